Source: an optimization exercise on an open RTL-to-GDS flow (aim: small area, a short achievable clock period and few clock cycles). Production flows keep margins and buffers that such runs may drop.
Where RTL was checked, it was by simulation tests only, not by an equivalence proof against the original.
Runs are listed by start time; runs that overlapped did not see each other's results, and the first one shown may already differ from the original design.
Some runs may be left out. An edit can pass the tests and still lose a function that they never use.
For runs 10 to 12, only the layout was checked, not whether the RTL still works.
Power figures rest on the tool's default switching activity, not on a simulated workload.

[flow/config.mk]
export PLATFORM = sky130hd
export DESIGN_NAME = tinymoa_dcim
export DESIGN_NICKNAME = tinymoa_dcim
export VERILOG_FILES = /design/flow/design.v
export SDC_FILE = /design/flow/constraint.sdc
export NUM_CORES = 4
export LEC_CHECK = 0
export CAP_MARGIN = 20
export CORE_MARGIN = 2
export CORE_UTILIZATION = 40
export SLEW_MARGIN = 20
[flow/design.v]
`default_nettype none
`timescale 1ns / 1ps
module tinymoa_compressor (
    input  [15:0] in,
    output [4:0]  out
);
    assign out = (5'd0 + in[0]) + in[1]  + in[2]  + in[3]
                       + in[4]  + in[5]  + in[6]  + in[7]
                       + in[8]  + in[9]  + in[10] + in[11]
                       + in[12] + in[13] + in[14] + in[15];
endmodule
`default_nettype none
`timescale 1ns / 1ps
module tinymoa_dcim #(
    parameter ARRAY_DIM = 32,  
    parameter ACC_WIDTH = 11   
)(
    input clk,
    input nrst,
    output reg        mmio_ready,
    input             mmio_write,
    input      [31:0] mmio_wdata,
    input             mmio_read,
    output reg [31:0] mmio_rdata,
    input      [5:0]  mmio_addr,
    input      [31:0] mem_rdata,
    output reg [31:0] mem_wdata,
    output reg        mem_write,
    output reg        mem_read,
    output reg [9:0]  mem_addr
);
    reg        cfg_start;
    reg        cfg_reload_weights;
    reg [2:0]  cfg_precision;     
    reg [9:0]  cfg_weight_base;   
    reg [9:0]  cfg_act_base;      
    reg [9:0]  cfg_result_base;   
    reg [5:0]  cfg_array_size;    
    reg [1:0]  status_reg;        
    reg [ARRAY_DIM-1:0] weight_reg [0:ARRAY_DIM-1];
    reg [ACC_WIDTH-1:0] shift_acc  [0:ARRAY_DIM-1];
    reg [ARRAY_DIM-1:0] act_slice;
    reg [15:0] bias_reg;
    wire [4:0] comp_lo_out [0:ARRAY_DIM-1];  
    wire [4:0] comp_hi_out [0:ARRAY_DIM-1];  
    wire [5:0] popcount [0:ARRAY_DIM-1];
    genvar col;
    generate
        for (col = 0; col < ARRAY_DIM; col = col + 1) begin : gen_col
            wire [ARRAY_DIM-1:0] xnor_bits = ~(weight_reg[col] ^ act_slice);
            tinymoa_compressor comp_lo (
                .in  (xnor_bits[15:0]),
                .out (comp_lo_out[col])
            );
            tinymoa_compressor comp_hi (
                .in  (xnor_bits[31:16]),
                .out (comp_hi_out[col])
            );
            assign popcount[col] = {1'b0, comp_lo_out[col]} + {1'b0, comp_hi_out[col]};
        end
    endgenerate
    localparam IDLE         = 3'd0;
    localparam LOAD_WEIGHTS = 3'd1;
    localparam FETCH_ACT    = 3'd2;
    localparam COMPUTE      = 3'd3;
    localparam STORE_RESULT = 3'd4;
    localparam DONE         = 3'd5;
    reg [2:0] state;
    reg [5:0] row_idx;     
    reg [2:0] bit_plane;   
    reg [1:0] fetch_wait;  
    always @(posedge clk or negedge nrst) begin
        if (!nrst) begin
            cfg_start          <= 1'b0;
            cfg_reload_weights <= 1'b1;
            cfg_precision      <= 3'd1;
            cfg_weight_base    <= 10'h180;
            cfg_act_base       <= 10'h1A0;
            cfg_result_base    <= 10'h1B0;
            cfg_array_size     <= ARRAY_DIM[5:0];
            mmio_ready         <= 1'b0;
            mmio_rdata         <= 32'd0;
        end else begin
            mmio_ready <= 1'b0;
            if (mmio_write) begin
                mmio_ready <= 1'b1;
                case (mmio_addr[5:2])
                    4'd0: {cfg_reload_weights, cfg_precision, cfg_start} <= mmio_wdata[4:0];
                    4'd2: cfg_weight_base <= mmio_wdata[9:0];
                    4'd3: cfg_act_base    <= mmio_wdata[9:0];
                    4'd4: cfg_result_base <= mmio_wdata[9:0];
                    4'd5: cfg_array_size  <= mmio_wdata[5:0];
                    default: ;
                endcase
            end
            if (mmio_read) begin
                mmio_ready <= 1'b1;
                case (mmio_addr[5:2])
                    4'd0: mmio_rdata <= {27'd0, cfg_reload_weights, cfg_precision, cfg_start};
                    4'd1: mmio_rdata <= status_reg;
                    4'd2: mmio_rdata <= {22'd0, cfg_weight_base};
                    4'd3: mmio_rdata <= {22'd0, cfg_act_base};
                    4'd4: mmio_rdata <= {22'd0, cfg_result_base};
                    4'd5: mmio_rdata <= {26'd0, cfg_array_size};
                    default: mmio_rdata <= 32'd0;
                endcase
            end
            if (state != IDLE) cfg_start <= 1'b0;
        end
    end
    wire signed [16:0] store_signed =
        {2'b0, shift_acc[row_idx], 1'b0} - {1'b0, bias_reg};
    wire [31:0] store_word =
        {{15{store_signed[16]}}, store_signed};
    integer i;
    always @(posedge clk or negedge nrst) begin
        if (!nrst) begin
            state      <= IDLE;
            status_reg <= 2'b0;
            row_idx    <= 6'b0;
            bit_plane  <= 3'b0;
            bias_reg   <= 16'b0;
            fetch_wait <= 2'b0;
            mem_write   <= 1'b0;
            mem_read   <= 1'b0;
            mem_addr  <= 10'b0;
            mem_wdata <= 32'b0;
            act_slice  <= {ARRAY_DIM{1'b0}};
            for (i = 0; i < ARRAY_DIM; i = i + 1) begin
                weight_reg[i] <= {ARRAY_DIM{1'b0}};
                shift_acc[i]  <= {ACC_WIDTH{1'b0}};
            end
        end else begin
            mem_write <= 1'b0;
            mem_read <= 1'b0;
            case (state)
                IDLE: begin
                    if (cfg_start) begin
                        status_reg <= 2'b01;  
                        for (i = 0; i < ARRAY_DIM; i = i + 1)
                            shift_acc[i] <= {ACC_WIDTH{1'b0}};
                        bias_reg <= cfg_array_size * ((16'd1 << cfg_precision) - 16'd1);
                        bit_plane <= cfg_precision - 3'd1;
                        row_idx   <= 6'd0;
                        state <= cfg_reload_weights ? LOAD_WEIGHTS : FETCH_ACT;
                    end
                end
                LOAD_WEIGHTS: begin
                    if (row_idx > 6'd1) begin
                        for (i = 0; i < ARRAY_DIM; i = i + 1)
                            weight_reg[i][row_idx - 6'd2] <= mem_rdata[i];
                    end
                    if (row_idx < cfg_array_size) begin
                        mem_read  <= 1'b1;
                        mem_addr <= cfg_weight_base + {4'd0, row_idx};
                        row_idx   <= row_idx + 6'd1;
                    end else if (row_idx == cfg_array_size) begin
                        row_idx <= row_idx + 6'd1;
                    end else begin
                        row_idx <= 6'd0;
                        state   <= FETCH_ACT;
                    end
                end
                FETCH_ACT: begin
                    case (fetch_wait)
                        2'd0: begin
                            mem_read   <= 1'b1;
                            mem_addr  <= cfg_act_base + {7'd0, bit_plane};
                            fetch_wait <= 2'd1;
                        end
                        2'd1: begin
                            fetch_wait <= 2'd2;
                        end
                        2'd2: begin
                            fetch_wait <= 2'd0;
                            act_slice  <= mem_rdata[ARRAY_DIM-1:0];
                            state      <= COMPUTE;
                        end
                        default: fetch_wait <= 2'd0;
                    endcase
                end
                COMPUTE: begin
                    for (i = 0; i < ARRAY_DIM; i = i + 1)
                        shift_acc[i] <= (shift_acc[i] << 1) + {{(ACC_WIDTH-6){1'b0}}, popcount[i]};
                    if (bit_plane > 3'd0) begin
                        bit_plane <= bit_plane - 3'd1;
                        state     <= FETCH_ACT;
                    end else begin
                        row_idx <= 6'd0;
                        state   <= STORE_RESULT;
                    end
                end
                STORE_RESULT: begin
                    if (row_idx < cfg_array_size) begin
                        mem_wdata <= store_word;
                        mem_addr  <= cfg_result_base + {4'd0, row_idx};
                        mem_write   <= 1'b1;
                        row_idx    <= row_idx + 6'd1;
                    end else begin
                        state <= DONE;
                    end
                end
                DONE: begin
                    status_reg <= 2'b10;  
                    state      <= IDLE;
                end
                default: state <= IDLE;
            endcase
        end
    end
endmodule
[flow/constraint.sdc]
create_clock -name core_clock -period 7.5 [get_ports {clk}]
set_input_delay 1.5000 -clock core_clock [delete_from_list [all_inputs] [get_ports {clk}]]
set_output_delay 1.5000 -clock core_clock [all_outputs]
set_load 0.01 [all_outputs]
[flow/run.sh]
#!/bin/bash
# synth_recipe.tcl (not shown) runs the flow's synth.tcl, then flattens the netlist and writes it again
# the make line also repeats each setting of config.mk as NAME=value (left out here)
make -C /OpenROAD-flow-scripts/flow DESIGN_CONFIG=/design/flow/config.mk WORK_HOME=/design/flow/orfs CLKGATE_MAP_FILE= SYNTH_SCRIPT=/design/flow/synth_recipe.tcl finish
==> notes.md, run 1 <==
* Worst Setup Start Kind: flop
* Rel. slew slack at 22.8%
* Initial Utilization at 40.2%
* Row cnt at 190
* Worst skew pair latency at 0.89 ns
* Initial antenna violation count at 10
* Post-DP HPWL at 263 mm
* Final hold violations at 0
* # setup viols final at 0
* Most frequent cells in the layout: 1,474 x dfrtp_1, 1,315 x inv_1, 868 x xnor2_1
* Arr. time, crit path at 7.95 ns
* Placed cell area at 113,000 sq um
* DRC at 0
* Pin count of the biggest net entering global routing at 201
* Crit-path max FO at 13
* Number of nets in the layout at 11,300
* Die area at 273,000 sq um
* Final hold slack at 0.477 ns
* Drt first pass iters at 7
* Outcome: no timing/DRC/antenna violations
* Final min period at 7.18 ns
* Worst slew pin tran at 1.16 ns
* Total Routing Usage GR at 27.4%
* Core area at 268,000 sq um
* Post-route ant nets at 0
* Synth Cell Area at 108,000 sq um
* Post-synth EDFFs at 0
* Ys flop type: dfrtp_1
* Area grow syn2layout at 10.8%
* Hold-fix buffer count after cts at 0
* Worst EP required at 8.28 ns
* # port buffers at 104
* Gr ovfl total at 0
* Top Ports at 151
* CTS root buffer: clkbuf_16
* DIE HEIGHT at 523 microns
* Num CTS Buffers at 189
* Via density at 5.78
* Largest register FFs at 1,024
* Register bit total from synthesis at 1,521
* WL/cell at 28.0 microns
* Async set-reset flop share out of synthesis at 100%
* Clock Tree Buf Depth at 4
* Layout cells sized above 1 at 9.59%
* Layout Skew at 0.0662 ns
* Post-route clock period utilization at 95.7%
* CTS tree: done
* Mean Syn Cell Area at 10.9 sq um
* Top post-synthesis cells by area: dfrtp_1 35%, fa_1 16%, xnor2_1 7.1%, ha_1 6.6%, a32o_1 6.0%
* CTS-repair resized insts at 0
* Crit Path Category: flop to flop
* Largest area contributor in the netlist: dfrtp_1
* WL final at 377 mm
* H-tree depth at 4
* Sequential-to-total area share from yosys stat at 35.4%
* Post-synth top area share at 35.1%
* HP Class: flop to flop
* DR iter-0 viols at 8,001
* Max-Cap Viols at 0
* Commonest non-fill, non-tap cell in the layout: dfrtp_1
* Max Fclk at 0.139 GHz
* RSZ-0062 raised after global routing: no
* First-pass GRT wire length at 549 mm
* Synth Instances at 9,875
* # clock sinks at 1,521
* Via Count at 77,700
* Routability cong. at 0.997
* Number of global-route vias before repair at 79,300
* Final Slew Violations at 0
* CP Capture Type: flop
* Final Cell Area at 119,000 sq um
* Die W at 523 microns
* Yosys Warn Count at 5
* Setup TNS at 0 ns
* Clock-pin slew on the worst setup and hold paths at 0.06 ns
* Post-CTS Setup Inserts at 0
* Post-synth cell types at 87
[per-stage QoR]
step                      setup slack (ns)  std cells  utilization, %
after CTS                            0.367      13500            44.5
after global routing                0.0987      13500            44.5
after global placement               0.412      13100            42.2
after detailed placement             0.364      13100            42.2
after floorplan                      0.868       9907               -
final                                0.324      13500            44.5
[synthesized netlist by cell type (68+ instances only)]
library cell     n
a32oi_1         68
a21o_1         147
buf_2          128
and3_1          94
o21ai_0        452
a22o_1         144
buf_1          110
xnor2_1        868
dfrtp_1       1509
nor2_1         138
o22ai_1         87
mux2_1         110
a32o_1         643
inv_1         1315
nor2b_1         79
xor2_1         547
clkbuf_1       427
mux2_2         247
a21oi_1        190
fa_1           848
nand2_1        518
ha_1           570
[critical path, cell delays in order, from the launching register on]
cell	delay (ns)
dfrtp_2	0.43
buf_4	0.36
buf_4	0.23
xnor2_1	0.13
ha_1	0.25
inv_1	0.07
fa_1	0.42
fa_1	0.54
fa_1	0.44
inv_1	0.16
fa_1	0.45
fa_1	0.44
fa_1	0.60
inv_1	0.08
fa_1	0.43
inv_1	0.06
ha_1	0.16
inv_1	0.06
fa_1	0.46
nor2b_1	0.11
o21ai_0	0.20
a21boi_0	0.46
o2111ai_1	0.20
xor2_1	0.18
o21ai_0	0.15
[layer usage]
metal	vias up	global-route usage (%)	part of all wire, %
met2	3235	41.2	44
met1	40600	37.9	43
met3	763	6.02	8.6
met4	8	11.7	4.9
met5	-	0	0.015
li1	33100	-	-
[logic make-up (layout without fill, tap and decap cells)]
family | after synthesis | after routing | synth area share (%)
xor gates and xnor gates | 1416 | 1416 | 11.5
other | 2 | 36 | 0.00697
and+or+nand+nor | 1038 | 1038 | 4.52
buffers and inverters | 2036 | 2034 | 7.44
DFF | 1521 | 1521 | 35.4
adders and majority gates | 1418 | 1418 | 22.4
AOI/OAI and AO/OA | 2032 | 2032 | 14.4
muxes | 412 | 412 | 4.30
[path summary, 6_finish.rpt]
path                              start            endpoint  slack (ns)  depth (start not counted)
max                        act_slice[1]    shift_acc[18][9]        0.32                         24
min                        mem_wdata[9]        mem_wdata[9]        0.48                          2
max reg2reg                act_slice[1]    shift_acc[18][9]        0.32                         24
min reg2reg                mem_wdata[9]        mem_wdata[9]        0.48                          2
max in group asynchronous          nrst  weight_reg[25][28]        5.10                          3
min in group asynchronous          nrst  cfg_result_base[6]        0.54                          1
[final cells by class]
cell class / count / area (sq um)
Fill cell: 24900 / 149000
Multi-Input combinational cell: 6350 / 61900
Sequential cell: 1521 / 38200
Clock buffer: 266 / 5450
Inverter: 1316 / 4940
Tap cell: 3552 / 4440
Timing Repair Buffer: 384 / 3630
Clock inverter: 68 / 766
Antenna cell: 2 / 5.00
Testbench counts, summed over its fixed seeds: cycles 20,856.
Power of run 1 is not shown: default switching activity piles up to over one toggle a cycle in this logic, so the estimate is an artifact.
==> run 2: changes to the inputs <==
==> flow/design.v (replaced) <==
`default_nettype none
module dcim_colsum (
    input  wire [127:0] x,
    output wire [9:0]   s,
    output wire [9:0]   c
);
    wire s1 = x[0] ^ x[1] ^ x[2];
    wire k2 = (x[0] & x[1]) | (x[0] & x[2]) | (x[1] & x[2]);
    wire s3 = x[3] ^ x[4] ^ x[5];
    wire k4 = (x[3] & x[4]) | (x[3] & x[5]) | (x[4] & x[5]);
    wire s5 = x[32] ^ x[33] ^ x[34];
    wire k6 = (x[32] & x[33]) | (x[32] & x[34]) | (x[33] & x[34]);
    wire s7 = x[35] ^ x[36] ^ x[37];
    wire k8 = (x[35] & x[36]) | (x[35] & x[37]) | (x[36] & x[37]);
    wire s9 = x[38] ^ x[39] ^ x[40];
    wire k10 = (x[38] & x[39]) | (x[38] & x[40]) | (x[39] & x[40]);
    wire s11 = x[64] ^ x[65] ^ x[66];
    wire k12 = (x[64] & x[65]) | (x[64] & x[66]) | (x[65] & x[66]);
    wire s13 = x[67] ^ x[68] ^ x[69];
    wire k14 = (x[67] & x[68]) | (x[67] & x[69]) | (x[68] & x[69]);
    wire s15 = x[70] ^ x[71] ^ x[72];
    wire k16 = (x[70] & x[71]) | (x[70] & x[72]) | (x[71] & x[72]);
    wire s17 = x[73] ^ x[74];
    wire k18 = x[73] & x[74];
    wire s19 = x[96] ^ x[97] ^ x[98];
    wire k20 = (x[96] & x[97]) | (x[96] & x[98]) | (x[97] & x[98]);
    wire s21 = x[99] ^ x[100] ^ x[101];
    wire k22 = (x[99] & x[100]) | (x[99] & x[101]) | (x[100] & x[101]);
    wire s23 = x[102] ^ x[103] ^ x[104];
    wire k24 = (x[102] & x[103]) | (x[102] & x[104]) | (x[103] & x[104]);
    wire s25 = x[105] ^ x[106] ^ x[107];
    wire k26 = (x[105] & x[106]) | (x[105] & x[107]) | (x[106] & x[107]);
    wire s27 = x[6] ^ x[7] ^ x[8];
    wire k28 = (x[6] & x[7]) | (x[6] & x[8]) | (x[7] & x[8]);
    wire s29 = x[9] ^ x[10] ^ x[11];
    wire k30 = (x[9] & x[10]) | (x[9] & x[11]) | (x[10] & x[11]);
    wire s31 = x[12] ^ x[13] ^ x[14];
    wire k32 = (x[12] & x[13]) | (x[12] & x[14]) | (x[13] & x[14]);
    wire s33 = x[15] ^ x[16] ^ x[17];
    wire k34 = (x[15] & x[16]) | (x[15] & x[17]) | (x[16] & x[17]);
    wire s35 = x[18] ^ x[19];
    wire k36 = x[18] & x[19];
    wire s37 = x[41] ^ x[42] ^ x[43];
    wire k38 = (x[41] & x[42]) | (x[41] & x[43]) | (x[42] & x[43]);
    wire s39 = x[44] ^ x[45] ^ x[46];
    wire k40 = (x[44] & x[45]) | (x[44] & x[46]) | (x[45] & x[46]);
    wire s41 = x[47] ^ x[48] ^ x[49];
    wire k42 = (x[47] & x[48]) | (x[47] & x[49]) | (x[48] & x[49]);
    wire s43 = x[50] ^ x[51] ^ x[52];
    wire k44 = (x[50] & x[51]) | (x[50] & x[52]) | (x[51] & x[52]);
    wire s45 = x[53] ^ x[54] ^ x[55];
    wire k46 = (x[53] & x[54]) | (x[53] & x[55]) | (x[54] & x[55]);
    wire s47 = x[56] ^ x[57] ^ x[58];
    wire k48 = (x[56] & x[57]) | (x[56] & x[58]) | (x[57] & x[58]);
    wire s49 = x[59] ^ x[60] ^ x[61];
    wire k50 = (x[59] & x[60]) | (x[59] & x[61]) | (x[60] & x[61]);
    wire s51 = x[75] ^ x[76] ^ x[77];
    wire k52 = (x[75] & x[76]) | (x[75] & x[77]) | (x[76] & x[77]);
    wire s53 = x[78] ^ x[79] ^ x[80];
    wire k54 = (x[78] & x[79]) | (x[78] & x[80]) | (x[79] & x[80]);
    wire s55 = x[81] ^ x[82] ^ x[83];
    wire k56 = (x[81] & x[82]) | (x[81] & x[83]) | (x[82] & x[83]);
    wire s57 = x[84] ^ x[85] ^ x[86];
    wire k58 = (x[84] & x[85]) | (x[84] & x[86]) | (x[85] & x[86]);
    wire s59 = x[87] ^ x[88] ^ x[89];
    wire k60 = (x[87] & x[88]) | (x[87] & x[89]) | (x[88] & x[89]);
    wire s61 = x[90] ^ x[91] ^ x[92];
    wire k62 = (x[90] & x[91]) | (x[90] & x[92]) | (x[91] & x[92]);
    wire s63 = x[93] ^ x[94] ^ x[95];
    wire k64 = (x[93] & x[94]) | (x[93] & x[95]) | (x[94] & x[95]);
    wire s65 = s11 ^ s13 ^ s15;
    wire k66 = (s11 & s13) | (s11 & s15) | (s13 & s15);
    wire s67 = x[108] ^ x[109] ^ x[110];
    wire k68 = (x[108] & x[109]) | (x[108] & x[110]) | (x[109] & x[110]);
    wire s69 = x[111] ^ x[112] ^ x[113];
    wire k70 = (x[111] & x[112]) | (x[111] & x[113]) | (x[112] & x[113]);
    wire s71 = x[114] ^ x[115] ^ x[116];
    wire k72 = (x[114] & x[115]) | (x[114] & x[116]) | (x[115] & x[116]);
    wire s73 = x[117] ^ x[118] ^ x[119];
    wire k74 = (x[117] & x[118]) | (x[117] & x[119]) | (x[118] & x[119]);
    wire s75 = x[120] ^ x[121] ^ x[122];
    wire k76 = (x[120] & x[121]) | (x[120] & x[122]) | (x[121] & x[122]);
    wire s77 = x[123] ^ x[124] ^ x[125];
    wire k78 = (x[123] & x[124]) | (x[123] & x[125]) | (x[124] & x[125]);
    wire s79 = x[126] ^ x[127] ^ s19;
    wire k80 = (x[126] & x[127]) | (x[126] & s19) | (x[127] & s19);
    wire s81 = s21 ^ s23 ^ s25;
    wire k82 = (s21 & s23) | (s21 & s25) | (s23 & s25);
    wire s83 = k12 ^ k14;
    wire k84 = k12 & k14;
    wire s85 = x[20] ^ x[21] ^ x[22];
    wire k86 = (x[20] & x[21]) | (x[20] & x[22]) | (x[21] & x[22]);
    wire s87 = x[23] ^ x[24] ^ x[25];
    wire k88 = (x[23] & x[24]) | (x[23] & x[25]) | (x[24] & x[25]);
    wire s89 = x[26] ^ x[27] ^ x[28];
    wire k90 = (x[26] & x[27]) | (x[26] & x[28]) | (x[27] & x[28]);
    wire s91 = x[62] ^ x[63] ^ s5;
    wire k92 = (x[62] & x[63]) | (x[62] & s5) | (x[63] & s5);
    wire s93 = s7 ^ s9 ^ k2;
    wire k94 = (s7 & s9) | (s7 & k2) | (s9 & k2);
    wire s95 = k4 ^ s37 ^ s39;
    wire k96 = (k4 & s37) | (k4 & s39) | (s37 & s39);
    wire s97 = s41 ^ s43 ^ s45;
    wire k98 = (s41 & s43) | (s41 & s45) | (s43 & s45);
    wire s99 = s47 ^ s49;
    wire k100 = s47 & s49;
    wire s101 = s17 ^ k6 ^ k8;
    wire k102 = (s17 & k6) | (s17 & k8) | (k6 & k8);
    wire s103 = k10 ^ s51 ^ s53;
    wire k104 = (k10 & s51) | (k10 & s53) | (s51 & s53);
    wire s105 = s55 ^ s57 ^ s59;
    wire k106 = (s55 & s57) | (s55 & s59) | (s57 & s59);
    wire s107 = s61 ^ s63 ^ s65;
    wire k108 = (s61 & s63) | (s61 & s65) | (s63 & s65);
    wire s109 = k38 ^ k40 ^ k42;
    wire k110 = (k38 & k40) | (k38 & k42) | (k40 & k42);
    wire s111 = k44 ^ k46;
    wire k112 = k44 & k46;
    wire s113 = k16 ^ k18 ^ s67;
    wire k114 = (k16 & k18) | (k16 & s67) | (k18 & s67);
    wire s115 = s69 ^ s71 ^ s73;
    wire k116 = (s69 & s71) | (s69 & s73) | (s71 & s73);
    wire s117 = s75 ^ s77 ^ s79;
    wire k118 = (s75 & s77) | (s75 & s79) | (s77 & s79);
    wire s119 = s81 ^ s83 ^ k52;
    wire k120 = (s81 & s83) | (s81 & k52) | (s83 & k52);
    wire s121 = k54 ^ k56 ^ k58;
    wire k122 = (k54 & k56) | (k54 & k58) | (k56 & k58);
    wire s123 = k60 ^ k62 ^ k64;
    wire k124 = (k60 & k62) | (k60 & k64) | (k62 & k64);
    wire s125 = k20 ^ k22 ^ k24;
    wire k126 = (k20 & k22) | (k20 & k24) | (k22 & k24);
    wire s127 = k26 ^ k68 ^ k70;
    wire k128 = (k26 & k68) | (k26 & k70) | (k68 & k70);
    wire s129 = k72 ^ k74 ^ k76;
    wire k130 = (k72 & k74) | (k72 & k76) | (k74 & k76);
    wire s131 = x[29] ^ x[30] ^ x[31];
    wire k132 = (x[29] & x[30]) | (x[29] & x[31]) | (x[30] & x[31]);
    wire s133 = s1 ^ s3 ^ s27;
    wire k134 = (s1 & s3) | (s1 & s27) | (s3 & s27);
    wire s135 = k28 ^ k30 ^ k32;
    wire k136 = (k28 & k30) | (k28 & k32) | (k30 & k32);
    wire s137 = k34 ^ k36 ^ s91;
    wire k138 = (k34 & k36) | (k34 & s91) | (k36 & s91);
    wire s139 = s93 ^ s95 ^ s97;
    wire k140 = (s93 & s95) | (s93 & s97) | (s95 & s97);
    wire s141 = k48 ^ k50 ^ s101;
    wire k142 = (k48 & k50) | (k48 & s101) | (k50 & s101);
    wire s143 = s103 ^ s105 ^ s107;
    wire k144 = (s103 & s105) | (s103 & s107) | (s105 & s107);
    wire s145 = s109 ^ s111 ^ k92;
    wire k146 = (s109 & s111) | (s109 & k92) | (s111 & k92);
    wire s147 = k94 ^ k96;
    wire k148 = k94 & k96;
    wire s149 = k66 ^ s113 ^ s115;
    wire k150 = (k66 & s113) | (k66 & s115) | (s113 & s115);
    wire s151 = s117 ^ s119 ^ s121;
    wire k152 = (s117 & s119) | (s117 & s121) | (s119 & s121);
    wire s153 = s123 ^ k102 ^ k104;
    wire k154 = (s123 & k102) | (s123 & k104) | (k102 & k104);
    wire s155 = k106 ^ k108 ^ k110;
    wire k156 = (k106 & k108) | (k106 & k110) | (k108 & k110);
    wire s157 = k78 ^ k80 ^ k82;
    wire k158 = (k78 & k80) | (k78 & k82) | (k80 & k82);
    wire s159 = k84 ^ s125 ^ s127;
    wire k160 = (k84 & s125) | (k84 & s127) | (s125 & s127);
    wire s161 = s129 ^ k114 ^ k116;
    wire k162 = (s129 & k114) | (s129 & k116) | (k114 & k116);
    wire s163 = k118 ^ k120 ^ k122;
    wire k164 = (k118 & k120) | (k118 & k122) | (k120 & k122);
    wire s165 = s29 ^ s31 ^ s33;
    wire k166 = (s29 & s31) | (s29 & s33) | (s31 & s33);
    wire s167 = s35 ^ s85;
    wire k168 = s35 & s85;
    wire s169 = s99 ^ k86 ^ k88;
    wire k170 = (s99 & k86) | (s99 & k88) | (k86 & k88);
    wire s171 = k90 ^ s135 ^ s137;
    wire k172 = (k90 & s135) | (k90 & s137) | (s135 & s137);
    wire s173 = s139 ^ k132;
    wire k174 = s139 & k132;
    wire s175 = k98 ^ k100 ^ s141;
    wire k176 = (k98 & k100) | (k98 & s141) | (k100 & s141);
    wire s177 = s143 ^ s145 ^ s147;
    wire k178 = (s143 & s145) | (s143 & s147) | (s145 & s147);
    wire s179 = k136 ^ k138 ^ k140;
    wire k180 = (k136 & k138) | (k136 & k140) | (k138 & k140);
    wire s181 = k112 ^ s149 ^ s151;
    wire k182 = (k112 & s149) | (k112 & s151) | (s149 & s151);
    wire s183 = s153 ^ s155 ^ k142;
    wire k184 = (s153 & s155) | (s153 & k142) | (s155 & k142);
    wire s185 = k144 ^ k146 ^ k148;
    wire k186 = (k144 & k146) | (k144 & k148) | (k146 & k148);
    wire s187 = k124 ^ s157 ^ s159;
    wire k188 = (k124 & s157) | (k124 & s159) | (s157 & s159);
    wire s189 = s161 ^ s163 ^ k150;
    wire k190 = (s161 & s163) | (s161 & k150) | (s163 & k150);
    wire s191 = k152 ^ k154 ^ k156;
    wire k192 = (k152 & k154) | (k152 & k156) | (k154 & k156);
    wire s193 = k126 ^ k128 ^ k130;
    wire k194 = (k126 & k128) | (k126 & k130) | (k128 & k130);
    wire s195 = k158 ^ k160 ^ k162;
    wire k196 = (k158 & k160) | (k158 & k162) | (k160 & k162);
    wire s197 = s87 ^ s89 ^ s131;
    wire k198 = (s87 & s89) | (s87 & s131) | (s89 & s131);
    wire s199 = k134 ^ s169 ^ s171;
    wire k200 = (k134 & s169) | (k134 & s171) | (s169 & s171);
    wire s201 = s173 ^ k166;
    wire k202 = s173 & k166;
    wire s203 = s175 ^ s177 ^ s179;
    wire k204 = (s175 & s177) | (s175 & s179) | (s177 & s179);
    wire s205 = k170 ^ k172 ^ k174;
    wire k206 = (k170 & k172) | (k170 & k174) | (k172 & k174);
    wire s207 = s181 ^ s183 ^ s185;
    wire k208 = (s181 & s183) | (s181 & s185) | (s183 & s185);
    wire s209 = k176 ^ k178 ^ k180;
    wire k210 = (k176 & k178) | (k176 & k180) | (k178 & k180);
    wire s211 = s187 ^ s189 ^ s191;
    wire k212 = (s187 & s189) | (s187 & s191) | (s189 & s191);
    wire s213 = k182 ^ k184 ^ k186;
    wire k214 = (k182 & k184) | (k182 & k186) | (k184 & k186);
    wire s215 = k164 ^ s193 ^ s195;
    wire k216 = (k164 & s193) | (k164 & s195) | (s193 & s195);
    wire s217 = k188 ^ k190 ^ k192;
    wire k218 = (k188 & k190) | (k188 & k192) | (k190 & k192);
    wire s219 = s133 ^ s165;
    wire k220 = s133 & s165;
    wire s221 = k168 ^ s199 ^ s201;
    wire k222 = (k168 & s199) | (k168 & s201) | (s199 & s201);
    wire s223 = s203 ^ s205 ^ k200;
    wire k224 = (s203 & s205) | (s203 & k200) | (s205 & k200);
    wire s225 = s207 ^ s209 ^ k204;
    wire k226 = (s207 & s209) | (s207 & k204) | (s209 & k204);
    wire s227 = s211 ^ s213 ^ k208;
    wire k228 = (s211 & s213) | (s211 & k208) | (s213 & k208);
    wire s229 = s215 ^ s217 ^ k212;
    wire k230 = (s215 & s217) | (s215 & k212) | (s217 & k212);
    wire s231 = k194 ^ k196 ^ k216;
    wire k232 = (k194 & k196) | (k194 & k216) | (k196 & k216);
    wire s233 = s167 ^ s197;
    wire k234 = s167 & s197;
    wire s235 = k198 ^ s221 ^ k220;
    wire k236 = (k198 & s221) | (k198 & k220) | (s221 & k220);
    wire s237 = k202 ^ s223 ^ k222;
    wire k238 = (k202 & s223) | (k202 & k222) | (s223 & k222);
    wire s239 = k206 ^ s225 ^ k224;
    wire k240 = (k206 & s225) | (k206 & k224) | (s225 & k224);
    wire s241 = k210 ^ s227 ^ k226;
    wire k242 = (k210 & s227) | (k210 & k226) | (s227 & k226);
    wire s243 = k214 ^ s229 ^ k228;
    wire k244 = (k214 & s229) | (k214 & k228) | (s229 & k228);
    wire s245 = k218 ^ s231 ^ k230;
    wire k246 = (k218 & s231) | (k218 & k230) | (s231 & k230);
    assign s = {1'b0, 1'b0, k232, s245, s243, s241, s239, s237, s235, s219};
    assign c = {1'b0, 1'b0, k246, k244, k242, k240, k238, k236, k234, s233};
endmodule
`default_nettype none
`timescale 1ns / 1ps
module tinymoa_dcim (
    input clk,
    input nrst,
    output reg        mmio_ready,
    input             mmio_write,
    input      [31:0] mmio_wdata,
    input             mmio_read,
    output     [31:0] mmio_rdata,
    input      [5:0]  mmio_addr,
    input      [31:0] mem_rdata,
    output     [31:0] mem_wdata,
    output reg        mem_write,
    output reg        mem_read,
    output reg [9:0]  mem_addr
);
    reg        cfg_reload;
    reg [2:0]  cfg_prec;
    reg [9:0]  cfg_wbase;
    reg [9:0]  cfg_abase;
    reg [9:0]  cfg_rbase;
    reg [5:0]  cfg_n;
    reg        busy;
    reg        done;
    reg [9:0]  rdata_q;           
    assign mmio_rdata = {22'd0, rdata_q};
    wire [3:0] reg_idx = mmio_addr[5:2];
    wire       start   = mmio_write && (reg_idx == 4'd0) && mmio_wdata[0] && !busy;
    always @(posedge clk or negedge nrst) begin
        if (!nrst) begin
            cfg_reload <= 1'b1;
            cfg_prec   <= 3'd1;
            cfg_wbase  <= 10'h180;
            cfg_abase  <= 10'h1A0;
            cfg_rbase  <= 10'h1B0;
            cfg_n      <= 6'd32;
            mmio_ready <= 1'b0;
        end else begin
            mmio_ready <= mmio_write | mmio_read;
            if (mmio_write) begin
                case (reg_idx)
                    4'd0: {cfg_reload, cfg_prec} <= mmio_wdata[4:1];
                    4'd2: cfg_wbase <= mmio_wdata[9:0];
                    4'd3: cfg_abase <= mmio_wdata[9:0];
                    4'd4: cfg_rbase <= mmio_wdata[9:0];
                    4'd5: cfg_n     <= mmio_wdata[5:0];
                    default: ;
                endcase
            end
        end
    end
    always @(posedge clk) begin
        case (reg_idx)
            4'd0: rdata_q <= {5'd0, cfg_reload, cfg_prec, 1'b0};
            4'd1: rdata_q <= {8'd0, done, busy};
            4'd2: rdata_q <= cfg_wbase;
            4'd3: rdata_q <= cfg_abase;
            4'd4: rdata_q <= cfg_rbase;
            4'd5: rdata_q <= {4'd0, cfg_n};
            default: rdata_q <= 10'd0;
        endcase
    end
    reg [4:0] ph;
    always @(posedge clk or negedge nrst) begin
        if (!nrst) ph <= 5'd0;
        else       ph <= ph + 5'd1;
    end
    wire [4:0]  rs = ph + 5'd1;
    wire [31:0] rot0 = rs[0] ? {mem_rdata[30:0], mem_rdata[31]}    : mem_rdata;
    wire [31:0] rot1 = rs[1] ? {rot0[29:0], rot0[31:30]}            : rot0;
    wire [31:0] rot2 = rs[2] ? {rot1[27:0], rot1[31:28]}            : rot1;
    wire [31:0] rot3 = rs[3] ? {rot2[23:0], rot2[31:24]}            : rot2;
    wire [31:0] rot  = rs[4] ? {rot3[15:0], rot3[31:16]}            : rot3;
    reg [3:0] tag0, tag1;
    wire      ld_row  = tag1[3] &  tag1[2] & tag1[0];
    wire      ld_act  = tag1[3] & ~tag1[2];
    reg [31:0] T [0:31];
    reg [31:0] A [0:3];
    reg [31:0] V;
    genvar gx, gp;
    generate
        for (gx = 1; gx < 32; gx = gx + 1) begin : g_torus
            always @(posedge clk)
                T[gx] <= {T[gx-1][30:0], T[gx-1][31]};
        end
        for (gp = 0; gp < 4; gp = gp + 1) begin : g_act
            always @(posedge clk)
                A[gp] <= (ld_act && tag1[1:0] == gp) ? rot : {A[gp][30:0], A[gp][31]};
        end
    endgenerate
    always @(posedge clk)
        T[0] <= ld_row ? rot : {T[31][30:0], T[31][31]};
    always @(posedge clk or negedge nrst) begin
        if (!nrst) V <= 32'd0;
        else       V <= {V[30:0], V[31] | ld_row};
    end
    reg  [3:0]   plane_en;
    wire [127:0] xb;
    genvar gj;
    generate
        for (gj = 0; gj < 32; gj = gj + 1) begin : g_x
            wire w = T[gj][0] & V[gj];
            assign xb[gj]      = plane_en[0] & ~(w ^ A[0][gj]);
            assign xb[32 + gj] = plane_en[1] & ~(w ^ A[1][gj]);
            assign xb[64 + gj] = plane_en[2] & ~(w ^ A[2][gj]);
            assign xb[96 + gj] = plane_en[3] & ~(w ^ A[3][gj]);
        end
    endgenerate
    wire [9:0] tree_s, tree_c;
    dcim_colsum u_sum (.x(xb), .s(tree_s), .c(tree_c));
    localparam S_IDLE  = 2'd0;
    localparam S_ISSUE = 2'd1;
    localparam S_WAIT  = 2'd2;
    localparam S_COMP  = 2'd3;
    reg [1:0] state;
    reg [5:0] cnt;
    wire [5:0] k_last   = {cfg_reload, 2'b00, cfg_prec} - 6'd1;
    wire       item_act = (cnt < {3'd0, cfg_prec});
    wire [4:0] row_r    = 5'd0 - (ph + 5'd3);      
    wire       row_ld   = ({1'b0, row_r} < cfg_n);
    reg        s1_v, s1_last;
    reg [4:0]  s1_col;
    reg [9:0]  s1_s, s1_c;
    reg        s2_last;
    reg [10:0] wdata_q;
    reg [8:0]  bias;
    assign mem_wdata = {{21{wdata_q[10]}}, wdata_q};
    always @(posedge clk)
        bias <= ({3'd0, cfg_n} << cfg_prec) - {3'd0, cfg_n};
    always @(posedge clk or negedge nrst) begin
        if (!nrst) begin
            state    <= S_IDLE;
            cnt      <= 6'd0;
            busy     <= 1'b0;
            done     <= 1'b0;
            mem_read <= 1'b0;
            mem_write <= 1'b0;
            tag0     <= 4'd0;
            tag1     <= 4'd0;
            s1_v     <= 1'b0;
            s1_last  <= 1'b0;
            s2_last  <= 1'b0;
            plane_en <= 4'd0;
        end else begin
            mem_read  <= 1'b0;
            mem_write <= 1'b0;
            tag0      <= 4'd0;
            tag1      <= tag0;
            s1_v      <= 1'b0;
            s1_last   <= 1'b0;
            s2_last   <= s1_last;
            case (state)
                S_IDLE: begin
                    if (start) begin
                        busy     <= 1'b1;
                        done     <= 1'b0;
                        plane_en <= {mmio_wdata[3:1] > 3'd3, mmio_wdata[3:1] > 3'd2,
                                     mmio_wdata[3:1] > 3'd1, mmio_wdata[3:1] > 3'd0};
                        mem_read <= 1'b1;
                        tag0     <= 4'b1000;
                        cnt      <= 6'd1;
                        state    <= (mmio_wdata[3:1] == 3'd1 && !mmio_wdata[4]) ? S_WAIT : S_ISSUE;
                        if (mmio_wdata[3:1] == 3'd1 && !mmio_wdata[4]) cnt <= 6'd0;
                    end
                end
                S_ISSUE: begin
                    if (item_act) begin
                        mem_read <= 1'b1;
                        tag0     <= {2'b10, cnt[1:0]};
                    end else begin
                        mem_read <= row_ld;
                        tag0     <= {3'b110, row_ld};
                    end
                    if (cnt == k_last) begin
                        cnt   <= 6'd0;
                        state <= S_WAIT;
                    end else begin
                        cnt <= cnt + 6'd1;
                    end
                end
                S_WAIT: begin
                    cnt <= cnt + 6'd1;
                    if (cnt[0]) begin
                        cnt   <= 6'd0;
                        state <= S_COMP;
                    end
                end
                S_COMP: begin
                    s1_v <= 1'b1;
                    cnt  <= cnt + 6'd1;
                    if (cnt[4:0] == 5'd31) begin
                        s1_last <= 1'b1;
                        cnt     <= 6'd0;
                        state   <= S_IDLE;
                    end
                end
            endcase
            mem_write <= s1_v && ({1'b0, s1_col} < cfg_n);
            if (s1_last) begin
                busy <= 1'b0;
                done <= 1'b1;
            end
        end
    end
    always @(posedge clk) begin
        if (s1_v)
            mem_addr <= cfg_rbase + {5'd0, s1_col};
        else if (state == S_ISSUE)
            mem_addr <= item_act ? cfg_abase + {7'd0, cnt[2:0]} : cfg_wbase + {5'd0, row_r};
        else
            mem_addr <= cfg_abase;
        s1_col  <= 5'd0 - ph;
        s1_s    <= tree_s;
        s1_c    <= tree_c;
        wdata_q <= {s1_s, 1'b0} + {s1_c, 1'b0} - {2'd0, bias};
    end
endmodule
==> notes.md, run 2 <==
* Drt first pass iters at 6 (-1)
* # clock sinks at 1,317 (-13%)
* RR Startpoint: plane_en[3]
* Die W at 318 microns (-39%)
* Worst EP required at 8.03 ns (-0.25 ns)
* R2r worst-path depth at 14 (-42%)
* Crit path capture: s1_s[3]
* CTS tree: done
* First-pass GRT wire length at 113 mm (-79%)
* CTS-repair resized insts at 0 (unchanged)
* Setup TNS at 0 ns (unchanged)
* Post-DP HPWL at 50.8 mm (-81%)
* Post-CTS Setup Inserts at 0 (unchanged)
* Post-Synth Adder-Cell Area at 8.36% (-14 points)
* Largest family of logic cells by synthesized area: adder cells
* Max-Cap Viols at 0 (unchanged)
* Most frequent cells in the layout: 1,213 x dfxtp_1, 211 x nand2_1, 190 x inv_1
* Rel. slew slack at 31.9% (+9.1 points)
* Pwr Density at 348 nW/um^2
* # port buffers at 104 (unchanged)
* DRC at 0 (unchanged)
* Final Slew Violations at 0 (unchanged)
* Routability cong. at 0.861 (-14%)
* Top post-synthesis cells by area: dfxtp_1 61%, fa_1 6.3%, dfrtp_1 5.8%, xor2_1 3.2%, mux2_2 2.6%
* Number of global-route vias before repair at 19,700 (-75%)
* Synth Area in Simple Gates at 5.75% (+1.2 points)
* Count leader, synth: dfxtp_1
* Area grow syn2layout at 16.2%
* # setup viols final at 0 (unchanged)
* HP Class: flop to flop
* Crit path top cell by count: fa_1
* End of the worst register-to-register path: s1_s[3]
* Crit-path slowest cell: dfrtp_1
* Ys flop type: dfxtp_1
* Number of nets in the layout at 3,384 (-70%)
* DR iter-0 viols at 1,152 (-86%)
* WL/cell at 15.9 microns (-43%)
* Final hold slack at 0.288 ns (-0.190 ns)
* Worst skew pair latency at 0.71 ns (-0.18 ns)
* Yosys Warn Count at 3 (-2)
* Post-synth cell types at 69 (-21%)
* Die area at 101,000 sq um (-63%)
* Crit-path max FO at 33 (+20)
* Sequential-to-total area share from yosys stat at 68.1% (+33 points)
* Via Count at 20,000 (-74%)
* Synth Cell Area at 39,500 sq um (-63%)
* Core area at 98,100 sq um (-63%)
* Arr. time, crit path at 6.35 ns (-1.60 ns)
* Outcome: no timing/DRC/antenna violations
* CP Launch Point: plane_en[3]
* CTS root buffer: clkbuf_16
* Post-synth EDFFs at 0 (unchanged)
* Clock-pin slew on the worst setup and hold paths at 0.06 ns (about the same)
* Worst Setup Start Kind: flop
* Worst VDD drop at 0.000239 V
* Via density at 4.43 (-23%)
* Cell chain of the critical path: nand2_1 -> fa_1 -> inv_1 -> fa_1 -> fa_1 -> inv_1 -> fa_1 -> inv_1 -> fa_1 -> inv_1 -> fa_1 -> fa_1 -> inv_1 -> fa_1
* Synth cell count leaders: 1,213 x dfxtp_1, 211 x nand2_1, 190 x inv_1
* R2R setup slack at 1.67 ns (+1.35 ns)
* Gr ovfl total at 0 (unchanged)
* H-tree depth at 3 (-1)
* Overall Power at 16.0 mW
* Layout Skew at 0.0614 ns (-0.00480 ns)
* # fillers at 8,727 (-65%)
* Post-route clock period utilization at 77.7% (-18 points)
* Clock Tree Buf Depth at 3 (-1)
* Post-synth top area share at 61.5% (+26 points)
* RSZ-0062 raised after global routing: no
* Initial Utilization at 40.3% (+0.071 points)
* Num CTS Buffers at 118 (-38%)
* Post-synthesis mux area share at 4.95% (+0.65 points)
* Final hold violations at 0 (unchanged)
* Worst slew pin tran at 1.02 ns (-0.136 ns)
* Largest area contributor in the netlist: dfxtp_1
* Max Fclk at 0.172 GHz (+23%)
* Layout cells sized above 1 at 12.3% (+2.8 points)
* Leakage at 18.9 nW
* Post-route ant nets at 0 (unchanged)
* Synth Area in XOR/XNOR at 3.66% (-7.9 points)
* Synth Area in Compound Gates at 5.60% (-8.8 points)
* Synth Instances at 2,995 (-70%)
* Crit Path Category: flop to flop
* CP Capture Type: flop
* Largest register FFs at 1,024 (unchanged)
* Register bit total from synthesis at 1,317 (-13%)
* Hold-fix buffer count after cts at 0 (unchanged)
* Top Ports at 151 (unchanged)
* DIE HEIGHT at 318 microns (-39%)
* Max incr delay on CP at 1.01 ns (+0.41 ns)
* Pin count of the biggest net entering global routing at 65 (-68%)
* Async set-reset flop share out of synthesis at 7.90% (-92 points)
* Row cnt at 115 (-39%)
* Initial antenna violation count at 6 (-4)
* Post-layout util at 46.8% (+2.2 points)
* WL final at 71.9 mm (-81%)
* Final min period at 5.83 ns (-1.35 ns)
* Commonest non-fill, non-tap cell in the layout: dfxtp_1
* Total Routing Usage GR at 14.4% (-13 points)
* Mean Syn Cell Area at 13.2 sq um (+21%)
==> run 2: metrics by stage <==
stage / setup slack [ns] / instances / cell area (sq um)
detailed placement: 1.71 / 4287 / 41700
global route: 1.39 / 4515 / 45900
finish: 1.67 / 4515 / 45900
floorplan: 2.40 / 3016 / 39600
global placement: 1.76 / 4287 / 41700
CTS: 1.65 / 4510 / 45900
==> run 2: logic make-up after synthesis <==
family / after synthesis
flops: 1317
buf+inv: 322
simple gates: 510
other cells: 1
mux: 144
fa+ha+maj: 189
xor+xnor: 165
compound gates: 347
==> run 2: final cells by class <==
| type | instances | area [sq um] | area share, % |
|---|---|---|---|
| Sequential cell | 1317 | 26900 | 58.6 |
| Tap cell | 1287 | 1610 | 3.51 |
| Clock buffer | 162 | 3360 | 7.32 |
| Multi-Input combinational cell | 1377 | 11400 | 24.7 |
| Antenna cell | 4 | 10.0 | 0.0218 |
| Clock inverter | 61 | 791 | 1.72 |
| Timing Repair Buffer | 117 | 1160 | 2.52 |
| Inverter | 190 | 713 | 1.55 |
==> run 2: routing by layer <==
metal  vias up  part of all wire [%]  track usage, %  routed length, microns
li1       9846                     -               -                       -
met1      9679                    50            20.9                   35700
met2       335                    43            21.7                   31200
met3       128                   4.3            2.50                    3070
met4         0                   2.7            5.12                    1950
met5         -                     0               0                       0
==> run 2: power by group <==
group | internal (mW) | total (mW) | switching [mW] | leakage [nW]
clock network | 3.56 | 6.17 | 2.61 | 2.02
logic | 0.789 | 1.69 | 0.903 | 5.69
registers | 7.69 | 8.10 | 0.407 | 11.2
==> run 2: how the worst min path moves through the flow <==
stage                   start  slack (ns)  cells after the start         to
global placement     T[28][8]        0.31                      0   T[29][9]
floorplan            T[9][31]        0.31                      0   T[10][0]
detailed placement  T[16][29]        0.31                      0  T[17][30]
CTS                  T[2][27]        0.29                      0   T[3][28]
finish               T[2][27]        0.29                      0   T[3][28]
global route         T[2][27]        0.29                      0   T[3][28]
==> run 2: worst max-delay path: cells and delay by family (launching register included) <==
kind / cells / cell delay [ns]
fa+ha+maj: 8 / 4.16
buf+inv: 5 / 0.28
flops: 1 / 1.01
simple gates: 1 / 0.18
Testbench counts for the RTL of run 2, summed over its fixed seeds: cycles 17,601.
==> run 3: changes to the inputs <==
==> flow/design.v (replaced) <==
`default_nettype none
module dcim_colsum (
    input  wire         clk,
    input  wire [127:0] x,
    input  wire [10:0]  nb,
    output wire [10:0]  res
);
    reg p1_0;
    reg p1_1;
    reg p1_2;
    reg p1_3;
    reg p1_4;
    reg p1_5;
    reg p1_6;
    reg p1_7;
    reg p1_8;
    reg p1_9;
    reg p1_10;
    reg p1_11;
    reg p1_12;
    reg p1_13;
    reg p1_14;
    reg p1_15;
    reg p1_16;
    reg p1_17;
    reg p1_18;
    reg p1_19;
    reg p1_20;
    reg p1_21;
    reg p1_22;
    reg p1_23;
    reg p1_24;
    reg p1_25;
    reg p1_26;
    reg p1_27;
    reg p1_28;
    reg p1_29;
    reg p1_30;
    reg p1_31;
    reg p1_32;
    reg p1_33;
    reg p1_34;
    reg p1_35;
    reg p1_36;
    reg p1_37;
    reg p1_38;
    reg p1_39;
    reg p1_40;
    reg p1_41;
    reg p1_42;
    reg p1_43;
    reg p1_44;
    reg p1_45;
    reg p1_46;
    reg p1_47;
    reg p1_48;
    reg p2_49;
    reg p2_50;
    reg p2_51;
    reg p2_52;
    reg p2_53;
    reg p2_54;
    reg p2_55;
    reg p2_56;
    reg p2_57;
    reg p2_58;
    reg p2_59;
    reg p2_60;
    reg p2_61;
    reg p2_62;
    reg p2_63;
    reg p2_64;
    reg p2_65;
    reg p2_66;
    wire s1 = x[0] ^ x[1] ^ x[2];
    wire k2 = (x[0] & x[1]) | (x[0] & x[2]) | (x[1] & x[2]);
    wire s3 = x[3] ^ x[4] ^ x[5];
    wire k4 = (x[3] & x[4]) | (x[3] & x[5]) | (x[4] & x[5]);
    wire s5 = x[6] ^ x[7] ^ x[8];
    wire k6 = (x[6] & x[7]) | (x[6] & x[8]) | (x[7] & x[8]);
    wire s7 = x[9] ^ x[10] ^ x[11];
    wire k8 = (x[9] & x[10]) | (x[9] & x[11]) | (x[10] & x[11]);
    wire s9 = x[12] ^ x[13] ^ x[14];
    wire k10 = (x[12] & x[13]) | (x[12] & x[14]) | (x[13] & x[14]);
    wire s11 = x[15] ^ x[16] ^ x[17];
    wire k12 = (x[15] & x[16]) | (x[15] & x[17]) | (x[16] & x[17]);
    wire s13 = x[18] ^ x[19] ^ x[20];
    wire k14 = (x[18] & x[19]) | (x[18] & x[20]) | (x[19] & x[20]);
    wire s15 = x[21] ^ x[22] ^ x[23];
    wire k16 = (x[21] & x[22]) | (x[21] & x[23]) | (x[22] & x[23]);
    wire s17 = x[24] ^ x[25] ^ x[26];
    wire k18 = (x[24] & x[25]) | (x[24] & x[26]) | (x[25] & x[26]);
    wire s19 = x[27] ^ x[28] ^ x[29];
    wire k20 = (x[27] & x[28]) | (x[27] & x[29]) | (x[28] & x[29]);
    wire s21 = x[30] ^ x[31] ^ nb[1];
    wire k22 = (x[30] & x[31]) | (x[30] & nb[1]) | (x[31] & nb[1]);
    wire s23 = x[32] ^ x[33] ^ x[34];
    wire k24 = (x[32] & x[33]) | (x[32] & x[34]) | (x[33] & x[34]);
    wire s25 = x[35] ^ x[36] ^ x[37];
    wire k26 = (x[35] & x[36]) | (x[35] & x[37]) | (x[36] & x[37]);
    wire s27 = x[38] ^ x[39] ^ x[40];
    wire k28 = (x[38] & x[39]) | (x[38] & x[40]) | (x[39] & x[40]);
    wire s29 = x[41] ^ x[42] ^ x[43];
    wire k30 = (x[41] & x[42]) | (x[41] & x[43]) | (x[42] & x[43]);
    wire s31 = x[44] ^ x[45] ^ x[46];
    wire k32 = (x[44] & x[45]) | (x[44] & x[46]) | (x[45] & x[46]);
    wire s33 = x[47] ^ x[48] ^ x[49];
    wire k34 = (x[47] & x[48]) | (x[47] & x[49]) | (x[48] & x[49]);
    wire s35 = x[50] ^ x[51] ^ x[52];
    wire k36 = (x[50] & x[51]) | (x[50] & x[52]) | (x[51] & x[52]);
    wire s37 = x[53] ^ x[54] ^ x[55];
    wire k38 = (x[53] & x[54]) | (x[53] & x[55]) | (x[54] & x[55]);
    wire s39 = x[56] ^ x[57] ^ x[58];
    wire k40 = (x[56] & x[57]) | (x[56] & x[58]) | (x[57] & x[58]);
    wire s41 = x[59] ^ x[60] ^ x[61];
    wire k42 = (x[59] & x[60]) | (x[59] & x[61]) | (x[60] & x[61]);
    wire s43 = x[62] ^ x[63] ^ nb[2];
    wire k44 = (x[62] & x[63]) | (x[62] & nb[2]) | (x[63] & nb[2]);
    wire s45 = x[64] ^ x[65] ^ x[66];
    wire k46 = (x[64] & x[65]) | (x[64] & x[66]) | (x[65] & x[66]);
    wire s47 = x[67] ^ x[68] ^ x[69];
    wire k48 = (x[67] & x[68]) | (x[67] & x[69]) | (x[68] & x[69]);
    wire s49 = x[70] ^ x[71] ^ x[72];
    wire k50 = (x[70] & x[71]) | (x[70] & x[72]) | (x[71] & x[72]);
    wire s51 = x[73] ^ x[74] ^ x[75];
    wire k52 = (x[73] & x[74]) | (x[73] & x[75]) | (x[74] & x[75]);
    wire s53 = x[76] ^ x[77] ^ x[78];
    wire k54 = (x[76] & x[77]) | (x[76] & x[78]) | (x[77] & x[78]);
    wire s55 = x[79] ^ x[80] ^ x[81];
    wire k56 = (x[79] & x[80]) | (x[79] & x[81]) | (x[80] & x[81]);
    wire s57 = x[82] ^ x[83] ^ x[84];
    wire k58 = (x[82] & x[83]) | (x[82] & x[84]) | (x[83] & x[84]);
    wire s59 = x[85] ^ x[86] ^ x[87];
    wire k60 = (x[85] & x[86]) | (x[85] & x[87]) | (x[86] & x[87]);
    wire s61 = x[88] ^ x[89] ^ x[90];
    wire k62 = (x[88] & x[89]) | (x[88] & x[90]) | (x[89] & x[90]);
    wire s63 = x[91] ^ x[92] ^ x[93];
    wire k64 = (x[91] & x[92]) | (x[91] & x[93]) | (x[92] & x[93]);
    wire s65 = x[94] ^ x[95] ^ nb[3];
    wire k66 = (x[94] & x[95]) | (x[94] & nb[3]) | (x[95] & nb[3]);
    wire s67 = x[96] ^ x[97] ^ x[98];
    wire k68 = (x[96] & x[97]) | (x[96] & x[98]) | (x[97] & x[98]);
    wire s69 = x[99] ^ x[100] ^ x[101];
    wire k70 = (x[99] & x[100]) | (x[99] & x[101]) | (x[100] & x[101]);
    wire s71 = x[102] ^ x[103] ^ x[104];
    wire k72 = (x[102] & x[103]) | (x[102] & x[104]) | (x[103] & x[104]);
    wire s73 = x[105] ^ x[106] ^ x[107];
    wire k74 = (x[105] & x[106]) | (x[105] & x[107]) | (x[106] & x[107]);
    wire s75 = x[108] ^ x[109] ^ x[110];
    wire k76 = (x[108] & x[109]) | (x[108] & x[110]) | (x[109] & x[110]);
    wire s77 = x[111] ^ x[112] ^ x[113];
    wire k78 = (x[111] & x[112]) | (x[111] & x[113]) | (x[112] & x[113]);
    wire s79 = x[114] ^ x[115] ^ x[116];
    wire k80 = (x[114] & x[115]) | (x[114] & x[116]) | (x[115] & x[116]);
    wire s81 = x[117] ^ x[118] ^ x[119];
    wire k82 = (x[117] & x[118]) | (x[117] & x[119]) | (x[118] & x[119]);
    wire s83 = x[120] ^ x[121] ^ x[122];
    wire k84 = (x[120] & x[121]) | (x[120] & x[122]) | (x[121] & x[122]);
    wire s85 = x[123] ^ x[124] ^ x[125];
    wire k86 = (x[123] & x[124]) | (x[123] & x[125]) | (x[124] & x[125]);
    wire s87 = x[126] ^ x[127] ^ nb[4];
    wire k88 = (x[126] & x[127]) | (x[126] & nb[4]) | (x[127] & nb[4]);
    wire s89 = s1 ^ s3 ^ s5;
    wire k90 = (s1 & s3) | (s1 & s5) | (s3 & s5);
    wire s91 = s7 ^ s9 ^ s11;
    wire k92 = (s7 & s9) | (s7 & s11) | (s9 & s11);
    wire s93 = s13 ^ s15 ^ s17;
    wire k94 = (s13 & s15) | (s13 & s17) | (s15 & s17);
    wire s95 = k2 ^ k4 ^ k6;
    wire k96 = (k2 & k4) | (k2 & k6) | (k4 & k6);
    wire s97 = k8 ^ k10 ^ k12;
    wire k98 = (k8 & k10) | (k8 & k12) | (k10 & k12);
    wire s99 = k14 ^ k16 ^ k18;
    wire k100 = (k14 & k16) | (k14 & k18) | (k16 & k18);
    wire s101 = k20 ^ k22 ^ s23;
    wire k102 = (k20 & k22) | (k20 & s23) | (k22 & s23);
    wire s103 = s25 ^ s27 ^ s29;
    wire k104 = (s25 & s27) | (s25 & s29) | (s27 & s29);
    wire s105 = s31 ^ s33 ^ s35;
    wire k106 = (s31 & s33) | (s31 & s35) | (s33 & s35);
    wire s107 = s37 ^ s39 ^ s41;
    wire k108 = (s37 & s39) | (s37 & s41) | (s39 & s41);
    wire s109 = k24 ^ k26 ^ k28;
    wire k110 = (k24 & k26) | (k24 & k28) | (k26 & k28);
    wire s111 = k30 ^ k32 ^ k34;
    wire k112 = (k30 & k32) | (k30 & k34) | (k32 & k34);
    wire s113 = k36 ^ k38 ^ k40;
    wire k114 = (k36 & k38) | (k36 & k40) | (k38 & k40);
    wire s115 = k42 ^ k44 ^ s45;
    wire k116 = (k42 & k44) | (k42 & s45) | (k44 & s45);
    wire s117 = s47 ^ s49 ^ s51;
    wire k118 = (s47 & s49) | (s47 & s51) | (s49 & s51);
    wire s119 = s53 ^ s55 ^ s57;
    wire k120 = (s53 & s55) | (s53 & s57) | (s55 & s57);
    wire s121 = s59 ^ s61 ^ s63;
    wire k122 = (s59 & s61) | (s59 & s63) | (s61 & s63);
    wire s123 = k46 ^ k48 ^ k50;
    wire k124 = (k46 & k48) | (k46 & k50) | (k48 & k50);
    wire s125 = k52 ^ k54 ^ k56;
    wire k126 = (k52 & k54) | (k52 & k56) | (k54 & k56);
    wire s127 = k58 ^ k60 ^ k62;
    wire k128 = (k58 & k60) | (k58 & k62) | (k60 & k62);
    wire s129 = k64 ^ k66 ^ s67;
    wire k130 = (k64 & k66) | (k64 & s67) | (k66 & s67);
    wire s131 = s69 ^ s71 ^ s73;
    wire k132 = (s69 & s71) | (s69 & s73) | (s71 & s73);
    wire s133 = s75 ^ s77 ^ s79;
    wire k134 = (s75 & s77) | (s75 & s79) | (s77 & s79);
    wire s135 = s81 ^ s83 ^ s85;
    wire k136 = (s81 & s83) | (s81 & s85) | (s83 & s85);
    wire s137 = k68 ^ k70 ^ k72;
    wire k138 = (k68 & k70) | (k68 & k72) | (k70 & k72);
    wire s139 = k74 ^ k76 ^ k78;
    wire k140 = (k74 & k76) | (k74 & k78) | (k76 & k78);
    wire s141 = k80 ^ k82 ^ k84;
    wire k142 = (k80 & k82) | (k80 & k84) | (k82 & k84);
    wire s143 = k86 ^ k88 ^ nb[5];
    wire k144 = (k86 & k88) | (k86 & nb[5]) | (k88 & nb[5]);
    wire s145 = s89 ^ s91 ^ s93;
    wire k146 = (s89 & s91) | (s89 & s93) | (s91 & s93);
    wire s147 = k90 ^ k92 ^ k94;
    wire k148 = (k90 & k92) | (k90 & k94) | (k92 & k94);
    wire s149 = s95 ^ s97 ^ s99;
    wire k150 = (s95 & s97) | (s95 & s99) | (s97 & s99);
    wire s151 = s101 ^ s103 ^ s105;
    wire k152 = (s101 & s103) | (s101 & s105) | (s103 & s105);
    wire s153 = k96 ^ k98 ^ k100;
    wire k154 = (k96 & k98) | (k96 & k100) | (k98 & k100);
    wire s155 = k102 ^ k104 ^ k106;
    wire k156 = (k102 & k104) | (k102 & k106) | (k104 & k106);
    wire s157 = k108 ^ s109 ^ s111;
    wire k158 = (k108 & s109) | (k108 & s111) | (s109 & s111);
    wire s159 = s113 ^ s115 ^ s117;
    wire k160 = (s113 & s115) | (s113 & s117) | (s115 & s117);
    wire s161 = s119 ^ s121 ^ s65;
    wire k162 = (s119 & s121) | (s119 & s65) | (s121 & s65);
    wire s163 = k110 ^ k112 ^ k114;
    wire k164 = (k110 & k112) | (k110 & k114) | (k112 & k114);
    wire s165 = k116 ^ k118 ^ k120;
    wire k166 = (k116 & k118) | (k116 & k120) | (k118 & k120);
    wire s167 = k122 ^ s123 ^ s125;
    wire k168 = (k122 & s123) | (k122 & s125) | (s123 & s125);
    wire s169 = s127 ^ s129 ^ s131;
    wire k170 = (s127 & s129) | (s127 & s131) | (s129 & s131);
    wire s171 = s133 ^ s135 ^ s87;
    wire k172 = (s133 & s135) | (s133 & s87) | (s135 & s87);
    wire s173 = k124 ^ k126 ^ k128;
    wire k174 = (k124 & k126) | (k124 & k128) | (k126 & k128);
    wire s175 = k130 ^ k132 ^ k134;
    wire k176 = (k130 & k132) | (k130 & k134) | (k132 & k134);
    wire s177 = k136 ^ s137 ^ s139;
    wire k178 = (k136 & s137) | (k136 & s139) | (s137 & s139);
    wire s179 = k138 ^ k140 ^ k142;
    wire k180 = (k138 & k140) | (k138 & k142) | (k140 & k142);
    wire s181 = p1_1 ^ p1_2 ^ p1_3;
    wire k182 = (p1_1 & p1_2) | (p1_1 & p1_3) | (p1_2 & p1_3);
    wire s183 = p1_4 ^ p1_5 ^ p1_6;
    wire k184 = (p1_4 & p1_5) | (p1_4 & p1_6) | (p1_5 & p1_6);
    wire s185 = p1_7 ^ p1_8 ^ p1_9;
    wire k186 = (p1_7 & p1_8) | (p1_7 & p1_9) | (p1_8 & p1_9);
    wire s187 = p1_10 ^ p1_11 ^ p1_12;
    wire k188 = (p1_10 & p1_11) | (p1_10 & p1_12) | (p1_11 & p1_12);
    wire s189 = p1_13 ^ p1_14 ^ p1_15;
    wire k190 = (p1_13 & p1_14) | (p1_13 & p1_15) | (p1_14 & p1_15);
    wire s191 = p1_18 ^ p1_19 ^ p1_20;
    wire k192 = (p1_18 & p1_19) | (p1_18 & p1_20) | (p1_19 & p1_20);
    wire s193 = p1_21 ^ p1_22 ^ p1_23;
    wire k194 = (p1_21 & p1_22) | (p1_21 & p1_23) | (p1_22 & p1_23);
    wire s195 = p1_24 ^ p1_25 ^ p1_26;
    wire k196 = (p1_24 & p1_25) | (p1_24 & p1_26) | (p1_25 & p1_26);
    wire s197 = p1_28 ^ p1_29 ^ p1_30;
    wire k198 = (p1_28 & p1_29) | (p1_28 & p1_30) | (p1_29 & p1_30);
    wire s199 = p1_31 ^ p1_32 ^ p1_33;
    wire k200 = (p1_31 & p1_32) | (p1_31 & p1_33) | (p1_32 & p1_33);
    wire s201 = p1_34 ^ p1_35 ^ p1_36;
    wire k202 = (p1_34 & p1_35) | (p1_34 & p1_36) | (p1_35 & p1_36);
    wire s203 = p1_38 ^ p1_39 ^ p1_40;
    wire k204 = (p1_38 & p1_39) | (p1_38 & p1_40) | (p1_39 & p1_40);
    wire s205 = p1_41 ^ p1_42 ^ p1_43;
    wire k206 = (p1_41 & p1_42) | (p1_41 & p1_43) | (p1_42 & p1_43);
    wire s207 = k182 ^ s183 ^ s185;
    wire k208 = (k182 & s183) | (k182 & s185) | (s183 & s185);
    wire s209 = k184 ^ k186 ^ s187;
    wire k210 = (k184 & k186) | (k184 & s187) | (k186 & s187);
    wire s211 = s189 ^ p1_16 ^ p1_17;
    wire k212 = (s189 & p1_16) | (s189 & p1_17) | (p1_16 & p1_17);
    wire s213 = k188 ^ k190 ^ s191;
    wire k214 = (k188 & k190) | (k188 & s191) | (k190 & s191);
    wire s215 = s193 ^ s195 ^ p1_27;
    wire k216 = (s193 & s195) | (s193 & p1_27) | (s195 & p1_27);
    wire s217 = k192 ^ k194 ^ k196;
    wire k218 = (k192 & k194) | (k192 & k196) | (k194 & k196);
    wire s219 = s197 ^ s199 ^ s201;
    wire k220 = (s197 & s199) | (s197 & s201) | (s199 & s201);
    wire s221 = k198 ^ k200 ^ k202;
    wire k222 = (k198 & k200) | (k198 & k202) | (k200 & k202);
    wire s223 = k204 ^ k206 ^ p1_44;
    wire k224 = (k204 & k206) | (k204 & p1_44) | (k206 & p1_44);
    wire s225 = k208 ^ s209 ^ s211;
    wire k226 = (k208 & s209) | (k208 & s211) | (s209 & s211);
    wire s227 = k210 ^ k212 ^ s213;
    wire k228 = (k210 & k212) | (k210 & s213) | (k212 & s213);
    wire s229 = k214 ^ k216 ^ s217;
    wire k230 = (k214 & k216) | (k214 & s217) | (k216 & s217);
    wire s231 = k218 ^ k220 ^ s221;
    wire k232 = (k218 & k220) | (k218 & s221) | (k220 & s221);
    wire s233 = k222 ^ s223 ^ p1_45;
    wire k234 = (k222 & s223) | (k222 & p1_45) | (s223 & p1_45);
    wire s235 = k226 ^ s227 ^ s215;
    wire k236 = (k226 & s227) | (k226 & s215) | (s227 & s215);
    wire s237 = k228 ^ s229 ^ s219;
    wire k238 = (k228 & s229) | (k228 & s219) | (s229 & s219);
    wire s239 = k230 ^ s231 ^ s203;
    wire k240 = (k230 & s231) | (k230 & s203) | (s231 & s203);
    wire s241 = k234 ^ k224 ^ p1_46;
    wire k242 = (k234 & k224) | (k234 & p1_46) | (k224 & p1_46);
    wire s243 = p2_54 ^ p2_55 ^ p2_56;
    wire k244 = (p2_54 & p2_55) | (p2_54 & p2_56) | (p2_55 & p2_56);
    wire s245 = p2_57 ^ p2_58 ^ p2_59;
    wire k246 = (p2_57 & p2_58) | (p2_57 & p2_59) | (p2_58 & p2_59);
    wire s247 = p2_60 ^ p2_61 ^ p2_62;
    wire k248 = (p2_60 & p2_61) | (p2_60 & p2_62) | (p2_61 & p2_62);
    always @(posedge clk) begin
        p1_0 <= nb[0];
        p1_1 <= s145;
        p1_2 <= s19;
        p1_3 <= s21;
        p1_4 <= k146;
        p1_5 <= s147;
        p1_6 <= s149;
        p1_7 <= s151;
        p1_8 <= s107;
        p1_9 <= s43;
        p1_10 <= k148;
        p1_11 <= k150;
        p1_12 <= k152;
        p1_13 <= s153;
        p1_14 <= s155;
        p1_15 <= s157;
        p1_16 <= s159;
        p1_17 <= s161;
        p1_18 <= k154;
        p1_19 <= k156;
        p1_20 <= k158;
        p1_21 <= k160;
        p1_22 <= k162;
        p1_23 <= s163;
        p1_24 <= s165;
        p1_25 <= s167;
        p1_26 <= s169;
        p1_27 <= s171;
        p1_28 <= k164;
        p1_29 <= k166;
        p1_30 <= k168;
        p1_31 <= k170;
        p1_32 <= k172;
        p1_33 <= s173;
        p1_34 <= s175;
        p1_35 <= s177;
        p1_36 <= s141;
        p1_37 <= s143;
        p1_38 <= k174;
        p1_39 <= k176;
        p1_40 <= k178;
        p1_41 <= s179;
        p1_42 <= k144;
        p1_43 <= nb[6];
        p1_44 <= k180;
        p1_45 <= nb[7];
        p1_46 <= nb[8];
        p1_47 <= nb[9];
        p1_48 <= nb[10];
        p2_49 <= p1_0;
        p2_50 <= s181;
        p2_51 <= s207;
        p2_52 <= s225;
        p2_53 <= s235;
        p2_54 <= k236;
        p2_55 <= s237;
        p2_56 <= p1_37;
        p2_57 <= k238;
        p2_58 <= s239;
        p2_59 <= s205;
        p2_60 <= k240;
        p2_61 <= k232;
        p2_62 <= s233;
        p2_63 <= s241;
        p2_64 <= k242;
        p2_65 <= p1_47;
        p2_66 <= p1_48;
    end
    wire [10:0] row0 = {p2_66, p2_64, k248, k246, k244, s243, p2_53, p2_52, p2_51, p2_50, p2_49};
    wire [10:0] row1 = {1'b0, p2_65, p2_63, s247, s245, 1'b0, 1'b0, 1'b0, 1'b0, 1'b0, 1'b0};
    assign res = row0 + row1;
endmodule
`default_nettype none
`timescale 1ns / 1ps
module tinymoa_dcim (
    input clk,
    input nrst,
    output reg        mmio_ready,
    input             mmio_write,
    input      [31:0] mmio_wdata,
    input             mmio_read,
    output     [31:0] mmio_rdata,
    input      [5:0]  mmio_addr,
    input      [31:0] mem_rdata,
    output     [31:0] mem_wdata,
    output reg        mem_write,
    output reg        mem_read,
    output reg [9:0]  mem_addr
);
    reg        cfg_reload;
    reg [2:0]  cfg_prec;
    reg [9:0]  cfg_wbase;
    reg [9:0]  cfg_abase;
    reg [9:0]  cfg_rbase;
    reg [5:0]  cfg_n;
    reg        busy;
    reg        done;
    reg [9:0]  rdata_q;           
    assign mmio_rdata = {22'd0, rdata_q};
    wire [3:0] reg_idx = mmio_addr[5:2];
    wire       start   = mmio_write && (reg_idx == 4'd0) && mmio_wdata[0] && !busy;
    always @(posedge clk or negedge nrst) begin
        if (!nrst) begin
            cfg_reload <= 1'b1;
            cfg_prec   <= 3'd1;
            cfg_wbase  <= 10'h180;
            cfg_abase  <= 10'h1A0;
            cfg_rbase  <= 10'h1B0;
            cfg_n      <= 6'd32;
            mmio_ready <= 1'b0;
        end else begin
            mmio_ready <= mmio_write | mmio_read;
            if (mmio_write) begin
                case (reg_idx)
                    4'd0: {cfg_reload, cfg_prec} <= mmio_wdata[4:1];
                    4'd2: cfg_wbase <= mmio_wdata[9:0];
                    4'd3: cfg_abase <= mmio_wdata[9:0];
                    4'd4: cfg_rbase <= mmio_wdata[9:0];
                    4'd5: cfg_n     <= mmio_wdata[5:0];
                    default: ;
                endcase
            end
        end
    end
    always @(posedge clk) begin
        case (reg_idx)
            4'd0: rdata_q <= {5'd0, cfg_reload, cfg_prec, 1'b0};
            4'd1: rdata_q <= {8'd0, done, busy};
            4'd2: rdata_q <= cfg_wbase;
            4'd3: rdata_q <= cfg_abase;
            4'd4: rdata_q <= cfg_rbase;
            4'd5: rdata_q <= {4'd0, cfg_n};
            default: rdata_q <= 10'd0;
        endcase
    end
    reg [4:0] rs, nph, rr;
    always @(posedge clk or negedge nrst) begin
        if (!nrst) begin
            rs  <= 5'd1;
            nph <= 5'd0;
            rr  <= 5'd29;
        end else begin
            rs  <= rs + 5'd1;
            nph <= nph - 5'd1;
            rr  <= rr - 5'd1;
        end
    end
    wire [31:0] rot0 = rs[0] ? {mem_rdata[30:0], mem_rdata[31]} : mem_rdata;
    wire [31:0] rot1 = rs[1] ? {rot0[29:0], rot0[31:30]}         : rot0;
    wire [31:0] rot2 = rs[2] ? {rot1[27:0], rot1[31:28]}         : rot1;
    wire [31:0] rot3 = rs[3] ? {rot2[23:0], rot2[31:24]}         : rot2;
    wire [31:0] rot  = rs[4] ? {rot3[15:0], rot3[31:16]}         : rot3;
    reg [3:0] tag0;
    reg [3:0] ld_act;
    reg       ld_row;
    reg [31:0] T [0:31];
    reg [31:0] A [0:3];
    reg [31:0] V;
    genvar gx, gp;
    generate
        for (gx = 1; gx < 32; gx = gx + 1) begin : g_torus
            always @(posedge clk)
                T[gx] <= {T[gx-1][30:0], T[gx-1][31] & V[gx-1]};
        end
        for (gp = 0; gp < 4; gp = gp + 1) begin : g_act
            always @(posedge clk)
                A[gp] <= ld_act[gp] ? rot : {A[gp][30:0], A[gp][31]};
        end
    endgenerate
    always @(posedge clk)
        T[0] <= ld_row ? rot : {T[31][30:0], T[31][31] & V[31]};
    always @(posedge clk or negedge nrst) begin
        if (!nrst) V <= 32'd0;
        else       V <= {V[30:0], V[31] | ld_row};
    end
    reg  [3:0]   plane_en;
    reg  [10:0]  nb;             
    wire [127:0] xb;
    genvar gj;
    generate
        for (gj = 0; gj < 32; gj = gj + 1) begin : g_x
            wire w = T[gj][0];
            assign xb[gj]      = plane_en[0] & ~(w ^ A[0][gj]);
            assign xb[32 + gj] = plane_en[1] & ~(w ^ A[1][gj]);
            assign xb[64 + gj] = plane_en[2] & ~(w ^ A[2][gj]);
            assign xb[96 + gj] = plane_en[3] & ~(w ^ A[3][gj]);
        end
    endgenerate
    wire [10:0] res;
    dcim_colsum u_sum (.clk(clk), .x(xb), .nb(nb), .res(res));
    reg [10:0] wdata_q;
    assign mem_wdata = {{21{wdata_q[10]}}, wdata_q};
    always @(posedge clk)
        nb <= {5'd0, cfg_n} - ({5'd0, cfg_n} << cfg_prec);
    localparam S_IDLE = 3'd0;
    localparam S_ACT  = 3'd1;
    localparam S_ROW  = 3'd2;
    localparam S_WAIT = 3'd3;
    localparam S_COMP = 3'd4;
    reg [2:0] state;
    reg [4:0] cnt;
    reg [1:0] pm1;               
    reg       rl;                
    reg       va, vb;            
    reg       la, lb;            
    reg [4:0] ca, cb;            
    wire [1:0] st_p   = mmio_wdata[2:1] - 2'd1;
    wire       row_ld = ({1'b0, rr} < cfg_n);
    always @(posedge clk or negedge nrst) begin
        if (!nrst) begin
            state     <= S_IDLE;
            cnt       <= 5'd0;
            busy      <= 1'b0;
            done      <= 1'b0;
            mem_read  <= 1'b0;
            mem_write <= 1'b0;
            tag0      <= 4'd0;
            ld_act    <= 4'd0;
            ld_row    <= 1'b0;
            va        <= 1'b0;
            vb        <= 1'b0;
            la        <= 1'b0;
            lb        <= 1'b0;
            plane_en  <= 4'd0;
            pm1       <= 2'd0;
            rl        <= 1'b0;
        end else begin
            mem_read  <= 1'b0;
            tag0      <= 4'd0;
            ld_act    <= {tag0[3] & ~tag0[2] & (tag0[1:0] == 2'd3),
                          tag0[3] & ~tag0[2] & (tag0[1:0] == 2'd2),
                          tag0[3] & ~tag0[2] & (tag0[1:0] == 2'd1),
                          tag0[3] & ~tag0[2] & (tag0[1:0] == 2'd0)};
            ld_row    <= tag0[3] & tag0[2] & tag0[0];
            va        <= (state == S_COMP);
            la        <= (state == S_COMP) && (cnt == 5'd31);
            vb        <= va;
            lb        <= la;
            mem_write <= vb && ({1'b0, cb} < cfg_n);
            cnt       <= cnt + 5'd1;
            case (state)
                S_IDLE: begin
                    cnt <= 5'd1;
                    if (start) begin
                        busy     <= 1'b1;
                        done     <= 1'b0;
                        plane_en <= {mmio_wdata[3:1] > 3'd3, mmio_wdata[3:1] > 3'd2,
                                     mmio_wdata[3:1] > 3'd1, mmio_wdata[3:1] > 3'd0};
                        pm1      <= st_p;
                        rl       <= mmio_wdata[4];
                        mem_read <= 1'b1;
                        tag0     <= 4'b1000;
                        if (st_p != 2'd0)
                            state <= S_ACT;
                        else if (mmio_wdata[4]) begin
                            state <= S_ROW;
                            cnt   <= 5'd0;
                        end else begin
                            state <= S_WAIT;
                            cnt   <= 5'd0;
                        end
                    end
                end
                S_ACT: begin
                    mem_read <= 1'b1;
                    tag0     <= {2'b10, cnt[1:0]};
                    if (cnt[1:0] == pm1) begin
                        state <= rl ? S_ROW : S_WAIT;
                        cnt   <= 5'd0;
                    end
                end
                S_ROW: begin
                    mem_read <= row_ld;
                    tag0     <= {3'b110, row_ld};
                    if (cnt == 5'd31) state <= S_WAIT;
                end
                S_WAIT: begin
                    if (cnt[0]) begin
                        state <= S_COMP;
                        cnt   <= 5'd0;
                    end
                end
                S_COMP: begin
                    if (cnt == 5'd31) state <= S_IDLE;
                end
                default: state <= S_IDLE;
            endcase
            if (lb) begin
                busy <= 1'b0;
                done <= 1'b1;
            end
        end
    end
    always @(posedge clk) begin
        ca      <= nph;
        cb      <= ca;
        wdata_q <= res;
        if (vb)
            mem_addr <= cfg_rbase + {5'd0, cb};
        else if (state == S_ROW)
            mem_addr <= cfg_wbase + {5'd0, rr};
        else if (state == S_ACT)
            mem_addr <= cfg_abase + {8'd0, cnt[1:0]};
        else
            mem_addr <= cfg_abase;
    end
endmodule
--- a/flow/config.mk
+++ b/flow/config.mk
@@ -5,7 +5,9 @@
 export SDC_FILE = /design/flow/constraint.sdc
 export NUM_CORES = 4
 export LEC_CHECK = 0
+export ABC_CLOCK_PERIOD_IN_PS = 3000
 export CAP_MARGIN = 20
 export CORE_MARGIN = 2
 export CORE_UTILIZATION = 40
+export SETUP_SLACK_MARGIN = 4.5
 export SLEW_MARGIN = 20
==> notes.md, run 3 <==
* Outcome: no timing/DRC/antenna violations
* Rel. slew slack at 36.8% (+4.9 points)
* Top post-synthesis cells by area: dfxtp_1 62%, fa_1 6.2%, dfrtp_1 6.2%, mux2_2 5.7%, xnor2_1 3.2%
* Placed cell area at 43,400 sq um (+4.1%)
* Crit Path Category: input pin to flop
* Most frequent cells in the layout: 1,269 x dfxtp_1, 207 x mux2_2, 174 x inv_1
* # fillers at 9,051 (+3.7%)
* Largest register FFs at 1,024 (unchanged)
* Drt first pass iters at 6 (unchanged)
* RSZ-0062 raised after global routing: yes
* Post-route ant nets at 0 (unchanged)
* Placed cells at 4,293 (+0.14%)
* Via Count at 20,500 (+2.4%)
* Post-Layout Cell Count at 4,565 (+1.1%)
* # setup viols final at 0 (unchanged)
* Final hold violations at 0 (unchanged)
* Die W at 326 microns (+2.3%)
* Post-synth top area share at 61.5% (about the same)
* Arr. time, crit path at 3.64 ns (-2.71 ns)
* Antenna Cells at 0 (-4)
* Final hold slack at 0.301 ns (+0.0138 ns)
* Synth Cell Area at 41,400 sq um (+4.7%)
* # clock sinks at 1,391 (+5.6%)
* CTS root buffer: clkbuf_16
* Layout Skew at 0.0379 ns (-0.0234 ns)
* WL/cell at 16.6 microns (+4.2%)
* Initial antenna violation count at 8 (+2)
* Leakage at 19.9 nW (+5.2%)
* Number of nets in the layout at 3,333 (-1.5%)
* Count leader, synth: dfxtp_1
* Final min period at 3.02 ns (-2.80 ns)
* Number of global-route vias before repair at 20,600 (+4.7%)
* Max Fclk at 0.331 GHz (+93%)
* Num CTS Buffers at 132 (+12%)
* Largest area contributor in the netlist: dfxtp_1
* Ys flop type: dfxtp_1
* Total Routing Usage GR at 14.6% (+0.18 points)
* Async set-reset flop share out of synthesis at 8.63% (+0.73 points)
* Register bit total from synthesis at 1,391 (+5.6%)
* Core area at 102,000 sq um (+4.1%)
* CP Capture Type: flop
* Commonest non-fill, non-tap cell in the layout: dfxtp_1
* Layout cells sized above 1 at 18.7% (+6.4 points)
* Worst Setup Start Kind: input pin
* Top Ports at 151 (unchanged)
* Pin count of the biggest net entering global routing at 68 (+4.6%)
* Synth Instances at 2,959 (-1.2%)
* Worst EP required at 8.12 ns (+0.09 ns)
* Gr ovfl total at 0 (unchanged)
* Worst slew pin tran at 0.948 ns (-0.0738 ns)
* Clock-pin slew on the worst setup and hold paths at 0.06 ns (about the same)
* Post-route clock period utilization at 40.3% (-37 points)
* Setup slack after layout at 4.48 ns (+2.80 ns)
* Sequential-to-total area share from yosys stat at 68.8% (+0.74 points)
* First-pass GRT wire length at 119 mm (+5.1%)
* DR iter-0 viols at 1,161 (+0.78%)
* DRC at 0 (unchanged)
* Area grow syn2layout at 18.8%
* Initial Utilization at 40.5% (+0.22 points)
* HP Class: flop to flop
* Post-synth cell types at 66 (-4.3%)
* Pwr Density at 356 nW/um^2 (+2.3%)
* Final Cell Area at 49,100 sq um (+7.1%)
* Final Slew Violations at 0 (unchanged)
* Yosys Warn Count at 4 (+1)
* Post-synth EDFFs at 0 (unchanged)
* Worst skew pair latency at 0.75 ns (+0.04 ns)
* Die area at 106,000 sq um (+4.6%)
* H-tree depth at 4 (+1)
* Post-place setup slack at 3.17 ns (+1.46 ns)
* Mean Syn Cell Area at 14.0 sq um (+6.0%)
* Clock Tree Buf Depth at 3 (unchanged)
* Setup TNS at 0 ns (unchanged)
* # port buffers at 104 (unchanged)
* WL final at 75.7 mm (+5.3%)
* Post-DP HPWL at 50.7 mm (-0.29%)
* Worst VDD drop at 0.000187 V (-22%)
* Max-Cap Viols at 0 (unchanged)
* CTS tree: done
* Routability cong. at 0.828 (-3.9%)
* DIE HEIGHT at 326 microns (+2.3%)
* Hold-fix buffer count after cts at 0 (unchanged)
* Crit-path max FO at 5 (-85%)
* Row cnt at 117 (+1.7%)
* Synth cell count leaders: 1,271 x dfxtp_1, 208 x mux2_2, 174 x inv_1
* Via density at 4.48 (+1.3%)
==> run 3: cell count changes in the layout (fill, tap and decap cells not counted), moves of 36 or more <==
| cell | before | now |
|---|---|---|
| o21ai_1 | 64 | 0 |
| nand2_1 | 211 | 134 |
| mux2_2 | 90 | 207 |
| nor2_1 | 156 | 46 |
| o22ai_1 | 1 | 37 |
| xor2_1 | 142 | 17 |
| xnor2_1 | 20 | 152 |
| a21oi_1 | 121 | 33 |
| clkdlybuf4s50_1 | 103 | 47 |
| dfxtp_1 | 1213 | 1269 |
==> run 3: metal layers <==
layer / routed length, microns / GRT usage [%] / vias to the layer above
met4: 1900 / 5.72 / 2
met5: 14 / 0 / -
li1: - / - / 9865
met1: 36600 / 20.3 / 10000
met2: 33900 / 22.3 / 435
met3: 3270 / 3.00 / 127
==> run 3: repair_timing <==
action / 4_1_cts / 5_1_grt
buffers inserted: 13 / 17
pin swaps: 3 / 8
endpoints found under the setup margin: 233 / 192
resized for setup: 127 / 52
==> run 3: power by group <==
| part | internal (mW) | switching (mW) | total, mW |
|---|---|---|---|
| sequential | 7.91 | 0.403 | 8.31 |
| combinational | 1.06 | 1.08 | 2.14 |
| clock | 4.14 | 2.88 | 7.02 |
==> run 3: cell families (layout without fill, tap and decap cells) <==
group                      after synthesis  after routing  synth area share [%]
muxes                                  249            249                  6.76
DFF                                   1391           1391                  68.8
other                                    1             22               0.00907
xor gates and xnor gates               169            169                  3.58
AOI/OAI and AO/OA                      288            288                  5.62
adders and majority gates              169            169                  7.45
buffers and inverters                  345            562                  3.66
and+or+nand+nor                        347            347                  4.09
==> run 3: metrics by stage <==
step	power (mW)	utilization, %
floorplan	9.81	-
global placement	10.7	42.5
detailed placement	10.7	42.5
CTS	17.7	47.7
global route	18.3	48.1
finish	17.5	48.1
==> run 3: worst paths after layout <==
path,startpoint,slack [ns],cells past startpoint,to
setup / recovery,mem_rdata[10],4.48,7,A[0][0]
setup reg to reg,rs[1],4.70,6,A[0][0]
min in group asynchronous,nrst,0.76,1,V[5]
max in group asynchronous,nrst,5.26,2,plane_en[3]
hold reg to reg,T[15][22],0.30,0,T[16][23]
hold / removal,T[15][22],0.30,0,T[16][23]
==> run 3: layout make-up <==
cell class	instances	area [sq um]	share of cell area [%]
Tap cell	1368	1710	3.48
Clock inverter	60	1020	2.07
Timing Repair Buffer	146	1550	3.16
Clock buffer	181	3780	7.69
Multi-Input combinational cell	1244	11900	24.3
Sequential cell	1391	28500	58.0
Inverter	175	657	1.34
==> run 3: worst max-delay path, cell delays in order <==
cell             delay (ns)
clkdlybuf4s50_1        0.44
mux2_1                 0.37
mux4_2                 0.60
o22ai_4                0.19
a221oi_4               0.07
buf_12                 0.17
mux2_2                 0.28
Testbench counts for the RTL of run 3, summed over its fixed seeds: cycles 17,921.
==> run 4: changes to the inputs <==
--- a/flow/config.mk
+++ b/flow/config.mk
@@ -5,9 +5,8 @@
 export SDC_FILE = /design/flow/constraint.sdc
 export NUM_CORES = 4
 export LEC_CHECK = 0
-export ABC_CLOCK_PERIOD_IN_PS = 3000
 export CAP_MARGIN = 20
 export CORE_MARGIN = 2
-export CORE_UTILIZATION = 40
+export CORE_UTILIZATION = 60
 export SETUP_SLACK_MARGIN = 4.5
 export SLEW_MARGIN = 20
==> notes.md, run 4 <==
* Post-synth cell types at 66 (unchanged)
* Top Ports at 151 (unchanged)
* Gr ovfl total at 0 (unchanged)
* Area grow syn2layout at 16.4%
* Layout cells sized above 1 at 18.6% (-0.094 points)
* Row cnt at 96 (-18%)
* Largest register FFs at 1,024 (unchanged)
* Via density at 5.12 (+14%)
* Arr. time, crit path at 3.61 ns (-0.03 ns)
* Register bit total from synthesis at 1,391 (unchanged)
* Worst slew pin tran at 0.967 ns (+0.0194 ns)
* Outcome: no timing/DRC/antenna violations
* Crit-path slowest cell: mux4_2
* Max incr delay on CP at 0.59 ns (about the same)
* Mean Syn Cell Area at 14.0 sq um (unchanged)
* Leakage at 19.8 nW (-0.72%)
* Flip-flop and latch area at 28,500 sq um (about the same)
* Cell chain of the critical path: clkdlybuf4s50_1 -> mux2_2 -> mux4_2 -> o22ai_4 -> a221oi_4 -> buf_12 -> mux2_2
* First-pass GRT wire length at 131 mm (+10%)
* Sequential-to-total area share from yosys stat at 68.8% (unchanged)
* Number of nets in the layout at 3,333 (unchanged)
* Most frequent cells in the layout: 1,270 x dfxtp_1, 204 x mux2_2, 174 x inv_1
* Final min period at 3.04 ns (+0.0221 ns)
* Delay-heaviest family, CP: multiplexers
* # setup viols final at 0 (unchanged)
* Synth Cell Area at 41,400 sq um (unchanged)
* Pwr Density at 347 nW/um^2 (-2.5%)
* DR iter-0 viols at 984 (-15%)
* Final hold violations at 0 (unchanged)
* WL final at 83.7 mm (+11%)
* Core area at 68,500 sq um (-33%)
* DRC at 0 (unchanged)
* H-tree depth at 3 (-1)
* Post-synth EDFFs at 0 (unchanged)
* Final Slew Violations at 0 (unchanged)
* Commonest non-fill, non-tap cell in the layout: dfxtp_1
* HP Class: flop to flop
* Clock Tree Buf Depth at 3 (unchanged)
* Initial Utilization at 60.4% (+20 points)
* Max-Cap Viols at 0 (unchanged)
* Num CTS Buffers at 121 (-8.3%)
* Overall Power at 16.7 mW (-4.5%)
* Ys flop type: dfxtp_1
* Max Fclk at 0.328 GHz (-0.73%)
* Die W at 267 microns (-18%)
* # clock sinks at 1,391 (unchanged)
* Clock-pin slew on the worst setup and hold paths at 0.07 ns (about the same)
* Yosys Warn Count at 4 (unchanged)
* CTS root buffer: clkbuf_16
* Largest area contributor in the netlist: dfxtp_1
* Post-route clock period utilization at 40.6% (+0.29 points)
* Post-synth top area share at 61.5% (unchanged)
* Routability cong. at 0.865 (+4.6%)
* Pin count of the biggest net entering global routing at 71 (+4.4%)
* Worst VDD drop at 0.000285 V (+52%)
* Crit path top cell by count: mux2_2
* # fillers at 4,438 (-51%)
* Count leader, synth: dfxtp_1
* RSZ-0062 raised after global routing: yes
* Drt first pass iters at 5 (-1)
* Setup TNS at 0 ns (unchanged)
* Number of global-route vias before repair at 22,300 (+8.4%)
* Async set-reset flop share out of synthesis at 8.63% (unchanged)
* CP Capture Type: flop
* Synth cell count leaders: 1,271 x dfxtp_1, 208 x mux2_2, 174 x inv_1
* Rel. slew slack at 35.5% (-1.3 points)
* Layout Skew at 0.0728 ns (+0.0349 ns)
* # port buffers at 104 (unchanged)
* DIE HEIGHT at 267 microns (-18%)
* Buffers plus inverters on the worst setup path at 2 (unchanged)
* Via Count at 20,900 (+2.0%)
* Crit-path max FO at 5 (unchanged)
* Multi-input gate area at 12,100 sq um (+1.1%)
* Worst Setup Start Kind: input pin
* Top post-synthesis cells by area: dfxtp_1 62%, fa_1 6.2%, dfrtp_1 6.2%, mux2_2 5.7%, xnor2_1 3.2%
* Die area at 71,100 sq um (-33%)
* Crit Path Category: input pin to flop
* Worst EP required at 8.06 ns (-0.06 ns)
* WL/cell at 20.5 microns (+24%)
* Synth Instances at 2,959 (unchanged)
* Initial antenna violation count at 4 (-4)
* Worst skew pair latency at 0.71 ns (-0.04 ns)
* Total Routing Usage GR at 24.3% (+9.7 points)
* Post-route ant nets at 0 (unchanged)
* CTS tree: done
* Post-DP HPWL at 53.6 mm (+5.7%)
## run 4: cell types whose count changed in the layout (fill, tap and decap cells not counted), sizes merged
cell	before	now
clkinvlp	5	10
clkdlybuf4s50	47	37
bufinv	15	3
inv	180	178
buf	53	55
clkbuf	193	183
dlymetal6s2s	1	10
dlygate4sd2	33	34
clkdlybuf4s15	0	14
clkinv	35	38
diode	0	1
## run 4: logic make-up (layout without fill, tap and decap cells)
group,after synthesis,in the layout,share of synthesized area [%]
flops,1391,1391,68.8
compound gates,288,288,5.62
other cells,1,23,0.00907
simple gates,347,347,4.09
xor+xnor,169,169,3.58
mux,249,249,6.76
fa+ha+maj,169,169,7.45
buf+inv,345,562,3.66
## run 4: metrics by stage
| step | hold slack, ns | worst slack, ns | utilization [%] | std cells | instance area (sq um) |
|---|---|---|---|---|---|
| floorplan | 0.310 | 4.58 | - | 2980 | 41400 |
| global placement | 0.309 | 3.12 | 62.5 | 3806 | 42800 |
| detailed placement | 0.312 | 3.14 | 62.5 | 3806 | 42800 |
| CTS | 0.271 | 4.30 | 69.7 | 4063 | 47700 |
| global route | 0.289 | 4.43 | 70.3 | 4080 | 48200 |
| finish | 0.268 | 4.46 | 70.3 | 4080 | 48200 |
## run 4: path summary, 6_finish.rpt
kind	slack (ns)	startpoint	endpoint	depth (start not counted)
worst max-delay path	4.46	mem_rdata[4]	A[1][0]	7
worst min-delay path	0.27	T[16][6]	T[17][7]	0
worst max register to register	4.64	cfg_prec[1]	nb[10]	10
worst min register to register	0.27	T[16][6]	T[17][7]	0
max in group asynchronous	5.27	nrst	rs[1]	2
min in group asynchronous	0.85	nrst	V[25]	1
## run 4: area by class of cell
cell class | instances | area share (%)
clock inverter | 54 | 1.12
sequential | 1391 | 59.2
multi-input combinational | 1244 | 25.0
clock buffer | 176 | 7.39
inverter | 175 | 1.36
timing repair buffer | 157 | 3.64
tap | 882 | 2.29
antenna | 1 | 0.00520
## run 4: report_power, final
group,switching [mW],internal (mW)
registers,0.421,7.91
clock network,2.76,3.44
logic,1.08,1.08
total,4.27,12.4
## run 4: repair_timing
action	4_1_cts	5_1_grt
resized for setup	113	76
setup endpoints to repair	262	179
pin swaps	8	10
gates cloned	0	0
hold buffers	0	0
buffers inserted	27	16
## run 4: metal layers
metal	share of wire, %	vias to the layer above	GRT usage, %
met5	0	-	0
met4	2.7	0	6.92
met3	3.2	151	3.40
met2	48	394	40.7
met1	46	10500	33.1
li1	-	9853	-
==> run 5: changes to the inputs <==
--- a/flow/config.mk
+++ b/flow/config.mk
@@ -7,6 +7,8 @@
 export LEC_CHECK = 0
 export CAP_MARGIN = 20
 export CORE_MARGIN = 2
-export CORE_UTILIZATION = 60
+export CORE_UTILIZATION = 70
+export CTS_BUF_LIST = sky130_fd_sc_hd__clkbuf_8
+export CTS_CLUSTER_SIZE = 30
 export SETUP_SLACK_MARGIN = 4.5
 export SLEW_MARGIN = 20
==> notes.md, run 5 <==
* Outcome: no timing/DRC/antenna violations
* Max Fclk at 0.305 GHz (-7.2%)
* Pin count of the biggest net entering global routing at 69 (-2.8%)
* Via density at 5.49 (+7.2%)
* Sequential-to-total area share from yosys stat at 68.8% (unchanged)
* Cell chain of the critical path: mux2_2 -> o21ai_0 -> nand2b_1 -> ha_1 -> nor2b_1 -> o21ai_0 -> a21boi_2 -> o311ai_1 -> nand2b_1 -> a31oi_1
* Die W at 247 microns (-7.3%)
* Crit-path max FO at 7 (+2)
* Hold-fix buffer count after cts at 0 (unchanged)
* # port buffers at 104 (unchanged)
* Commonest non-fill, non-tap cell in the layout: dfxtp_1
* Setup slack after layout at 4.22 ns (-0.235 ns)
* Final min period at 3.28 ns (+0.235 ns)
* Drt first pass iters at 5 (unchanged)
* DR iter-0 viols at 1,487 (+51%)
* RSZ-0062 raised after global routing: yes
* Final Cell Area at 47,700 sq um (-0.99%)
* Max-Cap Viols at 0 (unchanged)
* Placed cell area at 42,700 sq um (-0.30%)
* Most frequent cells in the layout: 1,270 x dfxtp_1, 243 x inv_1, 240 x clkbuf_8
* Top post-synthesis cells by area: dfxtp_1 62%, fa_1 6.2%, dfrtp_1 6.2%, mux2_2 5.7%, xnor2_1 3.2%
* WL/cell at 23.6 microns (+15%)
* Post-synth top area share at 61.5% (unchanged)
* Placed cells at 3,697 (-2.9%)
* Register bit total from synthesis at 1,391 (unchanged)
* Post-synth EDFFs at 0 (unchanged)
* Crit Path Category: flop to flop
* Buffers plus inverters on the worst setup path at 0 (-2)
* Number of nets in the layout at 3,393 (+1.8%)
* Final hold slack at 0.277 ns (+0.00880 ns)
* Clock Tree Buf Depth at 3 (unchanged)
* Routability cong. at 0.857 (-0.97%)
* Final Slew Violations at 0 (unchanged)
* Largest area contributor in the netlist: dfxtp_1
* CTS root buffer: clkbuf_8
* Overall Power at 16.9 mW (+0.96%)
* Top Ports at 151 (unchanged)
* Arr. time, crit path at 3.99 ns (+0.38 ns)
* Area grow syn2layout at 15.3%
* First-pass GRT wire length at 144 mm (+10%)
* Layout cells sized above 1 at 20.2% (+1.6 points)
* Largest register FFs at 1,024 (unchanged)
* Post-layout util at 81.3% (+11 points)
* Flip-flop and latch area at 28,500 sq um (unchanged)
* Via Count at 22,400 (+7.4%)
* Setup TNS at 0 ns (unchanged)
* Initial antenna violation count at 8 (+4)
* Worst EP required at 8.21 ns (+0.15 ns)
* Die area at 61,100 sq um (-14%)
* Final hold violations at 0 (unchanged)
* Pwr Density at 353 nW/um^2 (+2.0%)
* Post-DP HPWL at 57.5 mm (+7.3%)
* Synth Instances at 2,959 (unchanged)
* Multi-input gate area at 11,900 sq um (-1.4%)
* WL final at 96.4 mm (+15%)
* Worst Setup Start Kind: flop
* Initial Utilization at 70.5% (+10 points)
* Synth cell count leaders: 1,271 x dfxtp_1, 208 x mux2_2, 174 x inv_1
* Yosys Warn Count at 4 (unchanged)
* # setup viols final at 0 (unchanged)
* HP Class: flop to flop
* CP Capture Type: flop
* Row cnt at 89 (-7.3%)
* Gr ovfl total at 0 (unchanged)
* # clock sinks at 1,391 (unchanged)
* Post-place setup slack at 3.15 ns (+0.000900 ns)
* Delay-heaviest family, CP: compound AO/OA/AOI/OAI gates
* Layout Skew at 0.0668 ns (-0.00598 ns)
* Synth Cell Area at 41,400 sq um (unchanged)
* Async set-reset flop share out of synthesis at 8.63% (unchanged)
* Core area at 58,700 sq um (-14%)
* Post-Layout Cell Count at 4,087 (+0.17%)
* Ys flop type: dfxtp_1
* Clock-pin slew on the worst setup and hold paths at 0.08 ns (about the same)
* Number of global-route vias before repair at 24,300 (+8.6%)
* Worst VDD drop at 0.000346 V (+21%)
* DIE HEIGHT at 247 microns (-7.3%)
* Worst slew pin tran at 1.12 ns (+0.152 ns)
* Post-route clock period utilization at 43.7% (+3.1 points)
* Num CTS Buffers at 188 (+55%)
* Count leader, synth: dfxtp_1
* Max incr delay on CP at 0.51 ns (-0.08 ns)
* Rel. slew slack at 25.4% (-10 points)
* CTS tree: done
* Total Routing Usage GR at 32.0% (+7.7 points)
* Post-route ant nets at 0 (unchanged)
* Worst skew pair latency at 0.86 ns (+0.15 ns)
* DRC at 0 (unchanged)
* Post-synth cell types at 66 (unchanged)
* Mean Syn Cell Area at 14.0 sq um (unchanged)
* Leakage at 19.9 nW (+0.92%)
* Crit-path slowest cell: dfrtp_1
* # fillers at 2,748 (-38%)
* H-tree depth at 4 (+1)
run 5: final timing paths:
| path | from | endpoint | slack (ns) | cells after the start |
|---|---|---|---|---|
| worst max-delay path | cfg_n[2] | nb[10] | 4.22 | 10 |
| worst min-delay path | T[14][3] | T[15][4] | 0.28 | 0 |
| worst max register to register | cfg_n[2] | nb[10] | 4.22 | 10 |
| worst min register to register | T[14][3] | T[15][4] | 0.28 | 0 |
| max in group asynchronous | nrst | rs[1] | 5.41 | 3 |
| min in group asynchronous | nrst | V[0] | 0.56 | 1 |
run 5: layer usage:
layer,share of wire (%),GRT usage (%),vias to the layer above,wire length (microns)
met1,39,37.9,11200,37400
met2,51,55.7,869,49600
met3,5.4,6.50,266,5160
met4,4.3,15.7,4,4180
met5,0.027,0,-,26
li1,-,-,10000,-
run 5: logic make-up (layout without fill, tap and decap cells):
family | after synthesis | in the layout | share of synthesized area, %
flops | 1391 | 1391 | 68.8
compound gates | 288 | 288 | 5.62
other cells | 1 | 25 | 0.00907
mux | 249 | 249 | 6.76
fa+ha+maj | 169 | 169 | 7.45
simple gates | 347 | 347 | 4.09
xor+xnor | 169 | 169 | 3.58
buf+inv | 345 | 676 | 3.66
run 5: layout make-up:
type | count | share of cell area [%]
diodes | 3 | 0.0157
clock buffers | 240 | 6.93
clock inverters | 111 | 1.53
inverters | 175 | 1.38
multi-input cells | 1244 | 24.9
flip-flops and latches | 1391 | 59.7
well taps | 773 | 2.03
repair buffers | 150 | 3.43
run 5: where the power goes:
group / internal, mW / total, mW / switching, mW
clock: 3.07 / 6.04 / 2.96
combinational: 1.17 / 2.44 / 1.27
sequential: 7.91 / 8.38 / 0.467
run 5: timing repair:
action                                  CTS  global route
buffers inserted                         22            12
resized for setup                       185            39
gates cloned                              1             0
pin swaps                                 1             3
endpoints found under the setup margin  227           162
==> run 6: changes to the inputs <==
--- a/flow/config.mk
+++ b/flow/config.mk
@@ -8,7 +8,5 @@
 export CAP_MARGIN = 20
 export CORE_MARGIN = 2
 export CORE_UTILIZATION = 70
-export CTS_BUF_LIST = sky130_fd_sc_hd__clkbuf_8
-export CTS_CLUSTER_SIZE = 30
-export SETUP_SLACK_MARGIN = 4.5
+export SETUP_SLACK_MARGIN = 5.0
 export SLEW_MARGIN = 20
==> notes.md, run 6 <==
* Register bit total from synthesis at 1,391 (unchanged)
* # clock sinks at 1,391 (unchanged)
* First-pass GRT wire length at 170 mm (+18%)
* Die area at 61,100 sq um (unchanged)
* Met2 usage at 64.8% (+9.1 points)
* Synth Instances at 2,959 (unchanged)
* Async set-reset flop share out of synthesis at 8.63% (unchanged)
* Most frequent cells in the layout: 1,222 x dfxtp_1, 149 x xnor2_1, 145 x mux2_4
* Worst VDD drop at 0.000374 V (+8.2%)
* Drt first pass iters at 10 (+5)
* Clock Tree Buf Depth at 3 (unchanged)
* Final min period at 2.99 ns (-0.291 ns)
* Via Count at 25,100 (+12%)
* Via density at 6.14 (+12%)
* Num CTS Buffers at 116 (-38%)
* DRC at 0 (unchanged)
* Max incr delay on CP at 0.47 ns (-0.04 ns)
* # fillers at 2,121 (-23%)
* Sequential-to-total area share from yosys stat at 68.8% (unchanged)
* Ys flop type: dfxtp_1
* Worst Setup Start Kind: flop
* Initial Utilization at 70.5% (unchanged)
* Rel. slew slack at 27.8% (+2.4 points)
* H-tree depth at 3 (-1)
* Crit-path max FO at 4 (-3)
* Number of global-route vias before repair at 26,200 (+8.2%)
* Synth cell count leaders: 1,271 x dfxtp_1, 208 x mux2_2, 174 x inv_1
* Initial antenna violation count at 17 (+9)
* Setup slack after layout at 4.51 ns (+0.291 ns)
* DR iter-0 viols at 3,068 (+110%)
* Placed cells at 3,700 (+0.081%)
* Layout Skew at 0.0635 ns (-0.00336 ns)
* Cell chain of the critical path: buf_6 -> buf_4 -> mux2_4 -> o21ai_4 -> nor2_2 -> a21oi_2 -> ha_4 -> nor2_4 -> nor3_4 -> buf_6 -> o311ai_4 -> nand2b_4 -> a31oi_4
* Leakage at 21.2 nW (+6.1%)
* Max-Cap Viols at 0 (unchanged)
* HP Class: flop to flop
* Layout cells sized above 1 at 31.9% (+12 points)
* Grt met3 use at 8.30% (+1.8 points)
* Total Routing Usage GR at 38.4% (+6.4 points)
* DIE HEIGHT at 247 microns (unchanged)
* Final Slew Violations at 0 (unchanged)
* Max Fclk at 0.335 GHz (+9.7%)
* Crit path top cell by count: buf_6
* RSZ-0062 raised after global routing: yes
* Yosys Warn Count at 4 (unchanged)
* Mean Syn Cell Area at 14.0 sq um (unchanged)
* CP Launch Point: cfg_prec[1]
* Setup TNS at 0 ns (unchanged)
* Overall Power at 18.7 mW (+11%)
* Gr ovfl total at 0 (unchanged)
* Clock-pin slew on the worst setup and hold paths at 0.09 ns (about the same)
* Pin count of the biggest net entering global routing at 67 (-2.9%)
* Top post-synthesis cells by area: dfxtp_1 62%, fa_1 6.2%, dfrtp_1 6.2%, mux2_2 5.7%, xnor2_1 3.2%
* Largest register FFs at 1,024 (unchanged)
* Final hold violations at 0 (unchanged)
* WL/cell at 31.7 microns (+34%)
* Post-DP HPWL at 57.0 mm (-0.92%)
* # setup viols final at 0 (unchanged)
* Row cnt at 89 (unchanged)
* Core area at 58,700 sq um (unchanged)
* Count leader, synth: dfxtp_1
* Arr. time, crit path at 3.61 ns (-0.38 ns)
* RR Startpoint: cfg_prec[1]
* Pwr Density at 363 nW/um^2 (+2.7%)
* Post-synth EDFFs at 0 (unchanged)
* Grt peak-use layer: met2
* Routability cong. at 0.908 (+6.0%)
* Final hold slack at 0.285 ns (+0.00788 ns)
* Post-route clock period utilization at 39.8% (-3.9 points)
* Crit Path Category: flop to flop
* Post-place setup slack at 3.15 ns (+0.00780 ns)
* Post-synth top area share at 61.5% (unchanged)
* Largest area contributor in the netlist: dfxtp_1
* Commonest non-fill, non-tap cell in the layout: dfxtp_1
* Post-route ant nets at 0 (unchanged)
* Top Ports at 151 (unchanged)
* Number of nets in the layout at 3,441 (+1.4%)
* Die W at 247 microns (unchanged)
* Synth Cell Area at 41,400 sq um (unchanged)
* Met1 Resource Use GR at 44.2% (+6.4 points)
* Area grow syn2layout at 24.3%
* Buffers plus inverters on the worst setup path at 3 (+3)
* Delay-heaviest family, CP: simple AND/OR/NAND/NOR gates
* Worst EP required at 8.12 ns (-0.09 ns)
* Worst skew pair latency at 0.73 ns (-0.13 ns)
* CTS tree: done
* CTS root buffer: clkbuf_16
* Post-Layout Cell Count at 4,082 (-0.12%)
* Post-synth cell types at 66 (unchanged)
* Hold Path Origin: T[29][14]
* # port buffers at 104 (unchanged)
* WL final at 129 mm (+34%)
* Crit-path slowest cell: dfrtp_2
* CP Capture Type: flop
* Outcome: no timing/DRC/antenna violations
* Worst slew pin tran at 1.08 ns (-0.0365 ns)
run 6: timing repair:
| item | 4_1_cts | 5_1_grt |
|---|---|---|
| cloned | 4 | 2 |
| hold buffers | 0 | 0 |
| gates resized for setup | 699 | 246 |
| setup endpoints to repair | 369 | 275 |
| pin swaps | 94 | 62 |
| buffers inserted | 115 | 32 |
run 6: worst paths after layout:
path                            cells after the start           to  slack, ns
max in group asynchronous                           2  plane_en[1]       5.19
min in group asynchronous                           1         V[0]       0.94
worst min-delay path                                0    T[30][15]       0.29
worst min register to register                      0    T[30][15]       0.29
worst max-delay path                               13       nb[10]       4.51
worst max register to register                     13       nb[10]       4.51
run 6: cell families after synthesis:
| family | share of synthesized area (%) |
|---|---|
| DFF | 68.8 |
| muxes | 6.76 |
| buffers and inverters | 3.66 |
| other | 0.00907 |
| xor gates and xnor gates | 3.58 |
| adders and majority gates | 7.45 |
| and+or+nand+nor | 4.09 |
| AOI/OAI and AO/OA | 5.62 |
run 6: report_power, final:
| part | switching, mW | internal, mW | total, mW |
|---|---|---|---|
| clock network | 3.18 | 3.76 | 6.93 |
| registers | 0.501 | 7.91 | 8.42 |
| logic | 1.78 | 1.53 | 3.31 |
| total | 5.46 | 13.2 | 18.7 |
run 6: final cells by class:
type / count / area (sq um) / share of cell area, %
repair buffers: 270 / 2890 / 5.63
clock buffers: 153 / 3280 / 6.39
well taps: 773 / 967 / 1.88
multi-input cells: 1244 / 14000 / 27.3
diodes: 9 / 22.5 / 0.0438
flip-flops and latches: 1391 / 28600 / 55.6
inverters: 175 / 664 / 1.29
clock inverters: 67 / 971 / 1.89
run 6: metal layers:
metal / wire length [microns] / vias to the layer above / part of all wire (%)
met5: 90 / - / 0.070
met4: 11700 / 14 / 9.0
met3: 11600 / 733 / 9.0
met2: 62100 / 1837 / 48
met1: 43800 / 12400 / 34
li1: - / 10100 / -
run 6: stage by stage:
step | instance area (sq um) | util, %
3_5_place_dp | 43200 | 73.6
6_report | 51400 | 87.6
3_3_place_gp | 43200 | 73.6
2_1_floorplan | 42000 | -
5_1_grt | 51400 | 87.6
4_1_cts | 50200 | 85.6
==> run 7: changes to the inputs <==
--- a/flow/config.mk
+++ b/flow/config.mk
@@ -8,5 +8,7 @@
 export CAP_MARGIN = 20
 export CORE_MARGIN = 2
 export CORE_UTILIZATION = 70
-export SETUP_SLACK_MARGIN = 5.0
+export CTS_CLUSTER_DIAMETER = 200
+export CTS_CLUSTER_SIZE = 28
+export SETUP_SLACK_MARGIN = 4.5
 export SLEW_MARGIN = 20
==> notes.md, run 7 <==
* Register bit total from synthesis at 1,391 (unchanged)
* Arr. time, crit path at 3.64 ns (+0.03 ns)
* Sequential-to-total area share from yosys stat at 68.8% (unchanged)
* WL final at 89.6 mm (-31%)
* Worst slew pin tran at 1.19 ns (+0.109 ns)
* Synth cell count leaders: 1,271 x dfxtp_1, 208 x mux2_2, 174 x inv_1
* Synth Instances at 2,959 (unchanged)
* CP Launch Point: mem_rdata[31]
* Top post-synthesis cells by area: dfxtp_1 62%, fa_1 6.2%, dfrtp_1 6.2%, mux2_2 5.7%, xnor2_1 3.2%
* R2r worst-path depth at 10 (-3)
* Post-route clock period utilization at 40.3% (+0.47 points)
* Async set-reset flop share out of synthesis at 8.63% (unchanged)
* Hold Crit Depth at 0 (unchanged)
* Final hold slack at 0.295 ns (+0.0102 ns)
* Gr ovfl total at 0 (unchanged)
* Mean Syn Cell Area at 14.0 sq um (unchanged)
* Grt met3 use at 3.94% (-4.4 points)
* Synth Cell Area at 41,400 sq um (unchanged)
* Worst Setup Start Kind: input pin
* Crit Path Category: input pin to flop
* Antenna Cells at 0 (-9)
* Layout Skew at 0.0483 ns (-0.0152 ns)
* First-pass GRT wire length at 134 mm (-21%)
* Via Count at 21,100 (-16%)
* Worst EP required at 8.12 ns (about the same)
* Final min period at 3.02 ns (+0.0351 ns)
* Count leader, synth: dfxtp_1
* Via density at 5.53 (-10%)
* Number of nets in the layout at 3,261 (-5.2%)
* CTS root buffer: clkbuf_16
* Top Ports at 151 (unchanged)
* Post-synth cell types at 66 (unchanged)
* Post-Synth Adder-Cell Area at 7.45% (unchanged)
* Final hold violations at 0 (unchanged)
* Ys flop type: dfxtp_1
* Synth Area in Compound Gates at 5.62% (unchanged)
* RSZ-0062 raised after global routing: yes
* Largest area contributor in the netlist: dfxtp_1
* Area grow syn2layout at 10.1%
* Post-synthesis mux area share at 6.76% (unchanged)
* Number of global-route vias before repair at 22,200 (-15%)
* Yosys Warn Count at 4 (unchanged)
* Most frequent cells in the layout: 1,270 x dfxtp_1, 203 x mux2_2, 174 x inv_1
* Synth Area in Simple Gates at 4.09% (unchanged)
* Post-synth EDFFs at 0 (unchanged)
* # setup viols final at 0 (unchanged)
* # fillers at 3,146 (+48%)
* Die area at 61,100 sq um (unchanged)
* Largest family of logic cells by synthesized area: adder cells
* Outcome: no timing/DRC/antenna violations
* Post-route ant nets at 0 (unchanged)
* DIE HEIGHT at 247 microns (unchanged)
* Synth Area in XOR/XNOR at 3.58% (unchanged)
* Row cnt at 89 (unchanged)
* Setup TNS at 0 ns (unchanged)
* Pwr Density at 312 nW/um^2 (-14%)
* Core area at 58,700 sq um (unchanged)
* Post-synth top area share at 61.5% (unchanged)
* Hold-fix buffer count after cts at 0 (unchanged)
* Clock Tree Buf Depth at 3 (unchanged)
* Met2 usage at 53.1% (-12 points)
* Initial Utilization at 70.5% (unchanged)
* Largest register FFs at 1,024 (unchanged)
* Layout cells sized above 1 at 15.6% (-16 points)
* Final Slew Violations at 0 (unchanged)
* Commonest non-fill, non-tap cell in the layout: dfxtp_1
* Worst skew pair latency at 0.69 ns (-0.04 ns)
* Worst VDD drop at 0.000394 V (+5.3%)
* Total Routing Usage GR at 29.9% (-8.6 points)
* Met1 Resource Use GR at 37.3% (-6.9 points)
* HP Class: flop to flop
* Num CTS Buffers at 55 (-53%)
* Max Fclk at 0.331 GHz (-1.2%)
* Hold Path Origin: T[12][3]
* Pin count of the biggest net entering global routing at 69 (+3.0%)
* Post-DP HPWL at 57.5 mm (+0.93%)
* Die W at 247 microns (unchanged)
* Drt first pass iters at 6 (-4)
* Leakage at 18.5 nW (-12%)
* DR iter-0 viols at 1,442 (-53%)
* CP Capture Type: flop
* Clock-pin slew on the worst setup and hold paths at 0.11 ns (+0.02 ns)
* CTS tree: done
* Grt peak-use layer: met2
* RR Startpoint: cfg_prec[1]
* # port buffers at 104 (unchanged)
* Rel. slew slack at 20.5% (-7.3 points)
* Initial antenna violation count at 7 (-10)
* H-tree depth at 2 (-1)
* DRC at 0 (unchanged)
* # clock sinks at 1,391 (unchanged)
* Crit-path max FO at 5 (+1)
* Routability cong. at 0.857 (-5.7%)
* Max-Cap Viols at 0 (unchanged)
* WL/cell at 23.5 microns (-26%)
run 7: cell count changes in the layout (fill, tap and decap cells not counted), moves of 36 or more:
cell       delta
dfxtp_1      +48
mux2_2      +139
fa_1         +36
buf_6        -52
dfxtp_2      -41
clkbuf_16    -63
mux2_4      -139
fa_2         -36
buf_2        -44
buf_4        -73
run 7: report_power, final:
| part | switching [mW] | internal, mW | leakage [nW] |
|---|---|---|---|
| combinational | 1.17 | 1.09 | 5.98 |
| sequential | 0.456 | 7.90 | 11.8 |
| clock | 2.21 | 1.38 | 0.739 |
run 7: final cells by class:
cell class	count	area, sq um	area share, %
Clock inverter	4	91.3	0.200
Multi-Input combinational cell	1244	12200	26.9
Tap cell	773	967	2.12
Sequential cell	1391	28500	62.5
Inverter	175	657	1.44
Timing Repair Buffer	151	1670	3.66
Clock buffer	74	1450	3.18
run 7: cell families (layout without fill, tap and decap cells):
kind of cell / after synthesis / after routing
multiplexers: 249 / 249
adder cells (fa/ha/maj): 169 / 169
AO/OA/AOI/OAI: 288 / 288
other: 1 / 22
flip-flops: 1391 / 1391
AND/OR/NAND/NOR: 347 / 347
XOR/XNOR: 169 / 169
buffers and inverters: 345 / 404
run 7: critical path, stage by stage:
cell and delay, ns:
clkdlybuf4s50_1 0.58, mux2i_4 0.15, o2bb2ai_1 0.19, a221oi_2 0.37, o22ai_1 0.19, a221oi_4 0.26
buf_12 0.16, mux2_2 0.24
run 7: worst paths after layout:
path	to	slack [ns]
max	T[0][2]	4.48
min	T[13][4]	0.30
max reg2reg	nb[10]	4.54
min reg2reg	T[13][4]	0.30
max in group asynchronous	rs[1]	5.28
min in group asynchronous	V[31]	0.81
run 7: repair_timing:
action                     in CTS  in global routing
setup endpoints to repair     260                199
resized for setup             144                 91
gates cloned                    0                  0
pin swaps                      12                 10
setup buffers                  26                 11
run 7: per-layer routing:
| metal | share of wire (%) | up-vias |
|---|---|---|
| met5 | 0.025 | - |
| met4 | 3.6 | 4 |
| met3 | 4.6 | 190 |
| met2 | 51 | 610 |
| met1 | 41 | 10600 |
| li1 | - | 9634 |
run 7: through the flow:
step / total power [mW] / util [%] / area, sq um / setup slack, ns / std cells
2_1_floorplan: 9.81 / - / 41400 / 4.58 / 2980
3_3_place_gp: 10.5 / 72.7 / 42700 / 3.26 / 3697
3_5_place_dp: 10.7 / 72.7 / 42700 / 3.15 / 3697
4_1_cts: 14.2 / 76.7 / 45000 / 4.40 / 3801
5_1_grt: 14.7 / 77.6 / 45600 / 4.45 / 3812
6_report: 14.2 / 77.6 / 45600 / 4.48 / 3812
==> run 8: changes to the inputs <==
--- a/flow/design.v
+++ b/flow/design.v
@@ -72,6 +72,10 @@
     reg p2_64;
     reg p2_65;
     reg p2_66;
+    reg p2_67;
+    reg p2_68;
+    reg p2_69;
+    reg p2_70;
     wire s1 = x[0] ^ x[1] ^ x[2];
     wire k2 = (x[0] & x[1]) | (x[0] & x[2]) | (x[1] & x[2]);
     wire s3 = x[3] ^ x[4] ^ x[5];
@@ -306,20 +310,20 @@
     wire k232 = (k218 & k220) | (k218 & s221) | (k220 & s221);
     wire s233 = k222 ^ s223 ^ p1_45;
     wire k234 = (k222 & s223) | (k222 & p1_45) | (s223 & p1_45);
-    wire s235 = k226 ^ s227 ^ s215;
-    wire k236 = (k226 & s227) | (k226 & s215) | (s227 & s215);
-    wire s237 = k228 ^ s229 ^ s219;
-    wire k238 = (k228 & s229) | (k228 & s219) | (s229 & s219);
-    wire s239 = k230 ^ s231 ^ s203;
-    wire k240 = (k230 & s231) | (k230 & s203) | (s231 & s203);
-    wire s241 = k234 ^ k224 ^ p1_46;
-    wire k242 = (k234 & k224) | (k234 & p1_46) | (k224 & p1_46);
-    wire s243 = p2_54 ^ p2_55 ^ p2_56;
-    wire k244 = (p2_54 & p2_55) | (p2_54 & p2_56) | (p2_55 & p2_56);
-    wire s245 = p2_57 ^ p2_58 ^ p2_59;
-    wire k246 = (p2_57 & p2_58) | (p2_57 & p2_59) | (p2_58 & p2_59);
-    wire s247 = p2_60 ^ p2_61 ^ p2_62;
-    wire k248 = (p2_60 & p2_61) | (p2_60 & p2_62) | (p2_61 & p2_62);
+    wire s235 = p2_53 ^ p2_54 ^ p2_55;
+    wire k236 = (p2_53 & p2_54) | (p2_53 & p2_55) | (p2_54 & p2_55);
+    wire s237 = p2_56 ^ p2_57 ^ p2_58;
+    wire k238 = (p2_56 & p2_57) | (p2_56 & p2_58) | (p2_57 & p2_58);
+    wire s239 = p2_60 ^ p2_61 ^ p2_62;
+    wire k240 = (p2_60 & p2_61) | (p2_60 & p2_62) | (p2_61 & p2_62);
+    wire s241 = p2_66 ^ p2_67 ^ p2_68;
+    wire k242 = (p2_66 & p2_67) | (p2_66 & p2_68) | (p2_67 & p2_68);
+    wire s243 = k236 ^ s237 ^ p2_59;
+    wire k244 = (k236 & s237) | (k236 & p2_59) | (s237 & p2_59);
+    wire s245 = k238 ^ s239 ^ p2_63;
+    wire k246 = (k238 & s239) | (k238 & p2_63) | (s239 & p2_63);
+    wire s247 = k240 ^ p2_64 ^ p2_65;
+    wire k248 = (k240 & p2_64) | (k240 & p2_65) | (p2_64 & p2_65);
     always @(posedge clk) begin
         p1_0 <= nb[0];
         p1_1 <= s145;
@@ -374,23 +378,27 @@
         p2_50 <= s181;
         p2_51 <= s207;
         p2_52 <= s225;
-        p2_53 <= s235;
-        p2_54 <= k236;
-        p2_55 <= s237;
-        p2_56 <= p1_37;
-        p2_57 <= k238;
-        p2_58 <= s239;
-        p2_59 <= s205;
-        p2_60 <= k240;
-        p2_61 <= k232;
-        p2_62 <= s233;
-        p2_63 <= s241;
-        p2_64 <= k242;
-        p2_65 <= p1_47;
-        p2_66 <= p1_48;
+        p2_53 <= k226;
+        p2_54 <= s227;
+        p2_55 <= s215;
+        p2_56 <= k228;
+        p2_57 <= s229;
+        p2_58 <= s219;
+        p2_59 <= p1_37;
+        p2_60 <= k230;
+        p2_61 <= s231;
+        p2_62 <= s203;
+        p2_63 <= s205;
+        p2_64 <= k232;
+        p2_65 <= s233;
+        p2_66 <= k234;
+        p2_67 <= k224;
+        p2_68 <= p1_46;
+        p2_69 <= p1_47;
+        p2_70 <= p1_48;
     end
-    wire [10:0] row0 = {p2_66, p2_64, k248, k246, k244, s243, p2_53, p2_52, p2_51, p2_50, p2_49};
-    wire [10:0] row1 = {1'b0, p2_65, p2_63, s247, s245, 1'b0, 1'b0, 1'b0, 1'b0, 1'b0, 1'b0};
+    wire [10:0] row0 = {p2_70, k242, k248, k246, k244, s243, s235, p2_52, p2_51, p2_50, p2_49};
+    wire [10:0] row1 = {1'b0, p2_69, s241, s247, s245, 1'b0, 1'b0, 1'b0, 1'b0, 1'b0, 1'b0};
     assign res = row0 + row1;
 endmodule
 `default_nettype none
@@ -513,8 +521,11 @@
     dcim_colsum u_sum (.clk(clk), .x(xb), .nb(nb), .res(res));
     reg [10:0] wdata_q;
     assign mem_wdata = {{21{wdata_q[10]}}, wdata_q};
-    always @(posedge clk)
-        nb <= {5'd0, cfg_n} - ({5'd0, cfg_n} << cfg_prec);
+    reg [10:0] nsh;
+    always @(posedge clk) begin
+        nsh <= {5'd0, cfg_n} << cfg_prec;
+        nb  <= {5'd0, cfg_n} - nsh;
+    end
     localparam S_IDLE = 3'd0;
     localparam S_ACT  = 3'd1;
     localparam S_ROW  = 3'd2;
==> notes.md, run 8 <==
* Outcome: no timing/DRC/antenna violations
* Max Fclk at 0.326 GHz (-1.5%)
* Final Slew Violations at 0 (unchanged)
* Setup slack after layout at 4.43 ns (-0.0475 ns)
* Leakage at 18.7 nW (+0.89%)
* Hold-fix buffer count after cts at 0 (unchanged)
* Synth Cell Area at 41,600 sq um (+0.68%)
* Layout Skew at 0.0347 ns (-0.0136 ns)
* Setup TNS at 0 ns (unchanged)
* Rel. slew slack at 36.7% (+16 points)
* RSZ-0062 raised after global routing: yes
* Worst slew pin tran at 0.950 ns (-0.242 ns)
* Largest area contributor in the netlist: dfxtp_1
* Antenna Cells at 0 (unchanged)
* Post-DP HPWL at 54.4 mm (-5.4%)
* Top Ports at 151 (unchanged)
* Mean Syn Cell Area at 14.0 sq um (about the same)
* Layout cells sized above 1 at 14.6% (-0.97 points)
* Number of global-route vias before repair at 21,700 (-2.2%)
* Post-route clock period utilization at 40.9% (+0.63 points)
* Pin count of the biggest net entering global routing at 70 (+1.4%)
* Post-place setup slack at 3.28 ns (+0.135 ns)
* DR iter-0 viols at 1,187 (-18%)
* Post-route ant nets at 0 (unchanged)
* Count leader, synth: dfxtp_1
* Sequential-to-total area share from yosys stat at 69.1% (+0.26 points)
* Max-Cap Viols at 0 (unchanged)
* # clock sinks at 1,406 (+1.1%)
* Via density at 5.38 (-2.6%)
* # fillers at 3,304 (+5.0%)
* DRC at 0 (unchanged)
* Crit Path Category: input pin to flop
* Number of nets in the layout at 3,291 (+0.92%)
* WL/cell at 21.4 microns (-8.9%)
* # setup viols final at 0 (unchanged)
* Most frequent cells in the layout: 1,285 x dfxtp_1, 206 x mux2_2, 191 x inv_1
* Commonest non-fill, non-tap cell in the layout: dfxtp_1
* Ys flop type: dfxtp_1
* Worst EP required at 8.10 ns (-0.02 ns)
* Flip-flop and latch area at 28,800 sq um (+1.0%)
* DIE HEIGHT at 248 microns (+0.33%)
* Core area at 58,900 sq um (+0.38%)
* Multi-input gate area at 12,000 sq um (-2.3%)
* Initial Utilization at 70.7% (+0.21 points)
* Initial antenna violation count at 10 (+3)
* Worst Setup Start Kind: input pin
* CP Capture Type: flop
* Pwr Density at 324 nW/um^2 (+3.8%)
* # port buffers at 104 (unchanged)
* Gr ovfl total at 0 (unchanged)
* Top post-synthesis cells by area: dfxtp_1 62%, fa_1 6.2%, dfrtp_1 6.2%, mux2_2 5.6%, xnor2_1 3.2%
* Synth cell count leaders: 1,286 x dfxtp_1, 207 x mux2_2, 191 x inv_1
* Die W at 248 microns (+0.33%)
* Routability cong. at 0.854 (-0.35%)
* Register bit total from synthesis at 1,406 (+1.1%)
* Final min period at 3.07 ns (+0.0475 ns)
* Crit-path max FO at 5 (unchanged)
* Num CTS Buffers at 56 (+1.8%)
* Worst VDD drop at 0.000353 V (-10%)
* Drt first pass iters at 6 (unchanged)
* Post-synth cell types at 66 (unchanged)
* Worst skew pair latency at 0.67 ns (-0.02 ns)
* Yosys Warn Count at 4 (unchanged)
* Post-synth EDFFs at 0 (unchanged)
* Final hold violations at 0 (unchanged)
* Via Count at 20,700 (-1.7%)
* Clock-pin slew on the worst setup and hold paths at 0.11 ns (about the same)
* Largest register FFs at 1,024 (unchanged)
* Die area at 61,500 sq um (+0.67%)
* Total Routing Usage GR at 27.4% (-2.4 points)
* Async set-reset flop share out of synthesis at 8.53% (-0.092 points)
* First-pass GRT wire length at 127 mm (-5.5%)
* Post-synth top area share at 61.8% (+0.31 points)
* Area grow syn2layout at 9.64%
* WL final at 82.5 mm (-8.0%)
* CTS tree: done
* Synth Instances at 2,981 (+0.74%)
* Row cnt at 89 (unchanged)
* CTS root buffer: clkbuf_16
* HP Class: flop to flop
* H-tree depth at 2 (unchanged)
* Arr. time, crit path at 3.67 ns (+0.03 ns)
* Clock Tree Buf Depth at 3 (unchanged)
[run 8: cell count changes after synthesis, sizes merged, moves of 3 or more]
| cell | delta |
|---|---|
| a32oi | +3 |
| nor3 | +13 |
| buf | -7 |
| dfxtp | +15 |
| a31oi | -5 |
| o221ai | +3 |
| nand2 | +7 |
| a221oi | -3 |
| a211o | +3 |
| o31ai | -4 |
| nand2b | -8 |
| nor2 | -4 |
| a2bb2oi | -3 |
| inv | +17 |
[run 8: layout make-up]
| type | instances | share of cell area, % |
|---|---|---|
| timing repair buffer | 152 | 3.62 |
| multi-input combinational | 1241 | 26.2 |
| inverter | 191 | 1.57 |
| clock buffer | 82 | 3.28 |
| tap | 773 | 2.12 |
| sequential | 1406 | 63.0 |
| clock inverter | 4 | 0.164 |
[run 8: worst paths after layout]
path | from | to | slack, ns | depth (start not counted)
hold / removal | T[20][9] | T[21][10] | 0.33 | 0
min in group asynchronous | nrst | nph[0] | 0.86 | 1
max in group asynchronous | nrst | V[20] | 5.41 | 3
setup / recovery | mem_rdata[8] | A[0][22] | 4.43 | 8
setup reg to reg | rs[0] | A[3][24] | 4.59 | 7
hold reg to reg | T[20][9] | T[21][10] | 0.33 | 0
[run 8: kinds of logic (layout without fill, tap and decap cells)]
kind of cell / count (synthesis) / after routing / synth area share, %
multiplexers: 247 / 247 / 6.63
AO/OA/AOI/OAI: 275 / 275 / 5.35
adder cells (fa/ha/maj): 169 / 169 / 7.40
buffers and inverters: 355 / 429 / 3.76
AND/OR/NAND/NOR: 355 / 355 / 4.13
flip-flops: 1406 / 1406 / 69.1
XOR/XNOR: 173 / 173 / 3.64
other: 1 / 22 / 0.00900
[run 8: power by group]
group	leakage, nW	switching [mW]	internal, mW
sequential	11.9	0.518	8.16
combinational	6.03	1.28	1.24
clock	0.753	2.17	1.42
[run 8: per-layer routing]
metal  wire [microns]  global-route usage (%)
met3             3090                    2.97
met2            42200                    48.7
met1            34400                    35.2
met5                0                       0
met4             2830                    9.05
[run 8: worst max-delay path, stage by stage]
cell	delay [ns]
clkdlybuf4s50_1	0.54
mux2i_1	0.19
a22o_1	0.28
a211oi_4	0.26
o22ai_1	0.23
a221oi_4	0.35
buf_12	0.17
mux2_2	0.15
[run 8: timing repair]
action                     4_1_cts  5_1_grt
resized for setup               99       77
setup buffers                   32        7
pin swaps                        8       10
setup endpoints to repair      237      184
[run 8: stage by stage]
| stage | hold slack, ns | instance area [sq um] | power (mW) | cells | util, % |
|---|---|---|---|---|---|
| CTS | 0.326 | 45400 | 14.8 | 3840 | 77.0 |
| global route | 0.326 | 45700 | 15.4 | 3849 | 77.5 |
| finish | 0.325 | 45700 | 14.8 | 3849 | 77.5 |
| detailed placement | 0.312 | 43000 | 11.3 | 3722 | 72.9 |
| floorplan | 0.310 | 41700 | 10.4 | 3002 | - |
| global placement | 0.310 | 42900 | 11.2 | 3722 | 72.9 |
Testbench counts for the RTL of run 8, summed over its fixed seeds: cycles 17,921.
==> run 9: changes to the inputs <==
--- a/flow/config.mk
+++ b/flow/config.mk
@@ -10,5 +10,5 @@
 export CORE_UTILIZATION = 70
 export CTS_CLUSTER_DIAMETER = 200
 export CTS_CLUSTER_SIZE = 28
-export SETUP_SLACK_MARGIN = 4.5
+export SETUP_SLACK_MARGIN = 4.75
 export SLEW_MARGIN = 20
==> notes.md, run 9 <==
* Area grow syn2layout at 11.9%
* Via Count at 20,900 (+1.1%)
* Number of nets in the layout at 3,327 (+1.1%)
* Placed cells at 3,721 (-0.027%)
* Rel. slew slack at 18.6% (-18 points)
* CP Capture Type: primary output
* # clock sinks at 1,406 (unchanged)
* Post-route clock period utilization at 38.8% (-2.2 points)
* Post-Layout Cell Count at 3,886 (+0.96%)
* Final min period at 2.91 ns (-0.165 ns)
* # port buffers at 104 (unchanged)
* Hold Crit Depth at 0 (unchanged)
* Top Ports at 151 (unchanged)
* Largest register FFs at 1,024 (unchanged)
* Synth Cell Area at 41,600 sq um (unchanged)
* Wire length on met3 at 4.01 mm (+30%)
* Highest routed layer: met4
* # fillers at 3,128 (-5.3%)
* Gr ovfl total at 0 (unchanged)
* Pwr Density at 321 nW/um^2 (-0.89%)
* Worst slew pin tran at 1.22 ns (+0.268 ns)
* Leakage at 19.1 nW (+1.9%)
* Crit-path slowest cell: dfxtp_4
* Row cnt at 89 (unchanged)
* Post-route ant nets at 0 (unchanged)
* Metal1 wirelength at 34.9 mm (+1.5%)
* Buffers plus inverters on the worst setup path at 3 (+1)
* Max incr delay on CP at 0.38 ns (-0.16 ns)
* DR WL met2 at 43.1 mm (+2.2%)
* Synth cell count leaders: 1,286 x dfxtp_1, 207 x mux2_2, 191 x inv_1
* Max-Cap Viols at 0 (unchanged)
* Setup TNS at 0 ns (unchanged)
* Async set-reset flop share out of synthesis at 8.53% (unchanged)
* Worst EP required at 6.00 ns (-2.10 ns)
* Largest area contributor in the netlist: dfxtp_1
* Yosys Warn Count at 4 (unchanged)
* Top post-synthesis cells by area: dfxtp_1 62%, fa_1 6.2%, dfrtp_1 6.2%, mux2_2 5.6%, xnor2_1 3.2%
* Mean Syn Cell Area at 14.0 sq um (unchanged)
* Sequential-to-total area share from yosys stat at 69.1% (unchanged)
* Arr. time, crit path at 1.41 ns (-2.26 ns)
* Initial antenna violation count at 8 (-2)
* Die area at 61,500 sq um (unchanged)
* CTS root buffer: clkbuf_16
* Hold-fix buffer count after cts at 0 (unchanged)
* Worst skew pair latency at 0.66 ns (about the same)
* Crit path top cell by count: buf_12
* Cell chain of the critical path: buf_12 -> buf_12 -> buf_6
* Delay-heaviest family, CP: flip-flops
* Post-DP HPWL at 55.1 mm (+1.2%)
* Ys flop type: dfxtp_1
* Core area at 58,900 sq um (unchanged)
* Register bit total from synthesis at 1,406 (unchanged)
* Clock Tree Buf Depth at 3 (unchanged)
* Overall Power at 15.0 mW (+1.1%)
* Levels on crit path at 3 (-5)
* Total Routing Usage GR at 28.1% (+0.62 points)
* DIE HEIGHT at 248 microns (unchanged)
* Drt first pass iters at 6 (unchanged)
* RSZ-0062 raised after global routing: yes
* Number of global-route vias before repair at 22,000 (+1.3%)
* First-pass GRT wire length at 128 mm (+0.98%)
* Outcome: no timing/DRC/antenna violations
* Layout cells sized above 1 at 19.3% (+4.7 points)
* Commonest non-fill, non-tap cell in the layout: dfxtp_1
* Crit-path max FO at 5 (unchanged)
* HP Class: flop to flop
* Num CTS Buffers at 56 (unchanged)
* Post-synth top area share at 61.8% (unchanged)
* Max Fclk at 0.344 GHz (+5.7%)
* Final Slew Violations at 0 (unchanged)
* Most frequent cells in the layout: 1,273 x dfxtp_1, 191 x inv_1, 185 x mux2_2
* Post-synth EDFFs at 0 (unchanged)
* Final hold violations at 0 (unchanged)
* Initial Utilization at 70.7% (unchanged)
* WL final at 85.8 mm (+4.1%)
* Count leader, synth: dfxtp_1
* Worst VDD drop at 0.000362 V (+2.6%)
* Via density at 5.39 (+0.11%)
* Post-synth cell types at 66 (unchanged)
* Routability cong. at 0.865 (+1.3%)
* Worst Setup Start Kind: flop
* CTS tree: done
* Pin count of the biggest net entering global routing at 71 (+1.4%)
* WL/cell at 22.1 microns (+3.1%)
* Clock-pin slew on the worst setup and hold paths at 0.11 ns (about the same)
* DR iter-0 viols at 1,264 (+6.5%)
* Synth Instances at 2,981 (unchanged)
* Crit Path Category: flop to primary output
* R2r worst-path depth at 6 (-1)
* Layout Skew at 0.0366 ns (+0.00190 ns)
* H-tree depth at 2 (unchanged)
* # setup viols final at 0 (unchanged)
* DRC at 0 (unchanged)
* Die W at 248 microns (unchanged)
-- run 9: cell counts after synthesis --
Identical to the previous run, type by type.
-- run 9: worst paths after layout --
path                        startpoint       endpoint  slack [ns]
max                        wdata_q[10]  mem_wdata[12]        4.59
min                         u_sum.p1_0    u_sum.p2_49        0.32
max reg2reg                      rs[0]       A[0][14]        4.81
min reg2reg                 u_sum.p1_0    u_sum.p2_49        0.32
max in group asynchronous         nrst    plane_en[1]        5.08
min in group asynchronous         nrst         nph[1]        0.97
-- run 9: cell families after synthesis --
logic type	synth area share, %
buf+inv	3.76
other cells	0.00900
compound gates	5.35
fa+ha+maj	7.40
xor+xnor	3.64
mux	6.63
simple gates	4.13
flops	69.1
-- run 9: report_power, final --
group	switching, mW	internal, mW	total, mW	leakage, nW
Sequential	0.523	8.16	8.68	11.9
Combinational	1.33	1.34	2.68	6.39
Clock	2.18	1.42	3.59	0.753
-- run 9: stage by stage --
step	utilization [%]	area, sq um	hold WS [ns]	worst slack (ns)
global route	79.1	46600	0.329	4.56
floorplan	-	41800	0.310	4.59
finish	79.1	46600	0.323	4.59
global placement	73.0	43000	0.310	3.31
CTS	78.6	46300	0.328	4.49
detailed placement	73.0	43000	0.312	3.32
-- run 9: timing repair --
item | CTS | global route
endpoints found under the setup margin | 288 | 239
gates resized for setup | 395 | 101
gates cloned | 1 | 0
setup buffers | 59 | 17
pin swaps | 23 | 10
-- run 9: layout make-up --
type	count	area, sq um	share of cell area, %
Multi-Input combinational cell	1241	12500	26.9
Antenna cell	1	2.50	0.00537
Sequential cell	1406	28800	61.9
Clock inverter	4	75.1	0.161
Tap cell	773	967	2.08
Clock buffer	82	1500	3.22
Inverter	191	717	1.54
Timing Repair Buffer	188	1970	4.22
-- run 9: per-layer routing --
| metal | GRT usage [%] | up-vias |
|---|---|---|
| met3 | 3.89 | 213 |
| met4 | 11.2 | 0 |
| met1 | 35.6 | 10400 |
| met2 | 48.7 | 549 |
| li1 | - | 9770 |
| met5 | 0 | - |
==> run 10: changes to the inputs <==
--- a/flow/design.v
+++ b/flow/design.v
@@ -465,16 +465,10 @@
         endcase
     end
     reg [4:0] rs, nph, rr;
-    always @(posedge clk or negedge nrst) begin
-        if (!nrst) begin
-            rs  <= 5'd1;
-            nph <= 5'd0;
-            rr  <= 5'd29;
-        end else begin
-            rs  <= rs + 5'd1;
-            nph <= nph - 5'd1;
-            rr  <= rr - 5'd1;
-        end
+    always @(posedge clk) begin
+        rs  <= rs + 5'd1;
+        nph <= 5'd0 - rs;
+        rr  <= 5'd0 - (rs + 5'd3);
     end
     wire [31:0] rot0 = rs[0] ? {mem_rdata[30:0], mem_rdata[31]} : mem_rdata;
     wire [31:0] rot1 = rs[1] ? {rot0[29:0], rot0[31:30]}         : rot0;
@@ -520,7 +514,8 @@
     wire [10:0] res;
     dcim_colsum u_sum (.clk(clk), .x(xb), .nb(nb), .res(res));
     reg [10:0] wdata_q;
-    assign mem_wdata = {{21{wdata_q[10]}}, wdata_q};
+    reg        sign_q;
+    assign mem_wdata = {{11{sign_q}}, {10{wdata_q[10]}}, wdata_q};
     reg [10:0] nsh;
     always @(posedge clk) begin
         nsh <= {5'd0, cfg_n} << cfg_prec;
@@ -537,7 +532,7 @@
     reg       rl;                
     reg       va, vb;            
     reg       la, lb;            
-    reg [4:0] ca, cb;            
+    wire [4:0] cb = nph + 5'd2;  
     wire [1:0] st_p   = mmio_wdata[2:1] - 2'd1;
     wire       row_ld = ({1'b0, rr} < cfg_n);
     always @(posedge clk or negedge nrst) begin
@@ -555,9 +550,6 @@
             vb        <= 1'b0;
             la        <= 1'b0;
             lb        <= 1'b0;
-            plane_en  <= 4'd0;
-            pm1       <= 2'd0;
-            rl        <= 1'b0;
         end else begin
             mem_read  <= 1'b0;
             tag0      <= 4'd0;
@@ -578,10 +570,6 @@
                     if (start) begin
                         busy     <= 1'b1;
                         done     <= 1'b0;
-                        plane_en <= {mmio_wdata[3:1] > 3'd3, mmio_wdata[3:1] > 3'd2,
-                                     mmio_wdata[3:1] > 3'd1, mmio_wdata[3:1] > 3'd0};
-                        pm1      <= st_p;
-                        rl       <= mmio_wdata[4];
                         mem_read <= 1'b1;
                         tag0     <= 4'b1000;
                         if (st_p != 2'd0)
@@ -626,9 +614,14 @@
         end
     end
     always @(posedge clk) begin
-        ca      <= nph;
-        cb      <= ca;
+        if (state == S_IDLE) begin
+            plane_en <= {mmio_wdata[3:1] > 3'd3, mmio_wdata[3:1] > 3'd2,
+                         mmio_wdata[3:1] > 3'd1, mmio_wdata[3:1] > 3'd0};
+            pm1      <= st_p;
+            rl       <= mmio_wdata[4];
+        end
         wdata_q <= res;
+        sign_q  <= res[10] & res[9];
         if (vb)
             mem_addr <= cfg_rbase + {5'd0, cb};
         else if (state == S_ROW)
==> notes.md, run 10 <==
* WL/cell at 23.5 microns (+6.4%)
* Number of global-route vias before repair at 22,100 (+0.20%)
* Max incr delay on CP at 0.37 ns (about the same)
* Routability cong. at 0.897 (+3.7%)
* DR iter-0 viols at 1,300 (+2.8%)
* Top post-synthesis cells by area: dfxtp_1 63%, fa_1 6.3%, mux2_2 5.5%, dfrtp_1 5.2%, xnor2_1 3.2%
* Number of nets in the layout at 3,291 (-1.1%)
* Core area at 58,700 sq um (-0.38%)
* Largest register FFs at 1,024 (unchanged)
* Max-Cap Viols at 0 (unchanged)
* Final hold slack at 0.309 ns (-0.0145 ns)
* Synth Instances at 2,935 (-1.5%)
* Final Slew Violations at 0 (unchanged)
* Max Fclk at 0.346 GHz (+0.52%)
* Rel. slew slack at 32.6% (+14 points)
* # port buffers at 104 (unchanged)
* CTS root buffer: clkbuf_16
* Post-route ant nets at 0 (unchanged)
* Crit Path Category: flop to primary output
* Met2 usage at 50.5% (+1.7 points)
* Area grow syn2layout at 11.9% (about the same)
* WL final at 90.2 mm (+5.1%)
* Via density at 5.44 (+0.93%)
* Pin count of the biggest net entering global routing at 69 (-2.8%)
* Mean Syn Cell Area at 14.1 sq um (+0.66%)
* Die W at 247 microns (-0.44%)
* H-tree depth at 2 (unchanged)
* Grt peak-use layer: met2
* Largest area contributor in the netlist: dfxtp_1
* DRC at 0 (unchanged)
* RSZ-0062 raised after global routing: yes
* CP Capture Type: primary output
* Sequential-to-total area share from yosys stat at 69.1% (about the same)
* Initial Utilization at 70.3% (-0.37 points)
* Post-synth top area share at 62.6% (+0.75 points)
* Met1 Resource Use GR at 37.1% (+1.5 points)
* Worst Setup Start Kind: flop
* Post-Layout Cell Count at 3,840 (-1.2%)
* Final min period at 2.89 ns (-0.0151 ns)
* Hold Crit Depth at 0 (unchanged)
* Arr. time, crit path at 1.39 ns (-0.02 ns)
* Layout cells sized above 1 at 18.8% (-0.50 points)
* Placed cells at 3,685 (-0.97%)
* Post-DP HPWL at 53.5 mm (-2.8%)
* Row cnt at 89 (unchanged)
* Total Routing Usage GR at 28.9% (+0.82 points)
* Worst slew pin tran at 1.01 ns (-0.207 ns)
* Cell chain of the critical path: buf_6 -> buf_6 -> buf_6
* Synth cell count leaders: 1,290 x dfxtp_1, 201 x mux2_2, 172 x inv_1
* Crit path top cell by count: buf_6
* Crit-path max FO at 5 (unchanged)
* Pwr Density at 397 nW/um^2 (+24%)
* Worst VDD drop at 0.000348 V (-4.0%)
* Via Count at 20,900 (-0.26%)
* Grt met3 use at 4.32% (+0.43 points)
* Count leader, synth: dfxtp_1
* Post-synth cell types at 78 (+18%)
* Most frequent cells in the layout: 1,283 x dfxtp_1, 176 x mux2_2, 171 x inv_1
* Async set-reset flop share out of synthesis at 7.03% (-1.5 points)
* Commonest non-fill, non-tap cell in the layout: dfxtp_1
* Antenna Cells at 0 (-1)
* Leakage at 19.1 nW (+0.34%)
* Worst EP required at 6.00 ns (about the same)
* Final hold violations at 0 (unchanged)
* # clock sinks at 1,395 (-0.78%)
* Layout Skew at 0.0465 ns (+0.00983 ns)
* Yosys Warn Count at 4 (unchanged)
* Top Ports at 151 (unchanged)
* Clock-pin slew on the worst setup and hold paths at 0.10 ns (about the same)
* Num CTS Buffers at 55 (-1.8%)
* Initial antenna violation count at 3 (-5)
* Gr ovfl total at 0 (unchanged)
* Drt first pass iters at 7 (+1)
* DIE HEIGHT at 247 microns (-0.44%)
* Outcome: no timing/DRC/antenna violations
* Setup TNS at 0 ns (unchanged)
* Worst skew pair latency at 0.68 ns (+0.02 ns)
* Hold-fix buffer count after cts at 0 (unchanged)
* Ys flop type: dfxtp_1
* HP Class: flop to flop
* Post-route clock period utilization at 38.6% (-0.20 points)
* First-pass GRT wire length at 131 mm (+2.3%)
* Synth Cell Area at 41,300 sq um (-0.90%)
* # setup viols final at 0 (unchanged)
* Clock Tree Buf Depth at 3 (unchanged)
* CTS tree: done
* Die area at 60,900 sq um (-0.88%)
* R2r worst-path depth at 8 (+2)
* Crit-path slowest cell: dfxtp_4
* Register bit total from synthesis at 1,395 (-0.78%)
* Post-synth EDFFs at 7 (+7)
==> run 10: final timing paths <==
kind                             startpoint             to  slack (ns)
worst min-delay path               T[10][8]       T[11][9]        0.31
worst max-delay path                 sign_q  mem_wdata[27]        4.61
worst max register to register  u_sum.p2_62         sign_q        4.79
worst min register to register     T[10][8]       T[11][9]        0.31
min in group asynchronous              nrst   cfg_wbase[2]        0.78
max in group asynchronous              nrst      ld_act[0]        5.36
==> run 10: cells by family (layout without fill, tap and decap cells) <==
group / Yosys count / after routing / share of synthesized area, %
xor gates and xnor gates: 173 / 173 / 3.67
DFF: 1395 / 1395 / 69.1
and+or+nand+nor: 348 / 348 / 4.17
other: 1 / 22 / 0.00909
adders and majority gates: 172 / 172 / 7.56
muxes: 244 / 244 / 6.63
AOI/OAI and AO/OA: 268 / 268 / 5.34
buffers and inverters: 334 / 445 / 3.55
==> run 10: what timing repair did <==
action	CTS	global route
setup endpoints to repair	295	191
cloned	0	2
buffers inserted	57	17
resized for setup	380	82
pin swaps	30	14
==> run 10: report_power, final <==
part	total (mW)	internal, mW	switching (mW)
registers	9.02	8.41	0.609
logic	5.75	2.60	3.15
clock network	3.59	1.38	2.21
==> run 10: stage by stage <==
stage / utilization [%] / cell area (sq um) / power, mW / setup WS, ns
after detailed placement: 72.9 / 42800 / 14.3 / 3.33
after floorplan: - / 41500 / 12.4 / 4.59
final: 78.7 / 46200 / 18.4 / 4.61
after global routing: 78.7 / 46200 / 19.2 / 4.57
after CTS: 78.1 / 45800 / 18.1 / 4.57
after global placement: 72.9 / 42800 / 14.1 / 3.31
==> run 10: routing by layer <==
metal	wire [microns]	up-vias
met4	3000	2
met5	13	-
li1	-	9644
met3	4650	160
met2	45900	614
met1	36700	10500
==> run 10: layout make-up <==
type	count	area [sq um]
Clock buffer	76	1460
Fill cell	3065	12500
Inverter	174	654
Clock inverter	3	52.6
Tap cell	773	967
Multi-Input combinational cell	1227	12500
Sequential cell	1395	28500
Timing Repair Buffer	192	2050
==> run 10: worst max-delay path: cells and delay by family (launching register included) <==
| kind | cells | cell delay [ns] |
|---|---|---|
| flip-flops | 1 | 0.37 |
| buffers and inverters | 3 | 0.35 |
==> run 11: changes to the inputs <==
--- a/flow/config.mk
+++ b/flow/config.mk
@@ -9,6 +9,6 @@
 export CORE_MARGIN = 2
 export CORE_UTILIZATION = 70
 export CTS_CLUSTER_DIAMETER = 200
-export CTS_CLUSTER_SIZE = 28
+export CTS_CLUSTER_SIZE = 25
 export SETUP_SLACK_MARGIN = 4.75
 export SLEW_MARGIN = 20
==> notes.md, run 11 <==
* Outcome: no timing/DRC/antenna violations
* Register bit total from synthesis at 1,395 (unchanged)
* Crit-path slowest cell: dfxtp_4
* Yosys Warn Count at 4 (unchanged)
* Int Pwr at 12.6 mW (+1.4%)
* First-pass GRT wire length at 134 mm (+2.2%)
* Initial antenna violation count at 9 (+6)
* DR iter-0 viols at 1,262 (-2.9%)
* Ys flop type: dfxtp_1
* Pin count of the biggest net entering global routing at 69 (unchanged)
* Via Count at 21,000 (+0.61%)
* Final Slew Violations at 0 (unchanged)
* CP Capture Type: primary output
* Post-place setup slack at 3.33 ns (unchanged)
* Gr ovfl total at 0 (unchanged)
* Sequential-to-total area share from yosys stat at 69.1% (unchanged)
* HP Class: flop to flop
* CTS root buffer: clkbuf_16
* Area grow syn2layout at 12.2%
* Levels on crit path at 3 (unchanged)
* Arr. time, crit path at 1.42 ns (+0.03 ns)
* Drt first pass iters at 5 (-2)
* Rel. slew slack at 32.6% (+0.059 points)
* DIE HEIGHT at 247 microns (unchanged)
* Clock-pin slew on the worst setup and hold paths at 0.10 ns (about the same)
* Crit path top cell by count: buf_6
* Clock Tree Buf Depth at 3 (unchanged)
* # clock sinks at 1,395 (unchanged)
* Final hold violations at 0 (unchanged)
* Synth Instances at 2,935 (unchanged)
* # port buffers at 104 (unchanged)
* Async set-reset flop share out of synthesis at 7.03% (unchanged)
* Placed cells at 3,685 (unchanged)
* Crit Path Category: flop to primary output
* Switch share at 32.7% (+0.24 points)
* Post-Layout Cell Count at 3,855 (+0.39%)
* Largest register FFs at 1,024 (unchanged)
* Worst skew pair latency at 0.70 ns (+0.02 ns)
* Post-route clock period utilization at 38.9% (+0.38 points)
* Via density at 5.45 (+0.22%)
* Synth Cell Area at 41,300 sq um (unchanged)
* Post-DP HPWL at 53.5 mm (unchanged)
* RSZ-0062 raised after global routing: yes
* Sequential power share at 48.3% (-0.8 points)
* Routability cong. at 0.897 (unchanged)
* Most frequent cells in the layout: 1,277 x dfxtp_1, 176 x mux2_2, 171 x inv_1
* Crit-path max FO at 4 (-1)
* Worst VDD drop at 0.000347 V (-0.29%)
* Post-route ant nets at 0 (unchanged)
* Max incr delay on CP at 0.38 ns (about the same)
* Comb pwr share at 31.1% (-0.2 points)
* Clock share of power at 20.6% (+1.1 points)
* Cell chain of the critical path: buf_6 -> buf_12 -> buf_6
* Die W at 247 microns (unchanged)
* Final min period at 2.92 ns (+0.0287 ns)
* R2r worst-path depth at 7 (-1)
* Buffers plus inverters on the worst setup path at 3 (unchanged)
* Top post-synthesis cells by area: dfxtp_1 63%, fa_1 6.3%, mux2_2 5.5%, dfrtp_1 5.2%, xnor2_1 3.2%
* Delay-heaviest family, CP: flip-flops
* Number of nets in the layout at 3,300 (+0.27%)
* Initial Utilization at 70.3% (unchanged)
* Pwr Density at 403 nW/um^2 (+1.5%)
* Mean Syn Cell Area at 14.1 sq um (unchanged)
* RR Startpoint: plane_en[0]
* Post-synth EDFFs at 7 (unchanged)
* Row cnt at 89 (unchanged)
* Worst slew pin tran at 1.01 ns (-0.000878 ns)
* Core area at 58,700 sq um (unchanged)
* Top Ports at 151 (unchanged)
* Layout Skew at 0.0448 ns (-0.00163 ns)
* Total Routing Usage GR at 29.9% (+1.0 points)
* Max Fclk at 0.342 GHz (-0.98%)
* WL final at 91.5 mm (+1.5%)
* Hold-fix buffer count after cts at 0 (unchanged)
* Die area at 60,900 sq um (unchanged)
* WL/cell at 23.7 microns (+1.1%)
* # setup viols final at 0 (unchanged)
* H-tree depth at 2 (unchanged)
* Crit path capture: mem_wdata[23]
* Number of global-route vias before repair at 22,300 (+1.0%)
* Count leader, synth: dfxtp_1
* Num CTS Buffers at 61 (+11%)
* CTS tree: done
* R2R setup slack at 4.76 ns (-0.03 ns)
* # fillers at 3,023 (-1.4%)
* Post-synth top area share at 62.6% (unchanged)
* Largest area contributor in the netlist: dfxtp_1
* Post-synth cell types at 78 (unchanged)
* CP Launch Point: sign_q
* Switching power at 6.11 mW (+2.5%)
* Max-Cap Viols at 0 (unchanged)
* End of the worst register-to-register path: u_sum.p1_1
* Worst Setup Start Kind: flop
* Synth cell count leaders: 1,290 x dfxtp_1, 201 x mux2_2, 172 x inv_1
* Leakage at 19.2 nW (+0.15%)
* Setup TNS at 0 ns (unchanged)
* Commonest non-fill, non-tap cell in the layout: dfxtp_1
* DRC at 0 (unchanged)
* Layout cells sized above 1 at 19.0% (+0.15 points)
* Post-layout util at 78.9% (+0.18 points)
* Worst EP required at 6.00 ns (about the same)
* Setup slack after layout at 4.58 ns (-0.0287 ns)
[run 11: cell counts after synthesis]
Identical to the previous run, type by type.
[run 11: how the worst min path moves through the flow]
stage | from | cells after the start | end | slack (ns)
final | nb[7] | 0 | u_sum.p1_45 | 0.31
after global routing | nb[7] | 0 | u_sum.p1_45 | 0.32
after CTS | T[10][8] | 0 | T[11][9] | 0.31
after detailed placement | T[17][29] | 0 | T[18][30] | 0.31
after global placement | nb[10] | 0 | u_sum.p1_48 | 0.31
after floorplan | T[9][9] | 0 | T[10][10] | 0.31
[run 11: per-stage QoR]
step | total power, mW | hold slack (ns) | instance area, sq um
after detailed placement | 14.3 | 0.312 | 42800
after global routing | 19.5 | 0.316 | 46300
final | 18.7 | 0.314 | 46300
after floorplan | 12.4 | 0.310 | 41500
after global placement | 14.1 | 0.309 | 42800
after CTS | 18.3 | 0.311 | 45900
[run 11: repair_timing]
action / 4_1_cts / 5_1_grt
gates resized for setup: 391 / 78
pin swaps: 27 / 19
endpoints found under the setup margin: 292 / 175
setup buffers: 55 / 22
gates cloned: 0 / 2
[run 11: layer usage]
| layer | vias up | wire length [microns] | GRT usage (%) |
|---|---|---|---|
| li1 | 9668 | - | - |
| met1 | 10400 | 36500 | 36.9 |
| met2 | 680 | 46300 | 52.4 |
| met3 | 224 | 4970 | 5.26 |
| met4 | 4 | 3730 | 11.3 |
| met5 | - | 27 | 0 |
[run 11: cell families (layout without fill, tap and decap cells)]
family	Yosys count	count (layout)	synth area share, %
DFF	1395	1395	69.1
and+or+nand+nor	348	348	4.17
buffers and inverters	334	458	3.55
AOI/OAI and AO/OA	268	268	5.34
muxes	244	244	6.63
xor gates and xnor gates	173	173	3.67
adders and majority gates	172	172	7.56
other	1	24	0.00909
[run 11: power by group through the flow]
stage               combinational, mW  clock (mW)  sequential (mW)
floorplan                        3.47           0             8.93
CTS                              5.49        3.81             8.99
detailed placement               5.12           0             9.18
global route                     6.26        4.10             9.10
global placement                 4.93           0             9.13
finish                           5.81        3.84             9.02
[run 11: final cells by class]
| type | count | area (sq um) | share of cell area (%) |
|---|---|---|---|
| multi-input cells | 1227 | 12400 | 26.8 |
| inverters | 174 | 654 | 1.41 |
| diodes | 2 | 5.00 | 0.0108 |
| clock inverters | 3 | 56.3 | 0.122 |
| repair buffers | 195 | 2030 | 4.39 |
| flip-flops and latches | 1395 | 28500 | 61.6 |
| well taps | 773 | 967 | 2.09 |
| clock buffers | 86 | 1640 | 3.55 |
==> run 12: changes to the inputs <==
--- a/flow/config.mk
+++ b/flow/config.mk
@@ -7,7 +7,7 @@
 export LEC_CHECK = 0
 export CAP_MARGIN = 20
 export CORE_MARGIN = 2
-export CORE_UTILIZATION = 70
+export CORE_UTILIZATION = 80
 export CTS_CLUSTER_DIAMETER = 200
 export CTS_CLUSTER_SIZE = 25
 export SETUP_SLACK_MARGIN = 4.75
==> notes.md, run 12 <==
* Outcome: aborted with a tool error
* Failed at: clock tree synthesis
* Error: [ERROR DPL-0033] detailed placement checks failed during check placement.
* Post-CTS Setup Inserts at 80 (+45%)
* Hold-fix buffer count after cts at 0 (unchanged)
* Placed cells at 3,592 (-2.5%)
* Synth Instances at 2,935 (unchanged)
* Largest area contributor in the netlist: dfxtp_1
* Register bit total from synthesis at 1,395 (unchanged)
* Sequential-to-total area share from yosys stat at 69.1% (unchanged)
* Num CTS Buffers at 61 (unchanged)
* Mean Syn Cell Area at 14.1 sq um (unchanged)
* Clock Tree Buf Depth at 3 (unchanged)
* Post-synth EDFFs at 7 (unchanged)
* # port buffers at 104 (unchanged)
* Placed cell area at 42,700 sq um (-0.29%)
* H-tree depth at 2 (unchanged)
* Top post-synthesis cells by area: dfxtp_1 63%, fa_1 6.3%, mux2_2 5.5%, dfrtp_1 5.2%, xnor2_1 3.2%
* Async set-reset flop share out of synthesis at 7.03% (unchanged)
* Row cnt at 83 (-6.7%)
* Ys flop type: dfxtp_1
* CTS root buffer: clkbuf_16
* DIE HEIGHT at 231 microns (-6.4%)
* # clock sinks at 1,395 (unchanged)
* Count leader, synth: dfxtp_1
* CTS-repair resized insts at 459 (+17%)
* Post-synth cell types at 78 (unchanged)
* Routability cong. at 0.888 (-0.99%)
* Post-synth top area share at 62.6% (unchanged)
* Synth cell count leaders: 1,290 x dfxtp_1, 201 x mux2_2, 172 x inv_1
* Synth Cell Area at 41,300 sq um (unchanged)
* Post-place setup slack at 3.25 ns (-0.0857 ns)
* Yosys Warn Count at 4 (unchanged)
* Top Ports at 151 (unchanged)
* Post-DP HPWL at 67.6 mm (+26%)
* Die W at 231 microns (-6.4%)
* Initial Utilization at 80.6% (+10 points)
==> run 12: cell counts after synthesis <==
No cell type changed its count.
==> run 12: through the flow <==
step,hold WS [ns],utilization [%]
floorplan,0.310,-
global placement,0.310,83.3
detailed placement,0.312,83.3
==> run 12: cell families after synthesis <==
kind of cell	count (synthesis)	share of synthesized area [%]
and+or+nand+nor	348	4.17
AOI/OAI and AO/OA	268	5.34
xor gates and xnor gates	173	3.67
buffers and inverters	334	3.55
muxes	244	6.63
other	1	0.00909
adders and majority gates	172	7.56
DFF	1395	69.1
==> run 12: worst max path at each step <==
stage,endpoint,slack [ns],cells after the start,from
after global placement,cfg_n[0],3.25,4,mmio_addr[2]
after floorplan,A[0][16],4.59,5,mem_rdata[25]
after detailed placement,T[0][31],3.25,7,mem_rdata[2]
==> run 13: changes to the inputs <==
==> flow/design.v (replaced) <==
`default_nettype none
module dcim_colsum (
    input  wire         clk,
    input  wire [127:0] x,
    input  wire [10:0]  nb,
    output wire [10:0]  res
);
    reg p1_0;
    reg p1_1;
    reg p1_2;
    reg p1_3;
    reg p1_4;
    reg p1_5;
    reg p1_6;
    reg p1_7;
    reg p1_8;
    reg p1_9;
    reg p1_10;
    reg p1_11;
    reg p1_12;
    reg p1_13;
    reg p1_14;
    reg p1_15;
    reg p1_16;
    reg p1_17;
    reg p1_18;
    reg p1_19;
    reg p1_20;
    reg p1_21;
    reg p1_22;
    reg p1_23;
    reg p1_24;
    reg p1_25;
    reg p1_26;
    reg p1_27;
    reg p1_28;
    reg p1_29;
    reg p1_30;
    reg p1_31;
    reg p1_32;
    reg p1_33;
    reg p1_34;
    reg p1_35;
    reg p1_36;
    reg p1_37;
    reg p1_38;
    reg p1_39;
    reg p1_40;
    reg p2_41;
    reg p2_42;
    reg p2_43;
    reg p2_44;
    reg p2_45;
    reg p2_46;
    reg p2_47;
    reg p2_48;
    reg p2_49;
    reg p2_50;
    reg p2_51;
    reg p2_52;
    reg p2_53;
    reg p2_54;
    reg p2_55;
    reg p2_56;
    reg p2_57;
    reg p2_58;
    reg p2_59;
    reg p2_60;
    reg p2_61;
    reg p2_62;
    wire s1 = x[0] ^ x[1] ^ x[2];
    wire k2 = (x[0] & x[1]) | (x[0] & x[2]) | (x[1] & x[2]);
    wire s3 = x[3] ^ x[4] ^ x[5];
    wire k4 = (x[3] & x[4]) | (x[3] & x[5]) | (x[4] & x[5]);
    wire s5 = x[6] ^ x[7] ^ x[8];
    wire k6 = (x[6] & x[7]) | (x[6] & x[8]) | (x[7] & x[8]);
    wire s7 = x[9] ^ x[10] ^ x[11];
    wire k8 = (x[9] & x[10]) | (x[9] & x[11]) | (x[10] & x[11]);
    wire s9 = x[12] ^ x[13] ^ x[14];
    wire k10 = (x[12] & x[13]) | (x[12] & x[14]) | (x[13] & x[14]);
    wire s11 = x[15] ^ x[16] ^ x[17];
    wire k12 = (x[15] & x[16]) | (x[15] & x[17]) | (x[16] & x[17]);
    wire s13 = x[18] ^ x[19] ^ x[20];
    wire k14 = (x[18] & x[19]) | (x[18] & x[20]) | (x[19] & x[20]);
    wire s15 = x[21] ^ x[22] ^ x[23];
    wire k16 = (x[21] & x[22]) | (x[21] & x[23]) | (x[22] & x[23]);
    wire s17 = x[24] ^ x[25] ^ x[26];
    wire k18 = (x[24] & x[25]) | (x[24] & x[26]) | (x[25] & x[26]);
    wire s19 = x[27] ^ x[28] ^ x[29];
    wire k20 = (x[27] & x[28]) | (x[27] & x[29]) | (x[28] & x[29]);
    wire s21 = x[32] ^ x[33] ^ x[34];
    wire k22 = (x[32] & x[33]) | (x[32] & x[34]) | (x[33] & x[34]);
    wire s23 = x[35] ^ x[36] ^ x[37];
    wire k24 = (x[35] & x[36]) | (x[35] & x[37]) | (x[36] & x[37]);
    wire s25 = x[38] ^ x[39] ^ x[40];
    wire k26 = (x[38] & x[39]) | (x[38] & x[40]) | (x[39] & x[40]);
    wire s27 = x[41] ^ x[42] ^ x[43];
    wire k28 = (x[41] & x[42]) | (x[41] & x[43]) | (x[42] & x[43]);
    wire s29 = x[44] ^ x[45] ^ x[46];
    wire k30 = (x[44] & x[45]) | (x[44] & x[46]) | (x[45] & x[46]);
    wire s31 = x[47] ^ x[48] ^ x[49];
    wire k32 = (x[47] & x[48]) | (x[47] & x[49]) | (x[48] & x[49]);
    wire s33 = x[50] ^ x[51] ^ x[52];
    wire k34 = (x[50] & x[51]) | (x[50] & x[52]) | (x[51] & x[52]);
    wire s35 = x[53] ^ x[54] ^ x[55];
    wire k36 = (x[53] & x[54]) | (x[53] & x[55]) | (x[54] & x[55]);
    wire s37 = x[56] ^ x[57] ^ x[58];
    wire k38 = (x[56] & x[57]) | (x[56] & x[58]) | (x[57] & x[58]);
    wire s39 = x[59] ^ x[60] ^ x[61];
    wire k40 = (x[59] & x[60]) | (x[59] & x[61]) | (x[60] & x[61]);
    wire s41 = x[64] ^ x[65] ^ x[66];
    wire k42 = (x[64] & x[65]) | (x[64] & x[66]) | (x[65] & x[66]);
    wire s43 = x[67] ^ x[68] ^ x[69];
    wire k44 = (x[67] & x[68]) | (x[67] & x[69]) | (x[68] & x[69]);
    wire s45 = x[70] ^ x[71] ^ x[72];
    wire k46 = (x[70] & x[71]) | (x[70] & x[72]) | (x[71] & x[72]);
    wire s47 = x[73] ^ x[74] ^ x[75];
    wire k48 = (x[73] & x[74]) | (x[73] & x[75]) | (x[74] & x[75]);
    wire s49 = x[76] ^ x[77] ^ x[78];
    wire k50 = (x[76] & x[77]) | (x[76] & x[78]) | (x[77] & x[78]);
    wire s51 = x[79] ^ x[80] ^ x[81];
    wire k52 = (x[79] & x[80]) | (x[79] & x[81]) | (x[80] & x[81]);
    wire s53 = x[82] ^ x[83] ^ x[84];
    wire k54 = (x[82] & x[83]) | (x[82] & x[84]) | (x[83] & x[84]);
    wire s55 = x[85] ^ x[86] ^ x[87];
    wire k56 = (x[85] & x[86]) | (x[85] & x[87]) | (x[86] & x[87]);
    wire s57 = x[88] ^ x[89] ^ x[90];
    wire k58 = (x[88] & x[89]) | (x[88] & x[90]) | (x[89] & x[90]);
    wire s59 = x[91] ^ x[92] ^ x[93];
    wire k60 = (x[91] & x[92]) | (x[91] & x[93]) | (x[92] & x[93]);
    wire s61 = x[96] ^ x[97] ^ x[98];
    wire k62 = (x[96] & x[97]) | (x[96] & x[98]) | (x[97] & x[98]);
    wire s63 = x[99] ^ x[100] ^ x[101];
    wire k64 = (x[99] & x[100]) | (x[99] & x[101]) | (x[100] & x[101]);
    wire s65 = x[102] ^ x[103] ^ x[104];
    wire k66 = (x[102] & x[103]) | (x[102] & x[104]) | (x[103] & x[104]);
    wire s67 = x[105] ^ x[106] ^ x[107];
    wire k68 = (x[105] & x[106]) | (x[105] & x[107]) | (x[106] & x[107]);
    wire s69 = x[108] ^ x[109] ^ x[110];
    wire k70 = (x[108] & x[109]) | (x[108] & x[110]) | (x[109] & x[110]);
    wire s71 = x[111] ^ x[112] ^ x[113];
    wire k72 = (x[111] & x[112]) | (x[111] & x[113]) | (x[112] & x[113]);
    wire s73 = x[114] ^ x[115] ^ x[116];
    wire k74 = (x[114] & x[115]) | (x[114] & x[116]) | (x[115] & x[116]);
    wire s75 = x[117] ^ x[118] ^ x[119];
    wire k76 = (x[117] & x[118]) | (x[117] & x[119]) | (x[118] & x[119]);
    wire s77 = x[120] ^ x[121] ^ x[122];
    wire k78 = (x[120] & x[121]) | (x[120] & x[122]) | (x[121] & x[122]);
    wire s79 = x[123] ^ x[124] ^ x[125];
    wire k80 = (x[123] & x[124]) | (x[123] & x[125]) | (x[124] & x[125]);
    wire s81 = s1 ^ s3 ^ s5;
    wire k82 = (s1 & s3) | (s1 & s5) | (s3 & s5);
    wire s83 = s7 ^ s9 ^ s11;
    wire k84 = (s7 & s9) | (s7 & s11) | (s9 & s11);
    wire s85 = s13 ^ s15 ^ s17;
    wire k86 = (s13 & s15) | (s13 & s17) | (s15 & s17);
    wire s87 = s19 ^ x[30] ^ x[31];
    wire k88 = (s19 & x[30]) | (s19 & x[31]) | (x[30] & x[31]);
    wire s89 = k2 ^ k4 ^ k6;
    wire k90 = (k2 & k4) | (k2 & k6) | (k4 & k6);
    wire s91 = k8 ^ k10 ^ k12;
    wire k92 = (k8 & k10) | (k8 & k12) | (k10 & k12);
    wire s93 = k14 ^ k16 ^ k18;
    wire k94 = (k14 & k16) | (k14 & k18) | (k16 & k18);
    wire s95 = k20 ^ s21 ^ s23;
    wire k96 = (k20 & s21) | (k20 & s23) | (s21 & s23);
    wire s97 = s25 ^ s27 ^ s29;
    wire k98 = (s25 & s27) | (s25 & s29) | (s27 & s29);
    wire s99 = s31 ^ s33 ^ s35;
    wire k100 = (s31 & s33) | (s31 & s35) | (s33 & s35);
    wire s101 = s37 ^ s39 ^ x[62];
    wire k102 = (s37 & s39) | (s37 & x[62]) | (s39 & x[62]);
    wire s103 = k22 ^ k24 ^ k26;
    wire k104 = (k22 & k24) | (k22 & k26) | (k24 & k26);
    wire s105 = k28 ^ k30 ^ k32;
    wire k106 = (k28 & k30) | (k28 & k32) | (k30 & k32);
    wire s107 = k34 ^ k36 ^ k38;
    wire k108 = (k34 & k36) | (k34 & k38) | (k36 & k38);
    wire s109 = k40 ^ s41 ^ s43;
    wire k110 = (k40 & s41) | (k40 & s43) | (s41 & s43);
    wire s111 = s45 ^ s47 ^ s49;
    wire k112 = (s45 & s47) | (s45 & s49) | (s47 & s49);
    wire s113 = s51 ^ s53 ^ s55;
    wire k114 = (s51 & s53) | (s51 & s55) | (s53 & s55);
    wire s115 = s57 ^ s59 ^ x[94];
    wire k116 = (s57 & s59) | (s57 & x[94]) | (s59 & x[94]);
    wire s117 = k42 ^ k44 ^ k46;
    wire k118 = (k42 & k44) | (k42 & k46) | (k44 & k46);
    wire s119 = k48 ^ k50 ^ k52;
    wire k120 = (k48 & k50) | (k48 & k52) | (k50 & k52);
    wire s121 = k54 ^ k56 ^ k58;
    wire k122 = (k54 & k56) | (k54 & k58) | (k56 & k58);
    wire s123 = k60 ^ s61 ^ s63;
    wire k124 = (k60 & s61) | (k60 & s63) | (s61 & s63);
    wire s125 = s65 ^ s67 ^ s69;
    wire k126 = (s65 & s67) | (s65 & s69) | (s67 & s69);
    wire s127 = s71 ^ s73 ^ s75;
    wire k128 = (s71 & s73) | (s71 & s75) | (s73 & s75);
    wire s129 = s77 ^ s79 ^ x[126];
    wire k130 = (s77 & s79) | (s77 & x[126]) | (s79 & x[126]);
    wire s131 = k62 ^ k64 ^ k66;
    wire k132 = (k62 & k64) | (k62 & k66) | (k64 & k66);
    wire s133 = k68 ^ k70 ^ k72;
    wire k134 = (k68 & k70) | (k68 & k72) | (k70 & k72);
    wire s135 = k74 ^ k76 ^ k78;
    wire k136 = (k74 & k76) | (k74 & k78) | (k76 & k78);
    wire s137 = s81 ^ s83 ^ s85;
    wire k138 = (s81 & s83) | (s81 & s85) | (s83 & s85);
    wire s139 = k82 ^ k84 ^ k86;
    wire k140 = (k82 & k84) | (k82 & k86) | (k84 & k86);
    wire s141 = k88 ^ s89 ^ s91;
    wire k142 = (k88 & s89) | (k88 & s91) | (s89 & s91);
    wire s143 = s93 ^ s95 ^ s97;
    wire k144 = (s93 & s95) | (s93 & s97) | (s95 & s97);
    wire s145 = s99 ^ s101 ^ x[63];
    wire k146 = (s99 & s101) | (s99 & x[63]) | (s101 & x[63]);
    wire s147 = k90 ^ k92 ^ k94;
    wire k148 = (k90 & k92) | (k90 & k94) | (k92 & k94);
    wire s149 = k96 ^ k98 ^ k100;
    wire k150 = (k96 & k98) | (k96 & k100) | (k98 & k100);
    wire s151 = k102 ^ s103 ^ s105;
    wire k152 = (k102 & s103) | (k102 & s105) | (s103 & s105);
    wire s153 = s107 ^ s109 ^ s111;
    wire k154 = (s107 & s109) | (s107 & s111) | (s109 & s111);
    wire s155 = s113 ^ s115 ^ x[95];
    wire k156 = (s113 & s115) | (s113 & x[95]) | (s115 & x[95]);
    wire s157 = k104 ^ k106 ^ k108;
    wire k158 = (k104 & k106) | (k104 & k108) | (k106 & k108);
    wire s159 = k110 ^ k112 ^ k114;
    wire k160 = (k110 & k112) | (k110 & k114) | (k112 & k114);
    wire s161 = k116 ^ s117 ^ s119;
    wire k162 = (k116 & s117) | (k116 & s119) | (s117 & s119);
    wire s163 = s121 ^ s123 ^ s125;
    wire k164 = (s121 & s123) | (s121 & s125) | (s123 & s125);
    wire s165 = s127 ^ s129 ^ x[127];
    wire k166 = (s127 & s129) | (s127 & x[127]) | (s129 & x[127]);
    wire s167 = k118 ^ k120 ^ k122;
    wire k168 = (k118 & k120) | (k118 & k122) | (k120 & k122);
    wire s169 = k124 ^ k126 ^ k128;
    wire k170 = (k124 & k126) | (k124 & k128) | (k126 & k128);
    wire s171 = k130 ^ s131 ^ s133;
    wire k172 = (k130 & s131) | (k130 & s133) | (s131 & s133);
    wire s173 = k132 ^ k134 ^ k136;
    wire k174 = (k132 & k134) | (k132 & k136) | (k134 & k136);
    wire s175 = p1_0 ^ p1_1 ^ nb[1];
    wire k176 = (p1_0 & p1_1) | (p1_0 & nb[1]) | (p1_1 & nb[1]);
    wire s177 = p1_2 ^ p1_3 ^ p1_4;
    wire k178 = (p1_2 & p1_3) | (p1_2 & p1_4) | (p1_3 & p1_4);
    wire s179 = p1_5 ^ p1_6 ^ nb[2];
    wire k180 = (p1_5 & p1_6) | (p1_5 & nb[2]) | (p1_6 & nb[2]);
    wire s181 = p1_7 ^ p1_8 ^ p1_9;
    wire k182 = (p1_7 & p1_8) | (p1_7 & p1_9) | (p1_8 & p1_9);
    wire s183 = p1_10 ^ p1_11 ^ p1_12;
    wire k184 = (p1_10 & p1_11) | (p1_10 & p1_12) | (p1_11 & p1_12);
    wire s185 = p1_13 ^ p1_14 ^ p1_15;
    wire k186 = (p1_13 & p1_14) | (p1_13 & p1_15) | (p1_14 & p1_15);
    wire s187 = p1_16 ^ p1_17 ^ p1_18;
    wire k188 = (p1_16 & p1_17) | (p1_16 & p1_18) | (p1_17 & p1_18);
    wire s189 = p1_19 ^ p1_20 ^ p1_21;
    wire k190 = (p1_19 & p1_20) | (p1_19 & p1_21) | (p1_20 & p1_21);
    wire s191 = p1_22 ^ p1_23 ^ p1_24;
    wire k192 = (p1_22 & p1_23) | (p1_22 & p1_24) | (p1_23 & p1_24);
    wire s193 = p1_26 ^ p1_27 ^ p1_28;
    wire k194 = (p1_26 & p1_27) | (p1_26 & p1_28) | (p1_27 & p1_28);
    wire s195 = p1_29 ^ p1_30 ^ p1_31;
    wire k196 = (p1_29 & p1_30) | (p1_29 & p1_31) | (p1_30 & p1_31);
    wire s197 = p1_32 ^ p1_33 ^ p1_34;
    wire k198 = (p1_32 & p1_33) | (p1_32 & p1_34) | (p1_33 & p1_34);
    wire s199 = p1_36 ^ p1_37 ^ p1_38;
    wire k200 = (p1_36 & p1_37) | (p1_36 & p1_38) | (p1_37 & p1_38);
    wire s201 = k176 ^ s177 ^ s179;
    wire k202 = (k176 & s177) | (k176 & s179) | (s177 & s179);
    wire s203 = k178 ^ k180 ^ s181;
    wire k204 = (k178 & k180) | (k178 & s181) | (k180 & s181);
    wire s205 = s183 ^ s185 ^ nb[3];
    wire k206 = (s183 & s185) | (s183 & nb[3]) | (s185 & nb[3]);
    wire s207 = k182 ^ k184 ^ k186;
    wire k208 = (k182 & k184) | (k182 & k186) | (k184 & k186);
    wire s209 = s187 ^ s189 ^ s191;
    wire k210 = (s187 & s189) | (s187 & s191) | (s189 & s191);
    wire s211 = k188 ^ k190 ^ k192;
    wire k212 = (k188 & k190) | (k188 & k192) | (k190 & k192);
    wire s213 = s193 ^ s195 ^ s197;
    wire k214 = (s193 & s195) | (s193 & s197) | (s195 & s197);
    wire s215 = k194 ^ k196 ^ k198;
    wire k216 = (k194 & k196) | (k194 & k198) | (k196 & k198);
    wire s217 = s199 ^ p1_39 ^ nb[6];
    wire k218 = (s199 & p1_39) | (s199 & nb[6]) | (p1_39 & nb[6]);
    wire s219 = k200 ^ p1_40 ^ nb[7];
    wire k220 = (k200 & p1_40) | (k200 & nb[7]) | (p1_40 & nb[7]);
    wire s221 = k202 ^ s203 ^ s205;
    wire k222 = (k202 & s203) | (k202 & s205) | (s203 & s205);
    wire s223 = k204 ^ k206 ^ s207;
    wire k224 = (k204 & k206) | (k204 & s207) | (k206 & s207);
    wire s225 = s209 ^ p1_25 ^ nb[4];
    wire k226 = (s209 & p1_25) | (s209 & nb[4]) | (p1_25 & nb[4]);
    wire s227 = k208 ^ k210 ^ s211;
    wire k228 = (k208 & k210) | (k208 & s211) | (k210 & s211);
    wire s229 = s213 ^ p1_35 ^ nb[5];
    wire k230 = (s213 & p1_35) | (s213 & nb[5]) | (p1_35 & nb[5]);
    wire s231 = k212 ^ k214 ^ s215;
    wire k232 = (k212 & k214) | (k212 & s215) | (k214 & s215);
    wire s233 = k216 ^ k218 ^ s219;
    wire k234 = (k216 & k218) | (k216 & s219) | (k218 & s219);
    wire s235 = p2_45 ^ p2_46 ^ p2_47;
    wire k236 = (p2_45 & p2_46) | (p2_45 & p2_47) | (p2_46 & p2_47);
    wire s237 = p2_48 ^ p2_49 ^ p2_50;
    wire k238 = (p2_48 & p2_49) | (p2_48 & p2_50) | (p2_49 & p2_50);
    wire s239 = p2_52 ^ p2_53 ^ p2_54;
    wire k240 = (p2_52 & p2_53) | (p2_52 & p2_54) | (p2_53 & p2_54);
    wire s241 = p2_58 ^ p2_59 ^ p2_60;
    wire k242 = (p2_58 & p2_59) | (p2_58 & p2_60) | (p2_59 & p2_60);
    wire s243 = k236 ^ s237 ^ p2_51;
    wire k244 = (k236 & s237) | (k236 & p2_51) | (s237 & p2_51);
    wire s245 = k238 ^ s239 ^ p2_55;
    wire k246 = (k238 & s239) | (k238 & p2_55) | (s239 & p2_55);
    wire s247 = k240 ^ p2_56 ^ p2_57;
    wire k248 = (k240 & p2_56) | (k240 & p2_57) | (p2_56 & p2_57);
    always @(posedge clk) begin
        p1_0 <= s137;
        p1_1 <= s87;
        p1_2 <= k138;
        p1_3 <= s139;
        p1_4 <= s141;
        p1_5 <= s143;
        p1_6 <= s145;
        p1_7 <= k140;
        p1_8 <= k142;
        p1_9 <= k144;
        p1_10 <= k146;
        p1_11 <= s147;
        p1_12 <= s149;
        p1_13 <= s151;
        p1_14 <= s153;
        p1_15 <= s155;
        p1_16 <= k148;
        p1_17 <= k150;
        p1_18 <= k152;
        p1_19 <= k154;
        p1_20 <= k156;
        p1_21 <= s157;
        p1_22 <= s159;
        p1_23 <= s161;
        p1_24 <= s163;
        p1_25 <= s165;
        p1_26 <= k158;
        p1_27 <= k160;
        p1_28 <= k162;
        p1_29 <= k164;
        p1_30 <= k166;
        p1_31 <= s167;
        p1_32 <= s169;
        p1_33 <= s171;
        p1_34 <= s135;
        p1_35 <= k80;
        p1_36 <= k168;
        p1_37 <= k170;
        p1_38 <= k172;
        p1_39 <= s173;
        p1_40 <= k174;
        p2_41 <= nb[0];
        p2_42 <= s175;
        p2_43 <= s201;
        p2_44 <= s221;
        p2_45 <= k222;
        p2_46 <= s223;
        p2_47 <= s225;
        p2_48 <= k224;
        p2_49 <= k226;
        p2_50 <= s227;
        p2_51 <= s229;
        p2_52 <= k228;
        p2_53 <= k230;
        p2_54 <= s231;
        p2_55 <= s217;
        p2_56 <= k232;
        p2_57 <= s233;
        p2_58 <= k234;
        p2_59 <= k220;
        p2_60 <= nb[8];
        p2_61 <= nb[9];
        p2_62 <= nb[10];
    end
    wire [10:0] row0 = {p2_62, k242, k248, k246, k244, s243, s235, p2_44, p2_43, p2_42, p2_41};
    wire [10:0] row1 = {1'b0, p2_61, s241, s247, s245, 1'b0, 1'b0, 1'b0, 1'b0, 1'b0, 1'b0};
    assign res = row0 + row1;
endmodule
`default_nettype none
`timescale 1ns / 1ps
module tinymoa_dcim (
    input clk,
    input nrst,
    output reg        mmio_ready,
    input             mmio_write,
    input      [31:0] mmio_wdata,
    input             mmio_read,
    output     [31:0] mmio_rdata,
    input      [5:0]  mmio_addr,
    input      [31:0] mem_rdata,
    output     [31:0] mem_wdata,
    output reg        mem_write,
    output reg        mem_read,
    output reg [9:0]  mem_addr
);
    reg        cfg_reload;
    reg [2:0]  cfg_prec;
    reg [9:0]  cfg_wbase;
    reg [9:0]  cfg_abase;
    reg [9:0]  cfg_rbase;
    reg [5:0]  cfg_n;
    reg        busy;
    reg        done;
    reg [9:0]  rdata_q;           
    assign mmio_rdata = {22'd0, rdata_q};
    wire [3:0] reg_idx = mmio_addr[5:2];
    wire       start   = mmio_write && (reg_idx == 4'd0) && mmio_wdata[0] && !busy;
    always @(posedge clk or negedge nrst) begin
        if (!nrst) begin
            cfg_reload <= 1'b1;
            cfg_prec   <= 3'd1;
            cfg_wbase  <= 10'h180;
            cfg_abase  <= 10'h1A0;
            cfg_rbase  <= 10'h1B0;
            cfg_n      <= 6'd32;
            mmio_ready <= 1'b0;
        end else begin
            mmio_ready <= mmio_write | mmio_read;
            if (mmio_write) begin
                case (reg_idx)
                    4'd0: {cfg_reload, cfg_prec} <= mmio_wdata[4:1];
                    4'd2: cfg_wbase <= mmio_wdata[9:0];
                    4'd3: cfg_abase <= mmio_wdata[9:0];
                    4'd4: cfg_rbase <= mmio_wdata[9:0];
                    4'd5: cfg_n     <= mmio_wdata[5:0];
                    default: ;
                endcase
            end
        end
    end
    always @(posedge clk) begin
        case (reg_idx)
            4'd0: rdata_q <= {5'd0, cfg_reload, cfg_prec, 1'b0};
            4'd1: rdata_q <= {8'd0, done, busy};
            4'd2: rdata_q <= cfg_wbase;
            4'd3: rdata_q <= cfg_abase;
            4'd4: rdata_q <= cfg_rbase;
            4'd5: rdata_q <= {4'd0, cfg_n};
            default: rdata_q <= 10'd0;
        endcase
    end
    reg [4:0] rs, nph, rr;
    always @(posedge clk) begin
        rs  <= rs + 5'd1;
        nph <= 5'd0 - rs;
        rr  <= 5'd0 - (rs + 5'd3);
    end
    wire [31:0] rot0 = rs[0] ? {mem_rdata[30:0], mem_rdata[31]} : mem_rdata;
    wire [31:0] rot1 = rs[1] ? {rot0[29:0], rot0[31:30]}         : rot0;
    wire [31:0] rot2 = rs[2] ? {rot1[27:0], rot1[31:28]}         : rot1;
    wire [31:0] rot3 = rs[3] ? {rot2[23:0], rot2[31:24]}         : rot2;
    wire [31:0] rot  = rs[4] ? {rot3[15:0], rot3[31:16]}         : rot3;
    reg [3:0] tag0;
    reg [3:0] ld_act;
    reg       ld_row;
    reg [31:0] T [0:31];
    reg [31:0] A [0:3];
    reg [31:0] V;
    genvar gx, gp;
    generate
        for (gx = 1; gx < 32; gx = gx + 1) begin : g_torus
            always @(posedge clk)
                T[gx] <= {T[gx-1][30:0], T[gx-1][31] & V[gx-1]};
        end
        for (gp = 0; gp < 4; gp = gp + 1) begin : g_act
            always @(posedge clk)
                A[gp] <= ld_act[gp] ? rot : {A[gp][30:0], A[gp][31]};
        end
    endgenerate
    always @(posedge clk)
        T[0] <= ld_row ? rot : {T[31][30:0], T[31][31] & V[31]};
    always @(posedge clk or negedge nrst) begin
        if (!nrst) V <= 32'd0;
        else       V <= {V[30:0], V[31] | ld_row};
    end
    reg  [3:0]   plane_en;
    reg  [10:0]  nb;             
    wire [127:0] xb;
    genvar gj;
    generate
        for (gj = 0; gj < 32; gj = gj + 1) begin : g_x
            wire w = T[gj][0];
            assign xb[gj]      = plane_en[0] & ~(w ^ A[0][gj]);
            assign xb[32 + gj] = plane_en[1] & ~(w ^ A[1][gj]);
            assign xb[64 + gj] = plane_en[2] & ~(w ^ A[2][gj]);
            assign xb[96 + gj] = plane_en[3] & ~(w ^ A[3][gj]);
        end
    endgenerate
    wire [10:0] res;
    dcim_colsum u_sum (.clk(clk), .x(xb), .nb(nb), .res(res));
    reg [10:0] wdata_q;
    reg        sign_q;
    assign mem_wdata = {{11{sign_q}}, {10{wdata_q[10]}}, wdata_q};
    reg [10:0] nsh;
    always @(posedge clk) begin
        nsh <= {5'd0, cfg_n} << cfg_prec;
        nb  <= {5'd0, cfg_n} - nsh;
    end
    localparam S_IDLE = 3'd0;
    localparam S_ACT  = 3'd1;
    localparam S_ROW  = 3'd2;
    localparam S_WAIT = 3'd3;
    localparam S_COMP = 3'd4;
    reg [2:0] state;
    reg [4:0] cnt;
    reg [1:0] pm1;               
    reg       rl;                
    reg       va, vb;            
    reg       la, lb;            
    wire [4:0] cb = nph + 5'd2;  
    wire [1:0] st_p   = mmio_wdata[2:1] - 2'd1;
    wire       row_ld = ({1'b0, rr} < cfg_n);
    always @(posedge clk or negedge nrst) begin
        if (!nrst) begin
            state     <= S_IDLE;
            cnt       <= 5'd0;
            busy      <= 1'b0;
            done      <= 1'b0;
            mem_read  <= 1'b0;
            mem_write <= 1'b0;
            tag0      <= 4'd0;
            ld_act    <= 4'd0;
            ld_row    <= 1'b0;
            va        <= 1'b0;
            vb        <= 1'b0;
            la        <= 1'b0;
            lb        <= 1'b0;
        end else begin
            mem_read  <= 1'b0;
            tag0      <= 4'd0;
            ld_act    <= {tag0[3] & ~tag0[2] & (tag0[1:0] == 2'd3),
                          tag0[3] & ~tag0[2] & (tag0[1:0] == 2'd2),
                          tag0[3] & ~tag0[2] & (tag0[1:0] == 2'd1),
                          tag0[3] & ~tag0[2] & (tag0[1:0] == 2'd0)};
            ld_row    <= tag0[3] & tag0[2] & tag0[0];
            va        <= (state == S_COMP);
            la        <= (state == S_COMP) && (cnt == 5'd31);
            vb        <= va;
            lb        <= la;
            mem_write <= vb && ({1'b0, cb} < cfg_n);
            cnt       <= cnt + 5'd1;
            case (state)
                S_IDLE: begin
                    cnt      <= 5'd1;
                    mem_read <= !busy;
                    if (start) begin
                        busy      <= 1'b1;
                        done      <= 1'b0;
                        ld_act[0] <= 1'b1;
                        if (st_p != 2'd0) begin
                            mem_read <= 1'b1;
                            tag0     <= 4'b1001;
                            cnt      <= 5'd2;
                            if (st_p != 2'd1)
                                state <= S_ACT;
                            else begin
                                state <= mmio_wdata[4] ? S_ROW : S_WAIT;
                                cnt   <= 5'd0;
                            end
                        end else if (mmio_wdata[4]) begin
                            mem_read <= row_ld;
                            tag0     <= {3'b110, row_ld};
                            state    <= S_ROW;
                        end else begin
                            mem_read <= 1'b0;
                            state    <= S_WAIT;
                        end
                    end
                end
                S_ACT: begin
                    mem_read <= 1'b1;
                    tag0     <= {2'b10, cnt[1:0]};
                    if (cnt[1:0] == pm1) begin
                        state <= rl ? S_ROW : S_WAIT;
                        cnt   <= 5'd0;
                    end
                end
                S_ROW: begin
                    mem_read <= row_ld;
                    tag0     <= {3'b110, row_ld};
                    if (cnt == 5'd31) state <= S_WAIT;
                end
                S_WAIT: begin
                    if (cnt[0]) begin
                        state <= S_COMP;
                        cnt   <= 5'd0;
                    end
                end
                S_COMP: begin
                    if (cnt == 5'd31) state <= S_IDLE;
                end
                default: state <= S_IDLE;
            endcase
            if (lb) begin
                busy <= 1'b0;
                done <= 1'b1;
            end
        end
    end
    always @(posedge clk) begin
        if (state == S_IDLE) begin
            plane_en <= {mmio_wdata[3:1] > 3'd3, mmio_wdata[3:1] > 3'd2,
                         mmio_wdata[3:1] > 3'd1, mmio_wdata[3:1] > 3'd0};
            pm1      <= st_p;
            rl       <= mmio_wdata[4];
        end
        wdata_q <= res;
        sign_q  <= res[10] & res[9];
        if (vb)
            mem_addr <= cfg_rbase + {5'd0, cb};
        else if (state == S_ROW || (start && st_p == 2'd0))
            mem_addr <= cfg_wbase + {5'd0, rr};
        else if (state == S_ACT || start)
            mem_addr <= cfg_abase + {8'd0, cnt[1:0]};
        else if (mmio_write && reg_idx == 4'd3)
            mem_addr <= mmio_wdata[9:0];
        else
            mem_addr <= cfg_abase;
    end
endmodule
==> flow/flow/run.sh (new file) <==
#!/bin/bash
# Layout flow: the standard layout (standard.sh, unchanged scripts and
# settings), except that the port buffers that global placement inserts are
# sky130_fd_sc_hd__buf_2 cells instead of the cell buffer_ports picks by
# default (a delay cell here). Every port still gets its buffer.
set -euo pipefail
echo 'export BUFFER_PORTS_ARGS = -buffer_cell sky130_fd_sc_hd__buf_2' >> config.mk
bash standard.sh > standard.log 2>&1
==> flow/standard.sh (new file) <==
#!/bin/bash
# synth_recipe.tcl (not shown) runs the flow's synth.tcl, then flattens the netlist and writes it again
# the make line also repeats each setting of config.mk as NAME=value (left out here)
make -C /OpenROAD-flow-scripts/flow DESIGN_CONFIG=/design/flow/config.mk WORK_HOME=/design/flow/orfs CLKGATE_MAP_FILE= SYNTH_SCRIPT=/design/flow/synth_recipe.tcl "${@:-finish}"
--- a/flow/config.mk
+++ b/flow/config.mk
@@ -7,8 +7,9 @@
 export LEC_CHECK = 0
 export CAP_MARGIN = 20
 export CORE_MARGIN = 2
-export CORE_UTILIZATION = 80
+export CORE_UTILIZATION = 70
 export CTS_CLUSTER_DIAMETER = 200
 export CTS_CLUSTER_SIZE = 25
 export SETUP_SLACK_MARGIN = 4.75
 export SLEW_MARGIN = 20
+export BUFFER_PORTS_ARGS = -buffer_cell sky130_fd_sc_hd__buf_2
removed: flow/run.sh
==> notes.md, run 13 <==
* Top post-synthesis cells by area: dfxtp_1 63%, fa_1 6.3%, dfrtp_1 5.2%, xnor2_1 3.3%, a21oi_2 2.0%
* Max incr delay on CP at 0.42 ns
* DRC at 0
* # fillers at 3,163
* Initial antenna violation count at 3
* Crit-path max FO at 11
* Initial Utilization at 71.0% (-9.6 points)
* Largest area contributor in the netlist: dfxtp_1
* Final hold slack at 0.278 ns
* Drt first pass iters at 9
* Commonest non-fill, non-tap cell in the layout: dfxtp_1
* Die W at 246 microns (+6.5%)
* Worst VDD drop at 0.000380 V
* Setup TNS at 0 ns
* Mean Syn Cell Area at 13.3 sq um (-5.1%)
* Routability cong. at 0.872 (-1.8%)
* Worst slew pin tran at 0.931 ns
* HP Class: flop to flop
* R2r worst-path depth at 6
* Crit-path slowest cell: dfxtp_4
* Top Ports at 151 (unchanged)
* Buffers plus inverters on the worst setup path at 1
* Final hold violations at 0
* Placed cell area at 41,900 sq um (-1.8%)
* Layout cells sized above 1 at 14.7%
* Pwr Density at 362 nW/um^2
* Final Cell Area at 44,000 sq um
* Synth Instances at 3,076 (+4.8%)
* Number of nets in the layout at 3,378
* Cell chain of the critical path: buf_2
* WL/cell at 23.6 microns
* Post-route ant nets at 0
* Gr ovfl total at 0
* Worst Setup Start Kind: flop
* Most frequent cells in the layout: 1,264 x dfxtp_1, 198 x nor2_1, 172 x inv_1
* Antenna Cells at 0
* Synth Cell Area at 41,100 sq um (-0.51%)
* Post-synth EDFFs at 7 (unchanged)
* Levels on crit path at 1
* Clock-pin slew on the worst setup and hold paths at 0.09 ns
* DR iter-0 viols at 1,931
* Post-synth top area share at 62.5% (-0.068 points)
* Crit Path Category: flop to primary output
* Sequential-to-total area share from yosys stat at 69.0% (about the same)
* Post-route clock period utilization at 37.1%
* Max Fclk at 0.359 GHz
* Largest register FFs at 1,024
* H-tree depth at 2 (unchanged)
* Num CTS Buffers at 61 (unchanged)
* Flip-flop and latch area at 28,400 sq um
* Count leader, synth: dfxtp_1
* Number of global-route vias before repair at 22,800
* Ys flop type: dfxtp_1
* # setup viols final at 0
* Total Routing Usage GR at 29.8%
* Yosys Warn Count at 4 (unchanged)
* Post-DP HPWL at 55.2 mm (-18%)
* # port buffers at 104 (unchanged)
* Hold-fix buffer count after cts at 0 (unchanged)
* WL final at 92.4 mm
* Pin count of the biggest net entering global routing at 65
* Final min period at 2.78 ns
* Row cnt at 88 (+6.0%)
* Core area at 57,800 sq um
* Hold Crit Depth at 0
* CP Capture Type: primary output
* Final Slew Violations at 0
* Rel. slew slack at 37.9%
* # clock sinks at 1,387 (-0.57%)
* DIE HEIGHT at 246 microns (+6.5%)
* Leakage at 18.2 nW
* Clock Tree Buf Depth at 3 (unchanged)
* Synth cell count leaders: 1,282 x dfxtp_1, 201 x nor2_1, 174 x inv_1
* Arr. time, crit path at 1.28 ns
* Via Count at 21,800
* Multi-input gate area at 11,400 sq um
* CTS tree: done
* Via density at 5.56
* RSZ-0062 raised after global routing: yes
* Async set-reset flop share out of synthesis at 7.07% (+0.041 points)
* Max-Cap Viols at 0
* First-pass GRT wire length at 136 mm
* Overall Power at 15.9 mW
* Worst EP required at 6.00 ns
* Register bit total from synthesis at 1,387 (-0.57%)
* Worst skew pair latency at 0.71 ns
* CTS root buffer: clkbuf_16
* Delay-heaviest family, CP: flip-flops
* Layout Skew at 0.0671 ns
* Area grow syn2layout at 7.15%
* Outcome: no timing/DRC/antenna violations
* Die area at 60,600 sq um
* Post-synth cell types at 77 (-1.3%)
## run 13: metal layers
metal  wire [microns]  GRT usage, %
met1            36800          38.6
met3             5610          4.46
met2            45700          50.7
met5                0             0
met4             4230          12.0
## run 13: metrics by stage
step	utilization (%)	cells	setup slack [ns]
detailed placement	72.5	3809	3.57
CTS	75.9	3911	4.68
floorplan	-	3097	4.43
global route	76.1	3918	4.67
global placement	72.5	3809	3.62
finish	76.1	3918	4.72
## run 13: final timing paths
kind | start | endpoint | slack (ns)
setup reg to reg | T[6][0] | u_sum.p1_5 | 4.75
hold reg to reg | T[7][9] | T[8][10] | 0.28
min in group asynchronous | nrst | cfg_abase[6] | 0.84
setup / recovery | wdata_q[10] | mem_wdata[17] | 4.72
max in group asynchronous | nrst | V[10] | 5.37
hold / removal | T[7][9] | T[8][10] | 0.28
## run 13: kinds of logic after synthesis
| logic type | after synthesis | synth area share [%] |
|---|---|---|
| AOI/OAI and AO/OA | 369 | 6.60 |
| xor gates and xnor gates | 171 | 3.65 |
| adders and majority gates | 173 | 7.63 |
| buffers and inverters | 342 | 3.72 |
| DFF | 1387 | 69.0 |
| muxes | 139 | 3.89 |
| other | 1 | 0.00913 |
| and+or+nand+nor | 494 | 5.47 |
## run 13: where the power goes
group | leakage, nW | switching (mW) | internal, mW
clock network | 0.810 | 2.28 | 1.52
logic | 5.69 | 2.08 | 1.41
registers | 11.7 | 0.510 | 8.11
## run 13: what timing repair did
| action | 4_1_cts | 5_1_grt |
|---|---|---|
| cloned | 0 | 1 |
| gates resized for setup | 18 | 25 |
| pin swaps | 3 | 9 |
| endpoints found under the setup margin | 229 | 64 |
| buffers inserted | 17 | 6 |
## run 13: final cells by class
type / instances / share of cell area [%]
Sequential cell: 1387 / 64.5
Multi-Input combinational cell: 1368 / 25.9
Clock buffer: 81 / 3.64
Tap cell: 765 / 2.18
Timing Repair Buffer: 138 / 2.07
Inverter: 175 / 1.49
Clock inverter: 4 / 0.188
Testbench counts for the RTL of run 13, summed over its fixed seeds: cycles 17,601.
==> run 14: changes to the inputs <==
==> flow/run.sh (new file) <==
#!/bin/bash
# synth_recipe.tcl (not shown) runs the flow's synth.tcl, then flattens the netlist and writes it again
# the make line also repeats each setting of config.mk as NAME=value (left out here)
make -C /OpenROAD-flow-scripts/flow DESIGN_CONFIG=/design/flow/config.mk WORK_HOME=/design/flow/orfs CLKGATE_MAP_FILE= SYNTH_SCRIPT=/design/flow/synth_recipe.tcl finish
--- a/flow/config.mk
+++ b/flow/config.mk
@@ -8,8 +8,7 @@
 export CAP_MARGIN = 20
 export CORE_MARGIN = 2
 export CORE_UTILIZATION = 70
-export CTS_CLUSTER_DIAMETER = 200
+export CTS_CLUSTER_DIAMETER = 100
 export CTS_CLUSTER_SIZE = 25
 export SETUP_SLACK_MARGIN = 4.75
 export SLEW_MARGIN = 20
-export BUFFER_PORTS_ARGS = -buffer_cell sky130_fd_sc_hd__buf_2
removed: flow/flow/run.sh
removed: flow/standard.sh
==> notes.md, run 14 <==
* Worst slew pin tran at 0.942 ns (+0.0112 ns)
* Worst skew pair latency at 0.70 ns (about the same)
* Largest register FFs at 1,024 (unchanged)
* Largest area contributor in the netlist: dfxtp_1
* DIE HEIGHT at 246 microns (unchanged)
* DR iter-0 viols at 2,527 (+31%)
* Final hold violations at 0 (unchanged)
* R2R setup slack at 4.70 ns (-0.05 ns)
* Top Ports at 151 (unchanged)
* First-pass GRT wire length at 146 mm (+7.4%)
* Row cnt at 88 (unchanged)
* Gr ovfl total at 0 (unchanged)
* Layout Skew at 0.0622 ns (-0.00485 ns)
* # port buffers at 104 (unchanged)
* WL final at 99.8 mm (+8.0%)
* Hold Crit Depth at 0 (unchanged)
* RR Startpoint: T[20][0]
* CP Capture Type: primary output
* Synth Instances at 3,076 (unchanged)
* Worst EP required at 6.00 ns (about the same)
* Drt first pass iters at 6 (-3)
* Post-synth cell types at 77 (unchanged)
* Area grow syn2layout at 10.2%
* Register bit total from synthesis at 1,387 (unchanged)
* Post-route clock period utilization at 39.1% (+1.9 points)
* Hold EP: T[8][10]
* WL/cell at 25.3 microns (+7.2%)
* Die W at 246 microns (unchanged)
* Initial antenna violation count at 6 (+3)
* Routability cong. at 0.900 (+3.2%)
* HP Class: flop to flop
* Post-synth EDFFs at 7 (unchanged)
* Crit-path slowest cell: dfxtp_4
* Delay-heaviest family, CP: flip-flops
* Worst Setup Start Kind: flop
* Total Routing Usage GR at 32.4% (+2.5 points)
* Count leader, synth: dfxtp_1
* Overall Power at 16.5 mW (+3.8%)
* Via density at 5.74 (+3.2%)
* Setup TNS at 0 ns (unchanged)
* Crit path top cell by count: buf_6
* CTS root buffer: clkbuf_16
* Buffers plus inverters on the worst setup path at 3 (+2)
* Leakage at 18.7 nW (+2.6%)
* # setup viols final at 0 (unchanged)
* End of the worst register-to-register path: u_sum.p1_12
* Hold Path Origin: T[7][9]
* Post-route ant nets at 0 (unchanged)
* Max incr delay on CP at 0.38 ns (-0.04 ns)
* Pin count of the biggest net entering global routing at 65 (unchanged)
* Outcome: no timing/DRC/antenna violations
* Num CTS Buffers at 61 (unchanged)
* Number of nets in the layout at 3,400 (+0.65%)
* Arr. time, crit path at 1.43 ns (+0.15 ns)
* Sequential-to-total area share from yosys stat at 69.0% (unchanged)
* Crit Path Category: flop to primary output
* Crit-path max FO at 5 (-6)
* # clock sinks at 1,387 (unchanged)
* Max-Cap Viols at 0 (unchanged)
* Final Slew Violations at 0 (unchanged)
* H-tree depth at 2 (unchanged)
* Worst VDD drop at 0.000350 V (-8.0%)
* Top post-synthesis cells by area: dfxtp_1 63%, fa_1 6.3%, dfrtp_1 5.2%, xnor2_1 3.3%, a21oi_2 2.0%
* Core area at 57,800 sq um (unchanged)
* CTS tree: done
* Async set-reset flop share out of synthesis at 7.07% (unchanged)
* Initial Utilization at 71.0% (unchanged)
* Final min period at 2.93 ns (+0.145 ns)
* Max Fclk at 0.341 GHz (-4.9%)
* Clock Tree Buf Depth at 3 (unchanged)
* Pwr Density at 365 nW/um^2 (+0.97%)
* Clock-pin slew on the worst setup and hold paths at 0.11 ns (+0.02 ns)
* Yosys Warn Count at 4 (unchanged)
* Post-DP HPWL at 54.7 mm (-1.0%)
* Post-synth top area share at 62.5% (unchanged)
* Synth cell count leaders: 1,282 x dfxtp_1, 201 x nor2_1, 174 x inv_1
* Cell chain of the critical path: buf_6 -> buf_6 -> buf_6
* Commonest non-fill, non-tap cell in the layout: dfxtp_1
* Via Count at 22,700 (+4.0%)
* Number of global-route vias before repair at 23,800 (+4.4%)
* Most frequent cells in the layout: 1,254 x dfxtp_1, 197 x nor2_1, 172 x inv_1
* DRC at 0 (unchanged)
* Mean Syn Cell Area at 13.3 sq um (unchanged)
* R2r worst-path depth at 7 (+1)
* Die area at 60,600 sq um (unchanged)
* Rel. slew slack at 37.2% (-0.68 points)
* Synth Cell Area at 41,100 sq um (unchanged)
* RSZ-0062 raised after global routing: yes
* Layout cells sized above 1 at 15.8% (+1.1 points)
* Ys flop type: dfxtp_1
-- run 14: per-stage QoR --
stage / instances / hold slack [ns] / setup slack, ns / instance area (sq um) / utilization (%)
detailed placement: 3810 / 0.312 / 3.08 / 42400 / 73.4
CTS: 3936 / 0.295 / 4.55 / 45100 / 77.9
finish: 3948 / 0.302 / 4.57 / 45200 / 78.3
floorplan: 3097 / 0.310 / 4.43 / 41200 / -
global route: 3945 / 0.309 / 4.55 / 45200 / 78.3
global placement: 3810 / 0.310 / 3.13 / 42400 / 73.4
-- run 14: what timing repair did --
action | CTS | global route
gates resized for setup | 391 | 61
endpoints found under the setup margin | 290 | 178
buffers inserted | 35 | 9
hold buffers | 0 | 0
pin swaps | 19 | 9
cloned | 1 | 0
-- run 14: how the worst max path moves through the flow --
stage / from / to / slack [ns] / depth (start not counted)
after global placement: mmio_write / mem_addr[3] / 3.13 / 7
final: wdata_q[10] / mem_wdata[11] / 4.57 / 3
after floorplan: mmio_addr[5] / mem_addr[3] / 4.43 / 6
after global routing: wdata_q[10] / mem_wdata[11] / 4.55 / 3
after detailed placement: mmio_write / mem_addr[3] / 3.08 / 7
after CTS: wdata_q[10] / mem_wdata[16] / 4.55 / 3
-- run 14: cell families after synthesis --
kind of cell	share of synthesized area, %
flip-flops	69.0
adder cells (fa/ha/maj)	7.63
multiplexers	3.89
other	0.00913
XOR/XNOR	3.65
AO/OA/AOI/OAI	6.60
AND/OR/NAND/NOR	5.47
buffers and inverters	3.72
-- run 14: metal layers --
| metal | vias up | GRT usage (%) | wire length (microns) |
|---|---|---|---|
| li1 | 9904 | - | - |
| met2 | 1186 | 54.4 | 48400 |
| met5 | - | 0 | 26 |
| met4 | 4 | 14.9 | 5880 |
| met3 | 416 | 5.70 | 7420 |
| met1 | 11200 | 41.0 | 38000 |
-- run 14: layout make-up --
type	instances	area, sq um
antenna	3	7.51
clock buffer	86	1640
clock inverter	4	87.6
fill	3023	12600
inverter	175	663
multi-input combinational	1368	12000
sequential	1387	28400
tap	765	957
timing repair buffer	159	1510
timing repair inverter	1	7.51
-- run 14: report_power, final --
group          internal [mW]  switching [mW]  total [mW]
clock network           1.58            2.34        3.92
logic                   1.64            2.31        3.95
registers               8.11           0.539        8.65
==> run 15: changes to the inputs <==
==> flow/flow/run.sh (new file) <==
#!/bin/bash
# Layout flow: the standard layout (standard.sh, unchanged scripts and
# settings), except that the port buffers that global placement inserts are
# sky130_fd_sc_hd__buf_2 cells instead of the cell buffer_ports picks by
# default (a delay cell here). Every port still gets its buffer.
set -euo pipefail
echo 'export BUFFER_PORTS_ARGS = -buffer_cell sky130_fd_sc_hd__buf_2' >> config.mk
bash standard.sh > standard.log 2>&1
==> flow/standard.sh (new file) <==
#!/bin/bash
# synth_recipe.tcl (not shown) runs the flow's synth.tcl, then flattens the netlist and writes it again
# the make line also repeats each setting of config.mk as NAME=value (left out here)
make -C /OpenROAD-flow-scripts/flow DESIGN_CONFIG=/design/flow/config.mk WORK_HOME=/design/flow/orfs CLKGATE_MAP_FILE= SYNTH_SCRIPT=/design/flow/synth_recipe.tcl "${@:-finish}"
--- a/flow/config.mk
+++ b/flow/config.mk
@@ -10,5 +10,6 @@
 export CORE_UTILIZATION = 70
 export CTS_CLUSTER_DIAMETER = 100
 export CTS_CLUSTER_SIZE = 25
-export SETUP_SLACK_MARGIN = 4.75
+export SETUP_SLACK_MARGIN = 4.85
 export SLEW_MARGIN = 20
+export BUFFER_PORTS_ARGS = -buffer_cell sky130_fd_sc_hd__buf_2
removed: flow/run.sh
==> notes.md, run 15 <==
* Post-synth top area share at 62.5% (unchanged)
* Arr. time, crit path at 3.39 ns (+1.96 ns)
* Post-route clock period utilization at 38.1% (-0.95 points)
* Worst slew pin tran at 0.981 ns (+0.0388 ns)
* Synth Instances at 3,076 (unchanged)
* Crit Path Category: input pin to flop
* Mean Syn Cell Area at 13.3 sq um (unchanged)
* Drt first pass iters at 8 (+2)
* Synth Area in Compound Gates at 6.60% (unchanged)
* Met1 Resource Use GR at 39.8% (-1.2 points)
* Row cnt at 88 (unchanged)
* Setup TNS at 0 ns (unchanged)
* Leakage at 18.6 nW (-0.56%)
* Number of global-route vias before repair at 23,300 (-2.0%)
* CP Launch Point: mem_rdata[11]
* CTS tree: done
* Total Routing Usage GR at 31.4% (-0.99 points)
* Top post-synthesis cells by area: dfxtp_1 63%, fa_1 6.3%, dfrtp_1 5.2%, xnor2_1 3.3%, a21oi_2 2.0%
* Synth Cell Area at 41,100 sq um (unchanged)
* Area grow syn2layout at 9.23%
* Met2 usage at 52.0% (-2.4 points)
* Via density at 5.66 (-1.4%)
* Pwr Density at 370 nW/um^2 (+1.3%)
* R2r worst-path depth at 7 (unchanged)
* Routability cong. at 0.901 (+0.11%)
* Layout cells sized above 1 at 18.7% (+2.9 points)
* End of the worst register-to-register path: A[1][29]
* Grt peak-use layer: met2
* Most frequent cells in the layout: 1,242 x dfxtp_1, 198 x nor2_1, 159 x inv_1
* WL/cell at 25.1 microns (-0.71%)
* Layout Skew at 0.0428 ns (-0.0194 ns)
* Largest register FFs at 1,024 (unchanged)
* H-tree depth at 2 (unchanged)
* First-pass GRT wire length at 142 mm (-2.8%)
* Max Fclk at 0.350 GHz (+2.5%)
* Post-place setup slack at 3.60 ns (+0.516 ns)
* Post-synth cell types at 77 (unchanged)
* Clock-pin slew on the worst setup and hold paths at 0.12 ns (about the same)
* DRC at 0 (unchanged)
* Clock Tree Buf Depth at 3 (unchanged)
* Setup slack after layout at 4.64 ns (+0.0711 ns)
* Gr ovfl total at 0 (unchanged)
* Top Ports at 151 (unchanged)
* R2R setup slack at 4.70 ns (about the same)
* Register bit total from synthesis at 1,387 (unchanged)
* Num CTS Buffers at 61 (unchanged)
* Worst EP required at 8.03 ns (+2.03 ns)
* DR iter-0 viols at 1,901 (-25%)
* HP Class: flop to flop
* Crit-path max FO at 5 (unchanged)
* Final hold violations at 0 (unchanged)
* WL final at 99.3 mm (-0.51%)
* Initial antenna violation count at 8 (+2)
* # port buffers at 104 (unchanged)
* RSZ-0062 raised after global routing: yes
* Synth Area in Simple Gates at 5.47% (unchanged)
* Final Slew Violations at 0 (unchanged)
* Final min period at 2.86 ns (-0.0711 ns)
* Yosys Warn Count at 4 (unchanged)
* DIE HEIGHT at 246 microns (unchanged)
* Grt met3 use at 5.60% (-0.098 points)
* Post-synth EDFFs at 7 (unchanged)
* CP Capture Type: flop
* Worst skew pair latency at 0.68 ns (-0.02 ns)
* Worst VDD drop at 0.000320 V (-8.4%)
* Die W at 246 microns (unchanged)
* Max-Cap Viols at 0 (unchanged)
* Post-DP HPWL at 55.6 mm (+1.8%)
* Synth Area in XOR/XNOR at 3.65% (unchanged)
* Post-route ant nets at 0 (unchanged)
* Post-Synth Adder-Cell Area at 7.63% (unchanged)
* Ys flop type: dfxtp_1
* RR Startpoint: rs[3]
* Die area at 60,600 sq um (unchanged)
* Sequential-to-total area share from yosys stat at 69.0% (unchanged)
* Hold-fix buffer count after cts at 0 (unchanged)
* Synth cell count leaders: 1,282 x dfxtp_1, 201 x nor2_1, 174 x inv_1
* Largest family of logic cells by synthesized area: adder cells
* Via Count at 22,400 (-1.2%)
* Outcome: no timing/DRC/antenna violations
* Core area at 57,800 sq um (unchanged)
* # setup viols final at 0 (unchanged)
* Initial Utilization at 71.0% (unchanged)
* Rel. slew slack at 34.6% (-2.6 points)
* Number of nets in the layout at 3,413 (+0.38%)
* Crit path capture: A[1][29]
* Async set-reset flop share out of synthesis at 7.07% (unchanged)
* Largest area contributor in the netlist: dfxtp_1
* # clock sinks at 1,387 (unchanged)
* Post-synthesis mux area share at 3.89% (unchanged)
* Worst Setup Start Kind: input pin
* Count leader, synth: dfxtp_1
* Pin count of the biggest net entering global routing at 65 (unchanged)
* CTS root buffer: clkbuf_16
* Commonest non-fill, non-tap cell in the layout: dfxtp_1
==> run 15: cell counts after synthesis <==
No cell type changed its count.
==> run 15: metal layers <==
metal  up-vias  wire (microns)
met5         -              70
met4        10            6160
met3       395            7080
met2      1116           47700
met1     11000           38300
li1       9912               -
==> run 15: where the power goes <==
group          switching [mW]  leakage (nW)  internal [mW]
clock                    2.28         0.806           1.53
sequential              0.542          11.7           8.12
combinational            2.44          6.05           1.67
total                    5.26          18.6           11.3
==> run 15: worst max-delay path, stage by stage <==
cell and delay, ns:
buf_2 0.10, mux2_2 0.21, o22ai_1 0.10, a221oi_1 0.37, mux2i_1 0.17, mux2_2 0.44
a21oi_1 0.49
==> run 15: cells by family (layout without fill, tap and decap cells) <==
kind of cell	after synthesis	in the layout
flops	1387	1387
simple gates	494	494
compound gates	369	369
buf+inv	342	434
fa+ha+maj	173	173
xor+xnor	171	171
mux	139	139
other cells	1	24
==> run 15: per-stage QoR <==
stage / hold WS (ns) / area (sq um) / power (mW) / utilization [%] / cells
3_5_place_dp: 0.312 / 42100 / 11.9 / 72.9 / 3812
6_report: 0.315 / 44900 / 16.6 / 77.6 / 3956
5_1_grt: 0.314 / 44800 / 17.1 / 77.6 / 3955
3_3_place_gp: 0.310 / 42100 / 11.7 / 72.9 / 3812
4_1_cts: 0.328 / 44400 / 16.0 / 76.7 / 3927
2_1_floorplan: 0.310 / 41400 / 10.8 / - / 3097
==> run 15: worst min-delay path by stage <==
stage | from | to | slack (ns) | depth (start not counted)
after floorplan | T[9][9] | T[10][10] | 0.31 | 0
after global placement | T[8][11] | T[9][12] | 0.31 | 0
after detailed placement | T[24][18] | T[25][19] | 0.31 | 0
after CTS | T[8][18] | T[9][19] | 0.33 | 0
after global routing | T[2][29] | T[3][30] | 0.31 | 0
final | T[2][29] | T[3][30] | 0.31 | 0
==> run 15: repair_timing <==
action | in CTS | in global routing
hold endpoints to repair | 0 | 0
endpoints found under the setup margin | 265 | 136
cloned | 1 | 2
gates resized for setup | 76 | 85
buffers inserted | 28 | 25
pin swaps | 17 | 33
==> run 15: final cells by class <==
| cell class | instances | area, sq um |
|---|---|---|
| clock inverter | 2 | 31.3 |
| clock buffer | 84 | 1630 |
| multi-input combinational | 1368 | 11700 |
| sequential | 1387 | 28400 |
| timing repair buffer | 173 | 1430 |
| fill | 3086 | 13000 |
| antenna | 2 | 5.00 |
| inverter | 175 | 657 |
| tap | 765 | 957 |
==> run 16: changes to the inputs <==
--- a/flow/design.v
+++ b/flow/design.v
@@ -449,8 +449,11 @@
         endcase
     end
     reg [4:0] rs, nph, rr;
+    always @(posedge clk or negedge nrst) begin
+        if (!nrst) rs <= 5'd0;
+        else       rs <= rs + 5'd1;
+    end
     always @(posedge clk) begin
-        rs  <= rs + 5'd1;
         nph <= 5'd0 - rs;
         rr  <= 5'd0 - (rs + 5'd3);
     end
--- a/flow/config.mk
+++ b/flow/config.mk
@@ -8,8 +8,8 @@
 export CAP_MARGIN = 20
 export CORE_MARGIN = 2
 export CORE_UTILIZATION = 70
-export CTS_CLUSTER_DIAMETER = 100
+export CTS_CLUSTER_DIAMETER = 200
 export CTS_CLUSTER_SIZE = 25
-export SETUP_SLACK_MARGIN = 4.85
+export SETUP_SLACK_MARGIN = 4.75
 export SLEW_MARGIN = 20
 export BUFFER_PORTS_ARGS = -buffer_cell sky130_fd_sc_hd__buf_2
==> notes.md, run 16 <==
* Synth Cell Area at 41,100 sq um (+0.16%)
* Post-route ant nets at 0 (unchanged)
* Largest register FFs at 1,024 (unchanged)
* # port buffers at 104 (unchanged)
* Post-DP HPWL at 56.7 mm (+2.0%)
* Setup TNS at 0 ns (unchanged)
* Arr. time, crit path at 3.50 ns (+0.11 ns)
* Post-place setup slack at 3.65 ns (+0.0485 ns)
* # setup viols final at 0 (unchanged)
* WL/cell at 24.8 microns (-1.1%)
* Number of nets in the layout at 3,392 (-0.62%)
* Area grow syn2layout at 6.97%
* Crit path top cell by count: fa_1
* Leakage at 18.4 nW (-0.79%)
* End of the worst register-to-register path: u_sum.p1_25
* Core area at 57,900 sq um (+0.19%)
* Die W at 246 microns (about the same)
* HP Class: flop to flop
* Hold-fix buffer count after cts at 0 (unchanged)
* H-tree depth at 2 (unchanged)
* DR iter-0 viols at 2,236 (+18%)
* Initial antenna violation count at 8 (unchanged)
* Pin count of the biggest net entering global routing at 65 (unchanged)
* CP Capture Type: flop
* Worst Setup Start Kind: flop
* Via Count at 22,300 (-0.53%)
* First-pass GRT wire length at 139 mm (-1.6%)
* Cell chain of the critical path: xnor2_1 -> nand2_1 -> fa_1 -> inv_1 -> fa_1 -> fa_1
* CP Launch Point: T[29][0]
* R2r worst-path depth at 6 (-1)
* Post-synth EDFFs at 7 (unchanged)
* RSZ-0062 raised after global routing: yes
* Max-Cap Viols at 0 (unchanged)
* Final min period at 2.94 ns (+0.0816 ns)
* Post-synth cell types at 81 (+5.2%)
* Routability cong. at 0.904 (+0.27%)
* Row cnt at 88 (unchanged)
* Synth cell count leaders: 1,279 x dfxtp_1, 201 x nor2_1, 176 x inv_1
* Via density at 5.65 (-0.15%)
* Post-synth top area share at 62.3% (-0.24 points)
* Crit-path max FO at 5 (unchanged)
* CTS tree: done
* Clock Tree Buf Depth at 3 (unchanged)
* Synth Instances at 3,095 (+0.62%)
* Worst skew pair latency at 0.70 ns (+0.02 ns)
* Setup slack after layout at 4.56 ns (-0.0816 ns)
* DIE HEIGHT at 246 microns (about the same)
* Mean Syn Cell Area at 13.3 sq um (-0.46%)
* Drt first pass iters at 6 (-2)
* Rel. slew slack at 36.9% (+2.3 points)
* Number of global-route vias before repair at 23,200 (-0.79%)
* Worst VDD drop at 0.000326 V (+1.6%)
* Clock-pin slew on the worst setup and hold paths at 0.11 ns (about the same)
* Worst EP required at 8.06 ns (+0.03 ns)
* Pwr Density at 364 nW/um^2 (-1.5%)
* # clock sinks at 1,389 (+0.14%)
* Top Ports at 151 (unchanged)
* Outcome: no timing/DRC/antenna violations
* Layout Skew at 0.0640 ns (+0.0212 ns)
* Total Routing Usage GR at 30.8% (-0.56 points)
* Crit path capture: u_sum.p1_25
* Sequential-to-total area share from yosys stat at 69.1% (about the same)
* Crit Path Category: flop to flop
* Largest area contributor in the netlist: dfxtp_1
* Commonest non-fill, non-tap cell in the layout: dfxtp_1
* R2R setup slack at 4.56 ns (-0.14 ns)
* Yosys Warn Count at 4 (unchanged)
* Initial Utilization at 71.0% (about the same)
* Async set-reset flop share out of synthesis at 7.42% (+0.35 points)
* CTS root buffer: clkbuf_16
* Max incr delay on CP at 0.56 ns (+0.07 ns)
* Post-route clock period utilization at 39.2% (+1.1 points)
* Count leader, synth: dfxtp_1
* Max Fclk at 0.340 GHz (-2.8%)
* Crit-path slowest cell: fa_1
* Gr ovfl total at 0 (unchanged)
* DRC at 0 (unchanged)
* RR Startpoint: T[29][0]
* Num CTS Buffers at 61 (unchanged)
* Ys flop type: dfxtp_1
* Most frequent cells in the layout: 1,271 x dfxtp_1, 200 x nor2_1, 175 x inv_1
* Worst slew pin tran at 0.944 ns (-0.0373 ns)
* Register bit total from synthesis at 1,389 (+0.14%)
* Final hold violations at 0 (unchanged)
* Final Slew Violations at 0 (unchanged)
* Die area at 60,700 sq um (+0.15%)
* Layout cells sized above 1 at 13.9% (-4.8 points)
* Top post-synthesis cells by area: dfxtp_1 62%, fa_1 6.3%, dfrtp_1 5.5%, xnor2_1 3.2%, nor2_1 1.8%
* WL final at 97.8 mm (-1.4%)
## run 16: cell types whose count changed in the layout (fill, tap and decap cells not counted), moves of 23 or more
cell     before   now
buf_2        80   103
a21oi_2     122    86
o21ai_0      40    67
dfxtp_2      38     6
a21oi_1      64    97
buf_4        45    18
buf_6        30     2
dfxtp_1    1242  1271
## run 16: cell families after synthesis
family	share of synthesized area [%]
compound gates	6.66
xor+xnor	3.58
fa+ha+maj	7.62
buf+inv	3.71
flops	69.1
mux	3.69
other cells	0.00912
simple gates	5.65
## run 16: per-stage QoR
| step | cells | hold WS (ns) | area, sq um | power, mW | util [%] |
|---|---|---|---|---|---|
| after floorplan | 3116 | 0.310 | 41300 | 10.7 | - |
| after global routing | 3937 | 0.303 | 44000 | 16.5 | 75.9 |
| after detailed placement | 3830 | 0.312 | 42000 | 11.8 | 72.5 |
| final | 3941 | 0.295 | 44000 | 16.0 | 76.0 |
| after CTS | 3930 | 0.297 | 43900 | 15.7 | 75.7 |
| after global placement | 3830 | 0.310 | 42000 | 11.6 | 72.5 |
## run 16: area by class of cell
| type | count | area (sq um) |
|---|---|---|
| well taps | 765 | 957 |
| inverters | 177 | 664 |
| clock inverters | 3 | 62.6 |
| fillers | 3240 | 13900 |
| clock buffers | 86 | 1640 |
| diodes | 5 | 12.5 |
| repair buffers | 130 | 803 |
| flip-flops and latches | 1389 | 28400 |
| multi-input cells | 1386 | 11400 |
## run 16: how the worst min path moves through the flow
stage | start | end | cells after the start
floorplan | T[9][9] | T[10][10] | 0
global placement | T[8][25] | T[9][26] | 0
detailed placement | T[9][17] | T[10][18] | 0
CTS | T[13][16] | T[14][17] | 0
global route | T[13][16] | T[14][17] | 0
finish | T[13][16] | T[14][17] | 0
## run 16: worst max-delay path: cells and delay by family, from the launching register on
family,cells,cell delay (ns)
and+or+nand+nor,1,0.19
buffers and inverters,1,0.07
xor gates and xnor gates,1,0.53
DFF,1,0.44
adders and majority gates,3,1.57
## run 16: timing repair
action / in CTS / in global routing
setup buffers: 11 / 6
pin swaps: 1 / 5
setup endpoints to repair: 206 / 49
hold endpoints to repair: 0 / 0
resized for setup: 16 / 20
## run 16: report_power, final
group | internal [mW] | switching (mW)
clock network | 1.54 | 2.32
registers | 8.08 | 0.493
logic | 1.42 | 2.15
total | 11.0 | 4.97
## run 16: per-layer routing
metal	part of all wire, %	vias up	GRT usage (%)
li1	-	9923	-
met1	39	11000	40.2
met2	48	1005	50.8
met3	6.9	361	5.07
met4	5.6	2	14.1
met5	0.011	-	0
Testbench counts for the RTL of run 16, summed over its fixed seeds: cycles 17,601.
==> run 17: changes to the inputs <==
--- a/flow/config.mk
+++ b/flow/config.mk
@@ -12,4 +12,5 @@
 export CTS_CLUSTER_SIZE = 25
 export SETUP_SLACK_MARGIN = 4.75
 export SLEW_MARGIN = 20
+export TNS_END_PERCENT = 10
 export BUFFER_PORTS_ARGS = -buffer_cell sky130_fd_sc_hd__buf_2
==> notes.md, run 17 <==
* Ys flop type: dfxtp_1
* Max Fclk at 0.348 GHz (+2.4%)
* Worst EP required at 8.09 ns (+0.03 ns)
* Synth Cell Area at 41,100 sq um (unchanged)
* Pin count of the biggest net entering global routing at 65 (unchanged)
* Die W at 246 microns (unchanged)
* Via Count at 22,200 (-0.46%)
* CP Capture Type: flop
* Pwr Density at 363 nW/um^2 (-0.33%)
* Max-Cap Viols at 0 (unchanged)
* # setup viols final at 0 (unchanged)
* RR Startpoint: rs[3]
* CTS root buffer: clkbuf_16
* Number of global-route vias before repair at 23,200 (+0.22%)
* End of the worst register-to-register path: T[0][29]
* Hold-fix buffer count after cts at 0 (unchanged)
* Area grow syn2layout at 6.68%
* Cell chain of the critical path: buf_2 -> mux2_2 -> o22ai_1 -> o21ai_0 -> o21ai_0 -> mux2_2 -> a21oi_1
* WL/cell at 24.4 microns (-1.9%)
* Worst skew pair latency at 0.72 ns (+0.02 ns)
* Synth Instances at 3,095 (unchanged)
* First-pass GRT wire length at 139 mm (-0.13%)
* Post-route ant nets at 0 (unchanged)
* # port buffers at 104 (unchanged)
* Yosys Warn Count at 4 (unchanged)
* Layout cells sized above 1 at 13.3% (-0.62 points)
* Synth cell count leaders: 1,279 x dfxtp_1, 201 x nor2_1, 176 x inv_1
* Drt first pass iters at 6 (unchanged)
* Via density at 5.65 (-0.13%)
* Async set-reset flop share out of synthesis at 7.42% (unchanged)
* Post-synth top area share at 62.3% (unchanged)
* Worst VDD drop at 0.000327 V (+0.49%)
* # clock sinks at 1,389 (unchanged)
* WL final at 95.7 mm (-2.2%)
* Post-DP HPWL at 55.8 mm (-1.7%)
* Routability cong. at 0.892 (-1.3%)
* Setup TNS at 0 ns (unchanged)
* DRC at 0 (unchanged)
* Register bit total from synthesis at 1,389 (unchanged)
* Post-synth EDFFs at 7 (unchanged)
* R2r worst-path depth at 6 (unchanged)
* CTS tree: done
* Sequential-to-total area share from yosys stat at 69.1% (unchanged)
* Total Routing Usage GR at 30.7% (-0.056 points)
* Final min period at 2.87 ns (-0.0677 ns)
* Worst Setup Start Kind: input pin
* DIE HEIGHT at 246 microns (unchanged)
* Outcome: no timing/DRC/antenna violations
* RSZ-0062 raised after global routing: yes
* Initial antenna violation count at 8 (unchanged)
* R2R setup slack at 4.67 ns (+0.11 ns)
* Die area at 60,700 sq um (unchanged)
* HP Class: flop to flop
* Row cnt at 88 (unchanged)
* Post-route clock period utilization at 38.3% (-0.90 points)
* Largest area contributor in the netlist: dfxtp_1
* Worst slew pin tran at 0.919 ns (-0.0245 ns)
* Leakage at 18.4 nW (-0.22%)
* Final Slew Violations at 0 (unchanged)
* Layout Skew at 0.0695 ns (+0.00553 ns)
* Clock Tree Buf Depth at 3 (unchanged)
* Crit Path Category: input pin to flop
* Post-synth cell types at 81 (unchanged)
* Rel. slew slack at 38.5% (+1.6 points)
* CP Launch Point: mem_rdata[1]
* Final hold violations at 0 (unchanged)
* Crit path capture: T[0][29]
* Overall Power at 15.9 mW (-0.60%)
* H-tree depth at 2 (unchanged)
* DR iter-0 viols at 2,181 (-2.5%)
* Gr ovfl total at 0 (unchanged)
* Number of nets in the layout at 3,387 (-0.15%)
* Initial Utilization at 71.0% (unchanged)
* Arr. time, crit path at 3.46 ns (-0.04 ns)
* Commonest non-fill, non-tap cell in the layout: dfxtp_1
* Crit-path slowest cell: o21ai_0
* Clock-pin slew on the worst setup and hold paths at 0.10 ns (about the same)
* Max incr delay on CP at 0.44 ns (-0.12 ns)
* Final hold slack at 0.285 ns (-0.0102 ns)
* Top post-synthesis cells by area: dfxtp_1 62%, fa_1 6.3%, dfrtp_1 5.5%, xnor2_1 3.2%, nor2_1 1.8%
* Largest register FFs at 1,024 (unchanged)
* Core area at 57,900 sq um (unchanged)
* Crit-path max FO at 5 (unchanged)
* Mean Syn Cell Area at 13.3 sq um (unchanged)
* Top Ports at 151 (unchanged)
* # fillers at 3,253 (+0.40%)
* Num CTS Buffers at 61 (unchanged)
* Count leader, synth: dfxtp_1
* Most frequent cells in the layout: 1,276 x dfxtp_1, 200 x nor2_1, 176 x inv_1
[run 17: cell types whose count changed in the layout (fill, tap and decap cells not counted), sizes merged]
| cell | before | now |
|---|---|---|
| clkbuf | 86 | 81 |
| diode | 5 | 1 |
| inv | 177 | 178 |
| buf | 130 | 125 |
[run 17: worst min path at each step]
stage	start	endpoint	slack, ns	cells after the start
finish	T[10][13]	T[11][14]	0.29	0
global route	T[30][25]	T[31][26]	0.30	0
CTS	T[10][13]	T[11][14]	0.30	0
detailed placement	T[11][4]	T[12][5]	0.31	0
global placement	T[6][20]	T[7][21]	0.31	0
floorplan	T[9][9]	T[10][10]	0.31	0
[run 17: worst max-delay path, delay by kind of cell]
family	cells	cell delay (ns)
compound gates	4	1.20
mux	2	0.66
buf+inv	1	0.10
[run 17: stage by stage]
stage                     instances  setup WS [ns]  utilization (%)  instance area, sq um
after detailed placement       3830           3.64             72.5                 42000
after global routing           3927           4.60             75.7                 43900
final                          3928           4.63             75.8                 43900
after CTS                      3925           4.52             75.7                 43800
after floorplan                3116           4.70                -                 41300
after global placement         3830           3.61             72.5                 42000
[run 17: per-layer routing]
layer / GRT usage (%) / wire [microns] / vias up
met2: 51.2 / 46400 / 1037
met4: 13.8 / 4860 / 6
met5: 0 / 39 / -
li1: - / - / 9894
met3: 4.99 / 6690 / 356
met1: 39.9 / 37700 / 10900
[run 17: cell type report]
| cell class | count | area [sq um] | share of cell area, % |
|---|---|---|---|
| Sequential cell | 1389 | 28400 | 64.8 |
| Multi-Input combinational cell | 1386 | 11400 | 25.9 |
| Clock buffer | 81 | 1600 | 3.65 |
| Tap cell | 765 | 957 | 2.18 |
| Timing Repair Buffer | 125 | 771 | 1.76 |
| Inverter | 177 | 664 | 1.51 |
| Clock inverter | 4 | 82.6 | 0.188 |
| Antenna cell | 1 | 2.50 | 0.00570 |
[run 17: cells by family after synthesis]
kind of cell,count (synthesis),share of synthesized area [%]
xor gates and xnor gates,168,3.58
DFF,1389,69.1
other,1,0.00912
buffers and inverters,341,3.71
and+or+nand+nor,504,5.65
AOI/OAI and AO/OA,391,6.66
adders and majority gates,173,7.62
muxes,128,3.69
[run 17: where the power goes]
group | total, mW | leakage (nW) | switching [mW] | internal, mW
sequential | 8.56 | 11.7 | 0.480 | 8.08
clock | 3.83 | 0.810 | 2.31 | 1.52
combinational | 3.52 | 5.83 | 2.14 | 1.39
total | 15.9 | 18.4 | 4.93 | 11.0
[run 17: what timing repair did]
item,CTS,global route
setup buffers,10,2
gates cloned,0,0
gates resized for setup,4,12
pin swaps,0,1
setup endpoints to repair,202,200
==> run 18: changes to the inputs <==
--- a/flow/design.v
+++ b/flow/design.v
@@ -46,28 +46,47 @@
     reg p1_38;
     reg p1_39;
     reg p1_40;
-    reg p2_41;
-    reg p2_42;
-    reg p2_43;
-    reg p2_44;
-    reg p2_45;
-    reg p2_46;
-    reg p2_47;
-    reg p2_48;
-    reg p2_49;
-    reg p2_50;
-    reg p2_51;
-    reg p2_52;
-    reg p2_53;
-    reg p2_54;
-    reg p2_55;
-    reg p2_56;
-    reg p2_57;
-    reg p2_58;
-    reg p2_59;
+    reg p1_41;
+    reg p1_42;
+    reg p1_43;
+    reg p1_44;
+    reg p1_45;
+    reg p1_46;
+    reg p1_47;
+    reg p1_48;
+    reg p1_49;
+    reg p1_50;
+    reg p1_51;
+    reg p1_52;
+    reg p1_53;
+    reg p1_54;
+    reg p1_55;
+    reg p1_56;
+    reg p1_57;
+    reg p1_58;
+    reg p1_59;
     reg p2_60;
     reg p2_61;
     reg p2_62;
+    reg p2_63;
+    reg p2_64;
+    reg p2_65;
+    reg p2_66;
+    reg p2_67;
+    reg p2_68;
+    reg p2_69;
+    reg p2_70;
+    reg p2_71;
+    reg p2_72;
+    reg p2_73;
+    reg p2_74;
+    reg p2_75;
+    reg p2_76;
+    reg p2_77;
+    reg p2_78;
+    reg p2_79;
+    reg p2_80;
+    reg p2_81;
     wire s1 = x[0] ^ x[1] ^ x[2];
     wire k2 = (x[0] & x[1]) | (x[0] & x[2]) | (x[1] & x[2]);
     wire s3 = x[3] ^ x[4] ^ x[5];
@@ -204,185 +223,204 @@
     wire k134 = (k68 & k70) | (k68 & k72) | (k70 & k72);
     wire s135 = k74 ^ k76 ^ k78;
     wire k136 = (k74 & k76) | (k74 & k78) | (k76 & k78);
-    wire s137 = s81 ^ s83 ^ s85;
-    wire k138 = (s81 & s83) | (s81 & s85) | (s83 & s85);
-    wire s139 = k82 ^ k84 ^ k86;
-    wire k140 = (k82 & k84) | (k82 & k86) | (k84 & k86);
-    wire s141 = k88 ^ s89 ^ s91;
-    wire k142 = (k88 & s89) | (k88 & s91) | (s89 & s91);
-    wire s143 = s93 ^ s95 ^ s97;
-    wire k144 = (s93 & s95) | (s93 & s97) | (s95 & s97);
-    wire s145 = s99 ^ s101 ^ x[63];
-    wire k146 = (s99 & s101) | (s99 & x[63]) | (s101 & x[63]);
-    wire s147 = k90 ^ k92 ^ k94;
-    wire k148 = (k90 & k92) | (k90 & k94) | (k92 & k94);
-    wire s149 = k96 ^ k98 ^ k100;
-    wire k150 = (k96 & k98) | (k96 & k100) | (k98 & k100);
-    wire s151 = k102 ^ s103 ^ s105;
-    wire k152 = (k102 & s103) | (k102 & s105) | (s103 & s105);
-    wire s153 = s107 ^ s109 ^ s111;
-    wire k154 = (s107 & s109) | (s107 & s111) | (s109 & s111);
-    wire s155 = s113 ^ s115 ^ x[95];
-    wire k156 = (s113 & s115) | (s113 & x[95]) | (s115 & x[95]);
-    wire s157 = k104 ^ k106 ^ k108;
-    wire k158 = (k104 & k106) | (k104 & k108) | (k106 & k108);
-    wire s159 = k110 ^ k112 ^ k114;
-    wire k160 = (k110 & k112) | (k110 & k114) | (k112 & k114);
-    wire s161 = k116 ^ s117 ^ s119;
-    wire k162 = (k116 & s117) | (k116 & s119) | (s117 & s119);
-    wire s163 = s121 ^ s123 ^ s125;
-    wire k164 = (s121 & s123) | (s121 & s125) | (s123 & s125);
-    wire s165 = s127 ^ s129 ^ x[127];
-    wire k166 = (s127 & s129) | (s127 & x[127]) | (s129 & x[127]);
-    wire s167 = k118 ^ k120 ^ k122;
-    wire k168 = (k118 & k120) | (k118 & k122) | (k120 & k122);
-    wire s169 = k124 ^ k126 ^ k128;
-    wire k170 = (k124 & k126) | (k124 & k128) | (k126 & k128);
-    wire s171 = k130 ^ s131 ^ s133;
-    wire k172 = (k130 & s131) | (k130 & s133) | (s131 & s133);
-    wire s173 = k132 ^ k134 ^ k136;
-    wire k174 = (k132 & k134) | (k132 & k136) | (k134 & k136);
-    wire s175 = p1_0 ^ p1_1 ^ nb[1];
-    wire k176 = (p1_0 & p1_1) | (p1_0 & nb[1]) | (p1_1 & nb[1]);
-    wire s177 = p1_2 ^ p1_3 ^ p1_4;
-    wire k178 = (p1_2 & p1_3) | (p1_2 & p1_4) | (p1_3 & p1_4);
-    wire s179 = p1_5 ^ p1_6 ^ nb[2];
-    wire k180 = (p1_5 & p1_6) | (p1_5 & nb[2]) | (p1_6 & nb[2]);
-    wire s181 = p1_7 ^ p1_8 ^ p1_9;
-    wire k182 = (p1_7 & p1_8) | (p1_7 & p1_9) | (p1_8 & p1_9);
-    wire s183 = p1_10 ^ p1_11 ^ p1_12;
-    wire k184 = (p1_10 & p1_11) | (p1_10 & p1_12) | (p1_11 & p1_12);
-    wire s185 = p1_13 ^ p1_14 ^ p1_15;
-    wire k186 = (p1_13 & p1_14) | (p1_13 & p1_15) | (p1_14 & p1_15);
-    wire s187 = p1_16 ^ p1_17 ^ p1_18;
-    wire k188 = (p1_16 & p1_17) | (p1_16 & p1_18) | (p1_17 & p1_18);
-    wire s189 = p1_19 ^ p1_20 ^ p1_21;
-    wire k190 = (p1_19 & p1_20) | (p1_19 & p1_21) | (p1_20 & p1_21);
-    wire s191 = p1_22 ^ p1_23 ^ p1_24;
-    wire k192 = (p1_22 & p1_23) | (p1_22 & p1_24) | (p1_23 & p1_24);
-    wire s193 = p1_26 ^ p1_27 ^ p1_28;
-    wire k194 = (p1_26 & p1_27) | (p1_26 & p1_28) | (p1_27 & p1_28);
-    wire s195 = p1_29 ^ p1_30 ^ p1_31;
-    wire k196 = (p1_29 & p1_30) | (p1_29 & p1_31) | (p1_30 & p1_31);
-    wire s197 = p1_32 ^ p1_33 ^ p1_34;
-    wire k198 = (p1_32 & p1_33) | (p1_32 & p1_34) | (p1_33 & p1_34);
-    wire s199 = p1_36 ^ p1_37 ^ p1_38;
-    wire k200 = (p1_36 & p1_37) | (p1_36 & p1_38) | (p1_37 & p1_38);
-    wire s201 = k176 ^ s177 ^ s179;
-    wire k202 = (k176 & s177) | (k176 & s179) | (s177 & s179);
-    wire s203 = k178 ^ k180 ^ s181;
-    wire k204 = (k178 & k180) | (k178 & s181) | (k180 & s181);
-    wire s205 = s183 ^ s185 ^ nb[3];
-    wire k206 = (s183 & s185) | (s183 & nb[3]) | (s185 & nb[3]);
-    wire s207 = k182 ^ k184 ^ k186;
-    wire k208 = (k182 & k184) | (k182 & k186) | (k184 & k186);
-    wire s209 = s187 ^ s189 ^ s191;
-    wire k210 = (s187 & s189) | (s187 & s191) | (s189 & s191);
-    wire s211 = k188 ^ k190 ^ k192;
-    wire k212 = (k188 & k190) | (k188 & k192) | (k190 & k192);
-    wire s213 = s193 ^ s195 ^ s197;
-    wire k214 = (s193 & s195) | (s193 & s197) | (s195 & s197);
-    wire s215 = k194 ^ k196 ^ k198;
-    wire k216 = (k194 & k196) | (k194 & k198) | (k196 & k198);
-    wire s217 = s199 ^ p1_39 ^ nb[6];
-    wire k218 = (s199 & p1_39) | (s199 & nb[6]) | (p1_39 & nb[6]);
-    wire s219 = k200 ^ p1_40 ^ nb[7];
-    wire k220 = (k200 & p1_40) | (k200 & nb[7]) | (p1_40 & nb[7]);
-    wire s221 = k202 ^ s203 ^ s205;
-    wire k222 = (k202 & s203) | (k202 & s205) | (s203 & s205);
-    wire s223 = k204 ^ k206 ^ s207;
-    wire k224 = (k204 & k206) | (k204 & s207) | (k206 & s207);
-    wire s225 = s209 ^ p1_25 ^ nb[4];
-    wire k226 = (s209 & p1_25) | (s209 & nb[4]) | (p1_25 & nb[4]);
-    wire s227 = k208 ^ k210 ^ s211;
-    wire k228 = (k208 & k210) | (k208 & s211) | (k210 & s211);
-    wire s229 = s213 ^ p1_35 ^ nb[5];
-    wire k230 = (s213 & p1_35) | (s213 & nb[5]) | (p1_35 & nb[5]);
-    wire s231 = k212 ^ k214 ^ s215;
-    wire k232 = (k212 & k214) | (k212 & s215) | (k214 & s215);
-    wire s233 = k216 ^ k218 ^ s219;
-    wire k234 = (k216 & k218) | (k216 & s219) | (k218 & s219);
-    wire s235 = p2_45 ^ p2_46 ^ p2_47;
-    wire k236 = (p2_45 & p2_46) | (p2_45 & p2_47) | (p2_46 & p2_47);
-    wire s237 = p2_48 ^ p2_49 ^ p2_50;
-    wire k238 = (p2_48 & p2_49) | (p2_48 & p2_50) | (p2_49 & p2_50);
-    wire s239 = p2_52 ^ p2_53 ^ p2_54;
-    wire k240 = (p2_52 & p2_53) | (p2_52 & p2_54) | (p2_53 & p2_54);
-    wire s241 = p2_58 ^ p2_59 ^ p2_60;
-    wire k242 = (p2_58 & p2_59) | (p2_58 & p2_60) | (p2_59 & p2_60);
-    wire s243 = k236 ^ s237 ^ p2_51;
-    wire k244 = (k236 & s237) | (k236 & p2_51) | (s237 & p2_51);
-    wire s245 = k238 ^ s239 ^ p2_55;
-    wire k246 = (k238 & s239) | (k238 & p2_55) | (s239 & p2_55);
-    wire s247 = k240 ^ p2_56 ^ p2_57;
-    wire k248 = (k240 & p2_56) | (k240 & p2_57) | (p2_56 & p2_57);
+    wire s137 = p1_0 ^ p1_1 ^ p1_2;
+    wire k138 = (p1_0 & p1_1) | (p1_0 & p1_2) | (p1_1 & p1_2);
+    wire s139 = p1_4 ^ p1_5 ^ p1_6;
+    wire k140 = (p1_4 & p1_5) | (p1_4 & p1_6) | (p1_5 & p1_6);
+    wire s141 = p1_7 ^ p1_8 ^ p1_9;
+    wire k142 = (p1_7 & p1_8) | (p1_7 & p1_9) | (p1_8 & p1_9);
+    wire s143 = p1_10 ^ p1_11 ^ p1_12;
+    wire k144 = (p1_10 & p1_11) | (p1_10 & p1_12) | (p1_11 & p1_12);
+    wire s145 = p1_13 ^ p1_14 ^ p1_15;
+    wire k146 = (p1_13 & p1_14) | (p1_13 & p1_15) | (p1_14 & p1_15);
+    wire s147 = p1_16 ^ p1_17 ^ p1_18;
+    wire k148 = (p1_16 & p1_17) | (p1_16 & p1_18) | (p1_17 & p1_18);
+    wire s149 = p1_19 ^ p1_20 ^ p1_21;
+    wire k150 = (p1_19 & p1_20) | (p1_19 & p1_21) | (p1_20 & p1_21);
+    wire s151 = p1_22 ^ p1_23 ^ p1_24;
+    wire k152 = (p1_22 & p1_23) | (p1_22 & p1_24) | (p1_23 & p1_24);
+    wire s153 = p1_25 ^ p1_26 ^ p1_27;
+    wire k154 = (p1_25 & p1_26) | (p1_25 & p1_27) | (p1_26 & p1_27);
+    wire s155 = p1_28 ^ p1_29 ^ p1_30;
+    wire k156 = (p1_28 & p1_29) | (p1_28 & p1_30) | (p1_29 & p1_30);
+    wire s157 = p1_31 ^ p1_32 ^ p1_33;
+    wire k158 = (p1_31 & p1_32) | (p1_31 & p1_33) | (p1_32 & p1_33);
+    wire s159 = p1_34 ^ p1_35 ^ p1_36;
+    wire k160 = (p1_34 & p1_35) | (p1_34 & p1_36) | (p1_35 & p1_36);
+    wire s161 = p1_37 ^ p1_38 ^ p1_39;
+    wire k162 = (p1_37 & p1_38) | (p1_37 & p1_39) | (p1_38 & p1_39);
+    wire s163 = p1_40 ^ p1_41 ^ p1_42;
+    wire k164 = (p1_40 & p1_41) | (p1_40 & p1_42) | (p1_41 & p1_42);
+    wire s165 = p1_43 ^ p1_44 ^ p1_45;
+    wire k166 = (p1_43 & p1_44) | (p1_43 & p1_45) | (p1_44 & p1_45);
+    wire s167 = p1_46 ^ p1_47 ^ p1_48;
+    wire k168 = (p1_46 & p1_47) | (p1_46 & p1_48) | (p1_47 & p1_48);
+    wire s169 = p1_49 ^ p1_50 ^ p1_51;
+    wire k170 = (p1_49 & p1_50) | (p1_49 & p1_51) | (p1_50 & p1_51);
+    wire s171 = p1_52 ^ p1_53 ^ p1_54;
+    wire k172 = (p1_52 & p1_53) | (p1_52 & p1_54) | (p1_53 & p1_54);
+    wire s173 = p1_55 ^ p1_56 ^ nb[5];
+    wire k174 = (p1_55 & p1_56) | (p1_55 & nb[5]) | (p1_56 & nb[5]);
+    wire s175 = p1_57 ^ p1_58 ^ p1_59;
+    wire k176 = (p1_57 & p1_58) | (p1_57 & p1_59) | (p1_58 & p1_59);
+    wire s177 = s137 ^ p1_3 ^ nb[1];
+    wire k178 = (s137 & p1_3) | (s137 & nb[1]) | (p1_3 & nb[1]);
+    wire s179 = k138 ^ s139 ^ s141;
+    wire k180 = (k138 & s139) | (k138 & s141) | (s139 & s141);
+    wire s181 = s143 ^ s145 ^ nb[2];
+    wire k182 = (s143 & s145) | (s143 & nb[2]) | (s145 & nb[2]);
+    wire s183 = k140 ^ k142 ^ k144;
+    wire k184 = (k140 & k142) | (k140 & k144) | (k142 & k144);
+    wire s185 = k146 ^ s147 ^ s149;
+    wire k186 = (k146 & s147) | (k146 & s149) | (s147 & s149);
+    wire s187 = s151 ^ s153 ^ s155;
+    wire k188 = (s151 & s153) | (s151 & s155) | (s153 & s155);
+    wire s189 = k148 ^ k150 ^ k152;
+    wire k190 = (k148 & k150) | (k148 & k152) | (k150 & k152);
+    wire s191 = k154 ^ k156 ^ s157;
+    wire k192 = (k154 & k156) | (k154 & s157) | (k156 & s157);
+    wire s193 = s159 ^ s161 ^ s163;
+    wire k194 = (s159 & s161) | (s159 & s163) | (s161 & s163);
+    wire s195 = k158 ^ k160 ^ k162;
+    wire k196 = (k158 & k160) | (k158 & k162) | (k160 & k162);
+    wire s197 = k164 ^ k166 ^ s167;
+    wire k198 = (k164 & k166) | (k164 & s167) | (k166 & s167);
+    wire s199 = s169 ^ s171 ^ s173;
+    wire k200 = (s169 & s171) | (s169 & s173) | (s171 & s173);
+    wire s201 = k168 ^ k170 ^ k172;
+    wire k202 = (k168 & k170) | (k168 & k172) | (k170 & k172);
+    wire s203 = k174 ^ s175 ^ nb[6];
+    wire k204 = (k174 & s175) | (k174 & nb[6]) | (s175 & nb[6]);
+    wire s205 = k178 ^ s179 ^ s181;
+    wire k206 = (k178 & s179) | (k178 & s181) | (s179 & s181);
+    wire s207 = k180 ^ k182 ^ s183;
+    wire k208 = (k180 & k182) | (k180 & s183) | (k182 & s183);
+    wire s209 = s185 ^ s187 ^ nb[3];
+    wire k210 = (s185 & s187) | (s185 & nb[3]) | (s187 & nb[3]);
+    wire s211 = k184 ^ k186 ^ k188;
+    wire k212 = (k184 & k186) | (k184 & k188) | (k186 & k188);
+    wire s213 = s189 ^ s191 ^ s193;
+    wire k214 = (s189 & s191) | (s189 & s193) | (s191 & s193);
+    wire s215 = k190 ^ k192 ^ k194;
+    wire k216 = (k190 & k192) | (k190 & k194) | (k192 & k194);
+    wire s217 = s195 ^ s197 ^ s199;
+    wire k218 = (s195 & s197) | (s195 & s199) | (s197 & s199);
+    wire s219 = k196 ^ k198 ^ k200;
+    wire k220 = (k196 & k198) | (k196 & k200) | (k198 & k200);
+    wire s221 = k202 ^ k204 ^ k176;
+    wire k222 = (k202 & k204) | (k202 & k176) | (k204 & k176);
+    wire s223 = k206 ^ s207 ^ s209;
+    wire k224 = (k206 & s207) | (k206 & s209) | (s207 & s209);
+    wire s225 = k208 ^ k210 ^ s211;
+    wire k226 = (k208 & k210) | (k208 & s211) | (k210 & s211);
+    wire s227 = s213 ^ s165 ^ nb[4];
+    wire k228 = (s213 & s165) | (s213 & nb[4]) | (s165 & nb[4]);
+    wire s229 = k212 ^ k214 ^ s215;
+    wire k230 = (k212 & k214) | (k212 & s215) | (k214 & s215);
+    wire s231 = k216 ^ k218 ^ s219;
+    wire k232 = (k216 & k218) | (k216 & s219) | (k218 & s219);
+    wire s233 = k220 ^ s221 ^ nb[7];
+    wire k234 = (k220 & s221) | (k220 & nb[7]) | (s221 & nb[7]);
+    wire s235 = p2_64 ^ p2_65 ^ p2_66;
+    wire k236 = (p2_64 & p2_65) | (p2_64 & p2_66) | (p2_65 & p2_66);
+    wire s237 = p2_67 ^ p2_68 ^ p2_69;
+    wire k238 = (p2_67 & p2_68) | (p2_67 & p2_69) | (p2_68 & p2_69);
+    wire s239 = p2_71 ^ p2_72 ^ p2_73;
+    wire k240 = (p2_71 & p2_72) | (p2_71 & p2_73) | (p2_72 & p2_73);
+    wire s241 = p2_77 ^ p2_78 ^ p2_79;
+    wire k242 = (p2_77 & p2_78) | (p2_77 & p2_79) | (p2_78 & p2_79);
+    wire s243 = k236 ^ s237 ^ p2_70;
+    wire k244 = (k236 & s237) | (k236 & p2_70) | (s237 & p2_70);
+    wire s245 = k238 ^ s239 ^ p2_74;
+    wire k246 = (k238 & s239) | (k238 & p2_74) | (s239 & p2_74);
+    wire s247 = k240 ^ p2_75 ^ p2_76;
+    wire k248 = (k240 & p2_75) | (k240 & p2_76) | (p2_75 & p2_76);
     always @(posedge clk) begin
-        p1_0 <= s137;
-        p1_1 <= s87;
-        p1_2 <= k138;
-        p1_3 <= s139;
-        p1_4 <= s141;
-        p1_5 <= s143;
-        p1_6 <= s145;
-        p1_7 <= k140;
-        p1_8 <= k142;
-        p1_9 <= k144;
-        p1_10 <= k146;
-        p1_11 <= s147;
-        p1_12 <= s149;
-        p1_13 <= s151;
-        p1_14 <= s153;
-        p1_15 <= s155;
-        p1_16 <= k148;
-        p1_17 <= k150;
-        p1_18 <= k152;
-        p1_19 <= k154;
-        p1_20 <= k156;
-        p1_21 <= s157;
-        p1_22 <= s159;
-        p1_23 <= s161;
-        p1_24 <= s163;
-        p1_25 <= s165;
-        p1_26 <= k158;
-        p1_27 <= k160;
-        p1_28 <= k162;
-        p1_29 <= k164;
-        p1_30 <= k166;
-        p1_31 <= s167;
-        p1_32 <= s169;
-        p1_33 <= s171;
-        p1_34 <= s135;
-        p1_35 <= k80;
-        p1_36 <= k168;
-        p1_37 <= k170;
-        p1_38 <= k172;
-        p1_39 <= s173;
-        p1_40 <= k174;
-        p2_41 <= nb[0];
-        p2_42 <= s175;
-        p2_43 <= s201;
-        p2_44 <= s221;
-        p2_45 <= k222;
-        p2_46 <= s223;
-        p2_47 <= s225;
-        p2_48 <= k224;
-        p2_49 <= k226;
-        p2_50 <= s227;
-        p2_51 <= s229;
-        p2_52 <= k228;
-        p2_53 <= k230;
-        p2_54 <= s231;
-        p2_55 <= s217;
-        p2_56 <= k232;
-        p2_57 <= s233;
-        p2_58 <= k234;
-        p2_59 <= k220;
-        p2_60 <= nb[8];
-        p2_61 <= nb[9];
-        p2_62 <= nb[10];
+        p1_0 <= s81;
+        p1_1 <= s83;
+        p1_2 <= s85;
+        p1_3 <= s87;
+        p1_4 <= k82;
+        p1_5 <= k84;
+        p1_6 <= k86;
+        p1_7 <= k88;
+        p1_8 <= s89;
+        p1_9 <= s91;
+        p1_10 <= s93;
+        p1_11 <= s95;
+        p1_12 <= s97;
+        p1_13 <= s99;
+        p1_14 <= s101;
+        p1_15 <= x[63];
+        p1_16 <= k90;
+        p1_17 <= k92;
+        p1_18 <= k94;
+        p1_19 <= k96;
+        p1_20 <= k98;
+        p1_21 <= k100;
+        p1_22 <= k102;
+        p1_23 <= s103;
+        p1_24 <= s105;
+        p1_25 <= s107;
+        p1_26 <= s109;
+        p1_27 <= s111;
+        p1_28 <= s113;
+        p1_29 <= s115;
+        p1_30 <= x[95];
+        p1_31 <= k104;
+        p1_32 <= k106;
+        p1_33 <= k108;
+        p1_34 <= k110;
+        p1_35 <= k112;
+        p1_36 <= k114;
+        p1_37 <= k116;
+        p1_38 <= s117;
+        p1_39 <= s119;
+        p1_40 <= s121;
+        p1_41 <= s123;
+        p1_42 <= s125;
+        p1_43 <= s127;
+        p1_44 <= s129;
+        p1_45 <= x[127];
+        p1_46 <= k118;
+        p1_47 <= k120;
+        p1_48 <= k122;
+        p1_49 <= k124;
+        p1_50 <= k126;
+        p1_51 <= k128;
+        p1_52 <= k130;
+        p1_53 <= s131;
+        p1_54 <= s133;
+        p1_55 <= s135;
+        p1_56 <= k80;
+        p1_57 <= k132;
+        p1_58 <= k134;
+        p1_59 <= k136;
+        p2_60 <= nb[0];
+        p2_61 <= s177;
+        p2_62 <= s205;
+        p2_63 <= s223;
+        p2_64 <= k224;
+        p2_65 <= s225;
+        p2_66 <= s227;
+        p2_67 <= k226;
+        p2_68 <= k228;
+        p2_69 <= s229;
+        p2_70 <= s217;
+        p2_71 <= k230;
+        p2_72 <= s231;
+        p2_73 <= s201;
+        p2_74 <= s203;
+        p2_75 <= k232;
+        p2_76 <= s233;
+        p2_77 <= k234;
+        p2_78 <= k222;
+        p2_79 <= nb[8];
+        p2_80 <= nb[9];
+        p2_81 <= nb[10];
     end
-    wire [10:0] row0 = {p2_62, k242, k248, k246, k244, s243, s235, p2_44, p2_43, p2_42, p2_41};
-    wire [10:0] row1 = {1'b0, p2_61, s241, s247, s245, 1'b0, 1'b0, 1'b0, 1'b0, 1'b0, 1'b0};
+    wire [10:0] row0 = {p2_81, k242, k248, k246, k244, s243, s235, p2_63, p2_62, p2_61, p2_60};
+    wire [10:0] row1 = {1'b0, p2_80, s241, s247, s245, 1'b0, 1'b0, 1'b0, 1'b0, 1'b0, 1'b0};
     assign res = row0 + row1;
 endmodule
 `default_nettype none
--- a/flow/config.mk
+++ b/flow/config.mk
@@ -12,5 +12,4 @@
 export CTS_CLUSTER_SIZE = 25
 export SETUP_SLACK_MARGIN = 4.75
 export SLEW_MARGIN = 20
-export TNS_END_PERCENT = 10
 export BUFFER_PORTS_ARGS = -buffer_cell sky130_fd_sc_hd__buf_2
==> notes.md, run 18 <==
* Routability cong. at 0.864 (-3.1%)
* Die W at 247 microns (+0.23%)
* Final min period at 2.73 ns (-0.139 ns)
* Die area at 61,000 sq um (+0.45%)
* Clock-pin slew on the worst setup and hold paths at 0.09 ns (about the same)
* DIE HEIGHT at 247 microns (+0.23%)
* Post-synth cell types at 66 (-19%)
* Synth Instances at 3,112 (+0.55%)
* Yosys Warn Count at 4 (unchanged)
* Synth Cell Area at 41,300 sq um (+0.46%)
* Cell chain of the critical path: buf_2 -> mux2_2 -> o22ai_1 -> a221oi_1 -> mux2i_1 -> mux2_2 -> a21oi_1
* Worst EP required at 8.05 ns (-0.04 ns)
* Post-synth top area share at 62.9% (+0.63 points)
* Largest area contributor in the netlist: dfxtp_1
* Sequential-to-total area share from yosys stat at 69.7% (+0.60 points)
* Worst slew pin tran at 1.08 ns (+0.160 ns)
* Register bit total from synthesis at 1,408 (+1.4%)
* Gr ovfl total at 0 (unchanged)
* Drt first pass iters at 6 (unchanged)
* Initial antenna violation count at 2 (-6)
* CP Capture Type: flop
* Post-route ant nets at 0 (unchanged)
* Layout cells sized above 1 at 13.0% (-0.32 points)
* Max-Cap Viols at 0 (unchanged)
* Leakage at 18.8 nW (+2.6%)
* Count leader, synth: dfxtp_1
* HP Class: flop to flop
* Num CTS Buffers at 66 (+8.2%)
* Post-DP HPWL at 51.8 mm (-7.1%)
* Worst skew pair latency at 0.65 ns (-0.07 ns)
* Max incr delay on CP at 0.51 ns (+0.07 ns)
* First-pass GRT wire length at 123 mm (-12%)
* Top post-synthesis cells by area: dfxtp_1 63%, fa_1 6.3%, dfrtp_1 5.5%, xnor2_1 3.3%, mux2_2 1.9%
* Number of global-route vias before repair at 21,500 (-7.2%)
* # clock sinks at 1,408 (+1.4%)
* Rel. slew slack at 28.1% (-10 points)
* Commonest non-fill, non-tap cell in the layout: dfxtp_1
* Initial Utilization at 70.4% (-0.61 points)
* DRC at 0 (unchanged)
* Synth cell count leaders: 1,298 x dfxtp_1, 197 x nor2_1, 176 x inv_1
* # setup viols final at 0 (unchanged)
* Crit-path slowest cell: a221oi_1
* Clock Tree Buf Depth at 3 (unchanged)
* H-tree depth at 3 (+1)
* Placed cell area at 42,200 sq um (+0.62%)
* Flip-flop and latch area at 28,800 sq um (+1.4%)
* Via density at 5.28 (-6.4%)
* # fillers at 3,470 (+6.7%)
* Largest register FFs at 1,024 (unchanged)
* Worst Setup Start Kind: input pin
* Setup TNS at 0 ns (unchanged)
* Final hold violations at 0 (unchanged)
* Post-synth EDFFs at 7 (unchanged)
* Ys flop type: dfxtp_1
* Post-route clock period utilization at 36.4% (-1.9 points)
* Hold-fix buffer count after cts at 0 (unchanged)
* Pwr Density at 361 nW/um^2 (-0.51%)
* Post-place setup slack at 3.48 ns (-0.160 ns)
* Arr. time, crit path at 3.29 ns (-0.17 ns)
* CTS root buffer: clkbuf_16
* Buffers plus inverters on the worst setup path at 1 (unchanged)
* Core area at 58,700 sq um (+1.3%)
* Via Count at 20,900 (-5.7%)
* Crit path top cell by count: mux2_2
* WL final at 79.2 mm (-17%)
* Async set-reset flop share out of synthesis at 7.32% (-0.10 points)
* Row cnt at 89 (+1.1%)
* Crit Path Category: input pin to flop
* Number of nets in the layout at 3,402 (+0.44%)
* Worst VDD drop at 0.000460 V (+40%)
* Most frequent cells in the layout: 1,290 x dfxtp_1, 192 x nor2_1, 172 x inv_1
* RSZ-0062 raised after global routing: yes
* Top Ports at 151 (unchanged)
* Final Cell Area at 44,300 sq um (+1.0%)
* DR iter-0 viols at 1,362 (-38%)
* Final Slew Violations at 0 (unchanged)
* Layout Skew at 0.0241 ns (-0.0454 ns)
* Max Fclk at 0.366 GHz (+5.1%)
* Area grow syn2layout at 7.29%
* Crit-path max FO at 5 (unchanged)
* Total Routing Usage GR at 26.6% (-4.1 points)
* Delay-heaviest family, CP: multiplexers
* Outcome: no timing/DRC/antenna violations
* WL/cell at 20.0 microns (-18%)
* Mean Syn Cell Area at 13.3 sq um (about the same)
* # port buffers at 104 (unchanged)
* Multi-input gate area at 11,300 sq um (-0.53%)
* Setup slack after layout at 4.77 ns (+0.139 ns)
* CTS tree: done
* Pin count of the biggest net entering global routing at 65 (unchanged)
run 18: logic make-up (layout without fill, tap and decap cells):
family | after synthesis | count (layout) | synth area share [%]
mux | 150 | 150 | 4.10
fa+ha+maj | 173 | 173 | 7.58
other cells | 1 | 24 | 0.00908
buf+inv | 341 | 393 | 3.68
compound gates | 371 | 371 | 5.74
simple gates | 497 | 497 | 5.59
xor+xnor | 171 | 171 | 3.62
flops | 1408 | 1408 | 69.7
run 18: worst paths after layout:
path	slack [ns]	cells after the start	end	startpoint
max	4.77	7	T[0][21]	mem_rdata[11]
min	0.33	0	T[2][13]	T[1][12]
max reg2reg	4.79	8	u_sum.p2_66	u_sum.p1_38
min reg2reg	0.33	0	T[2][13]	T[1][12]
max in group asynchronous	5.22	2	rs[0]	nrst
min in group asynchronous	0.92	1	cfg_wbase[9]	nrst
run 18: layout make-up:
type | instances | area share, %
Sequential cell | 1408 | 65.0
Multi-Input combinational cell | 1384 | 25.5
Clock buffer | 91 | 3.99
Tap cell | 773 | 2.18
Inverter | 177 | 1.50
Timing Repair Buffer | 118 | 1.48
Clock inverter | 7 | 0.327
Antenna cell | 2 | 0.0113
run 18: layer usage:
| metal | vias up | part of all wire [%] | global-route usage, % |
|---|---|---|---|
| met5 | - | 0 | 0 |
| met4 | 0 | 2.3 | 8.15 |
| met3 | 116 | 4.8 | 3.48 |
| met1 | 10300 | 43 | 35.8 |
| li1 | 9940 | - | - |
| met2 | 556 | 50 | 45.2 |
run 18: worst register-to-register path: stages (launching register included):
cell and delay, ns:
dfxtp_2 0.34, fa_1 0.55, inv_2 0.04, fa_1 0.55, inv_2 0.04, fa_1 0.55
inv_2 0.05, fa_1 0.48, inv_1 0.04
run 18: metrics by stage:
stage                     hold slack (ns)  std cells  power [mW]  utilization [%]
after global routing                0.324       3958        16.8             75.5
after floorplan                     0.310       3133        11.0                -
after detailed placement            0.312       3855        12.1             72.0
after CTS                           0.319       3956        16.1             75.4
after global placement              0.310       3855        12.0             72.0
final                               0.326       3960        16.0             75.5
run 18: what timing repair did:
action                                 in CTS  in global routing
pin swaps                                   1                  7
setup endpoints to repair                 208                 37
setup buffers                               3                  0
endpoints found under the hold margin       0                  0
resized for setup                          25                 22
run 18: power by group:
| part | switching (mW) | internal, mW |
|---|---|---|
| clock network | 2.27 | 1.70 |
| logic | 1.88 | 1.42 |
| registers | 0.496 | 8.24 |
Testbench counts for the RTL of run 18, summed over its fixed seeds: cycles 17,601.
==> run 19: changes to the inputs <==
--- a/flow/config.mk
+++ b/flow/config.mk
@@ -10,6 +10,6 @@
 export CORE_UTILIZATION = 70
 export CTS_CLUSTER_DIAMETER = 200
 export CTS_CLUSTER_SIZE = 25
-export SETUP_SLACK_MARGIN = 4.75
+export SETUP_SLACK_MARGIN = 4.85
 export SLEW_MARGIN = 20
 export BUFFER_PORTS_ARGS = -buffer_cell sky130_fd_sc_hd__buf_2
==> notes.md, run 19 <==
* Worst Setup Start Kind: flop
* Final min period at 2.73 ns (-0.00532 ns)
* Comb pwr share at 21.2% (+0.6 points)
* DR WL met2 at 40.2 mm (+2.2%)
* CTS tree: done
* Overall Power at 16.1 mW (+0.79%)
* Metal1 wirelength at 35.3 mm (+3.1%)
* Outcome: no timing/DRC/antenna violations
* Yosys Warn Count at 4 (unchanged)
* Hold Path Origin: T[4][21]
* Hold-fix buffer count after cts at 0 (unchanged)
* CTS root buffer: clkbuf_16
* Arr. time, crit path at 3.26 ns (-0.03 ns)
* Via Count at 20,900 (+0.067%)
* Int Pwr at 11.4 mW (+0.77%)
* Die W at 247 microns (unchanged)
* Largest area contributor in the netlist: dfxtp_1
* Worst VDD drop at 0.000360 V (-22%)
* Num CTS Buffers at 66 (unchanged)
* Top post-synthesis cells by area: dfxtp_1 63%, fa_1 6.3%, dfrtp_1 5.5%, xnor2_1 3.3%, mux2_2 1.9%
* Total Routing Usage GR at 26.7% (+0.13 points)
* Post-synth cell types at 66 (unchanged)
* Hold EP: T[5][22]
* Post-DP HPWL at 52.7 mm (+1.8%)
* Routability cong. at 0.871 (+0.72%)
* R2r worst-path depth at 8 (unchanged)
* WL final at 80.6 mm (+1.8%)
* Switching power at 4.68 mW (+0.85%)
* Synth Cell Area at 41,300 sq um (unchanged)
* WL/cell at 20.3 microns (+1.7%)
* DR iter-0 viols at 1,070 (-21%)
* Max Fclk at 0.367 GHz (+0.20%)
* CP Capture Type: flop
* Initial Utilization at 70.4% (unchanged)
* Register bit total from synthesis at 1,408 (unchanged)
* Synth cell count leaders: 1,298 x dfxtp_1, 197 x nor2_1, 176 x inv_1
* Core area at 58,700 sq um (unchanged)
* Max incr delay on CP at 0.56 ns (+0.05 ns)
* Final Slew Violations at 0 (unchanged)
* Worst slew pin tran at 1.03 ns (-0.0523 ns)
* Async set-reset flop share out of synthesis at 7.32% (unchanged)
* Count leader, synth: dfxtp_1
* DRC at 0 (unchanged)
* Max-Cap Viols at 0 (unchanged)
* # port buffers at 104 (unchanged)
* Via density at 5.28 (about the same)
* Post-route clock period utilization at 36.4% (-0.071 points)
* Pin count of the biggest net entering global routing at 65 (unchanged)
* Post-place setup slack at 3.55 ns (+0.0701 ns)
* Crit Path Category: flop to flop
* Layout Skew at 0.0257 ns (+0.00166 ns)
* Setup TNS at 0 ns (unchanged)
* Clock-pin slew on the worst setup and hold paths at 0.10 ns (about the same)
* Row cnt at 89 (unchanged)
* Number of global-route vias before repair at 21,700 (+0.89%)
* Gr ovfl total at 0 (unchanged)
* Sequential power share at 54.3% (-0.3 points)
* Rel. slew slack at 31.6% (+3.5 points)
* Post-synth top area share at 62.9% (unchanged)
* Number of nets in the layout at 3,408 (+0.18%)
* Highest routed layer: met4
* Wire length on met3 at 3.09 mm (-19%)
* Die area at 61,000 sq um (unchanged)
* Worst EP required at 8.03 ns (-0.02 ns)
* Crit path top cell by count: fa_1
* RSZ-0062 raised after global routing: yes
* Initial antenna violation count at 1 (-1)
* Ys flop type: dfxtp_1
* Largest register FFs at 1,024 (unchanged)
* HP Class: flop to flop
* Commonest non-fill, non-tap cell in the layout: dfxtp_1
* Setup slack after layout at 4.77 ns (+0.00532 ns)
* Crit-path max FO at 1 (-4)
* End of the worst register-to-register path: u_sum.p2_66
* Clock Tree Buf Depth at 3 (unchanged)
* Synth Instances at 3,112 (unchanged)
* Layout cells sized above 1 at 14.5% (+1.5 points)
* Top Ports at 151 (unchanged)
* Final hold violations at 0 (unchanged)
* Area grow syn2layout at 7.87%
* Placed cell area at 42,300 sq um (+0.26%)
* Mean Syn Cell Area at 13.3 sq um (unchanged)
* Switch share at 29.0% (about the same)
* Pwr Density at 362 nW/um^2 (+0.25%)
* Sequential-to-total area share from yosys stat at 69.7% (unchanged)
* Hold Crit Depth at 0 (unchanged)
* Post-synth EDFFs at 7 (unchanged)
* Leakage at 18.9 nW (+0.34%)
* Drt first pass iters at 7 (+1)
* Final Cell Area at 44,600 sq um (+0.54%)
* # clock sinks at 1,408 (unchanged)
* H-tree depth at 3 (unchanged)
* Worst skew pair latency at 0.63 ns (-0.02 ns)
* Most frequent cells in the layout: 1,285 x dfxtp_1, 192 x nor2_1, 173 x inv_1
* DIE HEIGHT at 247 microns (unchanged)
* Cell chain of the critical path: inv_1 -> fa_1 -> fa_1 -> inv_2 -> fa_1 -> inv_1 -> fa_1 -> inv_1
* RR Startpoint: u_sum.p1_40
* Post-route ant nets at 0 (unchanged)
* Clock share of power at 24.5% (-0.3 points)
* First-pass GRT wire length at 123 mm (+0.42%)
* Crit-path slowest cell: fa_1
* # setup viols final at 0 (unchanged)
* R2R setup slack at 4.77 ns (-0.02 ns)
-- run 19: worst max-delay path, delay by kind of cell, from the launching register on --
family     cells  cell delay, ns
flops          1            0.35
buf+inv        4            0.22
fa+ha+maj      4            2.06
-- run 19: cells by family (layout without fill, tap and decap cells) --
family	after synthesis	count (layout)	share of synthesized area, %
buffers and inverters	341	397	3.68
AND/OR/NAND/NOR	497	497	5.59
flip-flops	1408	1408	69.7
XOR/XNOR	171	171	3.62
multiplexers	150	150	4.10
AO/OA/AOI/OAI	371	371	5.74
adder cells (fa/ha/maj)	173	173	7.58
other	1	25	0.00908
-- run 19: cell type report --
class	instances	area [sq um]
antenna	3	7.51
clock buffer	91	1790
clock inverter	5	85.1
timing repair buffer	124	717
multi-input combinational	1384	11500
sequential	1408	28800
tap	773	967
inverter	177	664
fill	3490	14100
-- run 19: worst max path at each step --
stage	start	endpoint
6_report	u_sum.p1_40	u_sum.p2_66
5_1_grt	u_sum.p1_40	u_sum.p2_66
4_1_cts	u_sum.p1_37	u_sum.p2_66
3_5_place_dp	mmio_addr[5]	mem_addr[6]
3_3_place_gp	mmio_addr[5]	mem_addr[6]
2_1_floorplan	mmio_addr[3]	mem_addr[5]
-- run 19: stage by stage --
step,hold slack (ns),util [%],std cells
4_1_cts,0.319,75.6,3956
5_1_grt,0.321,75.9,3963
3_3_place_gp,0.310,72.1,3855
3_5_place_dp,0.312,72.1,3855
2_1_floorplan,0.310,-,3133
6_report,0.322,75.9,3965
-- run 19: layer usage --
metal	vias up	track usage, %
li1	9959	-
met1	10400	35.4
met2	446	45.9
met3	125	3.70
met4	0	8.01
met5	-	0
-- run 19: repair_timing --
item | CTS | global route
endpoints found under the setup margin | 222 | 123
buffers inserted | 5 | 5
gates resized for setup | 44 | 31
pin swaps | 13 | 7
-- run 19: power by group through the flow --
stage | logic, mW | registers (mW) | clock network (mW)
after detailed placement | 3.27 | 8.92 | 0
after global placement | 3.16 | 8.88 | 0
final | 3.42 | 8.75 | 3.95
after floorplan | 2.30 | 8.73 | 0
after global routing | 3.81 | 8.83 | 4.27
after CTS | 3.38 | 8.77 | 4.01
==> run 20: changes to the inputs <==
--- a/flow/config.mk
+++ b/flow/config.mk
@@ -10,6 +10,6 @@
 export CORE_UTILIZATION = 70
 export CTS_CLUSTER_DIAMETER = 200
 export CTS_CLUSTER_SIZE = 25
-export SETUP_SLACK_MARGIN = 4.85
+export SETUP_SLACK_MARGIN = 4.95
 export SLEW_MARGIN = 20
 export BUFFER_PORTS_ARGS = -buffer_cell sky130_fd_sc_hd__buf_2
==> notes.md, run 20 <==
* Ys flop type: dfxtp_1
* Leakage at 19.2 nW (+1.6%)
* Placed cells at 3,855 (unchanged)
* Num CTS Buffers at 66 (unchanged)
* Worst Setup Start Kind: flop
* Worst VDD drop at 0.000421 V (+17%)
* Post-route clock period utilization at 35.9% (-0.52 points)
* CTS tree: done
* HP Class: flop to flop
* Outcome: no timing/DRC/antenna violations
* Post-synth EDFFs at 7 (unchanged)
* Layout cells sized above 1 at 18.4% (+3.9 points)
* Die area at 61,000 sq um (unchanged)
* Pin count of the biggest net entering global routing at 72 (+11%)
* Sequential power share at 53.4% (-0.9 points)
* Die W at 247 microns (unchanged)
* First-pass GRT wire length at 126 mm (+2.2%)
* Final Slew Violations at 0 (unchanged)
* Post-place setup slack at 3.62 ns (+0.0701 ns)
* Row cnt at 89 (unchanged)
* Clock-pin slew on the worst setup and hold paths at 0.10 ns (about the same)
* Final hold violations at 0 (unchanged)
* Post-Layout Cell Count at 3,981 (+0.40%)
* Switch share at 29.4% (+0.40 points)
* Crit-path slowest cell: dfxtp_4
* Total Routing Usage GR at 27.5% (+0.79 points)
* H-tree depth at 3 (unchanged)
* Initial Utilization at 70.4% (unchanged)
* # setup viols final at 0 (unchanged)
* RSZ-0062 raised after global routing: yes
* # clock sinks at 1,408 (unchanged)
* Synth Instances at 3,112 (unchanged)
* WL final at 82.9 mm (+2.8%)
* Rel. slew slack at 27.6% (-4.0 points)
* WL/cell at 20.8 microns (+2.4%)
* Routability cong. at 0.865 (-0.61%)
* Post-synth top area share at 62.9% (unchanged)
* Initial antenna violation count at 6 (+5)
* Crit-path max FO at 11 (+10)
* Layout Skew at 0.0351 ns (+0.00933 ns)
* Max Fclk at 0.372 GHz (+1.4%)
* Most frequent cells in the layout: 1,270 x dfxtp_1, 192 x nor2_1, 170 x inv_1
* Setup slack after layout at 4.81 ns (+0.0388 ns)
* DRC at 0 (unchanged)
* Hold Crit Depth at 0 (unchanged)
* Hold Path Origin: T[24][8]
* Commonest non-fill, non-tap cell in the layout: dfxtp_1
* Comb pwr share at 22.3% (+1.1 points)
* # port buffers at 104 (unchanged)
* Yosys Warn Count at 4 (unchanged)
* Async set-reset flop share out of synthesis at 7.32% (unchanged)
* RR Startpoint: u_sum.p1_24
* Synth Cell Area at 41,300 sq um (unchanged)
* Drt first pass iters at 5 (-2)
* Levels on crit path at 1 (-7)
* Crit Path Category: flop to primary output
* Worst skew pair latency at 0.65 ns (+0.02 ns)
* Via Count at 21,000 (+0.33%)
* Int Pwr at 11.6 mW (+1.3%)
* Final min period at 2.69 ns (-0.0388 ns)
* R2r worst-path depth at 6 (-2)
* Arr. time, crit path at 1.19 ns (-2.07 ns)
* Worst slew pin tran at 1.09 ns (+0.0599 ns)
* CP Capture Type: primary output
* Setup TNS at 0 ns (unchanged)
* Sequential-to-total area share from yosys stat at 69.7% (unchanged)
* CTS root buffer: clkbuf_16
* Gr ovfl total at 0 (unchanged)
* Post-route ant nets at 0 (unchanged)
* Largest area contributor in the netlist: dfxtp_1
* Core area at 58,700 sq um (unchanged)
* Clock share of power at 24.3% (-0.2 points)
* Pwr Density at 362 nW/um^2 (about the same)
* Count leader, synth: dfxtp_1
* Via density at 5.28 (about the same)
* Largest register FFs at 1,024 (unchanged)
* Number of nets in the layout at 3,424 (+0.47%)
* Max incr delay on CP at 0.40 ns (-0.16 ns)
* Delay-heaviest family, CP: flip-flops
* Synth cell count leaders: 1,298 x dfxtp_1, 197 x nor2_1, 176 x inv_1
* Cell chain of the critical path: buf_2
* Number of global-route vias before repair at 21,900 (+0.70%)
* Post-synth cell types at 66 (unchanged)
* CP Launch Point: sign_q
* DR iter-0 viols at 1,212 (+13%)
* Top Ports at 151 (unchanged)
* Register bit total from synthesis at 1,408 (unchanged)
* Top post-synthesis cells by area: dfxtp_1 63%, fa_1 6.3%, dfrtp_1 5.5%, xnor2_1 3.3%, mux2_2 1.9%
* Clock Tree Buf Depth at 3 (unchanged)
* Worst EP required at 6.00 ns (-2.03 ns)
* Mean Syn Cell Area at 13.3 sq um (unchanged)
* Overall Power at 16.4 mW (+1.9%)
* Switching power at 4.83 mW (+3.3%)
* Area grow syn2layout at 9.99%
* DIE HEIGHT at 247 microns (unchanged)
* Post-layout util at 77.4% (+1.5 points)
* Post-DP HPWL at 52.7 mm (about the same)
* Buffers plus inverters on the worst setup path at 1 (-3)
* Max-Cap Viols at 0 (unchanged)
run 20: repair_timing:
| action | 4_1_cts | 5_1_grt |
|---|---|---|
| setup buffers | 7 | 20 |
| resized for setup | 71 | 82 |
| hold buffers | 0 | 0 |
| pin swaps | 11 | 19 |
| gates cloned | 0 | 0 |
| endpoints found under the setup margin | 276 | 192 |
run 20: per-layer routing:
layer / up-vias / track usage, % / part of all wire [%]
li1: 9982 / - / -
met4: 4 / 7.32 / 2.4
met3: 127 / 3.56 / 4.1
met1: 10400 / 36.5 / 43
met2: 469 / 47.9 / 50
met5: - / 0 / 0.033
run 20: cell families (layout without fill, tap and decap cells):
logic type,count (synthesis),in the layout,synth area share (%)
simple gates,497,497,5.59
mux,150,150,4.10
xor+xnor,171,171,3.62
other cells,1,23,0.00908
fa+ha+maj,173,173,7.58
buf+inv,341,415,3.68
flops,1408,1408,69.7
compound gates,371,371,5.74
run 20: per-stage QoR:
stage | hold WS, ns | cell area [sq um]
2_1_floorplan | 0.310 | 42100
3_3_place_gp | 0.310 | 42800
3_5_place_dp | 0.312 | 42800
4_1_cts | 0.305 | 45000
5_1_grt | 0.317 | 45400
6_report | 0.304 | 45400
run 20: worst register-to-register path, delay by kind of cell (launching register included):
family                     cells  cell delay, ns
adders and majority gates      4            2.11
DFF                            1            0.33
buffers and inverters          2            0.13
run 20: final timing paths:
path                                  to  slack (ns)
min reg2reg                     T[25][9]        0.30
max in group asynchronous          rs[4]        5.23
max                        mem_wdata[28]        4.81
min in group asynchronous           V[1]        0.85
max reg2reg                  u_sum.p2_63        4.81
min                             T[25][9]        0.30
run 20: final cells by class:
class                   count  area, sq um
flip-flops and latches   1408        28800
fillers                  3268        13200
multi-input cells        1384        12000
clock buffers              91         1770
repair buffers            140         1030
well taps                 773          967
inverters                 177          664
clock inverters             7          141
diodes                      1         2.50
run 20: power by group through the flow:
stage | Clock [mW] | Sequential (mW) | Combinational, mW
finish | 4.00 | 8.77 | 3.66
global route | 4.31 | 8.84 | 4.06
CTS | 4.05 | 8.77 | 3.49
detailed placement | 0 | 8.91 | 3.30
global placement | 0 | 8.87 | 3.21
floorplan | 0 | 8.73 | 2.38
==> run 21: changes to the inputs <==
==> flow/config.mk (replaced) <==
export PLATFORM = sky130hd
export DESIGN_NAME = tinymoa_dcim
export DESIGN_NICKNAME = tinymoa_dcim
export VERILOG_FILES = /design/flow/design.v
export SDC_FILE = /design/flow/constraint.sdc
export NUM_CORES = 4
export LEC_CHECK = 0
export CAP_MARGIN = 5
export CORE_MARGIN = 2
export CORE_UTILIZATION = 70
export CTS_CLUSTER_DIAMETER = 200
export CTS_CLUSTER_SIZE = 25
export SETUP_SLACK_MARGIN = 4.85
export SLEW_MARGIN = 5
export BUFFER_PORTS_ARGS = -buffer_cell sky130_fd_sc_hd__buf_2
==> notes.md, run 21 <==
* Outcome: no timing/DRC/antenna violations
* CTS root buffer: clkbuf_16
* Max-Cap Viols at 0 (unchanged)
* Final hold violations at 0 (unchanged)
* Final Cell Area at 44,600 sq um (-1.9%)
* Register bit total from synthesis at 1,408 (unchanged)
* First-pass GRT wire length at 123 mm (-2.2%)
* Post-synth cell types at 66 (unchanged)
* Die area at 61,000 sq um (unchanged)
* Placed cell area at 42,300 sq um (-1.0%)
* Drt first pass iters at 5 (unchanged)
* Rel. slew slack at 31.8% (+4.2 points)
* Switching power at 4.67 mW (-3.2%)
* Levels on crit path at 8 (+7)
* Sequential power share at 54.3% (+0.9 points)
* Pwr Density at 362 nW/um^2 (about the same)
* Worst EP required at 8.03 ns (+2.03 ns)
* Routability cong. at 0.871 (+0.61%)
* Post-Layout Cell Count at 3,964 (-0.43%)
* Yosys Warn Count at 4 (unchanged)
* Int Pwr at 11.4 mW (-1.3%)
* Cell chain of the critical path: inv_1 -> fa_1 -> fa_1 -> inv_2 -> fa_1 -> inv_1 -> fa_1 -> inv_1
* Post-synth top area share at 62.9% (unchanged)
* WL/cell at 20.4 microns (-2.2%)
* Area grow syn2layout at 7.85%
* Placed cells at 3,855 (unchanged)
* # setup viols final at 0 (unchanged)
* Top post-synthesis cells by area: dfxtp_1 63%, fa_1 6.3%, dfrtp_1 5.5%, xnor2_1 3.3%, mux2_2 1.9%
* Row cnt at 89 (unchanged)
* DIE HEIGHT at 247 microns (unchanged)
* Final Slew Violations at 0 (unchanged)
* Crit path top cell by count: fa_1
* Synth Instances at 3,112 (unchanged)
* Layout cells sized above 1 at 14.5% (-3.9 points)
* # clock sinks at 1,408 (unchanged)
* R2r worst-path depth at 8 (+2)
* Layout Skew at 0.0251 ns (-0.00996 ns)
* Max Fclk at 0.367 GHz (-1.3%)
* DR iter-0 viols at 1,146 (-5.4%)
* Buffers plus inverters on the worst setup path at 4 (+3)
* Leakage at 18.9 nW (-1.5%)
* Count leader, synth: dfxtp_1
* Synth cell count leaders: 1,298 x dfxtp_1, 197 x nor2_1, 176 x inv_1
* H-tree depth at 3 (unchanged)
* Initial Utilization at 70.4% (unchanged)
* Comb pwr share at 21.2% (-1.1 points)
* Arr. time, crit path at 3.26 ns (+2.07 ns)
* Largest area contributor in the netlist: dfxtp_1
* Worst skew pair latency at 0.63 ns (-0.02 ns)
* Clock-pin slew on the worst setup and hold paths at 0.10 ns (about the same)
* Via Count at 20,900 (-0.70%)
* Total Routing Usage GR at 26.7% (-0.79 points)
* Final min period at 2.73 ns (+0.0360 ns)
* Largest register FFs at 1,024 (unchanged)
* Final hold slack at 0.323 ns (+0.0185 ns)
* Async set-reset flop share out of synthesis at 7.32% (unchanged)
* Crit Path Category: flop to flop
* Clock share of power at 24.5% (+0.2 points)
* Num CTS Buffers at 66 (unchanged)
* Pin count of the biggest net entering global routing at 65 (-9.7%)
* Die W at 247 microns (unchanged)
* Worst VDD drop at 0.000358 V (-15%)
* Top Ports at 151 (unchanged)
* CTS tree: done
* RSZ-0062 raised after global routing: yes
* Clock Tree Buf Depth at 3 (unchanged)
* Mean Syn Cell Area at 13.3 sq um (unchanged)
* Sequential-to-total area share from yosys stat at 69.7% (unchanged)
* Crit-path slowest cell: fa_1
* DRC at 0 (unchanged)
* Post-synth EDFFs at 7 (unchanged)
* Post-route clock period utilization at 36.3% (+0.48 points)
* Ys flop type: dfxtp_1
* R2R setup slack at 4.77 ns (-0.04 ns)
* Switch share at 29.0% (-0.41 points)
* Post-route ant nets at 0 (unchanged)
* Initial antenna violation count at 1 (-5)
* Via density at 5.26 (-0.27%)
* Max incr delay on CP at 0.56 ns (+0.16 ns)
* WL final at 80.8 mm (-2.6%)
* Worst Setup Start Kind: flop
* Setup TNS at 0 ns (unchanged)
* Gr ovfl total at 0 (unchanged)
* Number of global-route vias before repair at 21,700 (-0.70%)
* Most frequent cells in the layout: 1,285 x dfxtp_1, 192 x nor2_1, 173 x inv_1
* Delay-heaviest family, CP: adder cells
* Commonest non-fill, non-tap cell in the layout: dfxtp_1
* HP Class: flop to flop
* Number of nets in the layout at 3,408 (-0.47%)
* Hold Crit Depth at 0 (unchanged)
* Crit-path max FO at 1 (-10)
* Synth Cell Area at 41,300 sq um (unchanged)
* Post-DP HPWL at 52.7 mm (about the same)
* Core area at 58,700 sq um (unchanged)
* # port buffers at 104 (unchanged)
* Post-layout util at 75.9% (-1.5 points)
* Worst slew pin tran at 1.02 ns (-0.0631 ns)
* CP Capture Type: flop
==> run 21: cell counts after synthesis <==
Identical to the previous run, type by type.
==> run 21: cell families after synthesis <==
| kind of cell | Yosys count | share of synthesized area (%) |
|---|---|---|
| AO/OA/AOI/OAI | 371 | 5.74 |
| XOR/XNOR | 171 | 3.62 |
| adder cells (fa/ha/maj) | 173 | 7.58 |
| buffers and inverters | 341 | 3.68 |
| flip-flops | 1408 | 69.7 |
| multiplexers | 150 | 4.10 |
| other | 1 | 0.00908 |
| AND/OR/NAND/NOR | 497 | 5.59 |
==> run 21: worst paths after layout <==
| path | from | endpoint |
|---|---|---|
| max | u_sum.p1_40 | u_sum.p2_66 |
| min | T[4][21] | T[5][22] |
| max reg2reg | u_sum.p1_40 | u_sum.p2_66 |
| min reg2reg | T[4][21] | T[5][22] |
| max in group asynchronous | nrst | V[20] |
| min in group asynchronous | nrst | cfg_abase[6] |
==> run 21: layout make-up <==
type | instances | area (sq um)
Inverter | 177 | 664
Tap cell | 773 | 967
Clock inverter | 5 | 85.1
Clock buffer | 91 | 1790
Timing Repair Buffer | 124 | 713
Multi-Input combinational cell | 1384 | 11500
Sequential cell | 1408 | 28800
Antenna cell | 2 | 5.00
Fill cell | 3490 | 14100
==> run 21: power by group through the flow <==
stage	Combinational, mW	Sequential, mW	Clock [mW]
after global routing	3.81	8.83	4.27
after floorplan	2.30	8.73	0
final	3.41	8.76	3.95
after global placement	3.16	8.88	0
after detailed placement	3.27	8.92	0
after CTS	3.38	8.77	4.01
==> run 21: per-layer routing <==
| layer | GRT usage [%] | vias up | wire, microns |
|---|---|---|---|
| met5 | 0 | - | 0 |
| li1 | - | 9961 | - |
| met1 | 35.4 | 10300 | 35100 |
| met3 | 3.70 | 128 | 3180 |
| met2 | 45.9 | 434 | 40400 |
| met4 | 8.01 | 0 | 2080 |
==> run 21: per-stage QoR <==
stage / total power, mW / setup WS [ns]
after CTS: 16.2 / 4.75
final: 16.1 / 4.77
after global placement: 12.0 / 3.61
after global routing: 16.9 / 4.71
after detailed placement: 12.2 / 3.55
after floorplan: 11.0 / 4.45
==> run 21: repair_timing <==
action / 4_1_cts / 5_1_grt
hold buffers: 0 / 0
gates cloned: 0 / 0
gates resized for setup: 44 / 31
endpoints found under the setup margin: 222 / 127
buffers inserted: 5 / 6
pin swaps: 13 / 7
==> run 22: changes to the inputs <==
==> flow/config.mk (replaced) <==
export PLATFORM = sky130hd
export DESIGN_NAME = tinymoa_dcim
export DESIGN_NICKNAME = tinymoa_dcim
export VERILOG_FILES = /design/flow/design.v
export SDC_FILE = /design/flow/constraint.sdc
export NUM_CORES = 4
export LEC_CHECK = 0
export CAP_MARGIN = 20
export CORE_MARGIN = 2
export CORE_UTILIZATION = 75
export CTS_CLUSTER_DIAMETER = 200
export CTS_CLUSTER_SIZE = 25
export SETUP_SLACK_MARGIN = 4.85
export SLEW_MARGIN = 20
export BUFFER_PORTS_ARGS = -buffer_cell sky130_fd_sc_hd__buf_2
==> notes.md, run 22 <==
* Number of global-route vias before repair at 24,200 (+12%)
* Top Ports at 151 (unchanged)
* Hold-fix buffer count after cts at 0 (unchanged)
* Die area at 57,000 sq um (-6.6%)
* Mean Syn Cell Area at 13.3 sq um (unchanged)
* Synth Cell Area at 41,300 sq um (unchanged)
* Number of nets in the layout at 3,412 (+0.12%)
* Pwr Density at 381 nW/um^2 (+5.4%)
* Die W at 239 microns (-3.3%)
* DIE HEIGHT at 239 microns (-3.3%)
* Clock Tree Buf Depth at 3 (unchanged)
* Async set-reset flop share out of synthesis at 7.32% (unchanged)
* Drt first pass iters at 8 (+3)
* Ys flop type: dfxtp_1
* Setup TNS at 0 ns (unchanged)
* Final hold violations at 0 (unchanged)
* RSZ-0062 raised after global routing: yes
* Switching power at 5.44 mW (+16%)
* Comb pwr share at 23.9% (+2.7 points)
* Via Count at 23,100 (+11%)
* Leakage at 19.0 nW (+0.29%)
* Core area at 54,800 sq um (-6.7%)
* Worst skew pair latency at 0.67 ns (+0.04 ns)
* Post-synth top area share at 62.9% (unchanged)
* Max Fclk at 0.342 GHz (-6.8%)
* Synth cell count leaders: 1,298 x dfxtp_1, 197 x nor2_1, 176 x inv_1
* WL/cell at 26.3 microns (+29%)
* Layout cells sized above 1 at 15.2% (+0.75 points)
* CTS root buffer: clkbuf_16
* Via density at 5.94 (+13%)
* CTS tree: done
* Final hold slack at 0.304 ns (-0.0189 ns)
* Clock share of power at 24.2% (-0.3 points)
* Post-route clock period utilization at 39.0% (+2.6 points)
* Max-Cap Viols at 0 (unchanged)
* Total Routing Usage GR at 35.0% (+8.3 points)
* Post-layout util at 81.5% (+5.5 points)
* Largest area contributor in the netlist: dfxtp_1
* Register bit total from synthesis at 1,408 (unchanged)
* Worst EP required at 8.02 ns (about the same)
* DRC at 0 (unchanged)
* Clock-pin slew on the worst setup and hold paths at 0.12 ns (+0.02 ns)
* WL final at 102 mm (+27%)
* Pin count of the biggest net entering global routing at 65 (unchanged)
* Post-DP HPWL at 57.4 mm (+8.8%)
* Worst slew pin tran at 1.04 ns (+0.0170 ns)
* Post-synth cell types at 66 (unchanged)
* Placed cells at 3,786 (-1.8%)
* Initial Utilization at 75.4% (+5.0 points)
* Row cnt at 86 (-3.4%)
* Initial antenna violation count at 6 (+5)
* R2r worst-path depth at 8 (unchanged)
* # port buffers at 104 (unchanged)
* H-tree depth at 3 (unchanged)
* Crit-path max FO at 5 (+4)
* Post-synth EDFFs at 7 (unchanged)
* Sequential power share at 51.9% (-2.4 points)
* Largest register FFs at 1,024 (unchanged)
* # clock sinks at 1,408 (unchanged)
* Top post-synthesis cells by area: dfxtp_1 63%, fa_1 6.3%, dfrtp_1 5.5%, xnor2_1 3.3%, mux2_2 1.9%
* Post-route ant nets at 0 (unchanged)
* # setup viols final at 0 (unchanged)
* Num CTS Buffers at 66 (unchanged)
* Most frequent cells in the layout: 1,278 x dfxtp_1, 192 x nor2_1, 170 x inv_1
* Commonest non-fill, non-tap cell in the layout: dfxtp_1
* Gr ovfl total at 0 (unchanged)
* Area grow syn2layout at 8.00%
* Switch share at 32.0% (+3.0 points)
* Final min period at 2.92 ns (+0.198 ns)
* Outcome: no timing/DRC/antenna violations
* Yosys Warn Count at 4 (unchanged)
* First-pass GRT wire length at 147 mm (+19%)
* Final Slew Violations at 0 (unchanged)
* Post-Layout Cell Count at 3,898 (-1.7%)
* Rel. slew slack at 30.6% (-1.1 points)
* Routability cong. at 0.887 (+1.9%)
* Worst Setup Start Kind: input pin
* HP Class: flop to flop
* Worst VDD drop at 0.000378 V (+5.4%)
* Layout Skew at 0.0325 ns (+0.00741 ns)
* Int Pwr at 11.6 mW (+1.1%)
* Sequential-to-total area share from yosys stat at 69.7% (unchanged)
* Synth Instances at 3,112 (unchanged)
* Arr. time, crit path at 3.44 ns (+0.18 ns)
* CP Capture Type: flop
* DR iter-0 viols at 2,402 (+110%)
* Hold Crit Depth at 0 (unchanged)
* Crit Path Category: input pin to flop
* Count leader, synth: dfxtp_1
==> run 22: cell count changes in the layout (fill, tap and decap cells not counted), sizes merged <==
| cell | previous run | this run |
|---|---|---|
| clkbuf | 93 | 86 |
| clkinv | 1 | 2 |
| buf | 122 | 128 |
| diode | 2 | 5 |
==> run 22: worst paths after layout <==
path / to / slack, ns / startpoint
setup / recovery: A[0][5] / 4.58 / mem_rdata[18]
hold / removal: T[1][20] / 0.30 / T[0][19]
setup reg to reg: u_sum.p2_66 / 4.66 / u_sum.p1_36
hold reg to reg: T[1][20] / 0.30 / T[0][19]
max in group asynchronous: V[20] / 5.26 / nrst
min in group asynchronous: cfg_abase[6] / 0.88 / nrst
==> run 22: power groups by stage <==
stage | logic, mW | registers, mW | clock network [mW]
3_5_place_dp | 3.42 | 8.93 | 0
5_1_grt | 4.26 | 8.87 | 4.35
4_1_cts | 3.70 | 8.80 | 4.03
3_3_place_gp | 3.20 | 8.88 | 0
2_1_floorplan | 2.30 | 8.73 | 0
6_report | 4.06 | 8.83 | 4.12
==> run 22: routing by layer <==
| metal | GRT usage [%] | part of all wire, % | up-vias |
|---|---|---|---|
| met5 | 0 | 0.024 | - |
| met4 | 19.1 | 6.4 | 4 |
| met3 | 7.46 | 8.3 | 494 |
| met2 | 58.9 | 49 | 1335 |
| met1 | 42.4 | 36 | 11300 |
| li1 | - | - | 9959 |
==> run 22: cell type report <==
| class | instances | area, sq um |
|---|---|---|
| Antenna cell | 5 | 12.5 |
| Inverter | 177 | 664 |
| Sequential cell | 1408 | 28800 |
| Tap cell | 704 | 881 |
| Fill cell | 2509 | 10100 |
| Timing Repair Buffer | 128 | 808 |
| Clock inverter | 6 | 90.1 |
| Multi-Input combinational cell | 1384 | 11600 |
| Clock buffer | 86 | 1750 |
==> run 22: critical path, cell delays in order <==
cell and delay (ns):
buf_2 0.10, mux2i_1 0.18, a221oi_2 0.48, mux2i_1 0.18, mux2_2 0.42, a21oi_1 0.57
==> run 22: repair_timing <==
| action | CTS | global route |
|---|---|---|
| endpoints found under the setup margin | 250 | 111 |
| pin swaps | 13 | 7 |
| resized for setup | 55 | 48 |
| buffers inserted | 7 | 7 |
==> run 22: metrics by stage <==
step | total power, mW | worst slack [ns] | instance area [sq um]
6_report | 17.0 | 4.58 | 44600
5_1_grt | 17.5 | 4.65 | 44600
2_1_floorplan | 11.0 | 4.45 | 41600
3_5_place_dp | 12.4 | 3.61 | 42300
4_1_cts | 16.5 | 4.71 | 44300
3_3_place_gp | 12.1 | 3.63 | 42300
==> run 22: kinds of logic after synthesis <==
group,after synthesis,synth area share (%)
compound gates,371,5.74
xor+xnor,171,3.62
fa+ha+maj,173,7.58
buf+inv,341,3.68
flops,1408,69.7
mux,150,4.10
other cells,1,0.00908
simple gates,497,5.59
==> run 23: changes to the inputs <==
--- a/flow/config.mk
+++ b/flow/config.mk
@@ -7,9 +7,9 @@
 export LEC_CHECK = 0
 export CAP_MARGIN = 20
 export CORE_MARGIN = 2
-export CORE_UTILIZATION = 75
-export CTS_CLUSTER_DIAMETER = 200
-export CTS_CLUSTER_SIZE = 25
+export CORE_UTILIZATION = 70
+export CTS_CLUSTER_DIAMETER = 150
+export CTS_CLUSTER_SIZE = 30
 export SETUP_SLACK_MARGIN = 4.85
 export SLEW_MARGIN = 20
 export BUFFER_PORTS_ARGS = -buffer_cell sky130_fd_sc_hd__buf_2
==> notes.md, run 23 <==
* Most frequent cells in the layout: 1,277 x dfxtp_1, 192 x nor2_1, 172 x inv_1
* Crit-path slowest cell: dfxtp_4
* Synth Cell Area at 41,300 sq um (unchanged)
* Post-DP HPWL at 52.7 mm (-8.1%)
* WL final at 79.2 mm (-23%)
* Post-synth cell types at 66 (unchanged)
* Layout Skew at 0.0376 ns (+0.00511 ns)
* HP Class: flop to flop
* Delay-heaviest family, CP: flip-flops
* DR iter-0 viols at 1,207 (-50%)
* Core area at 58,700 sq um (+7.1%)
* Worst EP required at 6.00 ns (-2.02 ns)
* Buffers plus inverters on the worst setup path at 1 (unchanged)
* Max Fclk at 0.364 GHz (+6.5%)
* Final Slew Violations at 0 (unchanged)
* DIE HEIGHT at 247 microns (+3.5%)
* Worst skew pair latency at 0.66 ns (about the same)
* Worst slew pin tran at 1.09 ns (+0.0464 ns)
* Total Routing Usage GR at 26.3% (-8.8 points)
* Grt peak-use layer: met2
* First-pass GRT wire length at 121 mm (-18%)
* Post-synth top area share at 62.9% (unchanged)
* Clock Tree Buf Depth at 3 (unchanged)
* Number of global-route vias before repair at 21,200 (-12%)
* Number of nets in the layout at 3,395 (-0.50%)
* Sequential-to-total area share from yosys stat at 69.7% (unchanged)
* Crit Path Category: flop to primary output
* Hold-fix buffer count after cts at 0 (unchanged)
* Post-route clock period utilization at 36.6% (-2.4 points)
* Die area at 61,000 sq um (+7.0%)
* Synth Instances at 3,112 (unchanged)
* Initial Utilization at 70.4% (-5.0 points)
* Yosys Warn Count at 4 (unchanged)
* Ys flop type: dfxtp_1
* Final Cell Area at 44,200 sq um (-0.94%)
* Routability cong. at 0.871 (-1.8%)
* Top post-synthesis cells by area: dfxtp_1 63%, fa_1 6.3%, dfrtp_1 5.5%, xnor2_1 3.3%, mux2_2 1.9%
* Cell chain of the critical path: buf_2
* Max-Cap Viols at 0 (unchanged)
* Async set-reset flop share out of synthesis at 7.32% (unchanged)
* Rel. slew slack at 27.5% (-3.1 points)
* Met1 Resource Use GR at 35.0% (-7.4 points)
* Final hold slack at 0.314 ns (+0.0101 ns)
* Max incr delay on CP at 0.42 ns (-0.15 ns)
* Commonest non-fill, non-tap cell in the layout: dfxtp_1
* Final min period at 2.74 ns (-0.179 ns)
* CP Capture Type: primary output
* Pwr Density at 354 nW/um^2 (-7.2%)
* Grt met3 use at 3.03% (-4.4 points)
* RSZ-0062 raised after global routing: yes
* Num CTS Buffers at 52 (-21%)
* Area grow syn2layout at 6.98%
* Via density at 5.27 (-11%)
* Outcome: no timing/DRC/antenna violations
* Mean Syn Cell Area at 13.3 sq um (unchanged)
* Die W at 247 microns (+3.5%)
* Post-synth EDFFs at 7 (unchanged)
* Top Ports at 151 (unchanged)
* Leakage at 18.7 nW (-1.2%)
* Largest area contributor in the netlist: dfxtp_1
* Pin count of the biggest net entering global routing at 65 (unchanged)
* Placed cell area at 42,300 sq um (+0.20%)
* Gr ovfl total at 0 (unchanged)
* Register bit total from synthesis at 1,408 (unchanged)
* # port buffers at 104 (unchanged)
* Overall Power at 15.6 mW (-8.1%)
* Arr. time, crit path at 1.24 ns (-2.20 ns)
* H-tree depth at 2 (-1)
* Post-layout util at 75.3% (-6.2 points)
* Clock-pin slew on the worst setup and hold paths at 0.12 ns (about the same)
* WL/cell at 20.1 microns (-23%)
* Initial antenna violation count at 1 (-5)
* Post-route ant nets at 0 (unchanged)
* Drt first pass iters at 5 (-3)
* Crit-path max FO at 11 (+6)
* Via Count at 20,800 (-10%)
* Layout cells sized above 1 at 14.3% (-0.94 points)
* Worst Setup Start Kind: flop
* CTS tree: done
* # clock sinks at 1,408 (unchanged)
* # setup viols final at 0 (unchanged)
* CTS root buffer: clkbuf_16
* Largest register FFs at 1,024 (unchanged)
* # fillers at 3,547 (+41%)
* Met2 usage at 45.7% (-13 points)
* Synth cell count leaders: 1,298 x dfxtp_1, 197 x nor2_1, 176 x inv_1
* Final hold violations at 0 (unchanged)
* Row cnt at 89 (+3.5%)
* Count leader, synth: dfxtp_1
* Worst VDD drop at 0.000335 V (-11%)
* Setup TNS at 0 ns (unchanged)
* DRC at 0 (unchanged)
run 23: cell counts after synthesis:
Identical to the previous run, type by type.
run 23: layer usage:
layer  vias up  part of all wire [%]
li1       9919                     -
met1     10300                    44
met2       451                    50
met3       108                   3.7
met4         0                   2.5
met5         -                     0
run 23: stage by stage:
stage | cells | setup slack (ns)
after detailed placement | 3855 | 3.55
after global routing | 3942 | 4.71
after CTS | 3933 | 4.72
after global placement | 3855 | 3.61
after floorplan | 3133 | 4.45
final | 3942 | 4.76
run 23: area by class of cell:
cell class	count	area (sq um)	area share [%]
tap	773	967	2.19
multi-input combinational	1384	11500	26.1
clock buffer	72	1410	3.18
sequential	1408	28800	65.2
inverter	177	664	1.50
clock inverter	2	38.8	0.0878
timing repair buffer	125	774	1.75
antenna	1	2.50	0.00566
run 23: repair_timing:
item / 4_1_cts / 5_1_grt
resized for setup: 51 / 36
pin swaps: 13 / 9
setup buffers: 4 / 6
endpoints found under the setup margin: 220 / 103
run 23: logic make-up after synthesis:
kind of cell | share of synthesized area (%)
adder cells (fa/ha/maj) | 7.58
flip-flops | 69.7
other | 0.00908
AO/OA/AOI/OAI | 5.74
buffers and inverters | 3.68
XOR/XNOR | 3.62
AND/OR/NAND/NOR | 5.59
multiplexers | 4.10
run 23: report_power, final:
group	total [mW]	leakage, nW	switching (mW)	internal (mW)
clock network	3.46	0.698	2.13	1.33
logic	3.41	6.14	1.90	1.51
registers	8.76	11.9	0.513	8.25
run 23: worst paths after layout:
check / start / endpoint / slack, ns / depth (start not counted)
worst min register to register: T[26][3] / T[27][4] / 0.31 / 0
worst max register to register: u_sum.p1_17 / u_sum.p2_66 / 4.80 / 8
max in group asynchronous: nrst / V[21] / 5.26 / 2
worst min-delay path: T[26][3] / T[27][4] / 0.31 / 0
worst max-delay path: sign_q / mem_wdata[25] / 4.76 / 1
min in group asynchronous: nrst / cfg_abase[6] / 0.87 / 1

-- port drivers added, routing unchanged --
Ports are ideal in the flow. The routed layouts listed here were re-timed in OpenROAD. Step 1: set_driving_cell puts a clkbuf_16 on clk and a buf_2 on each other input, an assumption about the parent block. Step 2, shift: input delay + t, output delay - t, t = (earliest + latest rising clock arrival at the registers) / 2. This alone moves slack from input paths to output paths. Three values: no drivers, after step 1, after step 2; two values: the first two.
run	shift t [ns]	setup WS [ns]	pins driven straight from the clock port
run 1	0.960	0.324 / 0.324 / 0.324	1
run 2	0.744	1.675 / 1.675 / 1.675	1
run 3	0.803	4.478 / 4.525 / 3.722	1
run 4	0.736	4.456 / 4.484 / 3.755	1
run 5	0.887	4.220 / 4.220 / 3.664	1
run 6	0.774	4.512 / 4.512 / 4.069	1
run 7	0.729	4.476 / 4.490 / 3.775	1
run 8	0.715	4.429 / 4.472 / 3.757	1
run 9	0.706	4.593 / 4.531 / 4.011	1
run 10	0.720	4.609 / 4.543 / 4.066	1
run 11	0.735	4.580 / 4.519 / 4.004	1
run 13	0.736	4.715 / 4.649 / 4.078	1
run 14	0.728	4.570 / 4.506 / 4.001	1
run 15	0.730	4.641 / 4.663 / 3.952	1
run 16	0.734	4.560 / 4.560 / 4.123	1
run 17	0.752	4.628 / 4.613 / 3.915	1
run 18	0.700	4.767 / 4.755 / 4.104	1
run 19	0.686	4.772 / 4.734 / 4.236	1
run 20	0.701	4.811 / 4.745 / 4.244	1
run 21	0.686	4.775 / 4.733 / 4.209	1
run 22	0.724	4.577 / 4.617 / 3.893	1
run 23	0.712	4.756 / 4.687 / 4.208	1
After both steps every run listed still meets setup and hold. For run 3, which loses most, drivers alone change the setup slack by +0.047 ns; drivers and shift together by -0.756 ns.
